From an optimization exercise on the open Yosys and OpenROAD flow, aimed at small area; shortcuts taken in it are not production practice. At most, simulation tests tie the RTL to the original design; equivalence was not proved. Runs are listed by start time; runs that overlapped did not see each other's results, and the first one shown may already differ from the original design. Not every run is shown, and edits may drop behaviour that the tests do not exercise. The RTL of run 1 was laid out without a check of its function. Power figures rest on the tool's default switching activity, not on a simulated workload.

File: design/flow/run.sh
#!/bin/bash
# synth_recipe.tcl (not shown) runs the flow's synth.tcl, then flattens the netlist and writes it again
# the make line also repeats each setting of config.mk as NAME=value (left out here)
make -C /OpenROAD-flow-scripts/flow DESIGN_CONFIG=/design/flow/config.mk WORK_HOME=/design/flow/orfs CLKGATE_MAP_FILE= SYNTH_SCRIPT=/design/flow/synth_recipe.tcl finish
File: design/flow/config.mk
export PLATFORM = sky130hd
export DESIGN_NAME = issue_queues
export DESIGN_NICKNAME = issue_queues
export VERILOG_FILES = /design/flow/design.v
export SDC_FILE = /design/flow/constraint.sdc
export NUM_CORES = 4
export LEC_CHECK = 0
export CAP_MARGIN = 20
export CORE_MARGIN = 2
export CORE_UTILIZATION = 30
export PLACE_DENSITY = 0.38
export SLEW_MARGIN = 20
File: design/flow/constraint.sdc
create_clock -name core_clock -period 10.0 [get_ports {clk}]
set_input_delay 2.0000 -clock core_clock [delete_from_list [all_inputs] [get_ports {clk}]]
set_output_delay 2.0000 -clock core_clock [all_outputs]
set_load 0.01 [all_outputs]
File: design/flow/design.v
module ALU0_IQ (
    input               clk,
    input               rst_n,
    input               flush,
    input               inst0_ALU0_en,
    input               inst0_PR_source1_en,
    input               inst0_PR_source2_en,
    input               inst0_PR_source1_rdy,
    input               inst0_PR_source2_rdy,
    input       [5:0]   inst0_PR_dest,
    input       [5:0]   inst0_PR_source1,
    input       [5:0]   inst0_PR_source2,
    input       [4:0]   inst0_ALU0_op,
    input       [19:0]  inst0_ALU0_imm,
    input       [5:0]   inst0_ROB_ID,
    input               inst1_ALU0_en,
    input               inst1_PR_source1_en,
    input               inst1_PR_source2_en,
    input               inst1_PR_source1_rdy,
    input               inst1_PR_source2_rdy,
    input       [5:0]   inst1_PR_dest,
    input       [5:0]   inst1_PR_source1,
    input       [5:0]   inst1_PR_source2,
    input       [4:0]   inst1_ALU0_op,
    input       [19:0]  inst1_ALU0_imm,
    input       [5:0]   inst1_ROB_ID,
    input               inst2_ALU0_en,
    input               inst2_PR_source1_en,
    input               inst2_PR_source2_en,
    input               inst2_PR_source1_rdy,
    input               inst2_PR_source2_rdy,
    input       [5:0]   inst2_PR_dest,
    input       [5:0]   inst2_PR_source1,
    input       [5:0]   inst2_PR_source2,
    input       [4:0]   inst2_ALU0_op,
    input       [19:0]  inst2_ALU0_imm,
    input       [5:0]   inst2_ROB_ID,
    input               inst3_ALU0_en,
    input               inst3_PR_source1_en,
    input               inst3_PR_source2_en,
    input               inst3_PR_source1_rdy,
    input               inst3_PR_source2_rdy,
    input       [5:0]   inst3_PR_dest,
    input       [5:0]   inst3_PR_source1,
    input       [5:0]   inst3_PR_source2,
    input       [4:0]   inst3_ALU0_op,
    input       [19:0]  inst3_ALU0_imm,
    input       [5:0]   inst3_ROB_ID,
    input       [5:0]   dest_ALU0,
    input       [5:0]   dest_ALU1,
    input       [5:0]   dest_AGU,
    input       [5:0]   dest_BRU,
    output              wr_ALU0_IQ_pause,
    input               wr_pause,
    output              ALU0_selected_vld,   
    output  reg         ALU0_select_vld,
    output  reg [4:0]   ALU0_select_op,
    output  reg [19:0]  ALU0_select_imm,
    output  reg [5:0]   ALU0_select_dest,
    output  reg [5:0]   ALU0_select_source1,
    output  reg [5:0]   ALU0_select_source2,
    output  reg [5:0]   ALU0_select_ROB_ID
);
    reg [7:0]   ALU0_IQ_vld;
    reg [7:0]   ALU0_IQ_source1_en;
    reg [7:0]   ALU0_IQ_source1_rdy;
    reg [7:0]   ALU0_IQ_source2_en;
    reg [7:0]   ALU0_IQ_source2_rdy;
    reg [5:0]   ALU0_IQ_dest    [7:0];
    reg [5:0]   ALU0_IQ_source1 [7:0];
    reg [5:0]   ALU0_IQ_source2 [7:0];
    reg [5:0]   ALU0_IQ_ROB_ID  [7:0];
    reg [4:0]   ALU0_IQ_op      [7:0];
    reg [19:0]  ALU0_IQ_imm     [7:0];
    wire [7:0]  req_excute;
    wire [7:0]  grant_excute;
    wire [7:0]  converse_vld;
    wire [7:0]  converse_last_vld;
    wire [7:0]  last_vld;
    wire [7:0]  first_wr_onehot;
    reg  [7:0]  wr_en;
    reg  [1:0]  wr_from [7:0];
    wire [2:0]  room_need;
    wire [3:0]  room_have;
    assign room_need = inst0_ALU0_en + inst1_ALU0_en + inst2_ALU0_en + inst3_ALU0_en;
    assign room_have = (!ALU0_IQ_vld[0]) + (!ALU0_IQ_vld[1]) + (!ALU0_IQ_vld[2]) + (!ALU0_IQ_vld[3]) + 
                       (!ALU0_IQ_vld[4]) + (!ALU0_IQ_vld[5]) + (!ALU0_IQ_vld[6]) + (!ALU0_IQ_vld[7]) +
                       (|grant_excute);
    assign wr_ALU0_IQ_pause = (room_need > room_have);
    genvar i;
    generate
        for (i = 0; i < 8; i = i + 1) begin:get_req
            assign req_excute[i] = ALU0_IQ_vld[i] & 
                        ((!ALU0_IQ_source1_en[i]) | (ALU0_IQ_source1_en[i] & ALU0_IQ_source1_rdy[i])) & 
                        ((!ALU0_IQ_source2_en[i]) | (ALU0_IQ_source2_en[i] & ALU0_IQ_source2_rdy[i]));
        end
    endgenerate
    assign grant_excute = 
                        (req_excute & ((~req_excute) + 1));
    assign converse_vld = {ALU0_IQ_vld[0], ALU0_IQ_vld[1], ALU0_IQ_vld[2], ALU0_IQ_vld[3], 
                           ALU0_IQ_vld[4], ALU0_IQ_vld[5], ALU0_IQ_vld[6], ALU0_IQ_vld[7]};
    assign converse_last_vld = converse_vld & ((~converse_vld) + 1);
    assign last_vld = {converse_last_vld[0], converse_last_vld[1], converse_last_vld[2], converse_last_vld[3], 
                       converse_last_vld[4], converse_last_vld[5], converse_last_vld[6], converse_last_vld[7]};
    assign first_wr_onehot = (|grant_excute) ? last_vld : ((last_vld == 8'd0) ? 8'd1 : (last_vld << 1));
    always @(*) begin        
        if(wr_pause)
            wr_en = 8'd0;
        else case (first_wr_onehot)
            8'b00000001: 
                case (room_need)
                    4'd0: wr_en = 8'd0;
                    4'd1: wr_en = 8'b00000001;
                    4'd2: wr_en = 8'b00000011;
                    4'd3: wr_en = 8'b00000111;
                    4'd4: wr_en = 8'b00001111;
                    default: wr_en = 8'd0;
                endcase
            8'b00000010:
                case (room_need)
                    4'd0: wr_en = 8'd0;
                    4'd1: wr_en = 8'b00000010;
                    4'd2: wr_en = 8'b00000110;
                    4'd3: wr_en = 8'b00001110;
                    4'd4: wr_en = 8'b00011110;
                    default: wr_en = 8'd0;
                endcase
            8'b00000100: 
                case (room_need)
                    4'd0: wr_en = 8'd0;
                    4'd1: wr_en = 8'b00000100;
                    4'd2: wr_en = 8'b00001100;
                    4'd3: wr_en = 8'b00011100;
                    4'd4: wr_en = 8'b00111100;
                    default: wr_en = 8'd0;
                endcase
            8'b00001000:
                case (room_need)
                    4'd0: wr_en = 8'd0;
                    4'd1: wr_en = 8'b00001000;
                    4'd2: wr_en = 8'b00011000;
                    4'd3: wr_en = 8'b00111000;
                    4'd4: wr_en = 8'b01111000;
                    default: wr_en = 8'd0;
                endcase
            8'b00010000:
                case (room_need)
                    4'd0: wr_en = 8'd0;
                    4'd1: wr_en = 8'b00010000;
                    4'd2: wr_en = 8'b00110000;
                    4'd3: wr_en = 8'b01110000;
                    4'd4: wr_en = 8'b11110000;
                    default: wr_en = 8'd0;
                endcase
            8'b00100000:
                case (room_need)
                    4'd0: wr_en = 8'd0;
                    4'd1: wr_en = 8'b00100000;
                    4'd2: wr_en = 8'b01100000;
                    4'd3: wr_en = 8'b11100000;
                    default: wr_en = 8'd0;
                endcase
            8'b01000000:
                case (room_need)
                    4'd0: wr_en = 8'd0;
                    4'd1: wr_en = 8'b01000000;
                    4'd2: wr_en = 8'b11000000;
                    default: wr_en = 8'd0;
                endcase
            8'b10000000:
                case (room_need)
                    4'd0: wr_en = 8'd0;
                    4'd1: wr_en = 8'b10000000;
                    default: wr_en = 8'd0;
                endcase
            default: wr_en = 8'd0;
        endcase
    end
    always @(*) begin        
        case (first_wr_onehot)
            8'b00000001: casez ({inst0_ALU0_en, inst1_ALU0_en, inst2_ALU0_en, inst3_ALU0_en})
                4'b1???: wr_from[0] = 2'b00;
                4'b01??: wr_from[0] = 2'b01;
                4'b001?: wr_from[0] = 2'b10;
                4'b0001: wr_from[0] = 2'b11;
                default: wr_from[0] = 2'b00;
            endcase
            default: wr_from[0] = 2'b00;
        endcase
    end
    always @(*) begin        
        case (first_wr_onehot)
            8'b00000001: casez ({inst0_ALU0_en, inst1_ALU0_en, inst2_ALU0_en, inst3_ALU0_en})
                4'b1111: wr_from[1] = 2'b01;
                4'b1110: wr_from[1] = 2'b01;
                4'b1101: wr_from[1] = 2'b01;
                4'b1011: wr_from[1] = 2'b10;
                4'b0111: wr_from[1] = 2'b10;
                4'b1100: wr_from[1] = 2'b01;
                4'b1010: wr_from[1] = 2'b10;
                4'b0110: wr_from[1] = 2'b10;
                4'b1001: wr_from[1] = 2'b11;
                4'b0101: wr_from[1] = 2'b11;
                4'b0011: wr_from[1] = 2'b11;
                default: wr_from[1] = 2'b00;
            endcase
            8'b00000010: casez ({inst0_ALU0_en, inst1_ALU0_en, inst2_ALU0_en, inst3_ALU0_en})
                4'b1???: wr_from[1] = 2'b00;
                4'b01??: wr_from[1] = 2'b01;
                4'b001?: wr_from[1] = 2'b10;
                4'b0001: wr_from[1] = 2'b11;
                default: wr_from[1] = 2'b00;
            endcase
            default: wr_from[1] = 2'b00;
        endcase
    end
    always @(*) begin        
        case (first_wr_onehot)
            8'b00000001: casez ({inst0_ALU0_en, inst1_ALU0_en, inst2_ALU0_en, inst3_ALU0_en})
                4'b1111: wr_from[2] = 2'b10;
                4'b1110: wr_from[2] = 2'b10;
                4'b1101: wr_from[2] = 2'b11;
                4'b1011: wr_from[2] = 2'b11;
                4'b0111: wr_from[2] = 2'b11;
                default: wr_from[2] = 2'b00;
            endcase
            8'b00000010: casez ({inst0_ALU0_en, inst1_ALU0_en, inst2_ALU0_en, inst3_ALU0_en})
                4'b1111: wr_from[2] = 2'b01;
                4'b1110: wr_from[2] = 2'b01;
                4'b1101: wr_from[2] = 2'b01;
                4'b1011: wr_from[2] = 2'b10;
                4'b0111: wr_from[2] = 2'b10;
                4'b1100: wr_from[2] = 2'b01;
                4'b1010: wr_from[2] = 2'b10;
                4'b0110: wr_from[2] = 2'b10;
                4'b1001: wr_from[2] = 2'b11;
                4'b0101: wr_from[2] = 2'b11;
                4'b0011: wr_from[2] = 2'b11;
                default: wr_from[2] = 2'b00;
            endcase
            8'b00000100: casez ({inst0_ALU0_en, inst1_ALU0_en, inst2_ALU0_en, inst3_ALU0_en})
                4'b1???: wr_from[2] = 2'b00;
                4'b01??: wr_from[2] = 2'b01;
                4'b001?: wr_from[2] = 2'b10;
                4'b0001: wr_from[2] = 2'b11;
                default: wr_from[2] = 2'b00;
            endcase
            default: wr_from[2] = 2'b00;
        endcase
    end
    always @(*) begin        
        case (first_wr_onehot)
            8'b00000001: casez ({inst0_ALU0_en, inst1_ALU0_en, inst2_ALU0_en, inst3_ALU0_en})
                4'b1111: wr_from[3] = 2'b11;
                default: wr_from[3] = 2'b00;
            endcase
            8'b00000010: casez ({inst0_ALU0_en, inst1_ALU0_en, inst2_ALU0_en, inst3_ALU0_en})
                4'b1111: wr_from[3] = 2'b10;
                4'b1110: wr_from[3] = 2'b10;
                4'b1101: wr_from[3] = 2'b11;
                4'b1011: wr_from[3] = 2'b11;
                4'b0111: wr_from[3] = 2'b11;
                default: wr_from[3] = 2'b00;
            endcase
            8'b00000100: casez ({inst0_ALU0_en, inst1_ALU0_en, inst2_ALU0_en, inst3_ALU0_en})
                4'b1111: wr_from[3] = 2'b01;
                4'b1110: wr_from[3] = 2'b01;
                4'b1101: wr_from[3] = 2'b01;
                4'b1011: wr_from[3] = 2'b10;
                4'b0111: wr_from[3] = 2'b10;
                4'b1100: wr_from[3] = 2'b01;
                4'b1010: wr_from[3] = 2'b10;
                4'b0110: wr_from[3] = 2'b10;
                4'b1001: wr_from[3] = 2'b11;
                4'b0101: wr_from[3] = 2'b11;
                4'b0011: wr_from[3] = 2'b11;
                default: wr_from[3] = 2'b00;
            endcase
            8'b00001000: casez ({inst0_ALU0_en, inst1_ALU0_en, inst2_ALU0_en, inst3_ALU0_en})
                4'b1???: wr_from[3] = 2'b00;
                4'b01??: wr_from[3] = 2'b01;
                4'b001?: wr_from[3] = 2'b10;
                4'b0001: wr_from[3] = 2'b11;
                default: wr_from[3] = 2'b00;
            endcase
            default: wr_from[3] = 2'b00;
        endcase
    end
    always @(*) begin        
        case (first_wr_onehot)
            8'b00000010: casez ({inst0_ALU0_en, inst1_ALU0_en, inst2_ALU0_en, inst3_ALU0_en})
                4'b1111: wr_from[4] = 2'b11;
                default: wr_from[4] = 2'b00;
            endcase
            8'b00000100: casez ({inst0_ALU0_en, inst1_ALU0_en, inst2_ALU0_en, inst3_ALU0_en})
                4'b1111: wr_from[4] = 2'b10;
                4'b1110: wr_from[4] = 2'b10;
                4'b1101: wr_from[4] = 2'b11;
                4'b1011: wr_from[4] = 2'b11;
                4'b0111: wr_from[4] = 2'b11;
                default: wr_from[4] = 2'b00;
            endcase
            8'b00001000: casez ({inst0_ALU0_en, inst1_ALU0_en, inst2_ALU0_en, inst3_ALU0_en})
                4'b1111: wr_from[4] = 2'b01;
                4'b1110: wr_from[4] = 2'b01;
                4'b1101: wr_from[4] = 2'b01;
                4'b1011: wr_from[4] = 2'b10;
                4'b0111: wr_from[4] = 2'b10;
                4'b1100: wr_from[4] = 2'b01;
                4'b1010: wr_from[4] = 2'b10;
                4'b0110: wr_from[4] = 2'b10;
                4'b1001: wr_from[4] = 2'b11;
                4'b0101: wr_from[4] = 2'b11;
                4'b0011: wr_from[4] = 2'b11;
                default: wr_from[4] = 2'b00;
            endcase
            8'b00010000: casez ({inst0_ALU0_en, inst1_ALU0_en, inst2_ALU0_en, inst3_ALU0_en})
                4'b1???: wr_from[4] = 2'b00;
                4'b01??: wr_from[4] = 2'b01;
                4'b001?: wr_from[4] = 2'b10;
                4'b0001: wr_from[4] = 2'b11;
                default: wr_from[4] = 2'b00;
            endcase
            default: wr_from[4] = 2'b00;
        endcase
    end
    always @(*) begin        
        case (first_wr_onehot)
            8'b00000100: casez ({inst0_ALU0_en, inst1_ALU0_en, inst2_ALU0_en, inst3_ALU0_en})
                4'b1111: wr_from[5] = 2'b11;
                default: wr_from[5] = 2'b00;
            endcase
            8'b00001000: casez ({inst0_ALU0_en, inst1_ALU0_en, inst2_ALU0_en, inst3_ALU0_en})
                4'b1111: wr_from[5] = 2'b10;
                4'b1110: wr_from[5] = 2'b10;
                4'b1101: wr_from[5] = 2'b11;
                4'b1011: wr_from[5] = 2'b11;
                4'b0111: wr_from[5] = 2'b11;
                default: wr_from[5] = 2'b00;
            endcase
            8'b00010000: casez ({inst0_ALU0_en, inst1_ALU0_en, inst2_ALU0_en, inst3_ALU0_en})
                4'b1111: wr_from[5] = 2'b01;
                4'b1110: wr_from[5] = 2'b01;
                4'b1101: wr_from[5] = 2'b01;
                4'b1011: wr_from[5] = 2'b10;
                4'b0111: wr_from[5] = 2'b10;
                4'b1100: wr_from[5] = 2'b01;
                4'b1010: wr_from[5] = 2'b10;
                4'b0110: wr_from[5] = 2'b10;
                4'b1001: wr_from[5] = 2'b11;
                4'b0101: wr_from[5] = 2'b11;
                4'b0011: wr_from[5] = 2'b11;
                default: wr_from[5] = 2'b00;
            endcase
            8'b00100000: casez ({inst0_ALU0_en, inst1_ALU0_en, inst2_ALU0_en, inst3_ALU0_en})
                4'b1???: wr_from[5] = 2'b00;
                4'b01??: wr_from[5] = 2'b01;
                4'b001?: wr_from[5] = 2'b10;
                4'b0001: wr_from[5] = 2'b11;
                default: wr_from[5] = 2'b00;
            endcase
            default: wr_from[5] = 2'b00;
        endcase
    end
    always @(*) begin        
        case (first_wr_onehot)
            8'b00001000: casez ({inst0_ALU0_en, inst1_ALU0_en, inst2_ALU0_en, inst3_ALU0_en})
                4'b1111: wr_from[6] = 2'b11;
                default: wr_from[6] = 2'b00;
            endcase
            8'b00010000: casez ({inst0_ALU0_en, inst1_ALU0_en, inst2_ALU0_en, inst3_ALU0_en})
                4'b1111: wr_from[6] = 2'b10;
                4'b1110: wr_from[6] = 2'b10;
                4'b1101: wr_from[6] = 2'b11;
                4'b1011: wr_from[6] = 2'b11;
                4'b0111: wr_from[6] = 2'b11;
                default: wr_from[6] = 2'b00;
            endcase
            8'b00100000: casez ({inst0_ALU0_en, inst1_ALU0_en, inst2_ALU0_en, inst3_ALU0_en})
                4'b1111: wr_from[6] = 2'b01;
                4'b1110: wr_from[6] = 2'b01;
                4'b1101: wr_from[6] = 2'b01;
                4'b1011: wr_from[6] = 2'b10;
                4'b0111: wr_from[6] = 2'b10;
                4'b1100: wr_from[6] = 2'b01;
                4'b1010: wr_from[6] = 2'b10;
                4'b0110: wr_from[6] = 2'b10;
                4'b1001: wr_from[6] = 2'b11;
                4'b0101: wr_from[6] = 2'b11;
                4'b0011: wr_from[6] = 2'b11;
                default: wr_from[6] = 2'b00;
            endcase
            8'b01000000: casez ({inst0_ALU0_en, inst1_ALU0_en, inst2_ALU0_en, inst3_ALU0_en})
                4'b1???: wr_from[6] = 2'b00;
                4'b01??: wr_from[6] = 2'b01;
                4'b001?: wr_from[6] = 2'b10;
                4'b0001: wr_from[6] = 2'b11;
                default: wr_from[6] = 2'b00;
            endcase
            default: wr_from[6] = 2'b00;
        endcase
    end
    always @(*) begin        
        case (first_wr_onehot)
            8'b00010000: casez ({inst0_ALU0_en, inst1_ALU0_en, inst2_ALU0_en, inst3_ALU0_en})
                4'b1111: wr_from[7] = 2'b11;
                default: wr_from[7] = 2'b00;
            endcase
            8'b00100000: casez ({inst0_ALU0_en, inst1_ALU0_en, inst2_ALU0_en, inst3_ALU0_en})
                4'b1111: wr_from[7] = 2'b10;
                4'b1110: wr_from[7] = 2'b10;
                4'b1101: wr_from[7] = 2'b11;
                4'b1011: wr_from[7] = 2'b11;
                4'b0111: wr_from[7] = 2'b11;
                default: wr_from[7] = 2'b00;
            endcase
            8'b01000000: casez ({inst0_ALU0_en, inst1_ALU0_en, inst2_ALU0_en, inst3_ALU0_en})
                4'b1111: wr_from[7] = 2'b01;
                4'b1110: wr_from[7] = 2'b01;
                4'b1101: wr_from[7] = 2'b01;
                4'b1011: wr_from[7] = 2'b10;
                4'b0111: wr_from[7] = 2'b10;
                4'b1100: wr_from[7] = 2'b01;
                4'b1010: wr_from[7] = 2'b10;
                4'b0110: wr_from[7] = 2'b10;
                4'b1001: wr_from[7] = 2'b11;
                4'b0101: wr_from[7] = 2'b11;
                4'b0011: wr_from[7] = 2'b11;
                default: wr_from[7] = 2'b00;
            endcase
            8'b10000000: casez ({inst0_ALU0_en, inst1_ALU0_en, inst2_ALU0_en, inst3_ALU0_en})
                4'b1???: wr_from[7] = 2'b00;
                4'b01??: wr_from[7] = 2'b01;
                4'b001?: wr_from[7] = 2'b10;
                4'b0001: wr_from[7] = 2'b11;
                default: wr_from[7] = 2'b00;
            endcase
            default: wr_from[7] = 2'b00;
        endcase
    end
    always @(posedge clk or negedge rst_n) begin         
        if(!rst_n)begin
            ALU0_IQ_vld[0] <= 1'b0;
            ALU0_IQ_source1_en[0] <= 1'b0;
            ALU0_IQ_source1_rdy[0] <= 1'b0;
            ALU0_IQ_source2_en[0] <= 1'b0;
            ALU0_IQ_source2_rdy[0] <= 1'b0;
        end
        else if(flush)begin
            ALU0_IQ_vld[0] <= 1'b0;
            ALU0_IQ_source1_en[0] <= 1'b0;
            ALU0_IQ_source1_rdy[0] <= 1'b0;
            ALU0_IQ_source2_en[0] <= 1'b0;
            ALU0_IQ_source2_rdy[0] <= 1'b0;
        end
        else if(wr_en[0])begin
            case (wr_from[0])
                2'b00: begin
                    ALU0_IQ_vld[0] <= 1'b1;
                    ALU0_IQ_source1_en[0] <= inst0_PR_source1_en;
                    ALU0_IQ_source1_rdy[0] <= inst0_PR_source1_rdy;
                    ALU0_IQ_source2_en[0] <= inst0_PR_source2_en;
                    ALU0_IQ_source2_rdy[0] <= inst0_PR_source2_rdy;
                    ALU0_IQ_dest[0] <= inst0_PR_dest;
                    ALU0_IQ_source1[0] <= inst0_PR_source1;
                    ALU0_IQ_source2[0] <= inst0_PR_source2;
                    ALU0_IQ_op[0] <= inst0_ALU0_op;
                    ALU0_IQ_imm[0] <= inst0_ALU0_imm;
                    ALU0_IQ_ROB_ID[0] <= inst0_ROB_ID;
                end
                2'b01: begin
                    ALU0_IQ_vld[0] <= 1'b1;
                    ALU0_IQ_source1_en[0] <= inst1_PR_source1_en;
                    ALU0_IQ_source1_rdy[0] <= inst1_PR_source1_rdy;
                    ALU0_IQ_source2_en[0] <= inst1_PR_source2_en;
                    ALU0_IQ_source2_rdy[0] <= inst1_PR_source2_rdy;
                    ALU0_IQ_dest[0] <= inst1_PR_dest;
                    ALU0_IQ_source1[0] <= inst1_PR_source1;
                    ALU0_IQ_source2[0] <= inst1_PR_source2;
                    ALU0_IQ_op[0] <= inst1_ALU0_op;
                    ALU0_IQ_imm[0] <= inst1_ALU0_imm;
                    ALU0_IQ_ROB_ID[0] <= inst1_ROB_ID;
                end
                2'b10: begin
                    ALU0_IQ_vld[0] <= 1'b1;
                    ALU0_IQ_source1_en[0] <= inst2_PR_source1_en;
                    ALU0_IQ_source1_rdy[0] <= inst2_PR_source1_rdy;
                    ALU0_IQ_source2_en[0] <= inst2_PR_source2_en;
                    ALU0_IQ_source2_rdy[0] <= inst2_PR_source2_rdy;
                    ALU0_IQ_dest[0] <= inst2_PR_dest;
                    ALU0_IQ_source1[0] <= inst2_PR_source1;
                    ALU0_IQ_source2[0] <= inst2_PR_source2;
                    ALU0_IQ_op[0] <= inst2_ALU0_op;
                    ALU0_IQ_imm[0] <= inst2_ALU0_imm;
                    ALU0_IQ_ROB_ID[0] <= inst2_ROB_ID;
                end
                2'b11: begin
                    ALU0_IQ_vld[0] <= 1'b1;
                    ALU0_IQ_source1_en[0] <= inst3_PR_source1_en;
                    ALU0_IQ_source1_rdy[0] <= inst3_PR_source1_rdy;
                    ALU0_IQ_source2_en[0] <= inst3_PR_source2_en;
                    ALU0_IQ_source2_rdy[0] <= inst3_PR_source2_rdy;
                    ALU0_IQ_dest[0] <= inst3_PR_dest;
                    ALU0_IQ_source1[0] <= inst3_PR_source1;
                    ALU0_IQ_source2[0] <= inst3_PR_source2;
                    ALU0_IQ_op[0] <= inst3_ALU0_op;
                    ALU0_IQ_imm[0] <= inst3_ALU0_imm;
                    ALU0_IQ_ROB_ID[0] <= inst3_ROB_ID;
                end
            endcase
        end
        else if(grant_excute[0])begin
            ALU0_IQ_vld[0] <= ALU0_IQ_vld[1];
            ALU0_IQ_source1_rdy[0] <= ALU0_IQ_source1_rdy[1];
            ALU0_IQ_source2_rdy[0] <= ALU0_IQ_source2_rdy[1];
            ALU0_IQ_source1_en[0] <= ALU0_IQ_source1_en[1];
            ALU0_IQ_source2_en[0] <= ALU0_IQ_source2_en[1];
            ALU0_IQ_dest[0] <= ALU0_IQ_dest[1];
            ALU0_IQ_source1[0] <= ALU0_IQ_source1[1];
            ALU0_IQ_source2[0] <= ALU0_IQ_source2[1];
            ALU0_IQ_op[0] <= ALU0_IQ_op[1];
            ALU0_IQ_imm[0] <= ALU0_IQ_imm[1];
            ALU0_IQ_ROB_ID[0] <= ALU0_IQ_ROB_ID[1];
            if((ALU0_IQ_source1[1] == dest_ALU1) || (ALU0_IQ_source1[1] == dest_AGU) ||
               (ALU0_IQ_source1[1] == dest_BRU)  || (ALU0_IQ_source1[1] == dest_ALU0))
                ALU0_IQ_source1_rdy[0] <= 1'b1;
            if((ALU0_IQ_source2[1] == dest_ALU1) || (ALU0_IQ_source2[1] == dest_AGU) ||
               (ALU0_IQ_source2[1] == dest_BRU)  || (ALU0_IQ_source2[1] == dest_ALU0))
                ALU0_IQ_source2_rdy[0] <= 1'b1;
        end
        else begin
            if((ALU0_IQ_source1[0] == dest_ALU1) || (ALU0_IQ_source1[0] == dest_AGU) ||
               (ALU0_IQ_source1[0] == dest_BRU)  || (ALU0_IQ_source1[0] == dest_ALU0))
                ALU0_IQ_source1_rdy[0] <= 1'b1;
            if((ALU0_IQ_source2[0] == dest_ALU1) || (ALU0_IQ_source2[0] == dest_AGU) ||
               (ALU0_IQ_source2[0] == dest_BRU)  || (ALU0_IQ_source2[0] == dest_ALU0))
                ALU0_IQ_source2_rdy[0] <= 1'b1;
        end
    end
    always @(posedge clk or negedge rst_n) begin         
        if(!rst_n)begin
            ALU0_IQ_vld[1] <= 1'b0;
            ALU0_IQ_source1_en[1] <= 1'b0;
            ALU0_IQ_source1_rdy[1] <= 1'b0;
            ALU0_IQ_source2_en[1] <= 1'b0;
            ALU0_IQ_source2_rdy[1] <= 1'b0;
        end
        else if(flush)begin
            ALU0_IQ_vld[1] <= 1'b0;
            ALU0_IQ_source1_en[1] <= 1'b0;
            ALU0_IQ_source1_rdy[1] <= 1'b0;
            ALU0_IQ_source2_en[1] <= 1'b0;
            ALU0_IQ_source2_rdy[1] <= 1'b0;
        end
        else if(wr_en[1])begin
            case (wr_from[1])
                2'b00: begin
                    ALU0_IQ_vld[1] <= 1'b1;
                    ALU0_IQ_source1_en[1] <= inst0_PR_source1_en;
                    ALU0_IQ_source1_rdy[1] <= inst0_PR_source1_rdy;
                    ALU0_IQ_source2_en[1] <= inst0_PR_source2_en;
                    ALU0_IQ_source2_rdy[1] <= inst0_PR_source2_rdy;
                    ALU0_IQ_dest[1] <= inst0_PR_dest;
                    ALU0_IQ_source1[1] <= inst0_PR_source1;
                    ALU0_IQ_source2[1] <= inst0_PR_source2;
                    ALU0_IQ_op[1] <= inst0_ALU0_op;
                    ALU0_IQ_imm[1] <= inst0_ALU0_imm;
                    ALU0_IQ_ROB_ID[1] <= inst0_ROB_ID;
                end
                2'b01: begin
                    ALU0_IQ_vld[1] <= 1'b1;
                    ALU0_IQ_source1_en[1] <= inst1_PR_source1_en;
                    ALU0_IQ_source1_rdy[1] <= inst1_PR_source1_rdy;
                    ALU0_IQ_source2_en[1] <= inst1_PR_source2_en;
                    ALU0_IQ_source2_rdy[1] <= inst1_PR_source2_rdy;
                    ALU0_IQ_dest[1] <= inst1_PR_dest;
                    ALU0_IQ_source1[1] <= inst1_PR_source1;
                    ALU0_IQ_source2[1] <= inst1_PR_source2;
                    ALU0_IQ_op[1] <= inst1_ALU0_op;
                    ALU0_IQ_imm[1] <= inst1_ALU0_imm;
                    ALU0_IQ_ROB_ID[1] <= inst1_ROB_ID;
                end
                2'b10: begin
                    ALU0_IQ_vld[1] <= 1'b1;
                    ALU0_IQ_source1_en[1] <= inst2_PR_source1_en;
                    ALU0_IQ_source1_rdy[1] <= inst2_PR_source1_rdy;
                    ALU0_IQ_source2_en[1] <= inst2_PR_source2_en;
                    ALU0_IQ_source2_rdy[1] <= inst2_PR_source2_rdy;
                    ALU0_IQ_dest[1] <= inst2_PR_dest;
                    ALU0_IQ_source1[1] <= inst2_PR_source1;
                    ALU0_IQ_source2[1] <= inst2_PR_source2;
                    ALU0_IQ_op[1] <= inst2_ALU0_op;
                    ALU0_IQ_imm[1] <= inst2_ALU0_imm;
                    ALU0_IQ_ROB_ID[1] <= inst2_ROB_ID;
                end
                2'b11: begin
                    ALU0_IQ_vld[1] <= 1'b1;
                    ALU0_IQ_source1_en[1] <= inst3_PR_source1_en;
                    ALU0_IQ_source1_rdy[1] <= inst3_PR_source1_rdy;
                    ALU0_IQ_source2_en[1] <= inst3_PR_source2_en;
                    ALU0_IQ_source2_rdy[1] <= inst3_PR_source2_rdy;
                    ALU0_IQ_dest[1] <= inst3_PR_dest;
                    ALU0_IQ_source1[1] <= inst3_PR_source1;
                    ALU0_IQ_source2[1] <= inst3_PR_source2;
                    ALU0_IQ_op[1] <= inst3_ALU0_op;
                    ALU0_IQ_imm[1] <= inst3_ALU0_imm;
                    ALU0_IQ_ROB_ID[1] <= inst3_ROB_ID;
                end
            endcase
        end
        else if(grant_excute[1] || grant_excute[0])begin
            ALU0_IQ_vld[1] <= ALU0_IQ_vld[2];
            ALU0_IQ_source1_rdy[1] <= ALU0_IQ_source1_rdy[2];
            ALU0_IQ_source2_rdy[1] <= ALU0_IQ_source2_rdy[2];
            ALU0_IQ_source1_en[1] <= ALU0_IQ_source1_en[2];
            ALU0_IQ_source2_en[1] <= ALU0_IQ_source2_en[2];
            ALU0_IQ_dest[1] <= ALU0_IQ_dest[2];
            ALU0_IQ_source1[1] <= ALU0_IQ_source1[2];
            ALU0_IQ_source2[1] <= ALU0_IQ_source2[2];
            ALU0_IQ_op[1] <= ALU0_IQ_op[2];
            ALU0_IQ_imm[1] <= ALU0_IQ_imm[2];
            ALU0_IQ_ROB_ID[1] <= ALU0_IQ_ROB_ID[2];
            if((ALU0_IQ_source1[2] == dest_ALU1) || (ALU0_IQ_source1[2] == dest_AGU) ||
               (ALU0_IQ_source1[2] == dest_BRU)  || (ALU0_IQ_source1[2] == dest_ALU0))
                ALU0_IQ_source1_rdy[1] <= 1'b1;
            if((ALU0_IQ_source2[2] == dest_ALU1) || (ALU0_IQ_source2[2] == dest_AGU) ||
               (ALU0_IQ_source2[2] == dest_BRU)  || (ALU0_IQ_source2[2] == dest_ALU0))
                ALU0_IQ_source2_rdy[1] <= 1'b1;
        end
        else begin
            if((ALU0_IQ_source1[1] == dest_ALU1) || (ALU0_IQ_source1[1] == dest_AGU) ||
               (ALU0_IQ_source1[1] == dest_BRU)  || (ALU0_IQ_source1[1] == dest_ALU0))
                ALU0_IQ_source1_rdy[1] <= 1'b1;
            if((ALU0_IQ_source2[1] == dest_ALU1) || (ALU0_IQ_source2[1] == dest_AGU) ||
               (ALU0_IQ_source2[1] == dest_BRU)  || (ALU0_IQ_source2[1] == dest_ALU0))
                ALU0_IQ_source2_rdy[1] <= 1'b1;
        end
    end
    always @(posedge clk or negedge rst_n) begin         
        if(!rst_n)begin
            ALU0_IQ_vld[2] <= 1'b0;
            ALU0_IQ_source1_en[2] <= 1'b0;
            ALU0_IQ_source1_rdy[2] <= 1'b0;
            ALU0_IQ_source2_en[2] <= 1'b0;
            ALU0_IQ_source2_rdy[2] <= 1'b0;
        end
        else if(flush)begin
            ALU0_IQ_vld[2] <= 1'b0;
            ALU0_IQ_source1_en[2] <= 1'b0;
            ALU0_IQ_source1_rdy[2] <= 1'b0;
            ALU0_IQ_source2_en[2] <= 1'b0;
            ALU0_IQ_source2_rdy[2] <= 1'b0;
        end
        else if(wr_en[2])begin
            case (wr_from[2])
                2'b00: begin
                    ALU0_IQ_vld[2] <= 1'b1;
                    ALU0_IQ_source1_en[2] <= inst0_PR_source1_en;
                    ALU0_IQ_source1_rdy[2] <= inst0_PR_source1_rdy;
                    ALU0_IQ_source2_en[2] <= inst0_PR_source2_en;
                    ALU0_IQ_source2_rdy[2] <= inst0_PR_source2_rdy;
                    ALU0_IQ_dest[2] <= inst0_PR_dest;
                    ALU0_IQ_source1[2] <= inst0_PR_source1;
                    ALU0_IQ_source2[2] <= inst0_PR_source2;
                    ALU0_IQ_op[2] <= inst0_ALU0_op;
                    ALU0_IQ_imm[2] <= inst0_ALU0_imm;
                    ALU0_IQ_ROB_ID[2] <= inst0_ROB_ID;
                end
                2'b01: begin
                    ALU0_IQ_vld[2] <= 1'b1;
                    ALU0_IQ_source1_en[2] <= inst1_PR_source1_en;
                    ALU0_IQ_source1_rdy[2] <= inst1_PR_source1_rdy;
                    ALU0_IQ_source2_en[2] <= inst1_PR_source2_en;
                    ALU0_IQ_source2_rdy[2] <= inst1_PR_source2_rdy;
                    ALU0_IQ_dest[2] <= inst1_PR_dest;
                    ALU0_IQ_source1[2] <= inst1_PR_source1;
                    ALU0_IQ_source2[2] <= inst1_PR_source2;
                    ALU0_IQ_op[2] <= inst1_ALU0_op;
                    ALU0_IQ_imm[2] <= inst1_ALU0_imm;
                    ALU0_IQ_ROB_ID[2] <= inst1_ROB_ID;
                end
                2'b10: begin
                    ALU0_IQ_vld[2] <= 1'b1;
                    ALU0_IQ_source1_en[2] <= inst2_PR_source1_en;
                    ALU0_IQ_source1_rdy[2] <= inst2_PR_source1_rdy;
                    ALU0_IQ_source2_en[2] <= inst2_PR_source2_en;
                    ALU0_IQ_source2_rdy[2] <= inst2_PR_source2_rdy;
                    ALU0_IQ_dest[2] <= inst2_PR_dest;
                    ALU0_IQ_source1[2] <= inst2_PR_source1;
                    ALU0_IQ_source2[2] <= inst2_PR_source2;
                    ALU0_IQ_op[2] <= inst2_ALU0_op;
                    ALU0_IQ_imm[2] <= inst2_ALU0_imm;
                    ALU0_IQ_ROB_ID[2] <= inst2_ROB_ID;
                end
                2'b11: begin
                    ALU0_IQ_vld[2] <= 1'b1;
                    ALU0_IQ_source1_en[2] <= inst3_PR_source1_en;
                    ALU0_IQ_source1_rdy[2] <= inst3_PR_source1_rdy;
                    ALU0_IQ_source2_en[2] <= inst3_PR_source2_en;
                    ALU0_IQ_source2_rdy[2] <= inst3_PR_source2_rdy;
                    ALU0_IQ_dest[2] <= inst3_PR_dest;
                    ALU0_IQ_source1[2] <= inst3_PR_source1;
                    ALU0_IQ_source2[2] <= inst3_PR_source2;
                    ALU0_IQ_op[2] <= inst3_ALU0_op;
                    ALU0_IQ_imm[2] <= inst3_ALU0_imm;
                    ALU0_IQ_ROB_ID[2] <= inst3_ROB_ID;
                end
            endcase
        end
        else if(grant_excute[2] || grant_excute[1] || grant_excute[0])begin
            ALU0_IQ_vld[2] <= ALU0_IQ_vld[3];
            ALU0_IQ_source1_rdy[2] <= ALU0_IQ_source1_rdy[3];
            ALU0_IQ_source2_rdy[2] <= ALU0_IQ_source2_rdy[3];
            ALU0_IQ_source1_en[2] <= ALU0_IQ_source1_en[3];
            ALU0_IQ_source2_en[2] <= ALU0_IQ_source2_en[3];
            ALU0_IQ_dest[2] <= ALU0_IQ_dest[3];
            ALU0_IQ_source1[2] <= ALU0_IQ_source1[3];
            ALU0_IQ_source2[2] <= ALU0_IQ_source2[3];
            ALU0_IQ_op[2] <= ALU0_IQ_op[3];
            ALU0_IQ_imm[2] <= ALU0_IQ_imm[3];
            ALU0_IQ_ROB_ID[2] <= ALU0_IQ_ROB_ID[3];
            if((ALU0_IQ_source1[3] == dest_ALU1) || (ALU0_IQ_source1[3] == dest_AGU) ||
               (ALU0_IQ_source1[3] == dest_BRU)  || (ALU0_IQ_source1[3] == dest_ALU0))
                ALU0_IQ_source1_rdy[2] <= 1'b1;
            if((ALU0_IQ_source2[3] == dest_ALU1) || (ALU0_IQ_source2[3] == dest_AGU) ||
               (ALU0_IQ_source2[3] == dest_BRU)  || (ALU0_IQ_source2[3] == dest_ALU0))
                ALU0_IQ_source2_rdy[2] <= 1'b1;
        end
        else begin
            if((ALU0_IQ_source1[2] == dest_ALU1) || (ALU0_IQ_source1[2] == dest_AGU) ||
               (ALU0_IQ_source1[2] == dest_BRU)  || (ALU0_IQ_source1[2] == dest_ALU0))
                ALU0_IQ_source1_rdy[2] <= 1'b1;
            if((ALU0_IQ_source2[2] == dest_ALU1) || (ALU0_IQ_source2[2] == dest_AGU) ||
               (ALU0_IQ_source2[2] == dest_BRU)  || (ALU0_IQ_source2[2] == dest_ALU0))
                ALU0_IQ_source2_rdy[2] <= 1'b1;
        end
    end
    always @(posedge clk or negedge rst_n) begin         
        if(!rst_n)begin
            ALU0_IQ_vld[3] <= 1'b0;
            ALU0_IQ_source1_en[3] <= 1'b0;
            ALU0_IQ_source1_rdy[3] <= 1'b0;
            ALU0_IQ_source2_en[3] <= 1'b0;
            ALU0_IQ_source2_rdy[3] <= 1'b0;
        end
        else if(flush)begin
            ALU0_IQ_vld[3] <= 1'b0;
            ALU0_IQ_source1_en[3] <= 1'b0;
            ALU0_IQ_source1_rdy[3] <= 1'b0;
            ALU0_IQ_source2_en[3] <= 1'b0;
            ALU0_IQ_source2_rdy[3] <= 1'b0;
        end
        else if(wr_en[3])begin
            case (wr_from[3])
                2'b00: begin
                    ALU0_IQ_vld[3] <= 1'b1;
                    ALU0_IQ_source1_en[3] <= inst0_PR_source1_en;
                    ALU0_IQ_source1_rdy[3] <= inst0_PR_source1_rdy;
                    ALU0_IQ_source2_en[3] <= inst0_PR_source2_en;
                    ALU0_IQ_source2_rdy[3] <= inst0_PR_source2_rdy;
                    ALU0_IQ_dest[3] <= inst0_PR_dest;
                    ALU0_IQ_source1[3] <= inst0_PR_source1;
                    ALU0_IQ_source2[3] <= inst0_PR_source2;
                    ALU0_IQ_op[3] <= inst0_ALU0_op;
                    ALU0_IQ_imm[3] <= inst0_ALU0_imm;
                    ALU0_IQ_ROB_ID[3] <= inst0_ROB_ID;
                end
                2'b01: begin
                    ALU0_IQ_vld[3] <= 1'b1;
                    ALU0_IQ_source1_en[3] <= inst1_PR_source1_en;
                    ALU0_IQ_source1_rdy[3] <= inst1_PR_source1_rdy;
                    ALU0_IQ_source2_en[3] <= inst1_PR_source2_en;
                    ALU0_IQ_source2_rdy[3] <= inst1_PR_source2_rdy;
                    ALU0_IQ_dest[3] <= inst1_PR_dest;
                    ALU0_IQ_source1[3] <= inst1_PR_source1;
                    ALU0_IQ_source2[3] <= inst1_PR_source2;
                    ALU0_IQ_op[3] <= inst1_ALU0_op;
                    ALU0_IQ_imm[3] <= inst1_ALU0_imm;
                    ALU0_IQ_ROB_ID[3] <= inst1_ROB_ID;
                end
                2'b10: begin
                    ALU0_IQ_vld[3] <= 1'b1;
                    ALU0_IQ_source1_en[3] <= inst2_PR_source1_en;
                    ALU0_IQ_source1_rdy[3] <= inst2_PR_source1_rdy;
                    ALU0_IQ_source2_en[3] <= inst2_PR_source2_en;
                    ALU0_IQ_source2_rdy[3] <= inst2_PR_source2_rdy;
                    ALU0_IQ_dest[3] <= inst2_PR_dest;
                    ALU0_IQ_source1[3] <= inst2_PR_source1;
                    ALU0_IQ_source2[3] <= inst2_PR_source2;
                    ALU0_IQ_op[3] <= inst2_ALU0_op;
                    ALU0_IQ_imm[3] <= inst2_ALU0_imm;
                    ALU0_IQ_ROB_ID[3] <= inst2_ROB_ID;
                end
                2'b11: begin
                    ALU0_IQ_vld[3] <= 1'b1;
                    ALU0_IQ_source1_en[3] <= inst3_PR_source1_en;
                    ALU0_IQ_source1_rdy[3] <= inst3_PR_source1_rdy;
                    ALU0_IQ_source2_en[3] <= inst3_PR_source2_en;
                    ALU0_IQ_source2_rdy[3] <= inst3_PR_source2_rdy;
                    ALU0_IQ_dest[3] <= inst3_PR_dest;
                    ALU0_IQ_source1[3] <= inst3_PR_source1;
                    ALU0_IQ_source2[3] <= inst3_PR_source2;
                    ALU0_IQ_op[3] <= inst3_ALU0_op;
                    ALU0_IQ_imm[3] <= inst3_ALU0_imm;
                    ALU0_IQ_ROB_ID[3] <= inst3_ROB_ID;
                end
            endcase
        end
        else if(grant_excute[3] || grant_excute[2] || grant_excute[1] || grant_excute[0])begin
            ALU0_IQ_vld[3] <= ALU0_IQ_vld[4];
            ALU0_IQ_source1_rdy[3] <= ALU0_IQ_source1_rdy[4];
            ALU0_IQ_source2_rdy[3] <= ALU0_IQ_source2_rdy[4];
            ALU0_IQ_source1_en[3] <= ALU0_IQ_source1_en[4];
            ALU0_IQ_source2_en[3] <= ALU0_IQ_source2_en[4];
            ALU0_IQ_dest[3] <= ALU0_IQ_dest[4];
            ALU0_IQ_source1[3] <= ALU0_IQ_source1[4];
            ALU0_IQ_source2[3] <= ALU0_IQ_source2[4];
            ALU0_IQ_op[3] <= ALU0_IQ_op[4];
            ALU0_IQ_imm[3] <= ALU0_IQ_imm[4];
            ALU0_IQ_ROB_ID[3] <= ALU0_IQ_ROB_ID[4];
            if((ALU0_IQ_source1[4] == dest_ALU1) || (ALU0_IQ_source1[4] == dest_AGU) ||
               (ALU0_IQ_source1[4] == dest_BRU)  || (ALU0_IQ_source1[4] == dest_ALU0))
                ALU0_IQ_source1_rdy[3] <= 1'b1;
            if((ALU0_IQ_source2[4] == dest_ALU1) || (ALU0_IQ_source2[4] == dest_AGU) ||
               (ALU0_IQ_source2[4] == dest_BRU)  || (ALU0_IQ_source2[4] == dest_ALU0))
                ALU0_IQ_source2_rdy[3] <= 1'b1;
        end
        else begin
            if((ALU0_IQ_source1[3] == dest_ALU1) || (ALU0_IQ_source1[3] == dest_AGU) ||
               (ALU0_IQ_source1[3] == dest_BRU)  || (ALU0_IQ_source1[3] == dest_ALU0))
                ALU0_IQ_source1_rdy[3] <= 1'b1;
            if((ALU0_IQ_source2[3] == dest_ALU1) || (ALU0_IQ_source2[3] == dest_AGU) ||
               (ALU0_IQ_source2[3] == dest_BRU)  || (ALU0_IQ_source2[3] == dest_ALU0))
                ALU0_IQ_source2_rdy[3] <= 1'b1;
        end
    end
    always @(posedge clk or negedge rst_n) begin         
        if(!rst_n)begin
            ALU0_IQ_vld[4] <= 1'b0;
            ALU0_IQ_source1_en[4] <= 1'b0;
            ALU0_IQ_source1_rdy[4] <= 1'b0;
            ALU0_IQ_source2_en[4] <= 1'b0;
            ALU0_IQ_source2_rdy[4] <= 1'b0;
        end
        else if(flush)begin
            ALU0_IQ_vld[4] <= 1'b0;
            ALU0_IQ_source1_en[4] <= 1'b0;
            ALU0_IQ_source1_rdy[4] <= 1'b0;
            ALU0_IQ_source2_en[4] <= 1'b0;
            ALU0_IQ_source2_rdy[4] <= 1'b0;
        end
        else if(wr_en[4])begin
            case (wr_from[4])
                2'b00: begin
                    ALU0_IQ_vld[4] <= 1'b1;
                    ALU0_IQ_source1_en[4] <= inst0_PR_source1_en;
                    ALU0_IQ_source1_rdy[4] <= inst0_PR_source1_rdy;
                    ALU0_IQ_source2_en[4] <= inst0_PR_source2_en;
                    ALU0_IQ_source2_rdy[4] <= inst0_PR_source2_rdy;
                    ALU0_IQ_dest[4] <= inst0_PR_dest;
                    ALU0_IQ_source1[4] <= inst0_PR_source1;
                    ALU0_IQ_source2[4] <= inst0_PR_source2;
                    ALU0_IQ_op[4] <= inst0_ALU0_op;
                    ALU0_IQ_imm[4] <= inst0_ALU0_imm;
                    ALU0_IQ_ROB_ID[4] <= inst0_ROB_ID;
                end
                2'b01: begin
                    ALU0_IQ_vld[4] <= 1'b1;
                    ALU0_IQ_source1_en[4] <= inst1_PR_source1_en;
                    ALU0_IQ_source1_rdy[4] <= inst1_PR_source1_rdy;
                    ALU0_IQ_source2_en[4] <= inst1_PR_source2_en;
                    ALU0_IQ_source2_rdy[4] <= inst1_PR_source2_rdy;
                    ALU0_IQ_dest[4] <= inst1_PR_dest;
                    ALU0_IQ_source1[4] <= inst1_PR_source1;
                    ALU0_IQ_source2[4] <= inst1_PR_source2;
                    ALU0_IQ_op[4] <= inst1_ALU0_op;
                    ALU0_IQ_imm[4] <= inst1_ALU0_imm;
                    ALU0_IQ_ROB_ID[4] <= inst1_ROB_ID;
                end
                2'b10: begin
                    ALU0_IQ_vld[4] <= 1'b1;
                    ALU0_IQ_source1_en[4] <= inst2_PR_source1_en;
                    ALU0_IQ_source1_rdy[4] <= inst2_PR_source1_rdy;
                    ALU0_IQ_source2_en[4] <= inst2_PR_source2_en;
                    ALU0_IQ_source2_rdy[4] <= inst2_PR_source2_rdy;
                    ALU0_IQ_dest[4] <= inst2_PR_dest;
                    ALU0_IQ_source1[4] <= inst2_PR_source1;
                    ALU0_IQ_source2[4] <= inst2_PR_source2;
                    ALU0_IQ_op[4] <= inst2_ALU0_op;
                    ALU0_IQ_imm[4] <= inst2_ALU0_imm;
                    ALU0_IQ_ROB_ID[4] <= inst2_ROB_ID;
                end
                2'b11: begin
                    ALU0_IQ_vld[4] <= 1'b1;
                    ALU0_IQ_source1_en[4] <= inst3_PR_source1_en;
                    ALU0_IQ_source1_rdy[4] <= inst3_PR_source1_rdy;
                    ALU0_IQ_source2_en[4] <= inst3_PR_source2_en;
                    ALU0_IQ_source2_rdy[4] <= inst3_PR_source2_rdy;
                    ALU0_IQ_dest[4] <= inst3_PR_dest;
                    ALU0_IQ_source1[4] <= inst3_PR_source1;
                    ALU0_IQ_source2[4] <= inst3_PR_source2;
                    ALU0_IQ_op[4] <= inst3_ALU0_op;
                    ALU0_IQ_imm[4] <= inst3_ALU0_imm;
                    ALU0_IQ_ROB_ID[4] <= inst3_ROB_ID;
                end
            endcase
        end
        else if(grant_excute[4] || grant_excute[3] || grant_excute[2] || grant_excute[1] 
                || grant_excute[0])begin
            ALU0_IQ_vld[4] <= ALU0_IQ_vld[5];
            ALU0_IQ_source1_rdy[4] <= ALU0_IQ_source1_rdy[5];
            ALU0_IQ_source2_rdy[4] <= ALU0_IQ_source2_rdy[5];
            ALU0_IQ_source1_en[4] <= ALU0_IQ_source1_en[5];
            ALU0_IQ_source2_en[4] <= ALU0_IQ_source2_en[5];
            ALU0_IQ_dest[4] <= ALU0_IQ_dest[5];
            ALU0_IQ_source1[4] <= ALU0_IQ_source1[5];
            ALU0_IQ_source2[4] <= ALU0_IQ_source2[5];
            ALU0_IQ_op[4] <= ALU0_IQ_op[5];
            ALU0_IQ_imm[4] <= ALU0_IQ_imm[5];
            ALU0_IQ_ROB_ID[4] <= ALU0_IQ_ROB_ID[5];
            if((ALU0_IQ_source1[5] == dest_ALU1) || (ALU0_IQ_source1[5] == dest_AGU) ||
               (ALU0_IQ_source1[5] == dest_BRU)  || (ALU0_IQ_source1[5] == dest_ALU0))
                ALU0_IQ_source1_rdy[4] <= 1'b1;
            if((ALU0_IQ_source2[5] == dest_ALU1) || (ALU0_IQ_source2[5] == dest_AGU) ||
               (ALU0_IQ_source2[5] == dest_BRU)  || (ALU0_IQ_source2[5] == dest_ALU0))
                ALU0_IQ_source2_rdy[4] <= 1'b1;
        end
        else begin
            if((ALU0_IQ_source1[4] == dest_ALU1) || (ALU0_IQ_source1[4] == dest_AGU) ||
               (ALU0_IQ_source1[4] == dest_BRU)  || (ALU0_IQ_source1[4] == dest_ALU0))
                ALU0_IQ_source1_rdy[4] <= 1'b1;
            if((ALU0_IQ_source2[4] == dest_ALU1) || (ALU0_IQ_source2[4] == dest_AGU) ||
               (ALU0_IQ_source2[4] == dest_BRU)  || (ALU0_IQ_source2[4] == dest_ALU0))
                ALU0_IQ_source2_rdy[4] <= 1'b1;
        end
    end
    always @(posedge clk or negedge rst_n) begin         
        if(!rst_n)begin
            ALU0_IQ_vld[5] <= 1'b0;
            ALU0_IQ_source1_en[5] <= 1'b0;
            ALU0_IQ_source1_rdy[5] <= 1'b0;
            ALU0_IQ_source2_en[5] <= 1'b0;
            ALU0_IQ_source2_rdy[5] <= 1'b0;
        end
        else if(flush)begin
            ALU0_IQ_vld[5] <= 1'b0;
            ALU0_IQ_source1_en[5] <= 1'b0;
            ALU0_IQ_source1_rdy[5] <= 1'b0;
            ALU0_IQ_source2_en[5] <= 1'b0;
            ALU0_IQ_source2_rdy[5] <= 1'b0;
        end
        else if(wr_en[5])begin
            case (wr_from[5])
                2'b00: begin
                    ALU0_IQ_vld[5] <= 1'b1;
                    ALU0_IQ_source1_en[5] <= inst0_PR_source1_en;
                    ALU0_IQ_source1_rdy[5] <= inst0_PR_source1_rdy;
                    ALU0_IQ_source2_en[5] <= inst0_PR_source2_en;
                    ALU0_IQ_source2_rdy[5] <= inst0_PR_source2_rdy;
                    ALU0_IQ_dest[5] <= inst0_PR_dest;
                    ALU0_IQ_source1[5] <= inst0_PR_source1;
                    ALU0_IQ_source2[5] <= inst0_PR_source2;
                    ALU0_IQ_op[5] <= inst0_ALU0_op;
                    ALU0_IQ_imm[5] <= inst0_ALU0_imm;
                    ALU0_IQ_ROB_ID[5] <= inst0_ROB_ID;
                end
                2'b01: begin
                    ALU0_IQ_vld[5] <= 1'b1;
                    ALU0_IQ_source1_en[5] <= inst1_PR_source1_en;
                    ALU0_IQ_source1_rdy[5] <= inst1_PR_source1_rdy;
                    ALU0_IQ_source2_en[5] <= inst1_PR_source2_en;
                    ALU0_IQ_source2_rdy[5] <= inst1_PR_source2_rdy;
                    ALU0_IQ_dest[5] <= inst1_PR_dest;
                    ALU0_IQ_source1[5] <= inst1_PR_source1;
                    ALU0_IQ_source2[5] <= inst1_PR_source2;
                    ALU0_IQ_op[5] <= inst1_ALU0_op;
                    ALU0_IQ_imm[5] <= inst1_ALU0_imm;
                    ALU0_IQ_ROB_ID[5] <= inst1_ROB_ID;
                end
                2'b10: begin
                    ALU0_IQ_vld[5] <= 1'b1;
                    ALU0_IQ_source1_en[5] <= inst2_PR_source1_en;
                    ALU0_IQ_source1_rdy[5] <= inst2_PR_source1_rdy;
                    ALU0_IQ_source2_en[5] <= inst2_PR_source2_en;
                    ALU0_IQ_source2_rdy[5] <= inst2_PR_source2_rdy;
                    ALU0_IQ_dest[5] <= inst2_PR_dest;
                    ALU0_IQ_source1[5] <= inst2_PR_source1;
                    ALU0_IQ_source2[5] <= inst2_PR_source2;
                    ALU0_IQ_op[5] <= inst2_ALU0_op;
                    ALU0_IQ_imm[5] <= inst2_ALU0_imm;
                    ALU0_IQ_ROB_ID[5] <= inst2_ROB_ID;
                end
                2'b11: begin
                    ALU0_IQ_vld[5] <= 1'b1;
                    ALU0_IQ_source1_en[5] <= inst3_PR_source1_en;
                    ALU0_IQ_source1_rdy[5] <= inst3_PR_source1_rdy;
                    ALU0_IQ_source2_en[5] <= inst3_PR_source2_en;
                    ALU0_IQ_source2_rdy[5] <= inst3_PR_source2_rdy;
                    ALU0_IQ_dest[5] <= inst3_PR_dest;
                    ALU0_IQ_source1[5] <= inst3_PR_source1;
                    ALU0_IQ_source2[5] <= inst3_PR_source2;
                    ALU0_IQ_op[5] <= inst3_ALU0_op;
                    ALU0_IQ_imm[5] <= inst3_ALU0_imm;
                    ALU0_IQ_ROB_ID[5] <= inst3_ROB_ID;
                end
            endcase
        end
        else if(grant_excute[5] || grant_excute[4] || 
                grant_excute[3] || grant_excute[2] || grant_excute[1] || grant_excute[0])begin
            ALU0_IQ_vld[5] <= ALU0_IQ_vld[6];
            ALU0_IQ_source1_rdy[5] <= ALU0_IQ_source1_rdy[6];
            ALU0_IQ_source2_rdy[5] <= ALU0_IQ_source2_rdy[6];
            ALU0_IQ_source1_en[5] <= ALU0_IQ_source1_en[6];
            ALU0_IQ_source2_en[5] <= ALU0_IQ_source2_en[6];
            ALU0_IQ_dest[5] <= ALU0_IQ_dest[6];
            ALU0_IQ_source1[5] <= ALU0_IQ_source1[6];
            ALU0_IQ_source2[5] <= ALU0_IQ_source2[6];
            ALU0_IQ_op[5] <= ALU0_IQ_op[6];
            ALU0_IQ_imm[5] <= ALU0_IQ_imm[6];
            ALU0_IQ_ROB_ID[5] <= ALU0_IQ_ROB_ID[6];
            if((ALU0_IQ_source1[6] == dest_ALU1) || (ALU0_IQ_source1[6] == dest_AGU) ||
               (ALU0_IQ_source1[6] == dest_BRU)  || (ALU0_IQ_source1[6] == dest_ALU0))
                ALU0_IQ_source1_rdy[5] <= 1'b1;
            if((ALU0_IQ_source2[6] == dest_ALU1) || (ALU0_IQ_source2[6] == dest_AGU) ||
               (ALU0_IQ_source2[6] == dest_BRU)  || (ALU0_IQ_source2[6] == dest_ALU0))
                ALU0_IQ_source2_rdy[5] <= 1'b1;
        end
        else begin
            if((ALU0_IQ_source1[5] == dest_ALU1) || (ALU0_IQ_source1[5] == dest_AGU) ||
               (ALU0_IQ_source1[5] == dest_BRU)  || (ALU0_IQ_source1[5] == dest_ALU0))
                ALU0_IQ_source1_rdy[5] <= 1'b1;
            if((ALU0_IQ_source2[5] == dest_ALU1) || (ALU0_IQ_source2[5] == dest_AGU) ||
               (ALU0_IQ_source2[5] == dest_BRU)  || (ALU0_IQ_source2[5] == dest_ALU0))
                ALU0_IQ_source2_rdy[5] <= 1'b1;
        end
    end
    always @(posedge clk or negedge rst_n) begin         
        if(!rst_n)begin
            ALU0_IQ_vld[6] <= 1'b0;
            ALU0_IQ_source1_en[6] <= 1'b0;
            ALU0_IQ_source1_rdy[6] <= 1'b0;
            ALU0_IQ_source2_en[6] <= 1'b0;
            ALU0_IQ_source2_rdy[6] <= 1'b0;
        end
        else if(flush)begin
            ALU0_IQ_vld[6] <= 1'b0;
            ALU0_IQ_source1_en[6] <= 1'b0;
            ALU0_IQ_source1_rdy[6] <= 1'b0;
            ALU0_IQ_source2_en[6] <= 1'b0;
            ALU0_IQ_source2_rdy[6] <= 1'b0;
        end
        else if(wr_en[6])begin
            case (wr_from[6])
                2'b00: begin
                    ALU0_IQ_vld[6] <= 1'b1;
                    ALU0_IQ_source1_en[6] <= inst0_PR_source1_en;
                    ALU0_IQ_source1_rdy[6] <= inst0_PR_source1_rdy;
                    ALU0_IQ_source2_en[6] <= inst0_PR_source2_en;
                    ALU0_IQ_source2_rdy[6] <= inst0_PR_source2_rdy;
                    ALU0_IQ_dest[6] <= inst0_PR_dest;
                    ALU0_IQ_source1[6] <= inst0_PR_source1;
                    ALU0_IQ_source2[6] <= inst0_PR_source2;
                    ALU0_IQ_op[6] <= inst0_ALU0_op;
                    ALU0_IQ_imm[6] <= inst0_ALU0_imm;
                    ALU0_IQ_ROB_ID[6] <= inst0_ROB_ID;
                end
                2'b01: begin
                    ALU0_IQ_vld[6] <= 1'b1;
                    ALU0_IQ_source1_en[6] <= inst1_PR_source1_en;
                    ALU0_IQ_source1_rdy[6] <= inst1_PR_source1_rdy;
                    ALU0_IQ_source2_en[6] <= inst1_PR_source2_en;
                    ALU0_IQ_source2_rdy[6] <= inst1_PR_source2_rdy;
                    ALU0_IQ_dest[6] <= inst1_PR_dest;
                    ALU0_IQ_source1[6] <= inst1_PR_source1;
                    ALU0_IQ_source2[6] <= inst1_PR_source2;
                    ALU0_IQ_op[6] <= inst1_ALU0_op;
                    ALU0_IQ_imm[6] <= inst1_ALU0_imm;
                    ALU0_IQ_ROB_ID[6] <= inst1_ROB_ID;
                end
                2'b10: begin
                    ALU0_IQ_vld[6] <= 1'b1;
                    ALU0_IQ_source1_en[6] <= inst2_PR_source1_en;
                    ALU0_IQ_source1_rdy[6] <= inst2_PR_source1_rdy;
                    ALU0_IQ_source2_en[6] <= inst2_PR_source2_en;
                    ALU0_IQ_source2_rdy[6] <= inst2_PR_source2_rdy;
                    ALU0_IQ_dest[6] <= inst2_PR_dest;
                    ALU0_IQ_source1[6] <= inst2_PR_source1;
                    ALU0_IQ_source2[6] <= inst2_PR_source2;
                    ALU0_IQ_op[6] <= inst2_ALU0_op;
                    ALU0_IQ_imm[6] <= inst2_ALU0_imm;
                    ALU0_IQ_ROB_ID[6] <= inst2_ROB_ID;
                end
                2'b11: begin
                    ALU0_IQ_vld[6] <= 1'b1;
                    ALU0_IQ_source1_en[6] <= inst3_PR_source1_en;
                    ALU0_IQ_source1_rdy[6] <= inst3_PR_source1_rdy;
                    ALU0_IQ_source2_en[6] <= inst3_PR_source2_en;
                    ALU0_IQ_source2_rdy[6] <= inst3_PR_source2_rdy;
                    ALU0_IQ_dest[6] <= inst3_PR_dest;
                    ALU0_IQ_source1[6] <= inst3_PR_source1;
                    ALU0_IQ_source2[6] <= inst3_PR_source2;
                    ALU0_IQ_op[6] <= inst3_ALU0_op;
                    ALU0_IQ_imm[6] <= inst3_ALU0_imm;
                    ALU0_IQ_ROB_ID[6] <= inst3_ROB_ID;
                end
            endcase
        end
        else if(grant_excute[6] || grant_excute[5] || grant_excute[4] ||
                grant_excute[3] || grant_excute[2] || grant_excute[1] || grant_excute[0])begin
            ALU0_IQ_vld[6] <= ALU0_IQ_vld[7];
            ALU0_IQ_source1_rdy[6] <= ALU0_IQ_source1_rdy[7];
            ALU0_IQ_source2_rdy[6] <= ALU0_IQ_source2_rdy[7];
            ALU0_IQ_source1_en[6] <= ALU0_IQ_source1_en[7];
            ALU0_IQ_source2_en[6] <= ALU0_IQ_source2_en[7];
            ALU0_IQ_dest[6] <= ALU0_IQ_dest[7];
            ALU0_IQ_source1[6] <= ALU0_IQ_source1[7];
            ALU0_IQ_source2[6] <= ALU0_IQ_source2[7];
            ALU0_IQ_op[6] <= ALU0_IQ_op[7];
            ALU0_IQ_imm[6] <= ALU0_IQ_imm[7];
            ALU0_IQ_ROB_ID[6] <= ALU0_IQ_ROB_ID[7];
            if((ALU0_IQ_source1[7] == dest_ALU1) || (ALU0_IQ_source1[7] == dest_AGU) ||
               (ALU0_IQ_source1[7] == dest_BRU)  || (ALU0_IQ_source1[7] == dest_ALU0))
                ALU0_IQ_source1_rdy[6] <= 1'b1;
            if((ALU0_IQ_source2[7] == dest_ALU1) || (ALU0_IQ_source2[7] == dest_AGU) ||
               (ALU0_IQ_source2[7] == dest_BRU)  || (ALU0_IQ_source2[7] == dest_ALU0))
                ALU0_IQ_source2_rdy[6] <= 1'b1;
        end
        else begin
            if((ALU0_IQ_source1[6] == dest_ALU1) || (ALU0_IQ_source1[6] == dest_AGU) ||
               (ALU0_IQ_source1[6] == dest_BRU)  || (ALU0_IQ_source1[6] == dest_ALU0))
                ALU0_IQ_source1_rdy[6] <= 1'b1;
            if((ALU0_IQ_source2[6] == dest_ALU1) || (ALU0_IQ_source2[6] == dest_AGU) ||
               (ALU0_IQ_source2[6] == dest_BRU)  || (ALU0_IQ_source2[6] == dest_ALU0))
                ALU0_IQ_source2_rdy[6] <= 1'b1;
        end
    end
    always @(posedge clk or negedge rst_n) begin         
        if(!rst_n)begin
            ALU0_IQ_vld[7] <= 1'b0;
            ALU0_IQ_source1_en[7] <= 1'b0;
            ALU0_IQ_source1_rdy[7] <= 1'b0;
            ALU0_IQ_source2_en[7] <= 1'b0;
            ALU0_IQ_source2_rdy[7] <= 1'b0;
        end
        else if(flush)begin
            ALU0_IQ_vld[7] <= 1'b0;
            ALU0_IQ_source1_en[7] <= 1'b0;
            ALU0_IQ_source1_rdy[7] <= 1'b0;
            ALU0_IQ_source2_en[7] <= 1'b0;
            ALU0_IQ_source2_rdy[7] <= 1'b0;
        end
        else if(wr_en[7])begin
            case (wr_from[7])
                2'b00: begin
                    ALU0_IQ_vld[7] <= 1'b1;
                    ALU0_IQ_source1_en[7] <= inst0_PR_source1_en;
                    ALU0_IQ_source1_rdy[7] <= inst0_PR_source1_rdy;
                    ALU0_IQ_source2_en[7] <= inst0_PR_source2_en;
                    ALU0_IQ_source2_rdy[7] <= inst0_PR_source2_rdy;
                    ALU0_IQ_dest[7] <= inst0_PR_dest;
                    ALU0_IQ_source1[7] <= inst0_PR_source1;
                    ALU0_IQ_source2[7] <= inst0_PR_source2;
                    ALU0_IQ_op[7] <= inst0_ALU0_op;
                    ALU0_IQ_imm[7] <= inst0_ALU0_imm;
                    ALU0_IQ_ROB_ID[7] <= inst0_ROB_ID;
                end
                2'b01: begin
                    ALU0_IQ_vld[7] <= 1'b1;
                    ALU0_IQ_source1_en[7] <= inst1_PR_source1_en;
                    ALU0_IQ_source1_rdy[7] <= inst1_PR_source1_rdy;
                    ALU0_IQ_source2_en[7] <= inst1_PR_source2_en;
                    ALU0_IQ_source2_rdy[7] <= inst1_PR_source2_rdy;
                    ALU0_IQ_dest[7] <= inst1_PR_dest;
                    ALU0_IQ_source1[7] <= inst1_PR_source1;
                    ALU0_IQ_source2[7] <= inst1_PR_source2;
                    ALU0_IQ_op[7] <= inst1_ALU0_op;
                    ALU0_IQ_imm[7] <= inst1_ALU0_imm;
                    ALU0_IQ_ROB_ID[7] <= inst1_ROB_ID;
                end
                2'b10: begin
                    ALU0_IQ_vld[7] <= 1'b1;
                    ALU0_IQ_source1_en[7] <= inst2_PR_source1_en;
                    ALU0_IQ_source1_rdy[7] <= inst2_PR_source1_rdy;
                    ALU0_IQ_source2_en[7] <= inst2_PR_source2_en;
                    ALU0_IQ_source2_rdy[7] <= inst2_PR_source2_rdy;
                    ALU0_IQ_dest[7] <= inst2_PR_dest;
                    ALU0_IQ_source1[7] <= inst2_PR_source1;
                    ALU0_IQ_source2[7] <= inst2_PR_source2;
                    ALU0_IQ_op[7] <= inst2_ALU0_op;
                    ALU0_IQ_imm[7] <= inst2_ALU0_imm;
                    ALU0_IQ_ROB_ID[7] <= inst2_ROB_ID;
                end
                2'b11: begin
                    ALU0_IQ_vld[7] <= 1'b1;
                    ALU0_IQ_source1_en[7] <= inst3_PR_source1_en;
                    ALU0_IQ_source1_rdy[7] <= inst3_PR_source1_rdy;
                    ALU0_IQ_source2_en[7] <= inst3_PR_source2_en;
                    ALU0_IQ_source2_rdy[7] <= inst3_PR_source2_rdy;
                    ALU0_IQ_dest[7] <= inst3_PR_dest;
                    ALU0_IQ_source1[7] <= inst3_PR_source1;
                    ALU0_IQ_source2[7] <= inst3_PR_source2;
                    ALU0_IQ_op[7] <= inst3_ALU0_op;
                    ALU0_IQ_imm[7] <= inst3_ALU0_imm;
                    ALU0_IQ_ROB_ID[7] <= inst3_ROB_ID;
                end
            endcase
        end
        else if(|grant_excute)begin
            ALU0_IQ_vld[7] <= 1'b0;
            ALU0_IQ_source1_en[7] <= 1'b0;
            ALU0_IQ_source1_rdy[7] <= 1'b0;
            ALU0_IQ_source2_en[7] <= 1'b0;
            ALU0_IQ_source2_rdy[7] <= 1'b0;
            ALU0_IQ_dest[7] <= 6'd0;
            ALU0_IQ_source1[7] <= 6'd0;
            ALU0_IQ_source2[7] <= 6'd0;
            ALU0_IQ_op[7] <= 5'd0;
            ALU0_IQ_imm[7] <= 20'd0;
            ALU0_IQ_ROB_ID[7] <= 6'd0;
        end
        else begin
            if((ALU0_IQ_source1[7] == dest_ALU1) || (ALU0_IQ_source1[7] == dest_AGU) ||
               (ALU0_IQ_source1[7] == dest_BRU)  || (ALU0_IQ_source1[7] == dest_ALU0))
                ALU0_IQ_source1_rdy[7] <= 1'b1;
            if((ALU0_IQ_source2[7] == dest_ALU1) || (ALU0_IQ_source2[7] == dest_AGU) ||
               (ALU0_IQ_source2[7] == dest_BRU)  || (ALU0_IQ_source2[7] == dest_ALU0))
                ALU0_IQ_source2_rdy[7] <= 1'b1;
        end
    end
    always @(posedge clk or negedge rst_n) begin     
        if(!rst_n)begin
            ALU0_select_vld <= 1'b0;
            ALU0_select_op <= 5'd0;
            ALU0_select_imm <= 20'd0;
            ALU0_select_dest <= 6'd0;
            ALU0_select_source1 <= 6'd0;
            ALU0_select_source2 <= 6'd0;
            ALU0_select_ROB_ID <= 6'd0;
        end
        else if(flush)begin
            ALU0_select_vld <= 1'b0;
            ALU0_select_op <= 5'd0;
            ALU0_select_imm <= 20'd0;
            ALU0_select_dest <= 6'd0;
            ALU0_select_source1 <= 6'd0;
            ALU0_select_source2 <= 6'd0;
            ALU0_select_ROB_ID <= 6'd0;
        end
        else case (grant_excute)
            8'b00000001: begin
                ALU0_select_vld <= 1'b1;
                ALU0_select_op <= ALU0_IQ_op[0];
                ALU0_select_imm <= ALU0_IQ_imm[0];
                ALU0_select_dest <= ALU0_IQ_dest[0];
                ALU0_select_source1 <= ALU0_IQ_source1[0];
                ALU0_select_source2 <= ALU0_IQ_source2[0];
                ALU0_select_ROB_ID <= ALU0_IQ_ROB_ID[0];
            end
            8'b00000010: begin
                ALU0_select_vld <= 1'b1;
                ALU0_select_op <= ALU0_IQ_op[1];
                ALU0_select_imm <= ALU0_IQ_imm[1];
                ALU0_select_dest <= ALU0_IQ_dest[1];
                ALU0_select_source1 <= ALU0_IQ_source1[1];
                ALU0_select_source2 <= ALU0_IQ_source2[1];
                ALU0_select_ROB_ID <= ALU0_IQ_ROB_ID[1];
            end
            8'b00000100: begin
                ALU0_select_vld <= 1'b1;
                ALU0_select_op <= ALU0_IQ_op[2];
                ALU0_select_imm <= ALU0_IQ_imm[2];
                ALU0_select_dest <= ALU0_IQ_dest[2];
                ALU0_select_source1 <= ALU0_IQ_source1[2];
                ALU0_select_source2 <= ALU0_IQ_source2[2];
                ALU0_select_ROB_ID <= ALU0_IQ_ROB_ID[2];
            end
            8'b00001000: begin
                ALU0_select_vld <= 1'b1;
                ALU0_select_op <= ALU0_IQ_op[3];
                ALU0_select_imm <= ALU0_IQ_imm[3];
                ALU0_select_dest <= ALU0_IQ_dest[3];
                ALU0_select_source1 <= ALU0_IQ_source1[3];
                ALU0_select_source2 <= ALU0_IQ_source2[3];
                ALU0_select_ROB_ID <= ALU0_IQ_ROB_ID[3];
            end
            8'b00010000: begin
                ALU0_select_vld <= 1'b1;
                ALU0_select_op <= ALU0_IQ_op[4];
                ALU0_select_imm <= ALU0_IQ_imm[4];
                ALU0_select_dest <= ALU0_IQ_dest[4];
                ALU0_select_source1 <= ALU0_IQ_source1[4];
                ALU0_select_source2 <= ALU0_IQ_source2[4];
                ALU0_select_ROB_ID <= ALU0_IQ_ROB_ID[4];
            end
            8'b00100000: begin
                ALU0_select_vld <= 1'b1;
                ALU0_select_op <= ALU0_IQ_op[5];
                ALU0_select_imm <= ALU0_IQ_imm[5];
                ALU0_select_dest <= ALU0_IQ_dest[5];
                ALU0_select_source1 <= ALU0_IQ_source1[5];
                ALU0_select_source2 <= ALU0_IQ_source2[5];
                ALU0_select_ROB_ID <= ALU0_IQ_ROB_ID[5];
            end
            8'b01000000: begin
                ALU0_select_vld <= 1'b1;
                ALU0_select_op <= ALU0_IQ_op[6];
                ALU0_select_imm <= ALU0_IQ_imm[6];
                ALU0_select_dest <= ALU0_IQ_dest[6];
                ALU0_select_source1 <= ALU0_IQ_source1[6];
                ALU0_select_source2 <= ALU0_IQ_source2[6];
                ALU0_select_ROB_ID <= ALU0_IQ_ROB_ID[6];
            end
            8'b10000000: begin
                ALU0_select_vld <= 1'b1;
                ALU0_select_op <= ALU0_IQ_op[7];
                ALU0_select_imm <= ALU0_IQ_imm[7];
                ALU0_select_dest <= ALU0_IQ_dest[7];
                ALU0_select_source1 <= ALU0_IQ_source1[7];
                ALU0_select_source2 <= ALU0_IQ_source2[7];
                ALU0_select_ROB_ID <= ALU0_IQ_ROB_ID[7];
            end
            default: ALU0_select_vld <= 1'b0;
        endcase 
    end
    assign ALU0_selected_vld = |grant_excute;
endmodule
module ALU1_IQ (
    input               clk,
    input               rst_n,
    input               flush,
    input               inst0_ALU1_en,
    input               inst0_PR_source1_rdy,
    input               inst0_PR_source2_rdy,
    input       [5:0]   inst0_PR_dest,
    input       [5:0]   inst0_PR_source1,
    input       [5:0]   inst0_PR_source2,
    input       [2:0]   inst0_ALU1_op,
    input       [5:0]   inst0_ROB_ID,
    input               inst1_ALU1_en,
    input               inst1_PR_source1_rdy,
    input               inst1_PR_source2_rdy,
    input       [5:0]   inst1_PR_dest,
    input       [5:0]   inst1_PR_source1,
    input       [5:0]   inst1_PR_source2,
    input       [2:0]   inst1_ALU1_op,
    input       [5:0]   inst1_ROB_ID,
    input               inst2_ALU1_en,
    input               inst2_PR_source1_rdy,
    input               inst2_PR_source2_rdy,
    input       [5:0]   inst2_PR_dest,
    input       [5:0]   inst2_PR_source1,
    input       [5:0]   inst2_PR_source2,
    input       [2:0]   inst2_ALU1_op,
    input       [5:0]   inst2_ROB_ID,
    input               inst3_ALU1_en,
    input               inst3_PR_source1_rdy,
    input               inst3_PR_source2_rdy,
    input       [5:0]   inst3_PR_dest,
    input       [5:0]   inst3_PR_source1,
    input       [5:0]   inst3_PR_source2,
    input       [2:0]   inst3_ALU1_op,
    input       [5:0]   inst3_ROB_ID,
    output              wr_ALU1_IQ_pause,
    input               wr_pause,
    input       [5:0]   dest_ALU0,
    input       [5:0]   dest_ALU1,
    input       [5:0]   dest_AGU,
    input       [5:0]   dest_BRU,
    output  reg         ALU1_select_vld,
    output  reg [2:0]   ALU1_select_op,
    output  reg [5:0]   ALU1_select_dest,
    output  reg [5:0]   ALU1_select_source1,
    output  reg [5:0]   ALU1_select_source2,
    output  reg [5:0]   ALU1_select_ROB_ID
);
    reg [3:0]   ALU1_IQ_vld;
    reg [3:0]   ALU1_IQ_source1_rdy;
    reg [3:0]   ALU1_IQ_source2_rdy;
    reg [5:0]   ALU1_IQ_dest    [3:0];
    reg [5:0]   ALU1_IQ_source1 [3:0];
    reg [5:0]   ALU1_IQ_source2 [3:0];
    reg [5:0]   ALU1_IQ_ROB_ID  [3:0];
    reg [2:0]   ALU1_IQ_op      [3:0];
    wire [3:0]  req_excute;
    wire [3:0]  grant_excute;
    wire [3:0]  converse_vld;
    wire [3:0]  converse_last_vld;
    wire [3:0]  last_vld;
    wire [3:0]  first_wr_onehot;
    reg  [3:0]  wr_en;
    reg  [1:0]  wr_from [3:0];
    wire [2:0]  room_need;
    wire [2:0]  room_have;
    assign room_need = inst0_ALU1_en + inst1_ALU1_en + inst2_ALU1_en + inst3_ALU1_en;
    assign room_have = (!ALU1_IQ_vld[0]) + (!ALU1_IQ_vld[1]) + (!ALU1_IQ_vld[2]) + (!ALU1_IQ_vld[3]) + 
                       (|grant_excute);
    assign wr_ALU1_IQ_pause = (room_need > room_have);
    assign req_excute[0] = ALU1_IQ_vld[0] & ALU1_IQ_source1_rdy[0] & ALU1_IQ_source2_rdy[0];
    assign req_excute[1] = ALU1_IQ_vld[1] & ALU1_IQ_source1_rdy[1] & ALU1_IQ_source2_rdy[1];
    assign req_excute[2] = ALU1_IQ_vld[2] & ALU1_IQ_source1_rdy[2] & ALU1_IQ_source2_rdy[2];
    assign req_excute[3] = ALU1_IQ_vld[3] & ALU1_IQ_source1_rdy[3] & ALU1_IQ_source2_rdy[3];
    assign grant_excute = ( req_excute & ((~req_excute) + 1));
    assign converse_vld  = {ALU1_IQ_vld[0], ALU1_IQ_vld[1], ALU1_IQ_vld[2], ALU1_IQ_vld[3]};
    assign converse_last_vld = converse_vld & ((~converse_vld) + 1);
    assign last_vld = {converse_last_vld[0], converse_last_vld[1], converse_last_vld[2], converse_last_vld[3]};
    assign first_wr_onehot = (|grant_excute) ? last_vld : ((last_vld == 4'd0) ? 4'd1 : (last_vld << 1));
    always @(*) begin        
        if(wr_pause)
            wr_en = 4'd0;
        else case (first_wr_onehot)
            4'b0001: 
                case (room_need)
                    3'd0: wr_en = 4'd0;
                    3'd1: wr_en = 4'b0001;
                    3'd2: wr_en = 4'b0011;
                    3'd3: wr_en = 4'b0111;
                    3'd4: wr_en = 4'b1111;
                    default: wr_en = 4'd0;
                endcase
            4'b0010: 
                case (room_need)
                    3'd0: wr_en = 4'd0;
                    3'd1: wr_en = 4'b0010;
                    3'd2: wr_en = 4'b0110;
                    3'd3: wr_en = 4'b1110;
                    default: wr_en = 4'd0;
                endcase
            4'b0100: 
                case (room_need)
                    3'd0: wr_en = 4'd0;
                    3'd1: wr_en = 4'b0100;
                    3'd2: wr_en = 4'b1100;
                    default: wr_en = 4'd0;
                endcase
            4'b1000: 
                case (room_need)
                    3'd1: wr_en = 4'b1000;
                    default: wr_en = 4'd0;
                endcase
            default: wr_en = 8'd0;
        endcase
    end
    always @(*) begin        
        case (first_wr_onehot)
            4'b0001: casez ({inst0_ALU1_en, inst1_ALU1_en, inst2_ALU1_en, inst3_ALU1_en})
                4'b1???: wr_from[0] = 2'b00;
                4'b01??: wr_from[0] = 2'b01;
                4'b001?: wr_from[0] = 2'b10;
                4'b0001: wr_from[0] = 2'b11;
                default: wr_from[0] = 2'b00;
            endcase
            default: wr_from[0] = 2'b00;
        endcase
    end
    always @(*) begin        
        case (first_wr_onehot)
            4'b0001: casez ({inst0_ALU1_en, inst1_ALU1_en, inst2_ALU1_en, inst3_ALU1_en})
                4'b1111: wr_from[1] = 2'b01;
                4'b1110: wr_from[1] = 2'b01;
                4'b1101: wr_from[1] = 2'b01;
                4'b1011: wr_from[1] = 2'b10;
                4'b0111: wr_from[1] = 2'b10;
                4'b1100: wr_from[1] = 2'b01;
                4'b1010: wr_from[1] = 2'b10;
                4'b0110: wr_from[1] = 2'b10;
                4'b1001: wr_from[1] = 2'b11;
                4'b0101: wr_from[1] = 2'b11;
                4'b0011: wr_from[1] = 2'b11;
                default: wr_from[1] = 2'b00;
            endcase
            4'b0010: casez ({inst0_ALU1_en, inst1_ALU1_en, inst2_ALU1_en, inst3_ALU1_en})
                4'b1???: wr_from[1] = 2'b00;
                4'b01??: wr_from[1] = 2'b01;
                4'b001?: wr_from[1] = 2'b10;
                4'b0001: wr_from[1] = 2'b11;
                default: wr_from[1] = 2'b00;
            endcase
            default: wr_from[1] = 2'b00;
        endcase
    end
    always @(*) begin        
        case (first_wr_onehot)
            4'b0001: casez ({inst0_ALU1_en, inst1_ALU1_en, inst2_ALU1_en, inst3_ALU1_en})
                4'b1111: wr_from[2] = 2'b10;
                4'b1110: wr_from[2] = 2'b10;
                4'b1101: wr_from[2] = 2'b11;
                4'b1011: wr_from[2] = 2'b11;
                4'b0111: wr_from[2] = 2'b11;
                default: wr_from[2] = 2'b00;
            endcase
            4'b0010: casez ({inst0_ALU1_en, inst1_ALU1_en, inst2_ALU1_en, inst3_ALU1_en})
                4'b1111: wr_from[2] = 2'b01;
                4'b1110: wr_from[2] = 2'b01;
                4'b1101: wr_from[2] = 2'b01;
                4'b1011: wr_from[2] = 2'b10;
                4'b0111: wr_from[2] = 2'b10;
                4'b1100: wr_from[2] = 2'b01;
                4'b1010: wr_from[2] = 2'b10;
                4'b0110: wr_from[2] = 2'b10;
                4'b1001: wr_from[2] = 2'b11;
                4'b0101: wr_from[2] = 2'b11;
                4'b0011: wr_from[2] = 2'b11;
                default: wr_from[2] = 2'b00;
            endcase
            4'b0100: casez ({inst0_ALU1_en, inst1_ALU1_en, inst2_ALU1_en, inst3_ALU1_en})
                4'b1???: wr_from[2] = 2'b00;
                4'b01??: wr_from[2] = 2'b01;
                4'b001?: wr_from[2] = 2'b10;
                4'b0001: wr_from[2] = 2'b11;
                default: wr_from[2] = 2'b00;
            endcase
            default: wr_from[2] = 2'b00;
        endcase
    end
    always @(*) begin        
        case (first_wr_onehot)
            4'b0001: casez ({inst0_ALU1_en, inst1_ALU1_en, inst2_ALU1_en, inst3_ALU1_en})
                4'b1111: wr_from[3] = 2'b11;
                default: wr_from[3] = 2'b00;
            endcase
            4'b0010: casez ({inst0_ALU1_en, inst1_ALU1_en, inst2_ALU1_en, inst3_ALU1_en})
                4'b1111: wr_from[3] = 2'b10;
                4'b1110: wr_from[3] = 2'b10;
                4'b1101: wr_from[3] = 2'b11;
                4'b1011: wr_from[3] = 2'b11;
                4'b0111: wr_from[3] = 2'b11;
                default: wr_from[3] = 2'b00;
            endcase
            4'b0100: casez ({inst0_ALU1_en, inst1_ALU1_en, inst2_ALU1_en, inst3_ALU1_en})
                4'b1111: wr_from[3] = 2'b01;
                4'b1110: wr_from[3] = 2'b01;
                4'b1101: wr_from[3] = 2'b01;
                4'b1011: wr_from[3] = 2'b10;
                4'b0111: wr_from[3] = 2'b10;
                4'b1100: wr_from[3] = 2'b01;
                4'b1010: wr_from[3] = 2'b10;
                4'b0110: wr_from[3] = 2'b10;
                4'b1001: wr_from[3] = 2'b11;
                4'b0101: wr_from[3] = 2'b11;
                4'b0011: wr_from[3] = 2'b11;
                default: wr_from[3] = 2'b00;
            endcase
            4'b1000: casez ({inst0_ALU1_en, inst1_ALU1_en, inst2_ALU1_en, inst3_ALU1_en})
                4'b1???: wr_from[3] = 2'b00;
                4'b01??: wr_from[3] = 2'b01;
                4'b001?: wr_from[3] = 2'b10;
                4'b0001: wr_from[3] = 2'b11;
                default: wr_from[3] = 2'b00;
            endcase
            default: wr_from[3] = 2'b00;
        endcase
    end
    always @(posedge clk or negedge rst_n) begin     
        if(!rst_n)begin
            ALU1_IQ_vld[0] <= 1'b0;
            ALU1_IQ_source1_rdy[0] <= 1'b0;
            ALU1_IQ_source2_rdy[0] <= 1'b0;
        end
        else if(flush)begin
            ALU1_IQ_vld[0] <= 1'b0;
            ALU1_IQ_source1_rdy[0] <= 1'b0;
            ALU1_IQ_source2_rdy[0] <= 1'b0;
        end
        else if(wr_en[0])
            case (wr_from[0])
                2'b00:begin
                    ALU1_IQ_vld[0] <= 1'b1;
                    ALU1_IQ_source1_rdy[0] <= inst0_PR_source1_rdy;
                    ALU1_IQ_source2_rdy[0] <= inst0_PR_source2_rdy;
                    ALU1_IQ_dest[0] <= inst0_PR_dest;
                    ALU1_IQ_source1[0] <= inst0_PR_source1;
                    ALU1_IQ_source2[0] <= inst0_PR_source2;
                    ALU1_IQ_op[0] <= inst0_ALU1_op;
                    ALU1_IQ_ROB_ID[0] <= inst0_ROB_ID;
                end
                2'b01:begin
                    ALU1_IQ_vld[0] <= 1'b1;
                    ALU1_IQ_source1_rdy[0] <=  inst1_PR_source1_rdy;
                    ALU1_IQ_source2_rdy[0] <=  inst1_PR_source2_rdy;
                    ALU1_IQ_dest[0] <=  inst1_PR_dest;
                    ALU1_IQ_source1[0] <=  inst1_PR_source1;
                    ALU1_IQ_source2[0] <=  inst1_PR_source2;
                    ALU1_IQ_op[0] <=  inst1_ALU1_op;
                    ALU1_IQ_ROB_ID[0] <=  inst1_ROB_ID;
                end
                2'b10:begin
                    ALU1_IQ_vld[0] <= 1'b1;
                    ALU1_IQ_source1_rdy[0] <=  inst2_PR_source1_rdy;
                    ALU1_IQ_source2_rdy[0] <=  inst2_PR_source2_rdy;
                    ALU1_IQ_dest[0] <=  inst2_PR_dest;
                    ALU1_IQ_source1[0] <=  inst2_PR_source1;
                    ALU1_IQ_source2[0] <=  inst2_PR_source2;
                    ALU1_IQ_op[0] <=  inst2_ALU1_op;
                    ALU1_IQ_ROB_ID[0] <=  inst2_ROB_ID;
                end
                2'b11:begin
                    ALU1_IQ_vld[0] <= 1'b1;
                    ALU1_IQ_source1_rdy[0] <=  inst3_PR_source1_rdy;
                    ALU1_IQ_source2_rdy[0] <=  inst3_PR_source2_rdy;
                    ALU1_IQ_dest[0] <=  inst3_PR_dest;
                    ALU1_IQ_source1[0] <=  inst3_PR_source1;
                    ALU1_IQ_source2[0] <=  inst3_PR_source2;
                    ALU1_IQ_op[0] <=  inst3_ALU1_op;
                    ALU1_IQ_ROB_ID[0] <=  inst3_ROB_ID;
                end
            endcase
        else if(grant_excute[0])begin
             ALU1_IQ_vld[0] <=  ALU1_IQ_vld[1];
             ALU1_IQ_source1_rdy[0] <= ALU1_IQ_source1_rdy[1];
             ALU1_IQ_source2_rdy[0] <= ALU1_IQ_source2_rdy[1];
             ALU1_IQ_dest[0] <=  ALU1_IQ_dest[1];
             ALU1_IQ_source1[0] <=  ALU1_IQ_source1[1];
             ALU1_IQ_source2[0] <=  ALU1_IQ_source2[1];
             ALU1_IQ_op[0] <=  ALU1_IQ_op[1];
             ALU1_IQ_ROB_ID[0] <=  ALU1_IQ_ROB_ID[1];
            if(( ALU1_IQ_source1[1] == dest_ALU0) || ( ALU1_IQ_source1[1] == dest_AGU) ||
               ( ALU1_IQ_source1[1] == dest_BRU)  || ( ALU1_IQ_source1[1] == dest_ALU1))
                 ALU1_IQ_source1_rdy[0] <= 1'b1;
            if(( ALU1_IQ_source2[1] == dest_ALU0) || ( ALU1_IQ_source2[1] == dest_AGU) ||
               ( ALU1_IQ_source2[1] == dest_BRU)  || ( ALU1_IQ_source2[1] == dest_ALU1))
                 ALU1_IQ_source2_rdy[0] <= 1'b1;
        end
        else begin
            if(( ALU1_IQ_source1[0] == dest_ALU0) || ( ALU1_IQ_source1[0] == dest_AGU) ||
               ( ALU1_IQ_source1[0] == dest_BRU)  || ( ALU1_IQ_source1[0] == dest_ALU1))
                 ALU1_IQ_source1_rdy[0] <= 1'b1;
            if(( ALU1_IQ_source2[0] == dest_ALU0) || ( ALU1_IQ_source2[0] == dest_AGU) ||
               ( ALU1_IQ_source2[0] == dest_BRU)  || ( ALU1_IQ_source2[0] == dest_ALU1))
                 ALU1_IQ_source2_rdy[0] <= 1'b1;
        end
    end
    always @(posedge clk or negedge rst_n) begin     
        if(!rst_n)begin
            ALU1_IQ_vld[1] <= 1'b0;
            ALU1_IQ_source1_rdy[1] <= 1'b0;
            ALU1_IQ_source2_rdy[1] <= 1'b0;
        end
        else if(flush)begin
            ALU1_IQ_vld[1] <= 1'b0;
            ALU1_IQ_source1_rdy[1] <= 1'b0;
            ALU1_IQ_source2_rdy[1] <= 1'b0;
        end
        else if(wr_en[1])
            case (wr_from[1])
                2'b00:begin
                    ALU1_IQ_vld[1] <= 1'b1;
                    ALU1_IQ_source1_rdy[1] <= inst0_PR_source1_rdy;
                    ALU1_IQ_source2_rdy[1] <= inst0_PR_source2_rdy;
                    ALU1_IQ_dest[1] <= inst0_PR_dest;
                    ALU1_IQ_source1[1] <= inst0_PR_source1;
                    ALU1_IQ_source2[1] <= inst0_PR_source2;
                    ALU1_IQ_op[1] <= inst0_ALU1_op;
                    ALU1_IQ_ROB_ID[1] <= inst0_ROB_ID;
                end
                2'b01:begin
                    ALU1_IQ_vld[1] <= 1'b1;
                    ALU1_IQ_source1_rdy[1] <= inst1_PR_source1_rdy;
                    ALU1_IQ_source2_rdy[1] <= inst1_PR_source2_rdy;
                    ALU1_IQ_dest[1] <= inst1_PR_dest;
                    ALU1_IQ_source1[1] <= inst1_PR_source1;
                    ALU1_IQ_source2[1] <= inst1_PR_source2;
                    ALU1_IQ_op[1] <= inst1_ALU1_op;
                    ALU1_IQ_ROB_ID[1] <= inst1_ROB_ID;
                end
                2'b10:begin
                    ALU1_IQ_vld[1] <= 1'b1;
                    ALU1_IQ_source1_rdy[1] <= inst2_PR_source1_rdy;
                    ALU1_IQ_source2_rdy[1] <= inst2_PR_source2_rdy;
                    ALU1_IQ_dest[1] <= inst2_PR_dest;
                    ALU1_IQ_source1[1] <= inst2_PR_source1;
                    ALU1_IQ_source2[1] <= inst2_PR_source2;
                    ALU1_IQ_op[1] <= inst2_ALU1_op;
                    ALU1_IQ_ROB_ID[1] <= inst2_ROB_ID;
                end
                2'b11:begin
                    ALU1_IQ_vld[1] <= 1'b1;
                    ALU1_IQ_source1_rdy[1] <= inst3_PR_source1_rdy;
                    ALU1_IQ_source2_rdy[1] <= inst3_PR_source2_rdy;
                    ALU1_IQ_dest[1] <= inst3_PR_dest;
                    ALU1_IQ_source1[1] <= inst3_PR_source1;
                    ALU1_IQ_source2[1] <= inst3_PR_source2;
                    ALU1_IQ_op[1] <= inst3_ALU1_op;
                    ALU1_IQ_ROB_ID[1] <= inst3_ROB_ID;
                end
            endcase
        else if(grant_excute[1] | grant_excute[0])begin
             ALU1_IQ_vld[1] <= ALU1_IQ_vld[2];
             ALU1_IQ_source1_rdy[1] <= ALU1_IQ_source1_rdy[2];
             ALU1_IQ_source2_rdy[1] <= ALU1_IQ_source2_rdy[2];
             ALU1_IQ_dest[1] <= ALU1_IQ_dest[2];
             ALU1_IQ_source1[1] <= ALU1_IQ_source1[2];
             ALU1_IQ_source2[1] <= ALU1_IQ_source2[2];
             ALU1_IQ_op[1] <= ALU1_IQ_op[2];
             ALU1_IQ_ROB_ID[1] <= ALU1_IQ_ROB_ID[2];
            if(( ALU1_IQ_source1[2] == dest_ALU0) || ( ALU1_IQ_source1[2] == dest_AGU) ||
               ( ALU1_IQ_source1[2] == dest_BRU)  || ( ALU1_IQ_source1[2] == dest_ALU1))
                 ALU1_IQ_source1_rdy[1] <= 1'b1;
            if(( ALU1_IQ_source2[2] == dest_ALU0) || ( ALU1_IQ_source2[2] == dest_AGU) ||
               ( ALU1_IQ_source2[2] == dest_BRU)  || ( ALU1_IQ_source2[2] == dest_ALU1))
                 ALU1_IQ_source2_rdy[1] <= 1'b1;
        end
        else begin
            if(( ALU1_IQ_source1[1] == dest_ALU0) || ( ALU1_IQ_source1[1] == dest_AGU) ||
               ( ALU1_IQ_source1[1] == dest_BRU)  || ( ALU1_IQ_source1[1] == dest_ALU1))
                 ALU1_IQ_source1_rdy[1] <= 1'b1;
            if(( ALU1_IQ_source2[1] == dest_ALU0) || ( ALU1_IQ_source2[1] == dest_AGU) ||
               ( ALU1_IQ_source2[1] == dest_BRU)  || ( ALU1_IQ_source2[1] == dest_ALU1))
                 ALU1_IQ_source2_rdy[1] <= 1'b1;
        end
    end
    always @(posedge clk or negedge rst_n) begin     
        if(!rst_n)begin
            ALU1_IQ_vld[2] <= 1'b0;
            ALU1_IQ_source1_rdy[2] <= 1'b0;
            ALU1_IQ_source2_rdy[2] <= 1'b0;
        end
        else if(flush)begin
            ALU1_IQ_vld[2] <= 1'b0;
            ALU1_IQ_source1_rdy[2] <= 1'b0;
            ALU1_IQ_source2_rdy[2] <= 1'b0;
        end
        else if(wr_en[2])
            case (wr_from[2])
                2'b00:begin
                    ALU1_IQ_vld[2] <= 1'b1;
                    ALU1_IQ_source1_rdy[2] <= inst0_PR_source1_rdy;
                    ALU1_IQ_source2_rdy[2] <= inst0_PR_source2_rdy;
                    ALU1_IQ_dest[2] <= inst0_PR_dest;
                    ALU1_IQ_source1[2] <= inst0_PR_source1;
                    ALU1_IQ_source2[2] <= inst0_PR_source2;
                    ALU1_IQ_op[2] <= inst0_ALU1_op;
                    ALU1_IQ_ROB_ID[2] <= inst0_ROB_ID;
                end
                2'b01:begin
                    ALU1_IQ_vld[2] <= 1'b1;
                    ALU1_IQ_source1_rdy[2] <= inst1_PR_source1_rdy;
                    ALU1_IQ_source2_rdy[2] <= inst1_PR_source2_rdy;
                    ALU1_IQ_dest[2] <= inst1_PR_dest;
                    ALU1_IQ_source1[2] <= inst1_PR_source1;
                    ALU1_IQ_source2[2] <= inst1_PR_source2;
                    ALU1_IQ_op[2] <= inst1_ALU1_op;
                    ALU1_IQ_ROB_ID[2] <= inst1_ROB_ID;
                end
                2'b10:begin
                    ALU1_IQ_vld[2] <= 1'b1;
                    ALU1_IQ_source1_rdy[2] <= inst2_PR_source1_rdy;
                    ALU1_IQ_source2_rdy[2] <= inst2_PR_source2_rdy;
                    ALU1_IQ_dest[2] <= inst2_PR_dest;
                    ALU1_IQ_source1[2] <= inst2_PR_source1;
                    ALU1_IQ_source2[2] <= inst2_PR_source2;
                    ALU1_IQ_op[2] <= inst2_ALU1_op;
                    ALU1_IQ_ROB_ID[2] <= inst2_ROB_ID;
                end
                2'b11:begin
                    ALU1_IQ_vld[2] <= 1'b1;
                    ALU1_IQ_source1_rdy[2] <= inst3_PR_source1_rdy;
                    ALU1_IQ_source2_rdy[2] <= inst3_PR_source2_rdy;
                    ALU1_IQ_dest[2] <= inst3_PR_dest;
                    ALU1_IQ_source1[2] <= inst3_PR_source1;
                    ALU1_IQ_source2[2] <= inst3_PR_source2;
                    ALU1_IQ_op[2] <= inst3_ALU1_op;
                    ALU1_IQ_ROB_ID[2] <= inst3_ROB_ID;
                end
            endcase
        else if(grant_excute[2] | grant_excute[1] | grant_excute[0])begin
             ALU1_IQ_vld[2] <= ALU1_IQ_vld[3];
             ALU1_IQ_source1_rdy[2] <= ALU1_IQ_source1_rdy[3];
             ALU1_IQ_source2_rdy[2] <= ALU1_IQ_source2_rdy[3];
             ALU1_IQ_dest[2] <= ALU1_IQ_dest[3];
             ALU1_IQ_source1[2] <= ALU1_IQ_source1[3];
             ALU1_IQ_source2[2] <= ALU1_IQ_source2[3];
             ALU1_IQ_op[2] <= ALU1_IQ_op[3];
             ALU1_IQ_ROB_ID[2] <= ALU1_IQ_ROB_ID[3];
            if(( ALU1_IQ_source1[3] == dest_ALU0) || ( ALU1_IQ_source1[3] == dest_AGU) ||
               ( ALU1_IQ_source1[3] == dest_BRU)  || ( ALU1_IQ_source1[3] == dest_ALU1))
                 ALU1_IQ_source1_rdy[2] <= 1'b1;
            if(( ALU1_IQ_source2[3] == dest_ALU0) || ( ALU1_IQ_source2[3] == dest_AGU) ||
               ( ALU1_IQ_source2[3] == dest_BRU)  || ( ALU1_IQ_source2[3] == dest_ALU1))
                 ALU1_IQ_source2_rdy[2] <= 1'b1;
        end
        else begin
            if(( ALU1_IQ_source1[2] == dest_ALU0) || ( ALU1_IQ_source1[2] == dest_AGU) ||
               ( ALU1_IQ_source1[2] == dest_BRU)  || ( ALU1_IQ_source1[2] == dest_ALU1))
                 ALU1_IQ_source1_rdy[2] <= 1'b1;
            if(( ALU1_IQ_source2[2] == dest_ALU0) || ( ALU1_IQ_source2[2] == dest_AGU) ||
               ( ALU1_IQ_source2[2] == dest_BRU)  || ( ALU1_IQ_source2[2] == dest_ALU1))
                 ALU1_IQ_source2_rdy[2] <= 1'b1;
        end
    end
    always @(posedge clk or negedge rst_n) begin     
        if(!rst_n)begin
            ALU1_IQ_vld[3] <= 1'b0;
            ALU1_IQ_source1_rdy[3] <= 1'b0;
            ALU1_IQ_source2_rdy[3] <= 1'b0;
        end
        else if(flush)begin
            ALU1_IQ_vld[3] <= 1'b0;
            ALU1_IQ_source1_rdy[3] <= 1'b0;
            ALU1_IQ_source2_rdy[3] <= 1'b0;
        end
        else if(wr_en[3])
            case (wr_from[3])
                2'b00:begin
                    ALU1_IQ_vld[3] <= 1'b1;
                    ALU1_IQ_source1_rdy[3] <= inst0_PR_source1_rdy;
                    ALU1_IQ_source2_rdy[3] <= inst0_PR_source2_rdy;
                    ALU1_IQ_dest[3] <= inst0_PR_dest;
                    ALU1_IQ_source1[3] <= inst0_PR_source1;
                    ALU1_IQ_source2[3] <= inst0_PR_source2;
                    ALU1_IQ_op[3] <= inst0_ALU1_op;
                    ALU1_IQ_ROB_ID[3] <= inst0_ROB_ID;
                end
                2'b01:begin
                    ALU1_IQ_vld[3] <= 1'b1;
                    ALU1_IQ_source1_rdy[3] <= inst1_PR_source1_rdy;
                    ALU1_IQ_source2_rdy[3] <= inst1_PR_source2_rdy;
                    ALU1_IQ_dest[3] <= inst1_PR_dest;
                    ALU1_IQ_source1[3] <= inst1_PR_source1;
                    ALU1_IQ_source2[3] <= inst1_PR_source2;
                    ALU1_IQ_op[3] <= inst1_ALU1_op;
                    ALU1_IQ_ROB_ID[3] <= inst1_ROB_ID;
                end
                2'b10:begin
                    ALU1_IQ_vld[3] <= 1'b1;
                    ALU1_IQ_source1_rdy[3] <= inst2_PR_source1_rdy;
                    ALU1_IQ_source2_rdy[3] <= inst2_PR_source2_rdy;
                    ALU1_IQ_dest[3] <= inst2_PR_dest;
                    ALU1_IQ_source1[3] <= inst2_PR_source1;
                    ALU1_IQ_source2[3] <= inst2_PR_source2;
                    ALU1_IQ_op[3] <= inst2_ALU1_op;
                    ALU1_IQ_ROB_ID[3] <= inst2_ROB_ID;
                end
                2'b11:begin
                    ALU1_IQ_vld[3] <= 1'b1;
                    ALU1_IQ_source1_rdy[3] <= inst3_PR_source1_rdy;
                    ALU1_IQ_source2_rdy[3] <= inst3_PR_source2_rdy;
                    ALU1_IQ_dest[3] <= inst3_PR_dest;
                    ALU1_IQ_source1[3] <= inst3_PR_source1;
                    ALU1_IQ_source2[3] <= inst3_PR_source2;
                    ALU1_IQ_op[3] <= inst3_ALU1_op;
                    ALU1_IQ_ROB_ID[3] <= inst3_ROB_ID;
                end
            endcase
        else if(|grant_excute)begin
            ALU1_IQ_vld[3] <= 1'b0;
            ALU1_IQ_dest[3] <= 6'd0;
            ALU1_IQ_source1[3] <= 6'd0;
            ALU1_IQ_source2[3] <= 6'd0;
            ALU1_IQ_op[3] <= 3'd0;
            ALU1_IQ_ROB_ID[3] <= 6'd0;
            ALU1_IQ_source1_rdy[3] <= 1'b0;
            ALU1_IQ_source2_rdy[3] <= 1'b0;
        end
        else begin
            if(( ALU1_IQ_source1[3] == dest_ALU0) || ( ALU1_IQ_source1[3] == dest_AGU) ||
               ( ALU1_IQ_source1[3] == dest_BRU)  || ( ALU1_IQ_source1[3] == dest_ALU1))
                 ALU1_IQ_source1_rdy[3] <= 1'b1;
            if(( ALU1_IQ_source2[3] == dest_ALU0) || ( ALU1_IQ_source2[3] == dest_AGU) ||
               ( ALU1_IQ_source2[3] == dest_BRU)  || ( ALU1_IQ_source2[3] == dest_ALU1))
                 ALU1_IQ_source2_rdy[3] <= 1'b1;
        end
    end
    always @(posedge clk or negedge rst_n) begin     
        if(!rst_n)begin
            ALU1_select_vld <= 1'b0;
            ALU1_select_op <= 3'd0;
            ALU1_select_dest <= 6'd0;
            ALU1_select_source1 <= 6'd0;
            ALU1_select_source2 <= 6'd0;
            ALU1_select_ROB_ID <= 6'd0;
        end
        else if(flush)begin
            ALU1_select_vld <= 1'b0;
            ALU1_select_op <= 3'd0;
            ALU1_select_dest <= 6'd0;
            ALU1_select_source1 <= 6'd0;
            ALU1_select_source2 <= 6'd0;
            ALU1_select_ROB_ID <= 6'd0;
        end
        else case (grant_excute)
            4'b0001: begin
                ALU1_select_vld <= 1'b1;
                ALU1_select_op <= ALU1_IQ_op[0];
                ALU1_select_dest <= ALU1_IQ_dest[0];
                ALU1_select_source1 <= ALU1_IQ_source1[0];
                ALU1_select_source2 <= ALU1_IQ_source2[0];
                ALU1_select_ROB_ID <= ALU1_IQ_ROB_ID[0];
            end
            4'b0010: begin
                ALU1_select_vld <= 1'b1;
                ALU1_select_op <= ALU1_IQ_op[1];
                ALU1_select_dest <= ALU1_IQ_dest[1];
                ALU1_select_source1 <= ALU1_IQ_source1[1];
                ALU1_select_source2 <= ALU1_IQ_source2[1];
                ALU1_select_ROB_ID <= ALU1_IQ_ROB_ID[1];
            end
            4'b0100: begin
                ALU1_select_vld <= 1'b1;
                ALU1_select_op <= ALU1_IQ_op[2];
                ALU1_select_dest <= ALU1_IQ_dest[2];
                ALU1_select_source1 <= ALU1_IQ_source1[2];
                ALU1_select_source2 <= ALU1_IQ_source2[2];
                ALU1_select_ROB_ID <= ALU1_IQ_ROB_ID[2];
            end
            4'b1000: begin
                ALU1_select_vld <= 1'b1;
                ALU1_select_op <= ALU1_IQ_op[3];
                ALU1_select_dest <= ALU1_IQ_dest[3];
                ALU1_select_source1 <= ALU1_IQ_source1[3];
                ALU1_select_source2 <= ALU1_IQ_source2[3];
                ALU1_select_ROB_ID <= ALU1_IQ_ROB_ID[3];
            end
            default: ALU1_select_vld <= 1'b0;
        endcase 
    end
endmodule
module AGU (
    input               clk,
    input               rst_n,
    input               flush,
    input               CACOP_already,       
    input               INVTLB_already,      
    input               store_buffer_full,   
    input               AGU_busy,            
    input               inst0_AGU_en,
    input               inst0_PR_dest_en,
    input               inst0_PR_source1_en,
    input               inst0_PR_source2_en,
    input               inst0_PR_source1_rdy,
    input               inst0_PR_source2_rdy,
    input       [5:0]   inst0_PR_dest,
    input       [5:0]   inst0_PR_source1,
    input       [5:0]   inst0_PR_source2,
    input       [3:0]   inst0_AGU_op,
    input       [16:0]  inst0_AGU_imm,
    input       [5:0]   inst0_ROB_ID,
    input               inst1_AGU_en,
    input               inst1_PR_dest_en,
    input               inst1_PR_source1_en,
    input               inst1_PR_source2_en,
    input               inst1_PR_source1_rdy,
    input               inst1_PR_source2_rdy,
    input       [5:0]   inst1_PR_dest,
    input       [5:0]   inst1_PR_source1,
    input       [5:0]   inst1_PR_source2,
    input       [3:0]   inst1_AGU_op,
    input       [16:0]  inst1_AGU_imm,
    input       [5:0]   inst1_ROB_ID,
    input               inst2_AGU_en,
    input               inst2_PR_dest_en,
    input               inst2_PR_source1_en,
    input               inst2_PR_source2_en,
    input               inst2_PR_source1_rdy,
    input               inst2_PR_source2_rdy,
    input       [5:0]   inst2_PR_dest,
    input       [5:0]   inst2_PR_source1,
    input       [5:0]   inst2_PR_source2,
    input       [3:0]   inst2_AGU_op,
    input       [16:0]  inst2_AGU_imm,
    input       [5:0]   inst2_ROB_ID,
    input               inst3_AGU_en,
    input               inst3_PR_dest_en,
    input               inst3_PR_source1_en,
    input               inst3_PR_source2_en,
    input               inst3_PR_source1_rdy,
    input               inst3_PR_source2_rdy,
    input       [5:0]   inst3_PR_dest,
    input       [5:0]   inst3_PR_source1,
    input       [5:0]   inst3_PR_source2,
    input       [3:0]   inst3_AGU_op,
    input       [16:0]  inst3_AGU_imm,
    input       [5:0]   inst3_ROB_ID,
    output              wr_AGU_IQ_pause,
    input               wr_pause,
    input       [5:0]   dest_ALU0,
    input       [5:0]   dest_ALU1,
    input       [5:0]   dest_AGU,
    input       [5:0]   dest_BRU,
    output  reg         AGU_select_vld,
    output  reg [3:0]   AGU_select_op,
    output  reg [16:0]  AGU_select_imm,
    output  reg         AGU_select_dest_en,
    output  reg [5:0]   AGU_select_dest,
    output  reg [5:0]   AGU_select_source1,
    output  reg [5:0]   AGU_select_source2,
    output  reg [5:0]   AGU_select_ROB_ID
);
    reg [7:0]   AGU_IQ_vld;
    reg [7:0]   AGU_IQ_dest_en;
    reg [7:0]   AGU_IQ_source1_en;
    reg [7:0]   AGU_IQ_source1_rdy;
    reg [7:0]   AGU_IQ_source2_en;
    reg [7:0]   AGU_IQ_source2_rdy;
    reg [5:0]   AGU_IQ_dest    [7:0];
    reg [5:0]   AGU_IQ_source1 [7:0];
    reg [5:0]   AGU_IQ_source2 [7:0];
    reg [5:0]   AGU_IQ_ROB_ID  [7:0];
    reg [3:0]   AGU_IQ_op      [7:0];
    reg [16:0]  AGU_IQ_imm     [7:0];
    wire [2:0]  room_need;
    wire [3:0]  room_have;
    wire [7:0]  converse_vld;
    wire [7:0]  converse_last_vld;
    wire [7:0]  last_vld;
    wire [7:0]  first_wr_onehot;
    reg  [7:0]  wr_en;
    reg  [1:0]  wr_from [7:0];
    wire        entry0_ready;
    reg         grant;       
    assign room_need = inst0_AGU_en + inst1_AGU_en + inst2_AGU_en + inst3_AGU_en;
    assign room_have = (!AGU_IQ_vld[0]) + (!AGU_IQ_vld[1]) + (!AGU_IQ_vld[2]) + (!AGU_IQ_vld[3]) + 
                       (!AGU_IQ_vld[4]) + (!AGU_IQ_vld[5]) + (!AGU_IQ_vld[6]) + (!AGU_IQ_vld[7]) +
                       grant;
    assign wr_AGU_IQ_pause = (room_need > room_have);
    assign converse_vld = {AGU_IQ_vld[0], AGU_IQ_vld[1], AGU_IQ_vld[2], AGU_IQ_vld[3], 
                           AGU_IQ_vld[4], AGU_IQ_vld[5], AGU_IQ_vld[6], AGU_IQ_vld[7]};
    assign converse_last_vld = converse_vld & ((~converse_vld) + 1);
    assign last_vld = {converse_last_vld[0], converse_last_vld[1], converse_last_vld[2], converse_last_vld[3], 
                       converse_last_vld[4], converse_last_vld[5], converse_last_vld[6], converse_last_vld[7]};
    assign first_wr_onehot = grant ? last_vld : ((last_vld == 8'd0) ? 8'd1 : (last_vld << 1));
    assign entry0_ready = AGU_IQ_vld[0] & ((!AGU_IQ_source1_en[0]) | (AGU_IQ_source1_en[0] & AGU_IQ_source1_rdy[0])) & 
                                          ((!AGU_IQ_source2_en[0]) | (AGU_IQ_source2_en[0] & AGU_IQ_source2_rdy[0]));
    always @(*) begin        
        if(!entry0_ready)
            grant = 1'b0;
        else begin
            if(AGU_busy)
                grant = 1'b0;
            else case (AGU_IQ_op[0])
                4'b0000: grant = (!INVTLB_already);
                4'b0001: grant = (!CACOP_already);
                default: grant = 1'b1;
            endcase
        end
    end 
    always @(*) begin        
        if(wr_pause)
            wr_en = 8'd0;
        else case (first_wr_onehot)
            8'b00000001: 
                case (room_need)
                    4'd0: wr_en = 8'd0;
                    4'd1: wr_en = 8'b00000001;
                    4'd2: wr_en = 8'b00000011;
                    4'd3: wr_en = 8'b00000111;
                    4'd4: wr_en = 8'b00001111;
                    default: wr_en = 8'd0;
                endcase
            8'b00000010:
                case (room_need)
                    4'd0: wr_en = 8'd0;
                    4'd1: wr_en = 8'b00000010;
                    4'd2: wr_en = 8'b00000110;
                    4'd3: wr_en = 8'b00001110;
                    4'd4: wr_en = 8'b00011110;
                    default: wr_en = 8'd0;
                endcase
            8'b00000100: 
                case (room_need)
                    4'd0: wr_en = 8'd0;
                    4'd1: wr_en = 8'b00000100;
                    4'd2: wr_en = 8'b00001100;
                    4'd3: wr_en = 8'b00011100;
                    4'd4: wr_en = 8'b00111100;
                    default: wr_en = 8'd0;
                endcase
            8'b00001000:
                case (room_need)
                    4'd0: wr_en = 8'd0;
                    4'd1: wr_en = 8'b00001000;
                    4'd2: wr_en = 8'b00011000;
                    4'd3: wr_en = 8'b00111000;
                    4'd4: wr_en = 8'b01111000;
                    default: wr_en = 8'd0;
                endcase
            8'b00010000:
                case (room_need)
                    4'd0: wr_en = 8'd0;
                    4'd1: wr_en = 8'b00010000;
                    4'd2: wr_en = 8'b00110000;
                    4'd3: wr_en = 8'b01110000;
                    4'd4: wr_en = 8'b11110000;
                    default: wr_en = 8'd0;
                endcase
            8'b00100000:
                case (room_need)
                    4'd0: wr_en = 8'd0;
                    4'd1: wr_en = 8'b00100000;
                    4'd2: wr_en = 8'b01100000;
                    4'd3: wr_en = 8'b11100000;
                    default: wr_en = 8'd0;
                endcase
            8'b01000000:
                case (room_need)
                    4'd0: wr_en = 8'd0;
                    4'd1: wr_en = 8'b01000000;
                    4'd2: wr_en = 8'b11000000;
                    default: wr_en = 8'd0;
                endcase
            8'b10000000:
                case (room_need)
                    4'd0: wr_en = 8'd0;
                    4'd1: wr_en = 8'b10000000;
                    default: wr_en = 8'd0;
                endcase
            default: wr_en = 8'd0;
        endcase
    end
    always @(*) begin        
        case (first_wr_onehot)
            8'b00000001: casez ({inst0_AGU_en, inst1_AGU_en, inst2_AGU_en, inst3_AGU_en})
                4'b1???: wr_from[0] = 2'b00;
                4'b01??: wr_from[0] = 2'b01;
                4'b001?: wr_from[0] = 2'b10;
                4'b0001: wr_from[0] = 2'b11;
                default: wr_from[0] = 2'b00;
            endcase
            default: wr_from[0] = 2'b00;
        endcase
    end
    always @(*) begin        
        case (first_wr_onehot)
            8'b00000001: casez ({inst0_AGU_en, inst1_AGU_en, inst2_AGU_en, inst3_AGU_en})
                4'b1111: wr_from[1] = 2'b01;
                4'b1110: wr_from[1] = 2'b01;
                4'b1101: wr_from[1] = 2'b01;
                4'b1011: wr_from[1] = 2'b10;
                4'b0111: wr_from[1] = 2'b10;
                4'b1100: wr_from[1] = 2'b01;
                4'b1010: wr_from[1] = 2'b10;
                4'b0110: wr_from[1] = 2'b10;
                4'b1001: wr_from[1] = 2'b11;
                4'b0101: wr_from[1] = 2'b11;
                4'b0011: wr_from[1] = 2'b11;
                default: wr_from[1] = 2'b00;
            endcase
            8'b00000010: casez ({inst0_AGU_en, inst1_AGU_en, inst2_AGU_en, inst3_AGU_en})
                4'b1???: wr_from[1] = 2'b00;
                4'b01??: wr_from[1] = 2'b01;
                4'b001?: wr_from[1] = 2'b10;
                4'b0001: wr_from[1] = 2'b11;
                default: wr_from[1] = 2'b00;
            endcase
            default: wr_from[1] = 2'b00;
        endcase
    end
    always @(*) begin        
        case (first_wr_onehot)
            8'b00000001: casez ({inst0_AGU_en, inst1_AGU_en, inst2_AGU_en, inst3_AGU_en})
                4'b1111: wr_from[2] = 2'b10;
                4'b1110: wr_from[2] = 2'b10;
                4'b1101: wr_from[2] = 2'b11;
                4'b1011: wr_from[2] = 2'b11;
                4'b0111: wr_from[2] = 2'b11;
                default: wr_from[2] = 2'b00;
            endcase
            8'b00000010: casez ({inst0_AGU_en, inst1_AGU_en, inst2_AGU_en, inst3_AGU_en})
                4'b1111: wr_from[2] = 2'b01;
                4'b1110: wr_from[2] = 2'b01;
                4'b1101: wr_from[2] = 2'b01;
                4'b1011: wr_from[2] = 2'b10;
                4'b0111: wr_from[2] = 2'b10;
                4'b1100: wr_from[2] = 2'b01;
                4'b1010: wr_from[2] = 2'b10;
                4'b0110: wr_from[2] = 2'b10;
                4'b1001: wr_from[2] = 2'b11;
                4'b0101: wr_from[2] = 2'b11;
                4'b0011: wr_from[2] = 2'b11;
                default: wr_from[2] = 2'b00;
            endcase
            8'b00000100: casez ({inst0_AGU_en, inst1_AGU_en, inst2_AGU_en, inst3_AGU_en})
                4'b1???: wr_from[2] = 2'b00;
                4'b01??: wr_from[2] = 2'b01;
                4'b001?: wr_from[2] = 2'b10;
                4'b0001: wr_from[2] = 2'b11;
                default: wr_from[2] = 2'b00;
            endcase
            default: wr_from[2] = 2'b00;
        endcase
    end
    always @(*) begin        
        case (first_wr_onehot)
            8'b00000001: casez ({inst0_AGU_en, inst1_AGU_en, inst2_AGU_en, inst3_AGU_en})
                4'b1111: wr_from[3] = 2'b11;
                default: wr_from[3] = 2'b00;
            endcase
            8'b00000010: casez ({inst0_AGU_en, inst1_AGU_en, inst2_AGU_en, inst3_AGU_en})
                4'b1111: wr_from[3] = 2'b10;
                4'b1110: wr_from[3] = 2'b10;
                4'b1101: wr_from[3] = 2'b11;
                4'b1011: wr_from[3] = 2'b11;
                4'b0111: wr_from[3] = 2'b11;
                default: wr_from[3] = 2'b00;
            endcase
            8'b00000100: casez ({inst0_AGU_en, inst1_AGU_en, inst2_AGU_en, inst3_AGU_en})
                4'b1111: wr_from[3] = 2'b01;
                4'b1110: wr_from[3] = 2'b01;
                4'b1101: wr_from[3] = 2'b01;
                4'b1011: wr_from[3] = 2'b10;
                4'b0111: wr_from[3] = 2'b10;
                4'b1100: wr_from[3] = 2'b01;
                4'b1010: wr_from[3] = 2'b10;
                4'b0110: wr_from[3] = 2'b10;
                4'b1001: wr_from[3] = 2'b11;
                4'b0101: wr_from[3] = 2'b11;
                4'b0011: wr_from[3] = 2'b11;
                default: wr_from[3] = 2'b00;
            endcase
            8'b00001000: casez ({inst0_AGU_en, inst1_AGU_en, inst2_AGU_en, inst3_AGU_en})
                4'b1???: wr_from[3] = 2'b00;
                4'b01??: wr_from[3] = 2'b01;
                4'b001?: wr_from[3] = 2'b10;
                4'b0001: wr_from[3] = 2'b11;
                default: wr_from[3] = 2'b00;
            endcase
            default: wr_from[3] = 2'b00;
        endcase
    end
    always @(*) begin        
        case (first_wr_onehot)
            8'b00000010: casez ({inst0_AGU_en, inst1_AGU_en, inst2_AGU_en, inst3_AGU_en})
                4'b1111: wr_from[4] = 2'b11;
                default: wr_from[4] = 2'b00;
            endcase
            8'b00000100: casez ({inst0_AGU_en, inst1_AGU_en, inst2_AGU_en, inst3_AGU_en})
                4'b1111: wr_from[4] = 2'b10;
                4'b1110: wr_from[4] = 2'b10;
                4'b1101: wr_from[4] = 2'b11;
                4'b1011: wr_from[4] = 2'b11;
                4'b0111: wr_from[4] = 2'b11;
                default: wr_from[4] = 2'b00;
            endcase
            8'b00001000: casez ({inst0_AGU_en, inst1_AGU_en, inst2_AGU_en, inst3_AGU_en})
                4'b1111: wr_from[4] = 2'b01;
                4'b1110: wr_from[4] = 2'b01;
                4'b1101: wr_from[4] = 2'b01;
                4'b1011: wr_from[4] = 2'b10;
                4'b0111: wr_from[4] = 2'b10;
                4'b1100: wr_from[4] = 2'b01;
                4'b1010: wr_from[4] = 2'b10;
                4'b0110: wr_from[4] = 2'b10;
                4'b1001: wr_from[4] = 2'b11;
                4'b0101: wr_from[4] = 2'b11;
                4'b0011: wr_from[4] = 2'b11;
                default: wr_from[4] = 2'b00;
            endcase
            8'b00010000: casez ({inst0_AGU_en, inst1_AGU_en, inst2_AGU_en, inst3_AGU_en})
                4'b1???: wr_from[4] = 2'b00;
                4'b01??: wr_from[4] = 2'b01;
                4'b001?: wr_from[4] = 2'b10;
                4'b0001: wr_from[4] = 2'b11;
                default: wr_from[4] = 2'b00;
            endcase
            default: wr_from[4] = 2'b00;
        endcase
    end
    always @(*) begin        
        case (first_wr_onehot)
            8'b00000100: casez ({inst0_AGU_en, inst1_AGU_en, inst2_AGU_en, inst3_AGU_en})
                4'b1111: wr_from[5] = 2'b11;
                default: wr_from[5] = 2'b00;
            endcase
            8'b00001000: casez ({inst0_AGU_en, inst1_AGU_en, inst2_AGU_en, inst3_AGU_en})
                4'b1111: wr_from[5] = 2'b10;
                4'b1110: wr_from[5] = 2'b10;
                4'b1101: wr_from[5] = 2'b11;
                4'b1011: wr_from[5] = 2'b11;
                4'b0111: wr_from[5] = 2'b11;
                default: wr_from[5] = 2'b00;
            endcase
            8'b00010000: casez ({inst0_AGU_en, inst1_AGU_en, inst2_AGU_en, inst3_AGU_en})
                4'b1111: wr_from[5] = 2'b01;
                4'b1110: wr_from[5] = 2'b01;
                4'b1101: wr_from[5] = 2'b01;
                4'b1011: wr_from[5] = 2'b10;
                4'b0111: wr_from[5] = 2'b10;
                4'b1100: wr_from[5] = 2'b01;
                4'b1010: wr_from[5] = 2'b10;
                4'b0110: wr_from[5] = 2'b10;
                4'b1001: wr_from[5] = 2'b11;
                4'b0101: wr_from[5] = 2'b11;
                4'b0011: wr_from[5] = 2'b11;
                default: wr_from[5] = 2'b00;
            endcase
            8'b00100000: casez ({inst0_AGU_en, inst1_AGU_en, inst2_AGU_en, inst3_AGU_en})
                4'b1???: wr_from[5] = 2'b00;
                4'b01??: wr_from[5] = 2'b01;
                4'b001?: wr_from[5] = 2'b10;
                4'b0001: wr_from[5] = 2'b11;
                default: wr_from[5] = 2'b00;
            endcase
            default: wr_from[5] = 2'b00;
        endcase
    end
    always @(*) begin        
        case (first_wr_onehot)
            8'b00001000: casez ({inst0_AGU_en, inst1_AGU_en, inst2_AGU_en, inst3_AGU_en})
                4'b1111: wr_from[6] = 2'b11;
                default: wr_from[6] = 2'b00;
            endcase
            8'b00010000: casez ({inst0_AGU_en, inst1_AGU_en, inst2_AGU_en, inst3_AGU_en})
                4'b1111: wr_from[6] = 2'b10;
                4'b1110: wr_from[6] = 2'b10;
                4'b1101: wr_from[6] = 2'b11;
                4'b1011: wr_from[6] = 2'b11;
                4'b0111: wr_from[6] = 2'b11;
                default: wr_from[6] = 2'b00;
            endcase
            8'b00100000: casez ({inst0_AGU_en, inst1_AGU_en, inst2_AGU_en, inst3_AGU_en})
                4'b1111: wr_from[6] = 2'b01;
                4'b1110: wr_from[6] = 2'b01;
                4'b1101: wr_from[6] = 2'b01;
                4'b1011: wr_from[6] = 2'b10;
                4'b0111: wr_from[6] = 2'b10;
                4'b1100: wr_from[6] = 2'b01;
                4'b1010: wr_from[6] = 2'b10;
                4'b0110: wr_from[6] = 2'b10;
                4'b1001: wr_from[6] = 2'b11;
                4'b0101: wr_from[6] = 2'b11;
                4'b0011: wr_from[6] = 2'b11;
                default: wr_from[6] = 2'b00;
            endcase
            8'b01000000: casez ({inst0_AGU_en, inst1_AGU_en, inst2_AGU_en, inst3_AGU_en})
                4'b1???: wr_from[6] = 2'b00;
                4'b01??: wr_from[6] = 2'b01;
                4'b001?: wr_from[6] = 2'b10;
                4'b0001: wr_from[6] = 2'b11;
                default: wr_from[6] = 2'b00;
            endcase
            default: wr_from[6] = 2'b00;
        endcase
    end
    always @(*) begin        
        case (first_wr_onehot)
            8'b00010000: casez ({inst0_AGU_en, inst1_AGU_en, inst2_AGU_en, inst3_AGU_en})
                4'b1111: wr_from[7] = 2'b11;
                default: wr_from[7] = 2'b00;
            endcase
            8'b00100000: casez ({inst0_AGU_en, inst1_AGU_en, inst2_AGU_en, inst3_AGU_en})
                4'b1111: wr_from[7] = 2'b10;
                4'b1110: wr_from[7] = 2'b10;
                4'b1101: wr_from[7] = 2'b11;
                4'b1011: wr_from[7] = 2'b11;
                4'b0111: wr_from[7] = 2'b11;
                default: wr_from[7] = 2'b00;
            endcase
            8'b01000000: casez ({inst0_AGU_en, inst1_AGU_en, inst2_AGU_en, inst3_AGU_en})
                4'b1111: wr_from[7] = 2'b01;
                4'b1110: wr_from[7] = 2'b01;
                4'b1101: wr_from[7] = 2'b01;
                4'b1011: wr_from[7] = 2'b10;
                4'b0111: wr_from[7] = 2'b10;
                4'b1100: wr_from[7] = 2'b01;
                4'b1010: wr_from[7] = 2'b10;
                4'b0110: wr_from[7] = 2'b10;
                4'b1001: wr_from[7] = 2'b11;
                4'b0101: wr_from[7] = 2'b11;
                4'b0011: wr_from[7] = 2'b11;
                default: wr_from[7] = 2'b00;
            endcase
            8'b10000000: casez ({inst0_AGU_en, inst1_AGU_en, inst2_AGU_en, inst3_AGU_en})
                4'b1???: wr_from[7] = 2'b00;
                4'b01??: wr_from[7] = 2'b01;
                4'b001?: wr_from[7] = 2'b10;
                4'b0001: wr_from[7] = 2'b11;
                default: wr_from[7] = 2'b00;
            endcase
            default: wr_from[7] = 2'b00;
        endcase
    end
    always @(posedge clk or negedge rst_n) begin         
        if(!rst_n)begin
            AGU_IQ_vld[0] <= 1'b0;
            AGU_IQ_dest_en[0] <= 1'b0;
            AGU_IQ_source1_en[0] <= 1'b0;
            AGU_IQ_source1_rdy[0] <= 1'b0;
            AGU_IQ_source2_en[0] <= 1'b0;
            AGU_IQ_source2_rdy[0] <= 1'b0;
        end
        else if(flush)begin
            AGU_IQ_vld[0] <= 1'b0;
            AGU_IQ_dest_en[0] <= 1'b0;
            AGU_IQ_source1_en[0] <= 1'b0;
            AGU_IQ_source1_rdy[0] <= 1'b0;
            AGU_IQ_source2_en[0] <= 1'b0;
            AGU_IQ_source2_rdy[0] <= 1'b0;
        end
        else if(wr_en[0])begin
            case (wr_from[0])
                2'b00: begin
                    AGU_IQ_vld[0] <= 1'b1;
                    AGU_IQ_dest_en[0] <= inst0_PR_dest_en;
                    AGU_IQ_source1_en[0] <= inst0_PR_source1_en;
                    AGU_IQ_source1_rdy[0] <= inst0_PR_source1_rdy;
                    AGU_IQ_source2_en[0] <= inst0_PR_source2_en;
                    AGU_IQ_source2_rdy[0] <= inst0_PR_source2_rdy;
                    AGU_IQ_dest[0] <= inst0_PR_dest;
                    AGU_IQ_source1[0] <= inst0_PR_source1;
                    AGU_IQ_source2[0] <= inst0_PR_source2;
                    AGU_IQ_op[0] <= inst0_AGU_op;
                    AGU_IQ_imm[0] <= inst0_AGU_imm;
                    AGU_IQ_ROB_ID[0] <= inst0_ROB_ID;
                end
                2'b01: begin
                    AGU_IQ_vld[0] <= 1'b1;
                    AGU_IQ_dest_en[0] <= inst1_PR_dest_en;
                    AGU_IQ_source1_en[0] <= inst1_PR_source1_en;
                    AGU_IQ_source1_rdy[0] <= inst1_PR_source1_rdy;
                    AGU_IQ_source2_en[0] <= inst1_PR_source2_en;
                    AGU_IQ_source2_rdy[0] <= inst1_PR_source2_rdy;
                    AGU_IQ_dest[0] <= inst1_PR_dest;
                    AGU_IQ_source1[0] <= inst1_PR_source1;
                    AGU_IQ_source2[0] <= inst1_PR_source2;
                    AGU_IQ_op[0] <= inst1_AGU_op;
                    AGU_IQ_imm[0] <= inst1_AGU_imm;
                    AGU_IQ_ROB_ID[0] <= inst1_ROB_ID;
                end
                2'b10: begin
                    AGU_IQ_vld[0] <= 1'b1;
                    AGU_IQ_dest_en[0] <= inst2_PR_dest_en;
                    AGU_IQ_source1_en[0] <= inst2_PR_source1_en;
                    AGU_IQ_source1_rdy[0] <= inst2_PR_source1_rdy;
                    AGU_IQ_source2_en[0] <= inst2_PR_source2_en;
                    AGU_IQ_source2_rdy[0] <= inst2_PR_source2_rdy;
                    AGU_IQ_dest[0] <= inst2_PR_dest;
                    AGU_IQ_source1[0] <= inst2_PR_source1;
                    AGU_IQ_source2[0] <= inst2_PR_source2;
                    AGU_IQ_op[0] <= inst2_AGU_op;
                    AGU_IQ_imm[0] <= inst2_AGU_imm;
                    AGU_IQ_ROB_ID[0] <= inst2_ROB_ID;
                end
                2'b11: begin
                    AGU_IQ_vld[0] <= 1'b1;
                    AGU_IQ_dest_en[0] <= inst3_PR_dest_en;
                    AGU_IQ_source1_en[0] <= inst3_PR_source1_en;
                    AGU_IQ_source1_rdy[0] <= inst3_PR_source1_rdy;
                    AGU_IQ_source2_en[0] <= inst3_PR_source2_en;
                    AGU_IQ_source2_rdy[0] <= inst3_PR_source2_rdy;
                    AGU_IQ_dest[0] <= inst3_PR_dest;
                    AGU_IQ_source1[0] <= inst3_PR_source1;
                    AGU_IQ_source2[0] <= inst3_PR_source2;
                    AGU_IQ_op[0] <= inst3_AGU_op;
                    AGU_IQ_imm[0] <= inst3_AGU_imm;
                    AGU_IQ_ROB_ID[0] <= inst3_ROB_ID;
                end
            endcase
        end
        else if(grant)begin
            AGU_IQ_vld[0] <= AGU_IQ_vld[1];
            AGU_IQ_source1_rdy[0] <= AGU_IQ_source1_rdy[1];
            AGU_IQ_source2_rdy[0] <= AGU_IQ_source2_rdy[1];
            AGU_IQ_dest_en[0] <= AGU_IQ_dest_en[1];
            AGU_IQ_source1_en[0] <= AGU_IQ_source1_en[1];
            AGU_IQ_source2_en[0] <= AGU_IQ_source2_en[1];
            AGU_IQ_dest[0] <= AGU_IQ_dest[1];
            AGU_IQ_source1[0] <= AGU_IQ_source1[1];
            AGU_IQ_source2[0] <= AGU_IQ_source2[1];
            AGU_IQ_op[0] <= AGU_IQ_op[1];
            AGU_IQ_imm[0] <= AGU_IQ_imm[1];
            AGU_IQ_ROB_ID[0] <= AGU_IQ_ROB_ID[1];
            if((AGU_IQ_source1[1] == dest_ALU1) || (AGU_IQ_source1[1] == dest_ALU0) ||
               (AGU_IQ_source1[1] == dest_BRU)  || (AGU_IQ_source1[1] == dest_AGU))
                AGU_IQ_source1_rdy[0] <= 1'b1;
            if((AGU_IQ_source2[1] == dest_ALU1) || (AGU_IQ_source2[1] == dest_ALU0) ||
               (AGU_IQ_source2[1] == dest_BRU)  || (AGU_IQ_source2[1] == dest_AGU))
                AGU_IQ_source2_rdy[0] <= 1'b1;
        end
        else begin
            if((AGU_IQ_source1[0] == dest_ALU1) || (AGU_IQ_source1[0] == dest_ALU0) ||
               (AGU_IQ_source1[0] == dest_BRU)  || (AGU_IQ_source1[0] == dest_AGU))
                AGU_IQ_source1_rdy[0] <= 1'b1;
            if((AGU_IQ_source2[0] == dest_ALU1) || (AGU_IQ_source2[0] == dest_ALU0) ||
               (AGU_IQ_source2[0] == dest_BRU)  || (AGU_IQ_source2[0] == dest_AGU))
                AGU_IQ_source2_rdy[0] <= 1'b1;
        end
    end
    always @(posedge clk or negedge rst_n) begin         
        if(!rst_n)begin
            AGU_IQ_vld[1] <= 1'b0;
            AGU_IQ_dest_en[1] <= 1'b0;
            AGU_IQ_source1_en[1] <= 1'b0;
            AGU_IQ_source1_rdy[1] <= 1'b0;
            AGU_IQ_source2_en[1] <= 1'b0;
            AGU_IQ_source2_rdy[1] <= 1'b0;
        end
        else if(flush)begin
            AGU_IQ_vld[1] <= 1'b0;
            AGU_IQ_dest_en[1] <= 1'b0;
            AGU_IQ_source1_en[1] <= 1'b0;
            AGU_IQ_source1_rdy[1] <= 1'b0;
            AGU_IQ_source2_en[1] <= 1'b0;
            AGU_IQ_source2_rdy[1] <= 1'b0;
        end
        else if(wr_en[1])begin
            case (wr_from[1])
                2'b00: begin
                    AGU_IQ_vld[1] <= 1'b1;
                    AGU_IQ_dest_en[1] <= inst0_PR_dest_en;
                    AGU_IQ_source1_en[1] <= inst0_PR_source1_en;
                    AGU_IQ_source1_rdy[1] <= inst0_PR_source1_rdy;
                    AGU_IQ_source2_en[1] <= inst0_PR_source2_en;
                    AGU_IQ_source2_rdy[1] <= inst0_PR_source2_rdy;
                    AGU_IQ_dest[1] <= inst0_PR_dest;
                    AGU_IQ_source1[1] <= inst0_PR_source1;
                    AGU_IQ_source2[1] <= inst0_PR_source2;
                    AGU_IQ_op[1] <= inst0_AGU_op;
                    AGU_IQ_imm[1] <= inst0_AGU_imm;
                    AGU_IQ_ROB_ID[1] <= inst0_ROB_ID;
                end
                2'b01: begin
                    AGU_IQ_vld[1] <= 1'b1;
                    AGU_IQ_dest_en[1] <= inst1_PR_dest_en;
                    AGU_IQ_source1_en[1] <= inst1_PR_source1_en;
                    AGU_IQ_source1_rdy[1] <= inst1_PR_source1_rdy;
                    AGU_IQ_source2_en[1] <= inst1_PR_source2_en;
                    AGU_IQ_source2_rdy[1] <= inst1_PR_source2_rdy;
                    AGU_IQ_dest[1] <= inst1_PR_dest;
                    AGU_IQ_source1[1] <= inst1_PR_source1;
                    AGU_IQ_source2[1] <= inst1_PR_source2;
                    AGU_IQ_op[1] <= inst1_AGU_op;
                    AGU_IQ_imm[1] <= inst1_AGU_imm;
                    AGU_IQ_ROB_ID[1] <= inst1_ROB_ID;
                end
                2'b10: begin
                    AGU_IQ_vld[1] <= 1'b1;
                    AGU_IQ_dest_en[1] <= inst2_PR_dest_en;
                    AGU_IQ_source1_en[1] <= inst2_PR_source1_en;
                    AGU_IQ_source1_rdy[1] <= inst2_PR_source1_rdy;
                    AGU_IQ_source2_en[1] <= inst2_PR_source2_en;
                    AGU_IQ_source2_rdy[1] <= inst2_PR_source2_rdy;
                    AGU_IQ_dest[1] <= inst2_PR_dest;
                    AGU_IQ_source1[1] <= inst2_PR_source1;
                    AGU_IQ_source2[1] <= inst2_PR_source2;
                    AGU_IQ_op[1] <= inst2_AGU_op;
                    AGU_IQ_imm[1] <= inst2_AGU_imm;
                    AGU_IQ_ROB_ID[1] <= inst2_ROB_ID;
                end
                2'b11: begin
                    AGU_IQ_vld[1] <= 1'b1;
                    AGU_IQ_dest_en[1] <= inst3_PR_dest_en;
                    AGU_IQ_source1_en[1] <= inst3_PR_source1_en;
                    AGU_IQ_source1_rdy[1] <= inst3_PR_source1_rdy;
                    AGU_IQ_source2_en[1] <= inst3_PR_source2_en;
                    AGU_IQ_source2_rdy[1] <= inst3_PR_source2_rdy;
                    AGU_IQ_dest[1] <= inst3_PR_dest;
                    AGU_IQ_source1[1] <= inst3_PR_source1;
                    AGU_IQ_source2[1] <= inst3_PR_source2;
                    AGU_IQ_op[1] <= inst3_AGU_op;
                    AGU_IQ_imm[1] <= inst3_AGU_imm;
                    AGU_IQ_ROB_ID[1] <= inst3_ROB_ID;
                end
            endcase
        end
        else if(grant)begin
            AGU_IQ_vld[1] <= AGU_IQ_vld[2];
            AGU_IQ_source1_rdy[1] <= AGU_IQ_source1_rdy[2];
            AGU_IQ_source2_rdy[1] <= AGU_IQ_source2_rdy[2];
            AGU_IQ_dest_en[1] <= AGU_IQ_dest_en[2];
            AGU_IQ_source1_en[1] <= AGU_IQ_source1_en[2];
            AGU_IQ_source2_en[1] <= AGU_IQ_source2_en[2];
            AGU_IQ_dest[1] <= AGU_IQ_dest[2];
            AGU_IQ_source1[1] <= AGU_IQ_source1[2];
            AGU_IQ_source2[1] <= AGU_IQ_source2[2];
            AGU_IQ_op[1] <= AGU_IQ_op[2];
            AGU_IQ_imm[1] <= AGU_IQ_imm[2];
            AGU_IQ_ROB_ID[1] <= AGU_IQ_ROB_ID[2];
            if((AGU_IQ_source1[2] == dest_ALU1) || (AGU_IQ_source1[2] == dest_ALU0) ||
               (AGU_IQ_source1[2] == dest_BRU)  || (AGU_IQ_source1[2] == dest_AGU))
                AGU_IQ_source1_rdy[1] <= 1'b1;
            if((AGU_IQ_source2[2] == dest_ALU1) || (AGU_IQ_source2[2] == dest_ALU0) ||
               (AGU_IQ_source2[2] == dest_BRU)  || (AGU_IQ_source2[2] == dest_AGU))
                AGU_IQ_source2_rdy[1] <= 1'b1;
        end
        else begin
            if((AGU_IQ_source1[1] == dest_ALU1) || (AGU_IQ_source1[1] == dest_ALU0) ||
               (AGU_IQ_source1[1] == dest_BRU)  || (AGU_IQ_source1[1] == dest_AGU))
                AGU_IQ_source1_rdy[1] <= 1'b1;
            if((AGU_IQ_source2[1] == dest_ALU1) || (AGU_IQ_source2[1] == dest_ALU0) ||
               (AGU_IQ_source2[1] == dest_BRU)  || (AGU_IQ_source2[1] == dest_AGU))
                AGU_IQ_source2_rdy[1] <= 1'b1;
        end
    end
    always @(posedge clk or negedge rst_n) begin         
        if(!rst_n)begin
            AGU_IQ_vld[2] <= 1'b0;
            AGU_IQ_dest_en[2] <= 1'b0;
            AGU_IQ_source1_en[2] <= 1'b0;
            AGU_IQ_source1_rdy[2] <= 1'b0;
            AGU_IQ_source2_en[2] <= 1'b0;
            AGU_IQ_source2_rdy[2] <= 1'b0;
        end
        else if(flush)begin
            AGU_IQ_vld[2] <= 1'b0;
            AGU_IQ_dest_en[2] <= 1'b0;
            AGU_IQ_source1_en[2] <= 1'b0;
            AGU_IQ_source1_rdy[2] <= 1'b0;
            AGU_IQ_source2_en[2] <= 1'b0;
            AGU_IQ_source2_rdy[2] <= 1'b0;
        end
        else if(wr_en[2])begin
            case (wr_from[2])
                2'b00: begin
                    AGU_IQ_vld[2] <= 1'b1;
                    AGU_IQ_dest_en[2] <= inst0_PR_dest_en;
                    AGU_IQ_source1_en[2] <= inst0_PR_source1_en;
                    AGU_IQ_source1_rdy[2] <= inst0_PR_source1_rdy;
                    AGU_IQ_source2_en[2] <= inst0_PR_source2_en;
                    AGU_IQ_source2_rdy[2] <= inst0_PR_source2_rdy;
                    AGU_IQ_dest[2] <= inst0_PR_dest;
                    AGU_IQ_source1[2] <= inst0_PR_source1;
                    AGU_IQ_source2[2] <= inst0_PR_source2;
                    AGU_IQ_op[2] <= inst0_AGU_op;
                    AGU_IQ_imm[2] <= inst0_AGU_imm;
                    AGU_IQ_ROB_ID[2] <= inst0_ROB_ID;
                end
                2'b01: begin
                    AGU_IQ_vld[2] <= 1'b1;
                    AGU_IQ_dest_en[2] <= inst1_PR_dest_en;
                    AGU_IQ_source1_en[2] <= inst1_PR_source1_en;
                    AGU_IQ_source1_rdy[2] <= inst1_PR_source1_rdy;
                    AGU_IQ_source2_en[2] <= inst1_PR_source2_en;
                    AGU_IQ_source2_rdy[2] <= inst1_PR_source2_rdy;
                    AGU_IQ_dest[2] <= inst1_PR_dest;
                    AGU_IQ_source1[2] <= inst1_PR_source1;
                    AGU_IQ_source2[2] <= inst1_PR_source2;
                    AGU_IQ_op[2] <= inst1_AGU_op;
                    AGU_IQ_imm[2] <= inst1_AGU_imm;
                    AGU_IQ_ROB_ID[2] <= inst1_ROB_ID;
                end
                2'b10: begin
                    AGU_IQ_vld[2] <= 1'b1;
                    AGU_IQ_dest_en[2] <= inst2_PR_dest_en;
                    AGU_IQ_source1_en[2] <= inst2_PR_source1_en;
                    AGU_IQ_source1_rdy[2] <= inst2_PR_source1_rdy;
                    AGU_IQ_source2_en[2] <= inst2_PR_source2_en;
                    AGU_IQ_source2_rdy[2] <= inst2_PR_source2_rdy;
                    AGU_IQ_dest[2] <= inst2_PR_dest;
                    AGU_IQ_source1[2] <= inst2_PR_source1;
                    AGU_IQ_source2[2] <= inst2_PR_source2;
                    AGU_IQ_op[2] <= inst2_AGU_op;
                    AGU_IQ_imm[2] <= inst2_AGU_imm;
                    AGU_IQ_ROB_ID[2] <= inst2_ROB_ID;
                end
                2'b11: begin
                    AGU_IQ_vld[2] <= 1'b1;
                    AGU_IQ_dest_en[2] <= inst3_PR_dest_en;
                    AGU_IQ_source1_en[2] <= inst3_PR_source1_en;
                    AGU_IQ_source1_rdy[2] <= inst3_PR_source1_rdy;
                    AGU_IQ_source2_en[2] <= inst3_PR_source2_en;
                    AGU_IQ_source2_rdy[2] <= inst3_PR_source2_rdy;
                    AGU_IQ_dest[2] <= inst3_PR_dest;
                    AGU_IQ_source1[2] <= inst3_PR_source1;
                    AGU_IQ_source2[2] <= inst3_PR_source2;
                    AGU_IQ_op[2] <= inst3_AGU_op;
                    AGU_IQ_imm[2] <= inst3_AGU_imm;
                    AGU_IQ_ROB_ID[2] <= inst3_ROB_ID;
                end
            endcase
        end
        else if(grant)begin
            AGU_IQ_vld[2] <= AGU_IQ_vld[3];
            AGU_IQ_source1_rdy[2] <= AGU_IQ_source1_rdy[3];
            AGU_IQ_source2_rdy[2] <= AGU_IQ_source2_rdy[3];
            AGU_IQ_dest_en[2] <= AGU_IQ_dest_en[3];
            AGU_IQ_source1_en[2] <= AGU_IQ_source1_en[3];
            AGU_IQ_source2_en[2] <= AGU_IQ_source2_en[3];
            AGU_IQ_dest[2] <= AGU_IQ_dest[3];
            AGU_IQ_source1[2] <= AGU_IQ_source1[3];
            AGU_IQ_source2[2] <= AGU_IQ_source2[3];
            AGU_IQ_op[2] <= AGU_IQ_op[3];
            AGU_IQ_imm[2] <= AGU_IQ_imm[3];
            AGU_IQ_ROB_ID[2] <= AGU_IQ_ROB_ID[3];
            if((AGU_IQ_source1[3] == dest_ALU1) || (AGU_IQ_source1[3] == dest_ALU0) ||
               (AGU_IQ_source1[3] == dest_BRU)  || (AGU_IQ_source1[3] == dest_AGU))
                AGU_IQ_source1_rdy[2] <= 1'b1;
            if((AGU_IQ_source2[3] == dest_ALU1) || (AGU_IQ_source2[3] == dest_ALU0) ||
               (AGU_IQ_source2[3] == dest_BRU)  || (AGU_IQ_source2[3] == dest_AGU))
                AGU_IQ_source2_rdy[2] <= 1'b1;
        end
        else begin
            if((AGU_IQ_source1[2] == dest_ALU1) || (AGU_IQ_source1[2] == dest_ALU0) ||
               (AGU_IQ_source1[2] == dest_BRU)  || (AGU_IQ_source1[2] == dest_AGU))
                AGU_IQ_source1_rdy[2] <= 1'b1;
            if((AGU_IQ_source2[2] == dest_ALU1) || (AGU_IQ_source2[2] == dest_ALU0) ||
               (AGU_IQ_source2[2] == dest_BRU)  || (AGU_IQ_source2[2] == dest_AGU))
                AGU_IQ_source2_rdy[2] <= 1'b1;
        end
    end
    always @(posedge clk or negedge rst_n) begin         
        if(!rst_n)begin
            AGU_IQ_vld[3] <= 1'b0;
            AGU_IQ_dest_en[3] <= 1'b0;
            AGU_IQ_source1_en[3] <= 1'b0;
            AGU_IQ_source1_rdy[3] <= 1'b0;
            AGU_IQ_source2_en[3] <= 1'b0;
            AGU_IQ_source2_rdy[3] <= 1'b0;
        end
        else if(flush)begin
            AGU_IQ_vld[3] <= 1'b0;
            AGU_IQ_dest_en[3] <= 1'b0;
            AGU_IQ_source1_en[3] <= 1'b0;
            AGU_IQ_source1_rdy[3] <= 1'b0;
            AGU_IQ_source2_en[3] <= 1'b0;
            AGU_IQ_source2_rdy[3] <= 1'b0;
        end
        else if(wr_en[3])begin
            case (wr_from[3])
                2'b00: begin
                    AGU_IQ_vld[3] <= 1'b1;
                    AGU_IQ_dest_en[3] <= inst0_PR_dest_en;
                    AGU_IQ_source1_en[3] <= inst0_PR_source1_en;
                    AGU_IQ_source1_rdy[3] <= inst0_PR_source1_rdy;
                    AGU_IQ_source2_en[3] <= inst0_PR_source2_en;
                    AGU_IQ_source2_rdy[3] <= inst0_PR_source2_rdy;
                    AGU_IQ_dest[3] <= inst0_PR_dest;
                    AGU_IQ_source1[3] <= inst0_PR_source1;
                    AGU_IQ_source2[3] <= inst0_PR_source2;
                    AGU_IQ_op[3] <= inst0_AGU_op;
                    AGU_IQ_imm[3] <= inst0_AGU_imm;
                    AGU_IQ_ROB_ID[3] <= inst0_ROB_ID;
                end
                2'b01: begin
                    AGU_IQ_vld[3] <= 1'b1;
                    AGU_IQ_dest_en[3] <= inst1_PR_dest_en;
                    AGU_IQ_source1_en[3] <= inst1_PR_source1_en;
                    AGU_IQ_source1_rdy[3] <= inst1_PR_source1_rdy;
                    AGU_IQ_source2_en[3] <= inst1_PR_source2_en;
                    AGU_IQ_source2_rdy[3] <= inst1_PR_source2_rdy;
                    AGU_IQ_dest[3] <= inst1_PR_dest;
                    AGU_IQ_source1[3] <= inst1_PR_source1;
                    AGU_IQ_source2[3] <= inst1_PR_source2;
                    AGU_IQ_op[3] <= inst1_AGU_op;
                    AGU_IQ_imm[3] <= inst1_AGU_imm;
                    AGU_IQ_ROB_ID[3] <= inst1_ROB_ID;
                end
                2'b10: begin
                    AGU_IQ_vld[3] <= 1'b1;
                    AGU_IQ_dest_en[3] <= inst2_PR_dest_en;
                    AGU_IQ_source1_en[3] <= inst2_PR_source1_en;
                    AGU_IQ_source1_rdy[3] <= inst2_PR_source1_rdy;
                    AGU_IQ_source2_en[3] <= inst2_PR_source2_en;
                    AGU_IQ_source2_rdy[3] <= inst2_PR_source2_rdy;
                    AGU_IQ_dest[3] <= inst2_PR_dest;
                    AGU_IQ_source1[3] <= inst2_PR_source1;
                    AGU_IQ_source2[3] <= inst2_PR_source2;
                    AGU_IQ_op[3] <= inst2_AGU_op;
                    AGU_IQ_imm[3] <= inst2_AGU_imm;
                    AGU_IQ_ROB_ID[3] <= inst2_ROB_ID;
                end
                2'b11: begin
                    AGU_IQ_vld[3] <= 1'b1;
                    AGU_IQ_dest_en[3] <= inst3_PR_dest_en;
                    AGU_IQ_source1_en[3] <= inst3_PR_source1_en;
                    AGU_IQ_source1_rdy[3] <= inst3_PR_source1_rdy;
                    AGU_IQ_source2_en[3] <= inst3_PR_source2_en;
                    AGU_IQ_source2_rdy[3] <= inst3_PR_source2_rdy;
                    AGU_IQ_dest[3] <= inst3_PR_dest;
                    AGU_IQ_source1[3] <= inst3_PR_source1;
                    AGU_IQ_source2[3] <= inst3_PR_source2;
                    AGU_IQ_op[3] <= inst3_AGU_op;
                    AGU_IQ_imm[3] <= inst3_AGU_imm;
                    AGU_IQ_ROB_ID[3] <= inst3_ROB_ID;
                end
            endcase
        end
        else if(grant)begin
            AGU_IQ_vld[3] <= AGU_IQ_vld[4];
            AGU_IQ_source1_rdy[3] <= AGU_IQ_source1_rdy[4];
            AGU_IQ_source2_rdy[3] <= AGU_IQ_source2_rdy[4];
            AGU_IQ_dest_en[3] <= AGU_IQ_dest_en[4];
            AGU_IQ_source1_en[3] <= AGU_IQ_source1_en[4];
            AGU_IQ_source2_en[3] <= AGU_IQ_source2_en[4];
            AGU_IQ_dest[3] <= AGU_IQ_dest[4];
            AGU_IQ_source1[3] <= AGU_IQ_source1[4];
            AGU_IQ_source2[3] <= AGU_IQ_source2[4];
            AGU_IQ_op[3] <= AGU_IQ_op[4];
            AGU_IQ_imm[3] <= AGU_IQ_imm[4];
            AGU_IQ_ROB_ID[3] <= AGU_IQ_ROB_ID[4];
            if((AGU_IQ_source1[4] == dest_ALU1) || (AGU_IQ_source1[4] == dest_ALU0) ||
               (AGU_IQ_source1[4] == dest_BRU)  || (AGU_IQ_source1[4] == dest_AGU))
                AGU_IQ_source1_rdy[3] <= 1'b1;
            if((AGU_IQ_source2[4] == dest_ALU1) || (AGU_IQ_source2[4] == dest_ALU0) ||
               (AGU_IQ_source2[4] == dest_BRU)  || (AGU_IQ_source2[4] == dest_AGU))
                AGU_IQ_source2_rdy[3] <= 1'b1;
        end
        else begin
            if((AGU_IQ_source1[3] == dest_ALU1) || (AGU_IQ_source1[3] == dest_ALU0) ||
               (AGU_IQ_source1[3] == dest_BRU)  || (AGU_IQ_source1[3] == dest_AGU))
                AGU_IQ_source1_rdy[3] <= 1'b1;
            if((AGU_IQ_source2[3] == dest_ALU1) || (AGU_IQ_source2[3] == dest_ALU0) ||
               (AGU_IQ_source2[3] == dest_BRU)  || (AGU_IQ_source2[3] == dest_AGU))
                AGU_IQ_source2_rdy[3] <= 1'b1;
        end
    end
    always @(posedge clk or negedge rst_n) begin         
        if(!rst_n)begin
            AGU_IQ_vld[4] <= 1'b0;
            AGU_IQ_dest_en[4] <= 1'b0;
            AGU_IQ_source1_en[4] <= 1'b0;
            AGU_IQ_source1_rdy[4] <= 1'b0;
            AGU_IQ_source2_en[4] <= 1'b0;
            AGU_IQ_source2_rdy[4] <= 1'b0;
        end
        else if(flush)begin
            AGU_IQ_vld[4] <= 1'b0;
            AGU_IQ_dest_en[4] <= 1'b0;
            AGU_IQ_source1_en[4] <= 1'b0;
            AGU_IQ_source1_rdy[4] <= 1'b0;
            AGU_IQ_source2_en[4] <= 1'b0;
            AGU_IQ_source2_rdy[4] <= 1'b0;
        end
        else if(wr_en[4])begin
            case (wr_from[4])
                2'b00: begin
                    AGU_IQ_vld[4] <= 1'b1;
                    AGU_IQ_dest_en[4] <= inst0_PR_dest_en;
                    AGU_IQ_source1_en[4] <= inst0_PR_source1_en;
                    AGU_IQ_source1_rdy[4] <= inst0_PR_source1_rdy;
                    AGU_IQ_source2_en[4] <= inst0_PR_source2_en;
                    AGU_IQ_source2_rdy[4] <= inst0_PR_source2_rdy;
                    AGU_IQ_dest[4] <= inst0_PR_dest;
                    AGU_IQ_source1[4] <= inst0_PR_source1;
                    AGU_IQ_source2[4] <= inst0_PR_source2;
                    AGU_IQ_op[4] <= inst0_AGU_op;
                    AGU_IQ_imm[4] <= inst0_AGU_imm;
                    AGU_IQ_ROB_ID[4] <= inst0_ROB_ID;
                end
                2'b01: begin
                    AGU_IQ_vld[4] <= 1'b1;
                    AGU_IQ_dest_en[4] <= inst1_PR_dest_en;
                    AGU_IQ_source1_en[4] <= inst1_PR_source1_en;
                    AGU_IQ_source1_rdy[4] <= inst1_PR_source1_rdy;
                    AGU_IQ_source2_en[4] <= inst1_PR_source2_en;
                    AGU_IQ_source2_rdy[4] <= inst1_PR_source2_rdy;
                    AGU_IQ_dest[4] <= inst1_PR_dest;
                    AGU_IQ_source1[4] <= inst1_PR_source1;
                    AGU_IQ_source2[4] <= inst1_PR_source2;
                    AGU_IQ_op[4] <= inst1_AGU_op;
                    AGU_IQ_imm[4] <= inst1_AGU_imm;
                    AGU_IQ_ROB_ID[4] <= inst1_ROB_ID;
                end
                2'b10: begin
                    AGU_IQ_vld[4] <= 1'b1;
                    AGU_IQ_dest_en[4] <= inst2_PR_dest_en;
                    AGU_IQ_source1_en[4] <= inst2_PR_source1_en;
                    AGU_IQ_source1_rdy[4] <= inst2_PR_source1_rdy;
                    AGU_IQ_source2_en[4] <= inst2_PR_source2_en;
                    AGU_IQ_source2_rdy[4] <= inst2_PR_source2_rdy;
                    AGU_IQ_dest[4] <= inst2_PR_dest;
                    AGU_IQ_source1[4] <= inst2_PR_source1;
                    AGU_IQ_source2[4] <= inst2_PR_source2;
                    AGU_IQ_op[4] <= inst2_AGU_op;
                    AGU_IQ_imm[4] <= inst2_AGU_imm;
                    AGU_IQ_ROB_ID[4] <= inst2_ROB_ID;
                end
                2'b11: begin
                    AGU_IQ_vld[4] <= 1'b1;
                    AGU_IQ_dest_en[4] <= inst3_PR_dest_en;
                    AGU_IQ_source1_en[4] <= inst3_PR_source1_en;
                    AGU_IQ_source1_rdy[4] <= inst3_PR_source1_rdy;
                    AGU_IQ_source2_en[4] <= inst3_PR_source2_en;
                    AGU_IQ_source2_rdy[4] <= inst3_PR_source2_rdy;
                    AGU_IQ_dest[4] <= inst3_PR_dest;
                    AGU_IQ_source1[4] <= inst3_PR_source1;
                    AGU_IQ_source2[4] <= inst3_PR_source2;
                    AGU_IQ_op[4] <= inst3_AGU_op;
                    AGU_IQ_imm[4] <= inst3_AGU_imm;
                    AGU_IQ_ROB_ID[4] <= inst3_ROB_ID;
                end
            endcase
        end
        else if(grant)begin
            AGU_IQ_vld[4] <= AGU_IQ_vld[5];
            AGU_IQ_source1_rdy[4] <= AGU_IQ_source1_rdy[5];
            AGU_IQ_source2_rdy[4] <= AGU_IQ_source2_rdy[5];
            AGU_IQ_dest_en[4] <= AGU_IQ_dest_en[5];
            AGU_IQ_source1_en[4] <= AGU_IQ_source1_en[5];
            AGU_IQ_source2_en[4] <= AGU_IQ_source2_en[5];
            AGU_IQ_dest[4] <= AGU_IQ_dest[5];
            AGU_IQ_source1[4] <= AGU_IQ_source1[5];
            AGU_IQ_source2[4] <= AGU_IQ_source2[5];
            AGU_IQ_op[4] <= AGU_IQ_op[5];
            AGU_IQ_imm[4] <= AGU_IQ_imm[5];
            AGU_IQ_ROB_ID[4] <= AGU_IQ_ROB_ID[5];
            if((AGU_IQ_source1[5] == dest_ALU1) || (AGU_IQ_source1[5] == dest_ALU0) ||
               (AGU_IQ_source1[5] == dest_BRU)  || (AGU_IQ_source1[5] == dest_AGU))
                AGU_IQ_source1_rdy[4] <= 1'b1;
            if((AGU_IQ_source2[5] == dest_ALU1) || (AGU_IQ_source2[5] == dest_ALU0) ||
               (AGU_IQ_source2[5] == dest_BRU)  || (AGU_IQ_source2[5] == dest_AGU))
                AGU_IQ_source2_rdy[4] <= 1'b1;
        end
        else begin
            if((AGU_IQ_source1[4] == dest_ALU1) || (AGU_IQ_source1[4] == dest_ALU0) ||
               (AGU_IQ_source1[4] == dest_BRU)  || (AGU_IQ_source1[4] == dest_AGU))
                AGU_IQ_source1_rdy[4] <= 1'b1;
            if((AGU_IQ_source2[4] == dest_ALU1) || (AGU_IQ_source2[4] == dest_ALU0) ||
               (AGU_IQ_source2[4] == dest_BRU)  || (AGU_IQ_source2[4] == dest_AGU))
                AGU_IQ_source2_rdy[4] <= 1'b1;
        end
    end
    always @(posedge clk or negedge rst_n) begin         
        if(!rst_n)begin
            AGU_IQ_vld[5] <= 1'b0;
            AGU_IQ_dest_en[5] <= 1'b0;
            AGU_IQ_source1_en[5] <= 1'b0;
            AGU_IQ_source1_rdy[5] <= 1'b0;
            AGU_IQ_source2_en[5] <= 1'b0;
            AGU_IQ_source2_rdy[5] <= 1'b0;
        end
        else if(flush)begin
            AGU_IQ_vld[5] <= 1'b0;
            AGU_IQ_dest_en[5] <= 1'b0;
            AGU_IQ_source1_en[5] <= 1'b0;
            AGU_IQ_source1_rdy[5] <= 1'b0;
            AGU_IQ_source2_en[5] <= 1'b0;
            AGU_IQ_source2_rdy[5] <= 1'b0;
        end
        else if(wr_en[5])begin
            case (wr_from[5])
                2'b00: begin
                    AGU_IQ_vld[5] <= 1'b1;
                    AGU_IQ_dest_en[5] <= inst0_PR_dest_en;
                    AGU_IQ_source1_en[5] <= inst0_PR_source1_en;
                    AGU_IQ_source1_rdy[5] <= inst0_PR_source1_rdy;
                    AGU_IQ_source2_en[5] <= inst0_PR_source2_en;
                    AGU_IQ_source2_rdy[5] <= inst0_PR_source2_rdy;
                    AGU_IQ_dest[5] <= inst0_PR_dest;
                    AGU_IQ_source1[5] <= inst0_PR_source1;
                    AGU_IQ_source2[5] <= inst0_PR_source2;
                    AGU_IQ_op[5] <= inst0_AGU_op;
                    AGU_IQ_imm[5] <= inst0_AGU_imm;
                    AGU_IQ_ROB_ID[5] <= inst0_ROB_ID;
                end
                2'b01: begin
                    AGU_IQ_vld[5] <= 1'b1;
                    AGU_IQ_dest_en[5] <= inst1_PR_dest_en;
                    AGU_IQ_source1_en[5] <= inst1_PR_source1_en;
                    AGU_IQ_source1_rdy[5] <= inst1_PR_source1_rdy;
                    AGU_IQ_source2_en[5] <= inst1_PR_source2_en;
                    AGU_IQ_source2_rdy[5] <= inst1_PR_source2_rdy;
                    AGU_IQ_dest[5] <= inst1_PR_dest;
                    AGU_IQ_source1[5] <= inst1_PR_source1;
                    AGU_IQ_source2[5] <= inst1_PR_source2;
                    AGU_IQ_op[5] <= inst1_AGU_op;
                    AGU_IQ_imm[5] <= inst1_AGU_imm;
                    AGU_IQ_ROB_ID[5] <= inst1_ROB_ID;
                end
                2'b10: begin
                    AGU_IQ_vld[5] <= 1'b1;
                    AGU_IQ_dest_en[5] <= inst2_PR_dest_en;
                    AGU_IQ_source1_en[5] <= inst2_PR_source1_en;
                    AGU_IQ_source1_rdy[5] <= inst2_PR_source1_rdy;
                    AGU_IQ_source2_en[5] <= inst2_PR_source2_en;
                    AGU_IQ_source2_rdy[5] <= inst2_PR_source2_rdy;
                    AGU_IQ_dest[5] <= inst2_PR_dest;
                    AGU_IQ_source1[5] <= inst2_PR_source1;
                    AGU_IQ_source2[5] <= inst2_PR_source2;
                    AGU_IQ_op[5] <= inst2_AGU_op;
                    AGU_IQ_imm[5] <= inst2_AGU_imm;
                    AGU_IQ_ROB_ID[5] <= inst2_ROB_ID;
                end
                2'b11: begin
                    AGU_IQ_vld[5] <= 1'b1;
                    AGU_IQ_dest_en[5] <= inst3_PR_dest_en;
                    AGU_IQ_source1_en[5] <= inst3_PR_source1_en;
                    AGU_IQ_source1_rdy[5] <= inst3_PR_source1_rdy;
                    AGU_IQ_source2_en[5] <= inst3_PR_source2_en;
                    AGU_IQ_source2_rdy[5] <= inst3_PR_source2_rdy;
                    AGU_IQ_dest[5] <= inst3_PR_dest;
                    AGU_IQ_source1[5] <= inst3_PR_source1;
                    AGU_IQ_source2[5] <= inst3_PR_source2;
                    AGU_IQ_op[5] <= inst3_AGU_op;
                    AGU_IQ_imm[5] <= inst3_AGU_imm;
                    AGU_IQ_ROB_ID[5] <= inst3_ROB_ID;
                end
            endcase
        end
        else if(grant)begin
            AGU_IQ_vld[5] <= AGU_IQ_vld[6];
            AGU_IQ_source1_rdy[5] <= AGU_IQ_source1_rdy[6];
            AGU_IQ_source2_rdy[5] <= AGU_IQ_source2_rdy[6];
            AGU_IQ_dest_en[5] <= AGU_IQ_dest_en[6];
            AGU_IQ_source1_en[5] <= AGU_IQ_source1_en[6];
            AGU_IQ_source2_en[5] <= AGU_IQ_source2_en[6];
            AGU_IQ_dest[5] <= AGU_IQ_dest[6];
            AGU_IQ_source1[5] <= AGU_IQ_source1[6];
            AGU_IQ_source2[5] <= AGU_IQ_source2[6];
            AGU_IQ_op[5] <= AGU_IQ_op[6];
            AGU_IQ_imm[5] <= AGU_IQ_imm[6];
            AGU_IQ_ROB_ID[5] <= AGU_IQ_ROB_ID[6];
            if((AGU_IQ_source1[6] == dest_ALU1) || (AGU_IQ_source1[6] == dest_ALU0) ||
               (AGU_IQ_source1[6] == dest_BRU)  || (AGU_IQ_source1[6] == dest_AGU))
                AGU_IQ_source1_rdy[5] <= 1'b1;
            if((AGU_IQ_source2[6] == dest_ALU1) || (AGU_IQ_source2[6] == dest_ALU0) ||
               (AGU_IQ_source2[6] == dest_BRU)  || (AGU_IQ_source2[6] == dest_AGU))
                AGU_IQ_source2_rdy[5] <= 1'b1;
        end
        else begin
            if((AGU_IQ_source1[5] == dest_ALU1) || (AGU_IQ_source1[5] == dest_ALU0) ||
               (AGU_IQ_source1[5] == dest_BRU)  || (AGU_IQ_source1[5] == dest_AGU))
                AGU_IQ_source1_rdy[5] <= 1'b1;
            if((AGU_IQ_source2[5] == dest_ALU1) || (AGU_IQ_source2[5] == dest_ALU0) ||
               (AGU_IQ_source2[5] == dest_BRU)  || (AGU_IQ_source2[5] == dest_AGU))
                AGU_IQ_source2_rdy[5] <= 1'b1;
        end
    end
    always @(posedge clk or negedge rst_n) begin         
        if(!rst_n)begin
            AGU_IQ_vld[6] <= 1'b0;
            AGU_IQ_dest_en[6] <= 1'b0;
            AGU_IQ_source1_en[6] <= 1'b0;
            AGU_IQ_source1_rdy[6] <= 1'b0;
            AGU_IQ_source2_en[6] <= 1'b0;
            AGU_IQ_source2_rdy[6] <= 1'b0;
        end
        else if(flush)begin
            AGU_IQ_vld[6] <= 1'b0;
            AGU_IQ_dest_en[6] <= 1'b0;
            AGU_IQ_source1_en[6] <= 1'b0;
            AGU_IQ_source1_rdy[6] <= 1'b0;
            AGU_IQ_source2_en[6] <= 1'b0;
            AGU_IQ_source2_rdy[6] <= 1'b0;
        end
        else if(wr_en[6])begin
            case (wr_from[6])
                2'b00: begin
                    AGU_IQ_vld[6] <= 1'b1;
                    AGU_IQ_dest_en[6] <= inst0_PR_dest_en;
                    AGU_IQ_source1_en[6] <= inst0_PR_source1_en;
                    AGU_IQ_source1_rdy[6] <= inst0_PR_source1_rdy;
                    AGU_IQ_source2_en[6] <= inst0_PR_source2_en;
                    AGU_IQ_source2_rdy[6] <= inst0_PR_source2_rdy;
                    AGU_IQ_dest[6] <= inst0_PR_dest;
                    AGU_IQ_source1[6] <= inst0_PR_source1;
                    AGU_IQ_source2[6] <= inst0_PR_source2;
                    AGU_IQ_op[6] <= inst0_AGU_op;
                    AGU_IQ_imm[6] <= inst0_AGU_imm;
                    AGU_IQ_ROB_ID[6] <= inst0_ROB_ID;
                end
                2'b01: begin
                    AGU_IQ_vld[6] <= 1'b1;
                    AGU_IQ_dest_en[6] <= inst1_PR_dest_en;
                    AGU_IQ_source1_en[6] <= inst1_PR_source1_en;
                    AGU_IQ_source1_rdy[6] <= inst1_PR_source1_rdy;
                    AGU_IQ_source2_en[6] <= inst1_PR_source2_en;
                    AGU_IQ_source2_rdy[6] <= inst1_PR_source2_rdy;
                    AGU_IQ_dest[6] <= inst1_PR_dest;
                    AGU_IQ_source1[6] <= inst1_PR_source1;
                    AGU_IQ_source2[6] <= inst1_PR_source2;
                    AGU_IQ_op[6] <= inst1_AGU_op;
                    AGU_IQ_imm[6] <= inst1_AGU_imm;
                    AGU_IQ_ROB_ID[6] <= inst1_ROB_ID;
                end
                2'b10: begin
                    AGU_IQ_vld[6] <= 1'b1;
                    AGU_IQ_dest_en[6] <= inst2_PR_dest_en;
                    AGU_IQ_source1_en[6] <= inst2_PR_source1_en;
                    AGU_IQ_source1_rdy[6] <= inst2_PR_source1_rdy;
                    AGU_IQ_source2_en[6] <= inst2_PR_source2_en;
                    AGU_IQ_source2_rdy[6] <= inst2_PR_source2_rdy;
                    AGU_IQ_dest[6] <= inst2_PR_dest;
                    AGU_IQ_source1[6] <= inst2_PR_source1;
                    AGU_IQ_source2[6] <= inst2_PR_source2;
                    AGU_IQ_op[6] <= inst2_AGU_op;
                    AGU_IQ_imm[6] <= inst2_AGU_imm;
                    AGU_IQ_ROB_ID[6] <= inst2_ROB_ID;
                end
                2'b11: begin
                    AGU_IQ_vld[6] <= 1'b1;
                    AGU_IQ_dest_en[6] <= inst3_PR_dest_en;
                    AGU_IQ_source1_en[6] <= inst3_PR_source1_en;
                    AGU_IQ_source1_rdy[6] <= inst3_PR_source1_rdy;
                    AGU_IQ_source2_en[6] <= inst3_PR_source2_en;
                    AGU_IQ_source2_rdy[6] <= inst3_PR_source2_rdy;
                    AGU_IQ_dest[6] <= inst3_PR_dest;
                    AGU_IQ_source1[6] <= inst3_PR_source1;
                    AGU_IQ_source2[6] <= inst3_PR_source2;
                    AGU_IQ_op[6] <= inst3_AGU_op;
                    AGU_IQ_imm[6] <= inst3_AGU_imm;
                    AGU_IQ_ROB_ID[6] <= inst3_ROB_ID;
                end
            endcase
        end
        else if(grant)begin
            AGU_IQ_vld[6] <= AGU_IQ_vld[7];
            AGU_IQ_source1_rdy[6] <= AGU_IQ_source1_rdy[7];
            AGU_IQ_source2_rdy[6] <= AGU_IQ_source2_rdy[7];
            AGU_IQ_dest_en[6] <= AGU_IQ_dest_en[7];
            AGU_IQ_source1_en[6] <= AGU_IQ_source1_en[7];
            AGU_IQ_source2_en[6] <= AGU_IQ_source2_en[7];
            AGU_IQ_dest[6] <= AGU_IQ_dest[7];
            AGU_IQ_source1[6] <= AGU_IQ_source1[7];
            AGU_IQ_source2[6] <= AGU_IQ_source2[7];
            AGU_IQ_op[6] <= AGU_IQ_op[7];
            AGU_IQ_imm[6] <= AGU_IQ_imm[7];
            AGU_IQ_ROB_ID[6] <= AGU_IQ_ROB_ID[7];
            if((AGU_IQ_source1[7] == dest_ALU1) || (AGU_IQ_source1[7] == dest_ALU0) ||
               (AGU_IQ_source1[7] == dest_BRU)  || (AGU_IQ_source1[7] == dest_AGU))
                AGU_IQ_source1_rdy[6] <= 1'b1;
            if((AGU_IQ_source2[7] == dest_ALU1) || (AGU_IQ_source2[7] == dest_ALU0) ||
               (AGU_IQ_source2[7] == dest_BRU)  || (AGU_IQ_source2[7] == dest_AGU))
                AGU_IQ_source2_rdy[6] <= 1'b1;
        end
        else begin
            if((AGU_IQ_source1[6] == dest_ALU1) || (AGU_IQ_source1[6] == dest_ALU0) ||
               (AGU_IQ_source1[6] == dest_BRU)  || (AGU_IQ_source1[6] == dest_AGU))
                AGU_IQ_source1_rdy[6] <= 1'b1;
            if((AGU_IQ_source2[6] == dest_ALU1) || (AGU_IQ_source2[6] == dest_ALU0) ||
               (AGU_IQ_source2[6] == dest_BRU)  || (AGU_IQ_source2[6] == dest_AGU))
                AGU_IQ_source2_rdy[6] <= 1'b1;
        end
    end
    always @(posedge clk or negedge rst_n) begin         
        if(!rst_n)begin
            AGU_IQ_vld[7] <= 1'b0;
            AGU_IQ_dest_en[7] <= 1'b0;
            AGU_IQ_source1_en[7] <= 1'b0;
            AGU_IQ_source1_rdy[7] <= 1'b0;
            AGU_IQ_source2_en[7] <= 1'b0;
            AGU_IQ_source2_rdy[7] <= 1'b0;
        end
        else if(flush)begin
            AGU_IQ_vld[7] <= 1'b0;
            AGU_IQ_dest_en[7] <= 1'b0;
            AGU_IQ_source1_en[7] <= 1'b0;
            AGU_IQ_source1_rdy[7] <= 1'b0;
            AGU_IQ_source2_en[7] <= 1'b0;
            AGU_IQ_source2_rdy[7] <= 1'b0;
        end
        else if(wr_en[7])begin
            case (wr_from[7])
                2'b00: begin
                    AGU_IQ_vld[7] <= 1'b1;
                    AGU_IQ_dest_en[7] <= inst0_PR_dest_en;
                    AGU_IQ_source1_en[7] <= inst0_PR_source1_en;
                    AGU_IQ_source1_rdy[7] <= inst0_PR_source1_rdy;
                    AGU_IQ_source2_en[7] <= inst0_PR_source2_en;
                    AGU_IQ_source2_rdy[7] <= inst0_PR_source2_rdy;
                    AGU_IQ_dest[7] <= inst0_PR_dest;
                    AGU_IQ_source1[7] <= inst0_PR_source1;
                    AGU_IQ_source2[7] <= inst0_PR_source2;
                    AGU_IQ_op[7] <= inst0_AGU_op;
                    AGU_IQ_imm[7] <= inst0_AGU_imm;
                    AGU_IQ_ROB_ID[7] <= inst0_ROB_ID;
                end
                2'b01: begin
                    AGU_IQ_vld[7] <= 1'b1;
                    AGU_IQ_dest_en[7] <= inst1_PR_dest_en;
                    AGU_IQ_source1_en[7] <= inst1_PR_source1_en;
                    AGU_IQ_source1_rdy[7] <= inst1_PR_source1_rdy;
                    AGU_IQ_source2_en[7] <= inst1_PR_source2_en;
                    AGU_IQ_source2_rdy[7] <= inst1_PR_source2_rdy;
                    AGU_IQ_dest[7] <= inst1_PR_dest;
                    AGU_IQ_source1[7] <= inst1_PR_source1;
                    AGU_IQ_source2[7] <= inst1_PR_source2;
                    AGU_IQ_op[7] <= inst1_AGU_op;
                    AGU_IQ_imm[7] <= inst1_AGU_imm;
                    AGU_IQ_ROB_ID[7] <= inst1_ROB_ID;
                end
                2'b10: begin
                    AGU_IQ_vld[7] <= 1'b1;
                    AGU_IQ_dest_en[7] <= inst2_PR_dest_en;
                    AGU_IQ_source1_en[7] <= inst2_PR_source1_en;
                    AGU_IQ_source1_rdy[7] <= inst2_PR_source1_rdy;
                    AGU_IQ_source2_en[7] <= inst2_PR_source2_en;
                    AGU_IQ_source2_rdy[7] <= inst2_PR_source2_rdy;
                    AGU_IQ_dest[7] <= inst2_PR_dest;
                    AGU_IQ_source1[7] <= inst2_PR_source1;
                    AGU_IQ_source2[7] <= inst2_PR_source2;
                    AGU_IQ_op[7] <= inst2_AGU_op;
                    AGU_IQ_imm[7] <= inst2_AGU_imm;
                    AGU_IQ_ROB_ID[7] <= inst2_ROB_ID;
                end
                2'b11: begin
                    AGU_IQ_vld[7] <= 1'b1;
                    AGU_IQ_dest_en[7] <= inst3_PR_dest_en;
                    AGU_IQ_source1_en[7] <= inst3_PR_source1_en;
                    AGU_IQ_source1_rdy[7] <= inst3_PR_source1_rdy;
                    AGU_IQ_source2_en[7] <= inst3_PR_source2_en;
                    AGU_IQ_source2_rdy[7] <= inst3_PR_source2_rdy;
                    AGU_IQ_dest[7] <= inst3_PR_dest;
                    AGU_IQ_source1[7] <= inst3_PR_source1;
                    AGU_IQ_source2[7] <= inst3_PR_source2;
                    AGU_IQ_op[7] <= inst3_AGU_op;
                    AGU_IQ_imm[7] <= inst3_AGU_imm;
                    AGU_IQ_ROB_ID[7] <= inst3_ROB_ID;
                end
            endcase
        end
        else if(grant)begin
            AGU_IQ_vld[7] <= 1'b0;
            AGU_IQ_dest_en[7] <= 1'b0;
            AGU_IQ_source1_en[7] <= 1'b0;
            AGU_IQ_source1_rdy[7] <= 1'b0;
            AGU_IQ_source2_en[7] <= 1'b0;
            AGU_IQ_source2_rdy[7] <= 1'b0;
            AGU_IQ_dest[7] <= 6'd0;
            AGU_IQ_source1[7] <= 6'd0;
            AGU_IQ_source2[7] <= 6'd0;
            AGU_IQ_op[7] <= 5'd0;
            AGU_IQ_imm[7] <= 20'd0;
            AGU_IQ_ROB_ID[7] <= 6'd0;
        end
        else begin
            if((AGU_IQ_source1[7] == dest_ALU1) || (AGU_IQ_source1[7] == dest_ALU0) ||
               (AGU_IQ_source1[7] == dest_BRU)  || (AGU_IQ_source1[7] == dest_AGU))
                AGU_IQ_source1_rdy[7] <= 1'b1;
            if((AGU_IQ_source2[7] == dest_ALU1) || (AGU_IQ_source2[7] == dest_ALU0) ||
               (AGU_IQ_source2[7] == dest_BRU)  || (AGU_IQ_source2[7] == dest_AGU))
                AGU_IQ_source2_rdy[7] <= 1'b1;
        end
    end
    always @(posedge clk or negedge rst_n) begin     
        if(!rst_n)begin
            AGU_select_vld <= 1'b0;
            AGU_select_op <= 4'd0;
            AGU_select_imm <= 17'd0;
            AGU_select_dest_en <= 1'b0;
            AGU_select_dest <= 6'd0;
            AGU_select_source1 <= 6'd0;
            AGU_select_source2 <= 6'd0;
            AGU_select_ROB_ID <= 6'd0;
        end
        else if(flush)begin
            AGU_select_vld <= 1'b0;
            AGU_select_op <= 4'd0;
            AGU_select_imm <= 17'd0;
            AGU_select_dest_en <= 1'b0;
            AGU_select_dest <= 6'd0;
            AGU_select_source1 <= 6'd0;
            AGU_select_source2 <= 6'd0;
            AGU_select_ROB_ID <= 6'd0;
        end
        else if(grant)begin
            AGU_select_vld <= 1'b1;
            AGU_select_dest_en <= AGU_IQ_dest_en[0];
            AGU_select_op <= AGU_IQ_op[0];
            AGU_select_imm <= AGU_IQ_imm[0];
            AGU_select_dest <= AGU_IQ_dest[0];
            AGU_select_source1 <= AGU_IQ_source1[0];
            AGU_select_source2 <= AGU_IQ_source2[0];
            AGU_select_ROB_ID <= AGU_IQ_ROB_ID[0];
        end
        else
            AGU_select_vld <= 1'b0;
    end
endmodule
module BRU_IQ (
    input               clk,
    input               rst_n,
    input               flush,
    input       [31:0]  inst0_PC,
    input       [31:0]  inst0_target_PC,
    input       [25:0]  inst0_BRU_imm,
    input               inst0_BRU_en,
    input               inst0_PR_dest_en,
    input               inst0_PR_source1_en,
    input               inst0_PR_source2_en,
    input               inst0_PR_source1_rdy,
    input               inst0_PR_source2_rdy,
    input       [5:0]   inst0_PR_dest,
    input       [5:0]   inst0_PR_source1,
    input       [5:0]   inst0_PR_source2,
    input       [3:0]   inst0_BRU_op,
    input       [5:0]   inst0_ROB_ID,
    input       [31:0]  inst1_PC,
    input       [31:0]  inst1_target_PC,
    input       [25:0]  inst1_BRU_imm,
    input               inst1_BRU_en,
    input               inst1_PR_dest_en,
    input               inst1_PR_source1_en,
    input               inst1_PR_source2_en,
    input               inst1_PR_source1_rdy,
    input               inst1_PR_source2_rdy,
    input       [5:0]   inst1_PR_dest,
    input       [5:0]   inst1_PR_source1,
    input       [5:0]   inst1_PR_source2,
    input       [3:0]   inst1_BRU_op,
    input       [5:0]   inst1_ROB_ID,
    input       [31:0]  inst2_PC,
    input       [31:0]  inst2_target_PC,
    input       [25:0]  inst2_BRU_imm,
    input               inst2_BRU_en,
    input               inst2_PR_dest_en,
    input               inst2_PR_source1_en,
    input               inst2_PR_source2_en,
    input               inst2_PR_source1_rdy,
    input               inst2_PR_source2_rdy,
    input       [5:0]   inst2_PR_dest,
    input       [5:0]   inst2_PR_source1,
    input       [5:0]   inst2_PR_source2,
    input       [3:0]   inst2_BRU_op,
    input       [5:0]   inst2_ROB_ID,
    input       [31:0]  inst3_PC,
    input       [31:0]  inst3_target_PC,
    input       [25:0]  inst3_BRU_imm,
    input               inst3_BRU_en,
    input               inst3_PR_dest_en,
    input               inst3_PR_source1_en,
    input               inst3_PR_source2_en,
    input               inst3_PR_source1_rdy,
    input               inst3_PR_source2_rdy,
    input       [5:0]   inst3_PR_dest,
    input       [5:0]   inst3_PR_source1,
    input       [5:0]   inst3_PR_source2,
    input       [3:0]   inst3_BRU_op,
    input       [5:0]   inst3_ROB_ID,
    output              wr_BRU_IQ_pause,
    input               wr_pause,
    input       [5:0]   dest_ALU0,
    input       [5:0]   dest_ALU1,
    input       [5:0]   dest_AGU,
    input       [5:0]   dest_BRU,
    output              BRU_selected_vld,    
    output  reg         BRU_select_vld,
    output  reg         BRU_select_dest_en,
    output  reg [31:0]  BRU_select_PC,
    output  reg [31:0]  BRU_select_target_PC,
    output  reg [25:0]  BRU_select_imm,
    output  reg [3:0]   BRU_select_op,
    output  reg [5:0]   BRU_select_dest,
    output  reg [5:0]   BRU_select_source1,
    output  reg [5:0]   BRU_select_source2,
    output  reg [5:0]   BRU_select_ROB_ID
);
    reg [3:0]   BRU_IQ_vld;
    reg [3:0]   BRU_IQ_dest_en;
    reg [31:0]  BRU_IQ_PC [3:0];
    reg [31:0]  BRU_IQ_target_PC [31:0];
    reg [25:0]  BRU_IQ_imm  [31:0];
    reg [3:0]   BRU_IQ_source1_en;
    reg [3:0]   BRU_IQ_source2_en;
    reg [3:0]   BRU_IQ_source1_rdy;
    reg [3:0]   BRU_IQ_source2_rdy;
    reg [5:0]   BRU_IQ_dest    [3:0];
    reg [5:0]   BRU_IQ_source1 [3:0];
    reg [5:0]   BRU_IQ_source2 [3:0];
    reg [5:0]   BRU_IQ_ROB_ID  [3:0];
    reg [3:0]   BRU_IQ_op      [3:0];
    wire [3:0]  req_excute;
    wire [3:0]  grant_excute;
    wire [3:0]  converse_vld;
    wire [3:0]  converse_last_vld;
    wire [3:0]  last_vld;
    wire [3:0]  first_wr_onehot;
    reg  [3:0]  wr_en;
    reg  [1:0]  wr_from [3:0];
    wire [2:0]  room_need;
    wire [2:0]  room_have;
    assign room_need = inst0_BRU_en + inst1_BRU_en + inst2_BRU_en + inst3_BRU_en;
    assign room_have = (!BRU_IQ_vld[0]) + (!BRU_IQ_vld[1]) + (!BRU_IQ_vld[2]) + (!BRU_IQ_vld[3]) + 
                       (|grant_excute);
    assign wr_BRU_IQ_pause = (room_need > room_have);
    assign req_excute[0] = BRU_IQ_vld[0] & ((BRU_IQ_source1_en[0] & BRU_IQ_source1_rdy[0]) | !BRU_IQ_source1_en[0]) & 
                                           ((BRU_IQ_source2_en[0] & BRU_IQ_source2_rdy[0]) | !BRU_IQ_source2_en[0]);
    assign req_excute[1] = BRU_IQ_vld[1] & ((BRU_IQ_source1_en[1] & BRU_IQ_source1_rdy[1]) | !BRU_IQ_source1_en[1]) & 
                                           ((BRU_IQ_source2_en[1] & BRU_IQ_source2_rdy[1]) | !BRU_IQ_source2_en[1]);
    assign req_excute[2] = BRU_IQ_vld[2] & ((BRU_IQ_source1_en[2] & BRU_IQ_source1_rdy[2]) | !BRU_IQ_source1_en[2]) & 
                                           ((BRU_IQ_source2_en[2] & BRU_IQ_source2_rdy[2]) | !BRU_IQ_source2_en[2]);
    assign req_excute[3] = BRU_IQ_vld[3] & ((BRU_IQ_source1_en[3] & BRU_IQ_source1_rdy[3]) | !BRU_IQ_source1_en[3]) & 
                                           ((BRU_IQ_source2_en[3] & BRU_IQ_source2_rdy[3]) | !BRU_IQ_source2_en[3]);
    assign grant_excute = ( req_excute & ((~req_excute) + 1));
    assign converse_vld  = {BRU_IQ_vld[0], BRU_IQ_vld[1], BRU_IQ_vld[2], BRU_IQ_vld[3]};
    assign converse_last_vld = converse_vld & ((~converse_vld) + 1);
    assign last_vld = {converse_last_vld[0], converse_last_vld[1], converse_last_vld[2], converse_last_vld[3]};
    assign first_wr_onehot = (|grant_excute) ? last_vld : ((last_vld == 4'd0) ? 4'd1 : (last_vld << 1));
    always @(*) begin        
        if(wr_pause)
            wr_en = 4'd0;
        else case (first_wr_onehot)
            4'b0001: 
                case (room_need)
                    3'd0: wr_en = 4'd0;
                    3'd1: wr_en = 4'b0001;
                    3'd2: wr_en = 4'b0011;
                    3'd3: wr_en = 4'b0111;
                    3'd4: wr_en = 4'b1111;
                    default: wr_en = 4'd0;
                endcase
            4'b0010: 
                case (room_need)
                    3'd0: wr_en = 4'd0;
                    3'd1: wr_en = 4'b0010;
                    3'd2: wr_en = 4'b0110;
                    3'd3: wr_en = 4'b1110;
                    default: wr_en = 4'd0;
                endcase
            4'b0100: 
                case (room_need)
                    3'd0: wr_en = 4'd0;
                    3'd1: wr_en = 4'b0100;
                    3'd2: wr_en = 4'b1100;
                    default: wr_en = 4'd0;
                endcase
            4'b1000: 
                case (room_need)
                    3'd1: wr_en = 4'b1000;
                    default: wr_en = 4'd0;
                endcase
            default: wr_en = 8'd0;
        endcase
    end
    always @(*) begin        
        case (first_wr_onehot)
            4'b0001: casez ({inst0_BRU_en, inst1_BRU_en, inst2_BRU_en, inst3_BRU_en})
                4'b1???: wr_from[0] = 2'b00;
                4'b01??: wr_from[0] = 2'b01;
                4'b001?: wr_from[0] = 2'b10;
                4'b0001: wr_from[0] = 2'b11;
                default: wr_from[0] = 2'b00;
            endcase
            default: wr_from[0] = 2'b00;
        endcase
    end
    always @(*) begin        
        case (first_wr_onehot)
            4'b0001: casez ({inst0_BRU_en, inst1_BRU_en, inst2_BRU_en, inst3_BRU_en})
                4'b1111: wr_from[1] = 2'b01;
                4'b1110: wr_from[1] = 2'b01;
                4'b1101: wr_from[1] = 2'b01;
                4'b1011: wr_from[1] = 2'b10;
                4'b0111: wr_from[1] = 2'b10;
                4'b1100: wr_from[1] = 2'b01;
                4'b1010: wr_from[1] = 2'b10;
                4'b0110: wr_from[1] = 2'b10;
                4'b1001: wr_from[1] = 2'b11;
                4'b0101: wr_from[1] = 2'b11;
                4'b0011: wr_from[1] = 2'b11;
                default: wr_from[1] = 2'b00;
            endcase
            4'b0010: casez ({inst0_BRU_en, inst1_BRU_en, inst2_BRU_en, inst3_BRU_en})
                4'b1???: wr_from[1] = 2'b00;
                4'b01??: wr_from[1] = 2'b01;
                4'b001?: wr_from[1] = 2'b10;
                4'b0001: wr_from[1] = 2'b11;
                default: wr_from[1] = 2'b00;
            endcase
            default: wr_from[1] = 2'b00;
        endcase
    end
    always @(*) begin        
        case (first_wr_onehot)
            4'b0001: casez ({inst0_BRU_en, inst1_BRU_en, inst2_BRU_en, inst3_BRU_en})
                4'b1111: wr_from[2] = 2'b10;
                4'b1110: wr_from[2] = 2'b10;
                4'b1101: wr_from[2] = 2'b11;
                4'b1011: wr_from[2] = 2'b11;
                4'b0111: wr_from[2] = 2'b11;
                default: wr_from[2] = 2'b00;
            endcase
            4'b0010: casez ({inst0_BRU_en, inst1_BRU_en, inst2_BRU_en, inst3_BRU_en})
                4'b1111: wr_from[2] = 2'b01;
                4'b1110: wr_from[2] = 2'b01;
                4'b1101: wr_from[2] = 2'b01;
                4'b1011: wr_from[2] = 2'b10;
                4'b0111: wr_from[2] = 2'b10;
                4'b1100: wr_from[2] = 2'b01;
                4'b1010: wr_from[2] = 2'b10;
                4'b0110: wr_from[2] = 2'b10;
                4'b1001: wr_from[2] = 2'b11;
                4'b0101: wr_from[2] = 2'b11;
                4'b0011: wr_from[2] = 2'b11;
                default: wr_from[2] = 2'b00;
            endcase
            4'b0100: casez ({inst0_BRU_en, inst1_BRU_en, inst2_BRU_en, inst3_BRU_en})
                4'b1???: wr_from[2] = 2'b00;
                4'b01??: wr_from[2] = 2'b01;
                4'b001?: wr_from[2] = 2'b10;
                4'b0001: wr_from[2] = 2'b11;
                default: wr_from[2] = 2'b00;
            endcase
            default: wr_from[2] = 2'b00;
        endcase
    end
    always @(*) begin        
        case (first_wr_onehot)
            4'b0001: casez ({inst0_BRU_en, inst1_BRU_en, inst2_BRU_en, inst3_BRU_en})
                4'b1111: wr_from[3] = 2'b11;
                default: wr_from[3] = 2'b00;
            endcase
            4'b0010: casez ({inst0_BRU_en, inst1_BRU_en, inst2_BRU_en, inst3_BRU_en})
                4'b1111: wr_from[3] = 2'b10;
                4'b1110: wr_from[3] = 2'b10;
                4'b1101: wr_from[3] = 2'b11;
                4'b1011: wr_from[3] = 2'b11;
                4'b0111: wr_from[3] = 2'b11;
                default: wr_from[3] = 2'b00;
            endcase
            4'b0100: casez ({inst0_BRU_en, inst1_BRU_en, inst2_BRU_en, inst3_BRU_en})
                4'b1111: wr_from[3] = 2'b01;
                4'b1110: wr_from[3] = 2'b01;
                4'b1101: wr_from[3] = 2'b01;
                4'b1011: wr_from[3] = 2'b10;
                4'b0111: wr_from[3] = 2'b10;
                4'b1100: wr_from[3] = 2'b01;
                4'b1010: wr_from[3] = 2'b10;
                4'b0110: wr_from[3] = 2'b10;
                4'b1001: wr_from[3] = 2'b11;
                4'b0101: wr_from[3] = 2'b11;
                4'b0011: wr_from[3] = 2'b11;
                default: wr_from[3] = 2'b00;
            endcase
            4'b1000: casez ({inst0_BRU_en, inst1_BRU_en, inst2_BRU_en, inst3_BRU_en})
                4'b1???: wr_from[3] = 2'b00;
                4'b01??: wr_from[3] = 2'b01;
                4'b001?: wr_from[3] = 2'b10;
                4'b0001: wr_from[3] = 2'b11;
                default: wr_from[3] = 2'b00;
            endcase
            default: wr_from[3] = 2'b00;
        endcase
    end
    always @(posedge clk or negedge rst_n) begin     
        if(!rst_n)begin
            BRU_IQ_vld[0] <= 1'b0;
            BRU_IQ_dest_en[0] <= 1'b0;
            BRU_IQ_source1_rdy[0] <= 1'b0;
            BRU_IQ_source2_rdy[0] <= 1'b0;
        end
        else if(flush)begin
            BRU_IQ_vld[0] <= 1'b0;
            BRU_IQ_dest_en[0] <= 1'b0;
            BRU_IQ_source1_rdy[0] <= 1'b0;
            BRU_IQ_source2_rdy[0] <= 1'b0;
        end
        else if(wr_en[0])
            case (wr_from[0])
                2'b00:begin
                    BRU_IQ_vld[0] <= 1'b1;
                    BRU_IQ_dest_en[0] <= inst0_PR_dest_en;
                    BRU_IQ_source1_en[0] <= inst0_PR_source1_en;
                    BRU_IQ_source2_en[0] <= inst0_PR_source2_en;
                    BRU_IQ_PC[0] <= inst0_PC;
                    BRU_IQ_target_PC[0] <= inst0_target_PC;
                    BRU_IQ_imm[0] <= inst0_BRU_imm;
                    BRU_IQ_source1_rdy[0] <= inst0_PR_source1_rdy;
                    BRU_IQ_source2_rdy[0] <= inst0_PR_source2_rdy;
                    BRU_IQ_dest[0] <= inst0_PR_dest;
                    BRU_IQ_source1[0] <= inst0_PR_source1;
                    BRU_IQ_source2[0] <= inst0_PR_source2;
                    BRU_IQ_op[0] <= inst0_BRU_op;
                    BRU_IQ_ROB_ID[0] <= inst0_ROB_ID;
                end
                2'b01:begin
                    BRU_IQ_vld[0] <= 1'b1;
                    BRU_IQ_dest_en[0] <= inst1_PR_dest_en;
                    BRU_IQ_source1_en[0] <= inst1_PR_source1_en;
                    BRU_IQ_source2_en[0] <= inst1_PR_source2_en;
                    BRU_IQ_PC[0] <= inst1_PC;
                    BRU_IQ_target_PC[0] <= inst1_target_PC;
                    BRU_IQ_imm[0] <= inst1_BRU_imm;
                    BRU_IQ_source1_rdy[0] <= inst1_PR_source1_rdy;
                    BRU_IQ_source2_rdy[0] <= inst1_PR_source2_rdy;
                    BRU_IQ_dest[0] <= inst1_PR_dest;
                    BRU_IQ_source1[0] <= inst1_PR_source1;
                    BRU_IQ_source2[0] <= inst1_PR_source2;
                    BRU_IQ_op[0] <= inst1_BRU_op;
                    BRU_IQ_ROB_ID[0] <= inst1_ROB_ID;
                end
                2'b10:begin
                    BRU_IQ_vld[0] <= 1'b1;
                    BRU_IQ_dest_en[0] <= inst2_PR_dest_en;
                    BRU_IQ_source1_en[0] <= inst2_PR_source1_en;
                    BRU_IQ_source2_en[0] <= inst2_PR_source2_en;
                    BRU_IQ_PC[0] <= inst2_PC;
                    BRU_IQ_target_PC[0] <= inst2_target_PC;
                    BRU_IQ_imm[0] <= inst2_BRU_imm;
                    BRU_IQ_source1_rdy[0] <= inst2_PR_source1_rdy;
                    BRU_IQ_source2_rdy[0] <= inst2_PR_source2_rdy;
                    BRU_IQ_dest[0] <= inst2_PR_dest;
                    BRU_IQ_source1[0] <= inst2_PR_source1;
                    BRU_IQ_source2[0] <= inst2_PR_source2;
                    BRU_IQ_op[0] <= inst2_BRU_op;
                    BRU_IQ_ROB_ID[0] <= inst2_ROB_ID;
                end
                2'b11:begin
                    BRU_IQ_vld[0] <= 1'b1;
                    BRU_IQ_dest_en[0] <= inst3_PR_dest_en;
                    BRU_IQ_source1_en[0] <= inst3_PR_source1_en;
                    BRU_IQ_source2_en[0] <= inst3_PR_source2_en;
                    BRU_IQ_PC[0] <= inst3_PC;
                    BRU_IQ_target_PC[0] <= inst3_target_PC;
                    BRU_IQ_imm[0] <= inst3_BRU_imm;
                    BRU_IQ_source1_rdy[0] <= inst3_PR_source1_rdy;
                    BRU_IQ_source2_rdy[0] <= inst3_PR_source2_rdy;
                    BRU_IQ_dest[0] <= inst3_PR_dest;
                    BRU_IQ_source1[0] <= inst3_PR_source1;
                    BRU_IQ_source2[0] <= inst3_PR_source2;
                    BRU_IQ_op[0] <= inst3_BRU_op;
                    BRU_IQ_ROB_ID[0] <= inst3_ROB_ID;
                end
            endcase
        else if(grant_excute[0])begin
            BRU_IQ_vld[0] <= BRU_IQ_vld[1];
            BRU_IQ_source1_rdy[0] <= BRU_IQ_source1_rdy[1];
            BRU_IQ_source2_rdy[0] <= BRU_IQ_source2_rdy[1];
            BRU_IQ_dest_en[0] <= BRU_IQ_dest_en[1];
            BRU_IQ_source1_en[0] <= BRU_IQ_source1_en[1];
            BRU_IQ_source2_en[0] <= BRU_IQ_source2_en[1];
            BRU_IQ_PC[0] <= BRU_IQ_PC[1];
            BRU_IQ_target_PC[0] <= BRU_IQ_target_PC[1];
            BRU_IQ_imm[0] <= BRU_IQ_imm[1];
             BRU_IQ_dest[0] <= BRU_IQ_dest[1];
             BRU_IQ_source1[0] <= BRU_IQ_source1[1];
             BRU_IQ_source2[0] <= BRU_IQ_source2[1];
             BRU_IQ_op[0] <= BRU_IQ_op[1];
             BRU_IQ_ROB_ID[0] <= BRU_IQ_ROB_ID[1];
            if(( BRU_IQ_source1[1] == dest_ALU0) || ( BRU_IQ_source1[1] == dest_AGU) ||
               ( BRU_IQ_source1[1] == dest_ALU1) || ( BRU_IQ_source1[1] == dest_BRU))
                 BRU_IQ_source1_rdy[0] <= 1'b1;
            if(( BRU_IQ_source2[1] == dest_ALU0) || ( BRU_IQ_source2[1] == dest_AGU) ||
               ( BRU_IQ_source2[1] == dest_ALU1) || ( BRU_IQ_source2[1] == dest_BRU))
                 BRU_IQ_source2_rdy[0] <= 1'b1;
        end
        else begin
            if(( BRU_IQ_source1[0] == dest_ALU0) || ( BRU_IQ_source1[0] == dest_AGU) ||
               ( BRU_IQ_source1[0] == dest_ALU1) || ( BRU_IQ_source1[0] == dest_BRU))
                 BRU_IQ_source1_rdy[0] <= 1'b1;
            if(( BRU_IQ_source2[0] == dest_ALU0) || ( BRU_IQ_source2[0] == dest_AGU) ||
               ( BRU_IQ_source2[0] == dest_ALU1) || ( BRU_IQ_source2[0] == dest_BRU))
                 BRU_IQ_source2_rdy[0] <= 1'b1;
        end
    end
    always @(posedge clk or negedge rst_n) begin     
        if(!rst_n)begin
            BRU_IQ_vld[1] <= 1'b0;
            BRU_IQ_dest_en[1] <= 1'b0;
            BRU_IQ_source1_rdy[1] <= 1'b0;
            BRU_IQ_source2_rdy[1] <= 1'b0;
        end
        else if(flush)begin
            BRU_IQ_vld[1] <= 1'b0;
            BRU_IQ_dest_en[1] <= 1'b0;
            BRU_IQ_source1_rdy[1] <= 1'b0;
            BRU_IQ_source2_rdy[1] <= 1'b0;
        end
        else if(wr_en[1])
            case (wr_from[1])
                2'b00:begin
                    BRU_IQ_vld[1] <= 1'b1;
                    BRU_IQ_dest_en[1] <= inst0_PR_dest_en;
                    BRU_IQ_source1_en[1] <= inst0_PR_source1_en;
                    BRU_IQ_source2_en[1] <= inst0_PR_source2_en;
                    BRU_IQ_PC[1] <= inst0_PC;
                    BRU_IQ_target_PC[1] <= inst0_target_PC;
                    BRU_IQ_imm[1] <= inst0_BRU_imm;
                    BRU_IQ_source1_rdy[1] <= inst0_PR_source1_rdy;
                    BRU_IQ_source2_rdy[1] <= inst0_PR_source2_rdy;
                    BRU_IQ_dest[1] <= inst0_PR_dest;
                    BRU_IQ_source1[1] <= inst0_PR_source1;
                    BRU_IQ_source2[1] <= inst0_PR_source2;
                    BRU_IQ_op[1] <= inst0_BRU_op;
                    BRU_IQ_ROB_ID[1] <= inst0_ROB_ID;
                end
                2'b01:begin
                    BRU_IQ_vld[1] <= 1'b1;
                    BRU_IQ_dest_en[1] <= inst1_PR_dest_en;
                    BRU_IQ_source1_en[1] <= inst1_PR_source1_en;
                    BRU_IQ_source2_en[1] <= inst1_PR_source2_en;
                    BRU_IQ_PC[1] <= inst1_PC;
                    BRU_IQ_target_PC[1] <= inst1_target_PC;
                    BRU_IQ_imm[1] <= inst1_BRU_imm;
                    BRU_IQ_source1_rdy[1] <= inst1_PR_source1_rdy;
                    BRU_IQ_source2_rdy[1] <= inst1_PR_source2_rdy;
                    BRU_IQ_dest[1] <= inst1_PR_dest;
                    BRU_IQ_source1[1] <= inst1_PR_source1;
                    BRU_IQ_source2[1] <= inst1_PR_source2;
                    BRU_IQ_op[1] <= inst1_BRU_op;
                    BRU_IQ_ROB_ID[1] <= inst1_ROB_ID;
                end
                2'b10:begin
                    BRU_IQ_vld[1] <= 1'b1;
                    BRU_IQ_dest_en[1] <= inst2_PR_dest_en;
                    BRU_IQ_source1_en[1] <= inst2_PR_source1_en;
                    BRU_IQ_source2_en[1] <= inst2_PR_source2_en;
                    BRU_IQ_PC[1] <= inst2_PC;
                    BRU_IQ_target_PC[1] <= inst2_target_PC;
                    BRU_IQ_imm[1] <= inst2_BRU_imm;
                    BRU_IQ_source1_rdy[1] <= inst2_PR_source1_rdy;
                    BRU_IQ_source2_rdy[1] <= inst2_PR_source2_rdy;
                    BRU_IQ_dest[1] <= inst2_PR_dest;
                    BRU_IQ_source1[1] <= inst2_PR_source1;
                    BRU_IQ_source2[1] <= inst2_PR_source2;
                    BRU_IQ_op[1] <= inst2_BRU_op;
                    BRU_IQ_ROB_ID[1] <= inst2_ROB_ID;
                end
                2'b11:begin
                    BRU_IQ_vld[1] <= 1'b1;
                    BRU_IQ_dest_en[1] <= inst3_PR_dest_en;
                    BRU_IQ_source1_en[1] <= inst3_PR_source1_en;
                    BRU_IQ_source2_en[1] <= inst3_PR_source2_en;
                    BRU_IQ_PC[1] <= inst3_PC;
                    BRU_IQ_target_PC[1] <= inst3_target_PC;
                    BRU_IQ_imm[1] <= inst3_BRU_imm;
                    BRU_IQ_source1_rdy[1] <= inst3_PR_source1_rdy;
                    BRU_IQ_source2_rdy[1] <= inst3_PR_source2_rdy;
                    BRU_IQ_dest[1] <= inst3_PR_dest;
                    BRU_IQ_source1[1] <= inst3_PR_source1;
                    BRU_IQ_source2[1] <= inst3_PR_source2;
                    BRU_IQ_op[1] <= inst3_BRU_op;
                    BRU_IQ_ROB_ID[1] <= inst3_ROB_ID;
                end
            endcase
        else if(grant_excute[1] | grant_excute[0])begin
            BRU_IQ_vld[1] <= BRU_IQ_vld[2];
            BRU_IQ_source1_rdy[1] <= BRU_IQ_source1_rdy[2];
            BRU_IQ_source2_rdy[1] <= BRU_IQ_source2_rdy[2];
            BRU_IQ_dest_en[1] <= BRU_IQ_dest_en[2];
            BRU_IQ_source1_en[1] <= BRU_IQ_source1_en[2];
            BRU_IQ_source2_en[1] <= BRU_IQ_source2_en[2];
            BRU_IQ_PC[1] <= BRU_IQ_PC[2];
            BRU_IQ_target_PC[1] <= BRU_IQ_target_PC[2];
            BRU_IQ_imm[1] <= BRU_IQ_imm[2];
             BRU_IQ_dest[1] <= BRU_IQ_dest[2];
             BRU_IQ_source1[1] <= BRU_IQ_source1[2];
             BRU_IQ_source2[1] <= BRU_IQ_source2[2];
             BRU_IQ_op[1] <= BRU_IQ_op[2];
             BRU_IQ_ROB_ID[1] <= BRU_IQ_ROB_ID[2];
            if(( BRU_IQ_source1[2] == dest_ALU0) || ( BRU_IQ_source1[2] == dest_AGU) ||
               ( BRU_IQ_source1[2] == dest_ALU1) || ( BRU_IQ_source1[2] == dest_BRU))
                 BRU_IQ_source1_rdy[1] <= 1'b1;
            if(( BRU_IQ_source2[2] == dest_ALU0) || ( BRU_IQ_source2[2] == dest_AGU) ||
               ( BRU_IQ_source2[2] == dest_ALU1) || ( BRU_IQ_source2[2] == dest_BRU))
                 BRU_IQ_source2_rdy[1] <= 1'b1;
        end
        else begin
            if(( BRU_IQ_source1[1] == dest_ALU0) || ( BRU_IQ_source1[1] == dest_AGU) ||
               ( BRU_IQ_source1[1] == dest_ALU1) || ( BRU_IQ_source1[1] == dest_BRU))
                 BRU_IQ_source1_rdy[1] <= 1'b1;
            if(( BRU_IQ_source2[1] == dest_ALU0) || ( BRU_IQ_source2[1] == dest_AGU) ||
               ( BRU_IQ_source2[1] == dest_ALU1) || ( BRU_IQ_source2[1] == dest_BRU))
                 BRU_IQ_source2_rdy[1] <= 1'b1;
        end
    end
    always @(posedge clk or negedge rst_n) begin     
        if(!rst_n)begin
            BRU_IQ_vld[2] <= 1'b0;
            BRU_IQ_dest_en[2] <= 1'b0;
            BRU_IQ_source1_rdy[2] <= 1'b0;
            BRU_IQ_source2_rdy[2] <= 1'b0;
        end
        else if(flush)begin
            BRU_IQ_vld[2] <= 1'b0;
            BRU_IQ_dest_en[2] <= 1'b0;
            BRU_IQ_source1_rdy[2] <= 1'b0;
            BRU_IQ_source2_rdy[2] <= 1'b0;
        end
        else if(wr_en[2])
            case (wr_from[2])
                2'b00:begin
                    BRU_IQ_vld[2] <= 1'b1;
                    BRU_IQ_dest_en[2] <= inst0_PR_dest_en;
                    BRU_IQ_source1_en[2] <= inst0_PR_source1_en;
                    BRU_IQ_source2_en[2] <= inst0_PR_source2_en;
                    BRU_IQ_PC[2] <= inst0_PC;
                    BRU_IQ_target_PC[2] <= inst0_target_PC;
                    BRU_IQ_imm[2] <= inst0_BRU_imm;
                    BRU_IQ_source1_rdy[2] <= inst0_PR_source1_rdy;
                    BRU_IQ_source2_rdy[2] <= inst0_PR_source2_rdy;
                    BRU_IQ_dest[2] <= inst0_PR_dest;
                    BRU_IQ_source1[2] <= inst0_PR_source1;
                    BRU_IQ_source2[2] <= inst0_PR_source2;
                    BRU_IQ_op[2] <= inst0_BRU_op;
                    BRU_IQ_ROB_ID[2] <= inst0_ROB_ID;
                end
                2'b01:begin
                    BRU_IQ_vld[2] <= 1'b1;
                    BRU_IQ_dest_en[2] <= inst1_PR_dest_en;
                    BRU_IQ_source1_en[2] <= inst1_PR_source1_en;
                    BRU_IQ_source2_en[2] <= inst1_PR_source2_en;
                    BRU_IQ_PC[2] <= inst1_PC;
                    BRU_IQ_target_PC[2] <= inst1_target_PC;
                    BRU_IQ_imm[2] <= inst1_BRU_imm;
                    BRU_IQ_source1_rdy[2] <= inst1_PR_source1_rdy;
                    BRU_IQ_source2_rdy[2] <= inst1_PR_source2_rdy;
                    BRU_IQ_dest[2] <= inst1_PR_dest;
                    BRU_IQ_source1[2] <= inst1_PR_source1;
                    BRU_IQ_source2[2] <= inst1_PR_source2;
                    BRU_IQ_op[2] <= inst1_BRU_op;
                    BRU_IQ_ROB_ID[2] <= inst1_ROB_ID;
                end
                2'b10:begin
                    BRU_IQ_vld[2] <= 1'b1;
                    BRU_IQ_dest_en[2] <= inst2_PR_dest_en;
                    BRU_IQ_source1_en[2] <= inst2_PR_source1_en;
                    BRU_IQ_source2_en[2] <= inst2_PR_source2_en;
                    BRU_IQ_PC[2] <= inst2_PC;
                    BRU_IQ_target_PC[2] <= inst2_target_PC;
                    BRU_IQ_imm[2] <= inst2_BRU_imm;
                    BRU_IQ_source1_rdy[2] <= inst2_PR_source1_rdy;
                    BRU_IQ_source2_rdy[2] <= inst2_PR_source2_rdy;
                    BRU_IQ_dest[2] <= inst2_PR_dest;
                    BRU_IQ_source1[2] <= inst2_PR_source1;
                    BRU_IQ_source2[2] <= inst2_PR_source2;
                    BRU_IQ_op[2] <= inst2_BRU_op;
                    BRU_IQ_ROB_ID[2] <= inst2_ROB_ID;
                end
                2'b11:begin
                    BRU_IQ_vld[2] <= 1'b1;
                    BRU_IQ_dest_en[2] <= inst3_PR_dest_en;
                    BRU_IQ_source1_en[2] <= inst3_PR_source1_en;
                    BRU_IQ_source2_en[2] <= inst3_PR_source2_en;
                    BRU_IQ_PC[2] <= inst3_PC;
                    BRU_IQ_target_PC[2] <= inst3_target_PC;
                    BRU_IQ_imm[2] <= inst3_BRU_imm;
                    BRU_IQ_source1_rdy[2] <= inst3_PR_source1_rdy;
                    BRU_IQ_source2_rdy[2] <= inst3_PR_source2_rdy;
                    BRU_IQ_dest[2] <= inst3_PR_dest;
                    BRU_IQ_source1[2] <= inst3_PR_source1;
                    BRU_IQ_source2[2] <= inst3_PR_source2;
                    BRU_IQ_op[2] <= inst3_BRU_op;
                    BRU_IQ_ROB_ID[2] <= inst3_ROB_ID;
                end
            endcase
        else if(grant_excute[2] | grant_excute[1] | grant_excute[0])begin
            BRU_IQ_vld[2] <= BRU_IQ_vld[3];
            BRU_IQ_source1_rdy[2] <= BRU_IQ_source1_rdy[3];
            BRU_IQ_source2_rdy[2] <= BRU_IQ_source2_rdy[3];
            BRU_IQ_dest_en[2] <= BRU_IQ_dest_en[3];
            BRU_IQ_source1_en[2] <= BRU_IQ_source1_en[3];
            BRU_IQ_source2_en[2] <= BRU_IQ_source2_en[3];
            BRU_IQ_PC[2] <= BRU_IQ_PC[3];
            BRU_IQ_target_PC[2] <= BRU_IQ_target_PC[3];
            BRU_IQ_imm[2] <= BRU_IQ_imm[3];
             BRU_IQ_dest[2] <= BRU_IQ_dest[3];
             BRU_IQ_source1[2] <= BRU_IQ_source1[3];
             BRU_IQ_source2[2] <= BRU_IQ_source2[3];
             BRU_IQ_op[2] <= BRU_IQ_op[3];
             BRU_IQ_ROB_ID[2] <= BRU_IQ_ROB_ID[3];
            if(( BRU_IQ_source1[3] == dest_ALU0) || ( BRU_IQ_source1[3] == dest_AGU) ||
               ( BRU_IQ_source1[3] == dest_ALU1) || ( BRU_IQ_source1[3] == dest_BRU))
                 BRU_IQ_source1_rdy[2] <= 1'b1;
            if(( BRU_IQ_source2[3] == dest_ALU0) || ( BRU_IQ_source2[3] == dest_AGU) ||
               ( BRU_IQ_source2[3] == dest_ALU1) || ( BRU_IQ_source2[3] == dest_BRU))
                 BRU_IQ_source2_rdy[2] <= 1'b1;
        end
        else begin
            if(( BRU_IQ_source1[2] == dest_ALU0) || ( BRU_IQ_source1[2] == dest_AGU) ||
               ( BRU_IQ_source1[2] == dest_ALU1) || ( BRU_IQ_source1[2] == dest_BRU))
                 BRU_IQ_source1_rdy[2] <= 1'b1;
            if(( BRU_IQ_source2[2] == dest_ALU0) || ( BRU_IQ_source2[2] == dest_AGU) ||
               ( BRU_IQ_source2[2] == dest_ALU1) || ( BRU_IQ_source2[2] == dest_BRU))
                 BRU_IQ_source2_rdy[2] <= 1'b1;
        end
    end
    always @(posedge clk or negedge rst_n) begin     
        if(!rst_n)begin
            BRU_IQ_vld[3] <= 1'b0;
            BRU_IQ_dest_en[3] <= 1'b0;
            BRU_IQ_source1_rdy[3] <= 1'b0;
            BRU_IQ_source2_rdy[3] <= 1'b0;
        end
        else if(flush)begin
            BRU_IQ_vld[3] <= 1'b0;
            BRU_IQ_dest_en[3] <= 1'b0;
            BRU_IQ_source1_rdy[3] <= 1'b0;
            BRU_IQ_source2_rdy[3] <= 1'b0;
        end
        else if(wr_en[3])
            case (wr_from[3])
                2'b00:begin
                    BRU_IQ_vld[3] <= 1'b1;
                    BRU_IQ_dest_en[3] <= inst0_PR_dest_en;
                    BRU_IQ_source1_en[3] <= inst0_PR_source1_en;
                    BRU_IQ_source2_en[3] <= inst0_PR_source2_en;
                    BRU_IQ_PC[3] <= inst0_PC;
                    BRU_IQ_target_PC[3] <= inst0_target_PC;
                    BRU_IQ_imm[3] <= inst0_BRU_imm;
                    BRU_IQ_source1_rdy[3] <= inst0_PR_source1_rdy;
                    BRU_IQ_source2_rdy[3] <= inst0_PR_source2_rdy;
                    BRU_IQ_dest[3] <= inst0_PR_dest;
                    BRU_IQ_source1[3] <= inst0_PR_source1;
                    BRU_IQ_source2[3] <= inst0_PR_source2;
                    BRU_IQ_op[3] <= inst0_BRU_op;
                    BRU_IQ_ROB_ID[3] <= inst0_ROB_ID;
                end
                2'b01:begin
                    BRU_IQ_vld[3] <= 1'b1;
                    BRU_IQ_dest_en[3] <= inst1_PR_dest_en;
                    BRU_IQ_source1_en[3] <= inst1_PR_source1_en;
                    BRU_IQ_source2_en[3] <= inst1_PR_source2_en;
                    BRU_IQ_PC[3] <= inst1_PC;
                    BRU_IQ_target_PC[3] <= inst1_target_PC;
                    BRU_IQ_imm[3] <= inst1_BRU_imm;
                    BRU_IQ_source1_rdy[3] <= inst1_PR_source1_rdy;
                    BRU_IQ_source2_rdy[3] <= inst1_PR_source2_rdy;
                    BRU_IQ_dest[3] <= inst1_PR_dest;
                    BRU_IQ_source1[3] <= inst1_PR_source1;
                    BRU_IQ_source2[3] <= inst1_PR_source2;
                    BRU_IQ_op[3] <= inst1_BRU_op;
                    BRU_IQ_ROB_ID[3] <= inst1_ROB_ID;
                end
                2'b10:begin
                    BRU_IQ_vld[3] <= 1'b1;
                    BRU_IQ_dest_en[3] <= inst2_PR_dest_en;
                    BRU_IQ_source1_en[3] <= inst2_PR_source1_en;
                    BRU_IQ_source2_en[3] <= inst2_PR_source2_en;
                    BRU_IQ_PC[3] <= inst2_PC;
                    BRU_IQ_target_PC[3] <= inst2_target_PC;
                    BRU_IQ_imm[3] <= inst2_BRU_imm;
                    BRU_IQ_source1_rdy[3] <= inst2_PR_source1_rdy;
                    BRU_IQ_source2_rdy[3] <= inst2_PR_source2_rdy;
                    BRU_IQ_dest[3] <= inst2_PR_dest;
                    BRU_IQ_source1[3] <= inst2_PR_source1;
                    BRU_IQ_source2[3] <= inst2_PR_source2;
                    BRU_IQ_op[3] <= inst2_BRU_op;
                    BRU_IQ_ROB_ID[3] <= inst2_ROB_ID;
                end
                2'b11:begin
                    BRU_IQ_vld[3] <= 1'b1;
                    BRU_IQ_dest_en[3] <= inst3_PR_dest_en;
                    BRU_IQ_source1_en[3] <= inst3_PR_source1_en;
                    BRU_IQ_source2_en[3] <= inst3_PR_source2_en;
                    BRU_IQ_PC[3] <= inst3_PC;
                    BRU_IQ_target_PC[3] <= inst3_target_PC;
                    BRU_IQ_imm[3] <= inst3_BRU_imm;
                    BRU_IQ_source1_rdy[3] <= inst3_PR_source1_rdy;
                    BRU_IQ_source2_rdy[3] <= inst3_PR_source2_rdy;
                    BRU_IQ_dest[3] <= inst3_PR_dest;
                    BRU_IQ_source1[3] <= inst3_PR_source1;
                    BRU_IQ_source2[3] <= inst3_PR_source2;
                    BRU_IQ_op[3] <= inst3_BRU_op;
                    BRU_IQ_ROB_ID[3] <= inst3_ROB_ID;
                end
            endcase
        else if(|grant_excute)begin
            BRU_IQ_vld[3] <= 1'b0;
            BRU_IQ_dest_en[3] <= 1'b0;
            BRU_IQ_source1_en[3] <= 1'b0;
            BRU_IQ_source2_en[3] <= 1'b0;
            BRU_IQ_source1_rdy[3] <= 1'b0;
            BRU_IQ_source2_rdy[3] <= 1'b0;
            BRU_IQ_PC[3] <= 32'd0;
            BRU_IQ_target_PC[3] <= 32'd0;
            BRU_IQ_imm[3] <= 26'd0;
            BRU_IQ_dest[3] <= 6'd0;
            BRU_IQ_source1[3] <= 6'd0;
            BRU_IQ_source2[3] <= 6'd0;
            BRU_IQ_op[3] <= 4'd0;
            BRU_IQ_ROB_ID[3] <= 6'd0;
        end
        else begin
            if(( BRU_IQ_source1[3] == dest_ALU0) || ( BRU_IQ_source1[3] == dest_AGU) ||
               ( BRU_IQ_source1[3] == dest_ALU1) || ( BRU_IQ_source1[3] == dest_BRU))
                 BRU_IQ_source1_rdy[3] <= 1'b1;
            if(( BRU_IQ_source2[3] == dest_ALU0) || ( BRU_IQ_source2[3] == dest_AGU) ||
               ( BRU_IQ_source2[3] == dest_ALU1) || ( BRU_IQ_source2[3] == dest_BRU))
                 BRU_IQ_source2_rdy[3] <= 1'b1;
        end
    end
    always @(posedge clk or negedge rst_n) begin     
        if(!rst_n)begin
            BRU_select_vld <= 1'b0;
            BRU_select_dest_en <= 1'b0;
            BRU_select_PC <= 32'd0;
            BRU_select_target_PC <= 32'd0;
            BRU_select_imm <= 26'd0;
            BRU_select_op <= 4'd0;
            BRU_select_dest <= 6'd0;
            BRU_select_source1 <= 6'd0;
            BRU_select_source2 <= 6'd0;
            BRU_select_ROB_ID <= 6'd0;
        end
        else if(flush)begin
            BRU_select_vld <= 1'b0;
            BRU_select_dest_en <= 1'b0;
            BRU_select_PC <= 32'd0;
            BRU_select_target_PC <= 32'd0;
            BRU_select_imm <= 26'd0;
            BRU_select_op <= 4'd0;
            BRU_select_dest <= 6'd0;
            BRU_select_source1 <= 6'd0;
            BRU_select_source2 <= 6'd0;
            BRU_select_ROB_ID <= 6'd0;
        end
        else case (grant_excute)
            4'b0001: begin
                BRU_select_vld <= 1'b1;
                BRU_select_dest_en <= BRU_IQ_dest_en[0];
                BRU_select_PC <= BRU_IQ_PC[0];
                BRU_select_target_PC <= BRU_IQ_target_PC[0];
                BRU_select_imm <= BRU_IQ_imm[0];
                BRU_select_op <= BRU_IQ_op[0];
                BRU_select_dest <= BRU_IQ_dest[0];
                BRU_select_source1 <= BRU_IQ_source1[0];
                BRU_select_source2 <= BRU_IQ_source2[0];
                BRU_select_ROB_ID <= BRU_IQ_ROB_ID[0];
            end
            4'b0010: begin
                BRU_select_vld <= 1'b1;
                BRU_select_dest_en <= BRU_IQ_dest_en[1];
                BRU_select_PC <= BRU_IQ_PC[1];
                BRU_select_target_PC <= BRU_IQ_target_PC[1];
                BRU_select_imm <= BRU_IQ_imm[1];
                BRU_select_op <= BRU_IQ_op[1];
                BRU_select_dest <= BRU_IQ_dest[1];
                BRU_select_source1 <= BRU_IQ_source1[1];
                BRU_select_source2 <= BRU_IQ_source2[1];
                BRU_select_ROB_ID <= BRU_IQ_ROB_ID[1];
            end
            4'b0100: begin
                BRU_select_vld <= 1'b1;
                BRU_select_dest_en <= BRU_IQ_dest_en[2];
                BRU_select_PC <= BRU_IQ_PC[2];
                BRU_select_target_PC <= BRU_IQ_target_PC[2];
                BRU_select_imm <= BRU_IQ_imm[2];
                BRU_select_op <= BRU_IQ_op[2];
                BRU_select_dest <= BRU_IQ_dest[2];
                BRU_select_source1 <= BRU_IQ_source1[2];
                BRU_select_source2 <= BRU_IQ_source2[2];
                BRU_select_ROB_ID <= BRU_IQ_ROB_ID[2];
            end
            4'b1000: begin
                BRU_select_vld <= 1'b1;
                BRU_select_dest_en <= BRU_IQ_dest_en[3];
                BRU_select_PC <= BRU_IQ_PC[3];
                BRU_select_target_PC <= BRU_IQ_target_PC[3];
                BRU_select_imm <= BRU_IQ_imm[3];
                BRU_select_op <= BRU_IQ_op[3];
                BRU_select_dest <= BRU_IQ_dest[3];
                BRU_select_source1 <= BRU_IQ_source1[3];
                BRU_select_source2 <= BRU_IQ_source2[3];
                BRU_select_ROB_ID <= BRU_IQ_ROB_ID[3];
            end
            default: BRU_select_vld <= 1'b0;
        endcase 
    end
    assign BRU_selected_vld = |grant_excute;
endmodule
module issue_queues (
    input clk,
    input rst_n,
    input flush,
    input wr_pause,
    input CACOP_already,
    input INVTLB_already,
    input AGU_busy,
    input inst0_PR_dest_en,
    input inst0_PR_source1_en,
    input inst0_PR_source2_en,
    input inst0_PR_source1_rdy,
    input inst0_PR_source2_rdy,
    input [5:0] inst0_PR_dest,
    input [5:0] inst0_PR_source1,
    input [5:0] inst0_PR_source2,
    input [5:0] inst0_ROB_ID,
    input inst0_ALU0_en,
    input [4:0] inst0_ALU0_op,
    input [19:0] inst0_ALU0_imm,
    input inst0_ALU1_en,
    input [2:0] inst0_ALU1_op,
    input inst0_AGU_en,
    input [3:0] inst0_AGU_op,
    input [16:0] inst0_AGU_imm,
    input inst0_BRU_en,
    input [3:0] inst0_BRU_op,
    input [25:0] inst0_BRU_imm,
    input [31:0] inst0_PC,
    input [31:0] inst0_target_PC,
    input inst1_PR_dest_en,
    input inst1_PR_source1_en,
    input inst1_PR_source2_en,
    input inst1_PR_source1_rdy,
    input inst1_PR_source2_rdy,
    input [5:0] inst1_PR_dest,
    input [5:0] inst1_PR_source1,
    input [5:0] inst1_PR_source2,
    input [5:0] inst1_ROB_ID,
    input inst1_ALU0_en,
    input [4:0] inst1_ALU0_op,
    input [19:0] inst1_ALU0_imm,
    input inst1_ALU1_en,
    input [2:0] inst1_ALU1_op,
    input inst1_AGU_en,
    input [3:0] inst1_AGU_op,
    input [16:0] inst1_AGU_imm,
    input inst1_BRU_en,
    input [3:0] inst1_BRU_op,
    input [25:0] inst1_BRU_imm,
    input [31:0] inst1_PC,
    input [31:0] inst1_target_PC,
    input inst2_PR_dest_en,
    input inst2_PR_source1_en,
    input inst2_PR_source2_en,
    input inst2_PR_source1_rdy,
    input inst2_PR_source2_rdy,
    input [5:0] inst2_PR_dest,
    input [5:0] inst2_PR_source1,
    input [5:0] inst2_PR_source2,
    input [5:0] inst2_ROB_ID,
    input inst2_ALU0_en,
    input [4:0] inst2_ALU0_op,
    input [19:0] inst2_ALU0_imm,
    input inst2_ALU1_en,
    input [2:0] inst2_ALU1_op,
    input inst2_AGU_en,
    input [3:0] inst2_AGU_op,
    input [16:0] inst2_AGU_imm,
    input inst2_BRU_en,
    input [3:0] inst2_BRU_op,
    input [25:0] inst2_BRU_imm,
    input [31:0] inst2_PC,
    input [31:0] inst2_target_PC,
    input inst3_PR_dest_en,
    input inst3_PR_source1_en,
    input inst3_PR_source2_en,
    input inst3_PR_source1_rdy,
    input inst3_PR_source2_rdy,
    input [5:0] inst3_PR_dest,
    input [5:0] inst3_PR_source1,
    input [5:0] inst3_PR_source2,
    input [5:0] inst3_ROB_ID,
    input inst3_ALU0_en,
    input [4:0] inst3_ALU0_op,
    input [19:0] inst3_ALU0_imm,
    input inst3_ALU1_en,
    input [2:0] inst3_ALU1_op,
    input inst3_AGU_en,
    input [3:0] inst3_AGU_op,
    input [16:0] inst3_AGU_imm,
    input inst3_BRU_en,
    input [3:0] inst3_BRU_op,
    input [25:0] inst3_BRU_imm,
    input [31:0] inst3_PC,
    input [31:0] inst3_target_PC,
    input [5:0] dest_ALU0,
    input [5:0] dest_ALU1,
    input [5:0] dest_AGU,
    input [5:0] dest_BRU,
    output wr_ALU0_IQ_pause,
    output wr_ALU1_IQ_pause,
    output wr_AGU_IQ_pause,
    output wr_BRU_IQ_pause,
    output ALU0_selected_vld,
    output ALU0_select_vld,
    output [4:0] ALU0_select_op,
    output [19:0] ALU0_select_imm,
    output [5:0] ALU0_select_dest,
    output [5:0] ALU0_select_source1,
    output [5:0] ALU0_select_source2,
    output [5:0] ALU0_select_ROB_ID,
    output ALU1_select_vld,
    output [2:0] ALU1_select_op,
    output [5:0] ALU1_select_dest,
    output [5:0] ALU1_select_source1,
    output [5:0] ALU1_select_source2,
    output [5:0] ALU1_select_ROB_ID,
    output AGU_select_vld,
    output [3:0] AGU_select_op,
    output [16:0] AGU_select_imm,
    output AGU_select_dest_en,
    output [5:0] AGU_select_dest,
    output [5:0] AGU_select_source1,
    output [5:0] AGU_select_source2,
    output [5:0] AGU_select_ROB_ID,
    output BRU_selected_vld,
    output BRU_select_vld,
    output BRU_select_dest_en,
    output [31:0] BRU_select_PC,
    output [31:0] BRU_select_target_PC,
    output [25:0] BRU_select_imm,
    output [3:0] BRU_select_op,
    output [5:0] BRU_select_dest,
    output [5:0] BRU_select_source1,
    output [5:0] BRU_select_source2,
    output [5:0] BRU_select_ROB_ID
);
    ALU0_IQ u_alu0_iq (
        .clk(clk),
        .rst_n(rst_n),
        .flush(flush),
        .inst0_ALU0_en(inst0_ALU0_en),
        .inst0_PR_source1_en(inst0_PR_source1_en),
        .inst0_PR_source2_en(inst0_PR_source2_en),
        .inst0_PR_source1_rdy(inst0_PR_source1_rdy),
        .inst0_PR_source2_rdy(inst0_PR_source2_rdy),
        .inst0_PR_dest(inst0_PR_dest),
        .inst0_PR_source1(inst0_PR_source1),
        .inst0_PR_source2(inst0_PR_source2),
        .inst0_ALU0_op(inst0_ALU0_op),
        .inst0_ALU0_imm(inst0_ALU0_imm),
        .inst0_ROB_ID(inst0_ROB_ID),
        .inst1_ALU0_en(inst1_ALU0_en),
        .inst1_PR_source1_en(inst1_PR_source1_en),
        .inst1_PR_source2_en(inst1_PR_source2_en),
        .inst1_PR_source1_rdy(inst1_PR_source1_rdy),
        .inst1_PR_source2_rdy(inst1_PR_source2_rdy),
        .inst1_PR_dest(inst1_PR_dest),
        .inst1_PR_source1(inst1_PR_source1),
        .inst1_PR_source2(inst1_PR_source2),
        .inst1_ALU0_op(inst1_ALU0_op),
        .inst1_ALU0_imm(inst1_ALU0_imm),
        .inst1_ROB_ID(inst1_ROB_ID),
        .inst2_ALU0_en(inst2_ALU0_en),
        .inst2_PR_source1_en(inst2_PR_source1_en),
        .inst2_PR_source2_en(inst2_PR_source2_en),
        .inst2_PR_source1_rdy(inst2_PR_source1_rdy),
        .inst2_PR_source2_rdy(inst2_PR_source2_rdy),
        .inst2_PR_dest(inst2_PR_dest),
        .inst2_PR_source1(inst2_PR_source1),
        .inst2_PR_source2(inst2_PR_source2),
        .inst2_ALU0_op(inst2_ALU0_op),
        .inst2_ALU0_imm(inst2_ALU0_imm),
        .inst2_ROB_ID(inst2_ROB_ID),
        .inst3_ALU0_en(inst3_ALU0_en),
        .inst3_PR_source1_en(inst3_PR_source1_en),
        .inst3_PR_source2_en(inst3_PR_source2_en),
        .inst3_PR_source1_rdy(inst3_PR_source1_rdy),
        .inst3_PR_source2_rdy(inst3_PR_source2_rdy),
        .inst3_PR_dest(inst3_PR_dest),
        .inst3_PR_source1(inst3_PR_source1),
        .inst3_PR_source2(inst3_PR_source2),
        .inst3_ALU0_op(inst3_ALU0_op),
        .inst3_ALU0_imm(inst3_ALU0_imm),
        .inst3_ROB_ID(inst3_ROB_ID),
        .dest_ALU0(dest_ALU0),
        .dest_ALU1(dest_ALU1),
        .dest_AGU(dest_AGU),
        .dest_BRU(dest_BRU),
        .wr_ALU0_IQ_pause(wr_ALU0_IQ_pause),
        .wr_pause(wr_pause),
        .ALU0_selected_vld(ALU0_selected_vld),
        .ALU0_select_vld(ALU0_select_vld),
        .ALU0_select_op(ALU0_select_op),
        .ALU0_select_imm(ALU0_select_imm),
        .ALU0_select_dest(ALU0_select_dest),
        .ALU0_select_source1(ALU0_select_source1),
        .ALU0_select_source2(ALU0_select_source2),
        .ALU0_select_ROB_ID(ALU0_select_ROB_ID)
    );
    ALU1_IQ u_alu1_iq (
        .clk(clk),
        .rst_n(rst_n),
        .flush(flush),
        .inst0_ALU1_en(inst0_ALU1_en),
        .inst0_PR_source1_rdy(inst0_PR_source1_rdy),
        .inst0_PR_source2_rdy(inst0_PR_source2_rdy),
        .inst0_PR_dest(inst0_PR_dest),
        .inst0_PR_source1(inst0_PR_source1),
        .inst0_PR_source2(inst0_PR_source2),
        .inst0_ALU1_op(inst0_ALU1_op),
        .inst0_ROB_ID(inst0_ROB_ID),
        .inst1_ALU1_en(inst1_ALU1_en),
        .inst1_PR_source1_rdy(inst1_PR_source1_rdy),
        .inst1_PR_source2_rdy(inst1_PR_source2_rdy),
        .inst1_PR_dest(inst1_PR_dest),
        .inst1_PR_source1(inst1_PR_source1),
        .inst1_PR_source2(inst1_PR_source2),
        .inst1_ALU1_op(inst1_ALU1_op),
        .inst1_ROB_ID(inst1_ROB_ID),
        .inst2_ALU1_en(inst2_ALU1_en),
        .inst2_PR_source1_rdy(inst2_PR_source1_rdy),
        .inst2_PR_source2_rdy(inst2_PR_source2_rdy),
        .inst2_PR_dest(inst2_PR_dest),
        .inst2_PR_source1(inst2_PR_source1),
        .inst2_PR_source2(inst2_PR_source2),
        .inst2_ALU1_op(inst2_ALU1_op),
        .inst2_ROB_ID(inst2_ROB_ID),
        .inst3_ALU1_en(inst3_ALU1_en),
        .inst3_PR_source1_rdy(inst3_PR_source1_rdy),
        .inst3_PR_source2_rdy(inst3_PR_source2_rdy),
        .inst3_PR_dest(inst3_PR_dest),
        .inst3_PR_source1(inst3_PR_source1),
        .inst3_PR_source2(inst3_PR_source2),
        .inst3_ALU1_op(inst3_ALU1_op),
        .inst3_ROB_ID(inst3_ROB_ID),
        .dest_ALU0(dest_ALU0),
        .dest_ALU1(dest_ALU1),
        .dest_AGU(dest_AGU),
        .dest_BRU(dest_BRU),
        .wr_ALU1_IQ_pause(wr_ALU1_IQ_pause),
        .wr_pause(wr_pause),
        .ALU1_select_vld(ALU1_select_vld),
        .ALU1_select_op(ALU1_select_op),
        .ALU1_select_dest(ALU1_select_dest),
        .ALU1_select_source1(ALU1_select_source1),
        .ALU1_select_source2(ALU1_select_source2),
        .ALU1_select_ROB_ID(ALU1_select_ROB_ID)
    );
    AGU u_agu_iq (
        .clk(clk),
        .rst_n(rst_n),
        .flush(flush),
        .CACOP_already(CACOP_already),
        .INVTLB_already(INVTLB_already),
        .store_buffer_full(1'b0),
        .AGU_busy(AGU_busy),
        .inst0_AGU_en(inst0_AGU_en),
        .inst0_PR_dest_en(inst0_PR_dest_en),
        .inst0_PR_source1_en(inst0_PR_source1_en),
        .inst0_PR_source2_en(inst0_PR_source2_en),
        .inst0_PR_source1_rdy(inst0_PR_source1_rdy),
        .inst0_PR_source2_rdy(inst0_PR_source2_rdy),
        .inst0_PR_dest(inst0_PR_dest),
        .inst0_PR_source1(inst0_PR_source1),
        .inst0_PR_source2(inst0_PR_source2),
        .inst0_AGU_op(inst0_AGU_op),
        .inst0_AGU_imm(inst0_AGU_imm),
        .inst0_ROB_ID(inst0_ROB_ID),
        .inst1_AGU_en(inst1_AGU_en),
        .inst1_PR_dest_en(inst1_PR_dest_en),
        .inst1_PR_source1_en(inst1_PR_source1_en),
        .inst1_PR_source2_en(inst1_PR_source2_en),
        .inst1_PR_source1_rdy(inst1_PR_source1_rdy),
        .inst1_PR_source2_rdy(inst1_PR_source2_rdy),
        .inst1_PR_dest(inst1_PR_dest),
        .inst1_PR_source1(inst1_PR_source1),
        .inst1_PR_source2(inst1_PR_source2),
        .inst1_AGU_op(inst1_AGU_op),
        .inst1_AGU_imm(inst1_AGU_imm),
        .inst1_ROB_ID(inst1_ROB_ID),
        .inst2_AGU_en(inst2_AGU_en),
        .inst2_PR_dest_en(inst2_PR_dest_en),
        .inst2_PR_source1_en(inst2_PR_source1_en),
        .inst2_PR_source2_en(inst2_PR_source2_en),
        .inst2_PR_source1_rdy(inst2_PR_source1_rdy),
        .inst2_PR_source2_rdy(inst2_PR_source2_rdy),
        .inst2_PR_dest(inst2_PR_dest),
        .inst2_PR_source1(inst2_PR_source1),
        .inst2_PR_source2(inst2_PR_source2),
        .inst2_AGU_op(inst2_AGU_op),
        .inst2_AGU_imm(inst2_AGU_imm),
        .inst2_ROB_ID(inst2_ROB_ID),
        .inst3_AGU_en(inst3_AGU_en),
        .inst3_PR_dest_en(inst3_PR_dest_en),
        .inst3_PR_source1_en(inst3_PR_source1_en),
        .inst3_PR_source2_en(inst3_PR_source2_en),
        .inst3_PR_source1_rdy(inst3_PR_source1_rdy),
        .inst3_PR_source2_rdy(inst3_PR_source2_rdy),
        .inst3_PR_dest(inst3_PR_dest),
        .inst3_PR_source1(inst3_PR_source1),
        .inst3_PR_source2(inst3_PR_source2),
        .inst3_AGU_op(inst3_AGU_op),
        .inst3_AGU_imm(inst3_AGU_imm),
        .inst3_ROB_ID(inst3_ROB_ID),
        .dest_ALU0(dest_ALU0),
        .dest_ALU1(dest_ALU1),
        .dest_AGU(dest_AGU),
        .dest_BRU(dest_BRU),
        .wr_AGU_IQ_pause(wr_AGU_IQ_pause),
        .wr_pause(wr_pause),
        .AGU_select_vld(AGU_select_vld),
        .AGU_select_op(AGU_select_op),
        .AGU_select_imm(AGU_select_imm),
        .AGU_select_dest_en(AGU_select_dest_en),
        .AGU_select_dest(AGU_select_dest),
        .AGU_select_source1(AGU_select_source1),
        .AGU_select_source2(AGU_select_source2),
        .AGU_select_ROB_ID(AGU_select_ROB_ID)
    );
    BRU_IQ u_bru_iq (
        .clk(clk),
        .rst_n(rst_n),
        .flush(flush),
        .inst0_PC(inst0_PC),
        .inst0_target_PC(inst0_target_PC),
        .inst0_BRU_imm(inst0_BRU_imm),
        .inst0_BRU_en(inst0_BRU_en),
        .inst0_PR_dest_en(inst0_PR_dest_en),
        .inst0_PR_source1_en(inst0_PR_source1_en),
        .inst0_PR_source2_en(inst0_PR_source2_en),
        .inst0_PR_source1_rdy(inst0_PR_source1_rdy),
        .inst0_PR_source2_rdy(inst0_PR_source2_rdy),
        .inst0_PR_dest(inst0_PR_dest),
        .inst0_PR_source1(inst0_PR_source1),
        .inst0_PR_source2(inst0_PR_source2),
        .inst0_BRU_op(inst0_BRU_op),
        .inst0_ROB_ID(inst0_ROB_ID),
        .inst1_PC(inst1_PC),
        .inst1_target_PC(inst1_target_PC),
        .inst1_BRU_imm(inst1_BRU_imm),
        .inst1_BRU_en(inst1_BRU_en),
        .inst1_PR_dest_en(inst1_PR_dest_en),
        .inst1_PR_source1_en(inst1_PR_source1_en),
        .inst1_PR_source2_en(inst1_PR_source2_en),
        .inst1_PR_source1_rdy(inst1_PR_source1_rdy),
        .inst1_PR_source2_rdy(inst1_PR_source2_rdy),
        .inst1_PR_dest(inst1_PR_dest),
        .inst1_PR_source1(inst1_PR_source1),
        .inst1_PR_source2(inst1_PR_source2),
        .inst1_BRU_op(inst1_BRU_op),
        .inst1_ROB_ID(inst1_ROB_ID),
        .inst2_PC(inst2_PC),
        .inst2_target_PC(inst2_target_PC),
        .inst2_BRU_imm(inst2_BRU_imm),
        .inst2_BRU_en(inst2_BRU_en),
        .inst2_PR_dest_en(inst2_PR_dest_en),
        .inst2_PR_source1_en(inst2_PR_source1_en),
        .inst2_PR_source2_en(inst2_PR_source2_en),
        .inst2_PR_source1_rdy(inst2_PR_source1_rdy),
        .inst2_PR_source2_rdy(inst2_PR_source2_rdy),
        .inst2_PR_dest(inst2_PR_dest),
        .inst2_PR_source1(inst2_PR_source1),
        .inst2_PR_source2(inst2_PR_source2),
        .inst2_BRU_op(inst2_BRU_op),
        .inst2_ROB_ID(inst2_ROB_ID),
        .inst3_PC(inst3_PC),
        .inst3_target_PC(inst3_target_PC),
        .inst3_BRU_imm(inst3_BRU_imm),
        .inst3_BRU_en(inst3_BRU_en),
        .inst3_PR_dest_en(inst3_PR_dest_en),
        .inst3_PR_source1_en(inst3_PR_source1_en),
        .inst3_PR_source2_en(inst3_PR_source2_en),
        .inst3_PR_source1_rdy(inst3_PR_source1_rdy),
        .inst3_PR_source2_rdy(inst3_PR_source2_rdy),
        .inst3_PR_dest(inst3_PR_dest),
        .inst3_PR_source1(inst3_PR_source1),
        .inst3_PR_source2(inst3_PR_source2),
        .inst3_BRU_op(inst3_BRU_op),
        .inst3_ROB_ID(inst3_ROB_ID),
        .wr_BRU_IQ_pause(wr_BRU_IQ_pause),
        .wr_pause(wr_pause),
        .dest_ALU0(dest_ALU0),
        .dest_ALU1(dest_ALU1),
        .dest_AGU(dest_AGU),
        .dest_BRU(dest_BRU),
        .BRU_selected_vld(BRU_selected_vld),
        .BRU_select_vld(BRU_select_vld),
        .BRU_select_dest_en(BRU_select_dest_en),
        .BRU_select_PC(BRU_select_PC),
        .BRU_select_target_PC(BRU_select_target_PC),
        .BRU_select_imm(BRU_select_imm),
        .BRU_select_op(BRU_select_op),
        .BRU_select_dest(BRU_select_dest),
        .BRU_select_source1(BRU_select_source1),
        .BRU_select_source2(BRU_select_source2),
        .BRU_select_ROB_ID(BRU_select_ROB_ID)
    );
endmodule
==> impl_results.md, run 1 <==
* Status: finished clean
* Antenna violations before repair at 142
* Met2 GRT Util at 49.3%
* Final worst-path cycle share at 86.8%
* Commonest non-fill, non-tap cell in the layout: nand2_1
* Actual slew at the worst max-slew pin at 1270 ps
* Setup repair bufs after CTS at 0
* Clock Sinks at 1701
* Total track usage at 32.6%
* H-tree levels at 4
* First-pass GRT wire length at 1070000 µm
* I/O pins at 986
* Final WL at 785000 µm
* DR vias/cell at 6.14
* Vias in the first global route at 124000
* Syn Area/Cell at 8.70 µm²
* Synth Area in Compound Gates at 17.3%
* Synth top area share at 29.4%
* Slew margin rel. at 15.4%
* FF-to-FF setup slack at 3180 ps
* Global routing's busiest layer: met2
* Clk Latency, worst-skew pair at 1000 ps
* DR WL/cell at 36.5 µm
* Core ar. at 453000 µm²
* Adder-cell share of the synthesized area at 0.739%
* WP data arrival at 6680 ps
* Post-CTS sizing at 0
* Hpwl dp at 459000 µm
* Synth Area in Simple Gates at 17.7%
* Met1 usage at 45.5%
* Max cap viols at 0
* GPL Wtd Cong at 0.879
* Pre-CTS setup slack at 1410 ps
* CP Launch Point: u_alu0_iq.ALU0_IQ_source1_rdy[6]$_DFF_PN0_
* Worst reg-to-reg path cell count at 11
* Hold_sp: u_agu_iq.AGU_IQ_dest[0][1]$_DFFE_PP_
* Area delta synth->final at 15.2%
* Area contributors post-synth: edfxtp_1 29%, nand2_1 9.1%, mux2i_1 8.7%, dfrtp_1 6.6%, xor2_1 4.7%
* Die Y at 679 µm
* Layout cells sized above 1 at 10.5%
* Max-slew violations at 0
* Vias at 132000
* Leakage dissipation at 63.6 nW
* CTS Root Cell: clkbuf_16
* Nets@finish at 16100
* Max frequency at 115 MHz
* Post-synth EDFFs at 1340
* Ys flop type: edfxtp_1
* Full die area at 461000 µm²
* CTS clk-pin slew, worst paths at 60 ps
* Cell Rows at 247
* Syn nets at 16500
* Endpoint type of the worst setup path: primary output
* Share of flip-flops with an asynchronous set or reset at 21.2%
* Final setup fails at 0
* Most frequent cells in the layout: 3316 x nand2_1, 1340 x edfxtp_1, 1182 x mux2i_1, 880 x o21ai_0, 855 x clkdlybuf4s50_1
* Clock Skews at 53.9 ps
* Peak VDD IR at 0.556 mV
* Longest Clk Path Bufs at 4
* Mux share of post-synthesis cell area at 14.4%
* Worst min path class: flop to flop
* Largest net degree at the start of global routing at 153
* Sequential element share of the synthesized area at 36.0%
* Die width at 679 µm
* Crit Path Category: flop to primary output
* Main combinational cell family by area after synthesis: simple AND/OR/NAND/NOR gates
* Post-Route Setup TNS at 0 ps
* Mapped cell area at 137000 µm²
* RSZ-0062 raised after global routing: false
* R2r startpoint: u_alu0_iq.ALU0_IQ_source1_rdy[6]$_DFF_PN0_
* CTS Hold Buffers Added at 0
* Initial Util at 30.2%
* Synth Warn # at 33
* P per Cell Area at 283 nW/µm²
* # fillers at 46300
* 1st-pass router iterations at 10
* Startpoint Class: flop
* CTS Buf Count at 235
* M3 GR Usage at 5.81%
* TritonCTS clock tree: built
* Min Tclk post-route at 8680 ps
* Critical path destination: wr_ALU0_IQ_pause
* # DRC at 0
* Grt ovf at 0
* DR iter-0 viols at 17500
* FF-to-FF End: u_alu0_iq.ALU0_IQ_dest[3][1]$_DFFE_PP_
* ANT nets after route at 0
* Crit-path max FO at 32
* Setup slack after layout at 1320 ps
* Seq cells post-synth at 1701
* CP required at 8000 ps
* Final hold vios at 0
* Buffers on Ports at 985
* XOR/XNOR Fraction of Synth Area at 7.41%
* Area leader, netlist: edfxtp_1
* Synth Instances at 15700
* Unique masters post-synth at 105
==> per-layer routing <==
metal	vias up	part of all wire [%]
met5	-	0.033
li1	56100	-
met3	1383	8.3
met2	6891	43
met1	67500	44
met4	42	4.6
==> flip-flops by register name, indices dropped and copies added, names as in the netlist, 26 cells and up <==
signal                         flops
u_alu0_iq.ALU0_IQ_imm            160
u_agu_iq.AGU_IQ_imm              136
u_bru_iq.BRU_IQ_PC               128
u_bru_iq.BRU_IQ_target_PC        128
u_bru_iq.BRU_IQ_imm              104
u_agu_iq.AGU_IQ_ROB_ID            48
u_agu_iq.AGU_IQ_dest              48
u_agu_iq.AGU_IQ_source1           48
u_agu_iq.AGU_IQ_source2           48
u_alu0_iq.ALU0_IQ_ROB_ID          48
u_alu0_iq.ALU0_IQ_dest            48
u_alu0_iq.ALU0_IQ_source1         48
u_alu0_iq.ALU0_IQ_source2         48
u_alu0_iq.ALU0_IQ_op              40
u_agu_iq.AGU_IQ_op                32
u_bru_iq.BRU_select_PC            32
u_bru_iq.BRU_select_target_PC     32
u_bru_iq.BRU_select_imm           26
==> worst min-delay path by stage <==
stage	slack [ps]	cells past startpoint	endpoint
after detailed placement	490	2	u_agu_iq.AGU_select_imm[12]$_DFFE_PN0P_
after global routing	520	2	u_agu_iq.AGU_select_dest[1]$_DFFE_PN0P_
after floorplan	480	2	u_agu_iq.AGU_select_ROB_ID[0]$_DFFE_PN0P_
after CTS	480	2	u_agu_iq.AGU_select_dest[1]$_DFFE_PN0P_
final	490	2	u_agu_iq.AGU_select_dest[1]$_DFFE_PN0P_
after global placement	500	2	u_agu_iq.AGU_IQ_imm[6][5]$_DFFE_PP_
==> layout make-up <==
| class | instances | area, µm² | area share, % |
|---|---|---|---|
| multi-input cells | 11800 | 79900 | 50.7 |
| flip-flops and latches | 1701 | 49300 | 31.3 |
| repair buffers | 1373 | 12800 | 8.10 |
| well taps | 5976 | 7480 | 4.75 |
| clock buffers | 368 | 6800 | 4.32 |
| clock inverters | 72 | 716 | 0.454 |
| inverters | 106 | 418 | 0.265 |
| diodes | 65 | 163 | 0.103 |
==> cell families after synthesis <==
logic type,count (synthesis)
multiplexers,1736
flip-flops,1701
buffers and inverters,2176
AND/OR/NAND/NOR,5463
adder cells (fa/ha/maj),70
AO/OA/AOI/OAI,3408
XOR/XNOR,1157
==> worst max-delay path, cell delays in order, from the launching register on <==
cell	delay [ps]
dfrtp_1	450
o221ai_1	510
nand4_2	610
nor2_4	710
inv_4	460
fa_1	690
ha_1	170
inv_1	60
fa_1	420
xor2_1	160
ha_1	300
and3_1	170
a2111oi_0	340
clkdlybuf4s50_1	620
==> synth_stat cells (all sizes together), types with 170 or more instances <==
cell type,instances
xor2,735
and3,519
xnor2,422
buf,571
nand2,3327
a21o,170
mux2,405
o31ai,197
nor2b,245
a311oi,245
clkbuf,1499
dfrtp,361
nor4,188
nand3,482
mux2i,1182
edfxtp,1340
a31oi,277
nor2,447
a21oi,291
o21ai,901
a211oi,417
==> power by group <==
part	internal (W)	switching, W	leakage [nW]
Combinational	0.00866	0.0168	42.9
Clock	0.00491	0.00381	3.66
Sequential	0.00937	0.00108	17.1
Total	0.0229	0.0217	63.6
==> metrics by stage <==
step / hold WS [ps] / cell area, µm² / util (%) / power [W] / instances
floorplan: 481 / 137000 / - / 0.0260 / 15700
global placement: 504 / 150000 / 33.0 / 0.0355 / 21000
detailed placement: 495 / 150000 / 33.0 / 0.0356 / 21000
CTS: 483 / 157000 / 34.7 / 0.0444 / 21400
global route: 516 / 157000 / 34.7 / 0.0465 / 21500
finish: 491 / 158000 / 34.7 / 0.0446 / 21500
==> inputs of run 2 (changes only) <==
==> design/flow/design.v (replaced) <==
module iq_core #(
    parameter N       = 8,       
    parameter PW      = 37,      
    parameter INORDER = 0        
) (
    input                   clk,
    input                   rst_n,
    input                   flush,
    input                   wr_pause,
    input       [3:0]       en,          
    input       [4*PW-1:0]  pay_in,      
    input       [23:0]      s1_in,       
    input       [23:0]      s2_in,
    input       [3:0]       r1_in,       
    input       [3:0]       r2_in,
    input       [23:0]      wb,          
    input                   head_ok,     
    output      [PW-1:0]    head_pay,
    output                  pause,
    output                  granted,
    output  reg             sel_vld,
    output  reg [5:0]       sel_s1,
    output  reg [5:0]       sel_s2,
    output  reg [PW-1:0]    sel_pay
);
    reg  [N-1:0]    vld;
    reg  [N-1:0]    rdy1;
    reg  [N-1:0]    rdy2;
    reg  [6*N-1:0]  src1;
    reg  [6*N-1:0]  src2;
    reg  [PW*N-1:0] pay;
    function wake;
        input [5:0]  s;
        input [23:0] b;
        wake = (s == b[5:0]) | (s == b[11:6]) | (s == b[17:12]) | (s == b[23:18]);
    endfunction
    assign head_pay = pay[PW-1:0];
    wire [N-1:0] req = vld & rdy1 & rdy2;
    wire [N-1:0] grant;
    wire [N-1:0] shift;          
    genvar e;
    generate
        if (INORDER) begin : g_ino
            assign grant = {{(N-1){1'b0}}, req[0] & head_ok};
            assign shift = {N{req[0] & head_ok}};
        end else begin : g_ooo
            for (e = 0; e < N; e = e + 1) begin : g_gr
                if (e == 0) begin : g0
                    assign grant[0] = req[0];
                    assign shift[0] = req[0];
                end else begin : gn
                    assign grant[e] = req[e] & ~(|req[e-1:0]);
                    assign shift[e] = |req[e:0];
                end
            end
        end
    endgenerate
    assign granted = shift[N-1];
    wire [N:0] vnext;
    wire [N:0] vup = {1'b0, vld};
    assign vnext[N] = 1'b0;
    generate
        for (e = 0; e < N; e = e + 1) begin : g_vn
            assign vnext[e] = shift[e] ? vup[e+1] : vld[e];
        end
    endgenerate
    wire [N:0] first = {vnext[N-1:0], 1'b1} & ~vnext;
    wire ge1 = |en;
    wire ge2 = (en[0] & (en[1] | en[2] | en[3])) | (en[1] & (en[2] | en[3])) | (en[2] & en[3]);
    wire ge3 = (en[0] & en[1] & (en[2] | en[3])) | (en[2] & en[3] & (en[0] | en[1]));
    wire ge4 = &en;
    assign pause = (ge1 & vnext[N-1]) | (ge2 & vnext[N-2]) | (ge3 & vnext[N-3]) | (ge4 & vnext[N-4]);
    wire wr = ~wr_pause & ~pause;
    wire [1:0] c2 = en[0] + en[1];
    wire [1:0] c3 = en[0] + en[1] + en[2];
    wire [3:0] rk0 = 4'b0001;
    wire [3:0] rk1 = en[0] ? 4'b0010 : 4'b0001;
    wire [3:0] rk2 = 4'b0001 << c2;
    wire [3:0] rk3 = 4'b0001 << c3;
    wire [15:0] rk = {rk3, rk2, rk1, rk0};
    generate
        for (e = 0; e < N; e = e + 1) begin : g_ent
            wire [3:0] ws;
            genvar k;
            for (k = 0; k < 4; k = k + 1) begin : g_ws
                wire [3:0] at;
                genvar j;
                for (j = 0; j < 4; j = j + 1) begin : g_j
                    if (e - j >= 0) begin : g_ok
                        assign at[j] = rk[4*k+j] & first[e-j];
                    end else begin : g_no
                        assign at[j] = 1'b0;
                    end
                end
                assign ws[k] = wr & en[k] & (|at);
            end
            wire nw   = |ws;
            wire sh   = ~nw & shift[e];
            wire hold = ~nw & ~shift[e];
            wire [5:0]    a1 = src1[6*e +: 6];
            wire [5:0]    a2 = src2[6*e +: 6];
            wire [PW-1:0] ap = pay[PW*e +: PW];
            wire          w1 = rdy1[e] | wake(a1, wb);
            wire          w2 = rdy2[e] | wake(a2, wb);
            wire [5:0]    b1;
            wire [5:0]    b2;
            wire [PW-1:0] bp;
            wire          x1;
            wire          x2;
            if (e < N-1) begin : g_up
                assign b1 = src1[6*(e+1) +: 6];
                assign b2 = src2[6*(e+1) +: 6];
                assign bp = pay[PW*(e+1) +: PW];
                assign x1 = rdy1[e+1] | wake(b1, wb);
                assign x2 = rdy2[e+1] | wake(b2, wb);
            end else begin : g_top
                assign b1 = 6'd0;
                assign b2 = 6'd0;
                assign bp = {PW{1'b0}};
                assign x1 = 1'b0;
                assign x2 = 1'b0;
            end
            always @(posedge clk or negedge rst_n) begin
                if (!rst_n)
                    vld[e] <= 1'b0;
                else
                    vld[e] <= ~flush & (nw | vnext[e]);
            end
            always @(posedge clk) begin
                rdy1[e] <= (ws[0] & r1_in[0]) | (ws[1] & r1_in[1]) | (ws[2] & r1_in[2]) | (ws[3] & r1_in[3]) |
                           (sh & x1) | (hold & w1);
                rdy2[e] <= (ws[0] & r2_in[0]) | (ws[1] & r2_in[1]) | (ws[2] & r2_in[2]) | (ws[3] & r2_in[3]) |
                           (sh & x2) | (hold & w2);
                src1[6*e +: 6] <= ({6{ws[0]}} & s1_in[5:0]) | ({6{ws[1]}} & s1_in[11:6]) |
                                  ({6{ws[2]}} & s1_in[17:12]) | ({6{ws[3]}} & s1_in[23:18]) |
                                  ({6{sh}} & b1) | ({6{hold}} & a1);
                src2[6*e +: 6] <= ({6{ws[0]}} & s2_in[5:0]) | ({6{ws[1]}} & s2_in[11:6]) |
                                  ({6{ws[2]}} & s2_in[17:12]) | ({6{ws[3]}} & s2_in[23:18]) |
                                  ({6{sh}} & b2) | ({6{hold}} & a2);
                pay[PW*e +: PW] <= ({PW{ws[0]}} & pay_in[0*PW +: PW]) | ({PW{ws[1]}} & pay_in[1*PW +: PW]) |
                                   ({PW{ws[2]}} & pay_in[2*PW +: PW]) | ({PW{ws[3]}} & pay_in[3*PW +: PW]) |
                                   ({PW{sh}} & bp) | ({PW{hold}} & ap);
            end
        end
    endgenerate
    reg [5:0]    o1;
    reg [5:0]    o2;
    reg [PW-1:0] op;
    integer i;
    always @(*) begin
        if (INORDER) begin
            o1 = src1[5:0];
            o2 = src2[5:0];
            op = pay[PW-1:0];
        end else begin
            o1 = 6'd0;
            o2 = 6'd0;
            op = {PW{1'b0}};
            for (i = 0; i < N; i = i + 1) begin
                o1 = o1 | ({6{grant[i]}} & src1[6*i +: 6]);
                o2 = o2 | ({6{grant[i]}} & src2[6*i +: 6]);
                op = op | ({PW{grant[i]}} & pay[PW*i +: PW]);
            end
        end
    end
    always @(posedge clk or negedge rst_n) begin
        if (!rst_n)
            sel_vld <= 1'b0;
        else
            sel_vld <= ~flush & granted;
    end
    always @(posedge clk) begin
        sel_s1  <= o1;
        sel_s2  <= o2;
        sel_pay <= op;
    end
endmodule
module issue_queues (
    input clk,
    input rst_n,
    input flush,
    input wr_pause,
    input CACOP_already,
    input INVTLB_already,
    input AGU_busy,
    input inst0_PR_dest_en,
    input inst0_PR_source1_en,
    input inst0_PR_source2_en,
    input inst0_PR_source1_rdy,
    input inst0_PR_source2_rdy,
    input [5:0] inst0_PR_dest,
    input [5:0] inst0_PR_source1,
    input [5:0] inst0_PR_source2,
    input [5:0] inst0_ROB_ID,
    input inst0_ALU0_en,
    input [4:0] inst0_ALU0_op,
    input [19:0] inst0_ALU0_imm,
    input inst0_ALU1_en,
    input [2:0] inst0_ALU1_op,
    input inst0_AGU_en,
    input [3:0] inst0_AGU_op,
    input [16:0] inst0_AGU_imm,
    input inst0_BRU_en,
    input [3:0] inst0_BRU_op,
    input [25:0] inst0_BRU_imm,
    input [31:0] inst0_PC,
    input [31:0] inst0_target_PC,
    input inst1_PR_dest_en,
    input inst1_PR_source1_en,
    input inst1_PR_source2_en,
    input inst1_PR_source1_rdy,
    input inst1_PR_source2_rdy,
    input [5:0] inst1_PR_dest,
    input [5:0] inst1_PR_source1,
    input [5:0] inst1_PR_source2,
    input [5:0] inst1_ROB_ID,
    input inst1_ALU0_en,
    input [4:0] inst1_ALU0_op,
    input [19:0] inst1_ALU0_imm,
    input inst1_ALU1_en,
    input [2:0] inst1_ALU1_op,
    input inst1_AGU_en,
    input [3:0] inst1_AGU_op,
    input [16:0] inst1_AGU_imm,
    input inst1_BRU_en,
    input [3:0] inst1_BRU_op,
    input [25:0] inst1_BRU_imm,
    input [31:0] inst1_PC,
    input [31:0] inst1_target_PC,
    input inst2_PR_dest_en,
    input inst2_PR_source1_en,
    input inst2_PR_source2_en,
    input inst2_PR_source1_rdy,
    input inst2_PR_source2_rdy,
    input [5:0] inst2_PR_dest,
    input [5:0] inst2_PR_source1,
    input [5:0] inst2_PR_source2,
    input [5:0] inst2_ROB_ID,
    input inst2_ALU0_en,
    input [4:0] inst2_ALU0_op,
    input [19:0] inst2_ALU0_imm,
    input inst2_ALU1_en,
    input [2:0] inst2_ALU1_op,
    input inst2_AGU_en,
    input [3:0] inst2_AGU_op,
    input [16:0] inst2_AGU_imm,
    input inst2_BRU_en,
    input [3:0] inst2_BRU_op,
    input [25:0] inst2_BRU_imm,
    input [31:0] inst2_PC,
    input [31:0] inst2_target_PC,
    input inst3_PR_dest_en,
    input inst3_PR_source1_en,
    input inst3_PR_source2_en,
    input inst3_PR_source1_rdy,
    input inst3_PR_source2_rdy,
    input [5:0] inst3_PR_dest,
    input [5:0] inst3_PR_source1,
    input [5:0] inst3_PR_source2,
    input [5:0] inst3_ROB_ID,
    input inst3_ALU0_en,
    input [4:0] inst3_ALU0_op,
    input [19:0] inst3_ALU0_imm,
    input inst3_ALU1_en,
    input [2:0] inst3_ALU1_op,
    input inst3_AGU_en,
    input [3:0] inst3_AGU_op,
    input [16:0] inst3_AGU_imm,
    input inst3_BRU_en,
    input [3:0] inst3_BRU_op,
    input [25:0] inst3_BRU_imm,
    input [31:0] inst3_PC,
    input [31:0] inst3_target_PC,
    input [5:0] dest_ALU0,
    input [5:0] dest_ALU1,
    input [5:0] dest_AGU,
    input [5:0] dest_BRU,
    output wr_ALU0_IQ_pause,
    output wr_ALU1_IQ_pause,
    output wr_AGU_IQ_pause,
    output wr_BRU_IQ_pause,
    output ALU0_selected_vld,
    output ALU0_select_vld,
    output [4:0] ALU0_select_op,
    output [19:0] ALU0_select_imm,
    output [5:0] ALU0_select_dest,
    output [5:0] ALU0_select_source1,
    output [5:0] ALU0_select_source2,
    output [5:0] ALU0_select_ROB_ID,
    output ALU1_select_vld,
    output [2:0] ALU1_select_op,
    output [5:0] ALU1_select_dest,
    output [5:0] ALU1_select_source1,
    output [5:0] ALU1_select_source2,
    output [5:0] ALU1_select_ROB_ID,
    output AGU_select_vld,
    output [3:0] AGU_select_op,
    output [16:0] AGU_select_imm,
    output AGU_select_dest_en,
    output [5:0] AGU_select_dest,
    output [5:0] AGU_select_source1,
    output [5:0] AGU_select_source2,
    output [5:0] AGU_select_ROB_ID,
    output BRU_selected_vld,
    output BRU_select_vld,
    output BRU_select_dest_en,
    output [31:0] BRU_select_PC,
    output [31:0] BRU_select_target_PC,
    output [25:0] BRU_select_imm,
    output [3:0] BRU_select_op,
    output [5:0] BRU_select_dest,
    output [5:0] BRU_select_source1,
    output [5:0] BRU_select_source2,
    output [5:0] BRU_select_ROB_ID
);
    wire [23:0] wb = {dest_BRU, dest_AGU, dest_ALU1, dest_ALU0};
    wire [23:0] s1 = {inst3_PR_source1, inst2_PR_source1, inst1_PR_source1, inst0_PR_source1};
    wire [23:0] s2 = {inst3_PR_source2, inst2_PR_source2, inst1_PR_source2, inst0_PR_source2};
    wire [3:0]  r1 = {(~inst3_PR_source1_en | inst3_PR_source1_rdy), (~inst2_PR_source1_en | inst2_PR_source1_rdy), (~inst1_PR_source1_en | inst1_PR_source1_rdy), (~inst0_PR_source1_en | inst0_PR_source1_rdy)};
    wire [3:0]  r2 = {(~inst3_PR_source2_en | inst3_PR_source2_rdy), (~inst2_PR_source2_en | inst2_PR_source2_rdy), (~inst1_PR_source2_en | inst1_PR_source2_rdy), (~inst0_PR_source2_en | inst0_PR_source2_rdy)};
    wire [3:0]  q1 = {inst3_PR_source1_rdy, inst2_PR_source1_rdy, inst1_PR_source1_rdy, inst0_PR_source1_rdy};
    wire [3:0]  q2 = {inst3_PR_source2_rdy, inst2_PR_source2_rdy, inst1_PR_source2_rdy, inst0_PR_source2_rdy};
    wire [36:0] alu0_pay;
    iq_core #(.N(8), .PW(37), .INORDER(0)) u_alu0 (
        .clk(clk), .rst_n(rst_n), .flush(flush), .wr_pause(wr_pause),
        .en({inst3_ALU0_en, inst2_ALU0_en, inst1_ALU0_en, inst0_ALU0_en}),
        .pay_in({inst3_ALU0_op, inst3_ALU0_imm, inst3_PR_dest, inst3_ROB_ID, inst2_ALU0_op, inst2_ALU0_imm, inst2_PR_dest, inst2_ROB_ID, inst1_ALU0_op, inst1_ALU0_imm, inst1_PR_dest, inst1_ROB_ID, inst0_ALU0_op, inst0_ALU0_imm, inst0_PR_dest, inst0_ROB_ID}),
        .s1_in(s1), .s2_in(s2), .r1_in(r1), .r2_in(r2), .wb(wb),
        .head_ok(1'b1), .head_pay(),
        .pause(wr_ALU0_IQ_pause), .granted(ALU0_selected_vld),
        .sel_vld(ALU0_select_vld), .sel_s1(ALU0_select_source1), .sel_s2(ALU0_select_source2),
        .sel_pay(alu0_pay)
    );
    assign {ALU0_select_op, ALU0_select_imm, ALU0_select_dest, ALU0_select_ROB_ID} = alu0_pay;
    wire [14:0] alu1_pay;
    iq_core #(.N(4), .PW(15), .INORDER(0)) u_alu1 (
        .clk(clk), .rst_n(rst_n), .flush(flush), .wr_pause(wr_pause),
        .en({inst3_ALU1_en, inst2_ALU1_en, inst1_ALU1_en, inst0_ALU1_en}),
        .pay_in({inst3_ALU1_op, inst3_PR_dest, inst3_ROB_ID, inst2_ALU1_op, inst2_PR_dest, inst2_ROB_ID, inst1_ALU1_op, inst1_PR_dest, inst1_ROB_ID, inst0_ALU1_op, inst0_PR_dest, inst0_ROB_ID}),
        .s1_in(s1), .s2_in(s2), .r1_in(q1), .r2_in(q2), .wb(wb),
        .head_ok(1'b1), .head_pay(),
        .pause(wr_ALU1_IQ_pause), .granted(),
        .sel_vld(ALU1_select_vld), .sel_s1(ALU1_select_source1), .sel_s2(ALU1_select_source2),
        .sel_pay(alu1_pay)
    );
    assign {ALU1_select_op, ALU1_select_dest, ALU1_select_ROB_ID} = alu1_pay;
    wire [33:0] agu_pay;
    wire [33:0] agu_head;
    wire [3:0]  agu_head_op = agu_head[32:29];
    wire        agu_ok = ~AGU_busy & ~((agu_head_op == 4'b0000) & INVTLB_already)
                                   & ~((agu_head_op == 4'b0001) & CACOP_already);
    iq_core #(.N(8), .PW(34), .INORDER(1)) u_agu (
        .clk(clk), .rst_n(rst_n), .flush(flush), .wr_pause(wr_pause),
        .en({inst3_AGU_en, inst2_AGU_en, inst1_AGU_en, inst0_AGU_en}),
        .pay_in({inst3_PR_dest_en, inst3_AGU_op, inst3_AGU_imm, inst3_PR_dest, inst3_ROB_ID, inst2_PR_dest_en, inst2_AGU_op, inst2_AGU_imm, inst2_PR_dest, inst2_ROB_ID, inst1_PR_dest_en, inst1_AGU_op, inst1_AGU_imm, inst1_PR_dest, inst1_ROB_ID, inst0_PR_dest_en, inst0_AGU_op, inst0_AGU_imm, inst0_PR_dest, inst0_ROB_ID}),
        .s1_in(s1), .s2_in(s2), .r1_in(r1), .r2_in(r2), .wb(wb),
        .head_ok(agu_ok), .head_pay(agu_head),
        .pause(wr_AGU_IQ_pause), .granted(),
        .sel_vld(AGU_select_vld), .sel_s1(AGU_select_source1), .sel_s2(AGU_select_source2),
        .sel_pay(agu_pay)
    );
    assign {AGU_select_dest_en, AGU_select_op, AGU_select_imm, AGU_select_dest, AGU_select_ROB_ID} = agu_pay;
    wire [106:0] bru_pay;
    iq_core #(.N(4), .PW(107), .INORDER(0)) u_bru (
        .clk(clk), .rst_n(rst_n), .flush(flush), .wr_pause(wr_pause),
        .en({inst3_BRU_en, inst2_BRU_en, inst1_BRU_en, inst0_BRU_en}),
        .pay_in({inst3_PR_dest_en, inst3_PC, inst3_target_PC, inst3_BRU_imm, inst3_BRU_op, inst3_PR_dest, inst3_ROB_ID, inst2_PR_dest_en, inst2_PC, inst2_target_PC, inst2_BRU_imm, inst2_BRU_op, inst2_PR_dest, inst2_ROB_ID, inst1_PR_dest_en, inst1_PC, inst1_target_PC, inst1_BRU_imm, inst1_BRU_op, inst1_PR_dest, inst1_ROB_ID, inst0_PR_dest_en, inst0_PC, inst0_target_PC, inst0_BRU_imm, inst0_BRU_op, inst0_PR_dest, inst0_ROB_ID}),
        .s1_in(s1), .s2_in(s2), .r1_in(r1), .r2_in(r2), .wb(wb),
        .head_ok(1'b1), .head_pay(),
        .pause(wr_BRU_IQ_pause), .granted(BRU_selected_vld),
        .sel_vld(BRU_select_vld), .sel_s1(BRU_select_source1), .sel_s2(BRU_select_source2),
        .sel_pay(bru_pay)
    );
    assign {BRU_select_dest_en, BRU_select_PC, BRU_select_target_PC, BRU_select_imm, BRU_select_op,
            BRU_select_dest, BRU_select_ROB_ID} = bru_pay;
endmodule
==> design/flow/flow/run.sh (new file) <==
#!/bin/bash
# Layout flow: the standard flow (standard.sh) with three changes:
#  - synthesis is synth_recipe.tcl with ABC using an area script (flow/area.abc),
#  - each port gets the smallest buffer (buf_1) instead of clkdlybuf4s50_1,
#  - clock tree synthesis inserts no dummy loads.
# Each step's full log is in orfs/logs/; make's own output is in flow_make.log.
set -euo pipefail
W=$PWD
{ head -n 1 synth_recipe.tcl; cat flow/abc_area.tcl; tail -n +2 synth_recipe.tcl; } > flow_synth.tcl
export AREA_ABC_SCRIPT=$W/flow/area.abc
bash standard.sh \
  SYNTH_SCRIPT=$W/flow_synth.tcl \
  "BUFFER_PORTS_ARGS=-buffer_cell sky130_fd_sc_hd__buf_1" \
  "CTS_ARGS=-sink_clustering_enable -repair_clock_nets -dont_use_dummy_load" \
  finish > flow_make.log 2>&1
==> design/flow/flow/abc_area.tcl (new file) <==
# Inserted into synth_recipe.tcl after its first line: ABC maps the logic with
# the area-oriented script flow/area.abc instead of ORFS's speed script.
# Registers are mapped before ABC runs and are left as they are.
proc abc {args} {
  set i [lsearch -exact $args -script]
  if { $i >= 0 } { lset args [expr { $i + 1 }] $::env(AREA_ABC_SCRIPT) }
  yosys abc {*}$args
}
==> design/flow/flow/area.abc (new file) <==
&get -n
&st
&dch
&nf -a -R 1000
&put
topo
==> design/flow/standard.sh (new file) <==
#!/bin/bash
# synth_recipe.tcl (not shown) runs the flow's synth.tcl, then flattens the netlist and writes it again
# the make line also repeats each setting of config.mk as NAME=value (left out here)
make -C /OpenROAD-flow-scripts/flow DESIGN_CONFIG=/design/flow/config.mk WORK_HOME=/design/flow/orfs CLKGATE_MAP_FILE= SYNTH_SCRIPT=/design/flow/synth_recipe.tcl "${@:-finish}"
removed: design/flow/run.sh
==> run 2 against run 1 <==
Still clean. Critical path depth is 5 higher. Sequential power grew 31%. Sequential share of layout area decreased by 0.56 points. Via count is 15% lower. Wire length fell by 19%. Non-clock buffer count is 71 lower. Cell count fell by 27%. Fmax up 23%. Design area shrank 31%. Register-to-register slack got worse by 240 ps. Critical path type is now flop to flop. Highest routed layer unchanged.
==> impl_results.md, run 2 <==
* Final WL at 640000 µm
* CTS Hold Buffers Added at 0
* # DRC at 0
* Total chip power at 0.0376 W
* ANT nets after route at 0
* DR vias/cell at 7.14
* Most frequent cells in the layout: 2938 x nand2_1, 1643 x a222oi_1, 1633 x dfxtp_1, 863 x buf_1, 761 x nand3_1
* CTS Root Cell: clkbuf_16
* Crit path top cell by count: buf_4
* Worst-path cell chain: nand3_1 -> and3_1 -> and2_0 -> and3_1 -> and2_0 -> buf_4 -> nand2_1 -> a21oi_1 -> nor3_1 -> o21ai_0 -> nor2_1 -> nand2_1 -> nor2_4 -> buf_4 -> or4_1 -> nor2_4 -> buf_4 -> a221o_1
* Longest Clk Path Bufs at 4
* Layout cells sized above 1 at 6.93%
* Top cells by count, synth: 2938 x nand2_1, 1643 x a222oi_1, 1633 x dfxtp_1
* Clk Latency, worst-skew pair at 960 ps
* Status: finished clean
* Max cap viols at 0
* TritonCTS clock tree: built
* CTS clk-pin slew, worst paths at 60 ps
* CP top delay family: simple AND/OR/NAND/NOR gates
* Buffers on Ports at 985
* Syn Area/Cell at 8.89 µm²
* Cell Rows at 201
* Share of flip-flops with an asynchronous set or reset at 1.69%
* Layout Utilization at 36.3%
* Core ar. at 299000 µm²
* DR iter-0 viols at 26400
* Startpoint Class: flop
* Peak VDD IR at 0.348 mV
* Post-CTS sizing at 0
* Final setup fails at 0
* Total track usage at 39.5%
* Unique masters post-synth at 39
* Syn nets at 10900
* Buf/Inv on CP at 3
* CTS Buf Count at 215
* Antenna violations before repair at 171
* Final hold vios at 0
* Clock Skews at 80.8 ps
* Nets@finish at 12400
* Synth top area share at 36.3%
* Area leader, netlist: dfxtp_1
* Placed Area at 103000 µm²
* Clock Sinks at 1661
* Mapped cell area at 90100 µm²
* Sequential element share of the synthesized area at 37.1%
* Largest net degree at the start of global routing at 123
* RSZ-0062 raised after global routing: false
* Setup slack after layout at 2940 ps
* Commonest non-fill, non-tap cell in the layout: nand2_1
* Setup repair bufs after CTS at 0
* Actual slew at the worst max-slew pin at 1280 ps
* Synth Warn # at 4
* P per Cell Area at 346 nW/µm²
* DR WL/cell at 40.7 µm
* Die width at 552 µm
* Endpoint type of the worst setup path: flop
* Ys flop type: dfxtp_1
* Initial Util at 30.1%
* 1st-pass router iterations at 17
* Final worst-path cycle share at 70.6%
* Crit-path max FO at 52
* Area contributors post-synth: dfxtp_1 36%, a222oi_1 18%, nand2_1 12%, a221o_1 8.4%, xor2_1 6.6%
* Max frequency at 142 MHz
* Top-count cell post-synth: nand2_1
* I/O pins at 986
* Max stage delay cell, worst path: nor2_4
* Largest register FFs at 428
* Seq cells post-synth at 1661
* CP required at 10840 ps
* WP data arrival at 7900 ps
* Vias at 112000
* Crit Path Category: flop to flop
* Leading registers by flop count: u_bru.pay: 428 flops, u_alu0.pay: 296 flops, u_agu.pay: 272 flops
* Max-slew violations at 0
* Grt ovf at 0
* Slew margin rel. at 14.9%
* Min Tclk post-route at 7060 ps
* Top reg by flops: u_bru.pay
* Full die area at 305000 µm²
* Vias in the first global route at 106000
* GPL Wtd Cong at 0.893
* First-pass GRT wire length at 873000 µm
* Hpwl dp at 356000 µm
* Slowest stage delay, CP at 930 ps
* Worst min path class: flop to flop
* Area delta synth->final at 20.6%
* Synth Instances at 10100
* Post-synth EDFFs at 0
* H-tree levels at 4
* Finished layout cell area at 109000 µm²
* Pre-CTS setup slack at 2730 ps
* Post-Route Setup TNS at 0 ps
* Die Y at 552 µm
* Leakage dissipation at 42.9 nW
run 2: cell types whose count changed in the layout (fill, tap and decap cells not counted), moves of 389 or more:
cell / previous run / this run
buf_1: 0 / 863
a222oi_1: 120 / 1643
a211oi_1: 408 / 4
a221o_1: 92 / 752
and3_1: 518 / 9
mux2i_1: 1182 / 14
clkdlybuf4s50_1: 855 / 0
edfxtp_1: 1340 / 0
dfxtp_1: 0 / 1633
o21ai_0: 880 / 24
mux2_2: 389 / 0
run 2: kinds of logic (layout without fill, tap and decap cells):
logic type / after synthesis / after routing / share of synthesized area (%)
fa+ha+maj: 14 / 14 / 0.228
simple gates: 4263 / 4263 / 19.9
xor+xnor: 1152 / 1152 / 11.2
other cells: 0 / 108 / 0
buf+inv: 10 / 1527 / 0.0417
flops: 1661 / 1661 / 37.1
compound gates: 3020 / 3020 / 31.4
mux: 14 / 14 / 0.156
run 2: per-stage QoR:
step | hold WS, ps | cells
final | 353 | 15700
after global routing | 359 | 15700
after CTS | 355 | 15600
after detailed placement | 345 | 15400
after global placement | 347 | 15400
after floorplan | 332 | 10100
run 2: worst paths after layout:
path                                   startpoint                         to  slack [ps]  cells after the start
setup / recovery           u_alu0.rdy1[0]$_DFF_P_    u_alu0.pay[212]$_DFF_P_        2940                     18
hold / removal              u_agu.pay[12]$_DFF_P_  u_agu.sel_pay[12]$_DFF_P_         350                      0
setup reg to reg           u_alu0.rdy1[0]$_DFF_P_    u_alu0.pay[212]$_DFF_P_        2940                     18
hold reg to reg             u_agu.pay[12]$_DFF_P_  u_agu.sel_pay[12]$_DFF_P_         350                      0
max in group asynchronous                   rst_n    u_bru.sel_vld$_DFF_PN0_        8040                      2
min in group asynchronous                   rst_n    u_alu0.vld[7]$_DFF_PN0_        1330                      2
run 2: report_power, final:
| group | switching [W] | internal (W) |
|---|---|---|
| logic | 0.0109 | 0.00616 |
| clock network | 0.00313 | 0.00373 |
| registers | 0.00374 | 0.00988 |
run 2: layer usage:
| layer | global-route usage, % | wire [µm] |
|---|---|---|
| met5 | 0 | 496 |
| met4 | 23.5 | 39300 |
| met3 | 11.4 | 77700 |
| met2 | 60.4 | 279000 |
| met1 | 49.0 | 243000 |
run 2: cell type report:
| cell class | instances | area, µm² |
|---|---|---|
| antenna | 108 | 270 |
| sequential | 1661 | 33400 |
| clock buffer | 215 | 5380 |
| fill | 30700 | 191000 |
| timing repair buffer | 1302 | 6730 |
| multi-input combinational | 8463 | 57900 |
| tap | 3958 | 4950 |
| inverter | 10 | 37.5 |
run 2: worst register-to-register path, cell delays in order (launching register included):
cell and delay [ps]:
dfxtp_1 420, nand3_1 300, and3_1 530, and2_0 520
and3_1 400, and2_0 220, buf_4 190, nand2_1 140
a21oi_1 150, nor3_1 60, o21ai_0 120, nor2_1 140
nand2_1 550, nor2_4 70, buf_4 480, or4_1 820
nor2_4 930, buf_4 670, a221o_1 280
==> inputs of run 3 (changes only) <==
==> design/flow/run.sh (new file) <==
#!/bin/bash
# synth_recipe.tcl (not shown) runs the flow's synth.tcl, then flattens the netlist and writes it again
# the make line also repeats each setting of config.mk as NAME=value (left out here)
make -C /OpenROAD-flow-scripts/flow DESIGN_CONFIG=/design/flow/config.mk WORK_HOME=/design/flow/orfs CLKGATE_MAP_FILE= SYNTH_SCRIPT=/design/flow/synth_recipe.tcl finish
removed: design/flow/flow/run.sh
removed: design/flow/flow/abc_area.tcl
removed: design/flow/flow/area.abc
removed: design/flow/standard.sh
==> run 3 against run 2 <==
Non-clock buffer count is 14 higher. Count of clock-buffer cells in the layout increased by 128. Global-route usage fell by 3.5 points. Sequential share of layout area shrank 4.6 points. Largest cell class unchanged. Critical path type is now input port to primary output.
==> impl_results.md, run 3 <==
* Net Sw Frac at 47.3%
* Synth Warn # at 4
* DR vias/cell at 6.87
* Crit Path Category: input port to primary output
* Total chip power at 0.0433 W
* Mapped cell area at 108000 µm²
* Area contributors post-synth: dfxtp_1 30%, mux2i_1 9.6%, a32oi_1 7.1%, xor2_1 5.9%, o211ai_1 5.3%
* Net Switching at 0.0205 W
* Area delta synth->final at 18.0%
* Synth Instances at 12700
* Largest register FFs at 428
* Die width at 605 µm
* Syn Area/Cell at 8.55 µm²
* Placed Cells at 16800
* Clock Skews at 62.2 ps
* Setup slack after layout at 1820 ps
* Final worst-path cycle share at 81.8%
* Sequential power share at 31.5%
* Largest net degree at the start of global routing at 174
* 1st-pass router iterations at 13
* Vias in the first global route at 117000
* Leading registers by flop count: u_bru.pay: 428 flops, u_alu0.pay: 296 flops, u_agu.pay: 272 flops
* P_int at 0.0228 W
* DR iter-0 viols at 18400
* # fillers at 36200
* Grt ovf at 0
* Cell Rows at 220
* Min Tclk post-route at 8180 ps
* Leakage dissipation at 42.4 nW
* Post-CTS sizing at 0
* CTS Hold Buffers Added at 0
* # DRC at 0
* CTS Buf Count at 225
* Final WL at 693000 µm
* DR WL/cell at 40.2 µm
* Worst min path class: flop to flop
* Pre-CTS setup slack at 1950 ps
* Crit-path max FO at 16
* Syn nets at 13400
* Antenna violations before repair at 180
* P per Cell Area at 339 nW/µm²
* Setup repair bufs after CTS at 0
* Placed Area at 120000 µm²
* Layout cells sized above 1 at 8.05%
* RSZ-0062 raised after global routing: false
* CTS Root Cell: clkbuf_16
* H-tree levels at 4
* GPL Wtd Cong at 0.881
* WP data arrival at 6180 ps
* Max frequency at 122 MHz
* Finished layout cell area at 128000 µm²
* Vias at 118000
* Comb power frac at 48.5%
* Status: finished clean
* Max cap viols at 0
* Initial Util at 30.1%
* Commonest non-fill, non-tap cell in the layout: dfxtp_1
* Die Y at 605 µm
* Sequential element share of the synthesized area at 30.9%
* Top reg by flops: u_bru.pay
* Seq cells post-synth at 1661
* Ys flop type: dfxtp_1
* Top cells by count, synth: 1633 x dfxtp_1, 1466 x nand2_1, 1437 x clkbuf_1
* Peak VDD IR at 0.324 mV
* Startpoint Class: input port
* First-pass GRT wire length at 951000 µm
* TritonCTS clock tree: built
* Unique masters post-synth at 97
* CTS clk-pin slew, worst paths at 60 ps
* Area leader, netlist: dfxtp_1
* Most frequent cells in the layout: 1633 x dfxtp_1, 1455 x nand2_1, 1037 x mux2i_1, 951 x clkdlybuf4s50_1, 881 x a32oi_1
* Share of flip-flops with an asynchronous set or reset at 1.69%
* Clock power share at 20.0%
* Total track usage at 35.9%
* Longest Clk Path Bufs at 4
* I/O pins at 986
* Endpoint type of the worst setup path: primary output
* Final setup fails at 0
* Core ar. at 359000 µm²
* Hpwl dp at 394000 µm
* Max-slew violations at 0
* Actual slew at the worst max-slew pin at 1260 ps
* Post-Route Setup TNS at 0 ps
* Full die area at 366000 µm²
* Slew margin rel. at 16.3%
* Final hold vios at 0
* CP required at 8000 ps
* Post-route insts no fill at 17200
* Clock Sinks at 1661
* Post-synth EDFFs at 0
* Top-count cell post-synth: dfxtp_1
* ANT nets after route at 0
* Synth top area share at 30.2%
* Buffers on Ports at 985
* Nets@finish at 13000
* Clk Latency, worst-skew pair at 960 ps
[run 3: changes by cell type after synthesis, moves of 494 or more]
cell,previous run,this run
mux2i_1,14,1040
o211ai_1,7,758
a32oi_1,1,881
a221o_1,752,124
a222oi_1,1643,470
clkbuf_1,0,1437
nand3_1,761,267
nand2_1,2938,1466
[run 3: final timing paths]
path	slack, ps	end	startpoint	cells past startpoint
max	1820	wr_AGU_IQ_pause	inst0_AGU_en	9
min reg2reg	340	u_agu.sel_pay[7]$_DFF_P_	u_agu.pay[7]$_DFF_P_	0
max in group asynchronous	7960	u_alu0.vld[1]$_DFF_PN0_	rst_n	2
max reg2reg	3360	u_alu0.pay[191]$_DFF_P_	u_alu0.rdy1[0]$_DFF_P_	11
min	340	u_agu.sel_pay[7]$_DFF_P_	u_agu.pay[7]$_DFF_P_	0
min in group asynchronous	1330	u_agu.vld[5]$_DFF_PN0_	rst_n	2
[run 3: routing by layer]
metal	track usage, %	share of wire (%)
met1	44.8	39
met2	55.7	44
met3	9.92	11
met4	20.1	5.8
met5	0	0.14
[run 3: cell type report]
cell class | count | area, µm² | share of cell area [%]
Antenna cell | 74 | 185 | 0.145
Clock buffer | 343 | 6790 | 5.32
Clock inverter | 58 | 786 | 0.616
Inverter | 110 | 413 | 0.323
Multi-Input combinational cell | 8902 | 67600 | 53.0
Sequential cell | 1661 | 33400 | 26.2
Tap cell | 4773 | 5970 | 4.68
Timing Repair Buffer | 1316 | 12500 | 9.79
[run 3: logic make-up after synthesis]
family | after synthesis | share of synthesized area [%]
AOI/OAI and AO/OA | 4329 | 32.7
muxes | 1051 | 9.80
adders and majority gates | 17 | 0.217
xor gates and xnor gates | 1153 | 9.33
buffers and inverters | 2093 | 7.60
and+or+nand+nor | 2352 | 9.49
DFF | 1661 | 30.9
[run 3: critical path, cell delays in order]
cell and delay [ps]:
clkdlybuf4s50_1 930, clkinv_1 510, ha_1 510, nor2b_1 160, o21ai_0 120, a311oi_1 440, a211o_1 640, or3_1 290
clkdlybuf4s50_1 560
[run 3: through the flow]
step / hold WS, ps / util [%]
floorplan: 329 / -
global placement: 338 / 33.4
detailed placement: 340 / 33.4
CTS: 345 / 35.5
global route: 351 / 35.5
finish: 342 / 35.5
[run 3: power groups by stage]
| stage | logic (W) | clock network, W | registers (W) |
|---|---|---|---|
| after floorplan | 0.0143 | 0 | 0.0113 |
| after CTS | 0.0205 | 0.00878 | 0.0135 |
| after global placement | 0.0201 | 0 | 0.0135 |
| final | 0.0210 | 0.00867 | 0.0136 |
| after global routing | 0.0221 | 0.00901 | 0.0139 |
| after detailed placement | 0.0205 | 0 | 0.0136 |
==> inputs of run 4 (changes only) <==
--- a/design/flow/design.v
+++ b/design/flow/design.v
@@ -175,6 +175,172 @@
         sel_pay <= op;
     end
 endmodule
+module iq_nc #(
+    parameter N       = 4,
+    parameter PW      = 107,
+    parameter INORDER = 0        
+) (
+    input                   clk,
+    input                   rst_n,
+    input                   flush,
+    input                   wr_pause,
+    input       [3:0]       en,
+    input       [4*PW-1:0]  pay_in,
+    input       [23:0]      s1_in,
+    input       [23:0]      s2_in,
+    input       [3:0]       r1_in,
+    input       [3:0]       r2_in,
+    input       [23:0]      wb,
+    input                   head_ok,
+    output      [PW-1:0]    head_pay,
+    output                  pause,
+    output                  granted,
+    output  reg             sel_vld,
+    output  reg [5:0]       sel_s1,
+    output  reg [5:0]       sel_s2,
+    output  reg [PW-1:0]    sel_pay
+);
+    reg  [N-1:0]    vld;
+    reg  [N-1:0]    rdy1;
+    reg  [N-1:0]    rdy2;
+    reg  [6*N-1:0]  src1;
+    reg  [6*N-1:0]  src2;
+    reg  [PW*N-1:0] pay;
+    reg  [N*N-1:0]  old_;        
+    function wake;
+        input [5:0]  s;
+        input [23:0] b;
+        wake = (s == b[5:0]) | (s == b[11:6]) | (s == b[17:12]) | (s == b[23:18]);
+    endfunction
+    wire [N-1:0] req = vld & rdy1 & rdy2;
+    wire [N-1:0] grant;
+    wire [N-1:0] head;           
+    genvar e, j;
+    generate
+        for (e = 0; e < N; e = e + 1) begin : g_gr
+            wire [N-1:0] older;  
+            for (j = 0; j < N; j = j + 1) begin : g_b
+                if (j < e) begin : g_lo
+                    assign older[j] = old_[j*N+e];
+                end else if (j > e) begin : g_hi
+                    assign older[j] = ~old_[e*N+j];
+                end else begin : g_eq
+                    assign older[j] = 1'b0;
+                end
+            end
+            if (INORDER) begin : g_ino
+                assign head[e]  = vld[e] & ~(|(vld & older));
+                assign grant[e] = head[e] & req[e] & head_ok;
+            end else begin : g_ooo
+                assign head[e]  = 1'b0;
+                assign grant[e] = req[e] & ~(|(req & older));
+            end
+        end
+    endgenerate
+    assign granted = INORDER ? |grant : |req;
+    reg [PW-1:0] hp;
+    integer h;
+    always @(*) begin
+        hp = {PW{1'b0}};
+        for (h = 0; h < N; h = h + 1)
+            hp = hp | ({PW{head[h]}} & pay[PW*h +: PW]);
+    end
+    assign head_pay = hp;
+    wire [N-1:0] fr = ~vld | grant;
+    integer c;
+    reg [3:0] nfree;
+    reg [2:0] need;
+    always @(*) begin
+        nfree = 3'd0;
+        for (c = 0; c < N; c = c + 1)
+            nfree = nfree + fr[c];
+        need = en[0] + en[1] + en[2] + en[3];
+    end
+    assign pause = {1'b0, need} > nfree;
+    wire wr = ~wr_pause & ~pause;
+    wire [1:0] c2 = en[0] + en[1];
+    wire [1:0] c3 = en[0] + en[1] + en[2];
+    wire [3:0] rk0 = 4'b0001;
+    wire [3:0] rk1 = en[0] ? 4'b0010 : 4'b0001;
+    wire [3:0] rk2 = 4'b0001 << c2;
+    wire [3:0] rk3 = 4'b0001 << c3;
+    wire [15:0] rk = {rk3, rk2, rk1, rk0};
+    wire [N-1:0] nwv;
+    generate
+        for (e = 0; e < N; e = e + 1) begin : g_ent
+            reg [3:0] below;
+            always @(*) begin
+                below = 3'd0;
+                for (c = 0; c < e; c = c + 1)
+                    below = below + fr[c];
+            end
+            wire [3:0] at = (below < 4'd4) ? (4'b0001 << below[1:0]) : 4'b0000;
+            wire [3:0] ws;
+            genvar k;
+            for (k = 0; k < 4; k = k + 1) begin : g_ws
+                assign ws[k] = wr & fr[e] & en[k] & (|(rk[4*k +: 4] & at));
+            end
+            wire nw   = |ws;
+            wire hold = ~nw;
+            assign nwv[e] = nw;
+            wire [5:0]    a1 = src1[6*e +: 6];
+            wire [5:0]    a2 = src2[6*e +: 6];
+            wire [PW-1:0] ap = pay[PW*e +: PW];
+            always @(posedge clk or negedge rst_n) begin
+                if (!rst_n)
+                    vld[e] <= 1'b0;
+                else
+                    vld[e] <= ~flush & (nw | (vld[e] & ~grant[e]));
+            end
+            always @(posedge clk) begin
+                rdy1[e] <= (ws[0] & r1_in[0]) | (ws[1] & r1_in[1]) | (ws[2] & r1_in[2]) | (ws[3] & r1_in[3]) |
+                           (hold & (rdy1[e] | wake(a1, wb)));
+                rdy2[e] <= (ws[0] & r2_in[0]) | (ws[1] & r2_in[1]) | (ws[2] & r2_in[2]) | (ws[3] & r2_in[3]) |
+                           (hold & (rdy2[e] | wake(a2, wb)));
+                src1[6*e +: 6] <= ({6{ws[0]}} & s1_in[5:0]) | ({6{ws[1]}} & s1_in[11:6]) |
+                                  ({6{ws[2]}} & s1_in[17:12]) | ({6{ws[3]}} & s1_in[23:18]) |
+                                  ({6{hold}} & a1);
+                src2[6*e +: 6] <= ({6{ws[0]}} & s2_in[5:0]) | ({6{ws[1]}} & s2_in[11:6]) |
+                                  ({6{ws[2]}} & s2_in[17:12]) | ({6{ws[3]}} & s2_in[23:18]) |
+                                  ({6{hold}} & a2);
+                pay[PW*e +: PW] <= ({PW{ws[0]}} & pay_in[0*PW +: PW]) | ({PW{ws[1]}} & pay_in[1*PW +: PW]) |
+                                   ({PW{ws[2]}} & pay_in[2*PW +: PW]) | ({PW{ws[3]}} & pay_in[3*PW +: PW]) |
+                                   ({PW{hold}} & ap);
+            end
+        end
+        for (e = 0; e < N; e = e + 1) begin : g_age
+            for (j = e + 1; j < N; j = j + 1) begin : g_aj
+                always @(posedge clk)
+                    old_[e*N+j] <= nwv[j] | (~nwv[e] & old_[e*N+j]);
+            end
+        end
+    endgenerate
+    reg [5:0]    o1;
+    reg [5:0]    o2;
+    reg [PW-1:0] op;
+    integer i;
+    always @(*) begin
+        o1 = 6'd0;
+        o2 = 6'd0;
+        op = {PW{1'b0}};
+        for (i = 0; i < N; i = i + 1) begin
+            o1 = o1 | ({6{grant[i]}} & src1[6*i +: 6]);
+            o2 = o2 | ({6{grant[i]}} & src2[6*i +: 6]);
+            op = op | ({PW{grant[i]}} & pay[PW*i +: PW]);
+        end
+    end
+    always @(posedge clk or negedge rst_n) begin
+        if (!rst_n)
+            sel_vld <= 1'b0;
+        else
+            sel_vld <= ~flush & granted;
+    end
+    always @(posedge clk) begin
+        sel_s1  <= o1;
+        sel_s2  <= o2;
+        sel_pay <= op;
+    end
+endmodule
 module issue_queues (
     input clk,
     input rst_n,
@@ -333,7 +499,7 @@
     );
     assign {ALU0_select_op, ALU0_select_imm, ALU0_select_dest, ALU0_select_ROB_ID} = alu0_pay;
     wire [14:0] alu1_pay;
-    iq_core #(.N(4), .PW(15), .INORDER(0)) u_alu1 (
+    iq_nc #(.N(4), .PW(15), .INORDER(0)) u_alu1 (
         .clk(clk), .rst_n(rst_n), .flush(flush), .wr_pause(wr_pause),
         .en({inst3_ALU1_en, inst2_ALU1_en, inst1_ALU1_en, inst0_ALU1_en}),
         .pay_in({inst3_ALU1_op, inst3_PR_dest, inst3_ROB_ID, inst2_ALU1_op, inst2_PR_dest, inst2_ROB_ID, inst1_ALU1_op, inst1_PR_dest, inst1_ROB_ID, inst0_ALU1_op, inst0_PR_dest, inst0_ROB_ID}),
@@ -361,7 +527,7 @@
     );
     assign {AGU_select_dest_en, AGU_select_op, AGU_select_imm, AGU_select_dest, AGU_select_ROB_ID} = agu_pay;
     wire [106:0] bru_pay;
-    iq_core #(.N(4), .PW(107), .INORDER(0)) u_bru (
+    iq_nc #(.N(4), .PW(107), .INORDER(0)) u_bru (
         .clk(clk), .rst_n(rst_n), .flush(flush), .wr_pause(wr_pause),
         .en({inst3_BRU_en, inst2_BRU_en, inst1_BRU_en, inst0_BRU_en}),
         .pay_in({inst3_PR_dest_en, inst3_PC, inst3_target_PC, inst3_BRU_imm, inst3_BRU_op, inst3_PR_dest, inst3_ROB_ID, inst2_PR_dest_en, inst2_PC, inst2_target_PC, inst2_BRU_imm, inst2_BRU_op, inst2_PR_dest, inst2_ROB_ID, inst1_PR_dest_en, inst1_PC, inst1_target_PC, inst1_BRU_imm, inst1_BRU_op, inst1_PR_dest, inst1_ROB_ID, inst0_PR_dest_en, inst0_PC, inst0_target_PC, inst0_BRU_imm, inst0_BRU_op, inst0_PR_dest, inst0_ROB_ID}),
==> design/flow/flow/run.sh (new file) <==
#!/bin/bash
# Layout flow: the standard flow (standard.sh) with three changes:
#  - synthesis is synth_recipe.tcl with ABC using an area script (flow/area.abc),
#  - each port gets the smallest buffer (buf_1) instead of clkdlybuf4s50_1,
#  - clock tree synthesis uses clkbuf_8 on clusters of at most 14 flip-flops
#    and inserts no dummy loads.
# Each step's full log is in orfs/logs/; make's own output is in flow_make.log.
set -euo pipefail
W=$PWD
{ head -n 1 synth_recipe.tcl; cat flow/abc_area.tcl; tail -n +2 synth_recipe.tcl; } > flow_synth.tcl
export AREA_ABC_SCRIPT=$W/flow/area.abc
bash standard.sh \
  SYNTH_SCRIPT=$W/flow_synth.tcl \
  "BUFFER_PORTS_ARGS=-buffer_cell sky130_fd_sc_hd__buf_1" \
  "CTS_ARGS=-sink_clustering_enable -repair_clock_nets -dont_use_dummy_load -buf_list sky130_fd_sc_hd__clkbuf_8 -sink_clustering_size 14 -sink_clustering_max_diameter 50" \
  finish > flow_make.log 2>&1
==> design/flow/flow/abc_area.tcl (new file) <==
# Inserted into synth_recipe.tcl after its first line: ABC maps the logic with
# the area-oriented script flow/area.abc instead of ORFS's speed script.
# Registers are mapped before ABC runs and are left as they are.
proc abc {args} {
  set i [lsearch -exact $args -script]
  if { $i >= 0 } { lset args [expr { $i + 1 }] $::env(AREA_ABC_SCRIPT) }
  yosys abc {*}$args
}
==> design/flow/flow/area.abc (new file) <==
&get -n
&st
&dch
&nf -a -R 1000
&put
strash
&get -n
&st
&dch
&nf -a -R 1000
&put
strash
&get -n
&st
&dch
&nf -a -R 1000
&put
strash
&get -n
&st
&dch
&nf -a -R 1000
&put
strash
&get -n
&st
&dch
&nf -a -R 1000
&put
strash
&get -n
&st
&dch
&nf -a -R 1000
&put
strash
&get -n
&st
&dch
&nf -a -R 1000
&put
strash
&get -n
&st
&dch
&nf -a -R 1000
&put
strash
&get -n
&st
&dch
&nf -a -R 1000
&put
topo
==> design/flow/standard.sh (new file) <==
#!/bin/bash
# synth_recipe.tcl (not shown) runs the flow's synth.tcl, then flattens the netlist and writes it again
# the make line also repeats each setting of config.mk as NAME=value (left out here)
make -C /OpenROAD-flow-scripts/flow DESIGN_CONFIG=/design/flow/config.mk WORK_HOME=/design/flow/orfs CLKGATE_MAP_FILE= SYNTH_SCRIPT=/design/flow/synth_recipe.tcl "${@:-finish}"
--- a/design/flow/config.mk
+++ b/design/flow/config.mk
@@ -5,8 +5,8 @@
 export SDC_FILE = /design/flow/constraint.sdc
 export NUM_CORES = 4
 export LEC_CHECK = 0
-export CAP_MARGIN = 20
+export CAP_MARGIN = 10
 export CORE_MARGIN = 2
 export CORE_UTILIZATION = 30
 export PLACE_DENSITY = 0.38
-export SLEW_MARGIN = 20
+export SLEW_MARGIN = 10
removed: design/flow/run.sh
==> run 4 against run 3 <==
Still clean. Area after synthesis down 20%. Count of clock-buffer cells in the layout down 51. Critical path depth up 7. Non-clock buffer count down 98. Fmax up 9.8%. Sequential share of layout area up 6.5 points. First-iteration DRC count up 44%. Die area down 20%. Total power down 16%. Cell count down 15%. Design area down 19%. Critical path type is now flop to primary output. Critical endpoint is now wr_ALU1_IQ_pause. Largest cell class unchanged. Largest power group unchanged.
==> impl_results.md, run 4 <==
* Status: finished clean
* Hold_ws at 283 ps
* Synth Warn # at 4
* Clock power share at 15.3%
* Area contributors post-synth: dfxtp_1 38%, a222oi_1 21%, a22oi_1 10%, nand2_1 8.4%, xor2_1 7.2%
* Sequential element share of the synthesized area at 38.8%
* CTS Buf Count at 292
* Slew margin rel. at 6.22%
* Clk Latency, worst-skew pair at 1080 ps
* Commonest non-fill, non-tap cell in the layout: nand2_1
* Layout cells sized above 1 at 7.48%
* Max frequency at 134 MHz
* Synth top area share at 38.0%
* Max cap viols at 0
* TritonCTS clock tree: built
* Buffers on Ports at 985
* Final hold vios at 0
* Hpwl dp at 317000 µm
* Area delta synth->final at 18.7%
* Clock Skews at 116 ps
* CTS Root Cell: clkbuf_8
* Net Sw Frac at 48.4%
* Slowest stage delay, CP at 710 ps
* P_int at 0.0188 W
* Seq cells post-synth at 1673
* Worst-path cell chain: and3_1 -> o21ai_0 -> nor2_2 -> buf_4 -> nor2b_1 -> fa_1 -> clkinv_1 -> ha_1 -> ha_1 -> clkinv_1 -> ha_1 -> a21o_1 -> a21oi_1 -> a311oi_1 -> buf_4 -> buf_1
* Peak VDD IR at 0.413 mV
* Mapped cell area at 86600 µm²
* Worst min path class: flop to flop
* ANT nets after route at 0
* Vias at 106000
* # fillers at 29500
* Leakage dissipation at 40.0 nW
* Post-synth EDFFs at 0
* Syn Area/Cell at 9.35 µm²
* Comb power frac at 47.8%
* First-pass GRT wire length at 822000 µm
* RSZ-0062 raised after global routing: false
* Unique masters post-synth at 39
* Ys flop type: dfxtp_1
* Final setup fails at 0
* Full die area at 293000 µm²
* Top-count cell post-synth: nand2_1
* Longest Clk Path Bufs at 4
* WP data arrival at 5440 ps
* Die Y at 541 µm
* Share of flip-flops with an asynchronous set or reset at 1.67%
* Pre-CTS setup slack at 2140 ps
* Endpoint type of the worst setup path: primary output
* Grt ovf at 0
* Area leader, netlist: dfxtp_1
* Finished layout cell area at 103000 µm²
* Die width at 541 µm
* Crit-path max FO at 28
* Cell Rows at 197
* Net Switching at 0.0176 W
* Crit path top cell by count: ha_1
* Syn nets at 10000
* Antenna violations before repair at 184
* Core ar. at 288000 µm²
* Final worst-path cycle share at 74.4%
* Clock Sinks at 1673
* Sequential power share at 36.9%
* Vias in the first global route at 103000
* Top reg by flops: u_bru.pay
* Placed Area at 98600 µm²
* I/O pins at 986
* Largest register FFs at 428
* P per Cell Area at 354 nW/µm²
* Layout Utilization at 35.8%
* Max-slew violations at 0
* Leading registers by flop count: u_bru.pay: 428 flops, u_alu0.pay: 296 flops, u_agu.pay: 272 flops
* Initial Util at 30.1%
* Synth Instances at 9270
* DR WL/cell at 40.8 µm
* Setup repair bufs after CTS at 0
* Startpoint Class: flop
* Most frequent cells in the layout: 1928 x nand2_1, 1858 x a222oi_1, 1645 x dfxtp_1, 1171 x a22oi_1, 862 x buf_1
* Nets@finish at 11600
* Actual slew at the worst max-slew pin at 1410 ps
* DR vias/cell at 7.21
* Final WL at 599000 µm
* Top cells by count, synth: 1931 x nand2_1, 1858 x a222oi_1, 1645 x dfxtp_1
* Min Tclk post-route at 7440 ps
* Crit Path Category: flop to primary output
* Largest net degree at the start of global routing at 126
* 1st-pass router iterations at 17
* Post-CTS sizing at 0
* H-tree levels at 5
* CTS clk-pin slew, worst paths at 80 ps
* Total track usage at 38.4%
* # DRC at 0
* Max stage delay cell, worst path: fa_1
* Setup slack after layout at 2560 ps
* CTS Hold Buffers Added at 0
* GPL Wtd Cong at 0.873
* CP required at 8000 ps
* DR iter-0 viols at 26500
## run 4: cell types whose count changed in the layout (fill, tap and decap cells not counted), sizes merged, moves of 287 or more
cell | previous run | this run
o211ai | 854 | 0
a22oi | 696 | 1171
mux2i | 1042 | 9
nand2 | 1466 | 1931
clkdlybuf4s50 | 951 | 0
a222oi | 470 | 1858
a32oi | 882 | 0
o21ai | 329 | 42
nand3 | 270 | 636
buf | 365 | 1095
## run 4: worst paths after layout
| kind | start | end | slack (ps) | cells after the start |
|---|---|---|---|---|
| min in group asynchronous | rst_n | u_bru.vld[3]$_DFF_PN0_ | 1140 | 2 |
| hold reg to reg | u_agu.pay[6]$_DFF_P_ | u_agu.sel_pay[6]$_DFF_P_ | 280 | 0 |
| hold / removal | u_agu.pay[6]$_DFF_P_ | u_agu.sel_pay[6]$_DFF_P_ | 280 | 0 |
| setup reg to reg | u_alu0.vld[1]$_DFF_PN0_ | u_alu0.pay[184]$_DFF_P_ | 3010 | 16 |
| setup / recovery | u_alu1.rdy2[0]$_DFF_P_ | wr_ALU1_IQ_pause | 2560 | 16 |
| max in group asynchronous | rst_n | u_alu0.vld[6]$_DFF_PN0_ | 8250 | 2 |
## run 4: through the flow
stage               setup TNS [ps]  std cells  power (W)
floorplan                 -2873230       9270     0.0234
global placement                 0      14300     0.0300
detailed placement               0      14300     0.0302
CTS                              0      14600     0.0359
global route                     0      14600     0.0381
finish                           0      14700     0.0364
## run 4: cells by family (layout without fill, tap and decap cells)
family	count (synthesis)	after routing	share of synthesized area (%)
xor+xnor	1157	1157	11.7
simple gates	3087	3087	15.4
buf+inv	38	1548	0.165
compound gates	3269	3269	33.3
mux	9	9	0.104
fa+ha+maj	37	37	0.601
other cells	0	96	0
flops	1673	1673	38.8
## run 4: worst max-delay path: cells and delay by family, from the launching register on
kind	cells	cell delay, ps
AND/OR/NAND/NOR	3	830
flip-flops	1	410
AO/OA/AOI/OAI	4	590
adder cells (fa/ha/maj)	4	1530
buffers and inverters	5	1070
## run 4: metal layers
layer  up-vias  GRT usage, %  part of all wire [%]
li1      42500             -                     -
met2      8440          58.8                    44
met1     52800          47.4                    38
met4       132          23.3                   6.0
met3      1753          11.4                    12
met5         -        0.0658                  0.14
## run 4: area by class of cell
class / instances / area [µm²] / area share (%)
inverters: 38 / 144 / 0.140
clock buffers: 292 / 4020 / 3.91
well taps: 3781 / 4730 / 4.60
multi-input cells: 7559 / 54200 / 52.7
repair buffers: 1218 / 5900 / 5.74
diodes: 96 / 240 / 0.234
flip-flops and latches: 1673 / 33600 / 32.7
## run 4: power by group through the flow
stage | Clock, W | Combinational (W) | Sequential (W)
floorplan | 0 | 0.0111 | 0.0124
global placement | 0 | 0.0166 | 0.0134
CTS | 0.00567 | 0.0170 | 0.0132
detailed placement | 0 | 0.0169 | 0.0133
finish | 0.00557 | 0.0174 | 0.0134
global route | 0.00589 | 0.0186 | 0.0136
==> inputs of run 5 (changes only) <==
--- a/design/flow/config.mk
+++ b/design/flow/config.mk
@@ -6,7 +6,8 @@
 export NUM_CORES = 4
 export LEC_CHECK = 0
 export CAP_MARGIN = 10
+export CELL_PAD_IN_SITES_DETAIL_PLACEMENT = 1
 export CORE_MARGIN = 2
-export CORE_UTILIZATION = 30
-export PLACE_DENSITY = 0.38
+export CORE_UTILIZATION = 36
+export PLACE_DENSITY = 0.45
 export SLEW_MARGIN = 10
==> run 5 against run 4 <==
Clock skew decreased by 25 ps. Synthesized cell count did not move. Count of clock-buffer cells in the layout decreased by 14. Via count increased by 1.6%. Global-route usage is 5.8 points higher. Non-clock buffer count is 1 higher. Wire length decreased by 4.6%. Critical path type unchanged. Critical endpoint unchanged.
==> impl_results.md, run 5 <==
* Status: finished clean
* CTS Hold Buffers Added at 0
* TritonCTS clock tree: built
* Top-count cell post-synth: nand2_1
* Peak VDD IR at 0.336 mV
* Longest Clk Path Bufs at 4
* Clk Latency, worst-skew pair at 1130 ps
* Unique masters post-synth at 39
* Top reg by flops: u_bru.pay
* Vias at 107000
* Die Y at 495 µm
* Net Switching at 0.0174 W
* Ys flop type: dfxtp_1
* Sequential element share of the synthesized area at 38.8%
* DR vias/cell at 7.64
* Area delta synth->final at 17.6%
* CTS clk-pin slew, worst paths at 60 ps
* GPL Wtd Cong at 0.912
* Worst min path class: flop to flop
* Max cap viols at 0
* Min Tclk post-route at 7480 ps
* Total track usage at 44.3%
* Vias in the first global route at 108000
* Core ar. at 240000 µm²
* Sequential power share at 37.5%
* Leading registers by flop count: u_bru.pay: 428 flops, u_alu0.pay: 296 flops, u_agu.pay: 272 flops
* Max frequency at 134 MHz
* Post-CTS sizing at 0
* Buffers on Ports at 985
* Startpoint Class: flop
* I/O pins at 986
* Net Sw Frac at 48.4%
* Initial Util at 36.1%
* Largest register FFs at 428
* Top cells by count, synth: 1931 x nand2_1, 1858 x a222oi_1, 1645 x dfxtp_1
* Area leader, netlist: dfxtp_1
* DR WL/cell at 40.6 µm
* Area contributors post-synth: dfxtp_1 38%, a222oi_1 21%, a22oi_1 10%, nand2_1 8.4%, xor2_1 7.2%
* ANT nets after route at 0
* Final WL at 571000 µm
* P per Cell Area at 354 nW/µm²
* Crit-path max FO at 6
* Die width at 495 µm
* Finished layout cell area at 102000 µm²
* CP required at 8000 ps
* Slew margin rel. at 8.20%
* Layout cells sized above 1 at 7.37%
* H-tree levels at 5
* Placed Area at 97800 µm²
* First-pass GRT wire length at 803000 µm
* 1st-pass router iterations at 17
* WP data arrival at 5480 ps
* Comb power frac at 47.7%
* Setup slack after layout at 2520 ps
* Final setup fails at 0
* Worst-path cell chain: and3_1 -> o21ai_0 -> a211oi_4 -> nand2b_1 -> clkinv_1 -> fa_1 -> clkinv_1 -> ha_1 -> ha_1 -> clkinv_1 -> ha_1 -> a21o_1 -> a21oi_1 -> a311oi_1 -> buf_1
* Setup repair bufs after CTS at 0
* Leakage dissipation at 39.9 nW
* Hpwl dp at 312000 µm
* Synth Instances at 9270
* Final worst-path cycle share at 74.8%
* Actual slew at the worst max-slew pin at 1380 ps
* Layout Utilization at 42.5%
* Syn Area/Cell at 9.35 µm²
* Max-slew violations at 0
* Synth top area share at 38.0%
* Crit Path Category: flop to primary output
* Commonest non-fill, non-tap cell in the layout: nand2_1
* P_int at 0.0186 W
* Nets@finish at 11500
* Share of flip-flops with an asynchronous set or reset at 1.67%
* Synth Warn # at 4
* Clock Skews at 91.5 ps
* Placed Cells at 13700
* # DRC at 0
* Cell Rows at 180
* DR iter-0 viols at 25400
* Seq cells post-synth at 1673
* Syn nets at 10000
* Clock Sinks at 1673
* Endpoint type of the worst setup path: primary output
* Most frequent cells in the layout: 1928 x nand2_1, 1858 x a222oi_1, 1645 x dfxtp_1, 1171 x a22oi_1, 862 x buf_1
* RSZ-0062 raised after global routing: false
* Max stage delay cell, worst path: a311oi_1
* Slowest stage delay, CP at 700 ps
* Grt ovf at 0
* CTS Buf Count at 278
* Full die area at 245000 µm²
* Post-synth EDFFs at 0
* Clock power share at 14.8%
* Final hold vios at 0
* Pre-CTS setup slack at 2360 ps
* Antenna violations before repair at 164
* Largest net degree at the start of global routing at 126
* CTS Root Cell: clkbuf_8
* Mapped cell area at 86600 µm²
* Post-route insts no fill at 14000
-- run 5: cell families (layout without fill, tap and decap cells) --
kind of cell,count (synthesis),count (layout),share of synthesized area [%]
AND/OR/NAND/NOR,3087,3087,15.4
adder cells (fa/ha/maj),37,37,0.601
flip-flops,1673,1673,38.8
buffers and inverters,38,1535,0.165
multiplexers,9,9,0.104
other,0,97,0
XOR/XNOR,1157,1157,11.7
AO/OA/AOI/OAI,3269,3269,33.3
-- run 5: path summary, 6_finish.rpt --
kind / cells past startpoint / slack (ps) / endpoint / from
worst min register to register: 0 / 320 / u_agu.sel_pay[6]$_DFF_P_ / u_agu.pay[6]$_DFF_P_
worst min-delay path: 0 / 320 / u_agu.sel_pay[6]$_DFF_P_ / u_agu.pay[6]$_DFF_P_
worst max register to register: 16 / 2920 / u_alu0.pay[50]$_DFF_P_ / u_alu0.vld[1]$_DFF_PN0_
min in group asynchronous: 2 / 1110 / u_agu.sel_vld$_DFF_PN0_ / rst_n
worst max-delay path: 15 / 2520 / wr_ALU1_IQ_pause / u_alu1.rdy2[1]$_DFF_P_
max in group asynchronous: 2 / 8240 / u_alu0.vld[0]$_DFF_PN0_ / rst_n
-- run 5: layout make-up --
type                    count  area (µm²)
clock buffers             278        3830
repair buffers           1219        5840
diodes                     97         243
inverters                  38         144
well taps                3185        3990
fillers                 28000      138000
flip-flops and latches   1673       33600
multi-input cells        7559       54200
-- run 5: layer usage --
layer | track usage (%) | up-vias | share of wire [%]
li1 | - | 42500 | -
met1 | 54.2 | 53800 | 37
met2 | 66.6 | 8940 | 43
met3 | 13.1 | 2069 | 13
met4 | 30.3 | 104 | 7.0
met5 | 0.0196 | - | 0.13
-- run 5: metrics by stage --
step	hold WS (ps)	power (W)	TNS, ps
final	324	0.0361	0
after global routing	333	0.0377	0
after CTS	317	0.0354	0
after detailed placement	340	0.0300	0
after global placement	335	0.0294	0
after floorplan	332	0.0234	-2873230
-- run 5: critical path: cells and delay by family, from the launching register on --
kind                       cells  cell delay, ps
buffers and inverters          4             660
adders and majority gates      4            1500
AOI/OAI and AO/OA              5            1290
and+or+nand+nor                2             560
DFF                            1             360
-- run 5: power groups by stage --
| stage | sequential, W | clock, W | combinational, W |
|---|---|---|---|
| 2_1_floorplan | 0.0124 | 0 | 0.0111 |
| 3_3_place_gp | 0.0133 | 0 | 0.0161 |
| 3_5_place_dp | 0.0134 | 0 | 0.0167 |
| 4_1_cts | 0.0133 | 0.00539 | 0.0168 |
| 5_1_grt | 0.0137 | 0.00566 | 0.0184 |
| 6_report | 0.0135 | 0.00534 | 0.0172 |
==> inputs of run 6 (changes only) <==
==> design/flow/flow/run.sh (replaced) <==
#!/bin/bash
# Layout flow: the standard flow (standard.sh) with three changes:
#  - synthesis is synth_recipe.tcl with ABC using an area script (flow/area.abc),
#  - each port gets the smallest buffer (buf_1) instead of clkdlybuf4s50_1,
#  - clock tree synthesis uses clkbuf_8 on clusters of at most 16 flip-flops
#    and inserts no dummy loads.
# Each step's full log is in orfs/logs/; make's own output is in flow_make.log.
set -euo pipefail
W=$PWD
{ head -n 1 synth_recipe.tcl; cat flow/abc_area.tcl; tail -n +2 synth_recipe.tcl; } > flow_synth.tcl
export AREA_ABC_SCRIPT=$W/flow/area.abc
bash standard.sh \
  SYNTH_SCRIPT=$W/flow_synth.tcl \
  "BUFFER_PORTS_ARGS=-buffer_cell sky130_fd_sc_hd__buf_1" \
  "CTS_ARGS=-sink_clustering_enable -repair_clock_nets -dont_use_dummy_load -buf_list sky130_fd_sc_hd__clkbuf_8 -sink_clustering_size 16 -sink_clustering_max_diameter 55" \
  finish > flow_make.log 2>&1
==> run 6 against run 5 <==
Still clean on timing, DRC and antenna. Non-clock buffer count did not move. Register-to-register slack got worse by 60 ps. Via count shrank 0.16%. Count of clock-buffer cells in the layout shrank 74. Synthesized cell count did not move. Sequential power about the same. Wire length shrank 0.20%. Sequential cell count unchanged. Cell count down 0.45%. Largest cell class unchanged. Largest power group unchanged. Highest routed layer unchanged.
==> impl_results.md, run 6 <==
* # DRC at 0
* Area leader, netlist: dfxtp_1
* First-pass GRT wire length at 802000 µm
* Area of the multi-input gates at 54200 µm²
* Hpwl dp at 312000 µm
* DR vias/cell at 7.66
* Worst reg-to-reg path cell count at 16
* I/O pins at 986
* Area delta synth->final at 16.4%
* Crit Path Category: flop to primary output
* WP data arrival at 5410 ps
* Max-slew violations at 0
* Actual slew at the worst max-slew pin at 1410 ps
* Clock power share at 12.7%
* WHS Path Cells at 2
* Net Sw Frac at 49.0%
* P_int at 0.0179 W
* Slew margin rel. at 5.92%
* Clock Sinks at 1673
* Crit-path max FO at 6
* Placed Area at 97800 µm²
* Nets@finish at 11500
* Final worst-path cycle share at 74.1%
* CTS clk-pin slew, worst paths at 110 ps
* H-tree levels at 4
* Mapped cell area at 86600 µm²
* Core ar. at 240000 µm²
* ANT nets after route at 0
* Vias at 107000
* FF-to-FF setup slack at 2860 ps
* Setup repair bufs after CTS at 0
* Leading registers by flop count: u_bru.pay: 428 flops, u_alu0.pay: 296 flops, u_agu.pay: 272 flops
* # fillers at 28000
* Net Switching at 0.0173 W
* Most frequent cells in the layout: 1928 x nand2_1, 1858 x a222oi_1, 1645 x dfxtp_1, 1171 x a22oi_1, 862 x buf_1
* Sequential element share of the synthesized area at 38.8%
* Cell Rows at 180
* Sequential power share at 38.4%
* Final WL at 570000 µm
* Startpoint Class: flop
* Post-CTS sizing at 0
* Top reg by flops: u_bru.pay
* Max frequency at 135 MHz
* Min Tclk post-route at 7410 ps
* Syn Area/Cell at 9.35 µm²
* CTS Buf Count at 204
* Buffers on Ports at 985
* Final hold vios at 0
* Comb power frac at 48.9%
* Vias in the first global route at 108000
* Hold_ws at 338 ps
* Layout cells sized above 1 at 6.72%
* Synth Warn # at 4
* Seq cells post-synth at 1673
* Antenna violations before repair at 164
* 1st-pass router iterations at 14
* Longest Clk Path Bufs at 3
* Ys flop type: dfxtp_1
* RSZ-0062 raised after global routing: false
* Endpoint type of the worst setup path: primary output
* Full die area at 245000 µm²
* GPL Wtd Cong at 0.912
* Die Y at 495 µm
* Finished layout cell area at 101000 µm²
* P per Cell Area at 349 nW/µm²
* Clk Latency, worst-skew pair at 1090 ps
* CTS Root Cell: clkbuf_8
* Die width at 495 µm
* Unique masters post-synth at 39
* DR iter-0 viols at 25900
* Largest net degree at the start of global routing at 126
* Max cap viols at 0
* Clock Skews at 141 ps
* CTS Hold Buffers Added at 0
* Leakage dissipation at 39.4 nW
* Peak VDD IR at 0.338 mV
* Commonest non-fill, non-tap cell in the layout: nand2_1
* Synth top area share at 38.0%
* Status: finished clean
* Syn nets at 10000
* Total track usage at 44.2%
* Largest register FFs at 428
* Final setup fails at 0
* DR WL/cell at 40.7 µm
* Sequential cell area at 33600 µm²
* TritonCTS clock tree: built
* Grt ovf at 0
* Top cells by count, synth: 1931 x nand2_1, 1858 x a222oi_1, 1645 x dfxtp_1
* Initial Util at 36.1%
* Area contributors post-synth: dfxtp_1 38%, a222oi_1 21%, a22oi_1 10%, nand2_1 8.4%, xor2_1 7.2%
* Top-count cell post-synth: nand2_1
* Post-synth EDFFs at 0
* Worst min path class: flop to flop
* CP required at 8000 ps
* Total chip power at 0.0352 W
* Synth Instances at 9270
* Share of flip-flops with an asynchronous set or reset at 1.67%
## run 6: area by class of cell
| cell class | instances | share of cell area [%] |
|---|---|---|
| diodes | 108 | 0.268 |
| clock buffers | 204 | 2.78 |
| inverters | 38 | 0.143 |
| multi-input cells | 7559 | 53.7 |
| flip-flops and latches | 1673 | 33.3 |
| well taps | 3185 | 3.95 |
| repair buffers | 1219 | 5.79 |
## run 6: path summary, 6_finish.rpt
path	startpoint	endpoint
setup reg to reg	u_alu0.vld[1]$_DFF_PN0_	u_alu0.pay[50]$_DFF_P_
hold reg to reg	u_bru.pay[108]$_DFF_P_	u_bru.sel_pay[1]$_DFF_P_
setup / recovery	u_alu1.vld[1]$_DFF_PN0_	wr_ALU1_IQ_pause
min in group asynchronous	rst_n	u_bru.vld[0]$_DFF_PN0_
hold / removal	u_bru.pay[108]$_DFF_P_	u_bru.sel_pay[1]$_DFF_P_
max in group asynchronous	rst_n	u_alu0.vld[7]$_DFF_PN0_
## run 6: kinds of logic (layout without fill, tap and decap cells)
kind of cell,count (synthesis),in the layout,synth area share [%]
AOI/OAI and AO/OA,3269,3269,33.3
xor gates and xnor gates,1157,1157,11.7
adders and majority gates,37,37,0.601
buffers and inverters,38,1461,0.165
DFF,1673,1673,38.8
muxes,9,9,0.104
other,0,108,0
and+or+nand+nor,3087,3087,15.4
## run 6: worst max-delay path, cell delays in order, from the launching register on
cell and delay (ps):
dfrtp_1 360, and3_1 230, o21ai_0 160, a211oi_4 240, nand2b_1 320, clkinv_1 190, fa_1 680, clkinv_1 180
ha_1 250, ha_1 280, clkinv_1 60, ha_1 300, a21o_1 110, a21oi_1 60, a311oi_1 710, buf_1 240
## run 6: power by group through the flow
stage | clock [W] | sequential [W] | combinational [W]
after floorplan | 0 | 0.0124 | 0.0111
after global placement | 0 | 0.0133 | 0.0161
after detailed placement | 0 | 0.0134 | 0.0167
after CTS | 0.00453 | 0.0133 | 0.0168
after global routing | 0.00475 | 0.0137 | 0.0184
final | 0.00447 | 0.0135 | 0.0172
## run 6: metrics by stage
stage          setup TNS, ps  std cells  utilization [%]  setup WS, ps
4_1_cts                    0      13900             41.9          2520
3_5_place_dp               0      13700             40.8          2360
2_1_floorplan       -2873230       9270                -         -6260
6_report                   0      14000             42.0          2590
5_1_grt                    0      14000             42.0          2270
3_3_place_gp               0      13700             40.8          2430
## run 6: metal layers
metal	global-route usage [%]	up-vias	share of wire [%]
met1	54.0	53900	37
met5	0	-	0.13
li1	-	42400	-
met4	30.1	104	7.1
met3	13.0	2094	13
met2	66.8	8779	43
==> inputs of run 7 (changes only) <==
--- a/design/flow/config.mk
+++ b/design/flow/config.mk
@@ -8,6 +8,6 @@
 export CAP_MARGIN = 10
 export CELL_PAD_IN_SITES_DETAIL_PLACEMENT = 1
 export CORE_MARGIN = 2
-export CORE_UTILIZATION = 36
-export PLACE_DENSITY = 0.45
+export CORE_UTILIZATION = 42
+export PLACE_DENSITY = 0.52
 export SLEW_MARGIN = 10
==> run 7 against run 6 <==
Still clean. Fmax down 2.0%. Critical path depth down 2. Wire length fell by 3.8%. Largest power group unchanged.
==> impl_results.md, run 7 <==
* Area contributors post-synth: dfxtp_1 38%, a222oi_1 21%, a22oi_1 10%, nand2_1 8.4%, xor2_1 7.2%
* CTS Root Cell: clkbuf_8
* Synth Warn # at 4
* Die width at 458 µm
* Vias at 109000
* Full die area at 210000 µm²
* Top-count cell post-synth: nand2_1
* GPL Wtd Cong at 0.938
* Mapped cell area at 86600 µm²
* Synth top area share at 38.0%
* Seq cells post-synth at 1673
* Final hold vios at 0
* Pre-CTS setup slack at 2200 ps
* CP required at 8000 ps
* Buffers on Ports at 985
* Cell Rows at 166
* P_int at 0.0178 W
* Layout cells sized above 1 at 6.30%
* Max-slew violations at 0
* Post-synth EDFFs at 0
* I/O pins at 986
* Leading registers by flop count: u_bru.pay: 428 flops, u_alu0.pay: 296 flops, u_agu.pay: 272 flops
* WHS Path Cells at 0
* DR WL/cell at 40.7 µm
* Hold_sp: u_agu.pay[12]$_DFF_P_
* Sequential element share of the synthesized area at 38.8%
* Max cap viols at 0
* First-pass GRT wire length at 778000 µm
* Final setup fails at 0
* Leakage dissipation at 39.1 nW
* Initial Util at 42.3%
* Longest Clk Path Bufs at 3
* Startpoint Class: input port
* Commonest non-fill, non-tap cell in the layout: nand2_1
* ANT nets after route at 0
* Post-CTS sizing at 0
* Status: finished clean
* Synth Instances at 9270
* # DRC at 0
* Clock power share at 12.1%
* FF-to-FF setup slack at 2660 ps
* Clock Sinks at 1673
* Top cells by count, synth: 1931 x nand2_1, 1858 x a222oi_1, 1645 x dfxtp_1
* Comb power frac at 49.5%
* Vias in the first global route at 109000
* CTS Hold Buffers Added at 0
* 1st-pass router iterations at 17
* Crit Path Category: input port to primary output
* DR iter-0 viols at 29100
* Net Switching at 0.0172 W
* R2r startpoint: u_alu0.vld[1]$_DFF_PN0_
* Peak VDD IR at 0.375 mV
* Antenna violations before repair at 159
* RSZ-0062 raised after global routing: false
* Largest register FFs at 428
* Setup slack after layout at 2440 ps
* Core ar. at 205000 µm²
* FF-to-FF End: u_alu0.pay[203]$_DFF_P_
* CTS clk-pin slew, worst paths at 110 ps
* Endpoint type of the worst setup path: primary output
* DR vias/cell at 8.09
* Nets@finish at 11400
* Syn Area/Cell at 9.35 µm²
* Most frequent cells in the layout: 1928 x nand2_1, 1858 x a222oi_1, 1645 x dfxtp_1, 1171 x a22oi_1, 876 x buf_1
* Hold EP: u_agu.sel_pay[12]$_DFF_P_
* Clock Skews at 103 ps
* Ys flop type: dfxtp_1
* Max frequency at 132 MHz
* P per Cell Area at 350 nW/µm²
* Area leader, netlist: dfxtp_1
* Largest net degree at the start of global routing at 122
* Placed Area at 97000 µm²
* Syn nets at 10000
* TritonCTS clock tree: built
* Share of flip-flops with an asynchronous set or reset at 1.67%
* Net Sw Frac at 49.1%
* Finished layout cell area at 99800 µm²
* Grt ovf at 0
* Actual slew at the worst max-slew pin at 1370 ps
* Hpwl dp at 299000 µm
* Slew margin rel. at 8.87%
* Clk Latency, worst-skew pair at 1060 ps
* Final worst-path cycle share at 75.6%
* Final WL at 548000 µm
* WP data arrival at 5560 ps
* Crit-path max FO at 8
* Setup repair bufs after CTS at 0
* Worst min path class: flop to flop
* CTS Buf Count at 182
* Die Y at 458 µm
* Top reg by flops: u_bru.pay
* Unique masters post-synth at 39
* Sequential power share at 38.4%
* Total track usage at 49.4%
* H-tree levels at 4
* Worst reg-to-reg path cell count at 16
* Min Tclk post-route at 7560 ps
* Area delta synth->final at 15.2%
* # fillers at 24000
## run 7: logic make-up after synthesis
logic type | synth area share (%)
compound gates | 33.3
xor+xnor | 11.7
fa+ha+maj | 0.601
buf+inv | 0.165
flops | 38.8
mux | 0.104
simple gates | 15.4
## run 7: cell type report
type | count | area [µm²] | area share (%)
Multi-Input combinational cell | 7559 | 54200 | 54.3
Sequential cell | 1673 | 33600 | 33.7
Timing Repair Buffer | 1208 | 5680 | 5.69
Tap cell | 2688 | 3360 | 3.37
Clock buffer | 182 | 2500 | 2.51
Antenna cell | 117 | 293 | 0.293
Inverter | 38 | 144 | 0.144
## run 7: metrics by stage
step | util, % | setup TNS, ps | power, W | hold slack [ps] | std cells
2_1_floorplan | - | -2873230 | 0.0234 | 332 | 9270
3_3_place_gp | 47.4 | 0 | 0.0291 | 340 | 13200
3_5_place_dp | 47.4 | 0 | 0.0298 | 339 | 13200
4_1_cts | 48.6 | 0 | 0.0340 | 329 | 13300
5_1_grt | 48.7 | 0 | 0.0363 | 327 | 13400
6_report | 48.7 | 0 | 0.0349 | 323 | 13500
## run 7: worst max path at each step
stage / slack, ps / endpoint / start
global placement: 2380 / u_bru.pay[96]$_DFF_P_ / inst0_BRU_en
detailed placement: 2200 / u_bru.pay[29]$_DFF_P_ / inst0_BRU_en
finish: 2440 / wr_BRU_IQ_pause / inst0_BRU_en
CTS: 2450 / wr_BRU_IQ_pause / inst0_BRU_en
floorplan: -6260 / u_bru.rdy1[2]$_DFF_P_ / u_bru.vld[1]$_DFF_PN0_
global route: 2230 / wr_ALU1_IQ_pause / u_alu1.vld[3]$_DFF_PN0_
## run 7: critical path, cell delays in order
cell	delay, ps
buf_1	440
clkinv_1	390
ha_1	410
clkinv_1	210
fa_1	430
clkinv_1	60
ha_1	220
ha_1	310
nand2_1	60
nor2_1	90
a211oi_1	60
a311oi_2	290
buf_1	570
## run 7: power groups by stage
stage	Combinational, W	Sequential, W	Clock (W)
floorplan	0.0111	0.0124	0
CTS	0.0167	0.0132	0.00420
finish	0.0173	0.0134	0.00422
global route	0.0183	0.0136	0.00442
global placement	0.0160	0.0132	0
detailed placement	0.0166	0.0133	0
## run 7: metal layers
| layer | vias up | track usage, % | share of wire, % |
|---|---|---|---|
| li1 | 42300 | - | - |
| met1 | 53700 | 58.8 | 35 |
| met2 | 10200 | 72.8 | 42 |
| met3 | 2668 | 16.5 | 15 |
| met4 | 92 | 38.7 | 8.4 |
| met5 | - | 0.253 | 0.12 |
==> inputs of run 8 (changes only) <==
--- a/design/flow/design.v
+++ b/design/flow/design.v
@@ -487,7 +487,7 @@
     wire [3:0]  q1 = {inst3_PR_source1_rdy, inst2_PR_source1_rdy, inst1_PR_source1_rdy, inst0_PR_source1_rdy};
     wire [3:0]  q2 = {inst3_PR_source2_rdy, inst2_PR_source2_rdy, inst1_PR_source2_rdy, inst0_PR_source2_rdy};
     wire [36:0] alu0_pay;
-    iq_core #(.N(8), .PW(37), .INORDER(0)) u_alu0 (
+    iq_nc #(.N(8), .PW(37), .INORDER(0)) u_alu0 (
         .clk(clk), .rst_n(rst_n), .flush(flush), .wr_pause(wr_pause),
         .en({inst3_ALU0_en, inst2_ALU0_en, inst1_ALU0_en, inst0_ALU0_en}),
         .pay_in({inst3_ALU0_op, inst3_ALU0_imm, inst3_PR_dest, inst3_ROB_ID, inst2_ALU0_op, inst2_ALU0_imm, inst2_PR_dest, inst2_ROB_ID, inst1_ALU0_op, inst1_ALU0_imm, inst1_PR_dest, inst1_ROB_ID, inst0_ALU0_op, inst0_ALU0_imm, inst0_PR_dest, inst0_ROB_ID}),
--- a/design/flow/config.mk
+++ b/design/flow/config.mk
@@ -8,6 +8,6 @@
 export CAP_MARGIN = 10
 export CELL_PAD_IN_SITES_DETAIL_PLACEMENT = 1
 export CORE_MARGIN = 2
-export CORE_UTILIZATION = 42
-export PLACE_DENSITY = 0.52
+export CORE_UTILIZATION = 36
+export PLACE_DENSITY = 0.45
 export SLEW_MARGIN = 10
==> run 8 against run 7 <==
Setup slack lost 1900 ps. Area after synthesis decreased by 0.59%. Count of clock-buffer cells in the layout up 22. Critical endpoint is now wr_ALU0_IQ_pause. Critical path type is now flop to primary output. Wire length up 2.8%.
==> impl_results.md, run 8 <==
* Synth Warn # at 4
* Post-synth EDFFs at 0
* GPL Wtd Cong at 0.921
* Die width at 493 µm
* Sequential element share of the synthesized area at 39.7%
* CTS clk-pin slew, worst paths at 90 ps
* Top reg by flops: u_bru.pay
* Final hold vios at 0
* Crit Path Category: flop to primary output
* Post-Route Setup TNS at 0 ps
* Hold_ws at 340 ps
* Max-slew violations at 0
* Leading registers by flop count: u_bru.pay: 428 flops, u_alu0.pay: 296 flops, u_agu.pay: 272 flops
* Finished layout cell area at 100000 µm²
* TritonCTS clock tree: built
* WP data arrival at 7490 ps
* Buffers on Ports at 985
* Initial Util at 36.2%
* Total chip power at 0.0425 W
* Clock Sinks at 1701
* Nets@finish at 11200
* Post-route insts no fill at 13700
* First-pass GRT wire length at 786000 µm
* CP required at 8000 ps
* Commonest non-fill, non-tap cell in the layout: a222oi_1
* Clock power share at 10.6%
* Share of flip-flops with an asynchronous set or reset at 1.65%
* M3 GR Usage at 13.2%
* Final worst-path cycle share at 94.9%
* Final setup fails at 0
* Grt ovf at 0
* Startpoint Class: flop
* Max cap viols at 0
* Placed Cells at 13400
* H-tree levels at 4
* Max frequency at 105 MHz
* Net Switching at 0.0219 W
* Levels on crit path at 24
* Synth top area share at 38.9%
* Vias at 105000
* DR vias/cell at 7.69
* P_int at 0.0206 W
* Layout cells sized above 1 at 6.99%
* CTS Hold Buffers Added at 0
* Seq cells post-synth at 1701
* ANT nets after route at 0
* Post-CTS sizing at 0
* # DRC at 0
* CTS Buf Count at 204
* I/O pins at 986
* # fillers at 27400
* Final WL at 563000 µm
* Max stage delay cell, worst path: xor2_1
* Synth Instances at 8981
* Longest Clk Path Bufs at 3
* Core ar. at 238000 µm²
* Met2 GRT Util at 65.0%
* Crit path top cell by count: ha_1
* Actual slew at the worst max-slew pin at 1360 ps
* Total track usage at 43.6%
* FF-to-FF setup slack at 1310 ps
* Largest net degree at the start of global routing at 126
* Slowest stage delay, CP at 700 ps
* Area contributors post-synth: dfxtp_1 39%, a222oi_1 22%, a22oi_1 10%, nand2_1 8.0%, xor2_1 7.1%
* Full die area at 243000 µm²
* Vias in the first global route at 105000
* Top-count cell post-synth: a222oi_1
* Min Tclk post-route at 9490 ps
* Leakage dissipation at 39.7 nW
* Net Sw Frac at 51.5%
* Area leader, netlist: dfxtp_1
* Antenna violations before repair at 165
* 1st-pass router iterations at 27
* Setup repair bufs after CTS at 0
* Endpoint type of the worst setup path: primary output
* Met1 usage at 54.7%
* Most frequent cells in the layout: 1865 x a222oi_1, 1834 x nand2_1, 1673 x dfxtp_1, 1195 x a22oi_1, 863 x buf_1
* Top cells by count, synth: 1865 x a222oi_1, 1837 x nand2_1, 1673 x dfxtp_1
* Area delta synth->final at 16.4%
* P per Cell Area at 423 nW/µm²
* Status: finished clean
* Slew margin rel. at 9.55%
* DR iter-0 viols at 24700
* Clock Skews at 118 ps
* DR WL/cell at 41.2 µm
* Unique masters post-synth at 48
* Peak VDD IR at 0.732 mV
* Buf/Inv on CP at 4
* Die Y at 493 µm
* Mapped cell area at 86100 µm²
* Clk Latency, worst-skew pair at 1090 ps
* CP top delay family: adder cells
* Global routing's busiest layer: met2
* RSZ-0062 raised after global routing: false
* Worst reg-to-reg path cell count at 29
* Placed Area at 97200 µm²
* Crit-path max FO at 9
* WHS Path Cells at 0
* Largest register FFs at 428
* Syn Area/Cell at 9.59 µm²
* Worst-path cell chain: and3_1 -> a21oi_1 -> o21ai_0 -> a21oi_1 -> o221ai_1 -> nor2_4 -> nand2b_1 -> clkinv_1 -> fa_1 -> clkinv_1 -> ha_1 -> ha_1 -> ha_1 -> ha_1 -> xor2_1 -> ha_1 -> clkinv_1 -> ha_1 -> a21o_1 -> a21oi_1 -> a31oi_1 -> o21ai_0 -> a21oi_1 -> buf_1
* Syn nets at 9771
* Worst min path class: flop to flop
* Sequential power share at 32.5%
* Ys flop type: dfxtp_1
* Cell Rows at 179
* Hpwl dp at 308000 µm
* CTS Root Cell: clkbuf_8
* Comb power frac at 56.9%
-- run 8: changes by cell type in the layout (fill, tap and decap cells not counted), sizes merged, moves of 24 or more --
cell    delta
a22oi     +24
a21oi     -34
dfxtp     +28
nand2     -94
clkbuf    +31
nand3    -297
nor2      -30
-- run 8: per-layer routing --
metal  vias up  part of all wire (%)
li1      41300                     -
met1     53200                    37
met2      8796                    43
met3      1904                    14
met4       102                   6.5
met5         -                  0.11
-- run 8: worst paths after layout --
kind,start,endpoint
worst max-delay path,u_alu0.vld[1]$_DFF_PN0_,wr_ALU0_IQ_pause
worst min-delay path,u_agu.pay[8]$_DFF_P_,u_agu.sel_pay[8]$_DFF_P_
worst max register to register,u_alu0.vld[1]$_DFF_PN0_,u_alu0.rdy2[2]$_DFF_P_
worst min register to register,u_agu.pay[8]$_DFF_P_,u_agu.sel_pay[8]$_DFF_P_
max in group asynchronous,rst_n,u_bru.vld[2]$_DFF_PN0_
min in group asynchronous,rst_n,u_alu1.sel_vld$_DFF_PN0_
-- run 8: through the flow --
| step | utilization (%) | worst slack (ps) |
|---|---|---|
| floorplan | - | -6060 |
| global route | 42.1 | 189 |
| detailed placement | 40.9 | 1600 |
| CTS | 42.1 | 581 |
| finish | 42.2 | 507 |
| global placement | 40.9 | 1840 |
-- run 8: kinds of logic after synthesis --
group	Yosys count	synth area share, %
AOI/OAI and AO/OA	3316	33.9
xor gates and xnor gates	1170	11.9
buffers and inverters	53	0.231
muxes	7	0.0828
DFF	1701	39.7
adders and majority gates	55	0.904
and+or+nand+nor	2679	13.3
-- run 8: area by class of cell --
type	instances	area, µm²	area share, %
tap	3167	3960	3.95
inverter	53	208	0.207
multi-input combinational	7227	52900	52.8
antenna	104	260	0.260
sequential	1701	34200	34.1
timing repair buffer	1228	5940	5.92
clock buffer	204	2810	2.80
-- run 8: power by group through the flow --
stage          clock network [W]  registers (W)  logic (W)
4_1_cts                  0.00453         0.0136     0.0235
5_1_grt                  0.00477         0.0140     0.0257
2_1_floorplan                  0         0.0127     0.0145
3_3_place_gp                   0         0.0136     0.0226
6_report                 0.00449         0.0138     0.0242
3_5_place_dp                   0         0.0137     0.0234
==> inputs of run 9 (changes only) <==
--- a/design/flow/config.mk
+++ b/design/flow/config.mk
@@ -8,6 +8,6 @@
 export CAP_MARGIN = 10
 export CELL_PAD_IN_SITES_DETAIL_PLACEMENT = 1
 export CORE_MARGIN = 2
-export CORE_UTILIZATION = 36
-export PLACE_DENSITY = 0.45
+export CORE_UTILIZATION = 42
+export PLACE_DENSITY = 0.52
 export SLEW_MARGIN = 10
==> run 9 against run 8 <==
Highest routed layer unchanged. Fmax increased by 3.7%. Non-clock buffer count up 3. Critical endpoint unchanged. Largest power group unchanged. Critical path type unchanged. Cell count down 3.6%.
==> impl_results.md, run 9 <==
* Status: finished clean
* Worst min path class: flop to flop
* Actual slew at the worst max-slew pin at 1470 ps
* Clock Sinks at 1701
* Synth top area share at 38.9%
* Setup repair bufs after CTS at 0
* Hold_ws at 306 ps
* Antenna violations before repair at 145
* Slew margin rel. at 1.82%
* Pre-CTS setup slack at 1680 ps
* DR vias/cell at 8.11
* Clk Latency, worst-skew pair at 1050 ps
* CTS Buf Count at 179
* Die width at 457 µm
* Final worst-path cycle share at 91.5%
* Clock Skews at 86.7 ps
* Post-CTS sizing at 0
* Layout cells sized above 1 at 6.61%
* Area leader, netlist: dfxtp_1
* Share of flip-flops with an asynchronous set or reset at 1.65%
* Crit Path Category: flop to primary output
* WP data arrival at 7150 ps
* Hpwl dp at 301000 µm
* Sequential cell area at 34200 µm²
* Max frequency at 109 MHz
* # fillers at 23600
* Peak VDD IR at 0.931 mV
* Mapped cell area at 86100 µm²
* Max cap viols at 0
* 1st-pass router iterations at 17
* Syn Area/Cell at 9.59 µm²
* Sequential element share of the synthesized area at 39.7%
* Crit-path max FO at 9
* Min Tclk post-route at 9150 ps
* Die Y at 457 µm
* Vias at 107000
* RSZ-0062 raised after global routing: false
* Crit path top cell by count: ha_1
* DR WL/cell at 41.2 µm
* CTS clk-pin slew, worst paths at 110 ps
* Top-count cell post-synth: a222oi_1
* H-tree levels at 4
* Startpoint Class: flop
* Syn nets at 9771
* Cell Rows at 166
* P per Cell Area at 426 nW/µm²
* Commonest non-fill, non-tap cell in the layout: a222oi_1
* Setup slack after layout at 847 ps
* Endpoint type of the worst setup path: primary output
* Initial Util at 42.2%
* Max-slew violations at 0
* Final WL at 543000 µm
* Seq cells post-synth at 1701
* Synth Warn # at 4
* Nets@finish at 11200
* Area of the multi-input gates at 52900 µm²
* ANT nets after route at 0
* Longest Clk Path Bufs at 3
* Buffers on Ports at 985
* Worst-path cell chain: and3_1 -> a21oi_1 -> o21ai_0 -> a21oi_1 -> o221ai_1 -> nor2_4 -> nand2b_1 -> clkinv_1 -> fa_1 -> clkinv_1 -> ha_1 -> ha_1 -> ha_1 -> ha_1 -> xor2_1 -> ha_1 -> clkinv_1 -> ha_1 -> a21o_1 -> a21oi_1 -> a31oi_1 -> o21ai_0 -> a21oi_1 -> buf_1
* GPL Wtd Cong at 0.939
* Slowest stage delay, CP at 680 ps
* Core ar. at 204000 µm²
* Vias in the first global route at 106000
* Max stage delay cell, worst path: xor2_1
* Top cells by count, synth: 1865 x a222oi_1, 1837 x nand2_1, 1673 x dfxtp_1
* TritonCTS clock tree: built
* Grt ovf at 0
* Post-route insts no fill at 13200
* CP required at 8000 ps
* Ys flop type: dfxtp_1
* Final setup fails at 0
* Largest net degree at the start of global routing at 123
* Final hold vios at 0
* First-pass GRT wire length at 767000 µm
* I/O pins at 986
* Leading registers by flop count: u_bru.pay: 428 flops, u_alu0.pay: 296 flops, u_agu.pay: 272 flops
* Post-synth EDFFs at 0
* Placed Cells at 12900
* Layout Utilization at 48.6%
* CTS Root Cell: clkbuf_8
* Area delta synth->final at 15.2%
* Most frequent cells in the layout: 1865 x a222oi_1, 1834 x nand2_1, 1673 x dfxtp_1, 1195 x a22oi_1, 883 x buf_1
* Synth Instances at 8981
* Top reg by flops: u_bru.pay
* CTS Hold Buffers Added at 0
* Leakage dissipation at 39.5 nW
* Full die area at 209000 µm²
* Total track usage at 49.0%
* Total chip power at 0.0423 W
* Largest register FFs at 428
* Area contributors post-synth: dfxtp_1 39%, a222oi_1 22%, a22oi_1 10%, nand2_1 8.0%, xor2_1 7.1%
* # DRC at 0
* Unique masters post-synth at 48
* DR iter-0 viols at 28500
[run 9: cell counts after synthesis]
No cell type changed its count.
[run 9: power breakdown]
part / leakage, nW / switching, W / internal, W
sequential: 14.4 / 0.00339 / 0.0105
clock: 1.29 / 0.00261 / 0.00158
combinational: 23.8 / 0.0159 / 0.00829
[run 9: routing by layer]
layer  vias up  wire [µm]  global-route usage [%]
li1      41200          -                       -
met1     53100     192000                    60.5
met2     10200     226000                    71.5
met3      2338      83100                    16.5
met4        84      41600                    34.0
met5         -        774                   0.850
[run 9: critical path: cells and delay by family (launching register included)]
family / cells / cell delay (ps)
and+or+nand+nor: 3 / 600
AOI/OAI and AO/OA: 9 / 1250
xor gates and xnor gates: 1 / 680
adders and majority gates: 7 / 2710
buffers and inverters: 4 / 560
DFF: 1 / 380
[run 9: worst paths after layout]
path	from	endpoint	slack [ps]	depth (start not counted)
max	u_alu0.vld[1]$_DFF_PN0_	wr_ALU0_IQ_pause	850	24
max reg2reg	u_alu0.vld[1]$_DFF_PN0_	u_alu0.src2[47]$_DFF_P_	1460	30
min in group asynchronous	rst_n	u_agu.sel_vld$_DFF_PN0_	1160	2
min	u_agu.pay[1]$_DFF_P_	u_agu.sel_pay[1]$_DFF_P_	310	0
max in group asynchronous	rst_n	u_bru.sel_vld$_DFF_PN0_	8240	2
min reg2reg	u_agu.pay[1]$_DFF_P_	u_agu.sel_pay[1]$_DFF_P_	310	0
[run 9: cells by family (layout without fill, tap and decap cells)]
| family | count (synthesis) | count (layout) | share of synthesized area [%] |
|---|---|---|---|
| adders and majority gates | 55 | 55 | 0.904 |
| xor gates and xnor gates | 1170 | 1170 | 11.9 |
| muxes | 7 | 7 | 0.0828 |
| AOI/OAI and AO/OA | 3316 | 3316 | 33.9 |
| buffers and inverters | 53 | 1463 | 0.231 |
| and+or+nand+nor | 2679 | 2679 | 13.3 |
| DFF | 1701 | 1701 | 39.7 |
| other | 0 | 109 | 0 |
[run 9: cell type report]
cell class              count  area share, %
clock buffers             179           2.48
repair buffers           1231           5.89
flip-flops and latches   1701           34.5
inverters                  53          0.209
multi-input cells        7227           53.3
diodes                    109          0.275
well taps                2688           3.39
[run 9: metrics by stage]
stage | setup TNS [ps] | cell area, µm²
after detailed placement | 0 | 96500
final | 0 | 99200
after global routing | 0 | 99200
after CTS | 0 | 99000
after global placement | 0 | 96500
after floorplan | -4686850 | 86400

separate check: timing with driven ports:
How much do the figures lean on ideal ports? The routed layouts below were timed once more, with nothing changed but the port constraints. Step 1: set_driving_cell puts a clkbuf_16 on clk and a buf_2 on each other input, an assumption about the parent block. Step 2 also shifts input and output timing later by t, the mid clock arrival at the registers, as if the neighbouring blocks saw the same clock. Three values: no drivers, after step 1, after step 2; two values: the first two.
run | shift t [ns] | slack for setup (ns) | slew at the worst register clock pin (ns)
run 1 | 1.090 | 1.324 / 1.201 / 1.315 | 0.07 / 0.07
run 2 | 1.030 | 2.940 / 2.940 / 2.398 | 0.06 / 0.06
run 3 | 1.058 | 1.825 / 1.735 / 1.735 | 0.07 / 0.07
run 4 | 1.141 | 2.555 / 2.446 / 2.003 | 0.09 / 0.09
run 5 | 1.182 | 2.516 / 2.412 / 2.093 | 0.10 / 0.10
run 6 | 1.129 | 2.593 / 2.479 / 2.120 | 0.11 / 0.11
run 7 | 1.122 | 2.441 / 2.223 / 1.917 | 0.11 / 0.11
run 8 | 1.139 | 0.507 / 0.399 / 1.307 | 0.12 / 0.12
run 9 | 1.115 | 0.847 / 0.736 / 1.460 | 0.11 / 0.11
After both steps setup and hold are still met in every run listed. For run 4, which loses most, drivers alone change the setup slack by -0.109 ns; drivers and shift together by -0.552 ns.
